What follows belongs to an exercise in optimizing a design on an open flow for small area, a short achievable clock period and few clock cycles; a production flow would make more cautious choices.
Where RTL was checked, it was by simulation tests only, not by an equivalence proof against the original.
The runs stand in the order in which they began. Some may have run side by side, so a run need not build on the results above it, and the first need not be the original design.
Not every run is shown, and edits may drop behaviour that the tests do not exercise.
No functional check of the RTL was part of runs 7, 8, 17, 18, 21, 22, 24, 32, 35, 36, 38 and 50 to 52.
In runs 35 to 38, 51 and 52 the design's own scripts or RTL, not TritonCTS, make the clock network.
The clock port is modelled as an ideal driver, which makes a skipped or thinned clock tree look cheaper than it is; a real chip needs a root buffer or a tree.
Power and IR drop assume default switching activity.

[design/flow/run.sh]
#!/bin/bash
# synth_recipe.tcl (not shown) runs the flow's synth.tcl, then flattens the netlist and writes it again
# the make line also repeats each setting of config.mk as NAME=value (left out here)
make -C /OpenROAD-flow-scripts/flow DESIGN_CONFIG=/design/flow/config.mk WORK_HOME=/design/flow/orfs CLKGATE_MAP_FILE= SYNTH_SCRIPT=/design/flow/synth_recipe.tcl finish
[design/flow/config.mk]
export PLATFORM = sky130hd
export DESIGN_NAME = registers
export DESIGN_NICKNAME = registers
export VERILOG_FILES = /design/flow/design.v
export SDC_FILE = /design/flow/constraint.sdc
export NUM_CORES = 4
export LEC_CHECK = 0
export CAP_MARGIN = 20
export CORE_AREA = 10 10 150 150
export DIE_AREA = 0 0 160 160
export PLACE_DENSITY = 0.5
export SLEW_MARGIN = 20
[design/flow/constraint.sdc]
create_clock -name core_clock -period 4.0 [get_ports {axi_clk}]
set_input_delay 0.8000 -clock core_clock [delete_from_list [all_inputs] [get_ports {axi_clk}]]
set_output_delay 0.8000 -clock core_clock [all_outputs]
set_load 0.01 [all_outputs]
[design/flow/design.v]
module registers (
	input										axi_clk							,
	input			[11:0]						h2f_axi_awid					,
	input			[29:0]						h2f_axi_awaddr					,
	input										h2f_axi_awvalid					,
	output										h2f_axi_awready					,
	input			[31:0]						h2f_axi_wdata					,
	input			[3:0]						h2f_axi_wstrb					,
	input										h2f_axi_wlast					,
	input										h2f_axi_wvalid					,
	output										h2f_axi_wready					,
	output			[11:0]						h2f_axi_bid						,
	output			[1:0]						h2f_axi_bresp					,
	output										h2f_axi_bvalid					,
	input										h2f_axi_bready					,
	input			[11:0]						h2f_axi_arid					,
	input			[29:0]						h2f_axi_araddr					,
	input			[3:0]						h2f_axi_arlen					,
	input										h2f_axi_arvalid					,
	output										h2f_axi_arready					,
	output			[11:0] 						h2f_axi_rid						,
	output			[31:0]						h2f_axi_rdata					,
	output			[1:0]						h2f_axi_rresp					,
	output										h2f_axi_rlast					,
	output										h2f_axi_rvalid					,
	input										h2f_axi_rready					,
	input			[31:0]						reg_fpga_rev					,
	input										reg_sw1_4						,
	input										reg_sw1_3						,
	input										reg_sw1_2						,
	input										reg_sw1_1						,
	output										reg_jp3_4						,
	output										reg_jp3_3						,
	output										reg_jp3_2						,
	output										reg_jp3_1						,
	output										reg_led_8						,
	output										reg_led_7						,
	output										reg_led_6						,
	input										reg_led_5						,
	output			[20:1]						reg_jp5							,
	output			[6:1]						reg_jp4_rxn						,
	output			[6:1]						reg_jp4_rxp						,
	output			[6:1]						reg_jp4_txn						,
	output			[6:1]						reg_jp4_txp						,
	input										axi_rst							);
	wire			[11:0]				axi_i_awid						;
	wire			[6:2]				axi_i_awaddr					;
	wire								axi_i_awvalid					;
	wire								axi_o_awready					;
	wire			[31:0]				axi_i_wdata						;
	wire			[3:0]				axi_i_wstrb						;
	wire								axi_i_wlast						;
	wire								axi_i_wvalid					;
	wire								axi_o_wready_in					;
	reg									axi_o_wready					;
	wire			[11:0]				axi_o_bid_in					;
	reg				[11:0]				axi_o_bid						;
	wire			[1:0]				axi_o_bresp						;
	wire								axi_o_bvalid_in					;
	reg									axi_o_bvalid					;
	wire								axi_i_bready					;
	wire			[11:0]				axi_i_arid						;
	wire			[6:2]				axi_i_araddr					;
	wire			[3:0]				axi_i_arlen						;
	wire								axi_i_arvalid					;
	wire								axi_o_arready_in				;
	reg									axi_o_arready					;
	wire			[11:0] 				axi_o_rid_in					;
	reg				[11:0] 				axi_o_rid						;
	wire			[31:0]				axi_o_rdata_in					;
	reg				[31:0]				axi_o_rdata						;
	wire			[1:0]				axi_o_rresp						;
	wire								axi_o_rlast_in					;
	reg									axi_o_rlast						;
	wire								axi_o_rvalid_in					;
	reg									axi_o_rvalid					;
	wire								axi_i_rready					;
	wire								wadr_val						;
	wire								wdat_val						;
	wire								wr_act_in						;
	reg									wr_act							;
	reg				[6:2]				set_wadr_in						;
	reg				[6:2]				set_wadr						;
	wire			[6:2]				wr_adr_in						;
	reg				[6:2]				wr_adr							;
	wire			[31:0]				wr_dat_in						;
	reg				[31:0]				wr_dat							;
	wire			[3:0]				wr_stb_in						;
	reg				[3:0]				wr_stb							;
	wire								wr_done							;
	wire								radr_val						;
	reg									radr_val_1st					;
	reg									radr_val_2nd					;
	wire								rdat_val						;
	reg									rdat_val_1st					;
	reg				[6:2]				rd_adr_in						;
	reg				[6:2]				rd_adr							;
	wire								set_rdat						;
	reg				[3:0]				rd_cnt_in						;
	reg				[3:0]				rd_cnt							;
	wire								rd_cnt_zero						;
	wire								rd_cnt_last						;
	wire								rlast_set						;
	wire								rd_done_in						;
	reg									rd_done							;
	reg				[31:0]				rd_dat							;
	reg				[31:0]				rd_dat_nxt						;
	wire			[31:0]				fpga_rev						;
	wire								board_sw1_4						;
	wire								board_sw1_3						;
	wire								board_sw1_2						;
	wire								board_sw1_1						;
	reg									board_jp3_4						;
	reg									board_jp3_3						;
	reg									board_jp3_2						;
	reg									board_jp3_1						;
	reg									board_led_8						;
	reg									board_led_7						;
	reg									board_led_6						;
	wire								board_led_5						;
	reg				[20:1]				board_jp5						;
	reg				[6:1]				board_jp4_rxn					;
	reg				[6:1]				board_jp4_rxp					;
	reg				[6:1]				board_jp4_txn					;
	reg				[6:1]				board_jp4_txp					;
	wire			[31:0]				reg_00h							;
	wire			[31:0]				reg_04h							;
	wire			[31:0]				reg_08h							;
	wire			[31:0]				reg_0ch							;
	localparam PRM_RESP_OKAY	= 2'b00;
	localparam PRM_00H	= 5'b00000;
	localparam PRM_04H	= 5'b00001;
	localparam PRM_08H	= 5'b00010;
	localparam PRM_0CH	= 5'b00011;
	assign axi_i_awvalid		= h2f_axi_awvalid;
	assign axi_i_awaddr[6:2]	= h2f_axi_awaddr[6:2];
	assign axi_i_awid			= h2f_axi_awid;
	assign axi_i_wvalid			= h2f_axi_wvalid;
	assign axi_i_wlast			= h2f_axi_wlast;
	assign axi_i_wdata			= h2f_axi_wdata;
	assign axi_i_wstrb			= h2f_axi_wstrb;
	assign axi_i_bready			= h2f_axi_bready;
	assign axi_i_arvalid		= h2f_axi_arvalid;
	assign axi_i_araddr[6:2]	= h2f_axi_araddr[6:2];
	assign axi_i_arid			= h2f_axi_arid;
	assign axi_i_arlen			= h2f_axi_arlen;
	assign axi_i_rready			= h2f_axi_rready;
	assign h2f_axi_awready	= axi_o_awready;
	assign h2f_axi_wready	= axi_o_wready;
	assign h2f_axi_bvalid	= axi_o_bvalid;
	assign h2f_axi_bresp	= axi_o_bresp;
	assign h2f_axi_bid		= axi_o_bid;
	assign h2f_axi_arready	= axi_o_arready;
	assign h2f_axi_rvalid	= axi_o_rvalid;
	assign h2f_axi_rlast	= axi_o_rlast;
	assign h2f_axi_rdata	= axi_o_rdata;
	assign h2f_axi_rid		= axi_o_rid;
	assign h2f_axi_rresp	= axi_o_rresp;
	assign board_sw1_4	= reg_sw1_4;
	assign board_sw1_3	= reg_sw1_3;
	assign board_sw1_2	= reg_sw1_2;
	assign board_sw1_1	= reg_sw1_1;
	assign fpga_rev		= reg_fpga_rev;
	assign board_led_5	= reg_led_5;
	assign reg_jp3_4	= board_jp3_4;
	assign reg_jp3_3	= board_jp3_3;
	assign reg_jp3_2	= board_jp3_2;
	assign reg_jp3_1	= board_jp3_1;
	assign reg_led_8	= board_led_8;
	assign reg_led_7	= board_led_7;
	assign reg_led_6	= board_led_6;
	assign reg_jp5		= board_jp5;
	assign reg_jp4_rxn	= board_jp4_rxn;
	assign reg_jp4_rxp	= board_jp4_rxp;
	assign reg_jp4_txn	= board_jp4_txn;
	assign reg_jp4_txp	= board_jp4_txp;
	assign wadr_val = axi_o_awready & axi_i_awvalid;
	assign wdat_val = axi_o_wready  & axi_i_wvalid;
	always @ (posedge axi_clk)
	begin
		if(axi_rst)
		begin
			wr_act <= 1'b0;
		end
		else
		begin
			wr_act <= wr_act_in;
		end
	end
	assign wr_act_in = wadr_val | (wr_act & ~wr_done);
	assign axi_o_awready = ~wr_act;
	always @ (posedge axi_clk)
	begin
		set_wadr <= set_wadr_in;
	end
	always @ (wadr_val, wdat_val, axi_i_awaddr, set_wadr)
	begin
		case ({wadr_val, wdat_val})
			2'b10	: set_wadr_in <= axi_i_awaddr;
			2'b01	: set_wadr_in <= set_wadr + 5'b00001;
			default	: set_wadr_in <= set_wadr;
		endcase
	end
	always @ (posedge axi_clk)
	begin
		if(axi_rst)
		begin
			axi_o_wready <= 1'b0;
		end
		else
		begin
			axi_o_wready <= axi_o_wready_in;
		end
	end
	assign axi_o_wready_in = wadr_val | (axi_o_wready & ~(axi_i_wvalid & axi_i_wlast));
	always @ (posedge axi_clk)
	begin
		wr_adr <= wr_adr_in;
		wr_dat <= wr_dat_in;
		wr_stb <= wr_stb_in;
	end
	assign wr_adr_in = set_wadr;
	assign wr_dat_in = axi_i_wdata;
	assign wr_stb_in = wdat_val ? axi_i_wstrb : 4'b0000;
	assign axi_o_bresp = PRM_RESP_OKAY;
	always @ (posedge axi_clk)
	begin
		if(axi_rst)
		begin
			axi_o_bvalid <= 1'b0;
		end
		else
		begin
			axi_o_bvalid <= axi_o_bvalid_in;
		end
	end
	assign axi_o_bvalid_in = (wdat_val & axi_i_wlast) | (axi_o_bvalid & ~axi_i_bready);
	always @ (posedge axi_clk)
	begin
		axi_o_bid <= axi_o_bid_in;
	end
	assign axi_o_bid_in = wadr_val ? axi_i_awid : axi_o_bid;
	assign wr_done = axi_o_bvalid & axi_i_bready;
	assign radr_val = axi_o_arready & axi_i_arvalid;
	assign rdat_val = axi_i_rready  & axi_o_rvalid;
	always @ (posedge axi_clk)
	begin
		if(axi_rst)
		begin
			radr_val_1st <= 1'b0;
			radr_val_2nd <= 1'b0;
			rdat_val_1st <= 1'b0;
		end
		else
		begin
			radr_val_1st <= radr_val;
			radr_val_2nd <= radr_val_1st;
			rdat_val_1st <= rdat_val;
		end
	end
	always @ (posedge axi_clk)
	begin
		if(axi_rst)
		begin
			axi_o_arready <= 1'b1;
		end
		else
		begin
			axi_o_arready <= axi_o_arready_in;
		end
	end
	assign axi_o_arready_in = rd_done | (axi_o_arready & ~radr_val);
	always @ (posedge axi_clk)
	begin
		rd_adr <= rd_adr_in;
	end
	always @ (radr_val, radr_val_1st, rdat_val, axi_i_araddr, rd_adr)
	begin
		case ({radr_val, (radr_val_1st | rdat_val)})
			2'b10	: rd_adr_in <= axi_i_araddr;
			2'b01	: rd_adr_in <= rd_adr + 5'b00001;
			default	: rd_adr_in <= rd_adr;
		endcase
	end
	always @ (posedge axi_clk)
	begin
		axi_o_rdata <= axi_o_rdata_in;
	end
	assign set_rdat = radr_val_2nd;
	assign axi_o_rdata_in = set_rdat ? rd_dat : (rdat_val ? rd_dat_nxt : axi_o_rdata);
	always @ (posedge axi_clk)
	begin
		rd_cnt <= rd_cnt_in;
	end
	always @ (radr_val, rdat_val, axi_i_arlen, rd_cnt)
	begin
		case ({radr_val, rdat_val})
			2'b10	: rd_cnt_in <= axi_i_arlen;
			2'b01	: rd_cnt_in <= rd_cnt - 4'b0001;
			default	: rd_cnt_in <= rd_cnt;
		endcase
	end
	assign rd_cnt_zero = (rd_cnt == 4'b0000) ? 1'b1 : 1'b0;
	assign rd_cnt_last = (rd_cnt == 4'b0001) ? 1'b1 : 1'b0;
	always @ (posedge axi_clk)
	begin
		if(axi_rst)
		begin
			axi_o_rlast <= 1'b0;
		end
		else
		begin
			axi_o_rlast <= axi_o_rlast_in;
		end
	end
	assign rlast_set = (radr_val_2nd & rd_cnt_zero) | (rd_cnt_last & rdat_val);
	assign axi_o_rlast_in = rlast_set | (axi_o_rlast & ~axi_i_rready);
	always @ (posedge axi_clk)
	begin
		if(axi_rst)
		begin
			axi_o_rvalid <= 1'b0;
		end
		else
		begin
			axi_o_rvalid <= axi_o_rvalid_in;
		end
	end
	assign axi_o_rvalid_in = radr_val_2nd | (axi_o_rvalid & ~(axi_o_rlast & axi_i_rready));
	assign axi_o_rresp = PRM_RESP_OKAY;
	always @ (posedge axi_clk)
	begin
		axi_o_rid <= axi_o_rid_in;
	end
	assign axi_o_rid_in = radr_val ? axi_i_arid : axi_o_rid;
	always @ (posedge axi_clk)
	begin
		if(axi_rst)
		begin
			rd_done <= 1'b0;
		end
		else
		begin
			rd_done <= rd_done_in;
		end
	end
	assign rd_done_in = axi_o_rlast & rdat_val;
	always @ (posedge axi_clk)
	begin
		if(axi_rst)
		begin
			board_jp3_4		<= 1'b0;
			board_jp3_3		<= 1'b0;
			board_jp3_2		<= 1'b0;
			board_jp3_1		<= 1'b0;
			board_led_8		<= 1'b1;
			board_led_7		<= 1'b1;
			board_led_6		<= 1'b1;
			board_jp5		<= {20{1'b1}};
			board_jp4_rxn	<= {6{1'b1}};
			board_jp4_rxp	<= {6{1'b1}};
			board_jp4_txn	<= {6{1'b1}};
			board_jp4_txp	<= {6{1'b1}};
		end
		else
		begin
			if(wr_act)
			begin
				case (wr_adr[6:2])
					PRM_04H	:
					begin
						if(wr_stb[1])	begin	board_jp3_4			<= wr_dat[11];
												board_jp3_3			<= wr_dat[10];
												board_jp3_2			<= wr_dat[09];
												board_jp3_1			<= wr_dat[08];		end
						if(wr_stb[0])	begin	board_led_8			<= wr_dat[03];
												board_led_7			<= wr_dat[02];
												board_led_6			<= wr_dat[01];		end
					end
					PRM_08H	:
					begin
						if(wr_stb[2])	begin	board_jp5[20:17]	<= wr_dat[19:16];	end
						if(wr_stb[1])	begin	board_jp5[16:09]	<= wr_dat[15:08];	end
						if(wr_stb[0])	begin	board_jp5[08:01]	<= wr_dat[07:00];	end
					end
					PRM_0CH	:
					begin
						if(wr_stb[3])	begin	board_jp4_rxn[6:1]	<= wr_dat[29:24];	end
						if(wr_stb[2])	begin	board_jp4_rxp[6:1]	<= wr_dat[21:16];	end
						if(wr_stb[1])	begin	board_jp4_txn[6:1]	<= wr_dat[13:08];	end
						if(wr_stb[0])	begin	board_jp4_txp[6:1]	<= wr_dat[05:00];	end
					end
				endcase
			end
		end
	end
	always @ (posedge axi_clk)
	begin
		if(axi_rst)
		begin
			rd_dat <= {32{1'b0}};
		end
		else
		begin
			case (rd_adr[6:2])
				PRM_00H	: rd_dat <= reg_00h;
				PRM_04H	: rd_dat <= reg_04h;
				PRM_08H	: rd_dat <= reg_08h;
				PRM_0CH	: rd_dat <= reg_0ch;
				default	: rd_dat <= {32{1'b0}};
			endcase
		end
	end
	always @ (rd_adr, reg_00h, reg_04h, reg_08h, reg_0ch)
	begin
		case (rd_adr[6:2])
			PRM_00H	: rd_dat_nxt = reg_00h;
			PRM_04H	: rd_dat_nxt = reg_04h;
			PRM_08H	: rd_dat_nxt = reg_08h;
			PRM_0CH	: rd_dat_nxt = reg_0ch;
			default	: rd_dat_nxt = {32{1'b0}};
		endcase
	end
	assign reg_00h[31:00] = fpga_rev;
	assign reg_04h[31:24] = 8'b00000000;
	assign reg_04h[23:20] = 4'b0000;
	assign reg_04h[19]    = board_sw1_4;
	assign reg_04h[18]    = board_sw1_3;
	assign reg_04h[17]    = board_sw1_2;
	assign reg_04h[16]    = board_sw1_1;
	assign reg_04h[15:12] = 4'b0000;
	assign reg_04h[11]    = board_jp3_4;
	assign reg_04h[10]    = board_jp3_3;
	assign reg_04h[09]    = board_jp3_2;
	assign reg_04h[08]    = board_jp3_1;
	assign reg_04h[07:04] = 4'b0000;
	assign reg_04h[03]    = board_led_8;
	assign reg_04h[02]    = board_led_7;
	assign reg_04h[01]    = board_led_6;
	assign reg_04h[00]    = board_led_5;
	assign reg_08h[31:24] = 8'b00000000;
	assign reg_08h[23:20] = 4'b0000;
	assign reg_08h[19:00] = board_jp5[20:1];
	assign reg_0ch[31:30] = 2'b00;
	assign reg_0ch[29:24] = board_jp4_rxn[6:1];
	assign reg_0ch[23:22] = 2'b00;
	assign reg_0ch[21:16] = board_jp4_rxp[6:1];
	assign reg_0ch[15:14] = 2'b00;
	assign reg_0ch[13:08] = board_jp4_txn[6:1];
	assign reg_0ch[07:06] = 2'b00;
	assign reg_0ch[05:00] = board_jp4_txp[6:1];
endmodule
==> results of run 1 <==
[state kept, by name (all words and copies together), names as in the netlist, 4 cells and up]
register	flops
board_jp4_rxn	6
board_jp4_txn	6
rd_dat	32
axi_o_bid	12
wr_dat	28
board_jp4_txp	6
rd_adr	5
axi_o_rdata	32
board_jp4_rxp	6
board_jp5	20
wr_stb	4
rd_cnt	4
axi_o_rid	12
set_wadr	5
wr_adr	5
[worst max-delay path by stage]
stage,end,cells after the start,slack (ps)
floorplan,axi_o_rdata[0],2,1950
global placement,axi_o_rdata[25],4,1330
detailed placement,axi_o_rdata[15],5,1320
CTS,axi_o_rdata[15],5,1300
global route,axi_o_rdata[15],5,1130
finish,axi_o_rdata[15],5,1250
[cell usage in the layout, fill, tap and decap left out, types with 4 or more instances in the layout]
master and instances:
a22oi_1 12, a222oi_1 4, a221oi_1 12, a21bo_2 6
xor2_1 4, inv_8 5, a22o_1 12, edfxtp_1 70
conb_1 4, and2_1 5, nand2b_1 10, xnor2_1 4
dfxtp_1 128, o21ai_0 21, a31oi_1 6, inv_1 27
mux2i_1 58, a21oi_1 14, buf_4 5, nand3_1 4
nor2_1 105, nand2_1 36, and3_1 5, ha_1 11
clkbuf_16 18, clkdlybuf4s50_1 226
[per-layer routing]
layer,GRT usage,up-vias,part of all wire
li1,-,2595,-
met2,0.273,133,0.50
met4,0.0497,0,0.010
met3,0.0488,12,0.049
met5,0,-,0
met1,0.194,2469,0.44
[stage by stage]
| stage | hold WS, ps | cells | worst slack [ps] |
|---|---|---|---|
| 6_report | 408 | 1115 | 1250 |
| 5_1_grt | 418 | 1114 | 1130 |
| 4_1_cts | 414 | 1114 | 1300 |
| 3_5_place_dp | 393 | 1082 | 1320 |
| 3_3_place_gp | 385 | 1082 | 1330 |
| 2_1_floorplan | 368 | 627 | 1950 |
[cell families after synthesis]
kind of cell / Yosys count
simple gates: 187
other cells: 1
fa+ha+maj: 11
xor+xnor: 8
flops: 199
buf+inv: 68
mux: 61
compound gates: 89
[critical path: cells and delay by family (launching register included)]
kind                     cells  cell delay (ps)
buffers and inverters        1              130
AND/OR/NAND/NOR              1              910
flip-flops                   1              440
multiplexers                 1              200
adder cells (fa/ha/maj)      1              690
AO/OA/AOI/OAI                1              210
[cell type report]
cell class,count,area (um^2),area share
clock inverters,14,153,0.0146
diodes,1,2.50,0.000240
repair buffers,231,2300,0.220
well taps,265,332,0.0318
multi-input cells,360,2420,0.231
inverters,27,101,0.00971
flip-flops and latches,199,4690,0.449
clock buffers,18,450,0.0431
[power by group]
part	switching, W	internal, W	total, W	leakage (nW)
clock network	0.000804	0.000926	0.00173	0.288
registers	0.0000437	0.00218	0.00222	1.72
logic	0.000213	0.000225	0.000438	1.77
==> results_dict.tcl, run 1 <==
set metrics [dict create \
    rsz0062_at_grt "false" \
    final_max_slew_viol_count 0 \
    r2r_slack_ps 1250 \
    cts_max_path_buffers 2 \
    slowest_delay_ps 910 \
    cts_buffers 17 \
    synth_edf_count 70 \
    placementRows 51 \
    syn_area_um2 7350 \
    syn_to_final_growth_pct 42.1 \
    viasPerCell 4.67 \
    cts_setup_buffers 0 \
    status "no timing/DRC/antenna violations" \
    drt_iter0_drc 316 \
    drc_errors 0 \
    timing.fmax_mhz 364 \
    period_share 0.687 \
    crit_chain "inv_1 -> ha_1 -> nor4b_1 -> a22oi_1 -> mux2i_1" \
    startpoint "rd_adr[2]" \
    holdPathEnd "wr_adr[6]" \
    synth_seq_cells 199 \
    core_um2 19400 \
    die_area_um2 25600 \
    vdd_drop_max_mv 0.329 \
    critPathRequiredTime_ps 4270 \
    crit_path_top_delay_cell "nor4b_1" \
    synth_warnings 1 \
    slew_headroom 0.299 \
    synth.area.mux_share 0.0836 \
    clock_skew_ps 10.2 \
    synthAdderAreaFrac 0.0187 \
    io_buffers 227 \
    post-synth-top-area-cell "dfxtp_1" \
    synth_top_area_share 0.351 \
    cellPowerDensity_nw_per_um2 421 \
    cts_sinks 199 \
    rr_startpoint "rd_adr[2]" \
    clkTransAtPathRegs_ps 70 \
    htree_levels 4 \
    die_y_um 160 \
    grt_usage 0.162 \
    endpoint_kind "flip-flop" \
    grt.overflow.total 0 \
    drtPass1Iterations 7 \
    leakage_nw 3.78 \
    drt-total-wl_mm 20.9 \
    min_period_ps 2750 \
    cts_resized 0 \
    synthCells 624 \
    synth_most_common_cell "dfxtp_1" \
    cts_root_buffer "clkbuf_16" \
    die_x_um 160 \
    start_util 0.379 \
    cts_tree "yes" \
    grt_max_degree 66 \
    dpl_cell_area_um2 9830 \
    yosysSeqAreaShare 0.638 \
    holdPathStages 0 \
    drtAntennaViolNets 0 \
    tightest_slew_ps 1040 \
    synth-xor-area-share 0.00954 \
    antenna_found_initial 1 \
    gp_congestion 0.780 \
    p_total_w 0.00439 \
    ys_top_cells_by_count "dfxtp_1 (129), nor2_1 (105), edfxtp_1 (70), mux2i_1 (58), nand2_1 (36)" \
    crit_arrival_ps 3010 \
    grt_pass1_vias 5525 \
    async_reset_ff_frac 0 \
    grt_pass1_wl_mm 32.3 \
    synth-compound-area-share 0.0858 \
    wire_per_inst_um 18.7 \
    fill_cells 1774 \
    synthTopCellsByArea "dfxtp_1 (35%), edfxtp_1 (29%), mux2i_1 (7.9%), nor2_1 (5.4%), ha_1 (1.9%)" \
    finalHoldViolCount 0 \
    synthSimpleGateAreaFrac 0.127 \
    yosys.cell_types.count 41 \
    final_core_util 0.538 \
    hold_class "reg2reg" \
    r2r_end "axi_o_rdata[15]" \
    clk_latency_ps 430 \
    via_count 5209 \
    fin_nets 1016 \
    fin_setup_tns_ps 0 \
    reg2reg_depth 5 \
    final_area_um2 10400 \
    drive_gt1_frac 0.0707 \
    cap_violations 0 \
    ioPinCount 286 \
    synth_top_family_by_area "simple AND/OR/NAND/NOR gates" \
    critPathKind "reg2reg" \
    setup-violations-final 0 \
    hp-start "set_wadr[6]" \
    hold_buffers 0 \
    critical_path.max_fanout 17 \
    avgSynthCellArea_um2 11.8 \
    ys.flop_type "dfxtp_1" \
    dpl.hpwl_mm 15.8 \
    cp-start-kind "flip-flop" \
]
Testbench counts, summed over its fixed seeds: cycles 19,250.
==> inputs of run 2 (changes only) <==
==> design/flow/design.v (replaced) <==
module registers (
	input				axi_clk,
	input		[11:0]	h2f_axi_awid,
	input		[29:0]	h2f_axi_awaddr,
	input				h2f_axi_awvalid,
	output	reg			h2f_axi_awready,
	input		[31:0]	h2f_axi_wdata,
	input		[3:0]	h2f_axi_wstrb,
	input				h2f_axi_wlast,
	input				h2f_axi_wvalid,
	output	reg			h2f_axi_wready,
	output		[11:0]	h2f_axi_bid,
	output		[1:0]	h2f_axi_bresp,
	output	reg			h2f_axi_bvalid,
	input				h2f_axi_bready,
	input		[11:0]	h2f_axi_arid,
	input		[29:0]	h2f_axi_araddr,
	input		[3:0]	h2f_axi_arlen,
	input				h2f_axi_arvalid,
	output	reg			h2f_axi_arready,
	output		[11:0]	h2f_axi_rid,
	output	reg	[31:0]	h2f_axi_rdata,
	output		[1:0]	h2f_axi_rresp,
	output	reg			h2f_axi_rlast,
	output	reg			h2f_axi_rvalid,
	input				h2f_axi_rready,
	input		[31:0]	reg_fpga_rev,
	input				reg_sw1_4,
	input				reg_sw1_3,
	input				reg_sw1_2,
	input				reg_sw1_1,
	output	reg			reg_jp3_4,
	output	reg			reg_jp3_3,
	output	reg			reg_jp3_2,
	output	reg			reg_jp3_1,
	output	reg			reg_led_8,
	output	reg			reg_led_7,
	output	reg			reg_led_6,
	input				reg_led_5,
	output	reg	[20:1]	reg_jp5,
	output	reg	[6:1]	reg_jp4_rxn,
	output	reg	[6:1]	reg_jp4_rxp,
	output	reg	[6:1]	reg_jp4_txn,
	output	reg	[6:1]	reg_jp4_txp,
	input				axi_rst
);
	assign h2f_axi_bresp = 2'b00;
	assign h2f_axi_rresp = 2'b00;
	reg		[11:0]	oid;
	assign h2f_axi_bid = oid;
	assign h2f_axi_rid = oid;
	reg				dir;		 
	reg				wact;		 
	reg				wbuf;		 
	reg				wb_last;
	reg				bpend;		 
	reg				eng;		 
	reg				eng_new;	 
	reg		[4:0]	addr;		 
	reg		[3:0]	aux;		 
	reg		[11:0]	xid;		 
	wire aw_hs = h2f_axi_awvalid & h2f_axi_awready;
	wire w_hs  = h2f_axi_wvalid  & h2f_axi_wready;
	wire ar_hs = h2f_axi_arvalid & h2f_axi_arready;
	wire b_hs  = h2f_axi_bvalid  & h2f_axi_bready;
	wire r_hs  = h2f_axi_rvalid  & h2f_axi_rready;
	wire [4:0] base = (wact | eng) ? addr : (dir ? h2f_axi_araddr[6:2] : h2f_axi_awaddr[6:2]);
	wire fire_w = w_hs & (wact | aw_hs);		 
	wire fire_b = wbuf & aw_hs;					 
	wire fire   = fire_w | fire_b;
	wire lone_w = w_hs & ~wact & ~aw_hs;		 
	wire blast  = wbuf ? wb_last : h2f_axi_wlast;
	wire [3:0]  wstb = wbuf ? aux : h2f_axi_wstrb;
	wire [31:0] wdat = wbuf ? h2f_axi_rdata : h2f_axi_wdata;
	wire bgen   = fire & blast;
	wire [11:0] bgen_id = aw_hs ? h2f_axi_awid : xid;
	wire ob_free = ~h2f_axi_bvalid | h2f_axi_bready;
	wire wact_n  = (wact | aw_hs) & ~(fire & blast);
	wire wbuf_n  = (wbuf & ~aw_hs) | lone_w;
	wire bpend_n = (bpend & ~ob_free) | (bgen & ~ob_free);
	wire bvalid_n = (bgen | bpend) | (h2f_axi_bvalid & ~h2f_axi_bready);
	wire out_free = ~h2f_axi_rvalid | h2f_axi_rready;
	wire rload    = (ar_hs | eng) & out_free;		 
	wire [3:0] rrem = eng ? aux : h2f_axi_arlen;
	wire rfirst   = ar_hs | eng_new;
	wire eng_n    = rload ? (rrem != 4'd0) : (eng | ar_hs);
	wire eng_new_n = ~rload & (eng_new | ar_hs);
	wire rvalid_n = rload | (h2f_axi_rvalid & ~h2f_axi_rready);
	reg [31:0] word;
	always @(*) begin
		case (base)
			5'd0: word = reg_fpga_rev;
			5'd1: word = {12'b0, reg_sw1_4, reg_sw1_3, reg_sw1_2, reg_sw1_1, 4'b0,
			              reg_jp3_4, reg_jp3_3, reg_jp3_2, reg_jp3_1, 4'b0,
			              reg_led_8, reg_led_7, reg_led_6, reg_led_5};
			5'd2: word = {12'b0, reg_jp5};
			5'd3: word = {2'b0, reg_jp4_rxn, 2'b0, reg_jp4_rxp, 2'b0, reg_jp4_txn, 2'b0, reg_jp4_txp};
			default: word = 32'b0;
		endcase
	end
	wire wbusy_n = wact_n | wbuf_n | bpend_n | bvalid_n;
	wire rbusy_n = rvalid_n | eng_n;
	wire wbusy   = wact | wbuf | bpend | h2f_axi_bvalid;
	wire rbusy   = h2f_axi_rvalid | eng;
	wire dir_n   = wbusy_n ? 1'b0 :
	               rbusy_n ? 1'b1 :
	               wbusy   ? 1'b1 :
	               rbusy   ? 1'b0 :
	               dir     ? ~(h2f_axi_awvalid | h2f_axi_wvalid) :
	                         h2f_axi_arvalid;
	wire widle_n = ~wact_n & ~bpend_n & ~rbusy_n & ~dir_n;
	always @(posedge axi_clk) begin
		if (axi_rst) begin
			dir             <= 1'b0;
			wact            <= 1'b0;
			wbuf            <= 1'b0;
			bpend           <= 1'b0;
			eng             <= 1'b0;
			eng_new         <= 1'b0;
			h2f_axi_bvalid  <= 1'b0;
			h2f_axi_rvalid  <= 1'b0;
			h2f_axi_awready <= 1'b0;
			h2f_axi_wready  <= 1'b0;
			h2f_axi_arready <= 1'b0;
		end else begin
			dir             <= dir_n;
			wact            <= wact_n;
			wbuf            <= wbuf_n;
			bpend           <= bpend_n;
			eng             <= eng_n;
			eng_new         <= eng_new_n;
			h2f_axi_bvalid  <= bvalid_n;
			h2f_axi_rvalid  <= rvalid_n;
			h2f_axi_awready <= widle_n;
			h2f_axi_wready  <= wact_n | (widle_n & ~wbuf_n);
			h2f_axi_arready <= ~eng_n & ~wbusy_n & dir_n;
		end
	end
	always @(posedge axi_clk) begin
		addr <= (fire | rload) ? base + 5'd1 : base;
		if (lone_w)
			aux <= h2f_axi_wstrb;
		else if (dir)
			aux <= rload ? rrem - 4'd1 : rrem;
		if (lone_w)
			wb_last <= h2f_axi_wlast;
		if (aw_hs | (ar_hs & ~out_free) | (bgen & ~ob_free))
			xid <= aw_hs ? h2f_axi_awid : (ar_hs ? h2f_axi_arid : bgen_id);
		if (bgen & ob_free)
			oid <= bgen_id;
		else if (bpend & ob_free)
			oid <= xid;
		else if (rload & rfirst)
			oid <= ar_hs ? h2f_axi_arid : xid;
		if (rload) begin
			h2f_axi_rdata <= word;
			h2f_axi_rlast <= (rrem == 4'd0);
		end else if (lone_w)
			h2f_axi_rdata <= h2f_axi_wdata;
	end
	wire wr1 = fire & (base == 5'd1);
	wire wr2 = fire & (base == 5'd2);
	wire wr3 = fire & (base == 5'd3);
	always @(posedge axi_clk) begin
		if (axi_rst) begin
			{reg_jp3_4, reg_jp3_3, reg_jp3_2, reg_jp3_1} <= 4'b0000;
			{reg_led_8, reg_led_7, reg_led_6} <= 3'b111;
			reg_jp5     <= {20{1'b1}};
			reg_jp4_rxn <= {6{1'b1}};
			reg_jp4_rxp <= {6{1'b1}};
			reg_jp4_txn <= {6{1'b1}};
			reg_jp4_txp <= {6{1'b1}};
		end else begin
			if (wr1 & wstb[1]) {reg_jp3_4, reg_jp3_3, reg_jp3_2, reg_jp3_1} <= wdat[11:8];
			if (wr1 & wstb[0]) {reg_led_8, reg_led_7, reg_led_6} <= wdat[3:1];
			if (wr2 & wstb[2]) reg_jp5[20:17] <= wdat[19:16];
			if (wr2 & wstb[1]) reg_jp5[16:9]  <= wdat[15:8];
			if (wr2 & wstb[0]) reg_jp5[8:1]   <= wdat[7:0];
			if (wr3 & wstb[3]) reg_jp4_rxn <= wdat[29:24];
			if (wr3 & wstb[2]) reg_jp4_rxp <= wdat[21:16];
			if (wr3 & wstb[1]) reg_jp4_txn <= wdat[13:8];
			if (wr3 & wstb[0]) reg_jp4_txp <= wdat[5:0];
		end
	end
endmodule
==> run 2 against run 1 <==
Against the previous run: maximum frequency fell by 8.3%; sequential cell count fell by 70; wire length increased by 14%; largest power group is now combinational cells; still clean on timing, DRC and antenna; cell count rose by 2.8%; hold slack better by 110 ps; critical path depth rose by 4; clock power down 13%; synthesized area decreased by 10%; utilization decreased by 3.9 points; sequential share of layout area shrank 12 points.
==> results_dict.tcl, run 2 <==
set metrics [dict create \
    largestRegisters "h2f_axi_rdata (32), reg_jp5 (20)" \
    hold_class "reg2reg" \
    cap_violations 0 \
    clkTransAtPathRegs_ps 60 \
    vdd_drop_max_mv 0.333 \
    cp-start-kind "flip-flop" \
    fin_setup_tns_ps 0 \
    regMostFlops "h2f_axi_rdata" \
    drtAntennaViolNets 0 \
    syn_area_um2 6590 \
    tightest_slew_ps 941 \
    ys.flop_type "dfxtp_1" \
    cts_sinks 129 \
    whs_ps 517 \
    grt.overflow.total 0 \
    critPathKind "reg2reg" \
    antenna_found_initial 0 \
    synth_edf_count 62 \
    finalHoldViolCount 0 \
    synth-compound-area-share 0.187 \
    die_x_um 160 \
    grt_usage 0.180 \
    min_period_ps 2990 \
    endpoint_kind "flip-flop" \
    status "no timing/DRC/antenna violations" \
    setup-violations-final 0 \
    die_area_um2 25600 \
    synthTopCellsByArea "edfxtp_1 (28%), dfxtp_1 (20%), mux2i_1 (5.8%), nand2_1 (4.2%), nor2_1 (3.3%)" \
    slew_headroom 0.373 \
    synth_top_family_by_area "compound AO/OA/AOI/OAI gates" \
    clk_latency_ps 410 \
    most-common-layout-cells "clkdlybuf4s50_1 (230), nand2_1 (73), dfxtp_1 (66)" \
    synthCells 657 \
    cts_buffers 17 \
    syn_to_final_growth_pct 46.9 \
    synth.area.mux_share 0.0769 \
    core_um2 19400 \
    layout_commonest_cell "clkdlybuf4s50_1" \
    yosys.cell_types.count 59 \
    ys_top_cells_by_count "nand2_1 (73), dfxtp_1 (67), edfxtp_1 (62), nor2_1 (58), mux2i_1 (38)" \
    drt-total-wl_mm 23.8 \
    die_y_um 160 \
    avgSynthCellArea_um2 10.0 \
    rsz0062_at_grt "false" \
    via_count 5942 \
    pre_cts_ws_ps 572 \
    cts_max_path_buffers 2 \
    synth-xor-area-share 0.00930 \
    grt_pass1_wl_mm 36.7 \
    placementRows 51 \
    viasPerCell 5.18 \
    largest_reg_flops 32 \
    fin_nets 1042 \
    synth_most_common_cell "nand2_1" \
    diodes 0 \
    io_buffers 231 \
    gp_congestion 0.796 \
    hold_buffers 0 \
    cts_resized 0 \
    drive_gt1_frac 0.110 \
    fin_ws_ps 1010 \
    synthSimpleGateAreaFrac 0.174 \
    drc_errors 0 \
    grt_max_degree 48 \
    critPathRequiredTime_ps 4150 \
    cts_tree "yes" \
    timing.fmax_mhz 334 \
    drt_iter0_drc 361 \
    cts_root_buffer "clkbuf_16" \
    post-synth-top-area-cell "edfxtp_1" \
    final_max_slew_viol_count 0 \
    htree_levels 4 \
    grt_pass1_vias 6087 \
    synth_seq_cells 129 \
    synth_warnings 1 \
    critical_path.max_fanout 14 \
    ioPinCount 286 \
    cts_setup_buffers 0 \
    clock_skew_ps 10.7 \
    crit_arrival_ps 3140 \
    async_reset_ff_frac 0 \
    synth_top_area_share 0.283 \
    dpl.hpwl_mm 17.5 \
    drtPass1Iterations 5 \
    wire_per_inst_um 20.7 \
    yosysSeqAreaShare 0.486 \
    synthAdderAreaFrac 0.00949 \
    leakage_nw 3.49 \
    start_util 0.340 \
    cellPowerDensity_nw_per_um2 585 \
    period_share 0.749 \
]
run 2: kinds of logic after synthesis:
logic type                 after synthesis
AOI/OAI and AO/OA                      169
xor gates and xnor gates                 7
adders and majority gates                5
buffers and inverters                   69
DFF                                    129
muxes                                   49
other                                    1
and+or+nand+nor                        228
run 2: final cells by class:
class	count	area [um^2]
Multi-Input combinational cell	462	3030
Sequential cell	129	3200
Clock buffer	23	520
Timing Repair Buffer	255	2510
Tap cell	265	332
Fill cell	1824	9720
Inverter	3	11.3
Clock inverter	9	66.3
run 2: where the power goes:
group	leakage, nW	switching (W)	internal (W)
sequential	1.12	0.000165	0.00176
clock	0.287	0.000590	0.000921
combinational	2.08	0.00123	0.00100
total	3.49	0.00199	0.00368
run 2: routing by layer:
layer / vias up / track usage / routed length, um
li1: 2853 / - / -
met5: - / 0 / 0
met2: 240 / 0.295 / 11200
met1: 2835 / 0.222 / 10300
met3: 14 / 0.0622 / 1970
met4: 0 / 0.0455 / 223
run 2: critical path, stage by stage, from the launching register on:
cell,delay [ps]
dfxtp_1,470
or2_1,440
nor2_1,110
a21oi_1,330
inv_1,120
ha_1,230
or4_1,540
nand4_2,120
buf_4,240
o21ai_0,130
run 2: through the flow:
step / instance area [um^2] / total power [W] / std cells / utilization
5_1_grt: 9680 / 0.00601 / 1146 / 0.499
6_report: 9680 / 0.00567 / 1146 / 0.499
3_5_place_dp: 9090 / 0.00420 / 1114 / 0.469
3_3_place_gp: 9090 / 0.00417 / 1114 / 0.469
4_1_cts: 9680 / 0.00573 / 1146 / 0.499
2_1_floorplan: 6600 / 0.00323 / 660 / -
run 2: final timing paths:
kind                      endpoint  startpoint  cells past startpoint  slack, ps
setup / recovery  h2f_axi_rdata[0]        wact                      9       1010
hold / removal             eng_new     eng_new                      2        520
setup reg to reg  h2f_axi_rdata[0]        wact                      9       1010
hold reg to reg            eng_new     eng_new                      2        520
Testbench counts for the RTL of run 2, summed over its fixed seeds: cycles 12,061.
==> inputs of run 3 (changes only) <==
--- a/design/flow/design.v
+++ b/design/flow/design.v
@@ -53,4 +53,5 @@
 	reg				wact;		 
+	reg				wfirst;		 
 	reg				wbuf;		 
-	reg				wb_last;
+	reg				wapply;		 
 	reg				bpend;		 
@@ -64,19 +65,17 @@
 	wire ar_hs = h2f_axi_arvalid & h2f_axi_arready;
-	wire b_hs  = h2f_axi_bvalid  & h2f_axi_bready;
-	wire r_hs  = h2f_axi_rvalid  & h2f_axi_rready;
-	wire [4:0] base = (wact | eng) ? addr : (dir ? h2f_axi_araddr[6:2] : h2f_axi_awaddr[6:2]);
-	wire fire_w = w_hs & (wact | aw_hs);		 
-	wire fire_b = wbuf & aw_hs;					 
-	wire fire   = fire_w | fire_b;
+	wire [3:0] hstb = {h2f_axi_rdata[31], h2f_axi_rdata[30], h2f_axi_rdata[23], h2f_axi_rdata[22]};
+	wire [31:0] wcap = {h2f_axi_wstrb[3], h2f_axi_wstrb[2], h2f_axi_wdata[29:24],
+	                    h2f_axi_wstrb[1], h2f_axi_wstrb[0], h2f_axi_wdata[21:0]};
+	wire wk     = w_hs & (wact | aw_hs);		 
 	wire lone_w = w_hs & ~wact & ~aw_hs;		 
-	wire blast  = wbuf ? wb_last : h2f_axi_wlast;
-	wire [3:0]  wstb = wbuf ? aux : h2f_axi_wstrb;
-	wire [31:0] wdat = wbuf ? h2f_axi_rdata : h2f_axi_wdata;
-	wire bgen   = fire & blast;
+	wire hb     = wbuf & aw_hs;					 
+	wire bgen   = (wk & h2f_axi_wlast) | (hb & aux[0]);
 	wire [11:0] bgen_id = aw_hs ? h2f_axi_awid : xid;
 	wire ob_free = ~h2f_axi_bvalid | h2f_axi_bready;
-	wire wact_n  = (wact | aw_hs) & ~(fire & blast);
-	wire wbuf_n  = (wbuf & ~aw_hs) | lone_w;
-	wire bpend_n = (bpend & ~ob_free) | (bgen & ~ob_free);
-	wire bvalid_n = (bgen | bpend) | (h2f_axi_bvalid & ~h2f_axi_bready);
+	wire wact_n   = (wact | aw_hs) & ~bgen;
+	wire wfirst_n = aw_hs ? ~(w_hs | wbuf) : (wfirst & ~w_hs);
+	wire wbuf_n   = (wbuf & ~aw_hs) | lone_w;
+	wire wapply_n = wk | hb;
+	wire bpend_n  = (bpend | bgen) & ~ob_free;
+	wire bvalid_n = bgen | bpend | (h2f_axi_bvalid & ~h2f_axi_bready);
 	wire out_free = ~h2f_axi_rvalid | h2f_axi_rready;
@@ -84,2 +83,3 @@
 	wire [3:0] rrem = eng ? aux : h2f_axi_arlen;
+	wire [4:0] rsel = eng ? addr : h2f_axi_araddr[6:2];
 	wire rfirst   = ar_hs | eng_new;
@@ -90,3 +90,3 @@
 	always @(*) begin
-		case (base)
+		case (rsel)
 			5'd0: word = reg_fpga_rev;
@@ -100,5 +100,5 @@
 	end
-	wire wbusy_n = wact_n | wbuf_n | bpend_n | bvalid_n;
+	wire wbusy_n = wact_n | wbuf_n | bpend_n | bvalid_n | wapply_n;
 	wire rbusy_n = rvalid_n | eng_n;
-	wire wbusy   = wact | wbuf | bpend | h2f_axi_bvalid;
+	wire wbusy   = wact | wbuf | bpend | h2f_axi_bvalid | wapply;
 	wire rbusy   = h2f_axi_rvalid | eng;
@@ -115,3 +115,5 @@
 			wact            <= 1'b0;
+			wfirst          <= 1'b0;
 			wbuf            <= 1'b0;
+			wapply          <= 1'b0;
 			bpend           <= 1'b0;
@@ -127,3 +129,5 @@
 			wact            <= wact_n;
+			wfirst          <= wfirst_n;
 			wbuf            <= wbuf_n;
+			wapply          <= wapply_n;
 			bpend           <= bpend_n;
@@ -139,9 +143,14 @@
 	always @(posedge axi_clk) begin
-		addr <= (fire | rload) ? base + 5'd1 : base;
+		if (aw_hs)
+			addr <= h2f_axi_awaddr[6:2];
+		else if (w_hs & ~wfirst & wact)
+			addr <= addr + 5'd1;
+		else if (rload)
+			addr <= rsel + 5'd1;
+		else if (ar_hs)
+			addr <= h2f_axi_araddr[6:2];
 		if (lone_w)
-			aux <= h2f_axi_wstrb;
+			aux[0] <= h2f_axi_wlast;
 		else if (dir)
 			aux <= rload ? rrem - 4'd1 : rrem;
-		if (lone_w)
-			wb_last <= h2f_axi_wlast;
 		if (aw_hs | (ar_hs & ~out_free) | (bgen & ~ob_free))
@@ -157,8 +166,9 @@
 			h2f_axi_rlast <= (rrem == 4'd0);
-		end else if (lone_w)
-			h2f_axi_rdata <= h2f_axi_wdata;
+		end else if (w_hs)
+			h2f_axi_rdata <= wcap;
 	end
-	wire wr1 = fire & (base == 5'd1);
-	wire wr2 = fire & (base == 5'd2);
-	wire wr3 = fire & (base == 5'd3);
+	wire wr1 = wapply & (addr == 5'd1);
+	wire wr2 = wapply & (addr == 5'd2);
+	wire wr3 = wapply & (addr == 5'd3);
+	wire [31:0] wdat = h2f_axi_rdata;
 	always @(posedge axi_clk) begin
@@ -173,11 +183,11 @@
 		end else begin
-			if (wr1 & wstb[1]) {reg_jp3_4, reg_jp3_3, reg_jp3_2, reg_jp3_1} <= wdat[11:8];
-			if (wr1 & wstb[0]) {reg_led_8, reg_led_7, reg_led_6} <= wdat[3:1];
-			if (wr2 & wstb[2]) reg_jp5[20:17] <= wdat[19:16];
-			if (wr2 & wstb[1]) reg_jp5[16:9]  <= wdat[15:8];
-			if (wr2 & wstb[0]) reg_jp5[8:1]   <= wdat[7:0];
-			if (wr3 & wstb[3]) reg_jp4_rxn <= wdat[29:24];
-			if (wr3 & wstb[2]) reg_jp4_rxp <= wdat[21:16];
-			if (wr3 & wstb[1]) reg_jp4_txn <= wdat[13:8];
-			if (wr3 & wstb[0]) reg_jp4_txp <= wdat[5:0];
+			if (wr1 & hstb[1]) {reg_jp3_4, reg_jp3_3, reg_jp3_2, reg_jp3_1} <= wdat[11:8];
+			if (wr1 & hstb[0]) {reg_led_8, reg_led_7, reg_led_6} <= wdat[3:1];
+			if (wr2 & hstb[2]) reg_jp5[20:17] <= wdat[19:16];
+			if (wr2 & hstb[1]) reg_jp5[16:9]  <= wdat[15:8];
+			if (wr2 & hstb[0]) reg_jp5[8:1]   <= wdat[7:0];
+			if (wr3 & hstb[3]) reg_jp4_rxn <= wdat[29:24];
+			if (wr3 & hstb[2]) reg_jp4_rxp <= wdat[21:16];
+			if (wr3 & hstb[1]) reg_jp4_txn <= wdat[13:8];
+			if (wr3 & hstb[0]) reg_jp4_txp <= wdat[5:0];
 		end
==> run 3 against run 2 <==
Against the previous run: still clean; critical path type is now in2reg; critical path depth down 1; sequential cell count up 1; clock skew about the same.
==> results_dict.tcl, run 3 <==
set metrics [dict create \
    status "no timing/DRC/antenna violations" \
    antenna_found_initial 2 \
    synth-compound-area-share 0.208 \
    via_count 5792 \
    vdd_drop_max_mv 0.270 \
    synthTopCellsByArea "edfxtp_1 (30%), dfxtp_1 (20%), nand2_1 (5.8%), a211o_1 (4.2%), and3_1 (3.0%)" \
    synthSimpleGateAreaFrac 0.186 \
    start_util 0.335 \
    startpoint "h2f_axi_araddr[2]" \
    final_core_util 0.490 \
    yosysSeqAreaShare 0.502 \
    ys_top_cells_by_count "nand2_1 (101), edfxtp_1 (66), dfxtp_1 (64), nor2_1 (36), o21ai_0 (32)" \
    setup-violations-final 0 \
    clkTransAtPathRegs_ps 60 \
    cts_resized 0 \
    drtPass1Iterations 5 \
    final_max_slew_viol_count 0 \
    grt_max_degree 52 \
    clk_latency_ps 420 \
    die_x_um 160 \
    post-place-cells 1092 \
    cts_buffers 17 \
    htree_levels 4 \
    syn_area_um2 6500 \
    synth_seq_cells 130 \
    final_cell_count_no_fill 1124 \
    ys.flop_type "edfxtp_1" \
    r2r_end "h2f_axi_rdata[29]" \
    grt_usage 0.174 \
    cts_sinks 130 \
    cts_setup_buffers 0 \
    holdPathStages 2 \
    diodes 0 \
    syn_to_final_growth_pct 46.3 \
    synth_warnings 1 \
    cts_max_path_buffers 2 \
    leakage_nw 3.69 \
    reg2reg_depth 6 \
    period_share 0.724 \
    dr_wl_met3_mm 1.94 \
    holdPathEnd "reg_jp5[1]" \
    timing.fmax_mhz 346 \
    finalHoldViolCount 0 \
    wire_per_inst_um 20.6 \
    endpoint_kind "flip-flop" \
    grt.overflow.total 0 \
    ioPinCount 286 \
    post-synth-top-area-cell "edfxtp_1" \
    rsz0062_at_grt "false" \
    fill_cells 1826 \
    async_reset_ff_frac 0 \
    drt-total-wl_mm 23.2 \
    fin_nets 1023 \
    hp-start "reg_jp5[1]" \
    synth.area.mux_share 0.0187 \
    die_area_um2 25600 \
    drtAntennaViolNets 0 \
    clock_skew_ps 10.3 \
    most-common-layout-cells "clkdlybuf4s50_1 (226), nand2_1 (100), edfxtp_1 (66)" \
    r2r_slack_ps 1550 \
    cap_violations 0 \
    hold_class "reg2reg" \
    synth_most_common_cell "nand2_1" \
    regMostFlops "h2f_axi_rdata" \
    hold_buffers 0 \
    routed-wl-met2_mm 10.8 \
    yosys.cell_types.count 62 \
    drt_iter0_drc 330 \
    grt_pass1_wl_mm 35.3 \
    crit_arrival_ps 3030 \
    die_y_um 160 \
    critPathRequiredTime_ps 4130 \
    grt_pass1_vias 6141 \
    synth_top_area_share 0.305 \
    layout_commonest_cell "clkdlybuf4s50_1" \
    synthAdderAreaFrac 0.0154 \
    fin_setup_tns_ps 0 \
    avgSynthCellArea_um2 10.1 \
    slew_headroom 0.454 \
    largestRegisters "h2f_axi_rdata (32), reg_jp5 (20)" \
    dpl.hpwl_mm 17.1 \
    drc_errors 0 \
    dr.max_layer_used "met5" \
    synthCells 642 \
    synth-xor-area-share 0.0108 \
    gp_congestion 0.791 \
    tightest_slew_ps 818 \
    cts_tree "yes" \
    synth_edf_count 66 \
    rr_startpoint "addr[0]" \
    viasPerCell 5.15 \
    placementRows 51 \
    core_um2 19400 \
    synth_top_family_by_area "compound AO/OA/AOI/OAI gates" \
    min_period_ps 2890 \
    drive_gt1_frac 0.0757 \
    critPathKind "in2reg" \
    wl_met1_mm 10.2 \
    cellPowerDensity_nw_per_um2 546 \
    cts_root_buffer "clkbuf_16" \
    critical_path.max_fanout 17 \
    largest_reg_flops 32 \
    io_buffers 227 \
    cp-start-kind "input pin" \
]
## run 3: layer usage
layer / vias up / track usage
met3: 15 / 0.0707
li1: 2774 / -
met1: 2781 / 0.212
met2: 220 / 0.280
met4: 2 / 0.0401
met5: - / 0
## run 3: report_power, final
part / leakage, nW / switching, W / internal, W
clock: 0.298 / 0.000591 / 0.000993
combinational: 2.26 / 0.000865 / 0.000759
sequential: 1.13 / 0.000231 / 0.00176
## run 3: stage by stage
| stage | instance area, um^2 | hold slack (ps) | power (W) | setup slack (ps) |
|---|---|---|---|---|
| 3_5_place_dp | 8910 | 486 | 0.00366 | 660 |
| 2_1_floorplan | 6520 | 477 | 0.00288 | 1400 |
| 3_3_place_gp | 8910 | 476 | 0.00364 | 726 |
| 6_report | 9510 | 500 | 0.00520 | 1110 |
| 4_1_cts | 9510 | 494 | 0.00525 | 1090 |
| 5_1_grt | 9510 | 515 | 0.00548 | 943 |
## run 3: layout make-up
| cell class | instances | area, um^2 | area share |
|---|---|---|---|
| sequential | 130 | 3260 | 0.343 |
| multi-input combinational | 446 | 2890 | 0.304 |
| timing repair buffer | 242 | 2390 | 0.251 |
| clock buffer | 21 | 483 | 0.0508 |
| tap | 265 | 332 | 0.0349 |
| clock inverter | 11 | 123 | 0.0129 |
| inverter | 9 | 33.8 | 0.00355 |
## run 3: worst max path at each step
stage | depth (start not counted) | slack (ps) | to
floorplan | 5 | 1400 | h2f_axi_rdata[0]
global placement | 8 | 730 | h2f_axi_rdata[29]
detailed placement | 8 | 660 | h2f_axi_rdata[29]
CTS | 8 | 1090 | h2f_axi_rdata[29]
global route | 8 | 940 | h2f_axi_rdata[29]
finish | 8 | 1110 | h2f_axi_rdata[29]
## run 3: worst max-delay path: stages
cell	delay, ps
clkdlybuf4s50_1	440
nor2b_1	160
a21oi_1	240
inv_1	100
ha_1	480
o41ai_4	340
buf_4	300
o21ai_0	170
## run 3: logic make-up after synthesis
family | count (synthesis)
simple gates | 237
mux | 12
buf+inv | 69
compound gates | 177
fa+ha+maj | 8
flops | 130
other cells | 1
xor+xnor | 8
Testbench counts for the RTL of run 3, summed over its fixed seeds: cycles 12,061.
==> inputs of run 4 (changes only) <==
==> design/flow/flow/run.sh (new file) <==
#!/bin/bash
set -euo pipefail
bash standard.sh 'BUFFER_PORTS_ARGS=-buffer_cell sky130_fd_sc_hd__buf_1' finish > make.log 2>&1
==> design/flow/standard.sh (new file) <==
#!/bin/bash
# synth_recipe.tcl (not shown) runs the flow's synth.tcl, then flattens the netlist and writes it again
# the make line also repeats each setting of config.mk as NAME=value (left out here)
make -C /OpenROAD-flow-scripts/flow DESIGN_CONFIG=/design/flow/config.mk WORK_HOME=/design/flow/orfs CLKGATE_MAP_FILE= SYNTH_SCRIPT=/design/flow/synth_recipe.tcl "${@:-finish}"
removed: design/flow/run.sh
==> run 4 against run 3 <==
Against the previous run: still clean on timing, DRC and antenna; power decreased by 6.9%; cell count unchanged; die area unchanged; first-iteration DRC count decreased by 7.3%; synthesized cell count unchanged; critical path depth unchanged; wire length decreased by 6.0%; final area decreased by 15%; critical endpoint is now h2f_axi_rdata[9].
==> results_dict.tcl, run 4 <==
set metrics [dict create \
    status "no timing/DRC/antenna violations" \
    yosys.cell_types.count 62 \
    syn_area_um2 6500 \
    drtPass1Iterations 5 \
    core_um2 19400 \
    synth_top_area_share 0.305 \
    ys.flop_type "edfxtp_1" \
    synthTopCellsByArea "edfxtp_1 (30%), dfxtp_1 (20%), nand2_1 (5.8%), a211o_1 (4.2%), and3_1 (3.0%)" \
    drc_errors 0 \
    critPathRequiredTime_ps 4260 \
    io_buffers 227 \
    grt_pass1_wl_mm 34.1 \
    die_x_um 160 \
    ioPinCount 286 \
    wire_per_inst_um 19.4 \
    drtAntennaViolNets 0 \
    ys_top_cells_by_count "nand2_1 (101), edfxtp_1 (66), dfxtp_1 (64), nor2_1 (36), o21ai_0 (32)" \
    start_util 0.335 \
    syn_to_final_growth_pct 23.9 \
    clock_skew_ps 11.4 \
    cts_root_buffer "clkbuf_16" \
    cp-start-kind "input pin" \
    clk_latency_ps 430 \
    drive_gt1_frac 0.0757 \
    antenna_found_initial 0 \
    synth_most_common_cell "nand2_1" \
    endpoint_kind "flip-flop" \
    diodes 0 \
    cts_resized 0 \
    hold_buffers 0 \
    critical_path.max_fanout 16 \
    yosysSeqAreaShare 0.502 \
    timing.fmax_mhz 388 \
    min_period_ps 2580 \
    viasPerCell 5.13 \
    gp_congestion 0.777 \
    slew_headroom 0.471 \
    hold_class "reg2reg" \
    cts_setup_buffers 0 \
    rsz0062_at_grt "false" \
    vdd_drop_max_mv 0.317 \
    cts_sinks 130 \
    synth_warnings 1 \
    regMostFlops "h2f_axi_rdata" \
    post-synth-top-area-cell "edfxtp_1" \
    period_share 0.644 \
    cellPowerDensity_nw_per_um2 601 \
    fin_setup_tns_ps 0 \
    fin_nets 1023 \
    async_reset_ff_frac 0 \
    most-common-layout-cells "buf_1 (226), nand2_1 (100), edfxtp_1 (66)" \
    critPathKind "in2reg" \
    largest_reg_flops 32 \
    finalHoldViolCount 0 \
    dpl.hpwl_mm 15.9 \
    grt_max_degree 52 \
    via_count 5770 \
    clkTransAtPathRegs_ps 60 \
    cap_violations 0 \
    cts_tree "yes" \
    grt_pass1_vias 5927 \
    drt-total-wl_mm 21.8 \
    final_max_slew_viol_count 0 \
    largestRegisters "h2f_axi_rdata (32), reg_jp5 (20)" \
    htree_levels 4 \
    grt_usage 0.166 \
    final_cell_count_no_fill 1124 \
    synth_edf_count 66 \
    synthCells 642 \
    die_area_um2 25600 \
    post-place-cells 1092 \
    tightest_slew_ps 792 \
    crit_arrival_ps 2840 \
    layout_commonest_cell "buf_1" \
    whs_ps 493 \
    cts_buffers 17 \
    placementRows 51 \
    drt_iter0_drc 306 \
    avgSynthCellArea_um2 10.1 \
    leakage_nw 3.03 \
    grt.overflow.total 0 \
    setup-violations-final 0 \
    synth_seq_cells 130 \
    die_y_um 160 \
    cts_max_path_buffers 2 \
]
==> run 4: cell types whose count changed in the layout (fill, tap and decap cells not counted), moves of 2 or more <==
cell             change
inv_6                +2
bufinv_16            -2
clkbuf_8             +2
buf_1              +226
clkdlybuf4s50_1    -226
inv_4                -2
==> run 4: final timing paths <==
check | end | depth (start not counted) | slack (ps) | startpoint
worst min register to register | reg_jp5[1] | 2 | 490 | reg_jp5[1]
worst max-delay path | h2f_axi_rdata[9] | 8 | 1420 | h2f_axi_araddr[2]
worst min-delay path | reg_jp5[1] | 2 | 490 | reg_jp5[1]
worst max register to register | h2f_axi_rdata[9] | 6 | 1490 | addr[0]
==> run 4: critical path, cell delays in order <==
cell,delay (ps)
buf_1,110
nor2b_1,150
a21oi_1,260
ha_1,730
buf_4,380
a22o_1,160
a221oi_1,40
o21ai_0,200
==> run 4: layout make-up <==
cell class,instances,area (um^2)
Multi-Input combinational cell,446,2890
Sequential cell,130,3260
Inverter,9,33.8
Timing Repair Buffer,242,966
Fill cell,2004,11300
Clock inverter,10,70.1
Tap cell,265,332
Clock buffer,22,507
==> run 4: logic make-up after synthesis <==
kind of cell               count (synthesis)  synth area share
buffers and inverters                     69            0.0594
and+or+nand+nor                          237             0.186
DFF                                      130             0.502
muxes                                     12            0.0187
other                                      1          0.000576
adders and majority gates                  8            0.0154
xor gates and xnor gates                   8            0.0108
AOI/OAI and AO/OA                        177             0.208
==> run 4: report_power, final <==
group	internal (W)	leakage (nW)	switching, W
clock network	0.000901	0.281	0.000614
logic	0.000487	1.62	0.000855
registers	0.00176	1.13	0.000224
==> run 4: metal layers <==
layer  wire length (um)  up-vias  global-route usage
met3               1780       20              0.0558
met5                  0        -                   0
met1               9790     2723               0.212
li1                   -     2782                   -
met2               9930      245               0.259
met4                274        0              0.0492
==> run 4: through the flow <==
| stage | cell area [um^2] | setup slack, ps | power, W | util |
|---|---|---|---|---|
| floorplan | 6520 | 1400 | 0.00288 | - |
| global placement | 7480 | 1020 | 0.00337 | 0.386 |
| detailed placement | 7480 | 961 | 0.00338 | 0.386 |
| CTS | 8060 | 1410 | 0.00490 | 0.415 |
| global route | 8060 | 1280 | 0.00512 | 0.415 |
| finish | 8060 | 1420 | 0.00484 | 0.415 |
==> inputs of run 5 (changes only) <==
--- a/design/flow/config.mk
+++ b/design/flow/config.mk
@@ -8,5 +8,6 @@
 export CAP_MARGIN = 20
-export CORE_AREA = 10 10 150 150
-export DIE_AREA = 0 0 160 160
-export PLACE_DENSITY = 0.5
+export CORE_AREA = 8 8 122 122
+export DIE_AREA = 0 0 130 130
+export PLACE_DENSITY = 0.6
+export SETUP_SLACK_MARGIN = 2.0
 export SLEW_MARGIN = 20
==> run 5 against run 4 <==
Against the previous run: still clean on timing, DRC and antenna; first-iteration DRC count is 100% higher; utilization is 28 points higher; global-route usage is 9.0 points higher; synthesized area stayed put; sequential power hardly changed; critical path depth is 2 higher; cell count is 5.6% lower; critical path type unchanged; largest power group unchanged; highest routed layer is now met5.
==> results_dict.tcl, run 5 <==
set metrics [dict create \
    status "no timing/DRC/antenna violations" \
    regMostFlops "h2f_axi_rdata" \
    multi_input_area_um2 3270 \
    yosys.cell_types.count 62 \
    grt.overflow.total 0 \
    clkTransAtPathRegs_ps 60 \
    crit_arrival_ps 2290 \
    hold_buffers 0 \
    cts_sinks 130 \
    syn_area_um2 6500 \
    antenna_found_initial 1 \
    core_um2 12700 \
    p_sw_w 0.00181 \
    largestRegisters "h2f_axi_rdata (32), reg_jp5 (20)" \
    largest_reg_flops 32 \
    critPathRequiredTime_ps 4160 \
    fin_nets 1053 \
    drt-total-wl_mm 21.9 \
    vdd_drop_max_mv 0.321 \
    ys.flop_type "edfxtp_1" \
    critPathKind "in2reg" \
    min_period_ps 2130 \
    hp-start "reg_jp4_rxp[6]" \
    final_area_um2 8790 \
    grt_pass1_vias 6291 \
    slew_headroom 0.514 \
    grt_usage 0.256 \
    synth_most_common_cell "nand2_1" \
    swShare 0.341 \
    start_util 0.513 \
    ioPinCount 286 \
    synthTopCellsByArea "edfxtp_1 (30%), dfxtp_1 (20%), nand2_1 (5.8%), a211o_1 (4.2%), and3_1 (3.0%)" \
    drt_iter0_drc 614 \
    post-place-cells 991 \
    synth_seq_cells 130 \
    yosysSeqAreaShare 0.502 \
    power.internal_w 0.00350 \
    clk_latency_ps 420 \
    leakage_nw 3.37 \
    finalHoldViolCount 0 \
    cts_buffers 17 \
    io_buffers 227 \
    ys_top_cells_by_count "nand2_1 (101), edfxtp_1 (66), dfxtp_1 (64), nor2_1 (36), o21ai_0 (32)" \
    rr_startpoint "eng" \
    avgSynthCellArea_um2 10.1 \
    final_cell_count_no_fill 1061 \
    drc_errors 0 \
    synth_warnings 1 \
    rsz0062_at_grt "true" \
    cp-start-kind "input pin" \
    syn_to_final_growth_pct 35.2 \
    cts_max_path_buffers 2 \
    drtPass1Iterations 5 \
    async_reset_ff_frac 0 \
    tightest_slew_ps 730 \
    drtAntennaViolNets 0 \
    dpl_cell_area_um2 7440 \
    ff_latch_area_um2 3270 \
    setup-violations-final 0 \
    critical_path.max_fanout 7 \
    fill_cells 1039 \
    synth_top_area_share 0.305 \
    cellPowerDensity_nw_per_um2 604 \
    diodes 0 \
    timing.fmax_mhz 470 \
    wire_per_inst_um 20.6 \
    hold_class "reg2reg" \
    die_area_um2 16900 \
    most-common-layout-cells "buf_1 (223), nand2_1 (100), edfxtp_1 (66)" \
    startpoint "h2f_axi_araddr[2]" \
    combPwrFrac 0.324 \
    grt_pass1_wl_mm 33.2 \
    synthCells 642 \
    placementRows 41 \
    via_count 6209 \
    die_y_um 130 \
    dpl.hpwl_mm 14.5 \
    cts_root_buffer "clkbuf_16" \
    period_share 0.532 \
    htree_levels 4 \
    drive_gt1_frac 0.183 \
    pwr-share-clk 0.304 \
    synth_edf_count 66 \
    viasPerCell 5.85 \
    post-synth-top-area-cell "edfxtp_1" \
    whs_ps 490 \
    r2r_slack_ps 1910 \
    endpoint_kind "flip-flop" \
    grt_max_degree 34 \
    layout_commonest_cell "buf_1" \
    die_x_um 130 \
    final_max_slew_viol_count 0 \
    fin_setup_tns_ps 0 \
    gp_congestion 0.862 \
    cap_violations 0 \
    cts_tree "yes" \
    seqPwrFrac 0.372 \
    clock_skew_ps 5.86 \
]
run 5: critical path, stage by stage:
cell and delay [ps]:
buf_8 100, nor2b_4 130, a21oi_4 170, inv_2 90, ha_4 180, o41ai_4 330
buf_4 200, buf_6 110, buf_16 130, o21ai_2 50
run 5: cells by family after synthesis:
| logic type | count (synthesis) | share of synthesized area |
|---|---|---|
| other | 1 | 0.000576 |
| buffers and inverters | 69 | 0.0594 |
| and+or+nand+nor | 237 | 0.186 |
| adders and majority gates | 8 | 0.0154 |
| DFF | 130 | 0.502 |
| AOI/OAI and AO/OA | 177 | 0.208 |
| muxes | 12 | 0.0187 |
| xor gates and xnor gates | 8 | 0.0108 |
run 5: area by class of cell:
cell class / instances / area share
clock buffers: 25 / 0.0647
clock inverters: 7 / 0.00711
multi-input cells: 446 / 0.372
flip-flops and latches: 130 / 0.372
repair buffers: 272 / 0.157
well taps: 172 / 0.0245
inverters: 9 / 0.00384
run 5: repair_timing:
action | 4_1_cts | 5_1_grt
gates cloned | 3 | 0
buffers inserted | 29 | 6
gates resized for setup | 50 | 30
endpoints found under the setup margin | 92 | 49
pin swaps | 18 | 10
run 5: worst paths after layout:
| path | end | cells after the start |
|---|---|---|
| max | h2f_axi_rdata[21] | 10 |
| min | reg_jp4_rxp[6] | 1 |
| max reg2reg | h2f_axi_rdata[21] | 10 |
| min reg2reg | reg_jp4_rxp[6] | 1 |
run 5: routing by layer:
metal / vias up / track usage / wire length [um]
met5: - / 0 / 14
met4: 2 / 0.0908 / 385
met3: 29 / 0.0645 / 2180
met2: 351 / 0.417 / 10200
met1: 2971 / 0.323 / 9060
li1: 2856 / - / -
run 5: metrics by stage:
step	setup slack (ps)	util	power, W
after CTS	1840	0.680	0.00522
after detailed placement	1030	0.587	0.00338
final	1870	0.694	0.00531
after global routing	1820	0.694	0.00556
after global placement	1080	0.587	0.00335
after floorplan	1680	-	0.00296
run 5: power by group through the flow:
stage               clock, W  sequential, W  combinational (W)
finish               0.00162        0.00198            0.00172
floorplan                  0        0.00200           0.000961
detailed placement         0        0.00203            0.00134
CTS                  0.00163        0.00196            0.00162
global placement           0        0.00203            0.00133
global route         0.00169        0.00201            0.00186
==> inputs of run 6 (changes only) <==
--- a/design/flow/config.mk
+++ b/design/flow/config.mk
@@ -8,5 +8,5 @@
 export CAP_MARGIN = 20
-export CORE_AREA = 8 8 122 122
-export DIE_AREA = 0 0 130 130
-export PLACE_DENSITY = 0.6
+export CORE_AREA = 10 10 150 150
+export DIE_AREA = 0 0 160 160
+export PLACE_DENSITY = 0.5
 export SETUP_SLACK_MARGIN = 2.0
==> run 6 against run 5 <==
Against the previous run: wire length increased by 7.1%; critical path depth unchanged; synthesized cell count is the same; worst setup slack got worse by 2.1 ps; largest power group unchanged; highest routed layer is now met4.
==> results_dict.tcl, run 6 <==
set metrics [dict create \
    drt-total-wl_mm 23.4 \
    die_y_um 160 \
    syn_to_final_growth_pct 33.7 \
    synthCells 642 \
    synthTopCellsByArea "edfxtp_1 (30%), dfxtp_1 (20%), nand2_1 (5.8%), a211o_1 (4.2%), and3_1 (3.0%)" \
    clkTransAtPathRegs_ps 60 \
    cts_buffers 17 \
    synth_warnings 1 \
    synth_edf_count 66 \
    ioPinCount 286 \
    grt_max_degree 49 \
    setup-violations-final 0 \
    synthSimpleGateAreaFrac 0.186 \
    critPathRequiredTime_ps 4150 \
    wire_per_inst_um 20.4 \
    grt_pass1_wl_mm 35.8 \
    reg2reg_depth 8 \
    final_max_slew_viol_count 0 \
    htree_levels 4 \
    drt_iter0_drc 419 \
    cellPowerDensity_nw_per_um2 582 \
    placementRows 51 \
    vdd_drop_max_mv 0.305 \
    slew_headroom 0.585 \
    dpl.hpwl_mm 15.9 \
    cap_violations 0 \
    most-common-layout-cells "buf_1 (222), nand2_1 (100), edfxtp_1 (66)" \
    largestRegisters "h2f_axi_rdata (32), reg_jp5 (20)" \
    synth_seq_cells 130 \
    grt_usage 0.176 \
    r2r_slack_ps 1950 \
    synth_most_common_cell "nand2_1" \
    die_x_um 160 \
    min_period_ps 2130 \
    critPathKind "in2reg" \
    via_count 5994 \
    rr_startpoint "addr[0]" \
    finalHoldViolCount 0 \
    fin_setup_tns_ps 0 \
    crit_end "h2f_axi_rdata[12]" \
    die_area_um2 25600 \
    cp-start-kind "input pin" \
    status "no timing/DRC/antenna violations" \
    start_util 0.335 \
    syn_area_um2 6500 \
    ys.flop_type "edfxtp_1" \
    drc_errors 0 \
    layout_commonest_cell "buf_1" \
    synth-xor-area-share 0.0108 \
    synth.area.mux_share 0.0187 \
    r2r_end "h2f_axi_rdata[12]" \
    largest_reg_flops 32 \
    drive_gt1_frac 0.165 \
    startpoint "h2f_axi_araddr[2]" \
    synth-compound-area-share 0.208 \
    fin_nets 1048 \
    ys_top_cells_by_count "nand2_1 (101), edfxtp_1 (66), dfxtp_1 (64), nor2_1 (36), o21ai_0 (32)" \
    yosys.cell_types.count 62 \
    clk_latency_ps 420 \
    viasPerCell 5.22 \
    io_buffers 227 \
    gp_congestion 0.877 \
    core_um2 19400 \
    cts_sinks 130 \
    yosysSeqAreaShare 0.502 \
    dpl_cell_area_um2 7570 \
    cts_max_path_buffers 2 \
    critical_path.max_fanout 6 \
    tightest_slew_ps 623 \
    final_area_um2 8700 \
    async_reset_ff_frac 0 \
    grt_pass1_vias 6282 \
    drtPass1Iterations 5 \
    avgSynthCellArea_um2 10.1 \
    regMostFlops "h2f_axi_rdata" \
    p_total_w 0.00507 \
    cts_tree "yes" \
    cts_root_buffer "clkbuf_16" \
    leakage_nw 3.27 \
    rsz0062_at_grt "true" \
    grt.overflow.total 0 \
    synth_top_family_by_area "compound AO/OA/AOI/OAI gates" \
    timing.fmax_mhz 469 \
    diodes 0 \
    endpoint_kind "flip-flop" \
    synthAdderAreaFrac 0.0154 \
    hold_class "reg2reg" \
    period_share 0.533 \
    hold_buffers 0 \
    post-synth-top-area-cell "edfxtp_1" \
    crit_arrival_ps 2280 \
    antenna_found_initial 0 \
    synth_top_area_share 0.305 \
    drtAntennaViolNets 0 \
    clock_skew_ps 13.0 \
]
run 6: cell counts after synthesis:
Identical to the previous run, type by type.
run 6: power breakdown:
group / internal, W / switching (W)
clock: 0.000833 / 0.000623
sequential: 0.00176 / 0.000206
combinational: 0.000640 / 0.00100
total: 0.00323 / 0.00183
run 6: layout make-up:
type	count	area, um^2
Sequential cell	130	3270
Fill cell	1896	10700
Clock buffer	18	450
Tap cell	265	332
Multi-Input combinational cell	447	3200
Inverter	9	33.8
Clock inverter	14	103
Timing Repair Buffer	266	1310
run 6: how the worst min path moves through the flow:
stage | from | to | cells past startpoint
after floorplan | bpend | h2f_axi_bvalid | 2
after global placement | reg_jp5[7] | reg_jp5[7] | 2
after detailed placement | reg_jp5[2] | reg_jp5[2] | 2
after CTS | reg_jp5[5] | reg_jp5[5] | 2
after global routing | reg_jp5[2] | reg_jp5[2] | 2
final | reg_jp5[5] | reg_jp5[5] | 2
run 6: worst max-delay path, stage by stage:
cell and delay (ps):
buf_8 100, nor2b_4 130, a21oi_4 150, inv_2 90, ha_4 180, o41ai_4 370
buf_6 170, buf_6 100, buf_12 130, o21ai_4 60
run 6: what timing repair did:
item,4_1_cts,5_1_grt
cloned,4,0
buffers inserted,27,2
gates resized for setup,43,21
setup endpoints to repair,106,80
pin swaps,8,7
run 6: kinds of logic (layout without fill, tap and decap cells):
family | Yosys count | in the layout
flip-flops | 130 | 130
AO/OA/AOI/OAI | 177 | 178
other | 1 | 4
adder cells (fa/ha/maj) | 8 | 8
XOR/XNOR | 8 | 8
buffers and inverters | 69 | 307
AND/OR/NAND/NOR | 237 | 237
multiplexers | 12 | 12
run 6: metrics by stage:
step	setup WS, ps	utilization	std cells	hold slack [ps]
floorplan	1680	-	645	485
global placement	1100	0.390	1084	474
detailed placement	1050	0.390	1084	486
CTS	1890	0.444	1147	502
global route	1850	0.448	1149	520
finish	1870	0.448	1149	506
run 6: layer usage:
layer	GRT usage	vias up	wire (um)
met3	0.0586	23	1660
li1	-	2849	-
met2	0.287	227	11300
met5	0	-	0
met1	0.217	2895	10100
met4	0.0513	0	342
==> inputs of run 7 (changes only) <==
--- a/design/flow/design.v
+++ b/design/flow/design.v
@@ -62,2 +62,3 @@
 	reg		[11:0]	xid;		 
+	reg		[3:0]	esel;		 
 	wire aw_hs = h2f_axi_awvalid & h2f_axi_awready;
@@ -84,2 +85,6 @@
 	wire [4:0] rsel = eng ? addr : h2f_axi_araddr[6:2];
+	wire [4:0] ra = h2f_axi_araddr[6:2];
+	wire [3:0] adec = {ra == 5'd3, ra == 5'd2, ra == 5'd1, ra == 5'd0};
+	wire [3:0] sel = eng ? esel : adec;
+	wire [4:0] rnext = rsel + 5'd1;
 	wire rfirst   = ar_hs | eng_new;
@@ -88,14 +93,9 @@
 	wire rvalid_n = rload | (h2f_axi_rvalid & ~h2f_axi_rready);
-	reg [31:0] word;
-	always @(*) begin
-		case (rsel)
-			5'd0: word = reg_fpga_rev;
-			5'd1: word = {12'b0, reg_sw1_4, reg_sw1_3, reg_sw1_2, reg_sw1_1, 4'b0,
-			              reg_jp3_4, reg_jp3_3, reg_jp3_2, reg_jp3_1, 4'b0,
-			              reg_led_8, reg_led_7, reg_led_6, reg_led_5};
-			5'd2: word = {12'b0, reg_jp5};
-			5'd3: word = {2'b0, reg_jp4_rxn, 2'b0, reg_jp4_rxp, 2'b0, reg_jp4_txn, 2'b0, reg_jp4_txp};
-			default: word = 32'b0;
-		endcase
-	end
+	wire [31:0] w1 = {12'b0, reg_sw1_4, reg_sw1_3, reg_sw1_2, reg_sw1_1, 4'b0,
+	                  reg_jp3_4, reg_jp3_3, reg_jp3_2, reg_jp3_1, 4'b0,
+	                  reg_led_8, reg_led_7, reg_led_6, reg_led_5};
+	wire [31:0] w2 = {12'b0, reg_jp5};
+	wire [31:0] w3 = {2'b0, reg_jp4_rxn, 2'b0, reg_jp4_rxp, 2'b0, reg_jp4_txn, 2'b0, reg_jp4_txp};
+	wire [31:0] word = ({32{sel[0]}} & reg_fpga_rev) | ({32{sel[1]}} & w1) |
+	                   ({32{sel[2]}} & w2) | ({32{sel[3]}} & w3);
 	wire wbusy_n = wact_n | wbuf_n | bpend_n | bvalid_n | wapply_n;
@@ -148,5 +148,9 @@
 		else if (rload)
-			addr <= rsel + 5'd1;
+			addr <= rnext;
 		else if (ar_hs)
 			addr <= h2f_axi_araddr[6:2];
+		if (rload)
+			esel <= {rnext == 5'd3, rnext == 5'd2, rnext == 5'd1, rnext == 5'd0};
+		else if (ar_hs)
+			esel <= adec;
 		if (lone_w)
--- a/design/flow/config.mk
+++ b/design/flow/config.mk
@@ -9,2 +9,4 @@
 export CORE_AREA = 10 10 150 150
+export CTS_BUF_LIST = sky130_fd_sc_hd__clkbuf_8
+export CTS_CLUSTER_SIZE = 40
 export DIE_AREA = 0 0 160 160
==> run 7 against run 6 <==
Against the previous run: still clean on timing, DRC and antenna; non-clock buffer count shrank 1; die area unchanged; maximum frequency grew 5.7%; utilization grew 1.9 points; wire length increased by 6.3%; cell count up 10%; first-iteration DRC count is 23% lower; critical path type unchanged; critical endpoint is now h2f_axi_rdata[13]; largest power group unchanged.
==> results_dict.tcl, run 7 <==
set metrics [dict create \
    final_area_um2 9060 \
    synth_top_family_by_area "simple AND/OR/NAND/NOR gates" \
    synthTopCellsByArea "edfxtp_1 (30%), dfxtp_1 (18%), nand2_1 (7.0%), nand3b_1 (4.4%), nor2_1 (3.6%)" \
    synthSimpleGateAreaFrac 0.221 \
    swShare 0.387 \
    drtPass1Iterations 5 \
    viasPerCell 5.26 \
    grt_pass1_vias 6782 \
    dpl.hpwl_mm 17.6 \
    crit_arrival_ps 2330 \
    async_reset_ff_frac 0 \
    startpoint "h2f_axi_araddr[5]" \
    tightest_slew_ps 657 \
    fin_ws_ps 1990 \
    avgSynthCellArea_um2 9.19 \
    drtAntennaViolNets 0 \
    post-synth-top-area-cell "edfxtp_1" \
    placementRows 51 \
    core_um2 19400 \
    diodes 0 \
    grt_pass1_wl_mm 38.7 \
    critPathRequiredTime_ps 4310 \
    synth_edf_count 70 \
    most-common-layout-cells "buf_1 (219), nand2_1 (129), edfxtp_1 (70)" \
    pwr-share-clk 0.226 \
    cts_root_buffer "clkbuf_8" \
    gp_congestion 0.786 \
    grt.overflow.total 0 \
    grt_max_degree 34 \
    regMostFlops "h2f_axi_rdata" \
    crit_path_top_delay_cell "or4_4" \
    synth-xor-area-share 0.00985 \
    pre_cts_ws_ps 1030 \
    hp-start "h2f_axi_rdata[29]" \
    critical_path.max_fanout 10 \
    final_max_slew_viol_count 0 \
    synthAdderAreaFrac 0.0158 \
    crit_chain "buf_12 -> or4_4 -> o31ai_4 -> buf_4 -> buf_12 -> a22oi_1 -> a21oi_1" \
    yosysSeqAreaShare 0.476 \
    synth_seq_cells 134 \
    vdd_drop_max_mv 0.210 \
    cts_sinks 134 \
    syn_area_um2 7110 \
    setup-violations-final 0 \
    fin_nets 1167 \
    clkTransAtPathRegs_ps 80 \
    dpl_cell_area_um2 8320 \
    wire_per_inst_um 19.6 \
    p_total_w 0.00490 \
    largest_reg_flops 32 \
    cts_tree "yes" \
    htree_levels 4 \
    path_common_cell "buf_12" \
    r2r_slack_ps 2080 \
    largestRegisters "h2f_axi_rdata (32), reg_jp5 (20)" \
    rr_startpoint "eng" \
    cap_violations 0 \
    combPwrFrac 0.345 \
    period_share 0.504 \
    hold_class "reg2reg" \
    cts_max_path_buffers 2 \
    post-place-cells 1214 \
    start_util 0.367 \
    leakage_nw 3.44 \
    final_cell_count_no_fill 1267 \
    synth-compound-area-share 0.176 \
    cp-start-kind "input pin" \
    drc_errors 0 \
    timing.fmax_mhz 496 \
    ys_top_cells_by_count "nand2_1 (133), edfxtp_1 (70), nor2_1 (69), dfxtp_1 (64), nand3b_1 (42)" \
    seqPwrFrac 0.429 \
    min_period_ps 2010 \
    via_count 6660 \
    endpoint_kind "flip-flop" \
    ys.flop_type "edfxtp_1" \
    critPathKind "in2reg" \
    cellPowerDensity_nw_per_um2 541 \
    die_x_um 160 \
    drt-total-wl_mm 24.9 \
    layout_commonest_cell "buf_1" \
    grt_usage 0.188 \
    synth_top_area_share 0.296 \
    ioPinCount 286 \
    status "no timing/DRC/antenna violations" \
    synth_warnings 1 \
    power.internal_w 0.00301 \
    yosys.cell_types.count 57 \
    slowest_delay_ps 570 \
    finalHoldViolCount 0 \
    syn_to_final_growth_pct 27.5 \
    fin_setup_tns_ps 0 \
    synthCells 774 \
    die_y_um 160 \
    drive_gt1_frac 0.143 \
    slew_headroom 0.562 \
    clk_latency_ps 460 \
    antenna_found_initial 0 \
    synth.area.mux_share 0.0345 \
    synth_most_common_cell "nand2_1" \
    drt_iter0_drc 321 \
    io_buffers 227 \
    p_sw_w 0.00190 \
    rsz0062_at_grt "true" \
    cts_buffers 17 \
    clock_skew_ps 14.6 \
    die_area_um2 25600 \
]
## run 7: changes by cell type in the layout (fill, tap and decap cells not counted), moves of 11 or more
cell and delta:
nand3_1 +11, o21ai_2 -20, nand3b_1 +26, a21oi_1 +14, and3_1 -23, clkbuf_8 +17, a211o_1 -21, nor2_1 +34
a211oi_1 +12, o22a_1 -11, inv_1 +17, nand2_1 +29, clkbuf_16 -17
## run 7: power by group through the flow
stage               registers, W  clock network, W  logic [W]
floorplan                0.00209                 0    0.00106
global placement         0.00213                 0    0.00153
detailed placement       0.00214                 0    0.00154
CTS                      0.00211           0.00115    0.00162
global route             0.00214           0.00120    0.00189
finish                   0.00210           0.00111    0.00169
## run 7: metrics by stage
stage / utilization / hold slack (ps)
after global placement: 0.429 / 466
after floorplan: - / 480
after global routing: 0.467 / 509
after CTS: 0.457 / 491
final: 0.467 / 489
after detailed placement: 0.429 / 471
## run 7: cell type report
cell class | count | area (um^2)
clock buffers | 17 | 234
clock inverters | 15 | 146
fillers | 1954 | 10300
inverters | 29 | 113
multi-input cells | 542 | 3590
flip-flops and latches | 134 | 3390
well taps | 265 | 332
repair buffers | 265 | 1260
## run 7: repair_timing
item,in CTS,in global routing
endpoints found under the setup margin,122,37
hold buffers,0,0
gates cloned,1,1
pin swaps,4,17
resized for setup,28,24
setup buffers,5,14
## run 7: cell families (layout without fill, tap and decap cells)
family / count (synthesis) / in the layout
AND/OR/NAND/NOR: 326 / 327
AO/OA/AOI/OAI: 171 / 171
flip-flops: 134 / 134
buffers and inverters: 102 / 326
multiplexers: 23 / 23
adder cells (fa/ha/maj): 9 / 9
XOR/XNOR: 8 / 8
other: 1 / 4
## run 7: final timing paths
path         depth (start not counted)                 to
max                                  7  h2f_axi_rdata[13]
min                                  2     reg_jp4_rxn[6]
max reg2reg                          7    h2f_axi_arready
min reg2reg                          2     reg_jp4_rxn[6]
## run 7: metal layers
layer	track usage	routed length [um]	vias up
li1	-	-	3239
met4	0.0492	282	0
met2	0.295	11600	215
met1	0.244	11100	3187
met3	0.0609	1860	19
met5	0	0	-
## run 7: worst max-delay path, delay by kind of cell
kind | cells | cell delay (ps)
AO/OA/AOI/OAI | 3 | 540
AND/OR/NAND/NOR | 1 | 570
buffers and inverters | 3 | 420
==> inputs of run 8 (changes only) <==
--- a/design/flow/config.mk
+++ b/design/flow/config.mk
@@ -9,4 +9,2 @@
 export CORE_AREA = 10 10 150 150
-export CTS_BUF_LIST = sky130_fd_sc_hd__clkbuf_8
-export CTS_CLUSTER_SIZE = 40
 export DIE_AREA = 0 0 160 160
==> run 8 against run 7 <==
Against the previous run: non-clock buffer count rose by 5; combinational power up 4%; critical endpoint is now h2f_axi_rdata[3]; sequential power hardly changed; clock power is 38% higher; still clean on timing, DRC and antenna; synthesized cell count unchanged; count of clock-buffer cells in the layout stayed put; global-route usage is 0.12 points higher; critical path type unchanged; largest cell class unchanged.
==> results_dict.tcl, run 8 <==
set metrics [dict create \
    via_count 6696 \
    htree_levels 4 \
    cts_max_path_buffers 2 \
    critPathKind "in2reg" \
    ioPinCount 286 \
    critical_path.max_fanout 8 \
    clkTransAtPathRegs_ps 60 \
    die_area_um2 25600 \
    antenna_found_initial 0 \
    drive_gt1_frac 0.146 \
    clk_latency_ps 420 \
    drt-total-wl_mm 25.2 \
    die_x_um 160 \
    status "no timing/DRC/antenna violations" \
    post-synth-top-area-cell "edfxtp_1" \
    tightest_slew_ps 683 \
    synth_edf_count 70 \
    drtAntennaViolNets 0 \
    crit_arrival_ps 2290 \
    drtPass1Iterations 5 \
    grt.overflow.total 0 \
    regMostFlops "h2f_axi_rdata" \
    grt_max_degree 34 \
    cts_buffers 17 \
    endpoint_kind "flip-flop" \
    cts_sinks 134 \
    largestRegisters "h2f_axi_rdata (32), reg_jp5 (20)" \
    grt_pass1_vias 6825 \
    avgSynthCellArea_um2 9.19 \
    diodes 0 \
    fin_setup_tns_ps 0 \
    crit_path_top_delay_cell "or4_4" \
    slowest_delay_ps 580 \
    grt_pass1_wl_mm 39.0 \
    rsz0062_at_grt "true" \
    syn_to_final_growth_pct 31.5 \
    cts_root_buffer "clkbuf_16" \
    timing.fmax_mhz 493 \
    ys.flop_type "edfxtp_1" \
    io_buffers 227 \
    slew_headroom 0.545 \
    cp-start-kind "input pin" \
    ys_top_cells_by_count "nand2_1 (133), edfxtp_1 (70), nor2_1 (69), dfxtp_1 (64), nand3b_1 (42)" \
    final_max_slew_viol_count 0 \
    synth_seq_cells 134 \
    clock_skew_ps 9.39 \
    start_util 0.367 \
    crit_chain "buf_12 -> or4_4 -> o31ai_4 -> buf_6 -> buf_4 -> a22oi_2 -> a31oi_1" \
    layout_commonest_cell "buf_1" \
    placementRows 51 \
    die_y_um 160 \
    pre_cts_ws_ps 1030 \
    cellPowerDensity_nw_per_um2 576 \
    fin_nets 1172 \
    hold_class "reg2reg" \
    period_share 0.507 \
    gp_congestion 0.786 \
    min_period_ps 2030 \
    most-common-layout-cells "buf_1 (219), nand2_1 (129), edfxtp_1 (70)" \
    cts_tree "yes" \
    largest_reg_flops 32 \
    syn_area_um2 7110 \
    drt_iter0_drc 321 \
    dpl.hpwl_mm 17.6 \
    viasPerCell 5.26 \
    fin_ws_ps 1970 \
    wire_per_inst_um 19.8 \
    fill_cells 1906 \
    grt_usage 0.189 \
    synth_top_area_share 0.296 \
    finalHoldViolCount 0 \
    synthTopCellsByArea "edfxtp_1 (30%), dfxtp_1 (18%), nand2_1 (7.0%), nand3b_1 (4.4%), nor2_1 (3.6%)" \
    synthCells 774 \
    cap_violations 0 \
    synth_most_common_cell "nand2_1" \
    async_reset_ff_frac 0 \
    critPathRequiredTime_ps 4260 \
    yosysSeqAreaShare 0.476 \
    leakage_nw 3.58 \
    synth_warnings 1 \
    yosys.cell_types.count 57 \
    core_um2 19400 \
    vdd_drop_max_mv 0.290 \
    drc_errors 0 \
    setup-violations-final 0 \
]
## run 8: worst max-delay path: cells and delay by family
family                 cells  cell delay, ps
buffers and inverters      3             460
AND/OR/NAND/NOR            1             580
AO/OA/AOI/OAI              3             450
## run 8: power by group
part	internal, W	total, W	switching (W)
Sequential	0.00184	0.00210	0.000262
Combinational	0.000700	0.00175	0.00105
Clock	0.000870	0.00153	0.000660
## run 8: cell families after synthesis
| group | share of synthesized area |
|---|---|
| AO/OA/AOI/OAI | 0.176 |
| buffers and inverters | 0.0669 |
| adder cells (fa/ha/maj) | 0.0158 |
| multiplexers | 0.0345 |
| AND/OR/NAND/NOR | 0.221 |
| other | 0.000527 |
| XOR/XNOR | 0.00985 |
| flip-flops | 0.476 |
## run 8: worst paths after layout
kind / start / endpoint / slack, ps / cells after the start
max reg2reg: eng / h2f_axi_arready / 2050 / 7
min: h2f_axi_rdata[29] / reg_jp4_rxn[6] / 480 / 2
max: h2f_axi_araddr[2] / h2f_axi_rdata[3] / 1970 / 7
min reg2reg: h2f_axi_rdata[29] / reg_jp4_rxn[6] / 480 / 2
## run 8: through the flow
step | hold WS, ps | util | std cells | total power [W] | cell area, um^2
6_report | 483 | 0.482 | 1272 | 0.00538 | 9350
5_1_grt | 504 | 0.482 | 1272 | 0.00570 | 9350
4_1_cts | 486 | 0.469 | 1254 | 0.00532 | 9100
3_5_place_dp | 471 | 0.429 | 1214 | 0.00368 | 8320
3_3_place_gp | 466 | 0.429 | 1214 | 0.00367 | 8320
2_1_floorplan | 480 | - | 777 | 0.00315 | 7440
## run 8: routing by layer
metal  up-vias  track usage  routed length (um)
met2       218        0.298               11700
met5         -            0                   0
li1       3251            -                   -
met3        16       0.0648                1770
met1      3211        0.246               11400
met4         0       0.0426                 269
## run 8: repair_timing
action | 4_1_cts | 5_1_grt
pin swaps | 7 | 11
setup endpoints to repair | 128 | 31
resized for setup | 37 | 14
setup buffers | 7 | 16
hold buffers | 0 | 0
gates cloned | 1 | 2
## run 8: layout make-up
class                           count  area, um^2  share of cell area
Tap cell                          265         332              0.0355
Multi-Input combinational cell    542        3610               0.386
Clock inverter                     15         146              0.0157
Sequential cell                   134        3390               0.362
Timing Repair Buffer              270        1340               0.143
Inverter                           29         113              0.0120
Clock buffer                       17         425              0.0455
==> inputs of run 9 (changes only) <==
--- a/design/flow/design.v
+++ b/design/flow/design.v
@@ -66,2 +66,4 @@
 	wire ar_hs = h2f_axi_arvalid & h2f_axi_arready;
+	wire hs_id = aw_hs | ar_hs;
+	wire [11:0] id_in = dir ? h2f_axi_arid : h2f_axi_awid;
 	wire [3:0] hstb = {h2f_axi_rdata[31], h2f_axi_rdata[30], h2f_axi_rdata[23], h2f_axi_rdata[22]};
@@ -73,3 +75,2 @@
 	wire bgen   = (wk & h2f_axi_wlast) | (hb & aux[0]);
-	wire [11:0] bgen_id = aw_hs ? h2f_axi_awid : xid;
 	wire ob_free = ~h2f_axi_bvalid | h2f_axi_bready;
@@ -159,10 +160,6 @@
 			aux <= rload ? rrem - 4'd1 : rrem;
-		if (aw_hs | (ar_hs & ~out_free) | (bgen & ~ob_free))
-			xid <= aw_hs ? h2f_axi_awid : (ar_hs ? h2f_axi_arid : bgen_id);
-		if (bgen & ob_free)
-			oid <= bgen_id;
-		else if (bpend & ob_free)
-			oid <= xid;
-		else if (rload & rfirst)
-			oid <= ar_hs ? h2f_axi_arid : xid;
+		if (hs_id)
+			xid <= id_in;
+		if ((bgen | bpend) & ob_free | rload & rfirst)
+			oid <= hs_id ? id_in : xid;
 		if (rload) begin
@@ -176,23 +173,14 @@
 	wire wr3 = wapply & (addr == 5'd3);
-	wire [31:0] wdat = h2f_axi_rdata;
+	wire [31:0] wd1 = h2f_axi_rdata | {32{axi_rst}};		 
+	wire [11:8] wd0 = h2f_axi_rdata[11:8] & {4{~axi_rst}};	 
 	always @(posedge axi_clk) begin
-		if (axi_rst) begin
-			{reg_jp3_4, reg_jp3_3, reg_jp3_2, reg_jp3_1} <= 4'b0000;
-			{reg_led_8, reg_led_7, reg_led_6} <= 3'b111;
-			reg_jp5     <= {20{1'b1}};
-			reg_jp4_rxn <= {6{1'b1}};
-			reg_jp4_rxp <= {6{1'b1}};
-			reg_jp4_txn <= {6{1'b1}};
-			reg_jp4_txp <= {6{1'b1}};
-		end else begin
-			if (wr1 & hstb[1]) {reg_jp3_4, reg_jp3_3, reg_jp3_2, reg_jp3_1} <= wdat[11:8];
-			if (wr1 & hstb[0]) {reg_led_8, reg_led_7, reg_led_6} <= wdat[3:1];
-			if (wr2 & hstb[2]) reg_jp5[20:17] <= wdat[19:16];
-			if (wr2 & hstb[1]) reg_jp5[16:9]  <= wdat[15:8];
-			if (wr2 & hstb[0]) reg_jp5[8:1]   <= wdat[7:0];
-			if (wr3 & hstb[3]) reg_jp4_rxn <= wdat[29:24];
-			if (wr3 & hstb[2]) reg_jp4_rxp <= wdat[21:16];
-			if (wr3 & hstb[1]) reg_jp4_txn <= wdat[13:8];
-			if (wr3 & hstb[0]) reg_jp4_txp <= wdat[5:0];
-		end
+		if (wr1 & hstb[1] | axi_rst) {reg_jp3_4, reg_jp3_3, reg_jp3_2, reg_jp3_1} <= wd0[11:8];
+		if (wr1 & hstb[0] | axi_rst) {reg_led_8, reg_led_7, reg_led_6} <= wd1[3:1];
+		if (wr2 & hstb[2] | axi_rst) reg_jp5[20:17] <= wd1[19:16];
+		if (wr2 & hstb[1] | axi_rst) reg_jp5[16:9]  <= wd1[15:8];
+		if (wr2 & hstb[0] | axi_rst) reg_jp5[8:1]   <= wd1[7:0];
+		if (wr3 & hstb[3] | axi_rst) reg_jp4_rxn <= wd1[29:24];
+		if (wr3 & hstb[2] | axi_rst) reg_jp4_rxp <= wd1[21:16];
+		if (wr3 & hstb[1] | axi_rst) reg_jp4_txn <= wd1[13:8];
+		if (wr3 & hstb[0] | axi_rst) reg_jp4_txp <= wd1[5:0];
 	end
--- a/design/flow/config.mk
+++ b/design/flow/config.mk
@@ -9,5 +9,7 @@
 export CORE_AREA = 10 10 150 150
+export CTS_BUF_LIST = sky130_fd_sc_hd__clkbuf_8
+export CTS_CLUSTER_SIZE = 40
 export DIE_AREA = 0 0 160 160
 export PLACE_DENSITY = 0.5
-export SETUP_SLACK_MARGIN = 2.0
+export SETUP_SLACK_MARGIN = 2.3
 export SLEW_MARGIN = 20
==> run 9 against run 8 <==
Against the previous run: sequential power rose by about 10%; critical endpoint is now esel[3]; critical path type unchanged; still clean; clock skew increased by 9.2 ps; utilization rose by 3.5 points; global-route usage down 1.5 points; clock power shrank 26%; synthesized area down 7.0%.
==> results_dict.tcl, run 9 <==
set metrics [dict create \
    avgSynthCellArea_um2 11.0 \
    timing.fmax_mhz 468 \
    syn_area_um2 6610 \
    grt_pass1_wl_mm 34.9 \
    hold_class "reg2reg" \
    met2_usage 0.292 \
    vdd_drop_max_mv 0.227 \
    drc_errors 0 \
    via_count 6230 \
    dpl.hpwl_mm 15.6 \
    period_share 0.535 \
    viasPerCell 5.15 \
    post-place-cells 1043 \
    layout_commonest_cell "buf_4" \
    synth_most_common_cell "edfxtp_1" \
    r2r_slack_ps 1930 \
    synthTopCellsByArea "edfxtp_1 (49%), dfxtp_1 (7.6%), nand2_1 (3.6%), nor2_1 (3.5%), a21oi_1 (3.0%)" \
    syn_to_final_growth_pct 51.6 \
    diodes 0 \
    hp-start "xid[7]" \
    ys.flop_type "edfxtp_1" \
    antenna_found_initial 0 \
    crit_arrival_ps 2340 \
    grt_usage 0.174 \
    cp-start-kind "input pin" \
    rsz0062_at_grt "true" \
    post-synth-top-area-cell "edfxtp_1" \
    most-common-layout-cells "buf_4 (113), edfxtp_1 (109), buf_1 (109)" \
    final_cell_count_no_fill 1210 \
    cts_sinks 134 \
    die_area_um2 25600 \
    whs_ps 445 \
    grt.overflow.total 0 \
    grt_pass1_vias 6223 \
    clk_latency_ps 450 \
    wl_met1_mm 10.4 \
    cts_tree "yes" \
    final_max_slew_viol_count 0 \
    yosys.cell_types.count 58 \
    p_sw_w 0.00218 \
    start_util 0.341 \
    placementRows 51 \
    clock_skew_ps 18.6 \
    cellPowerDensity_nw_per_um2 593 \
    critical_path.max_fanout 5 \
    ys_top_cells_by_count "edfxtp_1 (109), nand2_1 (64), nor2_1 (62), a21oi_1 (39), or2_2 (29)" \
    drt-total-wl_mm 25.1 \
    dr.max_layer_used "met4" \
    power.internal_w 0.00376 \
    clkTransAtPathRegs_ps 80 \
    reg2reg_depth 10 \
    combPwrFrac 0.420 \
    critPathKind "in2reg" \
    multi_input_area_um2 3110 \
    routed-wl-met2_mm 12.4 \
    cap_violations 0 \
    cts_buffers 17 \
    drtPass1Iterations 5 \
    holdPathStages 2 \
    pwr-share-clk 0.190 \
    finalHoldViolCount 0 \
    leakage_nw 3.98 \
    use_met3 0.0532 \
    die_y_um 160 \
    swShare 0.367 \
    drive_gt1_frac 0.447 \
    synth_seq_cells 134 \
    drtAntennaViolNets 0 \
    synth_edf_count 109 \
    r2r_end "esel[3]" \
    cts_max_path_buffers 2 \
    fin_nets 1110 \
    largest_reg_flops 32 \
    wire_per_inst_um 20.8 \
    rr_startpoint "eng" \
    seqPwrFrac 0.389 \
    grt_max_degree 42 \
    cts_root_buffer "clkbuf_8" \
    io_buffers 227 \
    yosysSeqAreaShare 0.571 \
    core_um2 19400 \
    drt_iter0_drc 534 \
    ff_latch_area_um2 3790 \
    gp_congestion 0.804 \
    fin_setup_tns_ps 0 \
    busiest_layer "met2" \
    synth_top_area_share 0.495 \
    setup-violations-final 0 \
    die_x_um 160 \
    hold_buffers 0 \
    slew_headroom 0.436 \
    fill_cells 1790 \
    tightest_slew_ps 846 \
    min_period_ps 2140 \
    synthCells 599 \
    met1_usage 0.211 \
    async_reset_ff_frac 0 \
    critPathRequiredTime_ps 4200 \
    endpoint_kind "flip-flop" \
    holdPathEnd "xid[7]" \
    p_total_w 0.00594 \
    regMostFlops "h2f_axi_rdata" \
    dr_wl_met3_mm 1.85 \
    synth_warnings 1 \
    ioPinCount 286 \
    htree_levels 4 \
    largestRegisters "h2f_axi_rdata (32), reg_jp5 (20)" \
    status "no timing/DRC/antenna violations" \
]
==> run 9: cell count changes after synthesis, moves of 12 or more <==
cell,before,now
a222oi_1,0,16
edfxtp_1,70,109
clkbuf_1,40,16
inv_1,28,7
a311oi_1,12,0
or2_2,0,29
dfxtp_1,64,25
a221oi_1,25,12
nand3b_1,42,2
a22oi_1,17,0
nand2_1,133,64
a21oi_1,24,39
==> run 9: cells by family (layout without fill, tap and decap cells) <==
group | count (synthesis) | after routing | share of synthesized area
compound gates | 148 | 153 | 0.158
simple gates | 219 | 220 | 0.165
other cells | 1 | 4 | 0.000567
mux | 16 | 16 | 0.0244
xor+xnor | 8 | 8 | 0.0106
flops | 134 | 134 | 0.571
buf+inv | 64 | 401 | 0.0543
fa+ha+maj | 9 | 9 | 0.0170
==> run 9: what timing repair did <==
item	4_1_cts	5_1_grt
cloned	3	7
pin swaps	14	44
buffers inserted	68	57
setup endpoints to repair	295	188
gates resized for setup	91	180
==> run 9: power by group through the flow <==
stage	combinational [W]	sequential, W	clock [W]
floorplan	0.00120	0.00230	0
global placement	0.00160	0.00237	0
detailed placement	0.00163	0.00237	0
CTS	0.00211	0.00229	0.00116
global route	0.00270	0.00235	0.00122
finish	0.00250	0.00231	0.00113
==> run 9: worst max-delay path: stages <==
cell and delay, ps:
buf_12 100, nor2b_4 130, a21oi_4 130, inv_2 70
ha_4 180, and4_1 150, o21a_1 180, o32ai_2 110
a211oi_2 110, buf_4 160, a32o_1 200
==> run 9: how the worst max path moves through the flow <==
stage | slack [ps] | end | start | cells after the start
global placement | 990 | esel[2] | h2f_axi_araddr[3] | 10
detailed placement | 940 | esel[0] | h2f_axi_araddr[3] | 10
global route | 1850 | esel[3] | h2f_axi_araddr[2] | 11
finish | 1860 | esel[3] | h2f_axi_araddr[2] | 11
CTS | 1870 | esel[3] | h2f_axi_araddr[2] | 11
floorplan | 1440 | esel[3] | h2f_axi_araddr[2] | 11
==> run 9: metrics by stage <==
stage | util | instance area (um^2) | setup slack (ps)
2_1_floorplan | - | 6980 | 1440
5_1_grt | 0.517 | 10000 | 1850
3_5_place_dp | 0.401 | 7780 | 940
3_3_place_gp | 0.401 | 7780 | 988
6_report | 0.517 | 10000 | 1860
4_1_cts | 0.464 | 9000 | 1870
==> run 9: final cells by class <==
class                      count  area share
tap                          265      0.0331
sequential                   134       0.378
multi-input combinational    410       0.310
inverter                       7     0.00337
timing repair buffer         362       0.237
clock buffer                  17      0.0233
clock inverter                15      0.0155
Testbench counts for the RTL of run 9, summed over its fixed seeds: cycles 12,061.
==> inputs of run 10 (changes only) <==
--- a/design/flow/config.mk
+++ b/design/flow/config.mk
@@ -13,3 +13,3 @@
 export PLACE_DENSITY = 0.5
-export SETUP_SLACK_MARGIN = 2.3
+export SETUP_SLACK_MARGIN = 2.0
 export SLEW_MARGIN = 20
==> run 10 against run 9 <==
Against the previous run: cell count shrank 8.8%; synthesized area is the same; combinational power shrank 31%; clock power shrank 4%; count of clock-buffer cells in the layout is the same; critical path depth shrank 1; sequential cell count is the same; power shrank 14%; synthesized cell count is the same; wire length shrank 12%; non-clock buffer count shrank 100.
==> results_dict.tcl, run 10 <==
set metrics [dict create \
    pwr-share-clk 0.210 \
    core_um2 19400 \
    regMostFlops "h2f_axi_rdata" \
    drc_errors 0 \
    via_count 5599 \
    synth_top_area_share 0.495 \
    crit_arrival_ps 2270 \
    timing.fmax_mhz 484 \
    syn_area_um2 6610 \
    fin_nets 1004 \
    critical_path.max_fanout 4 \
    io_buffers 227 \
    r2r_end "reg_jp4_rxp[1]" \
    hp-start "xid[4]" \
    cellPowerDensity_nw_per_um2 603 \
    largestRegisters "h2f_axi_rdata (32), reg_jp5 (20)" \
    dpl_cell_area_um2 7690 \
    syn_to_final_growth_pct 28.6 \
    cts_root_buffer "clkbuf_8" \
    grt.overflow.total 0 \
    final_area_um2 8500 \
    holdPathStages 2 \
    layout_commonest_cell "buf_1" \
    rsz0062_at_grt "true" \
    drtAntennaViolNets 0 \
    cts_tree "yes" \
    antenna_found_initial 0 \
    cts_sinks 134 \
    grt_pass1_wl_mm 33.7 \
    crit_end "esel[3]" \
    critPathKind "in2reg" \
    largest_reg_flops 32 \
    fin_setup_tns_ps 0 \
    yosys.cell_types.count 58 \
    clk_latency_ps 450 \
    synth_warnings 1 \
    power.internal_w 0.00318 \
    ys_top_cells_by_count "edfxtp_1 (109), nand2_1 (64), nor2_1 (62), a21oi_1 (39), or2_2 (29)" \
    die_y_um 160 \
    swShare 0.380 \
    final_core_util 0.438 \
    synth_seq_cells 134 \
    ioPinCount 286 \
    min_period_ps 2070 \
    setup-violations-final 0 \
    clkTransAtPathRegs_ps 80 \
    placementRows 51 \
    cap_violations 0 \
    drt_iter0_drc 490 \
    synth_edf_count 109 \
    reg2reg_depth 4 \
    yosysSeqAreaShare 0.571 \
    post-place-cells 1045 \
    htree_levels 4 \
    diodes 0 \
    die_x_um 160 \
    final_max_slew_viol_count 0 \
    start_util 0.341 \
    synth_most_common_cell "edfxtp_1" \
    clock_skew_ps 18.6 \
    wire_per_inst_um 20.1 \
    drt-total-wl_mm 22.2 \
    cp-start-kind "input pin" \
    ys.flop_type "edfxtp_1" \
    crit_path_top_delay_cell "a32o_1" \
    rr_startpoint "addr[2]" \
    crit_chain "buf_12 -> nor2b_4 -> a21oi_4 -> inv_2 -> ha_4 -> and4_1 -> o21a_1 -> o32ai_4 -> a211oi_4 -> a32o_1" \
    fin_ws_ps 1930 \
    tightest_slew_ps 764 \
    endpoint_kind "flip-flop" \
    whs_ps 463 \
    grt_pass1_vias 5929 \
    status "no timing/DRC/antenna violations" \
    vdd_drop_max_mv 0.234 \
    drtPass1Iterations 6 \
    finalHoldViolCount 0 \
    final_cell_count_no_fill 1104 \
    slowest_delay_ps 230 \
    pre_cts_ws_ps 753 \
    cts_max_path_buffers 2 \
    avgSynthCellArea_um2 11.0 \
    synthTopCellsByArea "edfxtp_1 (49%), dfxtp_1 (7.6%), nand2_1 (3.6%), nor2_1 (3.5%), a21oi_1 (3.0%)" \
    seqPwrFrac 0.452 \
    leakage_nw 2.94 \
    cts_buffers 17 \
    critPathRequiredTime_ps 4200 \
    hold_class "reg2reg" \
    startpoint "h2f_axi_araddr[2]" \
    combPwrFrac 0.338 \
    gp_congestion 0.800 \
    post-synth-top-area-cell "edfxtp_1" \
    grt_usage 0.166 \
    most-common-layout-cells "buf_1 (221), edfxtp_1 (109), nand2_1 (62)" \
    async_reset_ff_frac 0 \
    viasPerCell 5.07 \
    slew_headroom 0.491 \
    drive_gt1_frac 0.182 \
    p_total_w 0.00513 \
    synthCells 599 \
    period_share 0.517 \
    grt_max_degree 41 \
    die_area_um2 25600 \
    p_sw_w 0.00195 \
    dpl.hpwl_mm 15.8 \
    r2r_slack_ps 1980 \
]
## run 10: cell count changes in the layout (fill, tap and decap cells not counted), moves of 8 or more
| cell | before | now |
|---|---|---|
| buf_1 | 109 | 221 |
| buf_4 | 113 | 25 |
| clkbuf_2 | 86 | 2 |
| buf_6 | 28 | 6 |
| o21ai_0 | 11 | 22 |
| a21o_4 | 10 | 2 |
| buf_2 | 10 | 2 |
| o21ai_2 | 9 | 1 |
## run 10: what timing repair did
| item | in CTS | in global routing |
|---|---|---|
| pin swaps | 9 | 6 |
| hold buffers | 0 | 0 |
| resized for setup | 33 | 24 |
| buffers inserted | 15 | 11 |
| gates cloned | 0 | 1 |
| endpoints found under the setup margin | 147 | 62 |
## run 10: cell families (layout without fill, tap and decap cells)
group                      after synthesis  count (layout)  share of synthesized area
DFF                                    134             134                      0.571
xor gates and xnor gates                 8               8                     0.0106
and+or+nand+nor                        219             219                      0.165
AOI/OAI and AO/OA                      148             148                      0.158
other                                    1               4                   0.000567
muxes                                   16              16                     0.0244
adders and majority gates                9               9                     0.0170
buffers and inverters                   64             301                     0.0543
## run 10: how the worst min path moves through the flow
stage              to  slack (ps)
6_report       xid[4]         460
5_1_grt        xid[8]         510
4_1_cts        xid[4]         470
3_5_place_dp   xid[4]         450
3_3_place_gp   xid[3]         440
2_1_floorplan  xid[0]         430
## run 10: power groups by stage
stage | clock (W) | combinational [W] | sequential, W
6_report | 0.00108 | 0.00173 | 0.00232
5_1_grt | 0.00116 | 0.00193 | 0.00237
4_1_cts | 0.00110 | 0.00169 | 0.00232
3_5_place_dp | 0 | 0.00158 | 0.00236
3_3_place_gp | 0 | 0.00154 | 0.00235
2_1_floorplan | 0 | 0.00107 | 0.00230
## run 10: routing by layer
layer / GRT usage / share of wire
met3: 0.0411 / 0.058
met5: 0 / 0
met2: 0.285 / 0.50
met4: 0.0576 / 0.018
met1: 0.200 / 0.42
## run 10: critical path, delay by kind of cell
kind / cells / cell delay (ps)
fa+ha+maj: 1 / 180
buf+inv: 2 / 170
compound gates: 5 / 790
simple gates: 2 / 320
## run 10: cell type report
cell class | count | area (um^2)
Inverter | 7 | 33.8
Fill cell | 1956 | 10900
Multi-Input combinational cell | 404 | 2760
Clock inverter | 15 | 131
Timing Repair Buffer | 262 | 1230
Sequential cell | 134 | 3780
Clock buffer | 17 | 234
Tap cell | 265 | 332
==> inputs of run 11 (changes only) <==
--- a/design/flow/config.mk
+++ b/design/flow/config.mk
@@ -7,2 +7,3 @@
 export LEC_CHECK = 0
+export ABC_AREA = 1
 export CAP_MARGIN = 20
==> run 11 against run 10 <==
Against the previous run: combinational power grew 6%; cell count grew 6.3%; count of clock-buffer cells in the layout is the same; still clean; critical path type unchanged; worst setup slack gained 170 ps; critical path depth shrank 1; power grew 5.1%; clock skew grew 0.81 ps; utilization shrank 2.5 points.
==> results_dict.tcl, run 11 <==
set metrics [dict create \
    status "no timing/DRC/antenna violations" \
    async_reset_ff_frac 0 \
    crit_end "addr[4]" \
    largest_reg_flops 32 \
    finalHoldViolCount 0 \
    synth_seq_cells 134 \
    seqPwrFrac 0.429 \
    synthTopCellsByArea "edfxtp_1 (51%), nand3_1 (8.2%), dfxtp_1 (7.8%), nand2_1 (7.4%), nor2_1 (5.3%)" \
    synth_edf_count 109 \
    pwr-share-clk 0.232 \
    drtPass1Iterations 5 \
    endpoint_kind "flip-flop" \
    layout_commonest_cell "buf_1" \
    cp-start-kind "input pin" \
    synth_most_common_cell "nand2_1" \
    cts_buffers 17 \
    leakage_nw 2.96 \
    cts_max_path_buffers 2 \
    diodes 0 \
    viasPerCell 4.76 \
    start_util 0.332 \
    largestRegisters "h2f_axi_rdata (32), reg_jp5 (20)" \
    crit_cells 9 \
    critPathBufInv 2 \
    drt-total-wl_mm 21.7 \
    r2r_slack_ps 2140 \
    whs_ps 492 \
    hold_buffers 0 \
    path_common_cell "nand3_1" \
    cts_sinks 134 \
    most-common-layout-cells "buf_1 (225), nand2_1 (120), edfxtp_1 (109)" \
    critPathKind "in2reg" \
    crit_chain "buf_1 -> inv_1 -> o21ai_4 -> ha_1 -> nand3_1 -> nand2_1 -> nand3_1 -> a21oi_1 -> nor2_1" \
    die_y_um 160 \
    die_area_um2 25600 \
    cap_violations 0 \
    startpoint "h2f_axi_araddr[2]" \
    grt.overflow.total 0 \
    slew_headroom 0.489 \
    synth_warnings 1 \
    ys.flop_type "edfxtp_1" \
    drtAntennaViolNets 0 \
    critPathRequiredTime_ps 4200 \
    reg2reg_depth 3 \
    post-synth-top-area-cell "edfxtp_1" \
    die_x_um 160 \
    timing.fmax_mhz 526 \
    rr_startpoint "addr[0]" \
    avgSynthCellArea_um2 9.40 \
    slowest_delay_ps 250 \
    vdd_drop_max_mv 0.258 \
    drive_gt1_frac 0.114 \
    gp_congestion 0.840 \
    synthCells 686 \
    period_share 0.475 \
    fin_nets 1074 \
    tightest_slew_ps 765 \
    io_buffers 227 \
    hold_class "reg2reg" \
    yosysSeqAreaShare 0.585 \
    crit_arrival_ps 2100 \
    final_max_slew_viol_count 0 \
    synth_top_area_share 0.508 \
    swShare 0.382 \
    regMostFlops "h2f_axi_rdata" \
    combPwrFrac 0.339 \
    yosys.cell_types.count 30 \
    grt_pass1_vias 5595 \
    fin_setup_tns_ps 0 \
    core_um2 19400 \
    rsz0062_at_grt "true" \
    p_sw_w 0.00206 \
    clock_skew_ps 19.4 \
    r2r_end "reg_jp4_txp[3]" \
    crit_path_top_delay_cell "ha_1" \
    grt_pass1_wl_mm 32.7 \
    grt_max_degree 39 \
    grt_usage 0.163 \
    clkTransAtPathRegs_ps 90 \
    htree_levels 4 \
    drt_iter0_drc 351 \
    syn_area_um2 6450 \
    via_count 5585 \
    cts_tree "yes" \
    min_period_ps 1900 \
    clk_latency_ps 440 \
    wire_per_inst_um 18.4 \
    cellPowerDensity_nw_per_um2 672 \
    ioPinCount 286 \
    setup-violations-final 0 \
    critical_path.max_fanout 6 \
    crit_family "compound AO/OA/AOI/OAI gates" \
    power.internal_w 0.00333 \
    fill_cells 2020 \
    antenna_found_initial 0 \
    ys_top_cells_by_count "nand2_1 (127), edfxtp_1 (109), nand3_1 (106), nor2_1 (91), inv_1 (37)" \
    dpl.hpwl_mm 15.9 \
    cts_root_buffer "clkbuf_8" \
    syn_to_final_growth_pct 24.5 \
    drc_errors 0 \
    placementRows 51 \
]
-- run 11: worst min-delay path by stage --
stage	from	cells past startpoint	to
after floorplan	xid[0]	2	xid[0]
final	xid[6]	2	xid[6]
after CTS	xid[5]	2	xid[5]
after global routing	xid[6]	2	xid[6]
after detailed placement	xid[5]	2	xid[5]
after global placement	xid[4]	2	xid[4]
-- run 11: area by class of cell --
class,count,area (um^2),share of cell area
inverter,41,161,0.0201
timing repair buffer,237,955,0.119
clock inverter,15,201,0.0251
clock buffer,17,234,0.0292
tap,265,332,0.0413
sequential,134,3780,0.471
multi-input combinational,465,2360,0.295
-- run 11: per-stage QoR --
step / instances / worst slack (ps) / total power, W / instance area [um^2] / utilization
finish: 1174 / 2100 / 0.00539 / 8020 / 0.414
detailed placement: 1138 / 1020 / 0.00412 / 7440 / 0.383
CTS: 1170 / 2030 / 0.00541 / 7930 / 0.409
global placement: 1138 / 1060 / 0.00411 / 7440 / 0.383
global route: 1174 / 2000 / 0.00576 / 8020 / 0.414
floorplan: 689 / 2050 / 0.00347 / 6480 / -
-- run 11: repair_timing --
action / in CTS / in global routing
pin swaps: 0 / 1
endpoints found under the hold margin: 0 / 0
buffers inserted: 0 / 3
gates cloned: 0 / 1
gates resized for setup: 22 / 15
setup endpoints to repair: 129 / 87
-- run 11: worst min-delay path, cell delays in order, from the launching register on --
cell and delay [ps]:
dfxtp_1 310, nor2_1 90, a31oi_1 50
-- run 11: kinds of logic (layout without fill, tap and decap cells) --
logic type                 count (synthesis)  after routing  share of synthesized area
DFF                                      134            134                      0.585
xor gates and xnor gates                   5              5                    0.00679
adders and majority gates                  9              9                     0.0175
and+or+nand+nor                          377            377                      0.262
buffers and inverters                     91            310                     0.0675
other                                      1              4                   0.000582
AOI/OAI and AO/OA                         69             70                     0.0602
-- run 11: layer usage --
layer	GRT usage	wire length, um	vias up
met5	0	0	-
met4	0.0388	204	0
met3	0.0468	1410	10
met2	0.260	10100	208
met1	0.212	9920	2622
li1	-	-	2745
-- run 11: power groups by stage --
stage / registers, W / clock network, W / logic, W
5_1_grt: 0.00236 / 0.00134 / 0.00206
4_1_cts: 0.00232 / 0.00128 / 0.00181
2_1_floorplan: 0.00238 / 0 / 0.00109
3_3_place_gp: 0.00235 / 0 / 0.00176
6_report: 0.00231 / 0.00125 / 0.00183
3_5_place_dp: 0.00235 / 0 / 0.00177
==> inputs of run 12 (changes only) <==
--- a/design/flow/design.v
+++ b/design/flow/design.v
@@ -89,3 +89,4 @@
 	wire [3:0] sel = eng ? esel : adec;
-	wire [4:0] rnext = rsel + 5'd1;
+	wire [4:0] addr1 = addr + 5'd1;
+	wire [4:0] rnext = eng ? addr1 : ra + 5'd1;
 	wire rfirst   = ar_hs | eng_new;
@@ -147,3 +148,3 @@
 		else if (w_hs & ~wfirst & wact)
-			addr <= addr + 5'd1;
+			addr <= addr1;
 		else if (rload)
@@ -153,3 +154,3 @@
 		if (rload)
-			esel <= {rnext == 5'd3, rnext == 5'd2, rnext == 5'd1, rnext == 5'd0};
+			esel <= {sel[2:0], rsel == 5'd31};
 		else if (ar_hs)
==> run 12 against run 11 <==
Against the previous run: register-to-register slack got worse by 30 ps; sequential power barely moved; sequential cell count did not move; wire length fell by 7.5%; count of clock-buffer cells in the layout did not move; global-route usage fell by 0.87 points; first-iteration DRC count fell by 9.1%; critical path type unchanged.
==> results_dict.tcl, run 12 <==
set metrics [dict create \
    layout_commonest_cell "buf_1" \
    cts_root_buffer "clkbuf_8" \
    hold_class "reg2reg" \
    yosys.cell_types.count 35 \
    ioPinCount 286 \
    cp-start-kind "input pin" \
    via_count 5309 \
    die_y_um 160 \
    yosysSeqAreaShare 0.590 \
    final_area_um2 7810 \
    most-common-layout-cells "buf_1 (225), nand2_1 (168), edfxtp_1 (109)" \
    vdd_drop_max_mv 0.231 \
    synthCells 667 \
    period_share 0.473 \
    drt-total-wl_mm 20.0 \
    critPathKind "in2reg" \
    cts_tree "yes" \
    pwr-share-clk 0.201 \
    combPwrFrac 0.335 \
    drtPass1Iterations 5 \
    core_um2 19400 \
    setup-violations-final 0 \
    finalHoldViolCount 0 \
    fin_setup_tns_ps 0 \
    grt_pass1_vias 5590 \
    endpoint_kind "flip-flop" \
    grt.overflow.total 0 \
    synthTopCellsByArea "edfxtp_1 (51%), nand2_1 (10%), dfxtp_1 (7.8%), nand3_1 (6.0%), nor2_1 (4.5%)" \
    synth_top_area_share 0.512 \
    drt_iter0_drc 319 \
    tightest_slew_ps 774 \
    p_total_w 0.00491 \
    ys.flop_type "edfxtp_1" \
    hold_buffers 0 \
    syn_to_final_growth_pct 22.2 \
    synth_warnings 1 \
    final_core_util 0.403 \
    clk_latency_ps 440 \
    grt_usage 0.154 \
    cts_max_path_buffers 2 \
    htree_levels 4 \
    ys_top_cells_by_count "nand2_1 (170), edfxtp_1 (109), nor2_1 (77), nand3_1 (76), inv_1 (35)" \
    swShare 0.386 \
    final_max_slew_viol_count 0 \
    largest_reg_flops 32 \
    die_area_um2 25600 \
    io_buffers 227 \
    power.internal_w 0.00301 \
    whs_ps 488 \
    cts_sinks 134 \
    crit_arrival_ps 2180 \
    grt_max_degree 39 \
    post-place-cells 1124 \
    grt_pass1_wl_mm 31.1 \
    cap_violations 0 \
    post-synth-top-area-cell "edfxtp_1" \
    regMostFlops "h2f_axi_rdata" \
    dpl_cell_area_um2 7360 \
    leakage_nw 2.89 \
    placementRows 51 \
    synth_seq_cells 134 \
    slew_headroom 0.483 \
    drtAntennaViolNets 0 \
    dpl.hpwl_mm 14.9 \
    largestRegisters "h2f_axi_rdata (32), reg_jp5 (20)" \
    async_reset_ff_frac 0 \
    viasPerCell 4.57 \
    p_sw_w 0.00190 \
    r2r_slack_ps 2110 \
    diodes 0 \
    antenna_found_initial 0 \
    min_period_ps 1890 \
    final_cell_count_no_fill 1161 \
    cts_buffers 17 \
    clock_skew_ps 11.1 \
    drive_gt1_frac 0.106 \
    seqPwrFrac 0.464 \
    clkTransAtPathRegs_ps 80 \
    cellPowerDensity_nw_per_um2 629 \
    status "no timing/DRC/antenna violations" \
    start_util 0.329 \
    critical_path.max_fanout 37 \
    synth_most_common_cell "nand2_1" \
    pre_cts_ws_ps 1410 \
    die_x_um 160 \
    rsz0062_at_grt "true" \
    critPathRequiredTime_ps 4280 \
    fin_ws_ps 2110 \
    synth_edf_count 109 \
    gp_congestion 0.793 \
    timing.fmax_mhz 528 \
    drc_errors 0 \
    syn_area_um2 6390 \
    wire_per_inst_um 17.3 \
    avgSynthCellArea_um2 9.58 \
    fin_nets 1060 \
]
==> run 12: cell count changes after synthesis, moves of 5 or more <==
cell,before,now
a31oi_1,26,15
buf_2,18,9
buf_4,17,22
clkbuf_1,14,8
nand2_1,127,170
nand3_1,106,76
nor2_1,91,77
or2_2,31,25
xor2_1,3,8
==> run 12: final cells by class <==
type	instances	area, um^2
clock buffer	17	234
inverter	39	156
timing repair buffer	238	957
fill	2093	11600
clock inverter	15	106
tap	265	332
multi-input combinational	453	2240
sequential	134	3780
==> run 12: path summary, 6_finish.rpt <==
check                                     start  depth (start not counted)        endpoint
worst min-delay path                    xid[10]                          2         xid[10]
worst max register to register          addr[2]                          3  reg_jp4_rxp[5]
worst min register to register          xid[10]                          2         xid[10]
worst max-delay path            h2f_axi_arvalid                          9         addr[0]
==> run 12: power groups by stage <==
stage | Combinational (W) | Clock (W) | Sequential [W]
4_1_cts | 0.00164 | 0.00102 | 0.00229
6_report | 0.00164 | 0.000987 | 0.00228
2_1_floorplan | 0.00101 | 0 | 0.00236
5_1_grt | 0.00188 | 0.00107 | 0.00233
3_3_place_gp | 0.00160 | 0 | 0.00232
3_5_place_dp | 0.00160 | 0 | 0.00232
==> run 12: worst max-delay path, cell delays in order <==
cell	delay [ps]
buf_1	110
nand2_1	190
nand2_1	110
nand2_2	130
buf_8	290
nor2_1	110
a21oi_1	180
nor2_1	70
o21ai_0	170
==> run 12: what timing repair did <==
action / CTS / global route
resized for setup: 16 / 14
pin swaps: 1 / 0
setup buffers: 2 / 3
cloned: 0 / 0
endpoints found under the setup margin: 116 / 70
==> run 12: cell families (layout without fill, tap and decap cells) <==
logic type	count (synthesis)	after routing	share of synthesized area
AO/OA/AOI/OAI	59	59	0.0566
XOR/XNOR	8	8	0.0110
AND/OR/NAND/NOR	374	374	0.256
flip-flops	134	134	0.590
buffers and inverters	83	309	0.0693
other	1	4	0.000587
adder cells (fa/ha/maj)	8	8	0.0157
==> run 12: per-layer routing <==
metal | track usage | up-vias | wire [um] | part of all wire
li1 | - | 2665 | - | -
met1 | 0.187 | 2442 | 8850 | 0.44
met2 | 0.250 | 186 | 9480 | 0.47
met3 | 0.0563 | 16 | 1490 | 0.074
met4 | 0.0455 | 0 | 227 | 0.011
met5 | 0 | - | 0 | 0
Testbench counts for the RTL of run 12, summed over its fixed seeds: cycles 12,061.
==> inputs of run 13 (changes only) <==
--- a/design/flow/config.mk
+++ b/design/flow/config.mk
@@ -14,3 +14,4 @@
 export PLACE_DENSITY = 0.5
-export SETUP_SLACK_MARGIN = 2.0
+export SETUP_SLACK_MARGIN = 2.2
 export SLEW_MARGIN = 20
+export TNS_END_PERCENT = 20
==> run 13 against run 12 <==
Against the previous run: cell count rose by 0.17%; register-to-register slack improved by 90 ps; final area rose by 2.8%; power rose by 5.8%; still clean on timing, DRC and antenna; global-route usage barely moved; sequential share of layout area fell by 1.3 points; hold slack got worse by 3.4 ps; largest power group unchanged; sequential cell count did not move; wire length rose by 1.6%; count of clock-buffer cells in the layout rose by 3; critical path depth fell by 8; clock skew rose by 2.8 ps.
==> results_dict.tcl, run 13 <==
set metrics [dict create \
    placementRows 51 \
    rr_startpoint "dir" \
    r2r_end "aux[2]" \
    cts_buffers 17 \
    synthCells 667 \
    wire_per_inst_um 17.5 \
    r2r_slack_ps 2200 \
    post-synth-top-area-cell "edfxtp_1" \
    cellPowerDensity_nw_per_um2 647 \
    synthTopCellsByArea "edfxtp_1 (51%), nand2_1 (10%), dfxtp_1 (7.8%), nand3_1 (6.0%), nor2_1 (4.5%)" \
    dpl.hpwl_mm 14.9 \
    syn_to_final_growth_pct 25.6 \
    grt_max_degree 39 \
    clk_latency_ps 440 \
    status "no timing/DRC/antenna violations" \
    ys.flop_type "edfxtp_1" \
    cap_violations 0 \
    final_max_slew_viol_count 0 \
    avgSynthCellArea_um2 9.58 \
    fin_setup_tns_ps 0 \
    synth_most_common_cell "nand2_1" \
    clock_skew_ps 13.9 \
    crit_family "flip-flops" \
    clkTransAtPathRegs_ps 70 \
    crit_arrival_ps 1030 \
    cts_tree "yes" \
    leakage_nw 2.98 \
    drt-total-wl_mm 20.4 \
    min_period_ps 1830 \
    holdPathStages 2 \
    htree_levels 4 \
    critical_path.max_fanout 2 \
    cts_max_path_buffers 2 \
    grt.overflow.total 0 \
    synthAdderAreaFrac 0.0157 \
    endpoint_kind "output port" \
    finalHoldViolCount 0 \
    via_count 5303 \
    largestRegisters "h2f_axi_rdata (32), reg_jp5 (20)" \
    synth-xor-area-share 0.0110 \
    ys_top_cells_by_count "nand2_1 (170), edfxtp_1 (109), nor2_1 (77), nand3_1 (76), inv_1 (35)" \
    synth_top_family_by_area "simple AND/OR/NAND/NOR gates" \
    yosysSeqAreaShare 0.590 \
    cts_root_buffer "clkbuf_8" \
    reg2reg_depth 2 \
    grt_usage 0.154 \
    vdd_drop_max_mv 0.271 \
    die_x_um 160 \
    p_total_w 0.00519 \
    regMostFlops "h2f_axi_rdata" \
    hp-start "xid[7]" \
    drtAntennaViolNets 0 \
    grt_pass1_vias 5395 \
    crit_path_top_delay_cell "edfxtp_1" \
    synth-compound-area-share 0.0566 \
    synth_edf_count 109 \
    timing.fmax_mhz 545 \
    rsz0062_at_grt "true" \
    die_y_um 160 \
    pre_cts_ws_ps 1400 \
    async_reset_ff_frac 0 \
    synthSimpleGateAreaFrac 0.256 \
    final_area_um2 8030 \
    critPathBufInv 1 \
    synth.area.mux_share 0 \
    layout_commonest_cell "buf_1" \
    synth_top_area_share 0.512 \
    critPathKind "reg2out" \
    slew_headroom 0.518 \
    drive_gt1_frac 0.124 \
    tightest_slew_ps 722 \
    fin_nets 1062 \
    grt_pass1_wl_mm 30.9 \
    ioPinCount 286 \
    dpl_cell_area_um2 7390 \
    holdPathEnd "xid[7]" \
    fin_ws_ps 2170 \
    largest_reg_flops 32 \
    viasPerCell 4.56 \
    drtPass1Iterations 4 \
    cp-start-kind "flip-flop" \
    crit_chain "buf_1" \
    diodes 0 \
    drc_errors 0 \
    yosys.cell_types.count 35 \
    cts_sinks 134 \
    setup-violations-final 0 \
    io_buffers 227 \
    synth_seq_cells 134 \
    critPathRequiredTime_ps 3200 \
    die_area_um2 25600 \
    start_util 0.329 \
    period_share 0.458 \
    drt_iter0_drc 292 \
    gp_congestion 0.805 \
    hold_buffers 0 \
    antenna_found_initial 0 \
    synth_warnings 1 \
    syn_area_um2 6390 \
    slowest_delay_ps 440 \
    core_um2 19400 \
    most-common-layout-cells "buf_1 (223), nand2_1 (163), edfxtp_1 (109)" \
    hold_class "reg2reg" \
]
[run 13: cell types whose count changed in the layout (fill, tap and decap cells not counted), sizes merged]
cell and delta:
buf +2, bufinv +3, clkbuf +2, clkinv -5, clkinvlp -1, o21ai +1
[run 13: layout make-up]
| type | count | area [um^2] |
|---|---|---|
| Fill cell | 2040 | 11400 |
| Sequential cell | 134 | 3780 |
| Multi-Input combinational cell | 454 | 2330 |
| Timing Repair Buffer | 239 | 998 |
| Tap cell | 265 | 332 |
| Clock buffer | 20 | 275 |
| Inverter | 39 | 156 |
| Clock inverter | 12 | 150 |
[run 13: worst max path at each step]
stage | startpoint | endpoint | slack, ps | depth (start not counted)
2_1_floorplan | h2f_axi_arvalid | oid[0] | 2140 | 6
3_3_place_gp | h2f_axi_araddr[2] | h2f_axi_rdata[22] | 1400 | 8
3_5_place_dp | h2f_axi_araddr[2] | h2f_axi_rdata[31] | 1400 | 8
4_1_cts | addr[1] | reg_jp4_txp[3] | 2040 | 3
5_1_grt | h2f_axi_araddr[3] | h2f_axi_rdata[3] | 2070 | 11
6_report | h2f_axi_rdata[8] | h2f_axi_rdata[8] | 2170 | 1
[run 13: through the flow]
stage	hold WS, ps	cells	utilization
6_report	484	1163	0.414
4_1_cts	488	1160	0.409
5_1_grt	514	1163	0.414
3_5_place_dp	474	1123	0.381
3_3_place_gp	477	1123	0.381
2_1_floorplan	462	670	-
[run 13: kinds of logic (layout without fill, tap and decap cells)]
kind of cell             count (synthesis)  in the layout
other                                    1              4
AND/OR/NAND/NOR                        374            374
buffers and inverters                   83            310
flip-flops                             134            134
adder cells (fa/ha/maj)                  8              8
AO/OA/AOI/OAI                           59             60
XOR/XNOR                                 8              8
[run 13: repair_timing]
item                       CTS  global route
pin swaps                    3             3
buffers inserted             4             3
setup endpoints to repair  246           236
resized for setup           24            16
gates cloned                 1             0
[run 13: metal layers]
layer  vias to the layer above  wire length, um  GRT usage
li1                       2663                -          -
met1                      2463             8850      0.187
met2                       167             9920      0.255
met3                        10             1420     0.0524
met4                         0              183     0.0363
met5                         -                0          0
[run 13: report_power, final]
group | internal (W) | switching, W
logic | 0.000548 | 0.00115
registers | 0.00206 | 0.000232
clock network | 0.000666 | 0.000538
==> inputs of run 14 (changes only) <==
==> design/flow/flow/run.sh (replaced) <==
#!/bin/bash
set -euo pipefail
bash standard.sh 'BUFFER_PORTS_ARGS=-buffer_cell sky130_fd_sc_hd__buf_1' \
  'CTS_ARGS=-sink_clustering_enable -repair_clock_nets -buf_list sky130_fd_sc_hd__clkbuf_8 -sink_clustering_size 40 -dont_use_dummy_load' \
  finish > make.log 2>&1
--- a/design/flow/config.mk
+++ b/design/flow/config.mk
@@ -14,4 +14,3 @@
 export PLACE_DENSITY = 0.5
-export SETUP_SLACK_MARGIN = 2.2
+export SETUP_SLACK_MARGIN = 2.0
 export SLEW_MARGIN = 20
-export TNS_END_PERCENT = 20
==> run 14 against run 13 <==
Against the previous run: still clean; power is 9.1% lower; non-clock buffer count is 4 lower; cell count is 1.7% lower; wire length is 2.7% lower; first-iteration DRC count is 17% lower; final area is 4.1% lower; largest power group unchanged.
==> results_dict.tcl, run 14 <==
set metrics [dict create \
    status "no timing/DRC/antenna violations" \
    ioPinCount 286 \
    synth.area.mux_share 0 \
    dpl.hpwl_mm 14.9 \
    fill_cells 2099 \
    ff_latch_area_um2 3780 \
    syn_area_um2 6390 \
    drt_iter0_drc 243 \
    synth-compound-area-share 0.0566 \
    cap_violations 0 \
    clk_latency_ps 440 \
    setup-violations-final 0 \
    min_period_ps 1910 \
    drt-total-wl_mm 19.8 \
    pwr-share-clk 0.170 \
    crit_path_top_delay_cell "buf_12" \
    io_buffers 227 \
    synth_most_common_cell "nand2_1" \
    die_x_um 160 \
    p_sw_w 0.00177 \
    layout_commonest_cell "buf_1" \
    seqPwrFrac 0.485 \
    drc_errors 0 \
    tightest_slew_ps 774 \
    diodes 0 \
    vdd_drop_max_mv 0.249 \
    most-common-layout-cells "buf_1 (223), nand2_1 (168), edfxtp_1 (109)" \
    die_area_um2 25600 \
    r2r_slack_ps 2110 \
    synth_edf_count 109 \
    grt_pass1_wl_mm 31.0 \
    cts_root_buffer "clkbuf_8" \
    rsz0062_at_grt "true" \
    crit_arrival_ps 2160 \
    synthTopCellsByArea "edfxtp_1 (51%), nand2_1 (10%), dfxtp_1 (7.8%), nand3_1 (6.0%), nor2_1 (4.5%)" \
    leakage_nw 2.84 \
    grt_pass1_vias 5571 \
    grt.overflow.total 0 \
    period_share 0.477 \
    post-place-cells 1124 \
    cts_max_path_buffers 2 \
    placementRows 51 \
    synth_seq_cells 134 \
    cp-start-kind "input pin" \
    power.internal_w 0.00295 \
    viasPerCell 4.61 \
    clock_skew_ps 28.6 \
    start_util 0.329 \
    clkTransAtPathRegs_ps 70 \
    synthCells 667 \
    syn_to_final_growth_pct 20.4 \
    avgSynthCellArea_um2 9.58 \
    swShare 0.375 \
    htree_levels 4 \
    fin_setup_tns_ps 0 \
    drtPass1Iterations 5 \
    gp_congestion 0.793 \
    hold_class "reg2reg" \
    multi_input_area_um2 2240 \
    critical_path.max_fanout 37 \
    timing.fmax_mhz 524 \
    ys.flop_type "edfxtp_1" \
    core_um2 19400 \
    final_area_um2 7690 \
    via_count 5264 \
    final_cell_count_no_fill 1143 \
    endpoint_kind "flip-flop" \
    synth_top_family_by_area "simple AND/OR/NAND/NOR gates" \
    grt_usage 0.153 \
    regMostFlops "h2f_axi_rdata" \
    largest_reg_flops 32 \
    final_max_slew_viol_count 0 \
    largestRegisters "h2f_axi_rdata (32), reg_jp5 (20)" \
    yosys.cell_types.count 35 \
    critPathRequiredTime_ps 4250 \
    critPathKind "in2reg" \
    synth_top_area_share 0.512 \
    async_reset_ff_frac 0 \
    ys_top_cells_by_count "nand2_1 (170), edfxtp_1 (109), nor2_1 (77), nand3_1 (76), inv_1 (35)" \
    crit_family "simple AND/OR/NAND/NOR gates" \
    cts_buffers 17 \
    wire_per_inst_um 17.4 \
    drtAntennaViolNets 0 \
    dpl_cell_area_um2 7360 \
    drive_gt1_frac 0.0923 \
    finalHoldViolCount 0 \
    synth_warnings 1 \
    yosysSeqAreaShare 0.590 \
    synthSimpleGateAreaFrac 0.256 \
    post-synth-top-area-cell "edfxtp_1" \
    slew_headroom 0.483 \
    synth-xor-area-share 0.0110 \
    grt_max_degree 39 \
    slowest_delay_ps 260 \
    fin_nets 1057 \
    cts_sinks 134 \
    cts_tree "yes" \
    critPathBufInv 2 \
    cellPowerDensity_nw_per_um2 614 \
    antenna_found_initial 0 \
    combPwrFrac 0.345 \
    crit_chain "buf_1 -> nand2_1 -> nand2_1 -> nand2_2 -> buf_12 -> nor2_1 -> a21oi_1 -> nor2_1 -> o21ai_0" \
    synthAdderAreaFrac 0.0157 \
    die_y_um 160 \
]
## run 14: cell types whose count changed in the layout (fill, tap and decap cells not counted), moves of 2 or more
cell,change
nand2_2,-3
o21ai_2,-3
buf_2,-2
clkinv_4,-2
o21ai_1,+5
buf_4,-2
clkbuf_2,+3
o21ai_4,-3
inv_6,-2
clkinvlp_4,-2
bufinv_16,-3
nand2_1,+5
clkbuf_8,-3
## run 14: worst paths after layout
path                                      start              to  cells after the start
worst min register to register           xid[7]          xid[7]                      2
worst max register to register          addr[2]  reg_jp4_rxp[5]                      3
worst max-delay path            h2f_axi_arvalid         addr[0]                      9
worst min-delay path                     xid[7]          xid[7]                      2
## run 14: cells by family after synthesis
kind of cell               after synthesis
adders and majority gates                8
and+or+nand+nor                        374
xor gates and xnor gates                 8
DFF                                    134
buffers and inverters                   83
AOI/OAI and AO/OA                       59
other                                    1
## run 14: metrics by stage
step | power, W | worst slack [ps] | util | hold WS (ps)
4_1_cts | 0.00477 | 2000 | 0.395 | 486
3_3_place_gp | 0.00391 | 1380 | 0.379 | 478
5_1_grt | 0.00510 | 1900 | 0.397 | 511
6_report | 0.00472 | 2090 | 0.397 | 486
3_5_place_dp | 0.00392 | 1410 | 0.379 | 479
2_1_floorplan | 0.00336 | 2000 | - | 462
## run 14: tightest hold or removal path, stage by stage, from the launching register on
cell and delay, ps:
dfxtp_1 300, nor2_1 90, a31oi_1 50
## run 14: layer usage
layer  vias up  track usage  wire [um]
li1       2637            -          -
met1      2440        0.187       8720
met2       167        0.250       9490
met3        20       0.0563       1350
met4         0       0.0426        269
met5         -            0          0
## run 14: what timing repair did
| item | CTS | global route |
|---|---|---|
| setup endpoints to repair | 116 | 75 |
| hold buffers | 0 | 0 |
| resized for setup | 16 | 19 |
| setup buffers | 2 | 0 |
| pin swaps | 1 | 0 |
## run 14: power groups by stage
stage / registers, W / clock network, W / logic, W
floorplan: 0.00236 / 0 / 0.00101
global placement: 0.00232 / 0 / 0.00160
detailed placement: 0.00232 / 0 / 0.00160
CTS: 0.00229 / 0.000837 / 0.00164
global route: 0.00234 / 0.000888 / 0.00187
finish: 0.00229 / 0.000805 / 0.00163
## run 14: final cells by class
type	instances	share of cell area
multi-input combinational	453	0.292
clock buffer	17	0.0304
timing repair buffer	235	0.122
inverter	39	0.0213
sequential	134	0.491
tap	265	0.0431
==> inputs of run 15 (changes only) <==
==> design/flow/flow/run.sh (replaced) <==
#!/bin/bash
set -euo pipefail
bash standard.sh 'BUFFER_PORTS_ARGS=-buffer_cell sky130_fd_sc_hd__buf_1' finish > make.log 2>&1
--- a/design/flow/config.mk
+++ b/design/flow/config.mk
@@ -9,8 +9,9 @@
 export CAP_MARGIN = 20
-export CORE_AREA = 10 10 150 150
+export CORE_AREA = 8 8 112 112
 export CTS_BUF_LIST = sky130_fd_sc_hd__clkbuf_8
 export CTS_CLUSTER_SIZE = 40
-export DIE_AREA = 0 0 160 160
-export PLACE_DENSITY = 0.5
-export SETUP_SLACK_MARGIN = 2.0
+export DIE_AREA = 0 0 120 120
+export PLACE_DENSITY = 0.6
+export SETUP_SLACK_MARGIN = 2.2
 export SLEW_MARGIN = 20
+export TNS_END_PERCENT = 20
==> run 15 against run 14 <==
Against the previous run: still clean on timing, DRC and antenna; power rose by 6.7%; maximum frequency up 2.5%; count of clock-buffer cells in the layout is 2 higher; sequential cell count is the same; final area grew 1.8%; sequential power barely moved; first-iteration DRC count grew 74%; register-to-register slack gained 190 ps; die area shrank 44%; utilization up 34 points; clock skew decreased by 19 ps; highest routed layer unchanged.
==> results_dict.tcl, run 15 <==
set metrics [dict create \
    rsz0062_at_grt "true" \
    path_common_cell "nor2_1" \
    syn_to_final_growth_pct 22.5 \
    htree_levels 4 \
    layout_commonest_cell "buf_1" \
    clock_skew_ps 9.86 \
    grt_max_degree 41 \
    largestRegisters "h2f_axi_rdata (32), reg_jp5 (20)" \
    final_core_util 0.732 \
    p_sw_w 0.00190 \
    seqPwrFrac 0.456 \
    status "no timing/DRC/antenna violations" \
    die_area_um2 14400 \
    cts_tree "yes" \
    final_area_um2 7830 \
    period_share 0.466 \
    final_cell_count_no_fill 1041 \
    dpl_cell_area_um2 7220 \
    wire_per_inst_um 17.3 \
    pre_cts_ws_ps 1340 \
    critPathKind "in2reg" \
    cellPowerDensity_nw_per_um2 643 \
    hold_class "reg2reg" \
    crit_path_top_delay_cell "nand2_2" \
    timing.fmax_mhz 537 \
    grt_pass1_wl_mm 27.8 \
    cts_sinks 134 \
    cap_violations 0 \
    synth_most_common_cell "nand2_1" \
    post-place-cells 997 \
    tightest_slew_ps 514 \
    syn_area_um2 6390 \
    fill_cells 842 \
    synth_edf_count 109 \
    post-synth-top-area-cell "edfxtp_1" \
    via_count 5609 \
    r2r_slack_ps 2300 \
    drc_errors 0 \
    cts_buffers 17 \
    drtAntennaViolNets 0 \
    cts_root_buffer "clkbuf_8" \
    critPathRequiredTime_ps 4170 \
    grt_pass1_vias 5574 \
    drt_iter0_drc 424 \
    finalHoldViolCount 0 \
    pwr-share-clk 0.213 \
    io_buffers 227 \
    avgSynthCellArea_um2 9.58 \
    swShare 0.376 \
    die_x_um 120 \
    cp-start-kind "input pin" \
    async_reset_ff_frac 0 \
    fin_nets 1065 \
    reg2reg_depth 5 \
    synthTopCellsByArea "edfxtp_1 (51%), nand2_1 (10%), dfxtp_1 (7.8%), nand3_1 (6.0%), nor2_1 (4.5%)" \
    drive_gt1_frac 0.129 \
    ys_top_cells_by_count "nand2_1 (170), edfxtp_1 (109), nor2_1 (77), nand3_1 (76), inv_1 (35)" \
    holdPathStages 2 \
    critical_path.max_fanout 13 \
    synthCells 667 \
    rr_startpoint "addr[0]" \
    vdd_drop_max_mv 0.389 \
    yosysSeqAreaShare 0.590 \
    hp-start "xid[5]" \
    combPwrFrac 0.331 \
    cts_max_path_buffers 2 \
    slew_headroom 0.657 \
    clk_latency_ps 420 \
    ioPinCount 286 \
    setup-violations-final 0 \
    leakage_nw 2.97 \
    crit_arrival_ps 2030 \
    crit_chain "buf_2 -> inv_1 -> ha_1 -> inv_1 -> nor2_1 -> nand2_1 -> nand2_2 -> nand2_1 -> nand3_1 -> nor2_1 -> nor2_1" \
    endpoint_kind "flip-flop" \
    regMostFlops "h2f_axi_rdata" \
    most-common-layout-cells "buf_1 (223), nand2_1 (163), edfxtp_1 (109)" \
    fin_ws_ps 2140 \
    final_max_slew_viol_count 0 \
    diodes 0 \
    placementRows 38 \
    largest_reg_flops 32 \
    fin_setup_tns_ps 0 \
    synth_warnings 1 \
    hold_buffers 0 \
    p_total_w 0.00504 \
    grt_usage 0.241 \
    clkTransAtPathRegs_ps 80 \
    holdPathEnd "xid[5]" \
    whs_ps 488 \
    start_util 0.597 \
    gp_congestion 0.875 \
    synth_seq_cells 134 \
    yosys.cell_types.count 35 \
    die_y_um 120 \
    slowest_delay_ps 200 \
    min_period_ps 1860 \
    r2r_end "reg_jp5[11]" \
    dpl.hpwl_mm 13.0 \
    ys.flop_type "edfxtp_1" \
    synth_top_area_share 0.512 \
    power.internal_w 0.00314 \
    core_um2 10700 \
    grt.overflow.total 0 \
    antenna_found_initial 0 \
    drt-total-wl_mm 18.0 \
    drtPass1Iterations 5 \
    viasPerCell 5.39 \
]
-- run 15: cell counts after synthesis --
No cell type changed its count.
-- run 15: cell families (layout without fill, tap and decap cells) --
logic type	after synthesis	in the layout	synth area share
AOI/OAI and AO/OA	59	59	0.0566
adders and majority gates	8	8	0.0157
buffers and inverters	83	314	0.0693
xor gates and xnor gates	8	8	0.0110
DFF	134	134	0.590
other	1	4	0.000587
and+or+nand+nor	374	374	0.256
-- run 15: layout make-up --
type / count / area, um^2 / area share
Sequential cell: 134 / 3780 / 0.483
Clock buffer: 19 / 262 / 0.0334
Multi-Input combinational cell: 453 / 2300 / 0.294
Inverter: 39 / 168 / 0.0214
Timing Repair Buffer: 243 / 1030 / 0.131
Clock inverter: 13 / 119 / 0.0152
Tap cell: 140 / 175 / 0.0224
-- run 15: how the worst max path moves through the flow --
stage,end,from,cells after the start
3_5_place_dp,h2f_axi_rdata[26],h2f_axi_arvalid,9
3_3_place_gp,h2f_axi_rdata[22],h2f_axi_arvalid,8
6_report,h2f_axi_rdata[19],h2f_axi_araddr[3],11
5_1_grt,h2f_axi_rdata[19],h2f_axi_araddr[3],11
2_1_floorplan,oid[0],h2f_axi_arvalid,6
4_1_cts,reg_jp5[11],axi_rst,5
-- run 15: worst max-delay path, delay by kind of cell --
family	cells	cell delay, ps
AND/OR/NAND/NOR	7	750
adder cells (fa/ha/maj)	1	180
buffers and inverters	3	280
-- run 15: layer usage --
layer / vias to the layer above / global-route usage / routed length, um
met1: 2640 / 0.290 / 7150
met3: 20 / 0.0700 / 1600
met5: - / 0 / 0
met4: 0 / 0.0788 / 289
met2: 271 / 0.410 / 8960
li1: 2678 / - / -
-- run 15: what timing repair did --
| action | 4_1_cts | 5_1_grt |
|---|---|---|
| cloned | 0 | 1 |
| endpoints found under the setup margin | 182 | 268 |
| buffers inserted | 1 | 10 |
| pin swaps | 2 | 0 |
| gates resized for setup | 22 | 23 |
-- run 15: power by group through the flow --
stage	Combinational, W	Clock, W	Sequential, W
final	0.00167	0.00107	0.00230
after global routing	0.00186	0.00115	0.00234
after CTS	0.00160	0.00109	0.00230
after detailed placement	0.00156	0	0.00232
after global placement	0.00152	0	0.00231
after floorplan	0.00103	0	0.00236
==> inputs of run 16 (changes only) <==
==> design/flow/flow/run.sh (replaced) <==
#!/bin/bash
set -euo pipefail
bash standard.sh 'BUFFER_PORTS_ARGS=-buffer_cell sky130_fd_sc_hd__buf_1' \
  'CTS_ARGS=-sink_clustering_enable -repair_clock_nets -buf_list sky130_fd_sc_hd__clkbuf_8 -sink_clustering_size 40 -dont_use_dummy_load' \
  finish > make.log 2>&1
--- a/design/flow/config.mk
+++ b/design/flow/config.mk
@@ -9,7 +9,7 @@
 export CAP_MARGIN = 20
-export CORE_AREA = 8 8 112 112
+export CORE_AREA = 10 10 150 150
 export CTS_BUF_LIST = sky130_fd_sc_hd__clkbuf_8
 export CTS_CLUSTER_SIZE = 40
-export DIE_AREA = 0 0 120 120
-export PLACE_DENSITY = 0.6
+export DIE_AREA = 0 0 160 160
+export PLACE_DENSITY = 0.5
 export SETUP_SLACK_MARGIN = 2.2
==> run 16 against run 15 <==
Against the previous run: still clean; synthesized cell count unchanged; combinational power about the same; wire length increased by 13%.
==> results_dict.tcl, run 16 <==
set metrics [dict create \
    synth_top_family_by_area "simple AND/OR/NAND/NOR gates" \
    final_core_util 0.404 \
    syn_area_um2 6390 \
    pre_cts_ws_ps 1400 \
    rsz0062_at_grt "true" \
    critical_path.max_fanout 2 \
    most-common-layout-cells "buf_1 (223), nand2_1 (163), edfxtp_1 (109)" \
    final_max_slew_viol_count 0 \
    timing.fmax_mhz 548 \
    drt_iter0_drc 274 \
    grt_pass1_wl_mm 30.8 \
    final_cell_count_no_fill 1148 \
    cts_root_buffer "clkbuf_8" \
    crit_chain "buf_1" \
    drtPass1Iterations 4 \
    cap_violations 0 \
    swShare 0.379 \
    post-synth-top-area-cell "edfxtp_1" \
    tightest_slew_ps 716 \
    synth_most_common_cell "nand2_1" \
    synth_top_area_share 0.512 \
    wire_per_inst_um 17.7 \
    critPathBufInv 1 \
    finalHoldViolCount 0 \
    grt_pass1_vias 5373 \
    antenna_found_initial 0 \
    cts_buffers 17 \
    synthSimpleGateAreaFrac 0.256 \
    synthAdderAreaFrac 0.0157 \
    post-place-cells 1123 \
    drt-total-wl_mm 20.3 \
    via_count 5287 \
    endpoint_kind "output port" \
    pwr-share-clk 0.171 \
    power.internal_w 0.00299 \
    fin_ws_ps 2180 \
    p_sw_w 0.00182 \
    die_area_um2 25600 \
    synth.area.mux_share 0 \
    viasPerCell 4.61 \
    critPathKind "reg2out" \
    start_util 0.329 \
    cp-start-kind "flip-flop" \
    synth_edf_count 109 \
    seqPwrFrac 0.477 \
    synth-compound-area-share 0.0566 \
    synth_warnings 1 \
    largest_reg_flops 32 \
    slowest_delay_ps 430 \
    avgSynthCellArea_um2 9.58 \
    dpl_cell_area_um2 7390 \
    htree_levels 4 \
    async_reset_ff_frac 0 \
    fill_cells 2057 \
    dpl.hpwl_mm 14.9 \
    syn_to_final_growth_pct 22.5 \
    grt.overflow.total 0 \
    largestRegisters "h2f_axi_rdata (32), reg_jp5 (20)" \
    grt_max_degree 39 \
    yosysSeqAreaShare 0.590 \
    crit_arrival_ps 1020 \
    synthTopCellsByArea "edfxtp_1 (51%), nand2_1 (10%), dfxtp_1 (7.8%), nand3_1 (6.0%), nor2_1 (4.5%)" \
    clkTransAtPathRegs_ps 70 \
    cts_max_path_buffers 2 \
    core_um2 19400 \
    drc_errors 0 \
    combPwrFrac 0.352 \
    crit_family "flip-flops" \
    min_period_ps 1820 \
    synthCells 667 \
    drive_gt1_frac 0.110 \
    ys_top_cells_by_count "nand2_1 (170), edfxtp_1 (109), nor2_1 (77), nand3_1 (76), inv_1 (35)" \
    cellPowerDensity_nw_per_um2 614 \
    period_share 0.456 \
    fin_setup_tns_ps 0 \
    multi_input_area_um2 2330 \
    clock_skew_ps 24.8 \
    final_area_um2 7830 \
    layout_commonest_cell "buf_1" \
    ff_latch_area_um2 3780 \
    grt_usage 0.153 \
    cts_tree "yes" \
    placementRows 51 \
    critPathRequiredTime_ps 3200 \
    drtAntennaViolNets 0 \
    die_y_um 160 \
    setup-violations-final 0 \
    leakage_nw 2.89 \
    clk_latency_ps 440 \
    ys.flop_type "edfxtp_1" \
    synth_seq_cells 134 \
    vdd_drop_max_mv 0.269 \
    yosys.cell_types.count 35 \
    die_x_um 160 \
    status "no timing/DRC/antenna violations" \
    crit_path_top_delay_cell "edfxtp_1" \
    cts_sinks 134 \
    regMostFlops "h2f_axi_rdata" \
    ioPinCount 286 \
    synth-xor-area-share 0.0110 \
    fin_nets 1062 \
    slew_headroom 0.522 \
    gp_congestion 0.805 \
    hold_class "reg2reg" \
    diodes 0 \
    io_buffers 227 \
]
==> run 16: routing by layer <==
layer  GRT usage  vias to the layer above  share of wire
met4      0.0401                        0          0.011
met5           0                        -              0
li1            -                     2649              -
met1       0.187                     2462           0.44
met2       0.253                      158           0.49
met3      0.0524                       18          0.062
==> run 16: worst paths after layout <==
path               endpoint           start  slack [ps]  cells after the start
max          reg_jp4_txp[2]  reg_jp4_txp[2]        2180                      1
max reg2reg       reg_led_7         addr[2]        2190                      3
min reg2reg          xid[7]          xid[7]         480                      2
min                  xid[7]          xid[7]         480                      2
==> run 16: cell families (layout without fill, tap and decap cells) <==
logic type | after synthesis | after routing
buffers and inverters | 83 | 295
AOI/OAI and AO/OA | 59 | 60
adders and majority gates | 8 | 8
xor gates and xnor gates | 8 | 8
other | 1 | 4
and+or+nand+nor | 374 | 374
DFF | 134 | 134
==> run 16: area by class of cell <==
type	instances	area share
Inverter	39	0.0200
Timing Repair Buffer	239	0.127
Clock buffer	17	0.0299
Sequential cell	134	0.483
Multi-Input combinational cell	454	0.297
Tap cell	265	0.0423
==> run 16: per-stage QoR <==
stage	power, W	hold WS (ps)
after floorplan	0.00339	462
after global placement	0.00394	477
after detailed placement	0.00395	474
after CTS	0.00485	488
after global routing	0.00515	514
final	0.00481	484
==> run 16: power groups by stage <==
stage	registers, W	clock network (W)	logic [W]
6_report	0.00230	0.000821	0.00169
3_3_place_gp	0.00232	0	0.00162
4_1_cts	0.00230	0.000849	0.00170
2_1_floorplan	0.00236	0	0.00103
5_1_grt	0.00234	0.000902	0.00190
3_5_place_dp	0.00233	0	0.00162
==> run 16: timing repair <==
| item | CTS | global route |
|---|---|---|
| resized for setup | 24 | 15 |
| gates cloned | 1 | 0 |
| hold buffers | 0 | 0 |
| setup buffers | 4 | 3 |
| endpoints found under the hold margin | 0 | 0 |
| endpoints found under the setup margin | 243 | 223 |
| pin swaps | 3 | 3 |
==> inputs of run 17 (changes only) <==
--- a/design/flow/design.v
+++ b/design/flow/design.v
@@ -85,3 +85,2 @@
 	wire [3:0] rrem = eng ? aux : h2f_axi_arlen;
-	wire [4:0] rsel = eng ? addr : h2f_axi_araddr[6:2];
 	wire [4:0] ra = h2f_axi_araddr[6:2];
@@ -90,3 +89,2 @@
 	wire [4:0] addr1 = addr + 5'd1;
-	wire [4:0] rnext = eng ? addr1 : ra + 5'd1;
 	wire rfirst   = ar_hs | eng_new;
@@ -149,10 +147,10 @@
 			addr <= addr1;
+		else if (ar_hs)
+			addr <= ra;
+		else if (rload & ~eng_new)
+			addr <= addr1;
+		if (ar_hs)
+			esel <= out_free ? {adec[2:0], ra == 5'd31} : adec;
 		else if (rload)
-			addr <= rnext;
-		else if (ar_hs)
-			addr <= h2f_axi_araddr[6:2];
-		if (rload)
-			esel <= {sel[2:0], rsel == 5'd31};
-		else if (ar_hs)
-			esel <= adec;
+			esel <= {esel[2:0], eng_new ? addr == 5'd31 : addr == 5'd30};
 		if (lone_w)
==> run 17 against run 16 <==
Against the previous run: still clean on timing, DRC and antenna; synthesized area shrank 1.8%; wire length grew 4.1%; hold slack gained 0.52 ps; sequential cell count is the same; utilization shrank 0.80 points; count of clock-buffer cells in the layout is the same; non-clock buffer count shrank 6; clock power is essentially flat.
==> results_dict.tcl, run 17 <==
set metrics [dict create \
    via_count 5369 \
    htree_levels 4 \
    slowest_delay_ps 490 \
    synth_most_common_cell "nand2_1" \
    async_reset_ff_frac 0 \
    drtPass1Iterations 5 \
    clkTransAtPathRegs_ps 60 \
    final_area_um2 7680 \
    combPwrFrac 0.359 \
    pre_cts_ws_ps 1370 \
    p_sw_w 0.00190 \
    cts_sinks 134 \
    hold_class "reg2reg" \
    yosysSeqAreaShare 0.601 \
    grt_usage 0.159 \
    slew_headroom 0.484 \
    cts_tree "yes" \
    cts_root_buffer "clkbuf_8" \
    drc_errors 0 \
    final_core_util 0.396 \
    syn_to_final_growth_pct 22.3 \
    viasPerCell 4.84 \
    start_util 0.324 \
    drive_gt1_frac 0.104 \
    ys_top_cells_by_count "nand2_1 (136), edfxtp_1 (109), nand3_1 (95), nor2_1 (53), inv_1 (35)" \
    grt.overflow.total 0 \
    fin_ws_ps 2150 \
    fin_setup_tns_ps 0 \
    yosys.cell_types.count 39 \
    cap_violations 0 \
    drtAntennaViolNets 0 \
    fin_nets 1020 \
    dpl_cell_area_um2 7300 \
    core_um2 19400 \
    min_period_ps 1850 \
    io_buffers 227 \
    synthTopCellsByArea "edfxtp_1 (52%), nand2_1 (8.1%), dfxtp_1 (8.0%), nand3_1 (7.6%), nor2_1 (3.2%)" \
    drt_iter0_drc 288 \
    holdPathStages 2 \
    synth_warnings 1 \
    synth_seq_cells 134 \
    clk_latency_ps 440 \
    grt_pass1_wl_mm 31.9 \
    seqPwrFrac 0.474 \
    tightest_slew_ps 773 \
    r2r_slack_ps 2150 \
    die_area_um2 25600 \
    vdd_drop_max_mv 0.215 \
    crit_path_top_delay_cell "o21ai_2" \
    status "no timing/DRC/antenna violations" \
    final_max_slew_viol_count 0 \
    cp-start-kind "flip-flop" \
    syn_area_um2 6280 \
    regMostFlops "h2f_axi_rdata" \
    grt_max_degree 41 \
    crit_arrival_ps 1900 \
    whs_ps 484 \
    fill_cells 2011 \
    cts_buffers 17 \
    synthCells 640 \
    critPathRequiredTime_ps 4050 \
    leakage_nw 2.78 \
    period_share 0.462 \
    synth_top_area_share 0.521 \
    critical_path.max_fanout 6 \
    die_x_um 160 \
    dpl.hpwl_mm 15.3 \
    drt-total-wl_mm 21.1 \
    synth_edf_count 109 \
    setup-violations-final 0 \
    crit_chain "ha_1 -> nand4_1 -> o21ai_2" \
    wire_per_inst_um 19.0 \
    clock_skew_ps 28.4 \
    critPathKind "reg2reg" \
    cts_max_path_buffers 2 \
    cellPowerDensity_nw_per_um2 639 \
    diodes 0 \
    timing.fmax_mhz 541 \
    largestRegisters "h2f_axi_rdata (32), reg_jp5 (20)" \
    largest_reg_flops 32 \
    gp_congestion 0.822 \
    endpoint_kind "flip-flop" \
    layout_commonest_cell "buf_1" \
    reg2reg_depth 3 \
    rsz0062_at_grt "true" \
    ys.flop_type "edfxtp_1" \
    power.internal_w 0.00301 \
    die_y_um 160 \
    pwr-share-clk 0.168 \
    finalHoldViolCount 0 \
    antenna_found_initial 0 \
    most-common-layout-cells "buf_1 (226), nand2_1 (126), edfxtp_1 (109)" \
    swShare 0.387 \
    placementRows 51 \
    avgSynthCellArea_um2 9.81 \
    post-synth-top-area-cell "edfxtp_1" \
    ioPinCount 286 \
    grt_pass1_vias 5586 \
]
## run 17: metal layers
layer / track usage / part of all wire
met3: 0.0568 / 0.079
met4: 0.0384 / 0.0086
met5: 0 / 0
met1: 0.203 / 0.44
met2: 0.252 / 0.47
## run 17: cell type report
class                   instances  area [um^2]  area share
flip-flops and latches        134         3780       0.492
repair buffers                233          935       0.122
clock buffers                  17          234      0.0305
multi-input cells             424         2250       0.294
inverters                      37          145      0.0189
well taps                     265          332      0.0432
## run 17: final timing paths
check,end,start
setup / recovery,reg_jp4_txn[2],addr[0]
hold / removal,xid[1],xid[1]
setup reg to reg,reg_jp4_txn[2],addr[0]
hold reg to reg,xid[1],xid[1]
## run 17: timing repair
| action | in CTS | in global routing |
|---|---|---|
| gates cloned | 0 | 1 |
| pin swaps | 1 | 3 |
| hold buffers | 0 | 0 |
| endpoints found under the setup margin | 209 | 270 |
| gates resized for setup | 20 | 12 |
| setup buffers | 1 | 1 |
## run 17: logic make-up after synthesis
family                   synth area share
XOR/XNOR                          0.00558
other                            0.000597
AND/OR/NAND/NOR                     0.251
adder cells (fa/ha/maj)           0.00797
AO/OA/AOI/OAI                      0.0642
buffers and inverters              0.0696
flip-flops                          0.601
## run 17: per-stage QoR
stage	cells	power, W
final	1110	0.00491
after global routing	1110	0.00527
after CTS	1108	0.00493
after detailed placement	1090	0.00407
after global placement	1090	0.00405
after floorplan	643	0.00347
## run 17: worst max-delay path, delay by kind of cell, from the launching register on
kind / cells / cell delay [ps]
fa+ha+maj: 1 / 250
compound gates: 1 / 490
simple gates: 1 / 290
flops: 1 / 450
## run 17: power groups by stage
stage,combinational [W],sequential (W),clock [W]
2_1_floorplan,0.00108,0.00239,0
3_3_place_gp,0.00170,0.00235,0
3_5_place_dp,0.00171,0.00236,0
4_1_cts,0.00175,0.00233,0.000857
5_1_grt,0.00198,0.00238,0.000915
6_report,0.00176,0.00233,0.000823
==> inputs of run 18 (changes only) <==
--- a/design/flow/config.mk
+++ b/design/flow/config.mk
@@ -14,4 +14,4 @@
 export PLACE_DENSITY = 0.5
-export SETUP_SLACK_MARGIN = 2.2
+export SETUP_SLACK_MARGIN = 2.35
 export SLEW_MARGIN = 20
-export TNS_END_PERCENT = 20
+export TNS_END_PERCENT = 10
==> run 18 against run 17 <==
Against the previous run: global-route usage shrank 0.17 points; wire length rose by 7.9%; largest power group unchanged; cell count is 3.0% higher; sequential share of layout area decreased by 3.2 points; synthesized area unchanged; utilization up 2.8 points; critical path type is now reg2out; die area did not move; critical path depth fell by 2; register-to-register slack improved by 90 ps; final area up 7.1%; still clean on timing, DRC and antenna.
==> results_dict.tcl, run 18 <==
set metrics [dict create \
    status "no timing/DRC/antenna violations" \
    start_util 0.324 \
    clock_skew_ps 32.0 \
    cts_max_path_buffers 2 \
    final_max_slew_viol_count 0 \
    combPwrFrac 0.396 \
    reg2reg_depth 3 \
    r2r_slack_ps 2240 \
    largest_reg_flops 32 \
    yosysSeqAreaShare 0.601 \
    drt_iter0_drc 435 \
    cts_root_buffer "clkbuf_8" \
    drtPass1Iterations 5 \
    fin_ws_ps 2170 \
    post-place-cells 1090 \
    critPathKind "reg2out" \
    syn_to_final_growth_pct 31.0 \
    fin_nets 1053 \
    r2r_end "reg_jp3_2" \
    busiest_layer "met2" \
    synth_warnings 1 \
    grt_max_degree 41 \
    ioPinCount 286 \
    crit_arrival_ps 1030 \
    avgSynthCellArea_um2 9.81 \
    period_share 0.458 \
    rsz0062_at_grt "true" \
    antenna_found_initial 0 \
    grt_usage 0.158 \
    synth_seq_cells 134 \
    met1_usage 0.194 \
    cp-start-kind "flip-flop" \
    drc_errors 0 \
    viasPerCell 4.85 \
    slew_headroom 0.611 \
    gp_congestion 0.799 \
    synthTopCellsByArea "edfxtp_1 (52%), nand2_1 (8.1%), dfxtp_1 (8.0%), nand3_1 (7.6%), nor2_1 (3.2%)" \
    pre_cts_ws_ps 1400 \
    met2_usage 0.252 \
    synth_edf_count 109 \
    critPathBufInv 1 \
    endpoint_kind "output port" \
    grt.overflow.total 0 \
    cap_violations 0 \
    grt_pass1_wl_mm 31.6 \
    wire_per_inst_um 19.9 \
    crit_path_top_delay_cell "edfxtp_1" \
    p_total_w 0.00522 \
    min_period_ps 1830 \
    regMostFlops "h2f_axi_rdata" \
    htree_levels 4 \
    synthCells 640 \
    cts_tree "yes" \
    fin_setup_tns_ps 0 \
    tightest_slew_ps 580 \
    clkTransAtPathRegs_ps 80 \
    largestRegisters "h2f_axi_rdata (32), reg_jp5 (20)" \
    critPathRequiredTime_ps 3200 \
    crit_family "flip-flops" \
    diodes 0 \
    p_sw_w 0.00203 \
    vdd_drop_max_mv 0.263 \
    seqPwrFrac 0.446 \
    placementRows 51 \
    timing.fmax_mhz 546 \
    synth_most_common_cell "nand2_1" \
    leakage_nw 3.00 \
    rr_startpoint "addr[2]" \
    final_cell_count_no_fill 1143 \
    pwr-share-clk 0.157 \
    power.internal_w 0.00319 \
    most-common-layout-cells "buf_1 (220), nand2_1 (124), edfxtp_1 (109)" \
    setup-violations-final 0 \
    die_x_um 160 \
    cts_buffers 17 \
    syn_area_um2 6280 \
    drive_gt1_frac 0.164 \
    cellPowerDensity_nw_per_um2 635 \
    via_count 5545 \
    use_met3 0.0568 \
    slowest_delay_ps 430 \
    synth_top_area_share 0.521 \
    finalHoldViolCount 0 \
    crit_chain "buf_1" \
    holdPathEnd "xid[5]" \
    yosys.cell_types.count 39 \
    cts_sinks 134 \
    async_reset_ff_frac 0 \
    whs_ps 484 \
    die_area_um2 25600 \
    grt_pass1_vias 5489 \
    critical_path.max_fanout 2 \
    die_y_um 160 \
    holdPathStages 2 \
    ys_top_cells_by_count "nand2_1 (136), edfxtp_1 (109), nand3_1 (95), nor2_1 (53), inv_1 (35)" \
    hold_class "reg2reg" \
    layout_commonest_cell "buf_1" \
    drt-total-wl_mm 22.8 \
    post-synth-top-area-cell "edfxtp_1" \
    core_um2 19400 \
    dpl.hpwl_mm 15.2 \
    ys.flop_type "edfxtp_1" \
    drtAntennaViolNets 0 \
    hp-start "xid[5]" \
    io_buffers 227 \
    swShare 0.388 \
    clk_latency_ps 440 \
]
## run 18: changes by cell type in the layout (fill, tap and decap cells not counted), moves of 4 or more
cell and change:
buf_4 +19, buf_1 -6, nand3_1 -6, nand2_8 +5, buf_6 +4, nand3_2 +4, o21ai_4 +4
## run 18: metrics by stage
step,cell area [um^2],util
floorplan,6410,-
global placement,7310,0.377
detailed placement,7310,0.377
CTS,7670,0.395
global route,8220,0.424
finish,8220,0.424
## run 18: power by group through the flow
stage	clock [W]	combinational, W	sequential (W)
2_1_floorplan	0	0.00109	0.00239
5_1_grt	0.000894	0.00230	0.00238
3_5_place_dp	0	0.00172	0.00235
6_report	0.000822	0.00207	0.00233
4_1_cts	0.000844	0.00177	0.00232
3_3_place_gp	0	0.00171	0.00234
## run 18: worst max-delay path by stage
stage | startpoint | end | cells past startpoint
finish | reg_jp4_rxp[6] | reg_jp4_rxp[6] | 1
global route | reg_jp4_rxn[4] | reg_jp4_rxn[4] | 1
CTS | h2f_axi_rdata[10] | h2f_axi_rdata[10] | 1
detailed placement | h2f_axi_araddr[5] | h2f_axi_rdata[16] | 8
global placement | h2f_axi_araddr[5] | h2f_axi_rdata[17] | 8
floorplan | h2f_axi_awvalid | oid[0] | 6
## run 18: routing by layer
| metal | part of all wire | routed length, um | vias up |
|---|---|---|---|
| met3 | 0.078 | 1790 | 24 |
| met1 | 0.44 | 9960 | 2620 |
| met5 | 0 | 0 | - |
| li1 | - | - | 2680 |
| met4 | 0.017 | 379 | 0 |
| met2 | 0.47 | 10700 | 221 |
## run 18: kinds of logic (layout without fill, tap and decap cells)
family	Yosys count	after routing	synth area share
simple gates	344	350	0.251
flops	134	134	0.601
buf+inv	86	315	0.0696
compound gates	67	67	0.0642
fa+ha+maj	4	4	0.00797
xor+xnor	4	4	0.00558
other cells	1	4	0.000597
## run 18: final cells by class
type                    count  area (um^2)
multi-input cells         429         2460
repair buffers            259         1240
inverters                  37          159
fillers                  2014        11200
well taps                 265          332
repair inverters            2         17.5
flip-flops and latches    134         3780
clock buffers              17          234
## run 18: repair_timing
action	4_1_cts	5_1_grt
gates cloned	0	12
endpoints found under the hold margin	0	0
pin swaps	2	12
setup buffers	3	21
hold buffers	0	0
endpoints found under the setup margin	279	276
resized for setup	29	54
==> inputs of run 19 (changes only) <==
--- a/design/flow/design.v
+++ b/design/flow/design.v
@@ -98,4 +98,8 @@
 	wire [31:0] w3 = {2'b0, reg_jp4_rxn, 2'b0, reg_jp4_rxp, 2'b0, reg_jp4_txn, 2'b0, reg_jp4_txp};
-	wire [31:0] word = ({32{sel[0]}} & reg_fpga_rev) | ({32{sel[1]}} & w1) |
-	                   ({32{sel[2]}} & w2) | ({32{sel[3]}} & w3);
+	wire [3:0] rs = sel & {4{rload}};
+	wire rs_w = ~rload & w_hs;
+	wire rs_h = ~rload & ~w_hs;
+	wire [31:0] rdata_n = ({32{rs[0]}} & reg_fpga_rev) | ({32{rs[1]}} & w1) |
+	                      ({32{rs[2]}} & w2) | ({32{rs[3]}} & w3) |
+	                      ({32{rs_w}} & wcap) | ({32{rs_h}} & h2f_axi_rdata);
 	wire wbusy_n = wact_n | wbuf_n | bpend_n | bvalid_n | wapply_n;
@@ -163,7 +167,5 @@
 			oid <= hs_id ? id_in : xid;
-		if (rload) begin
-			h2f_axi_rdata <= word;
+		h2f_axi_rdata <= rdata_n;
+		if (rload)
 			h2f_axi_rlast <= (rrem == 4'd0);
-		end else if (w_hs)
-			h2f_axi_rdata <= wcap;
 	end
--- a/design/flow/config.mk
+++ b/design/flow/config.mk
@@ -14,4 +14,4 @@
 export PLACE_DENSITY = 0.5
-export SETUP_SLACK_MARGIN = 2.35
+export SETUP_SLACK_MARGIN = 2.1
 export SLEW_MARGIN = 20
-export TNS_END_PERCENT = 10
+export TNS_END_PERCENT = 20
==> run 19 against run 18 <==
Against the previous run: still clean; cell count is 2.9% higher; register-to-register slack lost 70 ps; sequential share of layout area is 0.40 points lower; synthesized cell count is 7.2% higher; hold slack improved by 4.0 ps; clock power barely moved; critical path depth is 4 higher; power is 5.8% lower; wire length fell by 3.5%; sequential power shrank 5%; largest power group unchanged.
==> results_dict.tcl, run 19 <==
set metrics [dict create \
    timing.fmax_mhz 520 \
    cts_root_buffer "clkbuf_8" \
    critPathKind "in2reg" \
    ioPinCount 286 \
    grt_pass1_vias 5642 \
    synthTopCellsByArea "edfxtp_1 (38%), dfxtp_1 (19%), nand2_1 (10%), nand3_1 (6.9%), inv_1 (3.7%)" \
    most-common-layout-cells "buf_1 (227), nand2_1 (164), nand3_1 (84)" \
    cap_violations 0 \
    slew_headroom 0.500 \
    hp-start "xid[0]" \
    clkTransAtPathRegs_ps 60 \
    wl_met1_mm 9.50 \
    syn_to_final_growth_pct 23.7 \
    r2r_slack_ps 2170 \
    synth_top_family_by_area "simple AND/OR/NAND/NOR gates" \
    grt_usage 0.166 \
    endpoint_kind "flip-flop" \
    drive_gt1_frac 0.0922 \
    crit_path_top_delay_cell "buf_4" \
    synthSimpleGateAreaFrac 0.254 \
    diodes 0 \
    antenna_found_initial 0 \
    crit_family "buffers and inverters" \
    die_area_um2 25600 \
    whs_ps 488 \
    largestRegisters "h2f_axi_rdata (32), reg_jp5 (20)" \
    cts_sinks 134 \
    slowest_delay_ps 350 \
    dpl.hpwl_mm 15.8 \
    wire_per_inst_um 18.7 \
    post-synth-top-area-cell "edfxtp_1" \
    via_count 5541 \
    routed-wl-met2_mm 11.0 \
    syn_area_um2 6130 \
    async_reset_ff_frac 0 \
    grt_max_degree 33 \
    grt.overflow.total 0 \
    die_x_um 160 \
    dr.max_layer_used "met4" \
    die_y_um 160 \
    synthCells 686 \
    synthAdderAreaFrac 0.00816 \
    seqPwrFrac 0.452 \
    critPathRequiredTime_ps 4070 \
    final_max_slew_viol_count 0 \
    yosysSeqAreaShare 0.563 \
    gp_congestion 0.821 \
    critPathBufInv 4 \
    cts_max_path_buffers 2 \
    drc_errors 0 \
    p_sw_w 0.00197 \
    drtPass1Iterations 5 \
    holdPathStages 2 \
    drt-total-wl_mm 22.0 \
    regMostFlops "h2f_axi_rdata" \
    reg2reg_depth 5 \
    synth_warnings 1 \
    ys_top_cells_by_count "nand2_1 (167), nand3_1 (85), edfxtp_1 (77), inv_1 (60), dfxtp_1 (57)" \
    synth_edf_count 77 \
    cts_buffers 17 \
    use_met3 0.0419 \
    synth_seq_cells 134 \
    swShare 0.401 \
    drt_iter0_drc 296 \
    r2r_end "reg_jp5[4]" \
    leakage_nw 2.93 \
    core_um2 19400 \
    crit_arrival_ps 1990 \
    hold_class "reg2reg" \
    met1_usage 0.203 \
    grt_pass1_wl_mm 33.2 \
    crit_cells 5 \
    path_common_cell "buf_4" \
    synth_most_common_cell "nand2_1" \
    synth-xor-area-share 0.00714 \
    crit_chain "buf_1 -> buf_4 -> clkinvlp_4 -> buf_4 -> o21ai_0" \
    holdPathEnd "xid[0]" \
    cp-start-kind "input pin" \
    htree_levels 4 \
    start_util 0.316 \
    hold_buffers 0 \
    setup-violations-final 0 \
    power.internal_w 0.00294 \
    tightest_slew_ps 748 \
    fin_setup_tns_ps 0 \
    vdd_drop_max_mv 0.204 \
    cts_tree "yes" \
    synth-compound-area-share 0.0796 \
    layout_commonest_cell "buf_1" \
    busiest_layer "met2" \
    combPwrFrac 0.382 \
    fill_cells 2113 \
    status "no timing/DRC/antenna violations" \
    viasPerCell 4.71 \
    rsz0062_at_grt "true" \
    rr_startpoint "addr[0]" \
    ys.flop_type "edfxtp_1" \
    synth_top_area_share 0.377 \
    clock_skew_ps 23.5 \
    dr_wl_met3_mm 1.28 \
    pwr-share-clk 0.167 \
    drtAntennaViolNets 0 \
    clk_latency_ps 440 \
    fin_nets 1086 \
    finalHoldViolCount 0 \
    min_period_ps 1920 \
    placementRows 51 \
    yosys.cell_types.count 38 \
    critical_path.max_fanout 30 \
    period_share 0.481 \
    avgSynthCellArea_um2 8.94 \
    synth.area.mux_share 0 \
    largest_reg_flops 32 \
    io_buffers 227 \
    met2_usage 0.285 \
    cellPowerDensity_nw_per_um2 648 \
]
[run 19: cell types whose count changed after synthesis, moves of 14 or more]
cell,change
a21oi_1,+14
dfxtp_1,+32
edfxtp_1,-32
inv_1,+25
nand2_1,+31
[run 19: cells by family (layout without fill, tap and decap cells)]
family | Yosys count | after routing
and+or+nand+nor | 348 | 348
buffers and inverters | 110 | 330
AOI/OAI and AO/OA | 84 | 86
adders and majority gates | 4 | 4
xor gates and xnor gates | 5 | 5
other | 1 | 4
DFF | 134 | 134
[run 19: how the worst max path moves through the flow]
stage / start / endpoint / slack [ps]
after floorplan: h2f_axi_rready / addr[0] / 2080
after global placement: axi_rst / reg_jp5[3] / 1020
final: axi_rst / reg_jp3_3 / 2080
after detailed placement: axi_rst / reg_jp5[3] / 1000
after CTS: addr[0] / reg_jp4_rxp[6] / 2040
after global routing: axi_rst / reg_jp5[12] / 1990
[run 19: layout make-up]
class,instances,area [um^2],area share
Clock buffer,17,234,0.0309
Multi-Input combinational cell,447,2260,0.298
Timing Repair inverter,1,5.00,0.000660
Timing Repair Buffer,249,1050,0.138
Sequential cell,134,3460,0.456
Tap cell,265,332,0.0437
Inverter,63,248,0.0327
[run 19: what timing repair did]
action | 4_1_cts | 5_1_grt
endpoints found under the hold margin | 0 | 0
resized for setup | 11 | 15
setup buffers | 5 | 5
pin swaps | 0 | 1
cloned | 2 | 1
setup endpoints to repair | 106 | 109
[run 19: per-stage QoR]
step	cell area [um^2]	total power, W	cells	setup WS (ps)	utilization
2_1_floorplan	6160	0.00336	689	2080	-
3_3_place_gp	7140	0.00401	1146	1020	0.368
3_5_place_dp	7140	0.00401	1146	1000	0.368
4_1_cts	7470	0.00491	1170	2040	0.385
5_1_grt	7580	0.00528	1176	1990	0.391
6_report	7580	0.00491	1176	2080	0.391
[run 19: power groups by stage]
stage | Combinational, W | Sequential, W | Clock [W]
finish | 0.00188 | 0.00222 | 0.000821
global route | 0.00211 | 0.00227 | 0.000903
CTS | 0.00183 | 0.00223 | 0.000849
detailed placement | 0.00176 | 0.00225 | 0
global placement | 0.00175 | 0.00225 | 0
floorplan | 0.00109 | 0.00228 | 0
[run 19: tightest hold or removal path: cells and delay by family (launching register included)]
| kind | cells | cell delay [ps] |
|---|---|---|
| DFF | 1 | 300 |
| and+or+nand+nor | 1 | 90 |
| AOI/OAI and AO/OA | 1 | 50 |
Testbench counts for the RTL of run 19, summed over its fixed seeds: cycles 12,061.
==> inputs of run 20 (changes only) <==
--- a/design/flow/config.mk
+++ b/design/flow/config.mk
@@ -14,3 +14,3 @@
 export PLACE_DENSITY = 0.5
-export SETUP_SLACK_MARGIN = 2.1
+export SETUP_SLACK_MARGIN = 2.2
 export SLEW_MARGIN = 20
==> run 20 against run 19 <==
Against the previous run: critical path depth fell by 4; clock skew rose by 9.6 ps; critical endpoint is now reg_jp5[11]; final area is 0.20% higher; still clean on timing, DRC and antenna; worst setup slack better by 90 ps; sequential cell count unchanged; first-iteration DRC count up 35%; global-route usage down 0.57 points; largest cell class unchanged; register-to-register slack improved by 80 ps; hold slack worse by 8.8 ps.
==> results_dict.tcl, run 20 <==
set metrics [dict create \
    drt_iter0_drc 399 \
    ioPinCount 286 \
    slowest_delay_ps 440 \
    fin_nets 1083 \
    crit_path_top_delay_cell "edfxtp_1" \
    io_buffers 227 \
    critPathBufInv 1 \
    die_area_um2 25600 \
    start_util 0.316 \
    leakage_nw 2.95 \
    dpl.hpwl_mm 15.4 \
    post-synth-top-area-cell "edfxtp_1" \
    drt-total-wl_mm 21.0 \
    gp_congestion 0.813 \
    cts_max_path_buffers 2 \
    viasPerCell 4.67 \
    antenna_found_initial 0 \
    final_area_um2 7600 \
    syn_area_um2 6130 \
    ys.flop_type "edfxtp_1" \
    ys_top_cells_by_count "nand2_1 (167), nand3_1 (85), edfxtp_1 (77), inv_1 (60), dfxtp_1 (57)" \
    min_period_ps 1830 \
    largest_reg_flops 32 \
    diodes 0 \
    die_x_um 160 \
    crit_arrival_ps 1030 \
    regMostFlops "h2f_axi_rdata" \
    core_um2 19400 \
    status "no timing/DRC/antenna violations" \
    syn_to_final_growth_pct 23.9 \
    drc_errors 0 \
    synth_most_common_cell "nand2_1" \
    rsz0062_at_grt "true" \
    clock_skew_ps 33.1 \
    grt_pass1_vias 5561 \
    vdd_drop_max_mv 0.246 \
    ff_latch_area_um2 3460 \
    cts_sinks 134 \
    avgSynthCellArea_um2 8.94 \
    layout_commonest_cell "buf_1" \
    yosysSeqAreaShare 0.563 \
    htree_levels 4 \
    critical_path.max_fanout 2 \
    final_core_util 0.392 \
    critPathKind "reg2out" \
    synth_edf_count 77 \
    drtPass1Iterations 6 \
    fill_cells 2072 \
    placementRows 51 \
    endpoint_kind "output port" \
    synthTopCellsByArea "edfxtp_1 (38%), dfxtp_1 (19%), nand2_1 (10%), nand3_1 (6.9%), inv_1 (3.7%)" \
    finalHoldViolCount 0 \
    synthCells 686 \
    hold_buffers 0 \
    dpl_cell_area_um2 7150 \
    via_count 5482 \
    grt.overflow.total 0 \
    cellPowerDensity_nw_per_um2 645 \
    cp-start-kind "flip-flop" \
    clkTransAtPathRegs_ps 80 \
    synth_top_area_share 0.377 \
    drtAntennaViolNets 0 \
    tightest_slew_ps 614 \
    multi_input_area_um2 2290 \
    die_y_um 160 \
    wire_per_inst_um 17.9 \
    clk_latency_ps 440 \
    cts_tree "yes" \
    cts_root_buffer "clkbuf_8" \
    grt_pass1_wl_mm 32.1 \
    crit_family "flip-flops" \
    cts_buffers 17 \
    cap_violations 0 \
    most-common-layout-cells "buf_1 (227), nand2_1 (162), nand3_1 (84)" \
    synth_seq_cells 134 \
    timing.fmax_mhz 545 \
    hold_class "reg2reg" \
    async_reset_ff_frac 0 \
    synth_warnings 1 \
    whs_ps 479 \
    period_share 0.458 \
    crit_chain "buf_1" \
    grt_max_degree 33 \
    yosys.cell_types.count 38 \
    final_max_slew_viol_count 0 \
    p_total_w 0.00490 \
    fin_setup_tns_ps 0 \
    largestRegisters "h2f_axi_rdata (32), reg_jp5 (20)" \
    slew_headroom 0.586 \
    critPathRequiredTime_ps 3200 \
    grt_usage 0.160 \
    setup-violations-final 0 \
    drive_gt1_frac 0.0947 \
]
## run 20: cell counts after synthesis
No cell type changed its count.
## run 20: cell families after synthesis
logic type | after synthesis | synth area share
simple gates | 348 | 0.254
buf+inv | 110 | 0.0871
other cells | 1 | 0.000612
xor+xnor | 5 | 0.00714
compound gates | 84 | 0.0796
flops | 134 | 0.563
fa+ha+maj | 4 | 0.00816
## run 20: final timing paths
kind,start,endpoint,slack [ps],cells past startpoint
setup / recovery,reg_jp5[11],reg_jp5[11],2170,1
hold / removal,reg_jp5[20],h2f_axi_rdata[19],480,2
setup reg to reg,addr[2],reg_jp3_3,2250,3
hold reg to reg,reg_jp5[20],h2f_axi_rdata[19],480,2
## run 20: stage by stage
stage	std cells	setup slack (ps)
2_1_floorplan	689	2170
3_3_place_gp	1144	1360
3_5_place_dp	1144	1320
4_1_cts	1166	2070
5_1_grt	1173	2050
6_report	1173	2170
## run 20: layer usage
layer	up-vias	GRT usage	wire, um
li1	2725	-	-
met1	2538	0.201	9390
met2	202	0.264	9930
met3	17	0.0463	1450
met4	0	0.0426	267
met5	-	0	0
## run 20: power breakdown
part           internal, W  switching, W
Combinational     0.000607       0.00126
Sequential         0.00196      0.000246
Clock             0.000374      0.000448
Total              0.00295       0.00195
## run 20: tightest hold or removal path, cell delays in order (launching register included)
cell and delay (ps):
edfxtp_1 350, a21oi_1 60, nand2_1 40
## run 20: timing repair
item | CTS | global route
pin swaps | 1 | 4
buffers inserted | 4 | 7
endpoints found under the setup margin | 168 | 196
gates cloned | 1 | 0
resized for setup | 17 | 10
## run 20: layout make-up
cell class | instances | share of cell area
sequential | 134 | 0.455
multi-input combinational | 446 | 0.301
timing repair buffer | 248 | 0.138
tap | 265 | 0.0436
inverter | 63 | 0.0318
clock buffer | 17 | 0.0308
==> inputs of run 21 (changes only) <==
--- a/design/flow/design.v
+++ b/design/flow/design.v
@@ -62,3 +62,2 @@
 	reg		[11:0]	xid;		 
-	reg		[3:0]	esel;		 
 	wire aw_hs = h2f_axi_awvalid & h2f_axi_awready;
@@ -87,4 +86,6 @@
 	wire [3:0] adec = {ra == 5'd3, ra == 5'd2, ra == 5'd1, ra == 5'd0};
-	wire [3:0] sel = eng ? esel : adec;
 	wire [4:0] addr1 = addr + 5'd1;
+	wire [4:0] ea = eng_new ? addr : addr1;		 
+	wire [3:0] edec = {ea == 5'd3, ea == 5'd2, ea == 5'd1, ea == 5'd0};
+	wire [3:0] sel = eng ? edec : adec;
 	wire rfirst   = ar_hs | eng_new;
@@ -155,6 +156,2 @@
 			addr <= addr1;
-		if (ar_hs)
-			esel <= out_free ? {adec[2:0], ra == 5'd31} : adec;
-		else if (rload)
-			esel <= {esel[2:0], eng_new ? addr == 5'd31 : addr == 5'd30};
 		if (lone_w)
==> run 21 against run 20 <==
Against the previous run: critical path type is now reg2reg; sequential cell count down 4; global-route usage is essentially flat; count of clock-buffer cells in the layout is the same.
==> results_dict.tcl, run 21 <==
set metrics [dict create \
    status "no timing/DRC/antenna violations" \
    min_period_ps 1970 \
    final_core_util 0.418 \
    r2r_slack_ps 2030 \
    synth_top_area_share 0.359 \
    clock_skew_ps 34.2 \
    clk_latency_ps 450 \
    synth_most_common_cell "nand2_1" \
    syn_to_final_growth_pct 32.7 \
    regMostFlops "h2f_axi_rdata" \
    slew_headroom 0.501 \
    yosys.cell_types.count 39 \
    ys.flop_type "edfxtp_1" \
    die_area_um2 25600 \
    diodes 0 \
    timing.fmax_mhz 507 \
    ioPinCount 286 \
    fin_setup_tns_ps 0 \
    reg2reg_depth 11 \
    cts_buffers 17 \
    final_area_um2 8110 \
    most-common-layout-cells "buf_1 (226), nand2_1 (196), inv_1 (92)" \
    core_um2 19400 \
    cap_violations 0 \
    ys_top_cells_by_count "nand2_1 (228), inv_1 (99), edfxtp_1 (73), nor2_1 (61), dfxtp_1 (57)" \
    synth_seq_cells 130 \
    holdPathEnd "h2f_axi_rdata[12]" \
    dpl.hpwl_mm 15.8 \
    avgSynthCellArea_um2 8.28 \
    grt.overflow.total 0 \
    grt_pass1_wl_mm 32.1 \
    cp-start-kind "flip-flop" \
    post-place-cells 1201 \
    period_share 0.493 \
    cts_root_buffer "clkbuf_8" \
    largest_reg_flops 32 \
    crit_arrival_ps 2350 \
    yosysSeqAreaShare 0.546 \
    layout_commonest_cell "buf_1" \
    clkTransAtPathRegs_ps 90 \
    drt-total-wl_mm 21.3 \
    htree_levels 4 \
    syn_area_um2 6110 \
    synthTopCellsByArea "edfxtp_1 (36%), dfxtp_1 (19%), nand2_1 (14%), inv_1 (6.1%), o21ai_0 (4.1%)" \
    r2r_end "h2f_axi_rdata[13]" \
    hp-start "reg_jp5[13]" \
    critPathKind "reg2reg" \
    drc_errors 0 \
    p_total_w 0.00484 \
    grt_max_degree 25 \
    leakage_nw 3.26 \
    synth_warnings 1 \
    synthCells 738 \
    cts_max_path_buffers 2 \
    placementRows 51 \
    critPathRequiredTime_ps 4380 \
    vdd_drop_max_mv 0.242 \
    async_reset_ff_frac 0 \
    fill_cells 2055 \
    cellPowerDensity_nw_per_um2 597 \
    die_x_um 160 \
    rr_startpoint "addr[0]" \
    largestRegisters "h2f_axi_rdata (32), reg_jp5 (20)" \
    post-synth-top-area-cell "edfxtp_1" \
    setup-violations-final 0 \
    gp_congestion 0.767 \
    hold_class "reg2reg" \
    endpoint_kind "flip-flop" \
    fin_ws_ps 2030 \
    wire_per_inst_um 17.0 \
    die_y_um 160 \
    drtPass1Iterations 5 \
    rsz0062_at_grt "true" \
    dpl_cell_area_um2 7190 \
    hold_buffers 0 \
    drt_iter0_drc 365 \
    grt_pass1_vias 5782 \
    critical_path.max_fanout 8 \
    antenna_found_initial 0 \
    tightest_slew_ps 747 \
    finalHoldViolCount 0 \
    whs_ps 479 \
    viasPerCell 4.44 \
    pre_cts_ws_ps 1010 \
    cts_tree "yes" \
    via_count 5555 \
    final_cell_count_no_fill 1252 \
    io_buffers 227 \
    holdPathStages 2 \
    drtAntennaViolNets 0 \
    cts_sinks 130 \
    final_max_slew_viol_count 0 \
    drive_gt1_frac 0.146 \
    fin_nets 1162 \
    grt_usage 0.160 \
    synth_edf_count 73 \
    start_util 0.315 \
]
==> run 21: what timing repair did <==
action,4_1_cts,5_1_grt
setup buffers,23,9
pin swaps,23,20
gates cloned,1,1
endpoints found under the setup margin,197,204
resized for setup,55,34
==> run 21: critical path: stages, from the launching register on <==
cell	delay, ps
edfxtp_1	480
inv_2	120
ha_4	220
o21ai_4	170
o21bai_4	90
nor2_4	150
nand3_4	120
nor2_4	160
buf_12	130
clkbuf_16	150
nand2_2	40
nand3_1	70
==> run 21: report_power, final <==
| part | leakage, nW | internal, W | switching [W] | total [W] |
|---|---|---|---|---|
| logic | 1.97 | 0.000687 | 0.00122 | 0.00190 |
| registers | 1.16 | 0.00188 | 0.000244 | 0.00212 |
| clock network | 0.122 | 0.000373 | 0.000446 | 0.000819 |
==> run 21: cell type report <==
cell class              count  area [um^2]  area share
repair buffers            268         1280       0.158
well taps                 265          332      0.0409
clock buffers              17          234      0.0289
flip-flops and latches    130         3340       0.412
multi-input cells         470         2520       0.311
inverters                 102          399      0.0492
==> run 21: worst max-delay path by stage <==
| stage | startpoint | to | slack, ps | cells past startpoint |
|---|---|---|---|---|
| global placement | h2f_axi_arvalid | h2f_axi_rdata[5] | 1040 | 9 |
| finish | addr[0] | h2f_axi_rdata[13] | 2030 | 11 |
| global route | addr[1] | h2f_axi_rdata[26] | 1920 | 11 |
| detailed placement | h2f_axi_arvalid | h2f_axi_rdata[5] | 1010 | 9 |
| CTS | addr[2] | reg_jp5[2] | 2040 | 3 |
| floorplan | h2f_axi_arvalid | h2f_axi_rdata[22] | 2130 | 9 |
==> run 21: routing by layer <==
| metal | vias up | track usage | routed length, um |
|---|---|---|---|
| met3 | 24 | 0.0514 | 1520 |
| met1 | 2478 | 0.198 | 9500 |
| met5 | - | 0 | 0 |
| met4 | 0 | 0.0563 | 409 |
| li1 | 2846 | - | - |
| met2 | 207 | 0.256 | 9850 |
==> run 21: logic make-up after synthesis <==
kind of cell / share of synthesized area
and+or+nand+nor: 0.253
buffers and inverters: 0.103
DFF: 0.546
AOI/OAI and AO/OA: 0.0848
adders and majority gates: 0.00819
xor gates and xnor gates: 0.00430
other: 0.000614
==> inputs of run 22 (changes only) <==
--- a/design/flow/design.v
+++ b/design/flow/design.v
@@ -62,2 +62,3 @@
 	reg		[11:0]	xid;		 
+	reg		[3:0]	esel;		 
 	wire aw_hs = h2f_axi_awvalid & h2f_axi_awready;
@@ -86,6 +87,4 @@
 	wire [3:0] adec = {ra == 5'd3, ra == 5'd2, ra == 5'd1, ra == 5'd0};
+	wire [3:0] sel = eng ? esel : adec;
 	wire [4:0] addr1 = addr + 5'd1;
-	wire [4:0] ea = eng_new ? addr : addr1;		 
-	wire [3:0] edec = {ea == 5'd3, ea == 5'd2, ea == 5'd1, ea == 5'd0};
-	wire [3:0] sel = eng ? edec : adec;
 	wire rfirst   = ar_hs | eng_new;
@@ -156,2 +155,6 @@
 			addr <= addr1;
+		if (ar_hs)
+			esel <= out_free ? {adec[2:0], ra == 5'd31} : adec;
+		else if (rload)
+			esel <= {esel[2:0], eng_new ? addr == 5'd31 : addr == 5'd30};
 		if (lone_w)
@@ -171,14 +174,18 @@
 	wire wr3 = wapply & (addr == 5'd3);
-	wire [31:0] wd1 = h2f_axi_rdata | {32{axi_rst}};		 
-	wire [11:8] wd0 = h2f_axi_rdata[11:8] & {4{~axi_rst}};	 
+	wire [31:0] d = h2f_axi_rdata;
+	wire e1_1 = wr1 & hstb[1], e1_0 = wr1 & hstb[0];
+	wire e2_2 = wr2 & hstb[2], e2_1 = wr2 & hstb[1], e2_0 = wr2 & hstb[0];
+	wire e3_3 = wr3 & hstb[3], e3_2 = wr3 & hstb[2], e3_1 = wr3 & hstb[1], e3_0 = wr3 & hstb[0];
 	always @(posedge axi_clk) begin
-		if (wr1 & hstb[1] | axi_rst) {reg_jp3_4, reg_jp3_3, reg_jp3_2, reg_jp3_1} <= wd0[11:8];
-		if (wr1 & hstb[0] | axi_rst) {reg_led_8, reg_led_7, reg_led_6} <= wd1[3:1];
-		if (wr2 & hstb[2] | axi_rst) reg_jp5[20:17] <= wd1[19:16];
-		if (wr2 & hstb[1] | axi_rst) reg_jp5[16:9]  <= wd1[15:8];
-		if (wr2 & hstb[0] | axi_rst) reg_jp5[8:1]   <= wd1[7:0];
-		if (wr3 & hstb[3] | axi_rst) reg_jp4_rxn <= wd1[29:24];
-		if (wr3 & hstb[2] | axi_rst) reg_jp4_rxp <= wd1[21:16];
-		if (wr3 & hstb[1] | axi_rst) reg_jp4_txn <= wd1[13:8];
-		if (wr3 & hstb[0] | axi_rst) reg_jp4_txp <= wd1[5:0];
+		{reg_jp3_4, reg_jp3_3, reg_jp3_2, reg_jp3_1} <=
+			(({4{e1_1}} & d[11:8]) | ({4{~e1_1}} & {reg_jp3_4, reg_jp3_3, reg_jp3_2, reg_jp3_1})) & {4{~axi_rst}};
+		{reg_led_8, reg_led_7, reg_led_6} <=
+			({3{e1_0}} & d[3:1]) | ({3{~e1_0}} & {reg_led_8, reg_led_7, reg_led_6}) | {3{axi_rst}};
+		reg_jp5[20:17] <= ({4{e2_2}} & d[19:16]) | ({4{~e2_2}} & reg_jp5[20:17]) | {4{axi_rst}};
+		reg_jp5[16:9]  <= ({8{e2_1}} & d[15:8])  | ({8{~e2_1}} & reg_jp5[16:9])  | {8{axi_rst}};
+		reg_jp5[8:1]   <= ({8{e2_0}} & d[7:0])   | ({8{~e2_0}} & reg_jp5[8:1])   | {8{axi_rst}};
+		reg_jp4_rxn <= ({6{e3_3}} & d[29:24]) | ({6{~e3_3}} & reg_jp4_rxn) | {6{axi_rst}};
+		reg_jp4_rxp <= ({6{e3_2}} & d[21:16]) | ({6{~e3_2}} & reg_jp4_rxp) | {6{axi_rst}};
+		reg_jp4_txn <= ({6{e3_1}} & d[13:8])  | ({6{~e3_1}} & reg_jp4_txn) | {6{axi_rst}};
+		reg_jp4_txp <= ({6{e3_0}} & d[5:0])   | ({6{~e3_0}} & reg_jp4_txp) | {6{axi_rst}};
 	end
==> run 22 against run 21 <==
Against the previous run: via count increased by 11%; critical path depth down 10; count of clock-buffer cells in the layout unchanged; maximum frequency up 5.8%; clock skew fell by 4.0 ps; first-iteration DRC count decreased by 3.6%; die area unchanged; critical endpoint is now h2f_axi_rdata[13]; synthesized cell count is 8.8% higher; utilization shrank 1.7 points.
==> results_dict.tcl, run 22 <==
set metrics [dict create \
    status "no timing/DRC/antenna violations" \
    rr_startpoint "addr[1]" \
    cts_buffers 17 \
    htree_levels 4 \
    whs_ps 476 \
    layout_commonest_cell "buf_1" \
    crit_arrival_ps 1060 \
    cts_resized 19 \
    clk_latency_ps 450 \
    min_period_ps 1860 \
    yosys.cell_types.count 39 \
    drt_iter0_drc 352 \
    synth_top_area_share 0.355 \
    ys_top_cells_by_count "nand2_1 (220), dfxtp_1 (108), nand3_1 (104), inv_1 (70), nor2_1 (59)" \
    async_reset_ff_frac 0 \
    die_x_um 160 \
    crit_family "flip-flops" \
    tightest_slew_ps 946 \
    grt_pass1_wl_mm 34.7 \
    io_buffers 227 \
    critPathKind "reg2out" \
    synth_most_common_cell "nand2_1" \
    largest_reg_flops 32 \
    slew_headroom 0.369 \
    die_area_um2 25600 \
    setup-violations-final 0 \
    synthCells 803 \
    clock_skew_ps 30.2 \
    fin_nets 1216 \
    grt_usage 0.172 \
    leakage_nw 3.31 \
    drc_errors 0 \
    hold_buffers 0 \
    drive_gt1_frac 0.106 \
    synth_warnings 1 \
    fin_setup_tns_ps 0 \
    most-common-layout-cells "buf_1 (223), nand2_1 (210), dfxtp_1 (103)" \
    syn_area_um2 6100 \
    final_max_slew_viol_count 0 \
    largestRegisters "h2f_axi_rdata (32), reg_jp5 (20)" \
    critical_path.max_fanout 4 \
    cellPowerDensity_nw_per_um2 603 \
    wire_per_inst_um 17.7 \
    period_share 0.466 \
    crit_path_top_delay_cell "dfxtp_1" \
    hold_class "reg2reg" \
    cts_setup_buffers 6 \
    yosysSeqAreaShare 0.483 \
    post-synth-top-area-cell "dfxtp_1" \
    drt-total-wl_mm 23.1 \
    critPathRequiredTime_ps 3200 \
    clkTransAtPathRegs_ps 80 \
    finalHoldViolCount 0 \
    endpoint_kind "output port" \
    critPathBufInv 1 \
    cap_violations 0 \
    grt_max_degree 26 \
    diodes 0 \
    start_util 0.314 \
    startpoint "h2f_axi_rdata[13]" \
    hp-start "reg_jp3_1" \
    die_y_um 160 \
    slowest_delay_ps 420 \
    cts_max_path_buffers 2 \
    gp_congestion 0.818 \
    dpl.hpwl_mm 16.9 \
    antenna_found_initial 1 \
    cts_sinks 134 \
    grt_pass1_vias 6057 \
    core_um2 19400 \
    timing.fmax_mhz 537 \
    via_count 6168 \
    syn_to_final_growth_pct 27.6 \
    drtAntennaViolNets 0 \
    synthTopCellsByArea "dfxtp_1 (35%), nand2_1 (14%), edfxtp_1 (13%), nand3_1 (8.5%), inv_1 (4.3%)" \
    cp-start-kind "flip-flop" \
    avgSynthCellArea_um2 7.59 \
    fill_cells 2153 \
    grt.overflow.total 0 \
    rsz0062_at_grt "true" \
    placementRows 51 \
    vdd_drop_max_mv 0.277 \
    synth_edf_count 26 \
    drtPass1Iterations 5 \
    cts_tree "yes" \
    viasPerCell 4.72 \
    cts_root_buffer "clkbuf_8" \
    ioPinCount 286 \
    crit_chain "buf_1" \
    regMostFlops "h2f_axi_rdata" \
    ys.flop_type "dfxtp_1" \
    synth_seq_cells 134 \
]
## run 22: cell types whose count changed in the layout (fill, tap and decap cells not counted), moves of 5 or more
| cell | delta |
|---|---|
| nand2_2 | -19 |
| dfxtp_1 | +48 |
| nand3b_1 | -6 |
| a21oi_1 | +23 |
| o211ai_1 | +8 |
| edfxtp_1 | -47 |
| o21ai_4 | -6 |
| buf_12 | -5 |
| nand4_1 | +10 |
| nand2_1 | +14 |
| nand3_1 | +62 |
| inv_1 | -28 |
## run 22: per-stage QoR
| step | total power (W) | std cells | setup slack, ps | util | area, um^2 |
|---|---|---|---|---|---|
| after CTS | 0.00462 | 1286 | 1790 | 0.388 | 7530 |
| after global routing | 0.00503 | 1306 | 2070 | 0.401 | 7780 |
| final | 0.00469 | 1306 | 2140 | 0.401 | 7780 |
| after floorplan | 0.00314 | 806 | 2180 | - | 6200 |
| after global placement | 0.00369 | 1262 | 1110 | 0.370 | 7180 |
| after detailed placement | 0.00369 | 1262 | 1140 | 0.370 | 7180 |
## run 22: logic make-up (layout without fill, tap and decap cells)
| logic type | count (synthesis) | count (layout) | synth area share |
|---|---|---|---|
| simple gates | 423 | 424 | 0.302 |
| fa+ha+maj | 4 | 4 | 0.00821 |
| compound gates | 116 | 116 | 0.107 |
| buf+inv | 120 | 354 | 0.0929 |
| xor+xnor | 5 | 5 | 0.00718 |
| other cells | 1 | 4 | 0.000615 |
| flops | 134 | 134 | 0.483 |
## run 22: layout make-up
cell class              instances  area (um^2)  share of cell area
repair inverters                1         5.00            0.000643
flip-flops and latches        134         2960               0.380
inverters                      74          294              0.0378
multi-input cells             553         2790               0.359
repair buffers                262         1160               0.150
clock buffers                  17          234              0.0301
well taps                     265          332              0.0426
## run 22: per-layer routing
layer  global-route usage  part of all wire  vias to the layer above
li1                     -                 -                     3108
met1                0.208              0.44                     2811
met2                0.288              0.47                      226
met3               0.0604             0.079                       21
met4               0.0405             0.011                        2
met5                    0           0.00052                        -
## run 22: power by group
| part | internal (W) | total [W] | switching (W) |
|---|---|---|---|
| registers | 0.00179 | 0.00206 | 0.000271 |
| clock network | 0.000374 | 0.000847 | 0.000473 |
| logic | 0.000629 | 0.00179 | 0.00116 |
| total | 0.00279 | 0.00469 | 0.00190 |
## run 22: final timing paths
path                       endpoint  slack (ps)  cells after the start
setup / recovery  h2f_axi_rdata[13]        2140                      1
hold / removal            reg_jp3_1         480                      2
setup reg to reg          reg_jp3_1        2270                      8
hold reg to reg           reg_jp3_1         480                      2
==> inputs of run 23 (changes only) <==
--- a/design/flow/design.v
+++ b/design/flow/design.v
@@ -174,18 +174,14 @@
 	wire wr3 = wapply & (addr == 5'd3);
-	wire [31:0] d = h2f_axi_rdata;
-	wire e1_1 = wr1 & hstb[1], e1_0 = wr1 & hstb[0];
-	wire e2_2 = wr2 & hstb[2], e2_1 = wr2 & hstb[1], e2_0 = wr2 & hstb[0];
-	wire e3_3 = wr3 & hstb[3], e3_2 = wr3 & hstb[2], e3_1 = wr3 & hstb[1], e3_0 = wr3 & hstb[0];
+	wire [31:0] wd1 = h2f_axi_rdata | {32{axi_rst}};		 
+	wire [11:8] wd0 = h2f_axi_rdata[11:8] & {4{~axi_rst}};	 
 	always @(posedge axi_clk) begin
-		{reg_jp3_4, reg_jp3_3, reg_jp3_2, reg_jp3_1} <=
-			(({4{e1_1}} & d[11:8]) | ({4{~e1_1}} & {reg_jp3_4, reg_jp3_3, reg_jp3_2, reg_jp3_1})) & {4{~axi_rst}};
-		{reg_led_8, reg_led_7, reg_led_6} <=
-			({3{e1_0}} & d[3:1]) | ({3{~e1_0}} & {reg_led_8, reg_led_7, reg_led_6}) | {3{axi_rst}};
-		reg_jp5[20:17] <= ({4{e2_2}} & d[19:16]) | ({4{~e2_2}} & reg_jp5[20:17]) | {4{axi_rst}};
-		reg_jp5[16:9]  <= ({8{e2_1}} & d[15:8])  | ({8{~e2_1}} & reg_jp5[16:9])  | {8{axi_rst}};
-		reg_jp5[8:1]   <= ({8{e2_0}} & d[7:0])   | ({8{~e2_0}} & reg_jp5[8:1])   | {8{axi_rst}};
-		reg_jp4_rxn <= ({6{e3_3}} & d[29:24]) | ({6{~e3_3}} & reg_jp4_rxn) | {6{axi_rst}};
-		reg_jp4_rxp <= ({6{e3_2}} & d[21:16]) | ({6{~e3_2}} & reg_jp4_rxp) | {6{axi_rst}};
-		reg_jp4_txn <= ({6{e3_1}} & d[13:8])  | ({6{~e3_1}} & reg_jp4_txn) | {6{axi_rst}};
-		reg_jp4_txp <= ({6{e3_0}} & d[5:0])   | ({6{~e3_0}} & reg_jp4_txp) | {6{axi_rst}};
+		if (wr1 & hstb[1] | axi_rst) {reg_jp3_4, reg_jp3_3, reg_jp3_2, reg_jp3_1} <= wd0[11:8];
+		if (wr1 & hstb[0] | axi_rst) {reg_led_8, reg_led_7, reg_led_6} <= wd1[3:1];
+		if (wr2 & hstb[2] | axi_rst) reg_jp5[20:17] <= wd1[19:16];
+		if (wr2 & hstb[1] | axi_rst) reg_jp5[16:9]  <= wd1[15:8];
+		if (wr2 & hstb[0] | axi_rst) reg_jp5[8:1]   <= wd1[7:0];
+		if (wr3 & hstb[3] | axi_rst) reg_jp4_rxn <= wd1[29:24];
+		if (wr3 & hstb[2] | axi_rst) reg_jp4_rxp <= wd1[21:16];
+		if (wr3 & hstb[1] | axi_rst) reg_jp4_txn <= wd1[13:8];
+		if (wr3 & hstb[0] | axi_rst) reg_jp4_txp <= wd1[5:0];
 	end
--- a/design/flow/config.mk
+++ b/design/flow/config.mk
@@ -13,3 +13,3 @@
 export DIE_AREA = 0 0 160 160
-export PLACE_DENSITY = 0.5
+export PLACE_DENSITY = 0.75
 export SETUP_SLACK_MARGIN = 2.2
==> run 23 against run 22 <==
Against the previous run: still clean on timing, DRC and antenna; non-clock buffer count decreased by 7; synthesized area increased by 0.53%; critical path depth unchanged; count of clock-buffer cells in the layout unchanged; clock skew decreased by 2.5 ps; worst setup slack improved by 22 ps; first-iteration DRC count increased by 47%.
==> results_dict.tcl, run 23 <==
set metrics [dict create \
    crit_path_top_delay_cell "edfxtp_1" \
    cellPowerDensity_nw_per_um2 644 \
    via_count 5641 \
    synth_seq_cells 134 \
    whs_ps 487 \
    tightest_slew_ps 714 \
    ys_top_cells_by_count "nand2_1 (167), nand3_1 (85), edfxtp_1 (77), inv_1 (60), dfxtp_1 (57)" \
    hp-start "reg_jp5[10]" \
    final_cell_count_no_fill 1181 \
    vdd_drop_max_mv 0.290 \
    grt_pass1_vias 5694 \
    final_area_um2 7750 \
    drt-total-wl_mm 21.1 \
    cts_tree "yes" \
    grt.overflow.total 0 \
    rsz0062_at_grt "true" \
    crit_chain "buf_1" \
    dpl_cell_area_um2 7150 \
    drtPass1Iterations 5 \
    synth_warnings 1 \
    hold_buffers 0 \
    startpoint "reg_jp3_1" \
    fin_setup_tns_ps 0 \
    fin_ws_ps 2160 \
    synth_top_area_share 0.377 \
    final_max_slew_viol_count 0 \
    start_util 0.316 \
    cts_buffers 17 \
    slowest_delay_ps 440 \
    largestRegisters "h2f_axi_rdata (32), reg_jp5 (20)" \
    drtAntennaViolNets 0 \
    avgSynthCellArea_um2 8.94 \
    cts_sinks 134 \
    antenna_found_initial 0 \
    async_reset_ff_frac 0 \
    post-place-cells 1143 \
    synth_most_common_cell "nand2_1" \
    grt_pass1_wl_mm 31.9 \
    clkTransAtPathRegs_ps 70 \
    core_um2 19400 \
    die_x_um 160 \
    die_y_um 160 \
    finalHoldViolCount 0 \
    rr_startpoint "eng" \
    critical_path.max_fanout 2 \
    status "no timing/DRC/antenna violations" \
    synth_edf_count 77 \
    crit_arrival_ps 1040 \
    yosys.cell_types.count 38 \
    clk_latency_ps 440 \
    drt_iter0_drc 516 \
    syn_area_um2 6130 \
    dpl.hpwl_mm 15.8 \
    cts_root_buffer "clkbuf_8" \
    drive_gt1_frac 0.113 \
    pre_cts_ws_ps 1260 \
    cp-start-kind "flip-flop" \
    min_period_ps 1840 \
    grt_max_degree 30 \
    critPathRequiredTime_ps 3200 \
    critPathKind "reg2out" \
    hold_class "reg2reg" \
    fin_nets 1090 \
    timing.fmax_mhz 543 \
    drc_errors 0 \
    placementRows 51 \
    layout_commonest_cell "buf_1" \
    post-synth-top-area-cell "edfxtp_1" \
    slew_headroom 0.523 \
    most-common-layout-cells "buf_1 (225), nand2_1 (161), nand3_1 (83)" \
    wire_per_inst_um 17.9 \
    crit_family "flip-flops" \
    synthTopCellsByArea "edfxtp_1 (38%), dfxtp_1 (19%), nand2_1 (10%), nand3_1 (6.9%), inv_1 (3.7%)" \
    cts_max_path_buffers 2 \
    ys.flop_type "edfxtp_1" \
    htree_levels 4 \
    endpoint_kind "output port" \
    leakage_nw 3.00 \
    yosysSeqAreaShare 0.563 \
    gp_congestion 0.873 \
    r2r_slack_ps 2200 \
    io_buffers 227 \
    largest_reg_flops 32 \
    die_area_um2 25600 \
    synthCells 686 \
    ioPinCount 286 \
    clock_skew_ps 27.7 \
    cap_violations 0 \
    viasPerCell 4.78 \
    regMostFlops "h2f_axi_rdata" \
    setup-violations-final 0 \
    grt_usage 0.158 \
    period_share 0.460 \
    syn_to_final_growth_pct 26.4 \
    fill_cells 1991 \
    critPathBufInv 1 \
]
-- run 23: cell types whose count changed after synthesis, moves of 4 or more --
cell      previous run  this run
nand2_1            220       167
dfxtp_1            108        57
edfxtp_1            26        77
nand3_1            104        85
nor2_1              59        42
a21oi_1             37        21
or2_2                2        15
inv_1               70        60
o21ai_0             44        35
nand4_1             18        22
o211ai_1             9         5
o21ai_1              4         0
-- run 23: worst register-to-register path, delay by kind of cell (launching register included) --
family                   cells  cell delay (ps)
AO/OA/AOI/OAI                2              270
adder cells (fa/ha/maj)      1              130
AND/OR/NAND/NOR              3              590
flip-flops                   1              450
buffers and inverters        3              260
-- run 23: repair_timing --
| action | CTS | global route |
|---|---|---|
| pin swaps | 3 | 5 |
| setup endpoints to repair | 173 | 206 |
| buffers inserted | 8 | 11 |
| cloned | 1 | 0 |
| resized for setup | 19 | 29 |
-- run 23: routing by layer --
| layer | share of wire | track usage | up-vias |
|---|---|---|---|
| li1 | - | - | 2745 |
| met3 | 0.10 | 0.0607 | 19 |
| met1 | 0.40 | 0.185 | 2589 |
| met4 | 0.010 | 0.0351 | 0 |
| met5 | 0 | 0 | - |
| met2 | 0.49 | 0.269 | 288 |
-- run 23: layout make-up --
cell class	instances	area, um^2	share of cell area
repair inverters	1	7.51	0.000969
repair buffers	255	1130	0.146
clock buffers	17	234	0.0302
diodes	1	2.50	0.000323
well taps	265	332	0.0428
flip-flops and latches	134	3460	0.446
inverters	63	249	0.0321
multi-input cells	445	2330	0.301
-- run 23: final timing paths --
path | to | cells past startpoint
worst min-delay path | h2f_axi_rdata[9] | 2
worst min register to register | h2f_axi_rdata[9] | 2
worst max register to register | eng | 9
worst max-delay path | reg_jp3_1 | 1
-- run 23: where the power goes --
group / internal, W / switching, W
clock: 0.000374 / 0.000441
combinational: 0.000671 / 0.00128
sequential: 0.00197 / 0.000259
total: 0.00301 / 0.00198
-- run 23: stage by stage --
stage / utilization / power (W)
finish: 0.400 / 0.00499
global route: 0.399 / 0.00534
CTS: 0.389 / 0.00492
detailed placement: 0.368 / 0.00400
global placement: 0.368 / 0.00393
floorplan: - / 0.00338
-- run 23: cell families after synthesis --
kind of cell / synth area share
buf+inv: 0.0871
compound gates: 0.0796
flops: 0.563
xor+xnor: 0.00714
simple gates: 0.254
other cells: 0.000612
fa+ha+maj: 0.00816
Testbench counts for the RTL of run 23, summed over its fixed seeds: cycles 12,061.
==> inputs of run 24 (changes only) <==
--- a/design/flow/design.v
+++ b/design/flow/design.v
@@ -98,5 +98,6 @@
 	wire [31:0] w3 = {2'b0, reg_jp4_rxn, 2'b0, reg_jp4_rxp, 2'b0, reg_jp4_txn, 2'b0, reg_jp4_txp};
-	wire [3:0] rs = sel & {4{rload}};
-	wire rs_w = ~rload & w_hs;
-	wire rs_h = ~rload & ~w_hs;
+	wire stall = h2f_axi_rvalid & ~h2f_axi_rready;
+	wire [3:0] rs = sel & {4{dir & ~stall}};
+	wire rs_w = ~dir & h2f_axi_wready;
+	wire rs_h = dir ? stall : ~h2f_axi_wready;
 	wire [31:0] rdata_n = ({32{rs[0]}} & reg_fpga_rev) | ({32{rs[1]}} & w1) |
@@ -104,2 +105,4 @@
 	                      ({32{rs_w}} & wcap) | ({32{rs_h}} & h2f_axi_rdata);
+	wire ohold = (h2f_axi_bvalid & ~h2f_axi_bready) | stall | (eng & ~eng_new);
+	wire xuse  = wact | bpend | eng_new;
 	wire wbusy_n = wact_n | wbuf_n | bpend_n | bvalid_n | wapply_n;
@@ -147,24 +150,28 @@
 	always @(posedge axi_clk) begin
-		if (aw_hs)
-			addr <= h2f_axi_awaddr[6:2];
-		else if (w_hs & ~wfirst & wact)
-			addr <= addr1;
-		else if (ar_hs)
-			addr <= ra;
-		else if (rload & ~eng_new)
-			addr <= addr1;
-		if (ar_hs)
+		if (dir) begin
+			if (~eng)
+				addr <= ra;
+			else if (out_free & ~eng_new)
+				addr <= addr1;
+		end else begin
+			if (~wact)
+				addr <= h2f_axi_awaddr[6:2];
+			else if (w_hs & ~wfirst)
+				addr <= addr1;
+		end
+		if (eng) begin
+			if (out_free)
+				esel <= {esel[2:0], eng_new ? addr == 5'd31 : addr == 5'd30};
+		end else
 			esel <= out_free ? {adec[2:0], ra == 5'd31} : adec;
-		else if (rload)
-			esel <= {esel[2:0], eng_new ? addr == 5'd31 : addr == 5'd30};
-		if (lone_w)
+		if (dir)
+			aux <= out_free ? rrem - 4'd1 : rrem;
+		else if (~wbuf)
 			aux[0] <= h2f_axi_wlast;
-		else if (dir)
-			aux <= rload ? rrem - 4'd1 : rrem;
-		if (hs_id)
+		if (~xuse)
 			xid <= id_in;
-		if ((bgen | bpend) & ob_free | rload & rfirst)
+		if (~ohold)
 			oid <= hs_id ? id_in : xid;
 		h2f_axi_rdata <= rdata_n;
-		if (rload)
+		if (~stall)
 			h2f_axi_rlast <= (rrem == 4'd0);
--- a/design/flow/config.mk
+++ b/design/flow/config.mk
@@ -13,3 +13,3 @@
 export DIE_AREA = 0 0 160 160
-export PLACE_DENSITY = 0.75
+export PLACE_DENSITY = 0.5
 export SETUP_SLACK_MARGIN = 2.2
==> run 24 against run 23 <==
Against the previous run: combinational power up 8%; largest cell class unchanged; worst setup slack better by 5.9 ps; critical endpoint is now reg_jp4_rxp[2]; largest power group unchanged; die area is the same; sequential power is 5% higher; global-route usage increased by 0.60 points; register-to-register slack about the same; cell count fell by 1.9%; critical path depth did not move.
==> results_dict.tcl, run 24 <==
set metrics [dict create \
    dpl_cell_area_um2 7310 \
    slew_headroom 0.305 \
    grt_pass1_wl_mm 32.9 \
    crit_path_top_delay_cell "edfxtp_1" \
    most-common-layout-cells "buf_1 (225), nand2_1 (151), nand3_1 (106)" \
    cts_buffers 17 \
    syn_to_final_growth_pct 20.7 \
    placementRows 51 \
    layout_commonest_cell "buf_1" \
    ys.flop_type "edfxtp_1" \
    drive_gt1_frac 0.104 \
    io_buffers 227 \
    cts_tree "yes" \
    vdd_drop_max_mv 0.252 \
    htree_levels 4 \
    endpoint_kind "output port" \
    gp_congestion 0.821 \
    drtPass1Iterations 5 \
    fin_nets 1068 \
    cp-start-kind "flip-flop" \
    async_reset_ff_frac 0 \
    drt_iter0_drc 314 \
    clock_skew_ps 34.3 \
    start_util 0.330 \
    crit_chain "clkbuf_2" \
    clk_latency_ps 440 \
    via_count 5559 \
    fin_setup_tns_ps 0 \
    syn_area_um2 6410 \
    critPathRequiredTime_ps 3200 \
    synth_edf_count 89 \
    viasPerCell 4.80 \
    drc_errors 0 \
    fin_ws_ps 2160 \
    cts_max_path_buffers 2 \
    drtAntennaViolNets 0 \
    post-synth-top-area-cell "edfxtp_1" \
    largestRegisters "h2f_axi_rdata (32), reg_jp5 (20)" \
    avgSynthCellArea_um2 9.38 \
    antenna_found_initial 2 \
    status "no timing/DRC/antenna violations" \
    core_um2 19400 \
    cts_root_buffer "clkbuf_8" \
    clkTransAtPathRegs_ps 80 \
    tightest_slew_ps 1040 \
    pre_cts_ws_ps 896 \
    ys_top_cells_by_count "nand2_1 (153), nand3_1 (107), edfxtp_1 (89), inv_1 (51), dfxtp_1 (45)" \
    min_period_ps 1840 \
    critical_path.max_fanout 2 \
    die_x_um 160 \
    cts_sinks 134 \
    grt_usage 0.164 \
    slowest_delay_ps 430 \
    timing.fmax_mhz 545 \
    largest_reg_flops 32 \
    period_share 0.459 \
    hold_class "reg2reg" \
    grt_max_degree 57 \
    ioPinCount 286 \
    grt.overflow.total 0 \
    synthTopCellsByArea "edfxtp_1 (42%), dfxtp_1 (14%), nand2_1 (9.0%), nand3_1 (8.4%), buf_4 (3.3%)" \
    finalHoldViolCount 0 \
    yosysSeqAreaShare 0.558 \
    wire_per_inst_um 18.7 \
    cellPowerDensity_nw_per_um2 683 \
    final_max_slew_viol_count 0 \
    cap_violations 0 \
    final_area_um2 7730 \
    crit_family "flip-flops" \
    critPathKind "reg2out" \
    critPathBufInv 1 \
    diodes 0 \
    dpl.hpwl_mm 15.4 \
    die_y_um 160 \
    synth_warnings 1 \
    final_core_util 0.399 \
    die_area_um2 25600 \
    synth_top_area_share 0.417 \
    rsz0062_at_grt "true" \
    drt-total-wl_mm 21.7 \
    setup-violations-final 0 \
    synthCells 683 \
    leakage_nw 2.90 \
    grt_pass1_vias 5655 \
    crit_arrival_ps 1040 \
    yosys.cell_types.count 45 \
    regMostFlops "h2f_axi_rdata" \
    synth_seq_cells 134 \
    synth_most_common_cell "nand2_1" \
]
-- run 24: cell types whose count changed after synthesis, sizes merged, moves of 7 or more --
cell    delta
a21oi     -11
o21ai     -17
nand2     -14
edfxtp    +12
dfxtp     -12
nand4      +7
nand3     +27
-- run 24: cell type report --
class,instances,area (um^2)
Clock buffer,17,234
Fill cell,2086,11700
Inverter,58,229
Multi-Input combinational cell,445,2370
Sequential cell,134,3580
Tap cell,265,332
Timing Repair Buffer,239,985
-- run 24: what timing repair did --
action | CTS | global route
cloned | 1 | 0
hold buffers | 0 | 0
pin swaps | 2 | 2
setup endpoints to repair | 202 | 209
resized for setup | 21 | 17
setup buffers | 2 | 3
-- run 24: path summary, 6_finish.rpt --
check / start / end / slack (ps) / cells past startpoint
worst min-delay path: reg_jp5[14] / h2f_axi_rdata[13] / 500 / 2
worst min register to register: reg_jp5[14] / h2f_axi_rdata[13] / 500 / 2
worst max register to register: addr[0] / reg_jp5[11] / 2190 / 5
worst max-delay path: reg_jp4_rxp[2] / reg_jp4_rxp[2] / 2160 / 1
-- run 24: cells by family (layout without fill, tap and decap cells) --
family,count (synthesis),after routing,share of synthesized area
fa+ha+maj,4,4,0.00781
compound gates,62,62,0.0609
other cells,1,4,0.000585
mux,2,2,0.00312
simple gates,368,369,0.273
buf+inv,108,314,0.0912
flops,134,134,0.558
xor+xnor,4,4,0.00547
-- run 24: worst min-delay path, stage by stage, from the launching register on --
cell and delay [ps]:
edfxtp_1 360, a21oi_1 70, nand2_1 50
-- run 24: layer usage --
metal  part of all wire  routed length, um  vias to the layer above  track usage
li1                   -                  -                     2745            -
met1               0.44               9620                     2620        0.203
met2               0.48              10400                      170        0.263
met3              0.067               1460                       20       0.0596
met4              0.011                238                        4       0.0513
met5             0.0016                 34                        -            0
-- run 24: power by group --
| part | internal (W) | switching [W] | leakage (nW) |
|---|---|---|---|
| Combinational | 0.000680 | 0.00142 | 1.52 |
| Clock | 0.000374 | 0.000456 | 0.122 |
| Sequential | 0.00205 | 0.000306 | 1.26 |
-- run 24: per-stage QoR --
step           instances  power (W)  hold WS [ps]
2_1_floorplan        686    0.00376           486
3_3_place_gp        1135    0.00439           481
3_5_place_dp        1135    0.00439           484
4_1_cts             1155    0.00531           500
5_1_grt             1158    0.00568           529
6_report            1158    0.00528           499
==> inputs of run 25 (changes only) <==
--- a/design/flow/design.v
+++ b/design/flow/design.v
@@ -98,6 +98,5 @@
 	wire [31:0] w3 = {2'b0, reg_jp4_rxn, 2'b0, reg_jp4_rxp, 2'b0, reg_jp4_txn, 2'b0, reg_jp4_txp};
-	wire stall = h2f_axi_rvalid & ~h2f_axi_rready;
-	wire [3:0] rs = sel & {4{dir & ~stall}};
-	wire rs_w = ~dir & h2f_axi_wready;
-	wire rs_h = dir ? stall : ~h2f_axi_wready;
+	wire [3:0] rs = sel & {4{rload}};
+	wire rs_w = ~rload & w_hs;
+	wire rs_h = ~rload & ~w_hs;
 	wire [31:0] rdata_n = ({32{rs[0]}} & reg_fpga_rev) | ({32{rs[1]}} & w1) |
@@ -105,4 +104,2 @@
 	                      ({32{rs_w}} & wcap) | ({32{rs_h}} & h2f_axi_rdata);
-	wire ohold = (h2f_axi_bvalid & ~h2f_axi_bready) | stall | (eng & ~eng_new);
-	wire xuse  = wact | bpend | eng_new;
 	wire wbusy_n = wact_n | wbuf_n | bpend_n | bvalid_n | wapply_n;
@@ -150,28 +147,24 @@
 	always @(posedge axi_clk) begin
-		if (dir) begin
-			if (~eng)
-				addr <= ra;
-			else if (out_free & ~eng_new)
-				addr <= addr1;
-		end else begin
-			if (~wact)
-				addr <= h2f_axi_awaddr[6:2];
-			else if (w_hs & ~wfirst)
-				addr <= addr1;
-		end
-		if (eng) begin
-			if (out_free)
-				esel <= {esel[2:0], eng_new ? addr == 5'd31 : addr == 5'd30};
-		end else
+		if (aw_hs)
+			addr <= h2f_axi_awaddr[6:2];
+		else if (w_hs & ~wfirst & wact)
+			addr <= addr1;
+		else if (ar_hs)
+			addr <= ra;
+		else if (rload & ~eng_new)
+			addr <= addr1;
+		if (ar_hs)
 			esel <= out_free ? {adec[2:0], ra == 5'd31} : adec;
-		if (dir)
-			aux <= out_free ? rrem - 4'd1 : rrem;
-		else if (~wbuf)
+		else if (rload)
+			esel <= {esel[2:0], eng_new ? addr == 5'd31 : addr == 5'd30};
+		if (lone_w)
 			aux[0] <= h2f_axi_wlast;
-		if (~xuse)
+		else if (dir)
+			aux <= rload ? rrem - 4'd1 : rrem;
+		if (hs_id)
 			xid <= id_in;
-		if (~ohold)
+		if ((bgen | bpend) & ob_free | rload & rfirst)
 			oid <= hs_id ? id_in : xid;
 		h2f_axi_rdata <= rdata_n;
-		if (~stall)
+		if (rload)
 			h2f_axi_rlast <= (rrem == 4'd0);
==> design/flow/flow/run.sh (replaced) <==
#!/bin/bash
set -euo pipefail
bash standard.sh 'BUFFER_PORTS_ARGS=-buffer_cell sky130_fd_sc_hd__buf_1' \
  'CTS_ARGS=-sink_clustering_enable -repair_clock_nets -buf_list sky130_fd_sc_hd__clkbuf_8 -sink_clustering_size 30 -sink_clustering_max_diameter 80 -sink_clustering_levels 2 -dont_use_dummy_load' \
  finish > make.log 2>&1
==> run 25 against run 24 <==
Against the previous run: first-iteration DRC count rose by 27%; wire length decreased by 3.1%; maximum frequency up 0.14%; sequential power down 6%; count of clock-buffer cells in the layout is the same; synthesized cell count increased by 0.44%; largest cell class unchanged.
==> results_dict.tcl, run 25 <==
set metrics [dict create \
    status "no timing/DRC/antenna violations" \
    cap_violations 0 \
    rsz0062_at_grt "true" \
    slew_headroom 0.586 \
    seqPwrFrac 0.451 \
    post-place-cells 1144 \
    post-synth-top-area-cell "edfxtp_1" \
    final_max_slew_viol_count 0 \
    yosysSeqAreaShare 0.563 \
    die_area_um2 25600 \
    period_share 0.458 \
    routed-wl-met2_mm 9.93 \
    grt_usage 0.160 \
    r2r_slack_ps 2250 \
    combPwrFrac 0.381 \
    pwr-share-clk 0.168 \
    hp-start "reg_jp5[20]" \
    syn_to_final_growth_pct 23.9 \
    ys.flop_type "edfxtp_1" \
    synth_edf_count 77 \
    drive_gt1_frac 0.0947 \
    swShare 0.399 \
    die_y_um 160 \
    holdPathStages 2 \
    ys_top_cells_by_count "nand2_1 (167), nand3_1 (85), edfxtp_1 (77), inv_1 (60), dfxtp_1 (57)" \
    drt_iter0_drc 399 \
    cts_buffers 17 \
    fin_setup_tns_ps 0 \
    grt_pass1_vias 5561 \
    largestRegisters "h2f_axi_rdata (32), reg_jp5 (20)" \
    core_um2 19400 \
    drtPass1Iterations 6 \
    syn_area_um2 6130 \
    drc_errors 0 \
    layout_commonest_cell "buf_1" \
    synth_warnings 1 \
    cts_tree "yes" \
    wl_met1_mm 9.39 \
    most-common-layout-cells "buf_1 (227), nand2_1 (162), nand3_1 (84)" \
    crit_family "flip-flops" \
    gp_congestion 0.813 \
    synthCells 686 \
    synth_most_common_cell "nand2_1" \
    htree_levels 4 \
    antenna_found_initial 0 \
    crit_path_top_delay_cell "edfxtp_1" \
    start_util 0.316 \
    critPathBufInv 1 \
    largest_reg_flops 32 \
    clock_skew_ps 33.1 \
    critPathKind "reg2out" \
    wire_per_inst_um 17.9 \
    io_buffers 227 \
    synthTopCellsByArea "edfxtp_1 (38%), dfxtp_1 (19%), nand2_1 (10%), nand3_1 (6.9%), inv_1 (3.7%)" \
    crit_arrival_ps 1030 \
    critical_path.max_fanout 2 \
    cp-start-kind "flip-flop" \
    vdd_drop_max_mv 0.246 \
    r2r_end "reg_jp3_3" \
    via_count 5482 \
    drtAntennaViolNets 0 \
    placementRows 51 \
    fill_cells 2072 \
    finalHoldViolCount 0 \
    diodes 0 \
    avgSynthCellArea_um2 8.94 \
    critPathRequiredTime_ps 3200 \
    min_period_ps 1830 \
    holdPathEnd "h2f_axi_rdata[19]" \
    async_reset_ff_frac 0 \
    ioPinCount 286 \
    viasPerCell 4.67 \
    clkTransAtPathRegs_ps 80 \
    fin_nets 1083 \
    p_sw_w 0.00195 \
    synth_seq_cells 134 \
    grt_max_degree 33 \
    tightest_slew_ps 614 \
    dpl.hpwl_mm 15.4 \
    hold_class "reg2reg" \
    leakage_nw 2.95 \
    drt-total-wl_mm 21.0 \
    grt_pass1_wl_mm 32.1 \
    timing.fmax_mhz 545 \
    synth_top_area_share 0.377 \
    yosys.cell_types.count 38 \
    grt.overflow.total 0 \
    cts_max_path_buffers 2 \
    cts_root_buffer "clkbuf_8" \
    cts_sinks 134 \
    final_cell_count_no_fill 1173 \
    setup-violations-final 0 \
    power.internal_w 0.00295 \
    clk_latency_ps 440 \
    slowest_delay_ps 440 \
    cellPowerDensity_nw_per_um2 645 \
    dr.max_layer_used "met4" \
    die_x_um 160 \
    reg2reg_depth 3 \
    endpoint_kind "output port" \
    dr_wl_met3_mm 1.45 \
    regMostFlops "h2f_axi_rdata" \
    startpoint "reg_jp5[11]" \
    rr_startpoint "addr[2]" \
    crit_chain "buf_1" \
]
==> run 25: power groups by stage <==
stage	Sequential [W]	Clock, W	Combinational (W)
finish	0.00221	0.000822	0.00186
floorplan	0.00228	0	0.00110
CTS	0.00222	0.000850	0.00186
detailed placement	0.00225	0	0.00176
global placement	0.00225	0	0.00176
global route	0.00226	0.000910	0.00211
==> run 25: per-layer routing <==
metal / vias up / global-route usage
li1: 2725 / -
met1: 2538 / 0.201
met2: 202 / 0.264
met3: 17 / 0.0463
met4: 0 / 0.0426
met5: - / 0
==> run 25: stage by stage <==
step                total power, W   util  setup WS (ps)  cell area (um^2)  hold WS (ps)
floorplan                  0.00338      -           2170              6190           462
global route               0.00528  0.392           2050              7600           509
finish                     0.00490  0.392           2170              7600           479
global placement           0.00401  0.369           1360              7150           464
detailed placement         0.00401  0.369           1320              7150           460
CTS                        0.00494  0.387           2070              7500           474
==> run 25: worst max-delay path by stage <==
stage / end / depth (start not counted)
after global placement: h2f_axi_rdata[3] / 10
after detailed placement: h2f_axi_rdata[3] / 10
after floorplan: reg_jp5[10] / 3
after global routing: h2f_axi_rdata[18] / 11
final: reg_jp5[11] / 1
after CTS: reg_jp4_txp[4] / 4
==> run 25: cell type report <==
class / instances / area, um^2 / area share
Inverter: 63 / 241 / 0.0318
Timing Repair Buffer: 248 / 1050 / 0.138
Tap cell: 265 / 332 / 0.0436
Multi-Input combinational cell: 446 / 2290 / 0.301
Sequential cell: 134 / 3460 / 0.455
Clock buffer: 17 / 234 / 0.0308
==> run 25: kinds of logic (layout without fill, tap and decap cells) <==
family                     after synthesis  in the layout  share of synthesized area
other                                    1              4                   0.000612
adders and majority gates                4              4                    0.00816
AOI/OAI and AO/OA                       84             85                     0.0796
and+or+nand+nor                        348            348                      0.254
buffers and inverters                  110            328                     0.0871
DFF                                    134            134                      0.563
xor gates and xnor gates                 5              5                    0.00714
==> run 25: what timing repair did <==
action,in CTS,in global routing
hold buffers,0,0
hold endpoints to repair,0,0
gates resized for setup,17,10
setup buffers,4,7
endpoints found under the setup margin,168,196
cloned,1,0
pin swaps,1,4
Testbench counts for the RTL of run 25, summed over its fixed seeds: cycles 12,061.
==> inputs of run 26 (changes only) <==
==> design/flow/flow/run.sh (replaced) <==
#!/bin/bash
set -euo pipefail
bash standard.sh 'BUFFER_PORTS_ARGS=-buffer_cell sky130_fd_sc_hd__buf_1' \
  'CTS_ARGS=-sink_clustering_enable -repair_clock_nets -buf_list sky130_fd_sc_hd__clkbuf_8 -sink_clustering_size 40 -dont_use_dummy_load' \
  finish > make.log 2>&1
--- a/design/flow/config.mk
+++ b/design/flow/config.mk
@@ -13,2 +13,4 @@
 export DIE_AREA = 0 0 160 160
+export GPL_ROUTABILITY_DRIVEN = 0
+export GPL_TIMING_DRIVEN = 0
 export PLACE_DENSITY = 0.5
==> run 26 against run 25 <==
Against the previous run: still clean on timing, DRC and antenna; power rose by 1.9%; global-route usage rose by 0.64 points; clock skew fell by 0.96 ps; combinational power rose by 6%; utilization rose by 1.8 points; hold slack barely moved; die area did not move; critical endpoint is now h2f_axi_rid[3]; highest routed layer unchanged.
==> results_dict.tcl, run 26 <==
set metrics [dict create \
    crit_arrival_ps 1120 \
    io_buffers 227 \
    ys_top_cells_by_count "nand2_1 (167), nand3_1 (85), edfxtp_1 (77), inv_1 (60), dfxtp_1 (57)" \
    critPathRequiredTime_ps 3200 \
    drtAntennaViolNets 0 \
    layout_commonest_cell "buf_1" \
    fill_cells 2054 \
    timing.fmax_mhz 520 \
    slowest_delay_ps 420 \
    die_y_um 160 \
    min_period_ps 1920 \
    placementRows 51 \
    cellPowerDensity_nw_per_um2 628 \
    clkTransAtPathRegs_ps 80 \
    routed-wl-met2_mm 10.8 \
    die_area_um2 25600 \
    largestRegisters "h2f_axi_rdata (32), reg_jp5 (20)" \
    cp-start-kind "flip-flop" \
    cts_sinks 134 \
    critPathKind "reg2out" \
    synthTopCellsByArea "edfxtp_1 (38%), dfxtp_1 (19%), nand2_1 (10%), nand3_1 (6.9%), inv_1 (3.7%)" \
    cts_buffers 17 \
    critPathBufInv 2 \
    cts_root_buffer "clkbuf_8" \
    most-common-layout-cells "buf_1 (217), nand2_1 (163), nand3_1 (83)" \
    core_um2 19400 \
    tightest_slew_ps 629 \
    wl_met1_mm 9.56 \
    vdd_drop_max_mv 0.214 \
    setup-violations-final 0 \
    dr_wl_met3_mm 1.43 \
    grt_pass1_wl_mm 33.5 \
    whs_ps 479 \
    slew_headroom 0.580 \
    drc_errors 0 \
    regMostFlops "h2f_axi_rdata" \
    yosys.cell_types.count 38 \
    endpoint_kind "output port" \
    largest_reg_flops 32 \
    grt.overflow.total 0 \
    antenna_found_initial 0 \
    viasPerCell 4.62 \
    post-synth-top-area-cell "edfxtp_1" \
    htree_levels 4 \
    cts_tree "yes" \
    die_x_um 160 \
    start_util 0.316 \
    rsz0062_at_grt "true" \
    hold_buffers 0 \
    p_sw_w 0.00198 \
    synth_warnings 1 \
    grt_max_degree 17 \
    syn_area_um2 6130 \
    critical_path.max_fanout 2 \
    avgSynthCellArea_um2 8.94 \
    crit_chain "buf_4 -> buf_6" \
    r2r_slack_ps 2310 \
    drt_iter0_drc 294 \
    diodes 0 \
    cap_violations 0 \
    seqPwrFrac 0.440 \
    grt_usage 0.166 \
    crit_family "flip-flops" \
    ys.flop_type "edfxtp_1" \
    synth_seq_cells 134 \
    dpl.hpwl_mm 17.0 \
    synth_top_area_share 0.377 \
    crit_path_top_delay_cell "edfxtp_1" \
    fin_setup_tns_ps 0 \
    wire_per_inst_um 18.2 \
    swShare 0.397 \
    synth_most_common_cell "nand2_1" \
    status "no timing/DRC/antenna violations" \
    synthCells 686 \
    period_share 0.481 \
    syn_to_final_growth_pct 29.6 \
    final_max_slew_viol_count 0 \
    via_count 5587 \
    ioPinCount 286 \
    drt-total-wl_mm 22.0 \
    clk_latency_ps 440 \
    synth_edf_count 77 \
    hold_class "reg2reg" \
    clock_skew_ps 32.2 \
    fin_nets 1119 \
    yosysSeqAreaShare 0.563 \
    leakage_nw 3.17 \
    finalHoldViolCount 0 \
    pwr-share-clk 0.166 \
    async_reset_ff_frac 0 \
    combPwrFrac 0.394 \
    power.internal_w 0.00301 \
    cts_max_path_buffers 2 \
    dr.max_layer_used "met4" \
    grt_pass1_vias 5841 \
    drive_gt1_frac 0.140 \
    drtPass1Iterations 5 \
]
## run 26: area by class of cell
class	count	area, um^2	share of cell area
Buffer	47	357	0.0449
Sequential cell	134	3450	0.435
Tap cell	265	332	0.0417
Clock buffer	17	234	0.0294
Inverter	63	239	0.0301
Multi-Input combinational cell	445	2300	0.290
Timing Repair Buffer	238	1030	0.129
## run 26: logic make-up after synthesis
logic type,synth area share
simple gates,0.254
flops,0.563
buf+inv,0.0871
compound gates,0.0796
xor+xnor,0.00714
fa+ha+maj,0.00816
other cells,0.000612
## run 26: worst paths after layout
path               startpoint                 to  depth (start not counted)
setup / recovery       oid[3]     h2f_axi_rid[3]                          2
hold / removal    reg_jp5[14]  h2f_axi_rdata[13]                          2
setup reg to reg          eng                eng                         11
hold reg to reg   reg_jp5[14]  h2f_axi_rdata[13]                          2
## run 26: power by group through the flow
stage	Sequential (W)	Clock (W)	Combinational, W
4_1_cts	0.00219	0.000859	0.00192
2_1_floorplan	0.00228	0	0.00110
3_5_place_dp	0.00222	0	0.00190
5_1_grt	0.00224	0.000914	0.00221
6_report	0.00219	0.000828	0.00197
3_3_place_gp	0.00222	0	0.00188
## run 26: through the flow
step / total power, W / util / instances / worst slack, ps / cell area, um^2
2_1_floorplan: 0.00338 / - / 689 / 2170 / 6190
3_3_place_gp: 0.00410 / 0.380 / 1181 / 1200 / 7370
3_5_place_dp: 0.00412 / 0.381 / 1183 / 1590 / 7390
4_1_cts: 0.00497 / 0.398 / 1203 / 2030 / 7720
5_1_grt: 0.00536 / 0.410 / 1209 / 2010 / 7950
6_report: 0.00499 / 0.410 / 1209 / 2080 / 7950
## run 26: layer usage
layer / GRT usage / vias to the layer above
li1: - / 2798
met1: 0.206 / 2566
met2: 0.279 / 204
met3: 0.0504 / 19
met4: 0.0388 / 0
met5: 0 / -
## run 26: worst reg2reg max path, cell delays in order (launching register included)
cell and delay [ps]:
dfxtp_2 310, buf_6 100, inv_4 30, buf_8 120, or2_0 220, o21a_1 130
inv_1 60, ha_2 160, inv_2 40, nor3_4 180, a21boi_2 100, and2_1 130
## run 26: repair_timing
item,CTS,global route
cloned,0,0
buffers inserted,3,6
pin swaps,3,4
gates resized for setup,13,75
hold endpoints to repair,0,0
endpoints found under the setup margin,154,233
==> inputs of run 27 (changes only) <==
--- a/design/flow/config.mk
+++ b/design/flow/config.mk
@@ -8,3 +8,3 @@
 export ABC_AREA = 1
-export CAP_MARGIN = 20
+export CAP_MARGIN = 0
 export CORE_AREA = 10 10 150 150
@@ -13,7 +13,5 @@
 export DIE_AREA = 0 0 160 160
-export GPL_ROUTABILITY_DRIVEN = 0
-export GPL_TIMING_DRIVEN = 0
 export PLACE_DENSITY = 0.5
 export SETUP_SLACK_MARGIN = 2.2
-export SLEW_MARGIN = 20
+export SLEW_MARGIN = 0
 export TNS_END_PERCENT = 20
==> run 27 against run 26 <==
Against the previous run: critical endpoint is now reg_jp5[11]; highest routed layer unchanged; die area stayed put; via count is 1.8% lower; cell count is 2.9% lower; combinational power is 6% lower; first-iteration DRC count is 47% higher; sequential power hardly changed; hold slack better by 1.3 ps; synthesized cell count stayed put; global-route usage is 0.64 points lower.
==> results_dict.tcl, run 27 <==
set metrics [dict create \
    wl_met1_mm 9.46 \
    die_area_um2 25600 \
    vdd_drop_max_mv 0.248 \
    crit_cells 1 \
    htree_levels 4 \
    cp-start-kind "flip-flop" \
    synth_edf_count 77 \
    synthAdderAreaFrac 0.00816 \
    drive_gt1_frac 0.0957 \
    status "no timing/DRC/antenna violations" \
    gp_congestion 0.813 \
    synth-xor-area-share 0.00714 \
    crit_chain "buf_1" \
    critPathBufInv 1 \
    most-common-layout-cells "buf_1 (227), nand2_1 (162), nand3_1 (84)" \
    rsz0062_at_grt "true" \
    setup-violations-final 0 \
    synth.area.mux_share 0 \
    synthTopCellsByArea "edfxtp_1 (38%), dfxtp_1 (19%), nand2_1 (10%), nand3_1 (6.9%), inv_1 (3.7%)" \
    endpoint_kind "output port" \
    whs_ps 480 \
    start_util 0.316 \
    antenna_found_initial 0 \
    drt-total-wl_mm 21.0 \
    period_share 0.461 \
    cts_buffers 17 \
    fin_setup_tns_ps 0 \
    drc_errors 0 \
    core_um2 19400 \
    syn_area_um2 6130 \
    synth_top_area_share 0.377 \
    grt_pass1_vias 5555 \
    timing.fmax_mhz 543 \
    crit_family "flip-flops" \
    cellPowerDensity_nw_per_um2 644 \
    io_buffers 227 \
    multi_input_area_um2 2290 \
    ioPinCount 286 \
    reg2reg_depth 3 \
    crit_arrival_ps 1040 \
    clock_skew_ps 33.0 \
    wire_per_inst_um 17.9 \
    fin_nets 1084 \
    post-synth-top-area-cell "edfxtp_1" \
    holdPathStages 2 \
    synth_top_family_by_area "simple AND/OR/NAND/NOR gates" \
    largestRegisters "h2f_axi_rdata (32), reg_jp5 (20)" \
    routed-wl-met2_mm 9.89 \
    final_max_slew_viol_count 0 \
    fill_cells 2074 \
    clk_latency_ps 440 \
    drtAntennaViolNets 0 \
    drt_iter0_drc 432 \
    clkTransAtPathRegs_ps 80 \
    critical_path.max_fanout 2 \
    grt_pass1_wl_mm 32.1 \
    slew_headroom 0.544 \
    die_x_um 160 \
    avgSynthCellArea_um2 8.94 \
    finalHoldViolCount 0 \
    synthCells 686 \
    cap_violations 0 \
    cts_sinks 134 \
    die_y_um 160 \
    tightest_slew_ps 677 \
    diodes 0 \
    synth-compound-area-share 0.0796 \
    dr_wl_met3_mm 1.41 \
    dpl.hpwl_mm 15.4 \
    critPathRequiredTime_ps 3200 \
    dr.max_layer_used "met4" \
    syn_to_final_growth_pct 24.1 \
    regMostFlops "h2f_axi_rdata" \
    synth_most_common_cell "nand2_1" \
    layout_commonest_cell "buf_1" \
    cts_root_buffer "clkbuf_8" \
    grt.overflow.total 0 \
    drtPass1Iterations 5 \
    hold_class "reg2reg" \
    placementRows 51 \
    grt_max_degree 33 \
    yosys.cell_types.count 38 \
    cts_max_path_buffers 2 \
    via_count 5488 \
    crit_path_top_delay_cell "edfxtp_1" \
    ff_latch_area_um2 3460 \
    grt_usage 0.160 \
    async_reset_ff_frac 0 \
    ys.flop_type "edfxtp_1" \
    cts_tree "yes" \
    min_period_ps 1840 \
    leakage_nw 2.96 \
    synthSimpleGateAreaFrac 0.254 \
    largest_reg_flops 32 \
    yosysSeqAreaShare 0.563 \
    synth_warnings 1 \
    synth_seq_cells 134 \
    critPathKind "reg2out" \
    viasPerCell 4.67 \
    slowest_delay_ps 450 \
    ys_top_cells_by_count "nand2_1 (167), nand3_1 (85), edfxtp_1 (77), inv_1 (60), dfxtp_1 (57)" \
]
run 27: changes by cell type in the layout (fill, tap and decap cells not counted), sizes merged:
cell | before | now
clkbuf | 29 | 17
a21oi | 24 | 25
buf | 273 | 249
run 27: routing by layer:
metal | GRT usage | up-vias
met2 | 0.263 | 206
li1 | - | 2731
met1 | 0.201 | 2534
met3 | 0.0463 | 17
met4 | 0.0426 | 0
met5 | 0 | -
run 27: final cells by class:
class | instances | area share
inverter | 63 | 0.0317
multi-input combinational | 446 | 0.301
sequential | 134 | 0.455
clock buffer | 17 | 0.0308
timing repair buffer | 249 | 0.139
tap | 265 | 0.0436
run 27: final timing paths:
| kind | start | slack, ps | end |
|---|---|---|---|
| worst max register to register | addr[2] | 2200 | reg_jp3_3 |
| worst max-delay path | reg_jp5[11] | 2160 | reg_jp5[11] |
| worst min-delay path | reg_jp5[10] | 480 | h2f_axi_rdata[9] |
| worst min register to register | reg_jp5[10] | 480 | h2f_axi_rdata[9] |
run 27: kinds of logic (layout without fill, tap and decap cells):
kind of cell             Yosys count  after routing
AND/OR/NAND/NOR                  348            348
flip-flops                       134            134
buffers and inverters            110            329
AO/OA/AOI/OAI                     84             85
XOR/XNOR                           5              5
adder cells (fa/ha/maj)            4              4
other                              1              4
run 27: metrics by stage:
step	cells	setup WS, ps	area, um^2	utilization	power [W]
final	1174	2160	7610	0.392	0.00490
after global routing	1174	2050	7610	0.392	0.00528
after CTS	1166	2070	7500	0.387	0.00494
after detailed placement	1144	1320	7150	0.369	0.00401
after global placement	1144	1360	7150	0.369	0.00401
after floorplan	689	2170	6190	-	0.00338
run 27: repair_timing:
action,CTS,global route
cloned,1,0
endpoints found under the hold margin,0,0
setup endpoints to repair,168,196
pin swaps,1,4
resized for setup,18,10
hold buffers,0,0
setup buffers,4,8
run 27: power by group:
group	total, W	switching [W]	internal [W]	leakage [nW]
sequential	0.00221	0.000246	0.00196	1.20
clock	0.000822	0.000448	0.000374	0.122
combinational	0.00186	0.00126	0.000608	1.64
total	0.00490	0.00195	0.00295	2.96
==> inputs of run 28 (changes only) <==
--- a/design/flow/flow/run.sh
+++ b/design/flow/flow/run.sh
@@ -4,2 +4,2 @@
   'CTS_ARGS=-sink_clustering_enable -repair_clock_nets -buf_list sky130_fd_sc_hd__clkbuf_8 -sink_clustering_size 40 -dont_use_dummy_load' \
-  finish > make.log 2>&1
+  MATCH_CELL_FOOTPRINT=0 finish > make.log 2>&1
--- a/design/flow/config.mk
+++ b/design/flow/config.mk
@@ -8,3 +8,3 @@
 export ABC_AREA = 1
-export CAP_MARGIN = 0
+export CAP_MARGIN = 20
 export CORE_AREA = 10 10 150 150
@@ -15,3 +15,3 @@
 export SETUP_SLACK_MARGIN = 2.2
-export SLEW_MARGIN = 0
+export SLEW_MARGIN = 20
 export TNS_END_PERCENT = 20
==> run 28 against run 27 <==
Against the previous run: non-clock buffer count decreased by 1; worst setup slack better by 9.4 ps; hold slack worse by 1.3 ps; first-iteration DRC count fell by 7.6%; largest cell class unchanged.
==> results_dict.tcl, run 28 <==
set metrics [dict create \
    p_total_w 0.00490 \
    final_max_slew_viol_count 0 \
    finalHoldViolCount 0 \
    setup-violations-final 0 \
    crit_cells 1 \
    cellPowerDensity_nw_per_um2 645 \
    yosys.cell_types.count 38 \
    synth_seq_cells 134 \
    crit_chain "buf_1" \
    largestRegisters "h2f_axi_rdata (32), reg_jp5 (20)" \
    most-common-layout-cells "buf_1 (227), nand2_1 (162), nand3_1 (84)" \
    synth_warnings 1 \
    drtPass1Iterations 6 \
    status "no timing/DRC/antenna violations" \
    combPwrFrac 0.381 \
    regMostFlops "h2f_axi_rdata" \
    dr.max_layer_used "met4" \
    seqPwrFrac 0.451 \
    critPathRequiredTime_ps 3200 \
    ioPinCount 286 \
    reg2reg_depth 3 \
    synth_edf_count 77 \
    cts_root_buffer "clkbuf_8" \
    synth_top_area_share 0.377 \
    crit_path_top_delay_cell "edfxtp_1" \
    htree_levels 4 \
    diodes 0 \
    syn_area_um2 6130 \
    grt_usage 0.160 \
    antenna_found_initial 0 \
    period_share 0.458 \
    p_sw_w 0.00195 \
    largest_reg_flops 32 \
    rsz0062_at_grt "true" \
    grt.overflow.total 0 \
    async_reset_ff_frac 0 \
    clk_latency_ps 440 \
    grt_max_degree 33 \
    slew_headroom 0.586 \
    cts_tree "yes" \
    tightest_slew_ps 614 \
    cp-start-kind "flip-flop" \
    die_y_um 160 \
    fin_nets 1083 \
    drt-total-wl_mm 21.0 \
    core_um2 19400 \
    gp_congestion 0.813 \
    critPathBufInv 1 \
    syn_to_final_growth_pct 23.9 \
    fin_setup_tns_ps 0 \
    critical_path.max_fanout 2 \
    cap_violations 0 \
    clock_skew_ps 33.1 \
    crit_family "flip-flops" \
    dpl.hpwl_mm 15.4 \
    yosysSeqAreaShare 0.563 \
    wire_per_inst_um 17.9 \
    hold_class "reg2reg" \
    timing.fmax_mhz 545 \
    drc_errors 0 \
    grt_pass1_vias 5561 \
    routed-wl-met2_mm 9.93 \
    power.internal_w 0.00295 \
    crit_arrival_ps 1030 \
    swShare 0.399 \
    synth_most_common_cell "nand2_1" \
    drtAntennaViolNets 0 \
    die_area_um2 25600 \
    min_period_ps 1830 \
    drive_gt1_frac 0.0947 \
    placementRows 51 \
    final_area_um2 7600 \
    ys_top_cells_by_count "nand2_1 (167), nand3_1 (85), edfxtp_1 (77), inv_1 (60), dfxtp_1 (57)" \
    via_count 5482 \
    die_x_um 160 \
    slowest_delay_ps 440 \
    layout_commonest_cell "buf_1" \
    clkTransAtPathRegs_ps 80 \
    leakage_nw 2.95 \
    synthCells 686 \
    critPathKind "reg2out" \
    grt_pass1_wl_mm 32.1 \
    vdd_drop_max_mv 0.246 \
    avgSynthCellArea_um2 8.94 \
    ys.flop_type "edfxtp_1" \
    whs_ps 479 \
    wl_met1_mm 9.39 \
    viasPerCell 4.67 \
    post-synth-top-area-cell "edfxtp_1" \
    dr_wl_met3_mm 1.45 \
    cts_max_path_buffers 2 \
    drt_iter0_drc 399 \
    holdPathStages 2 \
    dpl_cell_area_um2 7150 \
    hold_buffers 0 \
    start_util 0.316 \
    io_buffers 227 \
    cts_buffers 17 \
    pwr-share-clk 0.168 \
    endpoint_kind "output port" \
    cts_sinks 134 \
    synthTopCellsByArea "edfxtp_1 (38%), dfxtp_1 (19%), nand2_1 (10%), nand3_1 (6.9%), inv_1 (3.7%)" \
]
[run 28: cell counts after synthesis]
Identical to the previous run, type by type.
[run 28: stage by stage]
stage               utilization  cells  worst slack (ps)
global placement          0.369   1144              1360
floorplan                     -    689              2170
global route              0.392   1173              2050
detailed placement        0.369   1144              1320
finish                    0.392   1173              2170
CTS                       0.387   1166              2070
[run 28: kinds of logic after synthesis]
family                   count (synthesis)  share of synthesized area
other                                    1                   0.000612
adder cells (fa/ha/maj)                  4                    0.00816
flip-flops                             134                      0.563
buffers and inverters                  110                     0.0871
AND/OR/NAND/NOR                        348                      0.254
AO/OA/AOI/OAI                           84                     0.0796
XOR/XNOR                                 5                    0.00714
[run 28: layer usage]
metal	track usage	vias to the layer above
met5	0	-
met4	0.0426	0
met3	0.0463	17
met2	0.264	202
met1	0.201	2538
li1	-	2725
[run 28: power by group through the flow]
stage	Clock (W)	Combinational, W	Sequential (W)
floorplan	0	0.00110	0.00228
global placement	0	0.00176	0.00225
detailed placement	0	0.00176	0.00225
CTS	0.000850	0.00186	0.00222
global route	0.000910	0.00211	0.00226
finish	0.000822	0.00186	0.00221
[run 28: layout make-up]
type                    count  area [um^2]
clock buffers              17          234
fillers                  2072        11800
inverters                  63          241
multi-input cells         446         2290
flip-flops and latches    134         3460
well taps                 265          332
repair buffers            248         1050
[run 28: worst paths after layout]
check | start | endpoint | slack (ps)
min | reg_jp5[20] | h2f_axi_rdata[19] | 480
max | reg_jp5[11] | reg_jp5[11] | 2170
max reg2reg | addr[2] | reg_jp3_3 | 2250
min reg2reg | reg_jp5[20] | h2f_axi_rdata[19] | 480
[run 28: timing repair]
action                     4_1_cts  5_1_grt
cloned                           1        0
gates resized for setup         18       10
setup buffers                    4        7
pin swaps                        1        4
setup endpoints to repair      168      196
==> inputs of run 29 (changes only) <==
==> design/flow/flow/run.sh (replaced) <==
#!/bin/bash
set -euo pipefail
bash standard.sh 'BUFFER_PORTS_ARGS=-buffer_cell sky130_fd_sc_hd__buf_1' \
  'CTS_ARGS=-sink_clustering_enable -repair_clock_nets -buf_list sky130_fd_sc_hd__clkbuf_8 -sink_clustering_size 40 -dont_use_dummy_load' \
  finish > make.log 2>&1
--- a/design/flow/config.mk
+++ b/design/flow/config.mk
@@ -14,3 +14,3 @@
 export PLACE_DENSITY = 0.5
-export SETUP_SLACK_MARGIN = 2.2
+export SETUP_SLACK_MARGIN = 2.3
 export SLEW_MARGIN = 20
==> run 29 against run 28 <==
Against the previous run: power increased by 2.8%; still clean; die area unchanged; utilization increased by 1.2 points; maximum frequency decreased by 0.75%; non-clock buffer count increased by 13; hold slack got worse by 18 ps; count of clock-buffer cells in the layout unchanged; synthesized cell count unchanged; clock power increased by 2%; via count increased by 1.2%; critical path type unchanged; global-route usage decreased by 0.059 points.
==> results_dict.tcl, run 29 <==
set metrics [dict create \
    final_cell_count_no_fill 1185 \
    final_area_um2 7840 \
    rr_startpoint "dir" \
    yosysSeqAreaShare 0.563 \
    crit_path_top_delay_cell "edfxtp_1" \
    fin_setup_tns_ps 0 \
    most-common-layout-cells "buf_1 (199), nand2_1 (162), nand3_1 (84)" \
    grt_usage 0.159 \
    diodes 0 \
    viasPerCell 4.68 \
    holdPathEnd "h2f_axi_rdata[1]" \
    gp_congestion 0.815 \
    drtPass1Iterations 7 \
    grt_max_degree 33 \
    antenna_found_initial 0 \
    via_count 5550 \
    drt_iter0_drc 295 \
    fin_ws_ps 2150 \
    drtAntennaViolNets 0 \
    critPathRequiredTime_ps 3200 \
    post-synth-top-area-cell "edfxtp_1" \
    cts_root_buffer "clkbuf_8" \
    r2r_end "oid[0]" \
    leakage_nw 3.11 \
    layout_commonest_cell "buf_1" \
    syn_area_um2 6130 \
    cts_tree "yes" \
    synthCells 686 \
    largest_reg_flops 32 \
    final_max_slew_viol_count 0 \
    htree_levels 4 \
    die_y_um 160 \
    cp-start-kind "flip-flop" \
    fin_nets 1095 \
    post-place-cells 1144 \
    critPathBufInv 1 \
    clk_latency_ps 450 \
    clock_skew_ps 31.9 \
    async_reset_ff_frac 0 \
    ioPinCount 286 \
    slew_headroom 0.494 \
    critical_path.max_fanout 2 \
    synthTopCellsByArea "edfxtp_1 (38%), dfxtp_1 (19%), nand2_1 (10%), nand3_1 (6.9%), inv_1 (3.7%)" \
    pre_cts_ws_ps 1320 \
    core_um2 19400 \
    crit_family "flip-flops" \
    ys.flop_type "edfxtp_1" \
    largestRegisters "h2f_axi_rdata (32), reg_jp5 (20)" \
    ys_top_cells_by_count "nand2_1 (167), nand3_1 (85), edfxtp_1 (77), inv_1 (60), dfxtp_1 (57)" \
    setup-violations-final 0 \
    grt_pass1_vias 5523 \
    hp-start "reg_jp5[2]" \
    synth_warnings 1 \
    cts_max_path_buffers 2 \
    synth_top_area_share 0.377 \
    tightest_slew_ps 757 \
    critPathKind "reg2out" \
    clkTransAtPathRegs_ps 90 \
    r2r_slack_ps 2320 \
    crit_chain "clkbuf_2" \
    rsz0062_at_grt "true" \
    yosys.cell_types.count 38 \
    io_buffers 227 \
    regMostFlops "h2f_axi_rdata" \
    die_x_um 160 \
    synth_edf_count 77 \
    cap_violations 0 \
    hold_buffers 0 \
    cts_sinks 134 \
    slowest_delay_ps 450 \
    finalHoldViolCount 0 \
    synth_most_common_cell "nand2_1" \
    endpoint_kind "output port" \
    period_share 0.462 \
    cts_buffers 17 \
    start_util 0.316 \
    vdd_drop_max_mv 0.230 \
    die_area_um2 25600 \
    grt.overflow.total 0 \
    wire_per_inst_um 18.0 \
    min_period_ps 1850 \
    drive_gt1_frac 0.150 \
    status "no timing/DRC/antenna violations" \
    timing.fmax_mhz 541 \
    reg2reg_depth 4 \
    drt-total-wl_mm 21.3 \
    dpl.hpwl_mm 15.8 \
    synth_seq_cells 134 \
    drc_errors 0 \
    crit_arrival_ps 1050 \
    hold_class "reg2reg" \
    syn_to_final_growth_pct 27.8 \
    dpl_cell_area_um2 7180 \
    placementRows 51 \
    cellPowerDensity_nw_per_um2 643 \
    grt_pass1_wl_mm 32.2 \
    avgSynthCellArea_um2 8.94 \
    holdPathStages 2 \
    fill_cells 2082 \
]
run 29: cell counts after synthesis:
No cell type changed its count.
run 29: routing by layer:
layer  vias to the layer above  share of wire  global-route usage
met5                         -              0                   0
met2                       209           0.48               0.263
li1                       2755              -                   -
met1                      2562           0.44               0.196
met3                        24          0.067              0.0499
met4                         0          0.016              0.0459
run 29: per-stage QoR:
stage | total power (W) | hold WS [ps] | util
2_1_floorplan | 0.00339 | 462 | -
3_3_place_gp | 0.00404 | 466 | 0.370
3_5_place_dp | 0.00404 | 468 | 0.370
4_1_cts | 0.00498 | 455 | 0.392
5_1_grt | 0.00540 | 473 | 0.404
6_report | 0.00504 | 461 | 0.404
run 29: cell families after synthesis:
family          count (synthesis)  share of synthesized area
xor+xnor                        5                    0.00714
compound gates                 84                     0.0796
fa+ha+maj                       4                    0.00816
flops                         134                      0.563
buf+inv                       110                     0.0871
simple gates                  348                      0.254
other cells                     1                   0.000612
run 29: worst max path at each step:
stage	from	cells after the start	endpoint	slack, ps
after floorplan	h2f_axi_arvalid	5	oid[0]	2240
after global placement	h2f_axi_arvalid	10	h2f_axi_rdata[9]	1350
after detailed placement	h2f_axi_arvalid	10	h2f_axi_rdata[8]	1320
after CTS	reg_jp3_2	1	reg_jp3_2	2120
after global routing	reg_jp3_2	1	reg_jp3_2	2100
final	reg_jp3_2	1	reg_jp3_2	2150
run 29: where the power goes:
part	switching, W	total, W	internal, W
Combinational	0.00127	0.00197	0.000701
Sequential	0.000259	0.00223	0.00198
Clock	0.000462	0.000836	0.000374
Total	0.00199	0.00504	0.00305
run 29: cell type report:
type	instances	area [um^2]	share of cell area
Sequential cell	134	3470	0.443
Multi-Input combinational cell	445	2310	0.295
Timing Repair Buffer	261	1230	0.158
Tap cell	265	332	0.0423
Inverter	63	253	0.0323
Clock buffer	17	234	0.0299
run 29: what timing repair did:
item / 4_1_cts / 5_1_grt
endpoints found under the setup margin: 230 / 231
resized for setup: 27 / 64
setup buffers: 9 / 15
pin swaps: 3 / 1
==> inputs of run 30 (changes only) <==
--- a/design/flow/config.mk
+++ b/design/flow/config.mk
@@ -14,3 +14,3 @@
 export PLACE_DENSITY = 0.5
-export SETUP_SLACK_MARGIN = 2.3
+export SETUP_SLACK_MARGIN = 2.25
 export SLEW_MARGIN = 20
==> run 30 against run 29 <==
Against the previous run: still clean; critical path depth unchanged; hold slack better by 9.6 ps; first-iteration DRC count up 2.0%; synthesized cell count unchanged; critical path type unchanged; critical endpoint is now reg_jp4_txn[1].
==> results_dict.tcl, run 30 <==
set metrics [dict create \
    status "no timing/DRC/antenna violations" \
    post-synth-top-area-cell "edfxtp_1" \
    tightest_slew_ps 737 \
    gp_congestion 0.807 \
    vdd_drop_max_mv 0.275 \
    ys_top_cells_by_count "nand2_1 (167), nand3_1 (85), edfxtp_1 (77), inv_1 (60), dfxtp_1 (57)" \
    crit_chain "clkbuf_2" \
    start_util 0.316 \
    drt-total-wl_mm 21.4 \
    synth_warnings 1 \
    diodes 0 \
    slowest_delay_ps 440 \
    wire_per_inst_um 18.0 \
    synth_most_common_cell "nand2_1" \
    regMostFlops "h2f_axi_rdata" \
    synth_edf_count 77 \
    viasPerCell 4.72 \
    cts_tree "yes" \
    crit_family "flip-flops" \
    async_reset_ff_frac 0 \
    min_period_ps 1840 \
    die_y_um 160 \
    crit_arrival_ps 1040 \
    die_area_um2 25600 \
    cts_max_path_buffers 2 \
    critPathKind "reg2out" \
    slew_headroom 0.508 \
    avgSynthCellArea_um2 8.94 \
    core_um2 19400 \
    ys.flop_type "edfxtp_1" \
    drc_errors 0 \
    grt_usage 0.161 \
    io_buffers 227 \
    syn_area_um2 6130 \
    critical_path.max_fanout 2 \
    grt_pass1_vias 5531 \
    drt_iter0_drc 301 \
    timing.fmax_mhz 542 \
    clock_skew_ps 29.8 \
    cap_violations 0 \
    grt_max_degree 29 \
    grt.overflow.total 0 \
    leakage_nw 3.04 \
    synth_top_area_share 0.377 \
    synth_seq_cells 134 \
    critPathRequiredTime_ps 3200 \
    yosys.cell_types.count 38 \
    finalHoldViolCount 0 \
    largest_reg_flops 32 \
    fin_setup_tns_ps 0 \
    cts_buffers 17 \
    clk_latency_ps 440 \
    clkTransAtPathRegs_ps 80 \
    synthCells 686 \
    period_share 0.461 \
    ioPinCount 286 \
    drtAntennaViolNets 0 \
    synthTopCellsByArea "edfxtp_1 (38%), dfxtp_1 (19%), nand2_1 (10%), nand3_1 (6.9%), inv_1 (3.7%)" \
    fin_nets 1096 \
    drtPass1Iterations 5 \
    hold_buffers 0 \
    yosysSeqAreaShare 0.563 \
    final_max_slew_viol_count 0 \
    placementRows 51 \
    cts_root_buffer "clkbuf_8" \
    cellPowerDensity_nw_per_um2 645 \
    most-common-layout-cells "buf_1 (217), nand2_1 (162), nand3_1 (83)" \
    whs_ps 471 \
    rsz0062_at_grt "true" \
    hold_class "reg2reg" \
    dpl.hpwl_mm 15.6 \
    crit_path_top_delay_cell "edfxtp_1" \
    via_count 5602 \
    layout_commonest_cell "buf_1" \
    antenna_found_initial 0 \
    htree_levels 4 \
    p_total_w 0.00503 \
    setup-violations-final 0 \
    cp-start-kind "flip-flop" \
    cts_sinks 134 \
    drive_gt1_frac 0.129 \
    grt_pass1_wl_mm 32.7 \
    critPathBufInv 1 \
    die_x_um 160 \
    endpoint_kind "output port" \
    syn_to_final_growth_pct 27.2 \
    largestRegisters "h2f_axi_rdata (32), reg_jp5 (20)" \
]
==> run 30: worst paths after layout <==
| check | slack (ps) | end | cells after the start | from |
|---|---|---|---|---|
| worst min register to register | 470 | h2f_axi_rdata[1] | 2 | reg_jp5[2] |
| worst min-delay path | 470 | h2f_axi_rdata[1] | 2 | reg_jp5[2] |
| worst max register to register | 2330 | eng | 9 | eng |
| worst max-delay path | 2160 | reg_jp4_txn[1] | 1 | reg_jp4_txn[1] |
==> run 30: stage by stage <==
step / cells / setup WS, ps / util / cell area [um^2]
3_3_place_gp: 1146 / 1310 / 0.371 / 7190
2_1_floorplan: 689 / 2170 / - / 6210
6_report: 1186 / 2160 / 0.402 / 7800
5_1_grt: 1186 / 2100 / 0.402 / 7800
4_1_cts: 1172 / 2040 / 0.391 / 7590
3_5_place_dp: 1146 / 1320 / 0.371 / 7190
==> run 30: power breakdown <==
part | switching [W] | total [W] | leakage (nW) | internal [W]
registers | 0.000256 | 0.00223 | 1.20 | 0.00197
logic | 0.00129 | 0.00197 | 1.72 | 0.000683
clock network | 0.000458 | 0.000832 | 0.122 | 0.000374
==> run 30: cells by family after synthesis <==
family,count (synthesis),synth area share
flops,134,0.563
buf+inv,110,0.0871
other cells,1,0.000612
compound gates,84,0.0796
xor+xnor,5,0.00714
simple gates,348,0.254
fa+ha+maj,4,0.00816
==> run 30: routing by layer <==
metal	track usage	vias up	routed length, um
li1	-	2757	-
met1	0.206	2600	9660
met2	0.263	226	9900
met3	0.0460	19	1570
met4	0.0376	0	243
met5	0	-	0
==> run 30: area by class of cell <==
class / instances / area [um^2]
Fill cell: 2077 / 11600
Sequential cell: 134 / 3470
Multi-Input combinational cell: 446 / 2330
Timing Repair Buffer: 261 / 1180
Tap cell: 265 / 332
Inverter: 63 / 255
Clock buffer: 17 / 234
==> run 30: what timing repair did <==
action                                  CTS  global route
setup buffers                             8            14
pin swaps                                 2             2
endpoints found under the setup margin  216           220
gates resized for setup                  25            40
gates cloned                              1             0
==> run 30: worst min-delay path, cell delays in order (launching register included) <==
cell and delay, ps:
edfxtp_1 350, a21oi_1 70, nand2_1 40
==> inputs of run 31 (changes only) <==
==> design/flow/flow/run.sh (replaced) <==
#!/bin/bash
set -euo pipefail
bash standard.sh 'BUFFER_PORTS_ARGS=-buffer_cell sky130_fd_sc_hd__buf_1' \
  'CTS_ARGS=-sink_clustering_enable -repair_clock_nets -buf_list sky130_fd_sc_hd__clkbuf_16 -sink_clustering_size 40 -dont_use_dummy_load' \
  finish > make.log 2>&1
--- a/design/flow/config.mk
+++ b/design/flow/config.mk
@@ -10,3 +10,2 @@
 export CORE_AREA = 10 10 150 150
-export CTS_BUF_LIST = sky130_fd_sc_hd__clkbuf_8
 export CTS_CLUSTER_SIZE = 40
@@ -14,3 +13,3 @@
 export PLACE_DENSITY = 0.5
-export SETUP_SLACK_MARGIN = 2.25
+export SETUP_SLACK_MARGIN = 2.2
 export SLEW_MARGIN = 20
==> run 31 against run 30 <==
Against the previous run: still clean; non-clock buffer count down 13; count of clock-buffer cells in the layout unchanged; synthesized cell count unchanged; synthesized area unchanged; sequential cell count unchanged; cell count down 1.1%; clock power up 48%; worst setup slack better by 33 ps; critical endpoint is now reg_jp5[11]; largest power group unchanged.
==> results_dict.tcl, run 31 <==
set metrics [dict create \
    leakage_nw 3.04 \
    synthCells 686 \
    via_count 5516 \
    critPathKind "reg2out" \
    critical_path.max_fanout 2 \
    regMostFlops "h2f_axi_rdata" \
    rsz0062_at_grt "true" \
    crit_path_top_delay_cell "edfxtp_1" \
    cts_max_path_buffers 2 \
    yosys.cell_types.count 38 \
    dpl_cell_area_um2 7150 \
    status "no timing/DRC/antenna violations" \
    die_x_um 160 \
    clock_skew_ps 23.6 \
    drt-total-wl_mm 21.1 \
    gp_congestion 0.813 \
    vdd_drop_max_mv 0.351 \
    syn_area_um2 6130 \
    grt.overflow.total 0 \
    critPathBufInv 1 \
    wl_met1_mm 9.46 \
    min_period_ps 1810 \
    placementRows 51 \
    grt_pass1_vias 5589 \
    synth_edf_count 77 \
    setup-violations-final 0 \
    synth_warnings 1 \
    clkTransAtPathRegs_ps 60 \
    final_core_util 0.402 \
    period_share 0.453 \
    cts_root_buffer "clkbuf_16" \
    most-common-layout-cells "buf_1 (227), nand2_1 (162), nand3_1 (84)" \
    dr.max_layer_used "met4" \
    final_area_um2 7800 \
    crit_chain "buf_1" \
    ioPinCount 286 \
    tightest_slew_ps 616 \
    endpoint_kind "output port" \
    drtPass1Iterations 5 \
    cap_violations 0 \
    slew_headroom 0.585 \
    drive_gt1_frac 0.0936 \
    drt_iter0_drc 434 \
    largest_reg_flops 32 \
    grt_pass1_wl_mm 32.2 \
    fill_cells 2047 \
    cts_tree "yes" \
    htree_levels 4 \
    multi_input_area_um2 2290 \
    layout_commonest_cell "buf_1" \
    cp-start-kind "flip-flop" \
    crit_family "flip-flops" \
    finalHoldViolCount 0 \
    post-synth-top-area-cell "edfxtp_1" \
    ys.flop_type "edfxtp_1" \
    synth_top_area_share 0.377 \
    fin_nets 1083 \
    hold_buffers 0 \
    drc_errors 0 \
    drtAntennaViolNets 0 \
    fin_setup_tns_ps 0 \
    critPathRequiredTime_ps 3200 \
    yosysSeqAreaShare 0.563 \
    grt_max_degree 33 \
    routed-wl-met2_mm 10.1 \
    largestRegisters "h2f_axi_rdata (32), reg_jp5 (20)" \
    final_max_slew_viol_count 0 \
    hold_class "reg2reg" \
    cts_sinks 134 \
    avgSynthCellArea_um2 8.94 \
    cellPowerDensity_nw_per_um2 682 \
    dr_wl_met3_mm 1.29 \
    grt_usage 0.161 \
    synthTopCellsByArea "edfxtp_1 (38%), dfxtp_1 (19%), nand2_1 (10%), nand3_1 (6.9%), inv_1 (3.7%)" \
    core_um2 19400 \
    viasPerCell 4.70 \
    antenna_found_initial 0 \
    die_area_um2 25600 \
    synth_most_common_cell "nand2_1" \
    ys_top_cells_by_count "nand2_1 (167), nand3_1 (85), edfxtp_1 (77), inv_1 (60), dfxtp_1 (57)" \
    slowest_delay_ps 440 \
    ff_latch_area_um2 3460 \
    diodes 0 \
    async_reset_ff_frac 0 \
    start_util 0.316 \
    synth_seq_cells 134 \
    syn_to_final_growth_pct 27.2 \
    timing.fmax_mhz 552 \
    crit_arrival_ps 1010 \
    wire_per_inst_um 18.0 \
    dpl.hpwl_mm 15.4 \
    die_y_um 160 \
    cts_buffers 17 \
    clk_latency_ps 420 \
    io_buffers 227 \
]
==> run 31: cell count changes in the layout (fill, tap and decap cells not counted), moves of 4 or more <==
cell,change
buf_1,+10
buf_4,-12
buf_6,-6
clkbuf_16,+17
clkbuf_2,-5
clkbuf_8,-17
dfxtp_1,+4
inv_1,+4
==> run 31: layer usage <==
layer / track usage / vias up
met4: 0.0551 / 0
met2: 0.266 / 189
met3: 0.0409 / 25
met5: 0 / -
li1: - / 2732
met1: 0.200 / 2570
==> run 31: logic make-up after synthesis <==
logic type               Yosys count  synth area share
adder cells (fa/ha/maj)            4           0.00816
AND/OR/NAND/NOR                  348             0.254
AO/OA/AOI/OAI                     84            0.0796
XOR/XNOR                           5           0.00714
flip-flops                       134             0.563
other                              1          0.000612
buffers and inverters            110            0.0871
==> run 31: final timing paths <==
| check | endpoint | startpoint | slack (ps) | depth (start not counted) |
|---|---|---|---|---|
| setup / recovery | reg_jp5[11] | reg_jp5[11] | 2190 | 1 |
| hold / removal | h2f_axi_rdata[19] | reg_jp5[20] | 470 | 2 |
| setup reg to reg | reg_jp3_2 | addr[2] | 2270 | 3 |
| hold reg to reg | h2f_axi_rdata[19] | reg_jp5[20] | 470 | 2 |
==> run 31: final cells by class <==
| class | count | share of cell area |
|---|---|---|
| clock buffer | 17 | 0.0546 |
| multi-input combinational | 446 | 0.293 |
| sequential | 134 | 0.444 |
| inverter | 63 | 0.0313 |
| tap | 265 | 0.0425 |
| timing repair buffer | 248 | 0.135 |
==> run 31: power breakdown <==
group / internal (W) / total (W) / switching (W)
Combinational: 0.000613 / 0.00187 / 0.00126
Sequential: 0.00197 / 0.00221 / 0.000247
Clock: 0.000733 / 0.00123 / 0.000495
Total: 0.00331 / 0.00532 / 0.00200
==> run 31: stage by stage <==
| stage | cells | worst slack, ps | hold slack [ps] | total power (W) |
|---|---|---|---|---|
| 6_report | 1173 | 2190 | 473 | 0.00532 |
| 5_1_grt | 1173 | 2060 | 506 | 0.00571 |
| 4_1_cts | 1166 | 2070 | 472 | 0.00536 |
| 3_5_place_dp | 1144 | 1320 | 460 | 0.00401 |
| 3_3_place_gp | 1144 | 1360 | 464 | 0.00401 |
| 2_1_floorplan | 689 | 2170 | 462 | 0.00338 |
==> run 31: repair_timing <==
action,4_1_cts,5_1_grt
pin swaps,1,4
endpoints found under the setup margin,121,167
cloned,1,0
setup buffers,4,7
gates resized for setup,19,10
==> inputs of run 32 (changes only) <==
--- a/design/flow/design.v
+++ b/design/flow/design.v
@@ -55,3 +55,3 @@
 	reg				wbuf;		 
-	reg				wapply;		 
+	reg		[3:1]	we;			 
 	reg				bpend;		 
@@ -79,3 +79,4 @@
 	wire wbuf_n   = (wbuf & ~aw_hs) | lone_w;
-	wire wapply_n = wk | hb;
+	wire [4:0] wa = aw_hs ? h2f_axi_awaddr[6:2] : (wfirst ? addr : addr + 5'd1);
+	wire [3:1] we_n = {3{wk | hb}} & {wa == 5'd3, wa == 5'd2, wa == 5'd1};
 	wire bpend_n  = (bpend | bgen) & ~ob_free;
@@ -104,5 +105,5 @@
 	                      ({32{rs_w}} & wcap) | ({32{rs_h}} & h2f_axi_rdata);
-	wire wbusy_n = wact_n | wbuf_n | bpend_n | bvalid_n | wapply_n;
+	wire wbusy_n = wact_n | wbuf_n | bpend_n | bvalid_n;
 	wire rbusy_n = rvalid_n | eng_n;
-	wire wbusy   = wact | wbuf | bpend | h2f_axi_bvalid | wapply;
+	wire wbusy   = wact | wbuf | bpend | h2f_axi_bvalid;
 	wire rbusy   = h2f_axi_rvalid | eng;
@@ -121,3 +122,3 @@
 			wbuf            <= 1'b0;
-			wapply          <= 1'b0;
+			we              <= 3'b000;
 			bpend           <= 1'b0;
@@ -135,3 +136,3 @@
 			wbuf            <= wbuf_n;
-			wapply          <= wapply_n;
+			we              <= we_n;
 			bpend           <= bpend_n;
@@ -171,5 +172,5 @@
 	end
-	wire wr1 = wapply & (addr == 5'd1);
-	wire wr2 = wapply & (addr == 5'd2);
-	wire wr3 = wapply & (addr == 5'd3);
+	wire wr1 = we[1];
+	wire wr2 = we[2];
+	wire wr3 = we[3];
 	wire [31:0] wd1 = h2f_axi_rdata | {32{axi_rst}};		 
==> design/flow/flow/run.sh (replaced) <==
#!/bin/bash
set -euo pipefail
bash standard.sh 'BUFFER_PORTS_ARGS=-buffer_cell sky130_fd_sc_hd__buf_1' \
  'CTS_ARGS=-sink_clustering_enable -repair_clock_nets -buf_list sky130_fd_sc_hd__clkbuf_8 -sink_clustering_size 40 -dont_use_dummy_load' \
  finish > make.log 2>&1
--- a/design/flow/config.mk
+++ b/design/flow/config.mk
@@ -10,2 +10,3 @@
 export CORE_AREA = 10 10 150 150
+export CTS_BUF_LIST = sky130_fd_sc_hd__clkbuf_8
 export CTS_CLUSTER_SIZE = 40
==> run 32 against run 31 <==
Against the previous run: die area unchanged; critical endpoint is now reg_led_6; first-iteration DRC count down 35%; utilization up 1.3 points; largest cell class unchanged; hold slack better by 9.2 ps; combinational power up 13%; synthesized cell count up 5.1%; non-clock buffer count up 26.
==> results_dict.tcl, run 32 <==
set metrics [dict create \
    most-common-layout-cells "buf_1 (224), nand2_1 (149), nand3_1 (84)" \
    r2r_slack_ps 2340 \
    use_met3 0.0524 \
    cts_tree "yes" \
    antenna_found_initial 0 \
    placementRows 51 \
    regMostFlops "h2f_axi_rdata" \
    synth_most_common_cell "nand2_1" \
    drive_gt1_frac 0.123 \
    cts_buffers 17 \
    rsz0062_at_grt "true" \
    period_share 0.459 \
    hold_class "reg2reg" \
    synth_warnings 1 \
    drt-total-wl_mm 21.7 \
    die_y_um 160 \
    die_area_um2 25600 \
    finalHoldViolCount 0 \
    ys_top_cells_by_count "nand2_1 (157), nand3_1 (87), edfxtp_1 (77), inv_1 (76), nor2_1 (70)" \
    diodes 0 \
    drc_errors 0 \
    core_um2 19400 \
    grt_pass1_wl_mm 33.2 \
    yosysSeqAreaShare 0.558 \
    synth_seq_cells 136 \
    timing.fmax_mhz 544 \
    r2r_end "h2f_axi_arready" \
    cts_max_path_buffers 2 \
    grt.overflow.total 0 \
    grt_usage 0.164 \
    final_core_util 0.415 \
    tightest_slew_ps 911 \
    status "no timing/DRC/antenna violations" \
    cp-start-kind "input pin" \
    final_area_um2 8040 \
    fin_setup_tns_ps 0 \
    met1_usage 0.208 \
    vdd_drop_max_mv 0.253 \
    whs_ps 482 \
    clkTransAtPathRegs_ps 80 \
    cap_violations 0 \
    critPathKind "in2reg" \
    grt_max_degree 33 \
    drtPass1Iterations 4 \
    clock_skew_ps 29.3 \
    largest_reg_flops 32 \
    leakage_nw 3.16 \
    fin_nets 1145 \
    cellPowerDensity_nw_per_um2 642 \
    synth_edf_count 77 \
    synth_top_area_share 0.369 \
    cts_root_buffer "clkbuf_8" \
    holdPathStages 2 \
    holdPathEnd "h2f_axi_rdata[12]" \
    slew_headroom 0.386 \
    syn_area_um2 6260 \
    htree_levels 4 \
    cts_sinks 136 \
    via_count 5720 \
    dpl.hpwl_mm 16.1 \
    post-place-cells 1184 \
    viasPerCell 4.62 \
    ys.flop_type "edfxtp_1" \
    min_period_ps 1840 \
    grt_pass1_vias 5890 \
    rr_startpoint "eng" \
    avgSynthCellArea_um2 8.68 \
    busiest_layer "met2" \
    gp_congestion 0.811 \
    synthCells 721 \
    start_util 0.323 \
    async_reset_ff_frac 0 \
    drt_iter0_drc 282 \
    hold_buffers 0 \
    critical_path.max_fanout 24 \
    final_cell_count_no_fill 1237 \
    ioPinCount 286 \
    hp-start "reg_jp5[13]" \
    reg2reg_depth 9 \
    dpl_cell_area_um2 7350 \
    crit_arrival_ps 1880 \
    met2_usage 0.260 \
    largestRegisters "h2f_axi_rdata (32), reg_jp5 (20)" \
    die_x_um 160 \
    endpoint_kind "flip-flop" \
    setup-violations-final 0 \
    final_max_slew_viol_count 0 \
    wire_per_inst_um 17.6 \
    critPathRequiredTime_ps 4040 \
    io_buffers 227 \
    yosys.cell_types.count 41 \
    syn_to_final_growth_pct 28.5 \
    layout_commonest_cell "buf_1" \
    post-synth-top-area-cell "edfxtp_1" \
    synthTopCellsByArea "edfxtp_1 (37%), dfxtp_1 (19%), nand2_1 (9.4%), nand3_1 (7.0%), inv_1 (4.6%)" \
    drtAntennaViolNets 0 \
    clk_latency_ps 440 \
]
[run 32: cell types whose count changed after synthesis, moves of 5 or more]
cell and delta:
inv_1 +16, nand4_1 -5, a21oi_1 -10, nor2_1 +28, nand2_1 -10, or2_2 -5
[run 32: layer usage]
layer,wire length (um),share of wire
met1,9740,0.45
met2,10200,0.47
met3,1500,0.069
met4,279,0.013
met5,0,0
[run 32: power breakdown]
part / leakage [nW] / switching [W] / internal [W] / total, W
clock: 0.122 / 0.000446 / 0.000374 / 0.000820
combinational: 1.83 / 0.00134 / 0.000784 / 0.00212
sequential: 1.22 / 0.000239 / 0.00198 / 0.00222
[run 32: per-stage QoR]
stage / power, W / worst slack (ps)
after floorplan: 0.00344 / 2190
after global placement: 0.00408 / 1250
after detailed placement: 0.00409 / 1220
after CTS: 0.00512 / 2100
after global routing: 0.00554 / 2110
final: 0.00516 / 2160
[run 32: layout make-up]
cell class	count	area (um^2)
Tap cell	265	332
Timing Repair Buffer	274	1270
Sequential cell	136	3510
Inverter	82	340
Clock buffer	17	234
Multi-Input combinational cell	463	2360
Fill cell	2051	11400
[run 32: kinds of logic (layout without fill, tap and decap cells)]
family | after synthesis | after routing | share of synthesized area
xor gates and xnor gates | 5 | 5 | 0.00700
buffers and inverters | 127 | 373 | 0.0916
DFF | 136 | 136 | 0.558
and+or+nand+nor | 364 | 365 | 0.257
adders and majority gates | 2 | 2 | 0.00400
other | 1 | 4 | 0.000599
AOI/OAI and AO/OA | 86 | 87 | 0.0818
[run 32: timing repair]
item | 4_1_cts | 5_1_grt
pin swaps | 1 | 5
setup buffers | 16 | 17
gates cloned | 1 | 1
resized for setup | 19 | 19
setup endpoints to repair | 161 | 197
[run 32: worst max-delay path by stage]
stage | slack (ps) | from | endpoint
after floorplan | 2190 | h2f_axi_arvalid | oid[0]
after global placement | 1250 | h2f_axi_arvalid | h2f_axi_rdata[1]
after detailed placement | 1220 | h2f_axi_arvalid | h2f_axi_rdata[1]
after CTS | 2100 | h2f_axi_arready | h2f_axi_arready
after global routing | 2110 | axi_rst | reg_led_6
final | 2160 | axi_rst | reg_led_6
[run 32: worst max-delay path: stages]
cell and delay, ps:
buf_1 60, buf_4 290, clkinvlp_4 240, buf_4 200, o21ai_0 270
==> inputs of run 33 (changes only) <==
--- a/design/flow/design.v
+++ b/design/flow/design.v
@@ -55,3 +55,3 @@
 	reg				wbuf;		 
-	reg		[3:1]	we;			 
+	reg				wapply;		 
 	reg				bpend;		 
@@ -79,4 +79,3 @@
 	wire wbuf_n   = (wbuf & ~aw_hs) | lone_w;
-	wire [4:0] wa = aw_hs ? h2f_axi_awaddr[6:2] : (wfirst ? addr : addr + 5'd1);
-	wire [3:1] we_n = {3{wk | hb}} & {wa == 5'd3, wa == 5'd2, wa == 5'd1};
+	wire wapply_n = wk | hb;
 	wire bpend_n  = (bpend | bgen) & ~ob_free;
@@ -105,5 +104,5 @@
 	                      ({32{rs_w}} & wcap) | ({32{rs_h}} & h2f_axi_rdata);
-	wire wbusy_n = wact_n | wbuf_n | bpend_n | bvalid_n;
+	wire wbusy_n = wact_n | wbuf_n | bpend_n | bvalid_n | wapply_n;
 	wire rbusy_n = rvalid_n | eng_n;
-	wire wbusy   = wact | wbuf | bpend | h2f_axi_bvalid;
+	wire wbusy   = wact | wbuf | bpend | h2f_axi_bvalid | wapply;
 	wire rbusy   = h2f_axi_rvalid | eng;
@@ -122,3 +121,3 @@
 			wbuf            <= 1'b0;
-			we              <= 3'b000;
+			wapply          <= 1'b0;
 			bpend           <= 1'b0;
@@ -136,3 +135,3 @@
 			wbuf            <= wbuf_n;
-			we              <= we_n;
+			wapply          <= wapply_n;
 			bpend           <= bpend_n;
@@ -172,5 +171,5 @@
 	end
-	wire wr1 = we[1];
-	wire wr2 = we[2];
-	wire wr3 = we[3];
+	wire wr1 = wapply & (addr == 5'd1);
+	wire wr2 = wapply & (addr == 5'd2);
+	wire wr3 = wapply & (addr == 5'd3);
 	wire [31:0] wd1 = h2f_axi_rdata | {32{axi_rst}};		 
--- a/design/flow/config.mk
+++ b/design/flow/config.mk
@@ -16,2 +16,2 @@
 export SLEW_MARGIN = 20
-export TNS_END_PERCENT = 20
+export TNS_END_PERCENT = 50
==> run 33 against run 32 <==
Against the previous run: still clean on timing, DRC and antenna; critical path depth is 4 lower; count of clock-buffer cells in the layout unchanged; sequential cell count shrank 2; synthesized cell count decreased by 4.9%; die area did not move; first-iteration DRC count up 32%; combinational power fell by 9.9%; wire length shrank 3.2%; worst setup slack about the same; utilization is 1.8 points lower; non-clock buffer count is 23 lower; maximum frequency is essentially flat; critical endpoint is now reg_jp5[11]; largest cell class unchanged.
==> results_dict.tcl, run 33 <==
set metrics [dict create \
    post-synth-top-area-cell "edfxtp_1" \
    grt_max_degree 33 \
    async_reset_ff_frac 0 \
    die_area_um2 25600 \
    grt_pass1_wl_mm 32.1 \
    cts_buffers 17 \
    final_area_um2 7700 \
    synthSimpleGateAreaFrac 0.254 \
    rsz0062_at_grt "true" \
    ys.flop_type "edfxtp_1" \
    drt-total-wl_mm 21.1 \
    critPathRequiredTime_ps 3200 \
    drc_errors 0 \
    status "no timing/DRC/antenna violations" \
    drt_iter0_drc 373 \
    fin_setup_tns_ps 0 \
    critPathBufInv 1 \
    synthAdderAreaFrac 0.00816 \
    synth_top_area_share 0.377 \
    synth.area.mux_share 0 \
    synthTopCellsByArea "edfxtp_1 (38%), dfxtp_1 (19%), nand2_1 (10%), nand3_1 (6.9%), inv_1 (3.7%)" \
    hold_class "reg2reg" \
    dpl_cell_area_um2 7150 \
    crit_arrival_ps 1040 \
    drtPass1Iterations 6 \
    clkTransAtPathRegs_ps 80 \
    start_util 0.316 \
    regMostFlops "h2f_axi_rdata" \
    endpoint_kind "output port" \
    setup-violations-final 0 \
    synth-compound-area-share 0.0796 \
    pwr-share-clk 0.166 \
    p_total_w 0.00494 \
    cap_violations 0 \
    critical_path.max_fanout 2 \
    fin_nets 1086 \
    ioPinCount 286 \
    period_share 0.459 \
    slowest_delay_ps 440 \
    cts_sinks 134 \
    seqPwrFrac 0.448 \
    largest_reg_flops 32 \
    die_x_um 160 \
    crit_chain "clkbuf_2" \
    cts_tree "yes" \
    final_max_slew_viol_count 0 \
    diodes 0 \
    io_buffers 227 \
    post-place-cells 1144 \
    yosysSeqAreaShare 0.563 \
    tightest_slew_ps 615 \
    dpl.hpwl_mm 15.4 \
    cp-start-kind "flip-flop" \
    drive_gt1_frac 0.135 \
    clk_latency_ps 440 \
    most-common-layout-cells "buf_1 (197), nand2_1 (162), nand3_1 (84)" \
    wire_per_inst_um 17.9 \
    synth_top_family_by_area "simple AND/OR/NAND/NOR gates" \
    combPwrFrac 0.386 \
    grt_pass1_vias 5566 \
    crit_path_top_delay_cell "edfxtp_1" \
    clock_skew_ps 32.2 \
    synth-xor-area-share 0.00714 \
    viasPerCell 4.68 \
    core_um2 19400 \
    grt_usage 0.160 \
    syn_area_um2 6130 \
    slew_headroom 0.590 \
    layout_commonest_cell "buf_1" \
    leakage_nw 3.07 \
    synth_warnings 1 \
    htree_levels 4 \
    vdd_drop_max_mv 0.259 \
    placementRows 51 \
    synth_edf_count 77 \
    syn_to_final_growth_pct 25.6 \
    final_cell_count_no_fill 1176 \
    die_y_um 160 \
    synth_seq_cells 134 \
    cts_root_buffer "clkbuf_8" \
    min_period_ps 1840 \
    finalHoldViolCount 0 \
    synth_most_common_cell "nand2_1" \
    synthCells 686 \
    antenna_found_initial 0 \
    ys_top_cells_by_count "nand2_1 (167), nand3_1 (85), edfxtp_1 (77), inv_1 (60), dfxtp_1 (57)" \
    yosys.cell_types.count 38 \
    cellPowerDensity_nw_per_um2 642 \
    p_sw_w 0.00196 \
    gp_congestion 0.813 \
    drtAntennaViolNets 0 \
    largestRegisters "h2f_axi_rdata (32), reg_jp5 (20)" \
    avgSynthCellArea_um2 8.94 \
    critPathKind "reg2out" \
    via_count 5498 \
    crit_family "flip-flops" \
    timing.fmax_mhz 544 \
    cts_max_path_buffers 2 \
    grt.overflow.total 0 \
    power.internal_w 0.00298 \
    swShare 0.396 \
]
run 33: final timing paths:
| check | startpoint | endpoint | slack [ps] | cells past startpoint |
|---|---|---|---|---|
| max | reg_jp5[11] | reg_jp5[11] | 2160 | 1 |
| min | reg_jp5[16] | h2f_axi_rdata[15] | 480 | 2 |
| max reg2reg | addr[0] | reg_jp4_txp[4] | 2290 | 5 |
| min reg2reg | reg_jp5[16] | h2f_axi_rdata[15] | 480 | 2 |
run 33: power by group through the flow:
stage / registers [W] / logic (W) / clock network [W]
2_1_floorplan: 0.00228 / 0.00110 / 0
3_3_place_gp: 0.00225 / 0.00176 / 0
3_5_place_dp: 0.00225 / 0.00176 / 0
4_1_cts: 0.00221 / 0.00188 / 0.000850
5_1_grt: 0.00227 / 0.00215 / 0.000910
6_report: 0.00221 / 0.00191 / 0.000819
run 33: what timing repair did:
action,in CTS,in global routing
gates cloned,1,0
hold buffers,0,0
setup endpoints to repair,168,195
buffers inserted,6,8
gates resized for setup,19,53
pin swaps,1,4
run 33: stage by stage:
stage,setup slack (ps),hold WS (ps),utilization
detailed placement,1320,460,0.369
floorplan,2170,462,-
finish,2160,483,0.397
global route,2110,509,0.397
CTS,2070,474,0.388
global placement,1360,464,0.369
run 33: logic make-up after synthesis:
kind of cell / count (synthesis)
compound gates: 84
xor+xnor: 5
fa+ha+maj: 4
buf+inv: 110
flops: 134
other cells: 1
simple gates: 348
run 33: routing by layer:
layer | vias up | GRT usage | wire length [um]
li1 | 2730 | - | -
met1 | 2553 | 0.200 | 9560
met2 | 198 | 0.263 | 9880
met3 | 17 | 0.0463 | 1350
met4 | 0 | 0.0426 | 263
met5 | - | 0 | 0
run 33: layout make-up:
class	count	area (um^2)
Clock buffer	17	234
Fill cell	2064	11700
Inverter	63	246
Multi-Input combinational cell	446	2300
Sequential cell	134	3460
Tap cell	265	332
Timing Repair Buffer	251	1120
Testbench counts for the RTL of run 33, summed over its fixed seeds: cycles 12,061.
==> inputs of run 34 (changes only) <==
--- a/design/flow/config.mk
+++ b/design/flow/config.mk
@@ -16,2 +16,2 @@
 export SLEW_MARGIN = 20
-export TNS_END_PERCENT = 50
+export TNS_END_PERCENT = 5
==> run 34 against run 33 <==
Against the previous run: synthesized cell count unchanged; wire length increased by 2.6%; clock skew decreased by 4.9 ps; global-route usage increased by 0.27 points; sequential power about the same; sequential share of layout area increased by 0.59 points; hold slack improved by 3.5 ps; clock power increased by 1%; sequential cell count unchanged; synthesized area unchanged; largest cell class unchanged.
==> results_dict.tcl, run 34 <==
set metrics [dict create \
    synth_warnings 1 \
    yosys.cell_types.count 38 \
    drc_errors 0 \
    pre_cts_ws_ps 1170 \
    grt_max_degree 33 \
    endpoint_kind "flip-flop" \
    grt_pass1_vias 5645 \
    die_area_um2 25600 \
    rsz0062_at_grt "true" \
    path_common_cell "nand3_1" \
    syn_area_um2 6130 \
    die_x_um 160 \
    gp_congestion 0.808 \
    layout_commonest_cell "buf_1" \
    fin_ws_ps 2130 \
    via_count 5474 \
    regMostFlops "h2f_axi_rdata" \
    largest_reg_flops 32 \
    syn_to_final_growth_pct 23.8 \
    synthTopCellsByArea "edfxtp_1 (38%), dfxtp_1 (19%), nand2_1 (10%), nand3_1 (6.9%), inv_1 (3.7%)" \
    crit_arrival_ps 1950 \
    final_area_um2 7590 \
    synth_top_area_share 0.377 \
    slew_headroom 0.499 \
    ys_top_cells_by_count "nand2_1 (167), nand3_1 (85), edfxtp_1 (77), inv_1 (60), dfxtp_1 (57)" \
    drtAntennaViolNets 0 \
    post-synth-top-area-cell "edfxtp_1" \
    critPathKind "in2reg" \
    cts_buffers 17 \
    crit_family "simple AND/OR/NAND/NOR gates" \
    cts_max_path_buffers 2 \
    cellPowerDensity_nw_per_um2 644 \
    critPathRequiredTime_ps 4080 \
    wire_per_inst_um 18.4 \
    viasPerCell 4.67 \
    dpl_cell_area_um2 7130 \
    most-common-layout-cells "buf_1 (227), nand2_1 (165), nand3_1 (85)" \
    clock_skew_ps 27.3 \
    grt_usage 0.163 \
    dpl.hpwl_mm 15.9 \
    avgSynthCellArea_um2 8.94 \
    fin_setup_tns_ps 0 \
    cts_root_buffer "clkbuf_8" \
    final_core_util 0.391 \
    drive_gt1_frac 0.0914 \
    cap_violations 0 \
    clk_latency_ps 440 \
    vdd_drop_max_mv 0.221 \
    placementRows 51 \
    crit_path_top_delay_cell "o21ai_4" \
    async_reset_ff_frac 0 \
    cts_tree "yes" \
    drt_iter0_drc 314 \
    slowest_delay_ps 220 \
    synthCells 686 \
    clkTransAtPathRegs_ps 70 \
    finalHoldViolCount 0 \
    timing.fmax_mhz 534 \
    period_share 0.468 \
    io_buffers 227 \
    final_max_slew_viol_count 0 \
    tightest_slew_ps 749 \
    drtPass1Iterations 4 \
    synth_most_common_cell "nand2_1" \
    min_period_ps 1870 \
    ioPinCount 286 \
    drt-total-wl_mm 21.6 \
    r2r_slack_ps 2260 \
    synth_seq_cells 134 \
    critical_path.max_fanout 12 \
    grt_pass1_wl_mm 32.7 \
    setup-violations-final 0 \
    htree_levels 4 \
    fin_nets 1083 \
    die_y_um 160 \
    hold_class "reg2reg" \
    critPathBufInv 2 \
    yosysSeqAreaShare 0.563 \
    largestRegisters "h2f_axi_rdata (32), reg_jp5 (20)" \
    start_util 0.316 \
    fill_cells 2090 \
    ys.flop_type "edfxtp_1" \
    synth_edf_count 77 \
    status "no timing/DRC/antenna violations" \
    core_um2 19400 \
    crit_chain "buf_1 -> nand2_1 -> inv_1 -> nand3_1 -> nand3_1 -> o21ai_0 -> o21ai_4" \
    antenna_found_initial 0 \
    grt.overflow.total 0 \
    cts_sinks 134 \
    leakage_nw 2.93 \
    diodes 0 \
    hold_buffers 0 \
    whs_ps 487 \
    cp-start-kind "input pin" \
]
-- run 34: cell counts after synthesis --
No cell type changed its count.
-- run 34: logic make-up after synthesis --
family | Yosys count | synth area share
and+or+nand+nor | 348 | 0.254
buffers and inverters | 110 | 0.0871
AOI/OAI and AO/OA | 84 | 0.0796
adders and majority gates | 4 | 0.00816
other | 1 | 0.000612
xor gates and xnor gates | 5 | 0.00714
DFF | 134 | 0.563
-- run 34: metrics by stage --
stage               power [W]  instances
floorplan             0.00337        689
global placement      0.00399       1142
detailed placement    0.00399       1143
CTS                   0.00493       1164
global route          0.00525       1173
finish                0.00489       1173
-- run 34: area by class of cell --
class | count | area [um^2] | area share
Tap cell | 265 | 332 | 0.0437
Clock buffer | 17 | 234 | 0.0308
Sequential cell | 134 | 3460 | 0.456
Inverter | 63 | 248 | 0.0326
Multi-Input combinational cell | 446 | 2270 | 0.299
Timing Repair Buffer | 247 | 1040 | 0.138
Timing Repair inverter | 1 | 5.00 | 0.000660
-- run 34: timing repair --
item	in CTS	in global routing
gates resized for setup	25	4
cloned	1	1
endpoints found under the hold margin	0	0
buffers inserted	3	8
setup endpoints to repair	204	224
pin swaps	1	3
-- run 34: worst paths after layout --
path,cells past startpoint,startpoint,end
setup / recovery,7,h2f_axi_wvalid,oid[9]
hold / removal,2,xid[10],xid[10]
setup reg to reg,6,addr[0],reg_jp5[8]
hold reg to reg,2,xid[10],xid[10]
-- run 34: worst min-delay path, stage by stage (launching register included) --
cell and delay [ps]:
dfxtp_1 300, nor2_1 90, a31oi_1 50
-- run 34: report_power, final --
part / internal (W) / switching [W]
registers: 0.00197 / 0.000248
logic: 0.000588 / 0.00126
clock network: 0.000374 / 0.000456
-- run 34: layer usage --
layer  track usage  vias up  wire, um
li1              -     2729         -
met1         0.193     2568      9250
met2         0.281      161     11000
met3        0.0434       16      1160
met4        0.0480        0       196
met5             0        -         0
==> inputs of run 35 (changes only) <==
--- a/design/flow/design.v
+++ b/design/flow/design.v
@@ -98,5 +98,6 @@
 	wire [31:0] w3 = {2'b0, reg_jp4_rxn, 2'b0, reg_jp4_rxp, 2'b0, reg_jp4_txn, 2'b0, reg_jp4_txp};
-	wire [3:0] rs = sel & {4{rload}};
-	wire rs_w = ~rload & w_hs;
-	wire rs_h = ~rload & ~w_hs;
+	wire stall = h2f_axi_rvalid & ~h2f_axi_rready;
+	wire [3:0] rs = sel & {4{dir & ~stall}};
+	wire rs_w = ~dir & h2f_axi_wready;
+	wire rs_h = dir ? stall : ~h2f_axi_wready;
 	wire [31:0] rdata_n = ({32{rs[0]}} & reg_fpga_rev) | ({32{rs[1]}} & w1) |
@@ -104,2 +105,4 @@
 	                      ({32{rs_w}} & wcap) | ({32{rs_h}} & h2f_axi_rdata);
+	wire ohold = (h2f_axi_bvalid & ~h2f_axi_bready) | stall | (eng & ~eng_new);
+	wire xuse  = wact | bpend | eng_new;
 	wire wbusy_n = wact_n | wbuf_n | bpend_n | bvalid_n | wapply_n;
@@ -147,24 +150,28 @@
 	always @(posedge axi_clk) begin
-		if (aw_hs)
-			addr <= h2f_axi_awaddr[6:2];
-		else if (w_hs & ~wfirst & wact)
-			addr <= addr1;
-		else if (ar_hs)
-			addr <= ra;
-		else if (rload & ~eng_new)
-			addr <= addr1;
-		if (ar_hs)
+		if (dir) begin
+			if (~eng)
+				addr <= ra;
+			else if (out_free & ~eng_new)
+				addr <= addr1;
+		end else begin
+			if (~wact)
+				addr <= h2f_axi_awaddr[6:2];
+			else if (w_hs & ~wfirst)
+				addr <= addr1;
+		end
+		if (eng) begin
+			if (out_free)
+				esel <= {esel[2:0], eng_new ? addr == 5'd31 : addr == 5'd30};
+		end else
 			esel <= out_free ? {adec[2:0], ra == 5'd31} : adec;
-		else if (rload)
-			esel <= {esel[2:0], eng_new ? addr == 5'd31 : addr == 5'd30};
-		if (lone_w)
+		if (dir)
+			aux <= out_free ? rrem - 4'd1 : rrem;
+		else if (~wbuf)
 			aux[0] <= h2f_axi_wlast;
-		else if (dir)
-			aux <= rload ? rrem - 4'd1 : rrem;
-		if (hs_id)
+		if (~xuse)
 			xid <= id_in;
-		if ((bgen | bpend) & ob_free | rload & rfirst)
+		if (~ohold)
 			oid <= hs_id ? id_in : xid;
 		h2f_axi_rdata <= rdata_n;
-		if (rload)
+		if (~stall)
 			h2f_axi_rlast <= (rrem == 4'd0);
==> design/flow/flow/run.sh (replaced) <==
#!/bin/bash
set -euo pipefail
bash standard.sh 'BUFFER_PORTS_ARGS=-buffer_cell sky130_fd_sc_hd__buf_1' \
  "PRE_CTS_TCL=$PWD/flow/manual_tree.tcl" \
  finish > make.log 2>&1
==> design/flow/flow/manual_tree.tcl (new file) <==
# Clock tree built by hand, in levels: the clock sinks are split into groups by
# location (k-means) and each group is driven by one clock buffer at its centre;
# the buffers' inputs are grouped again for the next level; the clock port drives
# the top level.
proc kmeans_groups {items K} {
  set n [llength $items]
  set sorted [lsort -real -index 1 $items]
  set cx {}; set cy {}
  for {set k 0} {$k < $K} {incr k} {
    set s [lindex $sorted [expr {int(($k + 0.5) * $n / $K)}]]
    lappend cx [lindex $s 1]; lappend cy [lindex $s 2]
  }
  for {set iter 0} {$iter < 100} {incr iter} {
    set sx [lrepeat $K 0.0]; set sy [lrepeat $K 0.0]; set sc [lrepeat $K 0]
    set assign {}
    foreach s $items {
      set best 0; set bd 1e30
      for {set k 0} {$k < $K} {incr k} {
        set d [expr {abs([lindex $s 1] - [lindex $cx $k]) + abs([lindex $s 2] - [lindex $cy $k])}]
        if {$d < $bd} { set bd $d; set best $k }
      }
      lappend assign $best
      lset sx $best [expr {[lindex $sx $best] + [lindex $s 1]}]
      lset sy $best [expr {[lindex $sy $best] + [lindex $s 2]}]
      lset sc $best [expr {[lindex $sc $best] + 1}]
    }
    for {set k 0} {$k < $K} {incr k} {
      if {[lindex $sc $k] > 0} {
        lset cx $k [expr {[lindex $sx $k] / [lindex $sc $k]}]
        lset cy $k [expr {[lindex $sy $k] / [lindex $sc $k]}]
      }
    }
  }
  return [list $assign $cx $cy $sc]
}

# items: list of {iterm x y}; drives each group from a new buffer; returns the buffers' inputs
proc drive_groups {items K cell prefix} {
  set block [ord::get_db_block]
  lassign [kmeans_groups $items $K] assign cx cy sc
  set master [[ord::get_db] findMaster $cell]
  set out {}
  for {set k 0} {$k < $K} {incr k} {
    if {[lindex $sc $k] == 0} { continue }
    set inst [odb::dbInst_create $block $master "${prefix}_$k"]
    $inst setLocation [expr {int([lindex $cx $k])}] [expr {int([lindex $cy $k])}]
    $inst setPlacementStatus PLACED
    set cn [odb::dbNet_create $block "${prefix}_net_$k"]
    $cn setSigType CLOCK
    [$inst findITerm X] connect $cn
    set net($k) $cn
    lappend out [list [$inst findITerm A] [lindex $cx $k] [lindex $cy $k]]
  }
  set i 0
  foreach s $items {
    set it [lindex $s 0]
    $it disconnect
    $it connect $net([lindex $assign $i])
    incr i
  }
  puts "clock level $prefix: [llength $out] x $cell, group sizes $sc"
  return $out
}

proc manual_clock_tree2 {levels} {
  set block [ord::get_db_block]
  set clk [$block findNet axi_clk]
  set items {}
  foreach it [$clk getITerms] {
    set bb [[$it getInst] getBBox]
    lappend items [list $it [expr {([$bb xMin] + [$bb xMax]) / 2.0}] [expr {([$bb yMin] + [$bb yMax]) / 2.0}]]
  }
  set l 0
  foreach {K cell} $levels {
    set items [drive_groups $items $K $cell clkman$l]
    incr l
  }
  foreach s $items { [lindex $s 0] connect $clk }
}

# Used as PRE_CTS_TCL: build the tree by hand (12 leaf clkbuf_8 under 3 clkbuf_16 fed
# by the clock port), then make the CTS call in cts.tcl a no-op so the rest of the
# step (placement legalisation, timing repair, outputs) runs as usual.
manual_clock_tree2 {12 sky130_fd_sc_hd__clkbuf_8 3 sky130_fd_sc_hd__clkbuf_16}
proc clock_tree_synthesis {args} { puts "clock tree built by hand; clock_tree_synthesis skipped" }
--- a/design/flow/config.mk
+++ b/design/flow/config.mk
@@ -16,2 +16,2 @@
 export SLEW_MARGIN = 20
-export TNS_END_PERCENT = 5
+export TNS_END_PERCENT = 20
==> run 35 against run 34 <==
Against the previous run: critical path depth down 3; clock power up 1%; maximum frequency up 6.3%; largest cell class unchanged; critical path type is now reg2reg; critical endpoint is now reg_jp5[20]; wire length up 4.9%; synthesized area up 4.5%; synthesized cell count down 0.44%; power up 10%; sequential share of layout area down 1.1 points.
==> results_dict.tcl, run 35 <==
set metrics [dict create \
    status "no timing/DRC/antenna violations" \
    period_share 0.440 \
    ys_top_cells_by_count "nand2_1 (153), nand3_1 (107), edfxtp_1 (89), inv_1 (51), dfxtp_1 (45)" \
    dpl_cell_area_um2 7310 \
    yosys.cell_types.count 45 \
    yosysSeqAreaShare 0.558 \
    drtPass1Iterations 4 \
    critical_path.max_fanout 5 \
    crit_arrival_ps 1720 \
    final_area_um2 8050 \
    min_period_ps 1760 \
    synthTopCellsByArea "edfxtp_1 (42%), dfxtp_1 (14%), nand2_1 (9.0%), nand3_1 (8.4%), buf_4 (3.3%)" \
    async_reset_ff_frac 0 \
    cp-start-kind "flip-flop" \
    largestRegisters "h2f_axi_rdata (32), reg_jp5 (20)" \
    drtAntennaViolNets 0 \
    regMostFlops "h2f_axi_rdata" \
    synth_edf_count 89 \
    synth_warnings 1 \
    dpl.hpwl_mm 15.4 \
    start_util 0.330 \
    die_area_um2 25600 \
    synth_most_common_cell "nand2_1" \
    critPathRequiredTime_ps 3960 \
    whs_ps 498 \
    swShare 0.408 \
    final_core_util 0.415 \
    slew_headroom 0.303 \
    endpoint_kind "flip-flop" \
    gp_congestion 0.821 \
    setup-violations-final 0 \
    hold_class "reg2reg" \
    grt.overflow.total 0 \
    fill_cells 2071 \
    seqPwrFrac 0.437 \
    vdd_drop_max_mv 0.287 \
    cap_violations 0 \
    pwr-share-clk 0.156 \
    antenna_found_initial 2 \
    synth_top_area_share 0.417 \
    largest_reg_flops 32 \
    syn_area_um2 6410 \
    drt-total-wl_mm 22.7 \
    synth_seq_cells 134 \
    die_y_um 160 \
    critPathKind "reg2reg" \
    placementRows 51 \
    cellPowerDensity_nw_per_um2 669 \
    combPwrFrac 0.406 \
    viasPerCell 4.83 \
    io_buffers 227 \
    grt_pass1_vias 5740 \
    leakage_nw 3.04 \
    power.internal_w 0.00319 \
    fin_setup_tns_ps 0 \
    clock_skew_ps 50.3 \
    core_um2 19400 \
    drc_errors 0 \
    synthCells 683 \
    via_count 5649 \
    timing.fmax_mhz 568 \
    layout_commonest_cell "buf_1" \
    ioPinCount 286 \
    avgSynthCellArea_um2 9.38 \
    finalHoldViolCount 0 \
    p_sw_w 0.00219 \
    fin_nets 1079 \
    tightest_slew_ps 1040 \
    grt_usage 0.165 \
    grt_pass1_wl_mm 34.2 \
    grt_max_degree 57 \
    clkTransAtPathRegs_ps 80 \
    diodes 0 \
    drt_iter0_drc 334 \
    syn_to_final_growth_pct 25.6 \
    p_total_w 0.00538 \
    most-common-layout-cells "buf_1 (223), nand2_1 (148), nand3_1 (98)" \
    clk_latency_ps 310 \
    wire_per_inst_um 19.4 \
    r2r_slack_ps 2240 \
    hold_buffers 0 \
    post-synth-top-area-cell "edfxtp_1" \
    die_x_um 160 \
    drive_gt1_frac 0.132 \
    final_max_slew_viol_count 0 \
    ys.flop_type "edfxtp_1" \
    rsz0062_at_grt "true" \
]
[run 35: changes by cell type after synthesis, sizes merged, moves of 7 or more]
cell	before	now
nand4	22	29
o21ai	35	18
dfxtp	57	45
nand2	172	158
edfxtp	77	89
a21oi	24	13
nand3	85	112
[run 35: layer usage]
metal  wire [um]  GRT usage
met5          34          0
met4         408     0.0296
met3        1390     0.0324
met2       10900      0.277
met1        9950      0.217
[run 35: area by class of cell]
class,instances,area (um^2),share of cell area
plain buffers,15,240,0.0298
flip-flops and latches,134,3580,0.445
multi-input cells,448,2520,0.314
inverters,58,234,0.0291
well taps,265,332,0.0412
repair buffers,249,1140,0.141
[run 35: worst max-delay path, cell delays in order (launching register included)]
cell	delay [ps]
edfxtp_1	480
inv_1	150
ha_1	170
nand3_1	230
o21ai_1	420
[run 35: power by group through the flow]
stage	Combinational [W]	Sequential, W	Clock [W]
6_report	0.00219	0.00235	0.000841
5_1_grt	0.00244	0.00241	0.000920
4_1_cts	0.00219	0.00238	0.000640
3_5_place_dp	0.00202	0.00237	0
3_3_place_gp	0.00202	0.00237	0
2_1_floorplan	0.00134	0.00242	0
[run 35: final timing paths]
| kind | start | end | depth (start not counted) |
|---|---|---|---|
| hold reg to reg | reg_jp5[13] | h2f_axi_rdata[12] | 2 |
| setup / recovery | addr[0] | reg_jp5[20] | 4 |
| setup reg to reg | addr[0] | reg_jp5[20] | 4 |
| hold / removal | reg_jp5[13] | h2f_axi_rdata[12] | 2 |
[run 35: logic make-up after synthesis]
group / share of synthesized area
simple gates: 0.273
flops: 0.558
buf+inv: 0.0912
compound gates: 0.0609
fa+ha+maj: 0.00781
xor+xnor: 0.00547
mux: 0.00312
other cells: 0.000585
[run 35: stage by stage]
| stage | std cells | setup slack [ps] |
|---|---|---|
| finish | 1169 | 2240 |
| global route | 1169 | 2140 |
| floorplan | 686 | 2210 |
| detailed placement | 1135 | 896 |
| global placement | 1135 | 887 |
| CTS | 1164 | 1940 |
[run 35: timing repair]
item | in CTS | in global routing
pin swaps | 10 | 5
resized for setup | 57 | 17
setup endpoints to repair | 145 | 111
buffers inserted | 9 | 5
gates cloned | 5 | 0
hold endpoints to repair | 0 | 0
==> inputs of run 36 (changes only) <==
--- a/design/flow/flow/manual_tree.tcl
+++ b/design/flow/flow/manual_tree.tcl
@@ -80,6 +80,6 @@
 
-# Used as PRE_CTS_TCL: build the tree by hand (12 leaf clkbuf_8 under 3 clkbuf_16 fed
+# Used as PRE_CTS_TCL: build the tree by hand (8 leaf clkbuf_16 under 2 clkbuf_16 fed
 # by the clock port), then make the CTS call in cts.tcl a no-op so the rest of the
 # step (placement legalisation, timing repair, outputs) runs as usual.
-manual_clock_tree2 {12 sky130_fd_sc_hd__clkbuf_8 3 sky130_fd_sc_hd__clkbuf_16}
+manual_clock_tree2 {8 sky130_fd_sc_hd__clkbuf_16 2 sky130_fd_sc_hd__clkbuf_16}
 proc clock_tree_synthesis {args} { puts "clock tree built by hand; clock_tree_synthesis skipped" }
==> run 36 against run 35 <==
Against the previous run: utilization rose by 0.17 points; synthesized area did not move; clock power rose by 4.9%; clock skew fell by 1.9 ps; power rose by 1.4%; cell count fell by 0.17%; worst setup slack improved by 32 ps; critical path type is now reg2out; critical endpoint is now h2f_axi_rvalid.
==> results_dict.tcl, run 36 <==
set metrics [dict create \
    synth_seq_cells 134 \
    crit_family "flip-flops" \
    cellPowerDensity_nw_per_um2 675 \
    yosys.cell_types.count 45 \
    final_area_um2 8080 \
    grt_max_degree 57 \
    seqPwrFrac 0.431 \
    vdd_drop_max_mv 0.327 \
    ys_top_cells_by_count "nand2_1 (153), nand3_1 (107), edfxtp_1 (89), inv_1 (51), dfxtp_1 (45)" \
    timing.fmax_mhz 579 \
    via_count 5644 \
    dpl_cell_area_um2 7310 \
    final_core_util 0.417 \
    largestRegisters "h2f_axi_rdata (32), reg_jp5 (20)" \
    critPathBufInv 1 \
    synth_top_area_share 0.417 \
    drtAntennaViolNets 0 \
    crit_arrival_ps 930 \
    drt-total-wl_mm 22.6 \
    rsz0062_at_grt "true" \
    status "no timing/DRC/antenna violations" \
    ioPinCount 286 \
    syn_to_final_growth_pct 26.1 \
    antenna_found_initial 2 \
    final_cell_count_no_fill 1167 \
    slew_headroom 0.306 \
    fin_setup_tns_ps 0 \
    drc_errors 0 \
    critical_path.max_fanout 3 \
    period_share 0.432 \
    diodes 0 \
    setup-violations-final 0 \
    critPathKind "reg2out" \
    combPwrFrac 0.408 \
    wire_per_inst_um 19.4 \
    hold_class "reg2reg" \
    async_reset_ff_frac 0 \
    grt_pass1_vias 5685 \
    pwr-share-clk 0.162 \
    most-common-layout-cells "buf_1 (222), nand2_1 (148), nand3_1 (97)" \
    largest_reg_flops 32 \
    critPathRequiredTime_ps 3200 \
    cp-start-kind "flip-flop" \
    final_max_slew_viol_count 0 \
    core_um2 19400 \
    dpl.hpwl_mm 15.4 \
    layout_commonest_cell "buf_1" \
    crit_path_top_delay_cell "dfxtp_1" \
    crit_chain "buf_1" \
    start_util 0.330 \
    drive_gt1_frac 0.132 \
    synthCells 683 \
    avgSynthCellArea_um2 9.38 \
    cap_violations 0 \
    grt.overflow.total 0 \
    clkTransAtPathRegs_ps 80 \
    finalHoldViolCount 0 \
    yosysSeqAreaShare 0.558 \
    regMostFlops "h2f_axi_rdata" \
    ys.flop_type "edfxtp_1" \
    syn_area_um2 6410 \
    die_y_um 160 \
    swShare 0.403 \
    drtPass1Iterations 5 \
    grt_pass1_wl_mm 34.0 \
    grt_usage 0.164 \
    synth_warnings 1 \
    endpoint_kind "output port" \
    die_area_um2 25600 \
    gp_congestion 0.821 \
    post-place-cells 1135 \
    drt_iter0_drc 406 \
    io_buffers 227 \
    placementRows 51 \
    die_x_um 160 \
    synth_most_common_cell "nand2_1" \
    power.internal_w 0.00325 \
    tightest_slew_ps 1030 \
    post-synth-top-area-cell "edfxtp_1" \
    p_sw_w 0.00220 \
    leakage_nw 3.05 \
    synthTopCellsByArea "edfxtp_1 (42%), dfxtp_1 (14%), nand2_1 (9.0%), nand3_1 (8.4%), buf_4 (3.3%)" \
    fin_nets 1077 \
    clk_latency_ps 330 \
    synth_edf_count 89 \
    slowest_delay_ps 420 \
    clock_skew_ps 48.4 \
    viasPerCell 4.84 \
    min_period_ps 1730 \
]
==> run 36: cell type report <==
cell class                 instances  area [um^2]
buffer                            10          250
inverter                          58          234
multi-input combinational        448         2530
sequential                       134         3580
tap                              265          332
fill                            2055        11300
timing repair buffer             252         1160
==> run 36: stage by stage <==
step | setup WS [ps] | total power (W) | hold slack, ps
3_5_place_dp | 896 | 0.00439 | 484
6_report | 2270 | 0.00546 | 498
3_3_place_gp | 887 | 0.00439 | 481
2_1_floorplan | 2210 | 0.00376 | 486
4_1_cts | 1950 | 0.00526 | 485
5_1_grt | 2160 | 0.00583 | 532
==> run 36: path summary, 6_finish.rpt <==
path	startpoint	endpoint	slack, ps	depth (start not counted)
worst min register to register	reg_jp5[14]	h2f_axi_rdata[13]	500	2
worst max-delay path	h2f_axi_rvalid	h2f_axi_rvalid	2270	1
worst max register to register	addr[4]	reg_jp5[15]	2270	4
worst min-delay path	reg_jp5[14]	h2f_axi_rdata[13]	500	2
==> run 36: what timing repair did <==
action                                  4_1_cts  5_1_grt
cloned                                        5        0
hold buffers                                  0        0
setup buffers                                 8        9
gates resized for setup                      57       16
pin swaps                                    11        6
endpoints found under the setup margin      145      107
==> run 36: power groups by stage <==
stage | combinational [W] | clock (W) | sequential, W
2_1_floorplan | 0.00134 | 0 | 0.00242
3_3_place_gp | 0.00202 | 0 | 0.00237
3_5_place_dp | 0.00202 | 0 | 0.00237
4_1_cts | 0.00219 | 0.000695 | 0.00238
5_1_grt | 0.00247 | 0.000954 | 0.00241
6_report | 0.00222 | 0.000882 | 0.00235
==> run 36: kinds of logic (layout without fill, tap and decap cells) <==
group                      count (synthesis)  in the layout  synth area share
other                                      1              4          0.000585
DFF                                      134            134             0.558
buffers and inverters                    108            320            0.0912
adders and majority gates                  4              4           0.00781
and+or+nand+nor                          368            372             0.273
xor gates and xnor gates                   4              4           0.00547
AOI/OAI and AO/OA                         62             62            0.0609
muxes                                      2              2           0.00312
==> run 36: metal layers <==
metal / global-route usage / routed length [um] / vias up
met5: 0 / 34 / -
met4: 0.0271 / 376 / 4
met3: 0.0339 / 1420 / 29
met2: 0.276 / 10800 / 181
met1: 0.215 / 9930 / 2663
li1: - / - / 2767
==> inputs of run 37 (changes only) <==
--- a/design/flow/design.v
+++ b/design/flow/design.v
@@ -98,6 +98,5 @@
 	wire [31:0] w3 = {2'b0, reg_jp4_rxn, 2'b0, reg_jp4_rxp, 2'b0, reg_jp4_txn, 2'b0, reg_jp4_txp};
-	wire stall = h2f_axi_rvalid & ~h2f_axi_rready;
-	wire [3:0] rs = sel & {4{dir & ~stall}};
-	wire rs_w = ~dir & h2f_axi_wready;
-	wire rs_h = dir ? stall : ~h2f_axi_wready;
+	wire [3:0] rs = sel & {4{rload}};
+	wire rs_w = ~rload & w_hs;
+	wire rs_h = ~rload & ~w_hs;
 	wire [31:0] rdata_n = ({32{rs[0]}} & reg_fpga_rev) | ({32{rs[1]}} & w1) |
@@ -105,4 +104,2 @@
 	                      ({32{rs_w}} & wcap) | ({32{rs_h}} & h2f_axi_rdata);
-	wire ohold = (h2f_axi_bvalid & ~h2f_axi_bready) | stall | (eng & ~eng_new);
-	wire xuse  = wact | bpend | eng_new;
 	wire wbusy_n = wact_n | wbuf_n | bpend_n | bvalid_n | wapply_n;
@@ -150,28 +147,24 @@
 	always @(posedge axi_clk) begin
-		if (dir) begin
-			if (~eng)
-				addr <= ra;
-			else if (out_free & ~eng_new)
-				addr <= addr1;
-		end else begin
-			if (~wact)
-				addr <= h2f_axi_awaddr[6:2];
-			else if (w_hs & ~wfirst)
-				addr <= addr1;
-		end
-		if (eng) begin
-			if (out_free)
-				esel <= {esel[2:0], eng_new ? addr == 5'd31 : addr == 5'd30};
-		end else
+		if (aw_hs)
+			addr <= h2f_axi_awaddr[6:2];
+		else if (w_hs & ~wfirst & wact)
+			addr <= addr1;
+		else if (ar_hs)
+			addr <= ra;
+		else if (rload & ~eng_new)
+			addr <= addr1;
+		if (ar_hs)
 			esel <= out_free ? {adec[2:0], ra == 5'd31} : adec;
-		if (dir)
-			aux <= out_free ? rrem - 4'd1 : rrem;
-		else if (~wbuf)
+		else if (rload)
+			esel <= {esel[2:0], eng_new ? addr == 5'd31 : addr == 5'd30};
+		if (lone_w)
 			aux[0] <= h2f_axi_wlast;
-		if (~xuse)
+		else if (dir)
+			aux <= rload ? rrem - 4'd1 : rrem;
+		if (hs_id)
 			xid <= id_in;
-		if (~ohold)
+		if ((bgen | bpend) & ob_free | rload & rfirst)
 			oid <= hs_id ? id_in : xid;
 		h2f_axi_rdata <= rdata_n;
-		if (~stall)
+		if (rload)
 			h2f_axi_rlast <= (rrem == 4'd0);
==> run 37 against run 36 <==
Against the previous run: critical path depth grew 7; via count shrank 0.85%; utilization shrank 0.67 points; cell count grew 1.3%; synthesized cell count grew 0.44%; first-iteration DRC count shrank 11%; clock power is essentially flat; critical path type is now in2reg; highest routed layer is now met4; still clean.
==> results_dict.tcl, run 37 <==
set metrics [dict create \
    core_um2 19400 \
    ff_latch_area_um2 3460 \
    synthCells 686 \
    fin_ws_ps 2230 \
    drt_iter0_drc 363 \
    fin_setup_tns_ps 0 \
    rr_startpoint "addr[2]" \
    status "no timing/DRC/antenna violations" \
    hp-start "xid[8]" \
    largest_reg_flops 32 \
    pwr-share-clk 0.170 \
    drt-total-wl_mm 21.8 \
    yosysSeqAreaShare 0.563 \
    antenna_found_initial 0 \
    ys.flop_type "edfxtp_1" \
    grt_pass1_wl_mm 33.2 \
    ioPinCount 286 \
    synth_seq_cells 134 \
    period_share 0.442 \
    synth_edf_count 77 \
    slew_headroom 0.575 \
    critPathRequiredTime_ps 3990 \
    cellPowerDensity_nw_per_um2 652 \
    crit_end "oid[9]" \
    hold_class "reg2reg" \
    clk_latency_ps 340 \
    final_max_slew_viol_count 0 \
    placementRows 51 \
    r2r_end "reg_jp3_4" \
    wire_per_inst_um 18.5 \
    crit_arrival_ps 1760 \
    fin_nets 1092 \
    layout_commonest_cell "buf_1" \
    die_y_um 160 \
    final_cell_count_no_fill 1182 \
    synth_warnings 1 \
    power.internal_w 0.00317 \
    fill_cells 2053 \
    io_buffers 227 \
    grt_max_degree 29 \
    min_period_ps 1770 \
    critical_path.max_fanout 12 \
    multi_input_area_um2 2360 \
    async_reset_ff_frac 0 \
    vdd_drop_max_mv 0.265 \
    grt_usage 0.159 \
    pre_cts_ws_ps 1320 \
    leakage_nw 3.09 \
    rsz0062_at_grt "true" \
    cap_violations 0 \
    diodes 0 \
    synthTopCellsByArea "edfxtp_1 (38%), dfxtp_1 (19%), nand2_1 (10%), nand3_1 (6.9%), inv_1 (3.7%)" \
    die_x_um 160 \
    finalHoldViolCount 0 \
    post-synth-top-area-cell "edfxtp_1" \
    startpoint "h2f_axi_wvalid" \
    setup-violations-final 0 \
    ys_top_cells_by_count "nand2_1 (167), nand3_1 (85), edfxtp_1 (77), inv_1 (60), dfxtp_1 (57)" \
    r2r_slack_ps 2250 \
    die_area_um2 25600 \
    timing.fmax_mhz 566 \
    regMostFlops "h2f_axi_rdata" \
    drtPass1Iterations 5 \
    reg2reg_depth 3 \
    dpl.hpwl_mm 15.4 \
    tightest_slew_ps 631 \
    via_count 5596 \
    synth_most_common_cell "nand2_1" \
    holdPathStages 2 \
    endpoint_kind "flip-flop" \
    p_sw_w 0.00202 \
    synth_top_area_share 0.377 \
    drc_errors 0 \
    cp-start-kind "input pin" \
    final_core_util 0.410 \
    critPathKind "in2reg" \
    seqPwrFrac 0.426 \
    combPwrFrac 0.404 \
    start_util 0.316 \
    swShare 0.389 \
    p_total_w 0.00519 \
    viasPerCell 4.73 \
    post-place-cells 1144 \
    syn_area_um2 6130 \
    grt_pass1_vias 5637 \
    avgSynthCellArea_um2 8.94 \
    clock_skew_ps 65.2 \
    syn_to_final_growth_pct 29.7 \
    yosys.cell_types.count 38 \
    grt.overflow.total 0 \
    largestRegisters "h2f_axi_rdata (32), reg_jp5 (20)" \
    drive_gt1_frac 0.113 \
    gp_congestion 0.813 \
    most-common-layout-cells "buf_1 (225), nand2_1 (160), nand3_1 (83)" \
    drtAntennaViolNets 0 \
    holdPathEnd "xid[8]" \
    clkTransAtPathRegs_ps 50 \
]
-- run 37: cell types whose count changed after synthesis, sizes merged, moves of 3 or more --
| cell | delta |
|---|---|
| nand3 | -27 |
| o21ai | +17 |
| nand2 | +14 |
| dfxtp | +12 |
| edfxtp | -12 |
| a21oi | +11 |
| nand4 | -7 |
| inv | +6 |
| or2 | -6 |
| o221ai | -4 |
| nor3 | +3 |
| o211ai | -3 |
-- run 37: kinds of logic (layout without fill, tap and decap cells) --
group           after synthesis  count (layout)  share of synthesized area
fa+ha+maj                     4               4                    0.00816
other cells                   1               4                   0.000612
simple gates                348             349                      0.254
compound gates               84              85                     0.0796
flops                       134             134                      0.563
xor+xnor                      5               5                    0.00714
buf+inv                     110             336                     0.0871
-- run 37: area by class of cell --
type | instances | area share
Sequential cell | 134 | 0.435
Multi-Input combinational cell | 447 | 0.297
Timing Repair Buffer | 263 | 0.162
Tap cell | 265 | 0.0417
Inverter | 63 | 0.0329
Buffer | 10 | 0.0315
-- run 37: metrics by stage --
stage | hold WS (ps) | instance area [um^2]
2_1_floorplan | 462 | 6190
3_3_place_gp | 464 | 7150
3_5_place_dp | 460 | 7150
4_1_cts | 461 | 7850
5_1_grt | 509 | 7950
6_report | 480 | 7950
-- run 37: routing by layer --
layer	up-vias	share of wire	wire, um	GRT usage
li1	2750	-	-	-
met3	22	0.066	1430	0.0262
met2	205	0.48	10600	0.280
met1	2619	0.44	9560	0.206
met4	0	0.013	274	0.0196
met5	-	0	0	0
-- run 37: critical path, stage by stage --
cell and delay (ps):
buf_1 80, nand2_1 180, inv_2 140, nand3_1 120, nand3_2 120, o21ai_2 80, o21ai_4 70, buf_12 160
-- run 37: power by group through the flow --
stage / logic (W) / registers, W / clock network (W)
after floorplan: 0.00110 / 0.00228 / 0
after global placement: 0.00176 / 0.00225 / 0
after detailed placement: 0.00176 / 0.00225 / 0
after CTS: 0.00209 / 0.00226 / 0.000695
after global routing: 0.00234 / 0.00226 / 0.000952
final: 0.00210 / 0.00221 / 0.000879
-- run 37: repair_timing --
action | CTS | global route
gates resized for setup | 58 | 9
cloned | 5 | 0
pin swaps | 5 | 3
hold buffers | 0 | 0
buffers inserted | 16 | 7
setup endpoints to repair | 182 | 116
hold endpoints to repair | 0 | 0
Testbench counts for the RTL of run 37, summed over its fixed seeds: cycles 12,061.
==> inputs of run 38 (changes only) <==
--- a/design/flow/design.v
+++ b/design/flow/design.v
@@ -98,5 +98,7 @@
 	wire [31:0] w3 = {2'b0, reg_jp4_rxn, 2'b0, reg_jp4_rxp, 2'b0, reg_jp4_txn, 2'b0, reg_jp4_txp};
-	wire [3:0] rs = sel & {4{rload}};
-	wire rs_w = ~rload & w_hs;
-	wire rs_h = ~rload & ~w_hs;
+	wire stall = h2f_axi_rvalid & ~h2f_axi_rready;
+	wire [3:0] rs = sel & {4{dir & ~stall}};
+	wire rs_w = ~dir & h2f_axi_wready;
+	wire rs_h = dir ? stall : ~h2f_axi_wready;
+	wire ohold = (h2f_axi_bvalid & ~h2f_axi_bready) | stall | (eng & ~eng_new);
 	wire [31:0] rdata_n = ({32{rs[0]}} & reg_fpga_rev) | ({32{rs[1]}} & w1) |
@@ -165,3 +167,3 @@
 			xid <= id_in;
-		if ((bgen | bpend) & ob_free | rload & rfirst)
+		if (~ohold)
 			oid <= hs_id ? id_in : xid;
==> run 38 against run 37 <==
Against the previous run: sequential cell count unchanged; sequential share of layout area shrank 1.5 points; register-to-register slack got worse by 150 ps; clock skew shrank 28 ps; largest cell class unchanged; worst setup slack worse by 130 ps; maximum frequency decreased by 6.7%; synthesized area increased by 1.4%; clock power decreased by 0.7%; largest power group is now combinational cells; combinational power up about 20%.
==> results_dict.tcl, run 38 <==
set metrics [dict create \
    grt_max_degree 33 \
    wire_per_inst_um 17.9 \
    clk_latency_ps 320 \
    critPathKind "reg2reg" \
    syn_area_um2 6220 \
    endpoint_kind "flip-flop" \
    crit_chain "inv_1 -> ha_1 -> nand4_1 -> o21ai_2" \
    fill_cells 2029 \
    final_max_slew_viol_count 0 \
    antenna_found_initial 0 \
    critPathBufInv 1 \
    core_um2 19400 \
    slew_headroom 0.650 \
    ioPinCount 286 \
    avgSynthCellArea_um2 8.77 \
    start_util 0.320 \
    die_x_um 160 \
    vdd_drop_max_mv 0.214 \
    critical_path.max_fanout 8 \
    finalHoldViolCount 0 \
    largestRegisters "h2f_axi_rdata (32), reg_jp5 (20)" \
    gp_congestion 0.797 \
    dpl_cell_area_um2 7190 \
    cp-start-kind "flip-flop" \
    hold_class "reg2reg" \
    grt_usage 0.158 \
    layout_commonest_cell "buf_1" \
    diodes 0 \
    cellPowerDensity_nw_per_um2 694 \
    ff_latch_area_um2 3460 \
    tightest_slew_ps 525 \
    r2r_slack_ps 2100 \
    setup-violations-final 0 \
    synth_edf_count 77 \
    rr_startpoint "addr[0]" \
    viasPerCell 4.67 \
    clock_skew_ps 37.2 \
    startpoint "addr[0]" \
    clkTransAtPathRegs_ps 80 \
    largest_reg_flops 32 \
    via_count 5660 \
    syn_to_final_growth_pct 32.7 \
    r2r_end "reg_jp5[9]" \
    drt_iter0_drc 373 \
    die_area_um2 25600 \
    drive_gt1_frac 0.151 \
    whs_ps 487 \
    crit_end "reg_jp5[9]" \
    grt.overflow.total 0 \
    ys_top_cells_by_count "nand2_1 (156), nand3_1 (81), edfxtp_1 (77), inv_1 (75), nor2_1 (62)" \
    critPathRequiredTime_ps 3940 \
    drtAntennaViolNets 0 \
    drtPass1Iterations 5 \
    yosys.cell_types.count 40 \
    grt_pass1_wl_mm 33.0 \
    async_reset_ff_frac 0 \
    final_area_um2 8250 \
    synth_seq_cells 134 \
    regMostFlops "h2f_axi_rdata" \
    crit_arrival_ps 1840 \
    synth_most_common_cell "nand2_1" \
    synth_warnings 1 \
    status "no timing/DRC/antenna violations" \
    ys.flop_type "edfxtp_1" \
    cap_violations 0 \
    drt-total-wl_mm 21.7 \
    most-common-layout-cells "buf_1 (224), nand2_1 (138), edfxtp_1 (77)" \
    leakage_nw 3.30 \
    synthTopCellsByArea "edfxtp_1 (37%), dfxtp_1 (18%), nand2_1 (9.4%), nand3_1 (6.5%), inv_1 (4.5%)" \
    crit_cells 4 \
    post-synth-top-area-cell "edfxtp_1" \
    fin_nets 1122 \
    io_buffers 227 \
    synth_top_area_share 0.372 \
    yosysSeqAreaShare 0.556 \
    grt_pass1_vias 5684 \
    synthCells 709 \
    reg2reg_depth 4 \
    drc_errors 0 \
    min_period_ps 1900 \
    p_total_w 0.00573 \
    timing.fmax_mhz 528 \
    crit_path_top_delay_cell "o21ai_2" \
    rsz0062_at_grt "true" \
    die_y_um 160 \
    period_share 0.474 \
    placementRows 51 \
    fin_setup_tns_ps 0 \
    multi_input_area_um2 2560 \
    dpl.hpwl_mm 15.4 \
    slowest_delay_ps 510 \
    crit_family "compound AO/OA/AOI/OAI gates" \
]
==> run 38: report_power, final <==
group	switching [W]	total, W	leakage, nW	internal, W
Combinational	0.00161	0.00252	1.97	0.000909
Clock	0.000427	0.000873	0.123	0.000446
Sequential	0.000292	0.00234	1.21	0.00205
Total	0.00233	0.00573	3.30	0.00340
==> run 38: per-layer routing <==
layer,track usage,wire length [um],up-vias
met5,0,0,-
met4,0.0159,221,0
met3,0.0280,1320,15
met2,0.282,10800,165
met1,0.200,9360,2663
li1,-,-,2817
==> run 38: cells by family (layout without fill, tap and decap cells) <==
kind of cell	Yosys count	count (layout)	share of synthesized area
simple gates	359	361	0.261
flops	134	134	0.556
buf+inv	127	359	0.0934
compound gates	78	79	0.0731
xor+xnor	6	6	0.00845
fa+ha+maj	4	4	0.00805
other cells	1	4	0.000603
==> run 38: how the worst min path moves through the flow <==
stage | to | start | cells past startpoint | slack [ps]
6_report | xid[6] | xid[6] | 2 | 490
5_1_grt | xid[8] | xid[8] | 2 | 510
4_1_cts | xid[6] | xid[6] | 2 | 480
3_5_place_dp | h2f_axi_rdata[9] | h2f_axi_rdata[9] | 2 | 470
3_3_place_gp | h2f_axi_rdata[9] | h2f_axi_rdata[9] | 2 | 470
2_1_floorplan | xid[0] | xid[0] | 2 | 460
==> run 38: what timing repair did <==
action / CTS / global route
gates cloned: 5 / 0
pin swaps: 19 / 0
setup endpoints to repair: 155 / 107
buffers inserted: 31 / 3
hold buffers: 0 / 0
gates resized for setup: 99 / 8
==> run 38: area by class of cell <==
cell class                      count  share of cell area
Timing Repair Buffer              266               0.157
Inverter                           82              0.0408
Sequential cell                   134               0.419
Multi-Input combinational cell    454               0.310
Tap cell                          265              0.0402
Buffer                             10              0.0303
Timing Repair inverter              1             0.00197
==> run 38: metrics by stage <==
| stage | utilization | std cells | setup WS [ps] |
|---|---|---|---|
| after global placement | 0.371 | 1162 | 1230 |
| final | 0.425 | 1212 | 2100 |
| after global routing | 0.425 | 1212 | 2020 |
| after CTS | 0.422 | 1209 | 1970 |
| after floorplan | - | 712 | 2190 |
| after detailed placement | 0.371 | 1163 | 1230 |
==> run 38: worst min-delay path: stages (launching register included) <==
cell and delay [ps]:
dfxtp_1 300, nor2_1 90, a31oi_1 50
==> inputs of run 39 (changes only) <==
--- a/design/flow/design.v
+++ b/design/flow/design.v
@@ -98,7 +98,5 @@
 	wire [31:0] w3 = {2'b0, reg_jp4_rxn, 2'b0, reg_jp4_rxp, 2'b0, reg_jp4_txn, 2'b0, reg_jp4_txp};
-	wire stall = h2f_axi_rvalid & ~h2f_axi_rready;
-	wire [3:0] rs = sel & {4{dir & ~stall}};
-	wire rs_w = ~dir & h2f_axi_wready;
-	wire rs_h = dir ? stall : ~h2f_axi_wready;
-	wire ohold = (h2f_axi_bvalid & ~h2f_axi_bready) | stall | (eng & ~eng_new);
+	wire [3:0] rs = sel & {4{rload}};
+	wire rs_w = ~rload & w_hs;
+	wire rs_h = ~rload & ~w_hs;
 	wire [31:0] rdata_n = ({32{rs[0]}} & reg_fpga_rev) | ({32{rs[1]}} & w1) |
@@ -167,3 +165,3 @@
 			xid <= id_in;
-		if (~ohold)
+		if ((bgen | bpend) & ob_free | rload & rfirst)
 			oid <= hs_id ? id_in : xid;
==> design/flow/flow/run.sh (replaced) <==
#!/bin/bash
set -euo pipefail
bash standard.sh 'BUFFER_PORTS_ARGS=-buffer_cell sky130_fd_sc_hd__buf_1' \
  'CTS_ARGS=-sink_clustering_enable -repair_clock_nets -buf_list sky130_fd_sc_hd__clkbuf_8 -sink_clustering_size 40 -dont_use_dummy_load' \
  finish > make.log 2>&1
--- a/design/flow/config.mk
+++ b/design/flow/config.mk
@@ -9,6 +9,6 @@
 export CAP_MARGIN = 20
-export CORE_AREA = 10 10 150 150
+export CORE_AREA = 10 10 140 140
 export CTS_BUF_LIST = sky130_fd_sc_hd__clkbuf_8
 export CTS_CLUSTER_SIZE = 40
-export DIE_AREA = 0 0 160 160
+export DIE_AREA = 0 0 150 150
 export PLACE_DENSITY = 0.5
removed: design/flow/flow/manual_tree.tcl
==> run 39 against run 38 <==
Against the previous run: register-to-register slack better by 110 ps; first-iteration DRC count is 4.8% lower; utilization is 3.5 points higher; largest power group is now registers; power is 13% lower; sequential power is 6% lower; die area is 12% lower; still clean on timing, DRC and antenna; clock skew is 7.0 ps lower; critical path type is now in2reg; via count is 0.97% higher; hold slack worse by 16 ps; critical endpoint is now reg_jp4_rxp[4].
==> results_dict.tcl, run 39 <==
set metrics [dict create \
    grt_usage 0.187 \
    htree_levels 4 \
    ff_latch_area_um2 3460 \
    die_y_um 150 \
    io_buffers 227 \
    synth-xor-area-share 0.00714 \
    synth_seq_cells 134 \
    vdd_drop_max_mv 0.231 \
    drc_errors 0 \
    synth.area.mux_share 0 \
    setup-violations-final 0 \
    synth_warnings 1 \
    min_period_ps 1880 \
    multi_input_area_um2 2330 \
    clk_latency_ps 450 \
    path_common_cell "buf_4" \
    leakage_nw 2.97 \
    clkTransAtPathRegs_ps 80 \
    tightest_slew_ps 715 \
    grt_max_degree 29 \
    async_reset_ff_frac 0 \
    fin_nets 1087 \
    cap_violations 0 \
    diodes 0 \
    crit_arrival_ps 2080 \
    drtPass1Iterations 5 \
    die_x_um 150 \
    hold_class "reg2reg" \
    synth-compound-area-share 0.0796 \
    drtAntennaViolNets 0 \
    fill_cells 1734 \
    synth_most_common_cell "nand2_1" \
    crit_chain "buf_1 -> inv_1 -> buf_4 -> o21ai_2 -> buf_4" \
    synthAdderAreaFrac 0.00816 \
    synth_top_area_share 0.377 \
    critPathRequiredTime_ps 4200 \
    cts_buffers 17 \
    synth_top_family_by_area "simple AND/OR/NAND/NOR gates" \
    wire_per_inst_um 19.2 \
    p_total_w 0.00500 \
    ys.flop_type "edfxtp_1" \
    ys_top_cells_by_count "nand2_1 (167), nand3_1 (85), edfxtp_1 (77), inv_1 (60), dfxtp_1 (57)" \
    layout_commonest_cell "buf_1" \
    yosysSeqAreaShare 0.563 \
    syn_area_um2 6130 \
    ioPinCount 286 \
    largest_reg_flops 32 \
    crit_path_top_delay_cell "inv_1" \
    syn_to_final_growth_pct 24.6 \
    hold_buffers 0 \
    antenna_found_initial 0 \
    period_share 0.470 \
    fin_ws_ps 2120 \
    synthSimpleGateAreaFrac 0.254 \
    pre_cts_ws_ps 1260 \
    synthTopCellsByArea "edfxtp_1 (38%), dfxtp_1 (19%), nand2_1 (10%), nand3_1 (6.9%), inv_1 (3.7%)" \
    grt.overflow.total 0 \
    avgSynthCellArea_um2 8.94 \
    fin_setup_tns_ps 0 \
    viasPerCell 5.05 \
    final_max_slew_viol_count 0 \
    yosys.cell_types.count 38 \
    post-synth-top-area-cell "edfxtp_1" \
    cts_max_path_buffers 2 \
    synth_edf_count 77 \
    clock_skew_ps 30.2 \
    drt-total-wl_mm 21.7 \
    largestRegisters "h2f_axi_rdata (32), reg_jp5 (20)" \
    rsz0062_at_grt "true" \
    gp_congestion 0.850 \
    critPathKind "in2reg" \
    most-common-layout-cells "buf_1 (227), nand2_1 (161), nand3_1 (83)" \
    dpl.hpwl_mm 15.6 \
    grt_pass1_vias 5846 \
    regMostFlops "h2f_axi_rdata" \
    drt_iter0_drc 355 \
    timing.fmax_mhz 532 \
    critical_path.max_fanout 14 \
    cp-start-kind "input pin" \
    via_count 5715 \
    cts_sinks 134 \
    cellPowerDensity_nw_per_um2 654 \
    drive_gt1_frac 0.104 \
    slew_headroom 0.522 \
    synthCells 686 \
    slowest_delay_ps 500 \
    cts_root_buffer "clkbuf_8" \
    grt_pass1_wl_mm 32.3 \
    endpoint_kind "flip-flop" \
    status "no timing/DRC/antenna violations" \
    core_um2 16600 \
    finalHoldViolCount 0 \
    cts_tree "yes" \
    die_area_um2 22500 \
    start_util 0.370 \
    placementRows 47 \
]
run 39: cell types whose count changed after synthesis, sizes merged, moves of 3 or more:
cell	change
buf	+3
nor3	-6
nor2	-21
o21ai	-8
a21oi	+11
inv	-18
nand3	+4
nand2	+10
run 39: worst paths after layout:
kind / from / to / slack (ps) / depth (start not counted)
min reg2reg: reg_jp5[8] / h2f_axi_rdata[7] / 470 / 2
min: reg_jp5[8] / h2f_axi_rdata[7] / 470 / 2
max: axi_rst / reg_jp4_rxp[4] / 2120 / 5
max reg2reg: addr[2] / reg_jp3_4 / 2210 / 3
run 39: metrics by stage:
stage	hold WS [ps]	cell area (um^2)	std cells	util
global route	491	7640	1132	0.461
CTS	477	7460	1121	0.450
floorplan	462	6190	689	-
finish	471	7640	1132	0.461
detailed placement	467	7080	1097	0.427
global placement	459	7080	1097	0.427
run 39: critical path, delay by kind of cell:
| kind | cells | cell delay (ps) |
|---|---|---|
| compound gates | 1 | 120 |
| buf+inv | 4 | 1140 |
run 39: power by group:
part / internal [W] / switching [W]
combinational: 0.000662 / 0.00130
clock: 0.000373 / 0.000451
sequential: 0.00196 / 0.000249
run 39: logic make-up after synthesis:
family,count (synthesis)
AND/OR/NAND/NOR,348
flip-flops,134
buffers and inverters,110
AO/OA/AOI/OAI,84
XOR/XNOR,5
adder cells (fa/ha/maj),4
other,1
run 39: area by class of cell:
| type | instances | area share |
|---|---|---|
| inverter | 63 | 0.0326 |
| timing repair buffer | 252 | 0.144 |
| multi-input combinational | 446 | 0.305 |
| tap | 220 | 0.0360 |
| sequential | 134 | 0.452 |
| clock buffer | 17 | 0.0306 |
run 39: per-layer routing:
layer,GRT usage,share of wire
met4,0.0753,0.026
met1,0.222,0.41
met2,0.304,0.48
met5,0,0
met3,0.0619,0.089
run 39: what timing repair did:
| action | CTS | global route |
|---|---|---|
| buffers inserted | 6 | 11 |
| gates cloned | 1 | 0 |
| resized for setup | 22 | 13 |
| pin swaps | 2 | 3 |
| endpoints found under the setup margin | 195 | 193 |
Testbench counts for the RTL of run 39, summed over its fixed seeds: cycles 12,061.
==> inputs of run 40 (changes only) <==
--- a/design/flow/config.mk
+++ b/design/flow/config.mk
@@ -9,6 +9,6 @@
 export CAP_MARGIN = 20
-export CORE_AREA = 10 10 140 140
+export CORE_AREA = 10 10 170 170
 export CTS_BUF_LIST = sky130_fd_sc_hd__clkbuf_8
 export CTS_CLUSTER_SIZE = 40
-export DIE_AREA = 0 0 150 150
+export DIE_AREA = 0 0 180 180
 export PLACE_DENSITY = 0.5
==> run 40 against run 39 <==
Against the previous run: still clean; cell count grew 10%; first-iteration DRC count shrank 26%; largest cell class unchanged; utilization shrank 15 points; clock skew grew 2.3 ps; via count shrank 2.1%.
==> results_dict.tcl, run 40 <==
set metrics [dict create \
    reg2reg_depth 4 \
    start_util 0.243 \
    vdd_drop_max_mv 0.239 \
    viasPerCell 4.48 \
    dpl.hpwl_mm 17.0 \
    critPathRequiredTime_ps 3200 \
    clock_skew_ps 32.5 \
    cts_buffers 17 \
    holdPathEnd "h2f_axi_rdata[17]" \
    die_x_um 180 \
    gp_congestion 0.852 \
    io_buffers 227 \
    wire_per_inst_um 18.5 \
    core_um2 25200 \
    rsz0062_at_grt "true" \
    syn_area_um2 6130 \
    rr_startpoint "addr[1]" \
    antenna_found_initial 1 \
    drt_iter0_drc 261 \
    fin_nets 1092 \
    clk_latency_ps 450 \
    synthCells 686 \
    placementRows 58 \
    critPathKind "reg2out" \
    holdPathStages 2 \
    htree_levels 4 \
    yosysSeqAreaShare 0.563 \
    die_y_um 180 \
    setup-violations-final 0 \
    period_share 0.459 \
    cellPowerDensity_nw_per_um2 642 \
    drtPass1Iterations 5 \
    slew_headroom 0.601 \
    cts_max_path_buffers 2 \
    endpoint_kind "output port" \
    min_period_ps 1840 \
    async_reset_ff_frac 0 \
    timing.fmax_mhz 545 \
    most-common-layout-cells "buf_1 (224), nand2_1 (160), nand3_1 (83)" \
    crit_chain "buf_1" \
    cap_violations 0 \
    r2r_end "reg_jp3_4" \
    syn_to_final_growth_pct 26.8 \
    fin_ws_ps 2160 \
    synth_edf_count 77 \
    hold_buffers 0 \
    synthTopCellsByArea "edfxtp_1 (38%), dfxtp_1 (19%), nand2_1 (10%), nand3_1 (6.9%), inv_1 (3.7%)" \
    finalHoldViolCount 0 \
    crit_arrival_ps 1040 \
    synth_top_area_share 0.377 \
    largest_reg_flops 32 \
    crit_path_top_delay_cell "edfxtp_1" \
    grt_pass1_wl_mm 34.3 \
    crit_family "flip-flops" \
    cts_sinks 134 \
    cts_root_buffer "clkbuf_8" \
    ioPinCount 286 \
    grt_pass1_vias 5711 \
    pre_cts_ws_ps 1220 \
    regMostFlops "h2f_axi_rdata" \
    cp-start-kind "flip-flop" \
    drc_errors 0 \
    final_max_slew_viol_count 0 \
    clkTransAtPathRegs_ps 90 \
    layout_commonest_cell "buf_1" \
    hold_class "reg2reg" \
    cts_tree "yes" \
    slowest_delay_ps 430 \
    critical_path.max_fanout 2 \
    hp-start "reg_jp5[18]" \
    leakage_nw 3.00 \
    die_area_um2 32400 \
    fin_setup_tns_ps 0 \
    synth_seq_cells 134 \
    ys_top_cells_by_count "nand2_1 (167), nand3_1 (85), edfxtp_1 (77), inv_1 (60), dfxtp_1 (57)" \
    synth_most_common_cell "nand2_1" \
    critPathBufInv 1 \
    via_count 5595 \
    r2r_slack_ps 2240 \
    post-synth-top-area-cell "edfxtp_1" \
    yosys.cell_types.count 38 \
    ys.flop_type "edfxtp_1" \
    drt-total-wl_mm 23.1 \
    tightest_slew_ps 595 \
    synth_warnings 1 \
    status "no timing/DRC/antenna violations" \
    drtAntennaViolNets 0 \
    largestRegisters "h2f_axi_rdata (32), reg_jp5 (20)" \
    grt_max_degree 29 \
    grt.overflow.total 0 \
    drive_gt1_frac 0.116 \
    avgSynthCellArea_um2 8.94 \
    grt_usage 0.135 \
]
[run 40: per-layer routing]
metal / vias to the layer above / global-route usage / share of wire
met5: - / 0 / 0
met4: 0 / 0.0413 / 0.022
met3: 28 / 0.0428 / 0.070
met2: 245 / 0.209 / 0.43
met1: 2576 / 0.176 / 0.47
li1: 2746 / - / -
[run 40: stage by stage]
step                power (W)  utilization  hold WS (ps)  cells  area [um^2]
finish                0.00499        0.309           449   1248         7780
global route          0.00538        0.309           488   1247         7770
CTS                   0.00498        0.303           442   1238         7630
detailed placement    0.00405        0.289           471   1214         7270
global placement      0.00404        0.289           463   1213         7270
floorplan             0.00338            -           462    689         6190
[run 40: worst max-delay path by stage]
stage                 startpoint                end  slack, ps  cells past startpoint
2_1_floorplan            axi_rst        reg_jp5[10]       2170                      3
3_3_place_gp   h2f_axi_araddr[5]  h2f_axi_rdata[22]       1280                      9
3_5_place_dp   h2f_axi_araddr[5]  h2f_axi_rdata[22]       1220                      9
4_1_cts                  addr[0]        reg_jp5[10]       2100                      5
5_1_grt                reg_led_7          reg_led_7       2100                      1
6_report               reg_led_7          reg_led_7       2160                      1
[run 40: final cells by class]
cell class	instances	area, um^2
fill	2737	17400
timing repair buffer	257	1110
tap	330	413
inverter	63	251
clock buffer	17	234
antenna	1	2.50
sequential	134	3460
multi-input combinational	446	2300
[run 40: kinds of logic (layout without fill, tap and decap cells)]
kind of cell	Yosys count	count (layout)	synth area share
adders and majority gates	4	4	0.00816
other	1	5	0.000612
buffers and inverters	110	337	0.0871
DFF	134	134	0.563
xor gates and xnor gates	5	5	0.00714
and+or+nand+nor	348	349	0.254
AOI/OAI and AO/OA	84	84	0.0796
[run 40: timing repair]
action | in CTS | in global routing
setup buffers | 7 | 8
gates cloned | 0 | 1
resized for setup | 19 | 28
pin swaps | 2 | 2
setup endpoints to repair | 187 | 210
hold endpoints to repair | 0 | 0
[run 40: report_power, final]
group / internal, W / total, W / switching, W / leakage [nW]
clock network: 0.000374 / 0.000849 / 0.000475 / 0.122
registers: 0.00197 / 0.00222 / 0.000254 / 1.20
logic: 0.000636 / 0.00192 / 0.00129 / 1.68
total: 0.00298 / 0.00499 / 0.00202 / 3.00
==> inputs of run 41 (changes only) <==
--- a/design/flow/config.mk
+++ b/design/flow/config.mk
@@ -7,8 +7,7 @@
 export LEC_CHECK = 0
-export ABC_AREA = 1
 export CAP_MARGIN = 20
-export CORE_AREA = 10 10 170 170
+export CORE_AREA = 10 10 150 150
 export CTS_BUF_LIST = sky130_fd_sc_hd__clkbuf_8
 export CTS_CLUSTER_SIZE = 40
-export DIE_AREA = 0 0 180 180
+export DIE_AREA = 0 0 160 160
 export PLACE_DENSITY = 0.5
==> run 41 against run 40 <==
Against the previous run: still clean; clock skew fell by 6.8 ps; sequential share of layout area fell by 2.2 points; maximum frequency fell by 7.5%; via count rose by 2.9%; hold slack improved by 17 ps; highest routed layer unchanged.
==> results_dict.tcl, run 41 <==
set metrics [dict create \
    status "no timing/DRC/antenna violations" \
    fin_nets 1003 \
    endpoint_kind "flip-flop" \
    io_buffers 227 \
    finalHoldViolCount 0 \
    async_reset_ff_frac 0 \
    tightest_slew_ps 767 \
    viasPerCell 5.27 \
    ys_top_cells_by_count "edfxtp_1 (77), nand2_1 (64), dfxtp_1 (57), nand3_1 (34), mux2i_1 (30)" \
    holdPathEnd "xid[3]" \
    reg2reg_depth 6 \
    cts_sinks 134 \
    drive_gt1_frac 0.173 \
    drtPass1Iterations 5 \
    synth_warnings 1 \
    vdd_drop_max_mv 0.280 \
    period_share 0.496 \
    layout_commonest_cell "buf_1" \
    synth_edf_count 77 \
    cap_violations 0 \
    dpl.hpwl_mm 16.1 \
    die_x_um 160 \
    clkTransAtPathRegs_ps 80 \
    avgSynthCellArea_um2 10.6 \
    holdPathStages 2 \
    clock_skew_ps 25.7 \
    synth_seq_cells 134 \
    largestRegisters "h2f_axi_rdata (32), reg_jp5 (20)" \
    grt_pass1_wl_mm 34.9 \
    p_total_w 0.00518 \
    crit_arrival_ps 2380 \
    slew_headroom 0.488 \
    most-common-layout-cells "buf_1 (217), edfxtp_1 (77), nand2_1 (63)" \
    wire_per_inst_um 21.6 \
    largest_reg_flops 32 \
    fin_setup_tns_ps 0 \
    cellPowerDensity_nw_per_um2 631 \
    final_cell_count_no_fill 1093 \
    cts_root_buffer "clkbuf_8" \
    ys.flop_type "edfxtp_1" \
    critPathRequiredTime_ps 4390 \
    leakage_nw 3.06 \
    antenna_found_initial 0 \
    post-place-cells 1044 \
    critical_path.max_fanout 5 \
    cts_buffers 17 \
    grt_usage 0.174 \
    final_max_slew_viol_count 0 \
    rr_startpoint "eng" \
    start_util 0.327 \
    grt.overflow.total 0 \
    regMostFlops "h2f_axi_rdata" \
    setup-violations-final 0 \
    ioPinCount 286 \
    rsz0062_at_grt "true" \
    grt_pass1_vias 5936 \
    r2r_end "h2f_axi_rdata[2]" \
    hp-start "xid[3]" \
    syn_to_final_growth_pct 29.3 \
    core_um2 19400 \
    hold_class "reg2reg" \
    drt-total-wl_mm 23.6 \
    post-synth-top-area-cell "edfxtp_1" \
    syn_area_um2 6340 \
    cts_tree "yes" \
    gp_congestion 0.848 \
    clk_latency_ps 450 \
    r2r_slack_ps 2140 \
    cp-start-kind "input pin" \
    yosys.cell_types.count 54 \
    diodes 0 \
    drt_iter0_drc 422 \
    via_count 5760 \
    timing.fmax_mhz 504 \
    critPathKind "in2reg" \
    drtAntennaViolNets 0 \
    die_y_um 160 \
    min_period_ps 1980 \
    drc_errors 0 \
    grt_max_degree 55 \
    synth_top_area_share 0.365 \
    htree_levels 4 \
    placementRows 51 \
    synthTopCellsByArea "edfxtp_1 (36%), dfxtp_1 (18%), mux2i_1 (4.7%), nand2_1 (3.8%), o22ai_1 (2.9%)" \
    synthCells 600 \
    hold_buffers 0 \
    cts_max_path_buffers 2 \
    synth_most_common_cell "edfxtp_1" \
    yosysSeqAreaShare 0.544 \
    die_area_um2 25600 \
]
run 41: worst max-delay path by stage:
stage	from	end	slack (ps)	cells past startpoint
finish	h2f_axi_araddr[6]	h2f_axi_rdata[13]	2020	7
global route	h2f_axi_araddr[6]	h2f_axi_rdata[1]	2020	7
CTS	addr[3]	reg_jp5[2]	2040	3
detailed placement	h2f_axi_araddr[3]	h2f_axi_rdata[8]	1000	5
global placement	h2f_axi_wvalid	oid[4]	1080	5
floorplan	h2f_axi_araddr[4]	h2f_axi_rdata[10]	1900	6
run 41: metal layers:
layer / track usage / up-vias / share of wire
met4: 0.0434 / 0 / 0.0099
met1: 0.211 / 2830 / 0.42
met5: 0 / - / 0
met2: 0.288 / 253 / 0.49
li1: - / 2658 / -
met3: 0.0612 / 19 / 0.074
run 41: kinds of logic (layout without fill, tap and decap cells):
kind of cell / count (synthesis) / count (layout) / share of synthesized area
and+or+nand+nor: 195 / 198 / 0.159
DFF: 134 / 134 / 0.544
muxes: 31 / 31 / 0.0491
other: 1 / 4 / 0.000591
xor gates and xnor gates: 8 / 8 / 0.0110
AOI/OAI and AO/OA: 151 / 151 / 0.169
adders and majority gates: 4 / 4 / 0.00789
buffers and inverters: 76 / 298 / 0.0594
run 41: layout make-up:
cell class,count,area (um^2)
clock buffers,17,234
fillers,1960,11200
inverters,18,80.1
multi-input cells,396,2800
flip-flops and latches,134,3470
well taps,265,332
repair buffers,263,1280
run 41: timing repair:
action,in CTS,in global routing
pin swaps,11,8
resized for setup,63,24
cloned,3,2
setup endpoints to repair,252,234
buffers inserted,22,5
run 41: worst max-delay path, cell delays in order:
cell and delay, ps:
buf_8 90, or4b_4 550, buf_6 140, o41ai_4 190, and2_4 260, clkbuf_16 170, a221o_1 150
run 41: metrics by stage:
step	hold WS, ps	util	setup WS [ps]	instance area [um^2]
2_1_floorplan	427	-	1900	6470
3_3_place_gp	436	0.379	1080	7360
3_5_place_dp	452	0.379	997	7360
4_1_cts	472	0.414	2040	8040
5_1_grt	504	0.423	2020	8200
6_report	465	0.423	2020	8200
run 41: power by group:
part / leakage (nW) / switching, W / internal, W
sequential: 1.20 / 0.000372 / 0.00197
clock: 0.122 / 0.000456 / 0.000374
combinational: 1.74 / 0.00114 / 0.000861
total: 3.06 / 0.00197 / 0.00321
==> inputs of run 42 (changes only) <==
--- a/design/flow/config.mk
+++ b/design/flow/config.mk
@@ -7,2 +7,3 @@
 export LEC_CHECK = 0
+export ABC_AREA = 1
 export CAP_MARGIN = 20
@@ -12,3 +13,3 @@
 export DIE_AREA = 0 0 160 160
-export PLACE_DENSITY = 0.5
+export PLACE_DENSITY = 0.4
 export SETUP_SLACK_MARGIN = 2.2
==> run 42 against run 41 <==
Against the previous run: final area shrank 5.2%; worst setup slack gained 150 ps; non-clock buffer count fell by 10; register-to-register slack improved by 150 ps; clock skew up 4.6 ps; still clean; die area is the same; first-iteration DRC count down 17%; critical path type is now reg2out; count of clock-buffer cells in the layout did not move.
==> results_dict.tcl, run 42 <==
set metrics [dict create \
    status "no timing/DRC/antenna violations" \
    critPathBufInv 1 \
    critPathRequiredTime_ps 3200 \
    synthCells 686 \
    synth-xor-area-share 0.00714 \
    largest_reg_flops 32 \
    tightest_slew_ps 622 \
    multi_input_area_um2 2370 \
    avgSynthCellArea_um2 8.94 \
    syn_area_um2 6130 \
    fin_setup_tns_ps 0 \
    whs_ps 481 \
    hold_buffers 0 \
    antenna_found_initial 0 \
    crit_family "flip-flops" \
    synthAdderAreaFrac 0.00816 \
    grt.overflow.total 0 \
    timing.fmax_mhz 547 \
    diodes 0 \
    synth_top_family_by_area "simple AND/OR/NAND/NOR gates" \
    final_cell_count_no_fill 1181 \
    ioPinCount 286 \
    grt_usage 0.170 \
    drtPass1Iterations 5 \
    regMostFlops "h2f_axi_rdata" \
    leakage_nw 3.01 \
    synth_top_area_share 0.377 \
    gp_congestion 0.822 \
    slowest_delay_ps 440 \
    final_max_slew_viol_count 0 \
    crit_path_top_delay_cell "edfxtp_1" \
    viasPerCell 4.80 \
    drt_iter0_drc 350 \
    largestRegisters "h2f_axi_rdata (32), reg_jp5 (20)" \
    die_x_um 160 \
    post-synth-top-area-cell "edfxtp_1" \
    finalHoldViolCount 0 \
    syn_to_final_growth_pct 26.8 \
    io_buffers 227 \
    grt_pass1_vias 5886 \
    p_sw_w 0.00203 \
    ys_top_cells_by_count "nand2_1 (167), nand3_1 (85), edfxtp_1 (77), inv_1 (60), dfxtp_1 (57)" \
    yosysSeqAreaShare 0.563 \
    fin_nets 1091 \
    setup-violations-final 0 \
    synth-compound-area-share 0.0796 \
    cellPowerDensity_nw_per_um2 646 \
    cts_tree "yes" \
    fill_cells 2102 \
    combPwrFrac 0.391 \
    seqPwrFrac 0.443 \
    dpl_cell_area_um2 7130 \
    most-common-layout-cells "buf_1 (220), nand2_1 (161), nand3_1 (83)" \
    power.internal_w 0.00299 \
    hold_class "reg2reg" \
    crit_arrival_ps 1030 \
    cts_root_buffer "clkbuf_8" \
    yosys.cell_types.count 38 \
    clock_skew_ps 30.3 \
    pwr-share-clk 0.165 \
    final_area_um2 7770 \
    via_count 5669 \
    drc_errors 0 \
    min_period_ps 1830 \
    synth_seq_cells 134 \
    drive_gt1_frac 0.118 \
    grt_pass1_wl_mm 33.8 \
    clkTransAtPathRegs_ps 70 \
    ys.flop_type "edfxtp_1" \
    post-place-cells 1140 \
    cap_violations 0 \
    synth.area.mux_share 0 \
    endpoint_kind "output port" \
    vdd_drop_max_mv 0.283 \
    critical_path.max_fanout 2 \
    die_area_um2 25600 \
    cp-start-kind "flip-flop" \
    crit_chain "buf_1" \
    layout_commonest_cell "buf_1" \
    async_reset_ff_frac 0 \
    p_total_w 0.00502 \
    rsz0062_at_grt "true" \
    swShare 0.405 \
    cts_buffers 17 \
    clk_latency_ps 440 \
    start_util 0.316 \
    synthSimpleGateAreaFrac 0.254 \
    die_y_um 160 \
    slew_headroom 0.584 \
    grt_max_degree 29 \
    critPathKind "reg2out" \
    period_share 0.457 \
    dpl.hpwl_mm 16.1 \
    htree_levels 4 \
    ff_latch_area_um2 3460 \
    core_um2 19400 \
    drt-total-wl_mm 23.0 \
    cts_sinks 134 \
    drtAntennaViolNets 0 \
    synth_most_common_cell "nand2_1" \
    synth_edf_count 77 \
    synthTopCellsByArea "edfxtp_1 (38%), dfxtp_1 (19%), nand2_1 (10%), nand3_1 (6.9%), inv_1 (3.7%)" \
    cts_max_path_buffers 2 \
    placementRows 51 \
    synth_warnings 1 \
    wire_per_inst_um 19.5 \
]
-- run 42: cell count changes after synthesis, sizes merged, moves of 12 or more --
| cell | previous run | this run |
|---|---|---|
| nand2 | 65 | 172 |
| nand3 | 34 | 85 |
| inv | 18 | 62 |
| mux2i | 30 | 0 |
| o22ai | 29 | 0 |
| nor2 | 15 | 43 |
| clkbuf | 28 | 10 |
| nand4 | 4 | 22 |
| a221o | 16 | 0 |
| or2 | 29 | 16 |
| a211o | 12 | 0 |
| a31oi | 2 | 14 |
| and3 | 13 | 1 |
-- run 42: power groups by stage --
stage | clock [W] | sequential, W | combinational (W)
3_3_place_gp | 0 | 0.00226 | 0.00175
5_1_grt | 0.000911 | 0.00227 | 0.00220
6_report | 0.000831 | 0.00223 | 0.00197
4_1_cts | 0.000863 | 0.00223 | 0.00196
3_5_place_dp | 0 | 0.00226 | 0.00177
2_1_floorplan | 0 | 0.00228 | 0.00110
-- run 42: what timing repair did --
action / in CTS / in global routing
setup endpoints to repair: 201 / 164
gates resized for setup: 33 / 20
gates cloned: 2 / 2
pin swaps: 7 / 1
setup buffers: 19 / 1
-- run 42: final cells by class --
cell class,count,area share
tap,265,0.0427
sequential,134,0.445
multi-input combinational,448,0.305
clock buffer,17,0.0301
inverter,63,0.0324
timing repair inverter,1,0.000644
timing repair buffer,253,0.144
-- run 42: worst paths after layout --
| kind | from | endpoint | slack, ps | depth (start not counted) |
|---|---|---|---|---|
| worst min register to register | reg_jp5[4] | h2f_axi_rdata[3] | 480 | 2 |
| worst min-delay path | reg_jp5[4] | h2f_axi_rdata[3] | 480 | 2 |
| worst max-delay path | reg_jp4_rxn[4] | reg_jp4_rxn[4] | 2170 | 1 |
| worst max register to register | dir | aux[1] | 2290 | 2 |
-- run 42: per-layer routing --
layer  global-route usage  up-vias  part of all wire
li1                     -     2749                 -
met1                0.206     2690              0.43
met2                0.289      208              0.49
met3               0.0491       22             0.068
met4               0.0447        0             0.015
met5                    0        -                 0
-- run 42: metrics by stage --
step / setup WS [ps] / util
floorplan: 2170 / -
global placement: 1300 / 0.367
detailed placement: 1290 / 0.367
CTS: 2140 / 0.397
global route: 2120 / 0.401
finish: 2170 / 0.401
-- run 42: worst reg2reg max path: cells and delay by family, from the launching register on --
| kind | cells | cell delay [ps] |
|---|---|---|
| simple gates | 1 | 340 |
| flops | 1 | 670 |
| buf+inv | 1 | 380 |
==> inputs of run 43 (changes only) <==
--- a/design/flow/config.mk
+++ b/design/flow/config.mk
@@ -13,3 +13,3 @@
 export DIE_AREA = 0 0 160 160
-export PLACE_DENSITY = 0.4
+export PLACE_DENSITY = 0.6
 export SETUP_SLACK_MARGIN = 2.2
==> run 43 against run 42 <==
Against the previous run: critical endpoint is now reg_jp3_3; register-to-register slack improved by 20 ps; combinational power fell by 3%; global-route usage shrank 0.85 points; hold slack gained 2.7 ps; critical path type unchanged; die area unchanged.
==> results_dict.tcl, run 43 <==
set metrics [dict create \
    status "no timing/DRC/antenna violations" \
    period_share 0.463 \
    holdPathStages 2 \
    post-place-cells 1145 \
    regMostFlops "h2f_axi_rdata" \
    via_count 5657 \
    synthTopCellsByArea "edfxtp_1 (38%), dfxtp_1 (19%), nand2_1 (10%), nand3_1 (6.9%), inv_1 (3.7%)" \
    hold_buffers 0 \
    fin_setup_tns_ps 0 \
    setup-violations-final 0 \
    wire_per_inst_um 18.0 \
    slew_headroom 0.524 \
    p_sw_w 0.00197 \
    ioPinCount 286 \
    yosysSeqAreaShare 0.563 \
    crit_arrival_ps 1050 \
    cts_root_buffer "clkbuf_8" \
    min_period_ps 1850 \
    ys_top_cells_by_count "nand2_1 (167), nand3_1 (85), edfxtp_1 (77), inv_1 (60), dfxtp_1 (57)" \
    p_total_w 0.00495 \
    drtPass1Iterations 5 \
    yosys.cell_types.count 38 \
    crit_chain "buf_1" \
    cellPowerDensity_nw_per_um2 638 \
    r2r_end "reg_jp4_txp[2]" \
    cap_violations 0 \
    drt_iter0_drc 350 \
    rsz0062_at_grt "true" \
    ff_latch_area_um2 3460 \
    power.internal_w 0.00299 \
    clock_skew_ps 30.8 \
    ys.flop_type "edfxtp_1" \
    r2r_slack_ps 2310 \
    synth_warnings 1 \
    combPwrFrac 0.385 \
    leakage_nw 3.02 \
    viasPerCell 4.77 \
    critPathRequiredTime_ps 3200 \
    cp-start-kind "flip-flop" \
    grt.overflow.total 0 \
    fin_nets 1096 \
    seqPwrFrac 0.446 \
    io_buffers 227 \
    critPathBufInv 1 \
    fill_cells 2038 \
    syn_to_final_growth_pct 26.6 \
    crit_path_top_delay_cell "edfxtp_1" \
    clk_latency_ps 450 \
    gp_congestion 0.813 \
    layout_commonest_cell "buf_1" \
    die_area_um2 25600 \
    final_max_slew_viol_count 0 \
    drtAntennaViolNets 0 \
    reg2reg_depth 5 \
    cts_tree "yes" \
    timing.fmax_mhz 540 \
    largestRegisters "h2f_axi_rdata (32), reg_jp5 (20)" \
    pwr-share-clk 0.169 \
    critPathKind "reg2out" \
    post-synth-top-area-cell "edfxtp_1" \
    grt_max_degree 29 \
    multi_input_area_um2 2320 \
    grt_pass1_wl_mm 32.5 \
    largest_reg_flops 32 \
    most-common-layout-cells "buf_1 (225), nand2_1 (161), nand3_1 (83)" \
    cts_buffers 17 \
    synth_top_area_share 0.377 \
    endpoint_kind "output port" \
    synth_seq_cells 134 \
    die_y_um 160 \
    tightest_slew_ps 713 \
    avgSynthCellArea_um2 8.94 \
    antenna_found_initial 1 \
    critical_path.max_fanout 2 \
    hold_class "reg2reg" \
    htree_levels 4 \
    swShare 0.397 \
    cts_sinks 134 \
    diodes 0 \
    placementRows 51 \
    crit_family "flip-flops" \
    grt_usage 0.162 \
    start_util 0.316 \
    final_cell_count_no_fill 1186 \
    grt_pass1_vias 5586 \
    die_x_um 160 \
    slowest_delay_ps 450 \
    clkTransAtPathRegs_ps 70 \
    cts_max_path_buffers 2 \
    finalHoldViolCount 0 \
    hp-start "reg_jp5[14]" \
    drive_gt1_frac 0.115 \
    drt-total-wl_mm 21.4 \
    synth_edf_count 77 \
    async_reset_ff_frac 0 \
    vdd_drop_max_mv 0.317 \
    holdPathEnd "h2f_axi_rdata[13]" \
    synthCells 686 \
    drc_errors 0 \
    core_um2 19400 \
    syn_area_um2 6130 \
    dpl.hpwl_mm 15.8 \
    synth_most_common_cell "nand2_1" \
    rr_startpoint "addr[0]" \
]
## run 43: cell counts after synthesis
Identical to the previous run, type by type.
## run 43: metrics by stage
step	instance area (um^2)	worst slack [ps]	hold slack (ps)	util
after CTS	7570	2060	485	0.390
after floorplan	6190	2170	462	-
after global placement	7160	1310	459	0.369
final	7760	2150	484	0.400
after global routing	7760	2070	488	0.400
after detailed placement	7170	1280	469	0.369
## run 43: final cells by class
type,count,share of cell area
clock buffers,17,0.0301
well taps,265,0.0427
multi-input cells,445,0.299
flip-flops and latches,134,0.446
inverters,63,0.0321
repair buffers,262,0.151
## run 43: layer usage
layer | global-route usage | up-vias | routed length [um]
met2 | 0.261 | 263 | 9910
met5 | 0 | - | 9
met4 | 0.0434 | 2 | 231
met3 | 0.0620 | 18 | 2030
li1 | - | 2754 | -
met1 | 0.197 | 2620 | 9190
## run 43: how the worst max path moves through the flow
stage,from,to,slack (ps),cells after the start
after floorplan,axi_rst,reg_jp5[10],2170,3
final,reg_jp3_3,reg_jp3_3,2150,1
after CTS,addr[0],reg_jp5[18],2060,4
after global routing,h2f_axi_rdata[10],h2f_axi_rdata[10],2070,1
after detailed placement,h2f_axi_araddr[5],h2f_axi_rdata[22],1280,9
after global placement,h2f_axi_rready,h2f_axi_rdata[5],1310,11
## run 43: power by group through the flow
stage	logic, W	clock network, W	registers [W]
after global placement	0.00175	0	0.00224
after global routing	0.00213	0.000927	0.00226
after CTS	0.00187	0.000870	0.00221
final	0.00191	0.000836	0.00221
after floorplan	0.00110	0	0.00228
after detailed placement	0.00177	0	0.00224
## run 43: repair_timing
action                     CTS  global route
pin swaps                    3             4
setup endpoints to repair  185           181
setup buffers                9            15
gates resized for setup     21            21
## run 43: cells by family after synthesis
logic type               Yosys count  share of synthesized area
AND/OR/NAND/NOR                  348                      0.254
flip-flops                       134                      0.563
buffers and inverters            110                     0.0871
AO/OA/AOI/OAI                     84                     0.0796
XOR/XNOR                           5                    0.00714
adder cells (fa/ha/maj)            4                    0.00816
other                              1                   0.000612
==> inputs of run 44 (changes only) <==
--- a/design/flow/design.v
+++ b/design/flow/design.v
@@ -101,5 +101,35 @@
 	wire rs_h = ~rload & ~w_hs;
-	wire [31:0] rdata_n = ({32{rs[0]}} & reg_fpga_rev) | ({32{rs[1]}} & w1) |
-	                      ({32{rs[2]}} & w2) | ({32{rs[3]}} & w3) |
-	                      ({32{rs_w}} & wcap) | ({32{rs_h}} & h2f_axi_rdata);
+	wire [31:0] rdata_n;
+	registers_ao6 u_rd0 (rs[0], reg_fpga_rev[0], rs[1], w1[0], rs[2], w2[0], rs[3], w3[0], rs_w, wcap[0], rs_h, h2f_axi_rdata[0], rdata_n[0]);
+	registers_ao6 u_rd1 (rs[0], reg_fpga_rev[1], rs[1], w1[1], rs[2], w2[1], rs[3], w3[1], rs_w, wcap[1], rs_h, h2f_axi_rdata[1], rdata_n[1]);
+	registers_ao6 u_rd2 (rs[0], reg_fpga_rev[2], rs[1], w1[2], rs[2], w2[2], rs[3], w3[2], rs_w, wcap[2], rs_h, h2f_axi_rdata[2], rdata_n[2]);
+	registers_ao6 u_rd3 (rs[0], reg_fpga_rev[3], rs[1], w1[3], rs[2], w2[3], rs[3], w3[3], rs_w, wcap[3], rs_h, h2f_axi_rdata[3], rdata_n[3]);
+	registers_ao5 u_rd4 (rs[0], reg_fpga_rev[4], rs[2], w2[4], rs[3], w3[4], rs_w, wcap[4], rs_h, h2f_axi_rdata[4], rdata_n[4]);
+	registers_ao5 u_rd5 (rs[0], reg_fpga_rev[5], rs[2], w2[5], rs[3], w3[5], rs_w, wcap[5], rs_h, h2f_axi_rdata[5], rdata_n[5]);
+	registers_ao4 u_rd6 (rs[0], reg_fpga_rev[6], rs[2], w2[6], rs_w, wcap[6], rs_h, h2f_axi_rdata[6], rdata_n[6]);
+	registers_ao4 u_rd7 (rs[0], reg_fpga_rev[7], rs[2], w2[7], rs_w, wcap[7], rs_h, h2f_axi_rdata[7], rdata_n[7]);
+	registers_ao6 u_rd8 (rs[0], reg_fpga_rev[8], rs[1], w1[8], rs[2], w2[8], rs[3], w3[8], rs_w, wcap[8], rs_h, h2f_axi_rdata[8], rdata_n[8]);
+	registers_ao6 u_rd9 (rs[0], reg_fpga_rev[9], rs[1], w1[9], rs[2], w2[9], rs[3], w3[9], rs_w, wcap[9], rs_h, h2f_axi_rdata[9], rdata_n[9]);
+	registers_ao6 u_rd10 (rs[0], reg_fpga_rev[10], rs[1], w1[10], rs[2], w2[10], rs[3], w3[10], rs_w, wcap[10], rs_h, h2f_axi_rdata[10], rdata_n[10]);
+	registers_ao6 u_rd11 (rs[0], reg_fpga_rev[11], rs[1], w1[11], rs[2], w2[11], rs[3], w3[11], rs_w, wcap[11], rs_h, h2f_axi_rdata[11], rdata_n[11]);
+	registers_ao5 u_rd12 (rs[0], reg_fpga_rev[12], rs[2], w2[12], rs[3], w3[12], rs_w, wcap[12], rs_h, h2f_axi_rdata[12], rdata_n[12]);
+	registers_ao5 u_rd13 (rs[0], reg_fpga_rev[13], rs[2], w2[13], rs[3], w3[13], rs_w, wcap[13], rs_h, h2f_axi_rdata[13], rdata_n[13]);
+	registers_ao4 u_rd14 (rs[0], reg_fpga_rev[14], rs[2], w2[14], rs_w, wcap[14], rs_h, h2f_axi_rdata[14], rdata_n[14]);
+	registers_ao4 u_rd15 (rs[0], reg_fpga_rev[15], rs[2], w2[15], rs_w, wcap[15], rs_h, h2f_axi_rdata[15], rdata_n[15]);
+	registers_ao6 u_rd16 (rs[0], reg_fpga_rev[16], rs[1], w1[16], rs[2], w2[16], rs[3], w3[16], rs_w, wcap[16], rs_h, h2f_axi_rdata[16], rdata_n[16]);
+	registers_ao6 u_rd17 (rs[0], reg_fpga_rev[17], rs[1], w1[17], rs[2], w2[17], rs[3], w3[17], rs_w, wcap[17], rs_h, h2f_axi_rdata[17], rdata_n[17]);
+	registers_ao6 u_rd18 (rs[0], reg_fpga_rev[18], rs[1], w1[18], rs[2], w2[18], rs[3], w3[18], rs_w, wcap[18], rs_h, h2f_axi_rdata[18], rdata_n[18]);
+	registers_ao6 u_rd19 (rs[0], reg_fpga_rev[19], rs[1], w1[19], rs[2], w2[19], rs[3], w3[19], rs_w, wcap[19], rs_h, h2f_axi_rdata[19], rdata_n[19]);
+	registers_ao4 u_rd20 (rs[0], reg_fpga_rev[20], rs[3], w3[20], rs_w, wcap[20], rs_h, h2f_axi_rdata[20], rdata_n[20]);
+	registers_ao4 u_rd21 (rs[0], reg_fpga_rev[21], rs[3], w3[21], rs_w, wcap[21], rs_h, h2f_axi_rdata[21], rdata_n[21]);
+	registers_ao3 u_rd22 (rs[0], reg_fpga_rev[22], rs_w, wcap[22], rs_h, h2f_axi_rdata[22], rdata_n[22]);
+	registers_ao3 u_rd23 (rs[0], reg_fpga_rev[23], rs_w, wcap[23], rs_h, h2f_axi_rdata[23], rdata_n[23]);
+	registers_ao4 u_rd24 (rs[0], reg_fpga_rev[24], rs[3], w3[24], rs_w, wcap[24], rs_h, h2f_axi_rdata[24], rdata_n[24]);
+	registers_ao4 u_rd25 (rs[0], reg_fpga_rev[25], rs[3], w3[25], rs_w, wcap[25], rs_h, h2f_axi_rdata[25], rdata_n[25]);
+	registers_ao4 u_rd26 (rs[0], reg_fpga_rev[26], rs[3], w3[26], rs_w, wcap[26], rs_h, h2f_axi_rdata[26], rdata_n[26]);
+	registers_ao4 u_rd27 (rs[0], reg_fpga_rev[27], rs[3], w3[27], rs_w, wcap[27], rs_h, h2f_axi_rdata[27], rdata_n[27]);
+	registers_ao4 u_rd28 (rs[0], reg_fpga_rev[28], rs[3], w3[28], rs_w, wcap[28], rs_h, h2f_axi_rdata[28], rdata_n[28]);
+	registers_ao4 u_rd29 (rs[0], reg_fpga_rev[29], rs[3], w3[29], rs_w, wcap[29], rs_h, h2f_axi_rdata[29], rdata_n[29]);
+	registers_ao3 u_rd30 (rs[0], reg_fpga_rev[30], rs_w, wcap[30], rs_h, h2f_axi_rdata[30], rdata_n[30]);
+	registers_ao3 u_rd31 (rs[0], reg_fpga_rev[31], rs_w, wcap[31], rs_h, h2f_axi_rdata[31], rdata_n[31]);
 	wire wbusy_n = wact_n | wbuf_n | bpend_n | bvalid_n | wapply_n;
@@ -188 +218,13 @@
 endmodule
+module registers_ao3 (input s0, input d0, input s1, input d1, input s2, input d2, output y);
+	assign y = (s0 & d0) | (s1 & d1) | (s2 & d2);
+endmodule
+module registers_ao4 (input s0, input d0, input s1, input d1, input s2, input d2, input s3, input d3, output y);
+	assign y = (s0 & d0) | (s1 & d1) | (s2 & d2) | (s3 & d3);
+endmodule
+module registers_ao5 (input s0, input d0, input s1, input d1, input s2, input d2, input s3, input d3, input s4, input d4, output y);
+	assign y = (s0 & d0) | (s1 & d1) | (s2 & d2) | (s3 & d3) | (s4 & d4);
+endmodule
+module registers_ao6 (input s0, input d0, input s1, input d1, input s2, input d2, input s3, input d3, input s4, input d4, input s5, input d5, output y);
+	assign y = (s0 & d0) | (s1 & d1) | (s2 & d2) | (s3 & d3) | (s4 & d4) | (s5 & d5);
+endmodule
--- a/design/flow/config.mk
+++ b/design/flow/config.mk
@@ -13,5 +13,6 @@
 export DIE_AREA = 0 0 160 160
-export PLACE_DENSITY = 0.6
+export PLACE_DENSITY = 0.5
 export SETUP_SLACK_MARGIN = 2.2
 export SLEW_MARGIN = 20
+export SYNTH_HIERARCHICAL = 1
 export TNS_END_PERCENT = 20
==> run 44 against run 43 <==
Against the previous run: power grew 0.43%; still clean on timing, DRC and antenna; clock power shrank 0.6%; critical path depth is the same; critical endpoint is now reg_jp5[4]; utilization grew 2.4 points; cell count grew 6.7%; synthesized cell count grew 8.0%; combinational power is essentially flat.
==> results_dict.tcl, run 44 <==
set metrics [dict create \
    grt_pass1_wl_mm 31.1 \
    hold_buffers 0 \
    io_buffers 227 \
    start_util 0.316 \
    fin_nets 1176 \
    critPathBufInv 1 \
    endpoint_kind "output port" \
    yosys.cell_types.count 34 \
    multi_input_area_um2 2580 \
    htree_levels 4 \
    hold_class "reg2reg" \
    cts_tree "yes" \
    synthTopCellsByArea "edfxtp_1 (38%), nand2_1 (19%), dfxtp_1 (19%), inv_1 (4.5%), nor2_1 (3.6%)" \
    syn_to_final_growth_pct 34.1 \
    antenna_found_initial 0 \
    crit_arrival_ps 1070 \
    multi_input_area_share 0.313 \
    drtAntennaViolNets 0 \
    ys_top_cells_by_count "nand2_1 (308), edfxtp_1 (77), inv_1 (74), nor2_1 (59), dfxtp_1 (57)" \
    grt_max_degree 39 \
    largestRegisters "h2f_axi_rdata (32), reg_jp5 (20)" \
    avgSynthCellArea_um2 8.28 \
    dpl.hpwl_mm 14.0 \
    clkTransAtPathRegs_ps 70 \
    final_area_um2 8230 \
    synth_most_common_cell "nand2_1" \
    clk_latency_ps 440 \
    clock_skew_ps 35.4 \
    drc_errors 0 \
    p_total_w 0.00498 \
    most-common-layout-cells "nand2_1 (298), buf_1 (219), edfxtp_1 (77)" \
    seq_cell_count 134 \
    nWellTaps 265 \
    min_period_ps 1870 \
    multi_input_comb_cells 512 \
    grt_pass1_vias 5546 \
    buffers_excl_clock 261 \
    placementRows 51 \
    yosysSeqAreaShare 0.563 \
    clkCellAreaFrac 0.0284 \
    fill_cells 2041 \
    drtPass1Iterations 4 \
    async_reset_ff_frac 0 \
    regMostFlops "h2f_axi_rdata" \
    status "no timing/DRC/antenna violations" \
    synthCells 741 \
    drt_iter0_drc 290 \
    fin_setup_tns_ps 0 \
    cp-start-kind "flip-flop" \
    cap_violations 0 \
    via_count 5521 \
    cts_max_path_buffers 2 \
    critPathRequiredTime_ps 3200 \
    synth_warnings 7 \
    die_y_um 160 \
    cts_sinks 134 \
    cts_buffers 17 \
    core_um2 19400 \
    timing.fmax_mhz 536 \
    vdd_drop_max_mv 0.273 \
    dominant-cell-class "sequential cells" \
    slew_headroom 0.592 \
    inv_count 77 \
    finalHoldViolCount 0 \
    crit_family "flip-flops" \
    met2_usage 0.258 \
    tightest_slew_ps 612 \
    busiest_layer "met2" \
    wire_per_inst_um 16.5 \
    drive_gt1_frac 0.143 \
    clkbuf_count 17 \
    grt.overflow.total 0 \
    ioPinCount 286 \
    slowest_delay_ps 460 \
    rsz0062_at_grt "true" \
    die_x_um 160 \
    setup-violations-final 0 \
    cts_root_buffer "clkbuf_8" \
    cellPowerDensity_nw_per_um2 605 \
    leakage_nw 3.47 \
    synth_seq_cells 134 \
    period_share 0.466 \
    drt-total-wl_mm 20.9 \
    crit_path_top_delay_cell "edfxtp_1" \
    ys.flop_type "edfxtp_1" \
    whs_ps 485 \
    gp_congestion 0.787 \
    grt_usage 0.155 \
    final_max_slew_viol_count 0 \
    use_met3 0.0483 \
    die_area_um2 25600 \
    synth_edf_count 77 \
    diodes 0 \
    synth_top_area_share 0.377 \
    dpl_cell_area_um2 7310 \
    post-synth-top-area-cell "edfxtp_1" \
    critical_path.max_fanout 2 \
    met1_usage 0.194 \
    ff_latch_area_um2 3460 \
    sh_seq_area 0.421 \
    layout_commonest_cell "nand2_1" \
    nonClkBufAreaFrac 0.159 \
    viasPerCell 4.36 \
    syn_area_um2 6140 \
    critPathKind "reg2out" \
    crit_chain "buf_1" \
    largest_reg_flops 32 \
]
==> run 44: cell count changes after synthesis, moves of 4 or more <==
| cell | before | now |
|---|---|---|
| nand4_1 | 22 | 4 |
| or2_2 | 15 | 25 |
| o211ai_1 | 5 | 1 |
| nor2_1 | 42 | 59 |
| nand3_1 | 85 | 19 |
| nand2_1 | 167 | 308 |
| inv_1 | 60 | 74 |
| buf_2 | 14 | 1 |
| o21ai_0 | 35 | 31 |
| a21oi_1 | 21 | 10 |
==> run 44: repair_timing <==
| item | CTS | global route |
|---|---|---|
| cloned | 4 | 3 |
| setup endpoints to repair | 162 | 202 |
| setup buffers | 18 | 10 |
| resized for setup | 36 | 45 |
| pin swaps | 5 | 14 |
==> run 44: worst min-delay path: cells and delay by family (launching register included) <==
family / cells / cell delay, ps
flops: 1 / 300
compound gates: 1 / 50
simple gates: 1 / 90
==> run 44: logic make-up (layout without fill, tap and decap cells) <==
group / Yosys count / after routing / synth area share
AO/OA/AOI/OAI: 64 / 67 / 0.0595
XOR/XNOR: 5 / 5 / 0.00714
adder cells (fa/ha/maj): 4 / 4 / 0.00816
buffers and inverters: 103 / 355 / 0.0744
flip-flops: 134 / 134 / 0.563
other: 1 / 4 / 0.000611
AND/OR/NAND/NOR: 430 / 432 / 0.287
==> run 44: path summary, 6_finish.rpt <==
| check | start | end | slack, ps | cells past startpoint |
|---|---|---|---|---|
| setup / recovery | reg_jp5[4] | reg_jp5[4] | 2130 | 1 |
| setup reg to reg | addr[0] | reg_jp5[11] | 2240 | 5 |
| hold / removal | xid[10] | xid[10] | 480 | 2 |
| hold reg to reg | xid[10] | xid[10] | 480 | 2 |
==> run 44: stage by stage <==
step	worst slack [ps]	util	cells
floorplan	2070	-	744
global placement	1280	0.377	1214
detailed placement	1240	0.377	1214
CTS	2090	0.410	1253
global route	2080	0.424	1266
finish	2130	0.424	1266
==> run 44: where the power goes <==
part / internal (W) / switching (W)
logic: 0.000709 / 0.00120
clock network: 0.000374 / 0.000457
registers: 0.00197 / 0.000273
total: 0.00305 / 0.00193
==> run 44: metal layers <==
metal  routed length [um]  vias to the layer above  part of all wire
met2                 9770                      162              0.47
met4                  123                        0            0.0059
met1                 9790                     2487              0.47
met3                 1170                        8             0.056
met5                    0                        -                 0
li1                     -                     2864                 -
Testbench counts for the RTL of run 44, summed over its fixed seeds: cycles 12,061.
==> inputs of run 45 (changes only) <==
--- a/design/flow/config.mk
+++ b/design/flow/config.mk
@@ -7,3 +7,2 @@
 export LEC_CHECK = 0
-export ABC_AREA = 1
 export CAP_MARGIN = 20
@@ -14,3 +13,3 @@
 export PLACE_DENSITY = 0.5
-export SETUP_SLACK_MARGIN = 2.2
+export SETUP_SLACK_MARGIN = 2.1
 export SLEW_MARGIN = 20
==> run 45 against run 44 <==
Against the previous run: synthesized area down 6.1%; via count fell by 13%; final area shrank 11%; cell count shrank 21%; critical endpoint is now h2f_axi_rdata[12]; largest power group unchanged; highest routed layer unchanged.
==> results_dict.tcl, run 45 <==
set metrics [dict create \
    cts_setup_buffers 17 \
    tightest_slew_ps 665 \
    avgSynthCellArea_um2 11.8 \
    grt_max_degree 34 \
    synthAdderAreaFrac 0.00868 \
    diodes 0 \
    grt_pass1_wl_mm 29.0 \
    syn_area_um2 5770 \
    clk_latency_ps 440 \
    final_max_slew_viol_count 0 \
    leakage_nw 2.66 \
    synth_warnings 7 \
    period_share 0.477 \
    htree_levels 4 \
    largest_reg_flops 32 \
    setup-violations-final 0 \
    cts_sinks 134 \
    combPwrFrac 0.333 \
    min_period_ps 1910 \
    synth_edf_count 77 \
    core_um2 19400 \
    finalHoldViolCount 0 \
    synth_most_common_cell "edfxtp_1" \
    layout_commonest_cell "buf_1" \
    cts_resized 8 \
    io_buffers 227 \
    synth_seq_cells 134 \
    ys.flop_type "edfxtp_1" \
    hold_buffers 0 \
    async_reset_ff_frac 0 \
    drtPass1Iterations 7 \
    endpoint_kind "flip-flop" \
    cap_violations 0 \
    cp-start-kind "input pin" \
    placementRows 51 \
    critPathKind "in2reg" \
    pwr-share-clk 0.175 \
    cellPowerDensity_nw_per_um2 637 \
    seqPwrFrac 0.492 \
    fin_nets 905 \
    post-synth-top-area-cell "edfxtp_1" \
    reg2reg_depth 5 \
    ioPinCount 286 \
    critical_path.max_fanout 17 \
    via_count 4820 \
    clkTransAtPathRegs_ps 70 \
    swShare 0.361 \
    crit_end "h2f_axi_rdata[12]" \
    yosys.cell_types.count 52 \
    viasPerCell 4.84 \
    grt_usage 0.143 \
    synthSimpleGateAreaFrac 0.135 \
    drt_iter0_drc 311 \
    synth-compound-area-share 0.161 \
    critPathRequiredTime_ps 4310 \
    ys_top_cells_by_count "edfxtp_1 (77), a22oi_1 (68), dfxtp_1 (57), nand2_1 (44), or2_2 (29)" \
    rsz0062_at_grt "true" \
    clock_skew_ps 33.4 \
    synthCells 487 \
    synth_top_family_by_area "compound AO/OA/AOI/OAI gates" \
    synth-xor-area-share 0.0137 \
    r2r_end "aux[2]" \
    gp_congestion 0.835 \
    drtAntennaViolNets 0 \
    synth_top_area_share 0.401 \
    final_core_util 0.380 \
    drc_errors 0 \
    most-common-layout-cells "buf_1 (226), edfxtp_1 (77), a22oi_1 (67)" \
    synth.area.mux_share 0.0419 \
    crit_chain "buf_1 -> nand2b_1 -> o21ai_4 -> inv_4 -> nor2_4 -> buf_12 -> buf_4 -> a222oi_1 -> nand2_1" \
    vdd_drop_max_mv 0.266 \
    largestRegisters "h2f_axi_rdata (32), reg_jp5 (20)" \
    antenna_found_initial 0 \
    grt.overflow.total 0 \
    hold_class "reg2reg" \
    start_util 0.297 \
    die_x_um 160 \
    die_area_um2 25600 \
    crit_arrival_ps 2220 \
    crit_path_top_delay_cell "a222oi_1" \
    cts_max_path_buffers 2 \
    regMostFlops "h2f_axi_rdata" \
    rr_startpoint "eng" \
    drt-total-wl_mm 19.0 \
    r2r_slack_ps 2130 \
    p_total_w 0.00469 \
    slew_headroom 0.557 \
    wire_per_inst_um 19.1 \
    yosysSeqAreaShare 0.599 \
    synthTopCellsByArea "edfxtp_1 (40%), dfxtp_1 (20%), a22oi_1 (8.9%), mux2i_1 (4.0%), or2_2 (3.1%)" \
    grt_pass1_vias 5182 \
    die_y_um 160 \
    p_sw_w 0.00169 \
    timing.fmax_mhz 524 \
    syn_to_final_growth_pct 27.7 \
    fin_setup_tns_ps 0 \
    startpoint "h2f_axi_rready" \
    status "no timing/DRC/antenna violations" \
    dpl.hpwl_mm 13.9 \
    drive_gt1_frac 0.140 \
    cts_buffers 17 \
    power.internal_w 0.00300 \
    slowest_delay_ps 310 \
    cts_root_buffer "clkbuf_8" \
    cts_tree "yes" \
]
run 45: cell types whose count changed in the layout (fill, tap and decap cells not counted), sizes merged, moves of 14 or more:
cell	before	now
a31oi	14	0
a22oi	0	68
nor2	61	17
mux2i	0	23
nand2	313	44
inv	75	11
run 45: metal layers:
layer / part of all wire / up-vias / wire, um / track usage
met5: 0 / - / 0 / 0
met4: 0.013 / 0 / 240 / 0.0396
met3: 0.085 / 14 / 1610 / 0.0560
met2: 0.47 / 216 / 9000 / 0.238
met1: 0.43 / 2288 / 8170 / 0.167
li1: - / 2302 / - / -
run 45: power groups by stage:
stage / clock network (W) / logic [W] / registers, W
finish: 0.000823 / 0.00156 / 0.00231
global route: 0.000912 / 0.00175 / 0.00235
CTS: 0.000862 / 0.00160 / 0.00230
detailed placement: 0 / 0.00145 / 0.00232
global placement: 0 / 0.00141 / 0.00230
floorplan: 0 / 0.000876 / 0.00230
run 45: critical path, delay by kind of cell:
| kind | cells | cell delay (ps) |
|---|---|---|
| compound gates | 2 | 430 |
| buf+inv | 4 | 570 |
| simple gates | 3 | 390 |
run 45: through the flow:
stage | hold slack, ps | setup slack, ps | instance area (um^2) | std cells
4_1_cts | 467 | 2030 | 7350 | 995
3_3_place_gp | 438 | 963 | 6850 | 959
5_1_grt | 488 | 1980 | 7360 | 995
6_report | 459 | 2090 | 7360 | 995
2_1_floorplan | 427 | 1780 | 5810 | 490
3_5_place_dp | 463 | 1080 | 6850 | 959
run 45: cells by family (layout without fill, tap and decap cells):
kind of cell	count (synthesis)	in the layout
other	1	4
and+or+nand+nor	148	150
adders and majority gates	4	4
AOI/OAI and AO/OA	127	127
DFF	134	134
buffers and inverters	40	278
xor gates and xnor gates	9	9
muxes	24	24
run 45: cell type report:
class / instances / area, um^2
Clock buffer: 17 / 234
Multi-Input combinational cell: 318 / 2180
Inverter: 11 / 43.8
Fill cell: 1989 / 12000
Tap cell: 265 / 332
Timing Repair Buffer: 250 / 1110
Sequential cell: 134 / 3460
run 45: how the worst min path moves through the flow:
stage | start | to | slack (ps) | depth (start not counted)
floorplan | xid[0] | xid[0] | 430 | 2
detailed placement | xid[5] | xid[5] | 460 | 2
finish | xid[5] | xid[5] | 460 | 2
CTS | xid[9] | xid[9] | 470 | 2
global route | xid[3] | xid[3] | 490 | 2
global placement | xid[8] | xid[8] | 440 | 2
==> inputs of run 46 (changes only) <==
--- a/design/flow/config.mk
+++ b/design/flow/config.mk
@@ -13,3 +13,3 @@
 export PLACE_DENSITY = 0.5
-export SETUP_SLACK_MARGIN = 2.1
+export SETUP_SLACK_MARGIN = 2.15
 export SLEW_MARGIN = 20
==> run 46 against run 45 <==
Against the previous run: clock power hardly changed; hold slack better by 1.7 ps; critical path depth is 4 lower; cell count is 0.20% higher; synthesized cell count stayed put; wire length hardly changed; critical endpoint is now addr[0].
==> results_dict.tcl, run 46 <==
set metrics [dict create \
    clkTransAtPathRegs_ps 60 \
    slew_headroom 0.601 \
    fin_nets 907 \
    grt_usage 0.143 \
    crit_end "addr[0]" \
    crit_family "simple AND/OR/NAND/NOR gates" \
    fill_cells 1985 \
    slowest_delay_ps 340 \
    ys.flop_type "edfxtp_1" \
    largest_reg_flops 32 \
    synth_edf_count 77 \
    viasPerCell 4.84 \
    crit_cells 5 \
    setup-violations-final 0 \
    wire_per_inst_um 19.1 \
    rsz0062_at_grt "true" \
    cellPowerDensity_nw_per_um2 634 \
    async_reset_ff_frac 0 \
    syn_area_um2 5770 \
    final_max_slew_viol_count 0 \
    most-common-layout-cells "buf_1 (223), edfxtp_1 (77), a22oi_1 (67)" \
    synth_most_common_cell "edfxtp_1" \
    cts_sinks 134 \
    antenna_found_initial 0 \
    htree_levels 4 \
    critPathRequiredTime_ps 4070 \
    synth_top_area_share 0.401 \
    ys_top_cells_by_count "edfxtp_1 (77), a22oi_1 (68), dfxtp_1 (57), nand2_1 (44), or2_2 (29)" \
    dpl.hpwl_mm 13.9 \
    critical_path.max_fanout 25 \
    diodes 0 \
    period_share 0.470 \
    hold_buffers 0 \
    finalHoldViolCount 0 \
    drt-total-wl_mm 19.0 \
    reg2reg_depth 3 \
    r2r_end "reg_jp5[1]" \
    grt_pass1_vias 5182 \
    grt_max_degree 34 \
    avgSynthCellArea_um2 11.8 \
    startpoint "h2f_axi_awvalid" \
    grt_pass1_wl_mm 29.0 \
    synth_warnings 7 \
    layout_commonest_cell "buf_1" \
    cts_root_buffer "clkbuf_8" \
    hp-start "xid[5]" \
    grt.overflow.total 0 \
    clk_latency_ps 440 \
    placementRows 51 \
    min_period_ps 1880 \
    yosys.cell_types.count 52 \
    start_util 0.297 \
    post-synth-top-area-cell "edfxtp_1" \
    final_core_util 0.382 \
    synthCells 487 \
    die_area_um2 25600 \
    status "no timing/DRC/antenna violations" \
    multi_input_area_um2 2210 \
    clock_skew_ps 31.9 \
    r2r_slack_ps 2260 \
    vdd_drop_max_mv 0.268 \
    crit_path_top_delay_cell "o221ai_1" \
    drive_gt1_frac 0.154 \
    cts_max_path_buffers 2 \
    yosysSeqAreaShare 0.599 \
    cts_tree "yes" \
    endpoint_kind "flip-flop" \
    synth_seq_cells 134 \
    drt_iter0_drc 311 \
    via_count 4821 \
    io_buffers 227 \
    synthTopCellsByArea "edfxtp_1 (40%), dfxtp_1 (20%), a22oi_1 (8.9%), mux2i_1 (4.0%), or2_2 (3.1%)" \
    die_x_um 160 \
    die_y_um 160 \
    syn_to_final_growth_pct 28.6 \
    timing.fmax_mhz 532 \
    cp-start-kind "input pin" \
    cts_buffers 17 \
    tightest_slew_ps 599 \
    drc_errors 0 \
    drtAntennaViolNets 0 \
    critPathKind "in2reg" \
    crit_arrival_ps 1950 \
    critPathBufInv 2 \
    leakage_nw 2.69 \
    crit_chain "buf_1 -> and2_2 -> nor2_1 -> buf_4 -> o221ai_1" \
    ff_latch_area_um2 3460 \
    core_um2 19400 \
    regMostFlops "h2f_axi_rdata" \
    fin_setup_tns_ps 0 \
    cap_violations 0 \
    gp_congestion 0.835 \
    ioPinCount 286 \
    drtPass1Iterations 7 \
    rr_startpoint "addr[3]" \
    hold_class "reg2reg" \
    largestRegisters "h2f_axi_rdata (32), reg_jp5 (20)" \
]
==> run 46: cell counts after synthesis <==
Identical to the previous run, type by type.
==> run 46: stage by stage <==
| step | std cells | cell area [um^2] | hold slack (ps) | total power (W) | worst slack [ps] |
|---|---|---|---|---|---|
| global route | 997 | 7420 | 488 | 0.00503 | 2030 |
| global placement | 959 | 6850 | 438 | 0.00371 | 963 |
| detailed placement | 959 | 6850 | 463 | 0.00376 | 1080 |
| finish | 997 | 7420 | 461 | 0.00470 | 2120 |
| CTS | 995 | 7360 | 467 | 0.00476 | 2040 |
| floorplan | 490 | 5810 | 427 | 0.00318 | 1780 |
==> run 46: cell type report <==
type | count | share of cell area
sequential | 134 | 0.466
multi-input combinational | 318 | 0.298
timing repair buffer | 252 | 0.153
tap | 265 | 0.0447
clock buffer | 17 | 0.0316
inverter | 11 | 0.00624
==> run 46: worst min-delay path by stage <==
stage               slack [ps]     end  depth (start not counted)
global placement           440  xid[8]                          2
global route               490  xid[3]                          2
floorplan                  430  xid[0]                          2
CTS                        470  xid[9]                          2
finish                     460  xid[5]                          2
detailed placement         460  xid[5]                          2
==> run 46: per-layer routing <==
metal / GRT usage / part of all wire
met2: 0.238 / 0.47
met1: 0.167 / 0.43
met4: 0.0396 / 0.013
met5: 0 / 0
met3: 0.0560 / 0.086
==> run 46: logic make-up (layout without fill, tap and decap cells) <==
logic type,after synthesis,in the layout,share of synthesized area
AO/OA/AOI/OAI,127,127,0.161
XOR/XNOR,9,9,0.0137
adder cells (fa/ha/maj),4,4,0.00868
buffers and inverters,40,280,0.0408
flip-flops,134,134,0.599
multiplexers,24,24,0.0419
other,1,4,0.000650
AND/OR/NAND/NOR,148,150,0.135
==> run 46: tightest hold or removal path, delay by kind of cell (launching register included) <==
kind	cells	cell delay [ps]
AOI/OAI and AO/OA	1	80
and+or+nand+nor	1	40
DFF	1	310
==> run 46: power by group <==
group | internal (W) | total [W] | switching, W | leakage, nW
registers | 0.00197 | 0.00231 | 0.000344 | 1.20
clock network | 0.000374 | 0.000821 | 0.000447 | 0.122
logic | 0.000662 | 0.00157 | 0.000906 | 1.36
==> run 46: timing repair <==
item / in CTS / in global routing
pin swaps: 8 / 1
endpoints found under the setup margin: 100 / 142
cloned: 2 / 0
gates resized for setup: 13 / 14
setup buffers: 17 / 2
==> inputs of run 47 (changes only) <==
--- a/design/flow/config.mk
+++ b/design/flow/config.mk
@@ -13,3 +13,3 @@
 export PLACE_DENSITY = 0.5
-export SETUP_SLACK_MARGIN = 2.15
+export SETUP_SLACK_MARGIN = 2.25
 export SLEW_MARGIN = 20
==> run 47 against run 46 <==
Against the previous run: synthesized cell count unchanged; count of clock-buffer cells in the layout unchanged; global-route usage hardly changed; sequential share of layout area down 2.0 points; hold slack worse by 1.9 ps; register-to-register slack gained 40 ps; sequential power about the same; utilization rose by 2.1 points; sequential cell count unchanged; critical path type is now reg2out; largest power group unchanged.
==> results_dict.tcl, run 47 <==
set metrics [dict create \
    hold_buffers 0 \
    die_x_um 160 \
    yosys.cell_types.count 52 \
    busiest_layer "met2" \
    cts_root_buffer "clkbuf_8" \
    htree_levels 4 \
    regMostFlops "h2f_axi_rdata" \
    grt_max_degree 34 \
    min_period_ps 1840 \
    post-place-cells 959 \
    ff_latch_area_um2 3490 \
    crit_path_top_delay_cell "edfxtp_1" \
    grt.overflow.total 0 \
    syn_to_final_growth_pct 35.5 \
    syn_area_um2 5770 \
    viasPerCell 4.82 \
    rr_startpoint "h2f_axi_arready" \
    cts_tree "yes" \
    met1_usage 0.168 \
    cts_buffers 17 \
    largest_reg_flops 32 \
    grt_usage 0.143 \
    clk_latency_ps 440 \
    final_max_slew_viol_count 0 \
    drt-total-wl_mm 19.3 \
    critPathRequiredTime_ps 3200 \
    io_buffers 227 \
    period_share 0.460 \
    cap_violations 0 \
    synth_warnings 7 \
    largestRegisters "h2f_axi_rdata (32), reg_jp5 (20)" \
    leakage_nw 2.93 \
    post-synth-top-area-cell "edfxtp_1" \
    layout_commonest_cell "buf_1" \
    start_util 0.297 \
    cts_max_path_buffers 2 \
    synth_most_common_cell "edfxtp_1" \
    fill_cells 1946 \
    holdPathStages 2 \
    drt_iter0_drc 313 \
    vdd_drop_max_mv 0.273 \
    grt_pass1_wl_mm 29.0 \
    critPathBufInv 1 \
    wire_per_inst_um 18.8 \
    crit_chain "clkbuf_2" \
    final_cell_count_no_fill 1023 \
    die_area_um2 25600 \
    timing.fmax_mhz 544 \
    multi_input_area_um2 2240 \
    cellPowerDensity_nw_per_um2 634 \
    reg2reg_depth 7 \
    synth_seq_cells 134 \
    die_y_um 160 \
    avgSynthCellArea_um2 11.8 \
    async_reset_ff_frac 0 \
    drc_errors 0 \
    cts_resized 24 \
    placementRows 51 \
    drtPass1Iterations 7 \
    cp-start-kind "flip-flop" \
    drive_gt1_frac 0.234 \
    most-common-layout-cells "buf_1 (201), edfxtp_1 (77), a22oi_1 (66)" \
    status "no timing/DRC/antenna violations" \
    grt_pass1_vias 5176 \
    synthCells 487 \
    slowest_delay_ps 440 \
    clock_skew_ps 30.6 \
    critPathKind "reg2out" \
    hold_class "reg2reg" \
    endpoint_kind "output port" \
    ys_top_cells_by_count "edfxtp_1 (77), a22oi_1 (68), dfxtp_1 (57), nand2_1 (44), or2_2 (29)" \
    drtAntennaViolNets 0 \
    fin_setup_tns_ps 0 \
    hp-start "xid[5]" \
    rsz0062_at_grt "true" \
    yosysSeqAreaShare 0.599 \
    holdPathEnd "xid[5]" \
    critical_path.max_fanout 2 \
    crit_family "flip-flops" \
    synth_top_area_share 0.401 \
    diodes 0 \
    met2_usage 0.238 \
    dpl.hpwl_mm 13.9 \
    setup-violations-final 0 \
    synthTopCellsByArea "edfxtp_1 (40%), dfxtp_1 (20%), a22oi_1 (8.9%), mux2i_1 (4.0%), or2_2 (3.1%)" \
    ys.flop_type "edfxtp_1" \
    cts_sinks 134 \
    use_met3 0.0560 \
    final_core_util 0.403 \
    via_count 4930 \
    cts_setup_buffers 19 \
    antenna_found_initial 0 \
    finalHoldViolCount 0 \
    crit_arrival_ps 1040 \
    clkTransAtPathRegs_ps 90 \
    fin_nets 933 \
    gp_congestion 0.835 \
    core_um2 19400 \
    r2r_end "h2f_axi_rdata[4]" \
    ioPinCount 286 \
    synth_edf_count 77 \
    r2r_slack_ps 2300 \
]
## run 47: cell counts after synthesis
No cell type changed its count.
## run 47: layer usage
metal | vias to the layer above | wire (um) | part of all wire
li1 | 2362 | - | -
met1 | 2337 | 8300 | 0.43
met2 | 218 | 9190 | 0.48
met3 | 13 | 1560 | 0.081
met4 | 0 | 227 | 0.012
met5 | - | 0 | 0
## run 47: final cells by class
class	instances	area share
sequential	134	0.447
clock buffer	17	0.0299
inverter	11	0.00592
tap	265	0.0424
timing repair buffer	278	0.188
multi-input combinational	318	0.287
## run 47: worst max path at each step
stage	start	endpoint	slack [ps]	depth (start not counted)
after floorplan	h2f_axi_arvalid	h2f_axi_rdata[0]	1780	7
after global placement	h2f_axi_araddr[3]	h2f_axi_rdata[0]	960	6
after detailed placement	h2f_axi_arvalid	h2f_axi_rdata[10]	1080	8
after CTS	h2f_axi_wready	h2f_axi_wready	2090	1
after global routing	reg_jp4_txn[6]	reg_jp4_txn[6]	2090	1
final	reg_jp4_txn[6]	reg_jp4_txn[6]	2160	1
## run 47: kinds of logic after synthesis
logic type / after synthesis / synth area share
other: 1 / 0.000650
adder cells (fa/ha/maj): 4 / 0.00868
flip-flops: 134 / 0.599
AND/OR/NAND/NOR: 148 / 0.135
XOR/XNOR: 9 / 0.0137
buffers and inverters: 40 / 0.0408
AO/OA/AOI/OAI: 127 / 0.161
multiplexers: 24 / 0.0419
## run 47: stage by stage
step | total power [W] | hold WS [ps] | cell area, um^2 | setup slack (ps)
after floorplan | 0.00318 | 427 | 5810 | 1780
after global placement | 0.00371 | 438 | 6850 | 963
after detailed placement | 0.00376 | 463 | 6850 | 1080
after CTS | 0.00479 | 467 | 7430 | 2090
after global routing | 0.00530 | 488 | 7820 | 2090
final | 0.00496 | 459 | 7820 | 2160
## run 47: Yosys stat by module, one instance, submodules excluded
module | flops+latches | cells inside | area (um^2)
registers | 134 | 383 | 5070
registers_ao6 | 0 | 4 | 27.5
registers_ao5 | 0 | 3 | 21.3
registers_ao4 | 0 | 3 | 18.8
registers_ao3 | 0 | 2 | 13.8
## run 47: power breakdown
group / internal [W] / leakage, nW / total, W / switching [W]
registers: 0.00199 / 1.21 / 0.00231 / 0.000324
logic: 0.000856 / 1.60 / 0.00183 / 0.000973
clock network: 0.000374 / 0.122 / 0.000818 / 0.000444
total: 0.00322 / 2.93 / 0.00496 / 0.00174
==> inputs of run 48 (changes only) <==
--- a/design/flow/config.mk
+++ b/design/flow/config.mk
@@ -13,3 +13,3 @@
 export PLACE_DENSITY = 0.5
-export SETUP_SLACK_MARGIN = 2.25
+export SETUP_SLACK_MARGIN = 2.3
 export SLEW_MARGIN = 20
==> run 48 against run 47 <==
Against the previous run: synthesized area unchanged; sequential share of layout area decreased by 1.0 points; global-route usage increased by 1.1 points; largest cell class unchanged.
==> results_dict.tcl, run 48 <==
set metrics [dict create \
    drc_errors 0 \
    via_count 5046 \
    post-synth-top-area-cell "edfxtp_1" \
    hold_buffers 0 \
    leakage_nw 3.07 \
    timing.fmax_mhz 554 \
    syn_to_final_growth_pct 39.4 \
    cts_tree "yes" \
    synthCells 487 \
    min_period_ps 1810 \
    critical_path.max_fanout 2 \
    critPathRequiredTime_ps 3200 \
    diodes 0 \
    die_y_um 160 \
    crit_family "flip-flops" \
    largest_reg_flops 32 \
    synth_warnings 7 \
    critPathBufInv 1 \
    period_share 0.452 \
    vdd_drop_max_mv 0.241 \
    final_max_slew_viol_count 0 \
    syn_area_um2 5770 \
    dpl.hpwl_mm 13.9 \
    cap_violations 0 \
    clk_latency_ps 430 \
    cp-start-kind "flip-flop" \
    start_util 0.297 \
    fin_nets 940 \
    htree_levels 4 \
    clock_skew_ps 23.7 \
    viasPerCell 4.90 \
    synthTopCellsByArea "edfxtp_1 (40%), dfxtp_1 (20%), a22oi_1 (8.9%), mux2i_1 (4.0%), or2_2 (3.1%)" \
    ys.flop_type "edfxtp_1" \
    most-common-layout-cells "buf_1 (173), edfxtp_1 (77), a22oi_1 (59)" \
    fin_setup_tns_ps 0 \
    regMostFlops "h2f_axi_rdata" \
    cts_max_path_buffers 2 \
    yosysSeqAreaShare 0.599 \
    grt_pass1_vias 5242 \
    slew_headroom 0.409 \
    finalHoldViolCount 0 \
    tightest_slew_ps 886 \
    gp_congestion 0.844 \
    grt.overflow.total 0 \
    cellPowerDensity_nw_per_um2 628 \
    critPathKind "reg2out" \
    fill_cells 1901 \
    slowest_delay_ps 420 \
    drive_gt1_frac 0.297 \
    drtPass1Iterations 6 \
    grt_usage 0.154 \
    yosys.cell_types.count 52 \
    async_reset_ff_frac 0 \
    grt_pass1_wl_mm 30.7 \
    cts_root_buffer "clkbuf_8" \
    cts_buffers 17 \
    drt-total-wl_mm 20.5 \
    ioPinCount 286 \
    placementRows 51 \
    clkTransAtPathRegs_ps 80 \
    avgSynthCellArea_um2 11.8 \
    drt_iter0_drc 348 \
    p_total_w 0.00505 \
    die_x_um 160 \
    die_area_um2 25600 \
    hold_class "reg2reg" \
    drtAntennaViolNets 0 \
    synth_edf_count 77 \
    crit_path_top_delay_cell "edfxtp_1" \
    crit_arrival_ps 1010 \
    status "no timing/DRC/antenna violations" \
    rsz0062_at_grt "true" \
    core_um2 19400 \
    endpoint_kind "output port" \
    layout_commonest_cell "buf_1" \
    io_buffers 227 \
    synth_seq_cells 134 \
    antenna_found_initial 0 \
    cts_sinks 134 \
    setup-violations-final 0 \
    synth_top_area_share 0.401 \
    wire_per_inst_um 19.9 \
    ys_top_cells_by_count "edfxtp_1 (77), a22oi_1 (68), dfxtp_1 (57), nand2_1 (44), or2_2 (29)" \
    synth_most_common_cell "edfxtp_1" \
    grt_max_degree 53 \
    crit_chain "clkbuf_2" \
    largestRegisters "h2f_axi_rdata (32), reg_jp5 (20)" \
    whs_ps 459 \
]
## run 48: area by class of cell
type,instances,area (um^2),share of cell area
multi-input combinational,320,2310,0.288
inverter,11,43.8,0.00545
sequential,134,3500,0.436
tap,265,332,0.0413
timing repair buffer,283,1610,0.200
clock buffer,17,234,0.0291
## run 48: stage by stage
step	utilization	cell area (um^2)	instances	setup WS, ps
floorplan	-	5810	490	1780
global placement	0.352	6830	957	1100
detailed placement	0.352	6830	957	1060
CTS	0.392	7600	1005	2120
global route	0.414	8040	1030	2120
finish	0.414	8040	1030	2190
## run 48: worst paths after layout
| check | end | start | depth (start not counted) | slack (ps) |
|---|---|---|---|---|
| worst max-delay path | reg_jp5[19] | reg_jp5[19] | 1 | 2190 |
| worst min-delay path | xid[7] | xid[7] | 2 | 460 |
| worst max register to register | aux[2] | eng | 5 | 2310 |
| worst min register to register | xid[7] | xid[7] | 2 | 460 |
## run 48: what timing repair did
| item | in CTS | in global routing |
|---|---|---|
| gates resized for setup | 55 | 123 |
| buffers inserted | 25 | 25 |
| pin swaps | 19 | 2 |
| gates cloned | 6 | 0 |
| setup endpoints to repair | 217 | 286 |
## run 48: per-module statistics from Yosys (local to each module, per instance)
module         times used  flip-flops and latches  cell area [um^2]
registers_ao4          12                       0              18.8
registers_ao3           4                       0              13.8
registers_ao5           4                       0              21.3
registers               1                     134              5070
registers_ao6          12                       0              27.5
## run 48: per-layer routing
layer / vias up / wire length, um / track usage
met5: - / 0 / 0
met4: 0 / 451 / 0.0505
met3: 25 / 1700 / 0.0648
met2: 244 / 9780 / 0.257
met1: 2399 / 8570 / 0.173
li1: 2378 / - / -
## run 48: power by group
group | switching (W) | internal (W) | total (W) | leakage, nW
clock | 0.000438 | 0.000374 | 0.000812 | 0.122
combinational | 0.00101 | 0.000900 | 0.00191 | 1.74
sequential | 0.000331 | 0.00200 | 0.00233 | 1.21
## run 48: cell families (layout without fill, tap and decap cells)
| group | after synthesis | after routing | share of synthesized area |
|---|---|---|---|
| AND/OR/NAND/NOR | 148 | 152 | 0.135 |
| flip-flops | 134 | 134 | 0.599 |
| AO/OA/AOI/OAI | 127 | 127 | 0.161 |
| buffers and inverters | 40 | 311 | 0.0408 |
| multiplexers | 24 | 24 | 0.0419 |
| XOR/XNOR | 9 | 9 | 0.0137 |
| adder cells (fa/ha/maj) | 4 | 4 | 0.00868 |
| other | 1 | 4 | 0.000650 |
==> inputs of run 49 (changes only) <==
--- a/design/flow/config.mk
+++ b/design/flow/config.mk
@@ -13,3 +13,3 @@
 export PLACE_DENSITY = 0.5
-export SETUP_SLACK_MARGIN = 2.3
+export SETUP_SLACK_MARGIN = 2.2
 export SLEW_MARGIN = 20
==> run 49 against run 48 <==
Against the previous run: non-clock buffer count down 20; cell count is 2.1% lower; largest power group unchanged; clock power is 0.7% higher.
==> results_dict.tcl, run 49 <==
set metrics [dict create \
    antenna_found_initial 0 \
    yosys.cell_types.count 52 \
    grt_pass1_vias 5172 \
    synthSimpleGateAreaFrac 0.135 \
    viasPerCell 4.82 \
    crit_arrival_ps 1040 \
    synth_top_family_by_area "compound AO/OA/AOI/OAI gates" \
    cts_buffers 17 \
    diodes 0 \
    drc_errors 0 \
    p_sw_w 0.00172 \
    avgSynthCellArea_um2 11.8 \
    clk_latency_ps 440 \
    routed-wl-met2_mm 9.09 \
    synth-compound-area-share 0.161 \
    synth_top_area_share 0.401 \
    ys_top_cells_by_count "edfxtp_1 (77), a22oi_1 (68), dfxtp_1 (57), nand2_1 (44), or2_2 (29)" \
    largestRegisters "h2f_axi_rdata (32), reg_jp5 (20)" \
    wire_per_inst_um 19.0 \
    rsz0062_at_grt "true" \
    fin_setup_tns_ps 0 \
    hold_class "reg2reg" \
    die_x_um 160 \
    die_y_um 160 \
    dr_wl_met3_mm 1.65 \
    via_count 4857 \
    wl_met1_mm 8.19 \
    crit_family "flip-flops" \
    synth.area.mux_share 0.0419 \
    grt.overflow.total 0 \
    most-common-layout-cells "buf_1 (204), edfxtp_1 (77), a22oi_1 (67)" \
    final_core_util 0.392 \
    async_reset_ff_frac 0 \
    critPathRequiredTime_ps 3200 \
    syn_to_final_growth_pct 31.7 \
    layout_commonest_cell "buf_1" \
    combPwrFrac 0.352 \
    drtPass1Iterations 7 \
    regMostFlops "h2f_axi_rdata" \
    grt_max_degree 34 \
    drtAntennaViolNets 0 \
    synth_edf_count 77 \
    io_buffers 227 \
    setup-violations-final 0 \
    crit_path_top_delay_cell "edfxtp_1" \
    start_util 0.297 \
    pwr-share-clk 0.169 \
    finalHoldViolCount 0 \
    cap_violations 0 \
    placementRows 51 \
    synth-xor-area-share 0.0137 \
    synthAdderAreaFrac 0.00868 \
    clock_skew_ps 33.2 \
    die_area_um2 25600 \
    rr_startpoint "addr[3]" \
    tightest_slew_ps 571 \
    core_um2 19400 \
    cellPowerDensity_nw_per_um2 637 \
    drt-total-wl_mm 19.1 \
    hp-start "xid[5]" \
    final_max_slew_viol_count 0 \
    synthTopCellsByArea "edfxtp_1 (40%), dfxtp_1 (20%), a22oi_1 (8.9%), mux2i_1 (4.0%), or2_2 (3.1%)" \
    synthCells 487 \
    ioPinCount 286 \
    hold_buffers 0 \
    cp-start-kind "flip-flop" \
    min_period_ps 1840 \
    drt_iter0_drc 317 \
    critical_path.max_fanout 2 \
    syn_area_um2 5770 \
    seqPwrFrac 0.479 \
    clkTransAtPathRegs_ps 90 \
    largest_reg_flops 32 \
    htree_levels 4 \
    vdd_drop_max_mv 0.277 \
    dr.max_layer_used "met4" \
    post-synth-top-area-cell "edfxtp_1" \
    cts_tree "yes" \
    cts_sinks 134 \
    slew_headroom 0.619 \
    gp_congestion 0.835 \
    power.internal_w 0.00312 \
    swShare 0.355 \
    synth_most_common_cell "edfxtp_1" \
    leakage_nw 2.82 \
    endpoint_kind "output port" \
    drive_gt1_frac 0.209 \
    slowest_delay_ps 440 \
    cts_max_path_buffers 2 \
    status "no timing/DRC/antenna violations" \
    timing.fmax_mhz 542 \
    fin_nets 918 \
    cts_root_buffer "clkbuf_8" \
    ys.flop_type "edfxtp_1" \
    period_share 0.461 \
    dpl.hpwl_mm 13.9 \
    critPathKind "reg2out" \
    yosysSeqAreaShare 0.599 \
    grt_pass1_wl_mm 29.0 \
    critPathBufInv 1 \
    synth_warnings 7 \
    crit_chain "clkbuf_2" \
    synth_seq_cells 134 \
    grt_usage 0.143 \
    startpoint "reg_jp4_txn[6]" \
]
==> run 49: layout make-up <==
type                            count  area, um^2
Multi-Input combinational cell    318        2220
Fill cell                        1970       11800
Tap cell                          265         332
Sequential cell                   134        3480
Clock buffer                       17         234
Inverter                           11        46.3
Timing Repair Buffer              263        1280
==> run 49: logic make-up (layout without fill, tap and decap cells) <==
group                      after synthesis  after routing
muxes                                   24             24
AOI/OAI and AO/OA                      127            127
and+or+nand+nor                        148            150
DFF                                    134            134
xor gates and xnor gates                 9              9
other                                    1              4
adders and majority gates                4              4
buffers and inverters                   40            291
==> run 49: power by group through the flow <==
| stage | registers [W] | logic (W) | clock network [W] |
|---|---|---|---|
| detailed placement | 0.00232 | 0.00145 | 0 |
| CTS | 0.00230 | 0.00162 | 0.000862 |
| finish | 0.00232 | 0.00171 | 0.000818 |
| floorplan | 0.00230 | 0.000876 | 0 |
| global route | 0.00236 | 0.00190 | 0.000913 |
| global placement | 0.00230 | 0.00141 | 0 |
==> run 49: layer usage <==
layer	vias up	GRT usage
met5	-	0
met4	0	0.0376
met3	8	0.0560
met2	225	0.238
met1	2293	0.168
li1	2331	-
==> run 49: final timing paths <==
path,to,slack [ps],depth (start not counted)
setup / recovery,reg_jp4_txn[6],2160,1
hold / removal,xid[5],460,2
setup reg to reg,reg_jp5[1],2220,3
hold reg to reg,xid[5],460,2
==> run 49: per-stage QoR <==
| step | hold slack (ps) | cell area (um^2) | worst slack [ps] | total power (W) | std cells |
|---|---|---|---|---|---|
| after floorplan | 427 | 5810 | 1780 | 0.00318 | 490 |
| after global placement | 438 | 6850 | 963 | 0.00371 | 959 |
| after detailed placement | 463 | 6850 | 1080 | 0.00376 | 959 |
| after CTS | 467 | 7410 | 2090 | 0.00479 | 997 |
| after global routing | 488 | 7600 | 2090 | 0.00518 | 1008 |
| final | 459 | 7600 | 2160 | 0.00484 | 1008 |
==> run 49: repair_timing <==
| item | 4_1_cts | 5_1_grt |
|---|---|---|
| endpoints found under the setup margin | 195 | 196 |
| setup buffers | 19 | 11 |
| cloned | 2 | 0 |
| gates resized for setup | 18 | 53 |
| endpoints found under the hold margin | 0 | 0 |
| pin swaps | 8 | 3 |
==> run 49: modules after synthesis, one instance, submodules excluded <==
module | cells inside | cell area, um^2 | times used
registers | 383 | 5070 | 1
registers_ao3 | 2 | 13.8 | 4
registers_ao4 | 3 | 18.8 | 12
registers_ao5 | 3 | 21.3 | 4
registers_ao6 | 4 | 27.5 | 12
==> inputs of run 50 (changes only) <==
--- a/design/flow/design.v
+++ b/design/flow/design.v
@@ -98,5 +98,6 @@
 	wire [31:0] w3 = {2'b0, reg_jp4_rxn, 2'b0, reg_jp4_rxp, 2'b0, reg_jp4_txn, 2'b0, reg_jp4_txp};
-	wire [3:0] rs = sel & {4{rload}};
-	wire rs_w = ~rload & w_hs;
-	wire rs_h = ~rload & ~w_hs;
+	wire stall = h2f_axi_rvalid & ~h2f_axi_rready;
+	wire [3:0] rs = sel & {4{dir & ~stall}};
+	wire rs_w = ~dir & h2f_axi_wready;
+	wire rs_h = dir ? stall : ~h2f_axi_wready;
 	wire [31:0] rdata_n;
==> run 50 against run 49 <==
Against the previous run: die area unchanged; clock skew is 9.5 ps lower; power increased by 2.8%; sequential cell count unchanged; via count is 2.3% higher; hold slack improved by 1.7 ps; largest power group unchanged; highest routed layer unchanged.
==> results_dict.tcl, run 50 <==
set metrics [dict create \
    final_area_um2 7650 \
    avgSynthCellArea_um2 11.8 \
    ys_top_cells_by_count "edfxtp_1 (77), a22oi_1 (68), dfxtp_1 (57), nand2_1 (43), or2_2 (28)" \
    cts_sinks 134 \
    grt.overflow.total 0 \
    cts_tree "yes" \
    synthSimpleGateAreaFrac 0.135 \
    status "no timing/DRC/antenna violations" \
    rsz0062_at_grt "true" \
    synth-compound-area-share 0.163 \
    via_count 4967 \
    timing.fmax_mhz 549 \
    fin_nets 913 \
    viasPerCell 4.95 \
    post-place-cells 953 \
    die_area_um2 25600 \
    grt_usage 0.155 \
    synth_edf_count 77 \
    synth_most_common_cell "edfxtp_1" \
    cp-start-kind "input pin" \
    regMostFlops "h2f_axi_rdata" \
    drt_iter0_drc 387 \
    synthAdderAreaFrac 0.00872 \
    cts_buffers 17 \
    fin_ws_ps 2180 \
    tightest_slew_ps 907 \
    syn_to_final_growth_pct 33.3 \
    fin_setup_tns_ps 0 \
    endpoint_kind "flip-flop" \
    grt_pass1_wl_mm 31.1 \
    drt-total-wl_mm 21.0 \
    drtAntennaViolNets 0 \
    syn_area_um2 5740 \
    synth_top_family_by_area "compound AO/OA/AOI/OAI gates" \
    clock_skew_ps 23.7 \
    yosysSeqAreaShare 0.602 \
    hold_class "reg2reg" \
    yosys.cell_types.count 51 \
    grt_pass1_vias 5214 \
    largest_reg_flops 32 \
    setup-violations-final 0 \
    synth_warnings 7 \
    placementRows 51 \
    final_max_slew_viol_count 0 \
    die_y_um 160 \
    finalHoldViolCount 0 \
    synthCells 485 \
    slew_headroom 0.392 \
    synth.area.mux_share 0.0403 \
    critical_path.max_fanout 12 \
    dpl.hpwl_mm 13.9 \
    pre_cts_ws_ps 1370 \
    synth_top_area_share 0.403 \
    vdd_drop_max_mv 0.263 \
    slowest_delay_ps 370 \
    synth-xor-area-share 0.0122 \
    start_util 0.296 \
    clkTransAtPathRegs_ps 70 \
    drc_errors 0 \
    cts_max_path_buffers 2 \
    antenna_found_initial 0 \
    fill_cells 1963 \
    gp_congestion 0.849 \
    cap_violations 0 \
    ys.flop_type "edfxtp_1" \
    min_period_ps 1820 \
    critPathRequiredTime_ps 4130 \
    drtPass1Iterations 7 \
    crit_arrival_ps 1950 \
    core_um2 19400 \
    layout_commonest_cell "buf_1" \
    crit_chain "buf_1 -> and2_2 -> o21ai_4 -> buf_4 -> o22ai_4 -> buf_12" \
    period_share 0.456 \
    grt_max_degree 43 \
    htree_levels 4 \
    die_x_um 160 \
    crit_path_top_delay_cell "and2_2" \
    async_reset_ff_frac 0 \
    critPathBufInv 3 \
    p_total_w 0.00498 \
    ioPinCount 286 \
    hold_buffers 0 \
    wire_per_inst_um 21.0 \
    crit_family "buffers and inverters" \
    diodes 0 \
    drive_gt1_frac 0.191 \
    io_buffers 227 \
    cts_root_buffer "clkbuf_8" \
    synth_seq_cells 134 \
    clk_latency_ps 430 \
    cellPowerDensity_nw_per_um2 651 \
    synthTopCellsByArea "edfxtp_1 (40%), dfxtp_1 (20%), a22oi_1 (8.9%), mux2i_1 (3.8%), or2_2 (3.1%)" \
    dpl_cell_area_um2 6880 \
    most-common-layout-cells "buf_1 (213), edfxtp_1 (77), a22oi_1 (65)" \
    critPathKind "in2reg" \
    leakage_nw 2.75 \
    largestRegisters "h2f_axi_rdata (32), reg_jp5 (20)" \
    final_cell_count_no_fill 1003 \
    post-synth-top-area-cell "edfxtp_1" \
]
## run 50: logic make-up (layout without fill, tap and decap cells)
| kind of cell | after synthesis | after routing |
|---|---|---|
| AO/OA/AOI/OAI | 127 | 128 |
| XOR/XNOR | 8 | 8 |
| AND/OR/NAND/NOR | 148 | 153 |
| other | 1 | 4 |
| flip-flops | 134 | 134 |
| multiplexers | 23 | 23 |
| buffers and inverters | 40 | 284 |
| adder cells (fa/ha/maj) | 4 | 4 |
## run 50: layout make-up
| type | instances | area (um^2) | area share |
|---|---|---|---|
| sequential | 134 | 3480 | 0.455 |
| inverter | 10 | 37.5 | 0.00491 |
| timing repair buffer | 257 | 1230 | 0.161 |
| clock buffer | 17 | 234 | 0.0306 |
| tap | 265 | 332 | 0.0433 |
| multi-input combinational | 320 | 2330 | 0.305 |
## run 50: repair_timing
item | 4_1_cts | 5_1_grt
endpoints found under the setup margin | 220 | 194
pin swaps | 12 | 4
setup buffers | 15 | 12
resized for setup | 32 | 28
cloned | 5 | 1
## run 50: final timing paths
kind                            cells past startpoint              end  slack, ps       startpoint
worst max register to register                      5  h2f_axi_arready       2220              eng
worst max-delay path                                6           oid[3]       2180  h2f_axi_arvalid
worst min register to register                      2           xid[3]        460           xid[3]
worst min-delay path                                2           xid[3]        460           xid[3]
## run 50: power breakdown
group / internal [W] / switching (W) / leakage [nW]
Combinational: 0.000737 / 0.00110 / 1.42
Sequential: 0.00199 / 0.000327 / 1.20
Clock: 0.000374 / 0.000456 / 0.122
## run 50: per-module statistics from Yosys (local to each module, per instance)
module         cells  cell area [um^2]  flip-flops and latches
registers        381              5040                     134
registers_ao3      2              13.8                       0
registers_ao4      3              18.8                       0
registers_ao5      3              21.3                       0
registers_ao6      4              27.5                       0
## run 50: layer usage
layer | wire [um] | GRT usage
met5 | 0 | 0
met4 | 203 | 0.0401
met3 | 1990 | 0.0586
met2 | 9800 | 0.250
met1 | 9050 | 0.191
## run 50: through the flow
step	hold WS [ps]	util
2_1_floorplan	427	-
3_3_place_gp	439	0.354
3_5_place_dp	454	0.354
4_1_cts	468	0.386
5_1_grt	500	0.394
6_report	460	0.394
## run 50: worst min-delay path, stage by stage, from the launching register on
cell and delay (ps):
dfxtp_1 310, nand2_1 40, o21ai_0 70
==> inputs of run 51 (changes only) <==
==> design/flow/flow/run.sh (replaced) <==
#!/bin/bash
set -euo pipefail
bash standard.sh 'BUFFER_PORTS_ARGS=-buffer_cell sky130_fd_sc_hd__buf_1' \
  "PRE_CTS_TCL=$PWD/flow/manual_tree.tcl" \
  finish > make.log 2>&1
==> design/flow/flow/manual_tree.tcl: back to that of run 36 <==
==> run 51 against run 50 <==
Against the previous run: still clean; power is 4.7% higher; worst setup slack better by 19 ps; cell count is 1.2% higher; global-route usage is 0.095 points higher; critical endpoint is now h2f_axi_rdata[22].
==> results_dict.tcl, run 51 <==
set metrics [dict create \
    cp-start-kind "flip-flop" \
    fin_setup_tns_ps 0 \
    io_buffers 227 \
    synthTopCellsByArea "edfxtp_1 (40%), dfxtp_1 (20%), a22oi_1 (8.9%), mux2i_1 (3.8%), or2_2 (3.1%)" \
    clkTransAtPathRegs_ps 90 \
    grt_pass1_vias 5372 \
    yosys.cell_types.count 51 \
    syn_to_final_growth_pct 41.2 \
    layout_commonest_cell "buf_1" \
    die_x_um 160 \
    critical_path.max_fanout 5 \
    gp_congestion 0.849 \
    core_um2 19400 \
    clk_latency_ps 340 \
    synth_top_area_share 0.403 \
    ioPinCount 286 \
    critPathRequiredTime_ps 3200 \
    hp-start "xid[6]" \
    final_max_slew_viol_count 0 \
    rsz0062_at_grt "true" \
    tightest_slew_ps 589 \
    placementRows 51 \
    crit_path_top_delay_cell "dfxtp_2" \
    syn_area_um2 5740 \
    synthCells 485 \
    yosysSeqAreaShare 0.602 \
    drtPass1Iterations 5 \
    critPathKind "reg2out" \
    min_period_ps 1800 \
    start_util 0.296 \
    clock_skew_ps 51.7 \
    wire_per_inst_um 21.2 \
    crit_family "flip-flops" \
    synth_warnings 7 \
    drtAntennaViolNets 0 \
    largest_reg_flops 32 \
    cap_violations 0 \
    slew_headroom 0.607 \
    largestRegisters "h2f_axi_rdata (32), reg_jp5 (20)" \
    grt_pass1_wl_mm 32.2 \
    cellPowerDensity_nw_per_um2 643 \
    avgSynthCellArea_um2 11.8 \
    via_count 5028 \
    endpoint_kind "output port" \
    regMostFlops "h2f_axi_rdata" \
    drt_iter0_drc 373 \
    ys.flop_type "edfxtp_1" \
    vdd_drop_max_mv 0.272 \
    grt.overflow.total 0 \
    status "no timing/DRC/antenna violations" \
    crit_chain "buf_1" \
    synth_most_common_cell "edfxtp_1" \
    antenna_found_initial 0 \
    drc_errors 0 \
    grt_usage 0.156 \
    dpl.hpwl_mm 13.9 \
    diodes 0 \
    drive_gt1_frac 0.223 \
    whs_ps 467 \
    fin_ws_ps 2200 \
    timing.fmax_mhz 555 \
    critPathBufInv 1 \
    post-synth-top-area-cell "edfxtp_1" \
    die_area_um2 25600 \
    ys_top_cells_by_count "edfxtp_1 (77), a22oi_1 (68), dfxtp_1 (57), nand2_1 (43), or2_2 (28)" \
    most-common-layout-cells "buf_1 (218), edfxtp_1 (77), dfxtp_1 (53)" \
    finalHoldViolCount 0 \
    die_y_um 160 \
    drt-total-wl_mm 21.5 \
    slowest_delay_ps 420 \
    setup-violations-final 0 \
    grt_max_degree 43 \
    async_reset_ff_frac 0 \
    pre_cts_ws_ps 1370 \
    viasPerCell 4.95 \
    hold_class "reg2reg" \
    period_share 0.451 \
    synth_seq_cells 134 \
    synth_edf_count 77 \
    fin_nets 925 \
    leakage_nw 2.90 \
    rr_startpoint "eng" \
    crit_arrival_ps 1000 \
    startpoint "h2f_axi_rdata[22]" \
]
-- run 51: final timing paths --
kind	to	slack (ps)	cells after the start
hold reg to reg	xid[6]	470	2
setup / recovery	h2f_axi_rdata[22]	2200	1
hold / removal	xid[6]	470	2
setup reg to reg	h2f_axi_rdata[31]	2290	7
-- run 51: report_power, final --
group / internal, W / total (W) / leakage, nW / switching (W)
logic: 0.000871 / 0.00201 / 1.58 / 0.00114
registers: 0.00197 / 0.00233 / 1.20 / 0.000352
clock network: 0.000446 / 0.000877 / 0.123 / 0.000430
-- run 51: per-stage QoR --
stage	instances	utilization	instance area [um^2]	power (W)
2_1_floorplan	488	-	5850	0.00327
3_3_place_gp	953	0.354	6880	0.00382
3_5_place_dp	953	0.354	6880	0.00386
4_1_cts	1009	0.411	7980	0.00501
5_1_grt	1015	0.418	8110	0.00552
6_report	1015	0.418	8110	0.00522
-- run 51: per-layer routing --
metal,vias up,global-route usage,part of all wire,wire length (um)
met4,0,0.0263,0.018,380
met2,261,0.268,0.47,10100
met3,26,0.0342,0.086,1860
li1,2355,-,-,-
met1,2386,0.198,0.43,9250
met5,-,0,0,0
-- run 51: kinds of logic (layout without fill, tap and decap cells) --
| logic type | Yosys count | after routing | synth area share |
|---|---|---|---|
| compound gates | 127 | 128 | 0.163 |
| other cells | 1 | 4 | 0.000653 |
| fa+ha+maj | 4 | 4 | 0.00872 |
| xor+xnor | 8 | 8 | 0.0122 |
| flops | 134 | 134 | 0.602 |
| simple gates | 148 | 154 | 0.135 |
| mux | 23 | 23 | 0.0403 |
| buf+inv | 40 | 295 | 0.0384 |
-- run 51: repair_timing --
action                     CTS  global route
gates cloned                10             0
setup endpoints to repair  209            93
setup buffers               36             6
pin swaps                   38             2
hold buffers                 0             0
gates resized for setup     78            23
-- run 51: worst reg2reg max path: cells and delay by family, from the launching register on --
| family | cells | cell delay, ps |
|---|---|---|
| AO/OA/AOI/OAI | 2 | 630 |
| flip-flops | 1 | 440 |
| buffers and inverters | 3 | 390 |
| AND/OR/NAND/NOR | 2 | 150 |
-- run 51: Yosys stat by module (local to each module, per instance) --
module	copies in the design	flops+latches
registers	1	134
registers_ao3	4	0
registers_ao4	12	0
registers_ao5	4	0
registers_ao6	12	0
-- run 51: area by class of cell --
class                   instances  area [um^2]
well taps                     265          332
plain buffers                  10          250
flip-flops and latches        134         3460
fillers                      1915        11300
inverters                      10         37.5
multi-input cells             321         2490
repair buffers                275         1530
==> inputs of run 52 (changes only) <==
--- a/design/flow/flow/manual_tree.tcl
+++ b/design/flow/flow/manual_tree.tcl
@@ -80,6 +80,6 @@
 
-# Used as PRE_CTS_TCL: build the tree by hand (8 leaf clkbuf_16 under 2 clkbuf_16 fed
+# Used as PRE_CTS_TCL: build the tree by hand (12 leaf clkbuf_8 under 3 clkbuf_16 fed
 # by the clock port), then make the CTS call in cts.tcl a no-op so the rest of the
 # step (placement legalisation, timing repair, outputs) runs as usual.
-manual_clock_tree2 {8 sky130_fd_sc_hd__clkbuf_16 2 sky130_fd_sc_hd__clkbuf_16}
+manual_clock_tree2 {12 sky130_fd_sc_hd__clkbuf_8 3 sky130_fd_sc_hd__clkbuf_16}
 proc clock_tree_synthesis {args} { puts "clock tree built by hand; clock_tree_synthesis skipped" }
==> run 52 against run 51 <==
Against the previous run: still clean on timing, DRC and antenna; sequential cell count did not move; power decreased by 0.45%; clock skew grew 28 ps; sequential power hardly changed; sequential share of layout area fell by 0.062 points; first-iteration DRC count shrank 2.4%; register-to-register slack worse by 50 ps; largest cell class unchanged; largest power group unchanged.
==> results_dict.tcl, run 52 <==
set metrics [dict create \
    crit_cells 8 \
    status "no timing/DRC/antenna violations" \
    grt_pass1_vias 5375 \
    ff_latch_area_um2 3460 \
    fill_cells 1911 \
    holdPathStages 2 \
    fin_nets 935 \
    p_sw_w 0.00192 \
    largest_reg_flops 32 \
    regMostFlops "h2f_axi_rdata" \
    viasPerCell 4.96 \
    syn_area_um2 5740 \
    final_max_slew_viol_count 0 \
    synth_most_common_cell "edfxtp_1" \
    most-common-layout-cells "buf_1 (218), edfxtp_1 (77), dfxtp_1 (54)" \
    crit_end "h2f_axi_rdata[8]" \
    grt.overflow.total 0 \
    path_common_cell "buf_12" \
    largestRegisters "h2f_axi_rdata (32), reg_jp5 (20)" \
    yosys.cell_types.count 51 \
    clk_latency_ps 330 \
    io_buffers 227 \
    cap_violations 0 \
    finalHoldViolCount 0 \
    startpoint "h2f_axi_araddr[5]" \
    critPathBufInv 3 \
    drive_gt1_frac 0.229 \
    post-synth-top-area-cell "edfxtp_1" \
    core_um2 19400 \
    reg2reg_depth 7 \
    synth_top_area_share 0.403 \
    clkTransAtPathRegs_ps 70 \
    setup-violations-final 0 \
    cellPowerDensity_nw_per_um2 640 \
    slowest_delay_ps 370 \
    final_area_um2 8110 \
    dpl.hpwl_mm 13.9 \
    drtAntennaViolNets 0 \
    yosysSeqAreaShare 0.602 \
    ys.flop_type "edfxtp_1" \
    drt_iter0_drc 364 \
    critPathRequiredTime_ps 4190 \
    synth_seq_cells 134 \
    via_count 5087 \
    pwr-share-clk 0.159 \
    holdPathEnd "xid[1]" \
    vdd_drop_max_mv 0.272 \
    synthCells 485 \
    synthTopCellsByArea "edfxtp_1 (40%), dfxtp_1 (20%), a22oi_1 (8.9%), mux2i_1 (3.8%), or2_2 (3.1%)" \
    fin_setup_tns_ps 0 \
    placementRows 51 \
    crit_path_top_delay_cell "nor4b_4" \
    die_area_um2 25600 \
    gp_congestion 0.849 \
    multi_input_area_um2 2490 \
    hold_buffers 0 \
    endpoint_kind "flip-flop" \
    die_y_um 160 \
    crit_arrival_ps 2020 \
    period_share 0.457 \
    layout_commonest_cell "buf_1" \
    synth_warnings 7 \
    ys_top_cells_by_count "edfxtp_1 (77), a22oi_1 (68), dfxtp_1 (57), nand2_1 (43), or2_2 (28)" \
    rsz0062_at_grt "true" \
    clock_skew_ps 79.8 \
    rr_startpoint "eng" \
    leakage_nw 2.92 \
    r2r_end "h2f_axi_rdata[31]" \
    die_x_um 160 \
    min_period_ps 1830 \
    crit_family "simple AND/OR/NAND/NOR gates" \
    grt_max_degree 43 \
    drtPass1Iterations 5 \
    combPwrFrac 0.392 \
    async_reset_ff_frac 0 \
    grt_pass1_wl_mm 32.0 \
    avgSynthCellArea_um2 11.8 \
    timing.fmax_mhz 546 \
    wire_per_inst_um 20.9 \
    synth_edf_count 77 \
    drt-total-wl_mm 21.4 \
    hp-start "xid[1]" \
    grt_usage 0.154 \
    swShare 0.370 \
    start_util 0.296 \
    syn_to_final_growth_pct 41.4 \
    critPathKind "in2reg" \
    ioPinCount 286 \
    drc_errors 0 \
    hold_class "reg2reg" \
    diodes 0 \
    seqPwrFrac 0.449 \
    tightest_slew_ps 557 \
    dpl_cell_area_um2 6880 \
    antenna_found_initial 0 \
    critical_path.max_fanout 9 \
    r2r_slack_ps 2240 \
    crit_chain "buf_12 -> nor4b_4 -> a22oi_2 -> buf_4 -> nor2_4 -> buf_12 -> a22oi_1 -> nand3_1" \
    power.internal_w 0.00327 \
    cp-start-kind "input pin" \
    slew_headroom 0.628 \
]
[run 52: cell families after synthesis]
family                     synth area share
and+or+nand+nor                       0.135
DFF                                   0.602
AOI/OAI and AO/OA                     0.163
buffers and inverters                0.0384
muxes                                0.0403
xor gates and xnor gates             0.0122
adders and majority gates           0.00872
other                              0.000653
[run 52: power groups by stage]
| stage | combinational [W] | sequential [W] | clock [W] |
|---|---|---|---|
| after floorplan | 0.000956 | 0.00232 | 0 |
| after global placement | 0.00153 | 0.00229 | 0 |
| after detailed placement | 0.00155 | 0.00230 | 0 |
| after CTS | 0.00198 | 0.00234 | 0.000640 |
| after global routing | 0.00223 | 0.00237 | 0.000910 |
| final | 0.00203 | 0.00233 | 0.000828 |
[run 52: metal layers]
layer / share of wire / track usage / up-vias / wire [um]
li1: - / - / 2377 / -
met2: 0.46 / 0.259 / 259 / 9960
met4: 0.025 / 0.0359 / 0 / 530
met1: 0.43 / 0.197 / 2421 / 9140
met5: 0 / 0 / - / 0
met3: 0.085 / 0.0360 / 30 / 1820
[run 52: area by class of cell]
class / count / share of cell area
inverter: 10 / 0.00463
sequential: 134 / 0.427
multi-input combinational: 321 / 0.306
tap: 265 / 0.0409
timing repair buffer: 280 / 0.192
buffer: 15 / 0.0296
[run 52: repair_timing]
item / in CTS / in global routing
gates cloned: 9 / 0
buffers inserted: 37 / 11
setup endpoints to repair: 209 / 100
pin swaps: 37 / 4
gates resized for setup: 70 / 25
[run 52: Yosys stat by module (local to each module, per instance)]
module / cell area, um^2 / times used / cells inside
registers_ao4: 18.8 / 12 / 3
registers: 5040 / 1 / 381
registers_ao6: 27.5 / 12 / 4
registers_ao3: 13.8 / 4 / 2
registers_ao5: 21.3 / 4 / 3
[run 52: per-stage QoR]
step	hold WS, ps	cells	util	total power, W	setup WS, ps
4_1_cts	442	1014	0.409	0.00496	1910
3_5_place_dp	454	953	0.354	0.00386	1370
6_report	448	1025	0.418	0.00519	2170
5_1_grt	467	1025	0.418	0.00551	2120
3_3_place_gp	439	953	0.354	0.00382	1340
2_1_floorplan	427	488	-	0.00327	2020
[run 52: worst min-delay path, cell delays in order (launching register included)]
cell     delay, ps
dfxtp_1        310
nand2_1         50
o21ai_2         60

-- port drivers added, routing unchanged --
In the flow no input, the clock included, has a driving cell. The finished layouts below were timed again as built, in two steps. Step 1 sets driving cells, clkbuf_16 on the clock port and buf_2 on the other inputs (assumed; they add their load-dependent delay and slew). Step 2 moves the port delays by t, midway between the first and last clock arrival at a register: inputs arrive t later, outputs are due t later. That takes back most of the time a late clock gives input paths. Slacks: ideal / step 1 / step 2; pairs: ideal / step 1.
run	t, ns	setup slack, ns	hold WS [ns]	worst setup path at the end
run 1	0.473	1.254 / 1.254 / 1.254	0.408 / 0.408 / 0.408	register to register
run 2	0.453	1.006 / 1.006 / 0.599	0.517 / 0.517 / 0.517	input to register
run 3	0.457	1.106 / 1.102 / 0.645	0.500 / 0.500 / 0.500	input to register
run 4	0.466	1.423 / 1.426 / 0.960	0.493 / 0.493 / 0.493	input to register
run 5	0.460	1.872 / 1.873 / 1.414	0.490 / 0.490 / 0.490	input to register
run 6	0.463	1.870 / 1.877 / 1.415	0.506 / 0.506 / 0.506	input to register
run 7	0.502	1.985 / 1.968 / 1.466	0.489 / 0.489 / 0.489	input to register
run 8	0.464	1.971 / 1.953 / 1.490	0.483 / 0.483 / 0.483	input to register
run 9	0.483	1.861 / 1.847 / 1.363	0.445 / 0.445 / 0.445	input to register
run 10	0.479	1.934 / 1.905 / 1.426	0.463 / 0.463 / 0.463	input to register
run 11	0.469	2.100 / 2.105 / 1.636	0.492 / 0.492 / 0.492	input to register
run 12	0.476	2.108 / 2.110 / 1.646	0.488 / 0.488 / 0.488	input to register
run 13	0.470	2.166 / 2.129 / 1.736	0.484 / 0.484 / 0.484	input to register
run 14	0.457	2.090 / 2.104 / 1.647	0.486 / 0.486 / 0.486	input to register
run 15	0.450	2.138 / 2.148 / 1.698	0.488 / 0.488 / 0.488	input to register
run 16	0.465	2.175 / 2.138 / 1.738	0.484 / 0.484 / 0.484	input to register
run 17	0.462	2.152 / 2.117 / 1.697	0.484 / 0.484 / 0.484	input to register
run 18	0.470	2.168 / 2.127 / 1.745	0.484 / 0.484 / 0.484	input to register
run 19	0.467	2.077 / 2.083 / 1.616	0.488 / 0.488 / 0.488	input to register
run 20	0.459	2.167 / 2.128 / 1.736	0.479 / 0.479 / 0.479	input to register
run 21	0.471	2.029 / 2.029 / 1.677	0.479 / 0.479 / 0.479	input to register
run 22	0.478	2.136 / 2.096 / 1.729	0.476 / 0.476 / 0.476	input to register
run 23	0.462	2.158 / 2.119 / 1.747	0.487 / 0.487 / 0.487	input to register
run 24	0.468	2.164 / 2.124 / 1.817	0.499 / 0.499 / 0.499	input to register
run 25	0.459	2.167 / 2.128 / 1.736	0.479 / 0.479 / 0.479	input to register
run 26	0.467	2.076 / 2.036 / 1.741	0.479 / 0.479 / 0.479	input to register
run 27	0.463	2.157 / 2.118 / 1.737	0.480 / 0.480 / 0.480	input to register
run 28	0.459	2.167 / 2.128 / 1.736	0.479 / 0.479 / 0.479	input to register
run 29	0.470	2.153 / 2.114 / 1.777	0.461 / 0.461 / 0.461	input to register
run 30	0.458	2.156 / 2.124 / 1.793	0.471 / 0.471 / 0.471	input to register
run 31	0.450	2.189 / 2.146 / 1.761	0.473 / 0.473 / 0.473	input to register
run 32	0.465	2.163 / 2.132 / 1.713	0.482 / 0.482 / 0.482	input to register
run 33	0.460	2.163 / 2.124 / 1.800	0.483 / 0.483 / 0.483	input to register
run 34	0.470	2.128 / 2.114 / 1.645	0.487 / 0.487 / 0.487	input to register
run 35	0.353	2.239 / 2.215 / 1.934	0.498 / 0.498 / 0.498	input to register
run 36	0.361	2.271 / 2.215 / 1.976	0.498 / 0.498 / 0.498	input to register
run 37	0.369	2.232 / 2.185 / 1.891	0.480 / 0.480 / 0.480	input to register
run 38	0.359	2.104 / 2.104 / 1.949	0.487 / 0.487 / 0.487	input to register
run 39	0.470	2.120 / 2.131 / 1.661	0.471 / 0.471 / 0.471	input to register
run 40	0.471	2.165 / 2.128 / 1.729	0.449 / 0.449 / 0.449	input to register
run 41	0.475	2.016 / 2.013 / 1.538	0.465 / 0.465 / 0.465	input to register
run 42	0.464	2.171 / 2.132 / 1.761	0.481 / 0.481 / 0.481	input to register
run 43	0.464	2.148 / 2.114 / 1.779	0.484 / 0.484 / 0.484	input to register
run 44	0.465	2.135 / 2.097 / 1.788	0.485 / 0.485 / 0.485	input to register
run 45	0.463	2.091 / 2.094 / 1.631	0.459 / 0.459 / 0.459	input to register
run 46	0.463	2.120 / 2.101 / 1.664	0.461 / 0.461 / 0.461	input to register
run 47	0.462	2.160 / 2.121 / 1.717	0.459 / 0.459 / 0.459	input to register
run 48	0.454	2.193 / 2.157 / 1.772	0.459 / 0.459 / 0.459	input to register
run 49	0.460	2.156 / 2.121 / 1.721	0.459 / 0.459 / 0.459	input to register
run 50	0.457	2.178 / 2.147 / 1.723	0.460 / 0.460 / 0.460	input to register
run 51	0.363	2.197 / 2.142 / 1.866	0.467 / 0.467 / 0.467	input to register
run 52	0.365	2.170 / 2.106 / 1.834	0.448 / 0.448 / 0.448	input to register
After both steps setup and hold are still met in every run listed. The setup slack of run 7, which loses most, moves by -0.017 ns with the drivers and by -0.519 ns with both steps.
